What follows belongs to an exercise in optimizing a design on an open flow for small area, a short achievable clock period and few clock cycles; a production flow would make more cautious choices.
RTL that was checked went through simulation tests only; none was proved equivalent to the original.
Runs are listed by start time; runs that overlapped did not see each other's results, and the first one shown may already differ from the original design.
Not every run is shown, and edits may drop behaviour that the tests do not exercise.
Function not checked in runs 5, 6, 13, 15, 26, 27, 32, 38 and 40 to 42: the RTL went through the layout flow alone.

===== design/flow/constraint.sdc =====
create_clock -name core_clock -period 8.0 [get_ports {Clk}]
set_input_delay 1.6000 -clock core_clock [delete_from_list [all_inputs] [get_ports {Clk}]]
set_output_delay 1.6000 -clock core_clock [all_outputs]
set_load 0.01 [all_outputs]

===== design/flow/config.mk =====
export PLATFORM = sky130hd
export DESIGN_NAME = EC_2
export DESIGN_NICKNAME = EC_2
export VERILOG_FILES = /design/flow/design.v
export SDC_FILE = /design/flow/constraint.sdc
export NUM_CORES = 4
export LEC_CHECK = 0
export CAP_MARGIN = 20
export CORE_MARGIN = 2
export CORE_UTILIZATION = 40
export SLEW_MARGIN = 20

===== design/flow/design.v =====
module Flip_Flop(
    input logic        clk,
    input logic        clear,
    input logic        D,
    output logic       Q,
    output logic       Q_bar
    );
    always_ff @(posedge clk or posedge clear) begin 
        if(clear) 
            Q <= 1'b0;
        else 
            Q <= D;
    end
    assign Q_bar = ~Q;
endmodule
module CU(
    input logic        Enter,
    input logic        Clk,
    input logic        Reset,
    input logic        Aeq0,
    input logic        Apos,
    input logic [2:0]  IR,
    output logic       IRload,
    output logic       JMPmux,
    output logic       PCload,
    output logic       Meminst,
    output logic       MemWr,
    output logic [1:0] Asel,
    output logic       Aload,
    output logic       Sub,
    output logic       Halt
    );
    logic [3:0] Q;
    logic [3:0] Q_bar;
    wire [4:0] and_gate_g;
    wire [3:0] or_gate_ff;
    wire [2:0] and_gate_ff;
    wire [1:0] and_gate_jmp_pc;
    wire [1:0] and_gate_pc;
    wire and_gate_Meminst;
    wire [1:0] and_gate_Aload;
    Flip_Flop U0 (
        .clk(Clk),
        .clear(Reset),
        .D(or_gate_ff[0]),
        .Q(Q[0]),
        .Q_bar(Q_bar[0])
    );
    Flip_Flop U1 (
        .clk(Clk),
        .clear(Reset),
        .D(or_gate_ff[1]),
        .Q(Q[1]),
        .Q_bar(Q_bar[1])
    );
    Flip_Flop U2 (
        .clk(Clk),
        .clear(Reset),
        .D(or_gate_ff[2]),
        .Q(Q[2]),
        .Q_bar(Q_bar[2])
    );
    Flip_Flop U3 (
        .clk(Clk),
        .clear(Reset),
        .D(or_gate_ff[3]),
        .Q(Q[3]),
        .Q_bar(Q_bar[3])
    );
    assign or_gate_ff[3] = and_gate_g[4] | and_gate_g[3] | and_gate_g[2];
    assign or_gate_ff[2] = and_gate_g[2] | and_gate_ff[2] | and_gate_g[4];
    assign or_gate_ff[1] = and_gate_g[1] | and_gate_ff[1] | and_gate_g[4];
    assign or_gate_ff[0] = and_gate_g[0] | and_gate_ff[0] | and_gate_g[4];
    assign and_gate_ff[2] = and_gate_g[3] & IR[2];
    assign and_gate_ff[1] = and_gate_g[3] & IR[1];
    assign and_gate_ff[0] = and_gate_g[3] & IR[0];
    assign and_gate_g[4] = Q[0] & Q[1] & Q[2] & Q[3];
    assign and_gate_g[3] = Q_bar[0] & Q[1] & Q_bar[2] & Q_bar[3];
    assign and_gate_g[2] = Q_bar[0] & Q_bar[1] & Q[2] & Q[3] & ~Enter;
    assign and_gate_g[1] = Q[0] & Q_bar[1] & Q_bar[2] & Q_bar[3];
    assign and_gate_g[0] = Q_bar[0] & Q_bar[1] & Q_bar[2] & Q_bar[3];
    assign IRload = Q_bar[3] & Q_bar[2] & Q_bar[1] & Q[0];
    assign and_gate_jmp_pc[1] = Q[3] & Q[2] & Q_bar[1] & Q[0];
    assign and_gate_jmp_pc[0] = Q[3] & Q[2] & Q[1] & Q_bar[0];
    assign JMPmux = and_gate_jmp_pc[1] | and_gate_jmp_pc[0];
    assign and_gate_pc[1] = and_gate_jmp_pc[1] & Aeq0;
    assign and_gate_pc[0] = and_gate_jmp_pc[0] & Apos;
    assign PCload = IRload | and_gate_pc[1] | and_gate_pc[0];
    assign and_gate_Meminst = Q_bar[3] & Q_bar[2] & Q[1] & Q_bar[0];
    assign MemWr = Q[3] & Q_bar[2] & Q_bar[1] & Q[0];
    assign Meminst = and_gate_Meminst | MemWr;
    assign Asel[1] = Q[3] & Q_bar[2] & Q_bar[1] & Q_bar[0];
    assign Asel[0] = Q[3] & Q[2] & Q_bar[1] & Q_bar[0];
    assign and_gate_Aload[1] = Q[3] & Q_bar[1] & Q_bar[0];
    assign and_gate_Aload[0] = Q[3] & Q_bar[2] & Q[1];
    assign Aload = and_gate_Aload[1] | and_gate_Aload[0];
    assign Sub = Q[3] & Q_bar[2] & Q[1] & Q[0];
    assign Halt = Q[3] & Q[2] & Q[1] & Q[0];
endmodule
module Mux4to1(
    input logic [1:0] sel,
    input logic [7:0] A,
    input logic [7:0] B,
    input logic [7:0] C,
    input logic [7:0] D,
    output logic [7:0] E
);
    always_comb begin 
        case(sel) 
            2'd0: E = A;
            2'd1: E = B; 
            2'd2: E = C;
            2'd3: E = D;
            default: E = 8'h00;
        endcase
    end
endmodule
module Mux2to1(
    input logic        sel,
    input logic [4:0]  A,
    input logic [4:0]  B,
    output logic [4:0] C
);
    always_comb begin 
        C = sel? B : A;
    end
endmodule
module Register8bit(
    input logic  clk, 
    input logic  clear, 
    input logic  load,
    input logic  [7:0] D,
    output logic [7:0] Q
    );
    always_ff @(posedge clk or posedge clear) begin
        if(clear)
            Q <= '0;
        else if(load)
            Q <= D;
    end
endmodule
module Register5bit(
    input logic  clk, 
    input logic  clear, 
    input logic  load,
    input logic  [4:0] D,
    output logic [4:0] Q
    );
    always_ff @(posedge clk or posedge clear) begin
        if(clear)
            Q <= '0;
        else if(load)
            Q <= D;
    end
endmodule
module Incr5bit(
    input logic  [4:0] D,
    output logic [4:0] Q
);
    always_comb begin
        Q = D + 1;
    end
endmodule 
module Adder8bit(
    input logic        sub,
    input logic [7:0]  A,
    input logic [7:0]  B,
    output logic [7:0] C
);
    always_comb begin 
        C = A + (sub ? -B : B);
    end 
endmodule 
module RAM32LocX8bit(
    input logic        clk,
    input logic        WE,
    input logic [4:0]  addr,
    input logic [7:0]  D,
    input logic        Load_en,
    input logic [4:0]  Load_addr,
    input logic [7:0]  Load_data,
    output logic [7:0] Q
);
    logic [7:0] mem [0:31];
    always_ff @(posedge clk) begin 
        if(Load_en)
            mem[Load_addr] <= Load_data;
        else if(WE) 
            mem[addr] <= D;
        Q <= mem[addr];
    end
endmodule
module DP(
    input logic        Clk,
    input logic        IRload,
    input logic        JMPmux,
    input logic        PCload,
    input logic        Meminst,
    input logic        MemWr,
    input logic        Aload,
    input logic        Reset,
    input logic        Sub,
    input logic [1:0]  Asel,
    input logic [7:0]  Data_input,
    input logic        Load_en,
    input logic [4:0]  Load_addr,
    input logic [7:0]  Load_data,
    output logic       Aeq0,
    output logic       Apos,
    output logic [2:0] IR,
    output logic [7:0] Data_output
    );
    logic [7:0] Mux4to1_out;
    logic [7:0] Adder8bit_out;
    logic [7:0] RAM_out;
    logic [4:0] Mux2to1_addr_out;
    logic [4:0] Mux2to1_jmp_out;
    logic [4:0] Register5bit_out;
    logic [4:0] Incr5bit_out;
    logic [7:0] Register8bit_out;
    logic [4:0] IR_intern;
    Mux4to1 U1 (
        .sel(Asel),
        .A(Adder8bit_out),
        .B(Data_input),
        .C(RAM_out),
        .D(8'h00),
        .E(Mux4to1_out)
    );
    Register8bit U2 (
        .clk(Clk),
        .clear(Reset),
        .load(Aload),
        .D(Mux4to1_out),
        .Q(Data_output)
    );
    Adder8bit U3 (
        .sub(Sub),
        .A(Data_output),
        .B(RAM_out),
        .C(Adder8bit_out)
    ); 
    RAM32LocX8bit U4 (
        .clk(Clk),
        .WE(MemWr),
        .addr(Mux2to1_addr_out),
        .D(Data_output),
        .Load_en(Load_en),
        .Load_addr(Load_addr),
        .Load_data(Load_data),
        .Q(RAM_out)
    );
    Mux2to1 U5 (
        .sel(Meminst),
        .A(Register5bit_out),
        .B(IR_intern),
        .C(Mux2to1_addr_out)
    );
    Register5bit U6 (
        .clk(Clk),
        .clear(Reset),
        .load(PCload),
        .D(Mux2to1_jmp_out),
        .Q(Register5bit_out)
    );
    Mux2to1 U7 (
        .sel(JMPmux),
        .A(Incr5bit_out),
        .B(IR_intern),
        .C(Mux2to1_jmp_out)
    );
    Incr5bit U8 (
        .D(Register5bit_out),
        .Q(Incr5bit_out)
    );
    Register8bit U9 (
        .clk(Clk),
        .clear(Reset),
        .load(IRload),
        .D(RAM_out),
        .Q(Register8bit_out)
    );
    assign IR = Register8bit_out[7:5];
    assign IR_intern = Register8bit_out[4:0];
    assign Aeq0 = ~|Data_output;
    assign Apos = ~Data_output[7];
endmodule
module EC_2(
    input logic        Enter,
    input logic        Clk,
    input logic        Reset, 
    input logic [7:0]  Data_input,
    input logic        Load_en,
    input logic [4:0]  Load_addr,
    input logic [7:0]  Load_data,
    output logic       Halt,
    output logic       In_wait,
    output logic [7:0] Data_output
    );
    logic       Aeq0;
    logic       Apos;
    logic [2:0] IR;
    logic       IRload;
    logic       JMPmux;
    logic       PCload;
    logic       Meminst;
    logic       MemWr;
    logic [1:0] Asel;
    logic       Aload;
    logic       Sub;
    CU U1 (
        .Enter(Enter),
        .Clk(Clk),
        .Reset(Reset),
        .Aeq0(Aeq0),
        .Apos(Apos),
        .IR(IR),
        .IRload(IRload),
        .JMPmux(JMPmux),
        .PCload(PCload),
        .Meminst(Meminst),
        .MemWr(MemWr),
        .Asel(Asel),
        .Aload(Aload),
        .Sub(Sub),
        .Halt(Halt)  
    );
    DP U2 (
        .Clk(Clk),
        .IRload(IRload),
        .JMPmux(JMPmux),
        .PCload(PCload),
        .Meminst(Meminst),
        .MemWr(MemWr),
        .Aload(Aload),
        .Reset(Reset),
        .Sub(Sub),
        .Asel(Asel),
        .Data_input(Data_input),
        .Load_en(Load_en),
        .Load_addr(Load_addr),
        .Load_data(Load_data),
        .Aeq0(Aeq0),
        .Apos(Apos),
        .IR(IR),
        .Data_output(Data_output)
    );
    assign In_wait = Asel[0];
endmodule

===== design/flow/run.sh =====
#!/bin/bash
# synth_recipe.tcl (not shown) runs the flow's synth.tcl, then flattens the netlist and writes it again
# the make line also repeats each setting of config.mk as NAME=value (left out here)
make -C /OpenROAD-flow-scripts/flow DESIGN_CONFIG=/design/flow/config.mk WORK_HOME=/design/flow/orfs CLKGATE_MAP_FILE= SYNTH_SCRIPT=/design/flow/synth_recipe.tcl finish

==> flow_metrics.env, run 1 <==
export IMPL_grt_pass1_vias=7294
export IMPL_synth_warnings=8
export IMPL_ys_ff_latch=289
export IMPL_cpMaxStageDelayCell="a2111oi_0"
export IMPL_num_io_pins=35
export IMPL_numCtsBuffers=29
export IMPL_first_pass_iters=5
export IMPL_drv_slew=0
export IMPL_whs_endpoint="U1.U2.Q$_DFF_PP0_"
export IMPL_drv_cap=0
export IMPL_routed_wl_microns=30000
export IMPL_start_util_pct=40.6
export IMPL_seq_area_frac_synth_pct=68.2
export IMPL_remaining_drc_errors=0
export IMPL_synthCells=868
export IMPL_io_buffers=34
export IMPL_gp_congestion=0.815
export IMPL_grtUsageMet1_pct=26.4
export IMPL_die_h_microns=180
export IMPL_relSlewSlack_pct=23.8
export IMPL_num_nets_final=938
export IMPL_drt_iter0_drc=839
export IMPL_layout_commonest_cell="edfxtp_1"
export IMPL_via_count=7515
export IMPL_layout_min_cycle_time_ps=4540
export IMPL_avgViaCountPerCell=5.70
export IMPL_r2r_setup_slack_ps=3460
export IMPL_setup_viol=0
export IMPL_worst_clock_skew_ps=6.72
export IMPL_rsz0062_at_grt="false"
export IMPL_cts_hold_buf=0
export IMPL_cts_tree="yes"
export IMPL_ant_nets=0
export IMPL_drive_gt1_share_pct=9.00
export IMPL_tightest_slew_ps=1110
export IMPL_grt_max_degree=57
export IMPL_area_growth_syn_to_layout_pct=13.2
export IMPL_path_class="flip-flop to flip-flop"
export IMPL_min_delay_path_depth=1
export IMPL_seq_area_sq_um=8470
export IMPL_fin_setup_tns_ps=0
export IMPL_synth_cell_types=59
export IMPL_grt_usage_pct=18.2
export IMPL_post_route_period_util_pct=56.8
export IMPL_grt_overflow=0
export IMPL_crit_required_ps=8410
export IMPL_cts_sinks=289
export IMPL_hold_viol_final=0
export IMPL_cp_depth=8
export IMPL_die_x_microns=180
export IMPL_crit_path_start_kind="flip-flop"
export IMPL_antenna_found_initial=1
export IMPL_globalRouteMet2Util_pct=28.9
export IMPL_clock_fmax_mhz=220
export IMPL_cts_resized=0
export IMPL_core_sq_um=30600
export IMPL_async_flop_share_pct=8.65
export IMPL_use_met3_pct=2.99
export IMPL_cts_root_buf="clkbuf_16"
export IMPL_busiest_layer="met2"
export IMPL_r2r_start="U1.U3.Q$_DFF_PP0_"
export IMPL_crit_fanout=50
export IMPL_clockBufferDepth=3
export IMPL_end_kind="flip-flop"
export IMPL_synth_fp_nets=905
export IMPL_layout_common_cells="edfxtp_1, mux2i_1, nand2_1"
export IMPL_r2r_end="U2.U4.Q[1]$_DFF_P_"
export IMPL_path_clk_slew_ps=60
export IMPL_hp_start="U2.U9.Q[7]$_DFFE_PP0P_"
export IMPL_fillers=2727
export IMPL_h_tree_depth=1
export IMPL_n_antenna_cell=0
export IMPL_num_rows=64
export IMPL_grt_pass1_wl_microns=45100
export IMPL_clkLatencyLatePin_ps=540
export IMPL_ys_flop_type="edfxtp_1"
export IMPL_syn_mean_instance_area_sq_um=14.3
export IMPL_crit_arrival_ps=4950
export IMPL_cpLargestDelayFamily="compound AO/OA/AOI/OAI gates"
export IMPL_rr_worst_depth=8
export IMPL_outcome="no timing/DRC/antenna violations"
export IMPL_cp_num_buf_inv=1
export IMPL_die_area_sq_um=32500
export IMPL_multi_input_area_sq_um=3710
export IMPL_critPathMaxStageDelay_ps=990
export IMPL_cts_setup_buffers=0
export IMPL_hpwlAfterDp_microns=19100
export IMPL_syn_cell_area_sq_um=12400
export IMPL_wl_per_cell_microns=22.8
export IMPL_critical_path_cell_chain="nand4bb_1 -> a21oi_4 -> nor2_4 -> buf_4 -> mux2_2 -> a2111oi_0 -> nand4_1 -> o41a_1"
export IMPL_hold_class="flip-flop to flip-flop"
export IMPL_synth_edff_count=256
==> worst register-to-register path, cell delays in order, from the launching register on <==
cell and delay, ps:
dfrtp_1 760, nand4bb_1 580, a21oi_4 740, nor2_4 30, buf_4 380, mux2_2 420, a2111oi_0 990, nand4_1 290
o41a_1 220
==> cells in the mapped netlist, types with 2 or more instances <==
cell | count | share of area [%]
nand2_1 | 56 | 1.7
ha_1 | 11 | 1.1
or2_2 | 3 | 0.15
a21o_1 | 8 | 0.48
nand4_1 | 12 | 0.60
nor3_1 | 8 | 0.32
o221ai_1 | 8 | 0.56
or3_1 | 3 | 0.15
nand2b_1 | 5 | 0.25
clkbuf_1 | 23 | 0.69
dfxtp_1 | 8 | 1.3
o22a_1 | 25 | 1.8
nand3_1 | 38 | 1.5
xnor2_1 | 8 | 0.56
xor2_1 | 4 | 0.28
buf_6 | 2 | 0.18
a21oi_1 | 20 | 0.81
mux2_1 | 4 | 0.36
a211oi_1 | 16 | 0.97
inv_1 | 15 | 0.45
o41a_1 | 8 | 0.72
a31oi_1 | 10 | 0.50
a2111oi_0 | 8 | 0.56
dfrtp_1 | 25 | 5.0
o211ai_1 | 3 | 0.18
nor2b_1 | 3 | 0.15
edfxtp_1 | 256 | 62
a21boi_0 | 9 | 0.54
a32o_1 | 2 | 0.16
buf_2 | 19 | 0.76
o21ai_0 | 35 | 1.4
mux2i_1 | 103 | 8.3
mux2_2 | 14 | 1.3
o22ai_1 | 19 | 0.96
nor2_1 | 52 | 1.6
o31ai_1 | 2 | 0.12
==> kinds of logic after synthesis <==
group / Yosys count / share of synthesized area [%]
mux: 121 / 9.92
xor+xnor: 12 / 0.845
flops: 289 / 68.2
fa+ha+maj: 12 / 1.27
compound gates: 183 / 10.5
simple gates: 190 / 7.18
buf+inv: 61 / 2.16
==> through the flow <==
| stage | util, % | std cells | hold WS, ps | setup slack (ps) | instance area, sq um |
|---|---|---|---|---|---|
| after floorplan | - | 868 | 463 | 4650 | 12400 |
| after detailed placement | 43.0 | 1265 | 500 | 3300 | 13200 |
| after CTS | 46.0 | 1317 | 515 | 3450 | 14100 |
| after global placement | 43.0 | 1265 | 488 | 3410 | 13200 |
| final | 46.0 | 1318 | 505 | 3460 | 14100 |
| after global routing | 46.0 | 1318 | 523 | 3170 | 14100 |
==> worst max path at each step <==
stage	start	end	slack, ps
after global placement	Load_en	U2.U4.mem[6][3]$_DFFE_PP_	3410
after detailed placement	Load_en	U2.U4.mem[6][3]$_DFFE_PP_	3300
after global routing	U1.U2.Q$_DFF_PP0_	U2.U4.Q[5]$_DFF_P_	3170
after floorplan	Load_en	U2.U4.mem[20][0]$_DFFE_PP_	4650
after CTS	U1.U2.Q$_DFF_PP0_	U2.U4.Q[5]$_DFF_P_	3450
final	U1.U3.Q$_DFF_PP0_	U2.U4.Q[1]$_DFF_P_	3460
==> area by class of cell <==
class                      count  area share, %
sequential                   289           60.2
multi-input combinational    518           26.3
clock buffer                  38           5.83
tap                          396           3.52
timing repair buffer          48           3.16
clock inverter                14          0.560
inverter                      15          0.400
==> layer usage <==
metal	routed length (microns)	vias up
met5	13	-
met4	594	2
met2	13900	263
li1	-	3453
met3	1840	41
met1	13700	3756
==> registers in the layout, summed over array words and instances, names as in the netlist, 5 cells and up <==
signal,flops
U2.U2.Q,8
U2.U4.Q,8
U2.U4.mem,256
U2.U6.Q,5
U2.U9.Q,8
Testbench counts, summed over its fixed seeds: cycles 174,096.
Power of run 1 is not shown: the default activity estimate is doubtful for this run.
==> run 2, diff against run 1 <==
==> design/flow/design.v (replaced) <==
module EC_2(
    input  logic       Enter,
    input  logic       Clk,
    input  logic       Reset,
    input  logic [7:0] Data_input,
    input  logic       Load_en,
    input  logic [4:0] Load_addr,
    input  logic [7:0] Load_data,
    output logic       Halt,
    output logic       In_wait,
    output logic [7:0] Data_output
    );
    localparam logic [2:0] OP_LOAD  = 3'd0;
    localparam logic [2:0] OP_STORE = 3'd1;
    localparam logic [2:0] OP_ADD   = 3'd2;
    localparam logic [2:0] OP_SUB   = 3'd3;
    localparam logic [2:0] OP_IN    = 3'd4;
    localparam logic [2:0] OP_JZ    = 3'd5;
    localparam logic [2:0] OP_JPOS  = 3'd6;
    localparam logic [2:0] OP_HALT  = 3'd7;
    logic [7:0] mem [0:31];
    logic [4:0] pc;       
    logic [7:0] ir_d;     
    logic       vd;       
    logic [7:0] ir_e;     
    logic       ve;       
    logic [7:0] opnd;     
    logic       tk;       
    logic [7:0] a;
    logic       halt_r;
    logic       inw;
    wire stall = halt_r | (inw & ~Enter);
    wire       squash   = ve & tk;
    wire [7:0] nx_word  = squash ? opnd : ir_d;
    wire       nx_valid = squash | vd;
    wire [2:0] nx_op    = nx_word[7:5];
    wire [4:0] ra       = nx_word[4:0];
    wire e_store = ve & (ir_e[7:5] == OP_STORE);
    logic [7:0] a_nx;
    always_comb begin
        a_nx = a;
        if (ve) begin
            case (ir_e[7:5])
                OP_LOAD: a_nx = opnd;
                OP_ADD:  a_nx = a + opnd;
                OP_SUB:  a_nx = a - opnd;
                OP_IN:   a_nx = Data_input;
                default: a_nx = a;
            endcase
        end
    end
    wire [7:0] rd_op = mem[ra];
    wire [7:0] rd_f  = mem[pc];
    wire [7:0] op_nx = (e_store && ir_e[4:0] == ra) ? a : rd_op;
    wire       nx_store = nx_valid & (nx_op == OP_STORE);
    wire [7:0] f_nx = (nx_store && ra == pc)              ? a_nx :
                      (e_store && ir_e[4:0] == pc)        ? a    : rd_f;
    wire tk_nx = nx_valid & (((nx_op == OP_JZ) & (a_nx == 8'd0)) |
                             ((nx_op == OP_JPOS) & ~a_nx[7]));
    wire [4:0] pc_nx = tk_nx ? ra + 5'd1 : pc + 5'd1;
    always_ff @(posedge Clk or posedge Reset) begin
        if (Reset) begin
            pc     <= 5'd0;
            vd     <= 1'b0;
            ve     <= 1'b0;
            a      <= 8'd0;
            halt_r <= 1'b0;
            inw    <= 1'b0;
        end else if (!stall) begin
            pc     <= pc_nx;
            vd     <= 1'b1;
            ve     <= nx_valid;
            a      <= a_nx;
            halt_r <= nx_valid & (nx_op == OP_HALT);
            inw    <= nx_valid & (nx_op == OP_IN);
        end
    end
    always_ff @(posedge Clk) begin
        if (!stall) begin
            ir_d <= f_nx;
            ir_e <= nx_word;
            opnd <= op_nx;
            tk   <= tk_nx;
        end
    end
    always_ff @(posedge Clk) begin
        if (Load_en)
            mem[Load_addr] <= Load_data;
        else if (e_store)
            mem[ir_e[4:0]] <= a;
    end
    assign Halt        = halt_r;
    assign In_wait     = inw;
    assign Data_output = a;
endmodule
==> run 2 against run 1 <==
Critical path depth up 7. Clock skew up 9.0 ps. Hold slack better by 2.2 ps. Synthesized cell count up 43%. Highest routed layer is now met4. Still clean on timing, DRC and antenna. Register-to-register slack worse by 150 ps. Critical path type unchanged. Clock-buffer cell count up 5. Global-route usage up 4.1 points. Core utilization down 0.52 points.
==> flow_metrics.env, run 2 <==
export IMPL_outcome="no timing/DRC/antenna violations"
export IMPL_grt_max_degree=76
export IMPL_clock_fmax_mhz=213
export IMPL_path_clk_slew_ps=60
export IMPL_syn_cell_area_sq_um=15400
export IMPL_gp_congestion=0.926
export IMPL_io_buffers=34
export IMPL_crit_path_start_kind="flip-flop"
export IMPL_critPathMaxStageDelay_ps=630
export IMPL_layout_common_cells="edfxtp_1, nand2_1, mux4_2"
export IMPL_h_tree_depth=2
export IMPL_ant_nets=0
export IMPL_grt_pass1_vias=10200
export IMPL_crit_arrival_ps=5140
export IMPL_clkLatencyLatePin_ps=520
export IMPL_cts_sinks=298
export IMPL_avgViaCountPerCell=6.09
export IMPL_core_sq_um=37800
export IMPL_die_h_microns=200
export IMPL_synth_warnings=1
export IMPL_n_antenna_cell=0
export IMPL_start_util_pct=40.8
export IMPL_fin_setup_tns_ps=0
export IMPL_cts_root_buf="clkbuf_16"
export IMPL_synth_area_leaders="edfxtp_1, mux4_2, nand2_1"
export IMPL_critical_path_cell_chain="and3b_1 -> a31oi_1 -> xnor2_1 -> ha_1 -> nand3b_1 -> a211oi_1 -> a311oi_1 -> o221a_2 -> o2111a_1 -> o21ai_1 -> o21ai_0 -> ha_1 -> or3_1 -> a21oi_1 -> a211o_1"
export IMPL_largest_register_ffs=256
export IMPL_synth_edff_count=281
export IMPL_tightest_slew_ps=1060
export IMPL_first_pass_iters=5
export IMPL_grt_overflow=0
export IMPL_cpMaxStageDelayCell="o21ai_1"
export IMPL_cts_tree="yes"
export IMPL_drt_iter0_drc=1299
export IMPL_synth_cell_types=58
export IMPL_die_area_sq_um=40200
export IMPL_hold_viol_final=0
export IMPL_numCtsBuffers=34
export IMPL_top_register="mem"
export IMPL_drv_cap=0
export IMPL_rr_worst_depth=15
export IMPL_routed_wl_microns=45100
export IMPL_post_place_ws_ps=3330
export IMPL_final_core_util_pct=45.5
export IMPL_via_count=10700
export IMPL_syn_mean_instance_area_sq_um=12.4
export IMPL_yosys_area_top_type="edfxtp_1"
export IMPL_yosys_area_top_type_share_pct=54.7
export IMPL_timing_hold_ws_ps=507
export IMPL_synth_fp_nets=1275
export IMPL_rsz0062_at_grt="false"
export IMPL_ys_flop_type="edfxtp_1"
export IMPL_hold_class="flip-flop to flip-flop"
export IMPL_num_nets_final=1269
export IMPL_clockBufferDepth=3
export IMPL_layout_min_cycle_time_ps=4700
export IMPL_cts_resized=0
export IMPL_crit_top_cell="ha_1"
export IMPL_remaining_drc_errors=0
export IMPL_num_io_pins=35
export IMPL_crit_fanout=16
export IMPL_post_route_period_util_pct=58.7
export IMPL_yosysMostFrequentCell="edfxtp_1"
export IMPL_layout_commonest_cell="edfxtp_1"
export IMPL_setup_slack_ps=3300
export IMPL_wl_per_cell_microns=25.6
export IMPL_synthCells=1240
export IMPL_drive_gt1_share_pct=13.7
export IMPL_die_x_microns=200
export IMPL_seq_area_frac_synth_pct=57.4
export IMPL_grt_usage_pct=22.3
export IMPL_area_growth_syn_to_layout_pct=11.6
export IMPL_cts_setup_buffers=0
export IMPL_drv_slew=0
export IMPL_end_kind="flip-flop"
export IMPL_relSlewSlack_pct=27.1
export IMPL_crit_required_ps=8450
export IMPL_setup_viol=0
export IMPL_synth_common_cells="edfxtp_1, nand2_1, mux4_2"
export IMPL_ys_ff_latch=298
export IMPL_grt_pass1_wl_microns=68000
export IMPL_worst_clock_skew_ps=15.7
export IMPL_min_delay_path_depth=1
export IMPL_path_class="flip-flop to flip-flop"
export IMPL_antenna_found_initial=0
export IMPL_cts_hold_buf=0
export IMPL_num_rows=71
export IMPL_async_flop_share_pct=5.70
export IMPL_hpwlAfterDp_microns=29100
==> run 2: changes by cell type in the layout (fill, tap and decap cells not counted), sizes merged, moves of 35 or more <==
cell    delta
a311oi    +49
nand3     +35
nand2    +223
mux2i     -77
mux4      +80
and3      +36
==> run 2: through the flow <==
stage                     instance area (sq um)  instances
after detailed placement                  16200       1709
after global routing                      17200       1766
final                                     17200       1766
after floorplan                           15400       1240
after global placement                    16200       1709
after CTS                                 17200       1766
==> run 2: path summary, 6_finish.rpt <==
path,endpoint,slack (ps),from
min in group asynchronous,a[0]$_DFFE_PP0N_,1510,Reset
max reg2reg,pc[2]$_DFFE_PP0N_,3300,ir_e[7]$_DFFE_PN_
max,pc[2]$_DFFE_PP0N_,3300,ir_e[7]$_DFFE_PN_
min reg2reg,vd$_DFFE_PP0N_,510,vd$_DFFE_PP0N_
min,vd$_DFFE_PP0N_,510,vd$_DFFE_PP0N_
max in group asynchronous,pc[0]$_DFFE_PP0N_,5980,Reset
==> run 2: layer usage <==
| layer | part of all wire [%] | up-vias | GRT usage (%) |
|---|---|---|---|
| li1 | - | 4731 | - |
| met1 | 42 | 5389 | 31.8 |
| met3 | 8.5 | 79 | 3.97 |
| met4 | 3.0 | 0 | 7.22 |
| met5 | 0 | - | 0 |
| met2 | 46 | 549 | 34.9 |
==> run 2: cell families (layout without fill, tap and decap cells) <==
kind of cell,Yosys count,after routing,share of synthesized area (%)
XOR/XNOR,28,28,1.59
multiplexers,114,114,14.1
adder cells (fa/ha/maj),10,10,0.860
AND/OR/NAND/NOR,499,499,14.4
flip-flops,298,298,57.4
buffers and inverters,112,127,3.12
AO/OA/AOI/OAI,179,179,8.51
==> run 2: worst max-delay path, delay by kind of cell (launching register included) <==
family                     cells  cell delay, ps
AOI/OAI and AO/OA              9            2080
xor gates and xnor gates       1             140
adders and majority gates      2             700
DFF                            1             620
and+or+nand+nor                3            1060
==> run 2: area by class of cell <==
| class | instances | area, sq um |
|---|---|---|
| Timing Repair Buffer | 51 | 468 |
| Clock buffer | 43 | 936 |
| Inverter | 19 | 73.8 |
| Clock inverter | 14 | 113 |
| Multi-Input combinational cell | 830 | 6120 |
| Fill cell | 3361 | 20600 |
| Sequential cell | 298 | 8870 |
| Tap cell | 511 | 639 |
Testbench counts for the RTL of run 2, summed over its fixed seeds: cycles 43,844.
Power of run 2 is not shown: the default activity estimate is doubtful for this run.
==> run 3, diff against run 2 <==
--- a/design/flow/config.mk
+++ b/design/flow/config.mk
@@ -8,4 +8,5 @@
 export CAP_MARGIN = 20
 export CORE_MARGIN = 2
 export CORE_UTILIZATION = 40
+export SETUP_SLACK_MARGIN = 5
 export SLEW_MARGIN = 20
==> run 3 against run 2 <==
Still clean on timing, DRC and antenna. Via count is 6.8% higher. Hold slack worse by 16 ps. Register-to-register slack better by 1000 ps. Setup slack better by 1000 ps. Design area increased by 12%. Critical path type unchanged. Critical endpoint unchanged. Highest routed layer unchanged.
==> flow_metrics.env, run 3 <==
export IMPL_wl_per_cell_microns=26.9
export IMPL_drive_gt1_share_pct=28.1
export IMPL_cts_root_buf="clkbuf_16"
export IMPL_drv_slew=0
export IMPL_grt_usage_pct=24.1
export IMPL_yosys_area_share_simple_pct=14.4
export IMPL_crit_arrival_ps=4160
export IMPL_clockBufferDepth=3
export IMPL_r2r_start="opnd[1]$_DFFE_PN_"
export IMPL_synth_area_leaders="edfxtp_1, mux4_2, nand2_1"
export IMPL_layout_commonest_cell="edfxtp_1"
export IMPL_syn_cell_area_sq_um=15400
export IMPL_cts_tree="yes"
export IMPL_start_util_pct=40.8
export IMPL_hold_viol_final=0
export IMPL_grt_overflow=0
export IMPL_core_sq_um=37800
export IMPL_synth_top_family_by_area="simple AND/OR/NAND/NOR gates"
export IMPL_yosys_area_top_type_share_pct=54.7
export IMPL_layout_min_cycle_time_ps=3700
export IMPL_numCtsBuffers=34
export IMPL_grt_pass1_vias=11000
export IMPL_synth_common_cells="edfxtp_1, nand2_1, mux4_2"
export IMPL_top_register="mem"
export IMPL_final_core_util_pct=50.8
export IMPL_n_antenna_cell=0
export IMPL_routed_wl_microns=50200
export IMPL_gp_congestion=0.856
export IMPL_area_growth_syn_to_layout_pct=24.7
export IMPL_die_h_microns=200
export IMPL_crit_fanout=7
export IMPL_async_flop_share_pct=5.70
export IMPL_synth_fa_ha_area_share_pct=0.860
export IMPL_die_area_sq_um=40200
export IMPL_outcome="no timing/DRC/antenna violations"
export IMPL_cts_hold_buf=0
export IMPL_seq_area_frac_synth_pct=57.4
export IMPL_hpwlAfterDp_microns=28400
export IMPL_syn_mean_instance_area_sq_um=12.4
export IMPL_avgViaCountPerCell=6.15
export IMPL_crit_required_ps=8460
export IMPL_ys_ff_latch=298
export IMPL_setup_viol=0
export IMPL_yosys_area_share_xor_xnor_pct=1.59
export IMPL_path_clk_slew_ps=60
export IMPL_yosysMostFrequentCell="edfxtp_1"
export IMPL_hp_start="inw$_DFFE_PP0N_"
export IMPL_yosys_area_top_type="edfxtp_1"
export IMPL_relSlewSlack_pct=35.8
export IMPL_final_area_sq_um=19200
export IMPL_antenna_found_initial=1
export IMPL_synthCells=1240
export IMPL_clock_fmax_mhz=270
export IMPL_largest_register_ffs=256
export IMPL_place_area_sq_um=16300
export IMPL_num_io_pins=35
export IMPL_cts_sinks=298
export IMPL_layout_common_cells="edfxtp_1, nand2_1, mux4_2"
export IMPL_rsz0062_at_grt="true"
export IMPL_worstSetupStartpoint="opnd[1]$_DFFE_PN_"
export IMPL_drv_cap=0
export IMPL_remaining_drc_errors=0
export IMPL_crit_path_start_kind="flip-flop"
export IMPL_ant_nets=0
export IMPL_end_kind="flip-flop"
export IMPL_synth_warnings=1
export IMPL_synth_mux_area_share_pct=14.1
export IMPL_first_pass_iters=6
export IMPL_num_rows=71
export IMPL_path_class="flip-flop to flip-flop"
export IMPL_grt_pass1_wl_microns=72600
export IMPL_post_place_ws_ps=3270
export IMPL_drt_iter0_drc=1434
export IMPL_tightest_slew_ps=945
export IMPL_fin_setup_tns_ps=0
export IMPL_hold_class="flip-flop to flip-flop"
export IMPL_io_buffers=34
export IMPL_grt_max_degree=73
export IMPL_setup_slack_ps=4300
export IMPL_h_tree_depth=2
export IMPL_post_route_period_util_pct=46.2
export IMPL_num_nets_final=1366
export IMPL_ys_flop_type="edfxtp_1"
export IMPL_clkLatencyLatePin_ps=540
export IMPL_worst_clock_skew_ps=32.7
export IMPL_via_count=11500
export IMPL_synth_fp_nets=1275
export IMPL_synth_cell_types=58
export IMPL_synth_compound_area_share_pct=8.51
export IMPL_die_x_microns=200
export IMPL_synth_edff_count=281
## run 3: cell families (layout without fill, tap and decap cells)
group / count (synthesis) / count (layout)
adders and majority gates: 10 / 10
buffers and inverters: 112 / 226
DFF: 298 / 298
xor gates and xnor gates: 28 / 28
AOI/OAI and AO/OA: 179 / 179
and+or+nand+nor: 499 / 500
muxes: 114 / 115
## run 3: worst max-delay path, cell delays in order (launching register included)
cell and delay, ps:
edfxtp_1 540, inv_2 100, ha_4 280, mux2i_2 80
fa_2 390, and3_4 170, or3_1 310, a21o_1 190
a211oi_2 220, o2111a_2 260, o21ai_4 90, nand2_1 80
o21ai_1 80, ha_2 240, or3_1 360, a21oi_2 120
a211o_1 100
## run 3: path summary, 6_finish.rpt
| kind | to | slack (ps) | cells past startpoint |
|---|---|---|---|
| setup / recovery | pc[2]$_DFFE_PP0N_ | 4300 | 16 |
| hold / removal | inw$_DFFE_PP0N_ | 490 | 2 |
| setup reg to reg | pc[2]$_DFFE_PP0N_ | 4300 | 16 |
| hold reg to reg | inw$_DFFE_PP0N_ | 490 | 2 |
| max in group asynchronous | pc[1]$_DFFE_PP0N_ | 5940 | 2 |
| min in group asynchronous | pc[4]$_DFFE_PP0N_ | 1520 | 2 |
## run 3: layout make-up
cell class                      count  area, sq um
Fill cell                        3197        18600
Timing Repair inverter              1         8.76
Timing Repair Buffer              145         1670
Tap cell                          511          639
Clock buffer                       42          881
Clock inverter                     19          231
Sequential cell                   298         8880
Multi-Input combinational cell    832         6830
Inverter                           19         97.6
## run 3: per-layer routing
| layer | vias up | track usage, % | share of wire, % |
|---|---|---|---|
| met5 | - | 0 | 0 |
| met4 | 0 | 8.78 | 3.7 |
| met3 | 101 | 4.91 | 9.6 |
| met2 | 706 | 37.5 | 46 |
| met1 | 5728 | 33.7 | 41 |
| li1 | 4948 | - | - |
## run 3: through the flow
stage | hold WS (ps) | instances
6_report | 491 | 1867
5_1_grt | 528 | 1867
4_1_cts | 497 | 1841
3_5_place_dp | 490 | 1707
3_3_place_gp | 500 | 1707
2_1_floorplan | 458 | 1240
## run 3: what timing repair did
action | in CTS | in global routing
resized for setup | 120 | 54
endpoints found under the setup margin | 573 | 503
gates cloned | 7 | 2
setup buffers | 66 | 24
pin swaps | 28 | 26
Power of run 3 is not shown: the default activity estimate is doubtful for this run.
==> run 4, diff against run 3 <==
--- a/design/flow/config.mk
+++ b/design/flow/config.mk
@@ -8,5 +8,5 @@
 export CAP_MARGIN = 20
 export CORE_MARGIN = 2
 export CORE_UTILIZATION = 40
-export SETUP_SLACK_MARGIN = 5
+export SETUP_SLACK_MARGIN = 3
 export SLEW_MARGIN = 20
==> run 4 against run 3 <==
Maximum frequency decreased by 20%. Sequential share of layout area increased by 5.3 points. Synthesized cell count unchanged. Non-clock buffer count decreased by 94. Cell count decreased by 5.4%. First-iteration DRC count decreased by 10%. Synthesized area unchanged. Highest routed layer unchanged.
==> flow_metrics.env, run 4 <==
export IMPL_outcome="no timing/DRC/antenna violations"
export IMPL_critical_path_cell_chain="nand2_1 -> a21oi_4 -> inv_4 -> buf_4 -> nand2_1 -> and3_1 -> a311oi_1 -> a311oi_1 -> a2111oi_0 -> a211o_1"
export IMPL_layout_min_cycle_time_ps=4610
export IMPL_synth_edff_count=281
export IMPL_cpMaxStageDelayCell="a2111oi_0"
export IMPL_cts_sinks=298
export IMPL_critPathMaxStageDelay_ps=720
export IMPL_hold_viol_final=0
export IMPL_yosys_area_top_type="edfxtp_1"
export IMPL_synth_common_cells="edfxtp_1, nand2_1, mux4_2"
export IMPL_crit_path_start_kind="flip-flop"
export IMPL_place_area_sq_um=16200
export IMPL_ys_flop_type="edfxtp_1"
export IMPL_clockBufferDepth=3
export IMPL_grt_max_degree=76
export IMPL_yosys_area_top_type_share_pct=54.7
export IMPL_avgViaCountPerCell=6.13
export IMPL_cp_num_buf_inv=2
export IMPL_path_clk_slew_ps=60
export IMPL_drv_slew=0
export IMPL_layout_common_cells="edfxtp_1, nand2_1, mux4_2"
export IMPL_grt_overflow=0
export IMPL_seq_area_frac_synth_pct=57.4
export IMPL_top_register="mem"
export IMPL_grt_usage_pct=22.3
export IMPL_hpwlAfterDp_microns=29100
export IMPL_synth_fp_nets=1275
export IMPL_gp_congestion=0.926
export IMPL_synth_warnings=1
export IMPL_cts_hold_buf=0
export IMPL_num_rows=71
export IMPL_crit_arrival_ps=5000
export IMPL_worst_clock_skew_ps=16.5
export IMPL_r2r_start="ve$_DFFE_PP0N_"
export IMPL_end_kind="flip-flop"
export IMPL_die_area_sq_um=40200
export IMPL_hp_start="vd$_DFFE_PP0N_"
export IMPL_cts_root_buf="clkbuf_16"
export IMPL_drt_iter0_drc=1285
export IMPL_cts_setup_buffers=0
export IMPL_h_tree_depth=2
export IMPL_grt_pass1_vias=10200
export IMPL_start_util_pct=40.8
export IMPL_via_count=10800
export IMPL_io_buffers=34
export IMPL_numCtsBuffers=34
export IMPL_grt_pass1_wl_microns=68000
export IMPL_final_area_sq_um=17200
export IMPL_crit_required_ps=8380
export IMPL_drive_gt1_share_pct=13.8
export IMPL_first_pass_iters=5
export IMPL_ant_nets=0
export IMPL_final_core_util_pct=45.5
export IMPL_cpLargestDelayFamily="compound AO/OA/AOI/OAI gates"
export IMPL_ys_ff_latch=298
export IMPL_fin_setup_tns_ps=0
export IMPL_wl_per_cell_microns=25.6
export IMPL_n_antenna_cell=0
export IMPL_largest_register_ffs=256
export IMPL_synth_cell_types=58
export IMPL_antenna_found_initial=0
export IMPL_die_x_microns=200
export IMPL_drv_cap=0
export IMPL_synth_area_leaders="edfxtp_1, mux4_2, nand2_1"
export IMPL_cts_tree="yes"
export IMPL_path_class="flip-flop to flip-flop"
export IMPL_remaining_drc_errors=0
export IMPL_yosysMostFrequentCell="edfxtp_1"
export IMPL_num_nets_final=1269
export IMPL_clkLatencyLatePin_ps=520
export IMPL_syn_mean_instance_area_sq_um=12.4
export IMPL_routed_wl_microns=45100
export IMPL_tightest_slew_ps=1100
export IMPL_crit_fanout=68
export IMPL_async_flop_share_pct=5.70
export IMPL_num_io_pins=35
export IMPL_synthCells=1240
export IMPL_die_h_microns=200
export IMPL_fillers=3361
export IMPL_hold_class="flip-flop to flip-flop"
export IMPL_rsz0062_at_grt="false"
export IMPL_layout_commonest_cell="edfxtp_1"
export IMPL_relSlewSlack_pct=24.3
export IMPL_clock_fmax_mhz=217
export IMPL_area_growth_syn_to_layout_pct=11.6
export IMPL_worstSetupStartpoint="ve$_DFFE_PP0N_"
export IMPL_post_route_period_util_pct=57.7
export IMPL_core_sq_um=37800
export IMPL_syn_cell_area_sq_um=15400
export IMPL_setup_viol=0
run 4: repair_timing:
action / CTS / global route
endpoints found under the setup margin: 0 / 1
resized for setup: 0 / 1
endpoints found under the hold margin: 0 / 0
run 4: worst paths after layout:
path	to	cells after the start	slack [ps]
max	opnd[6]$_DFFE_PN_	10	3390
min	vd$_DFFE_PP0N_	1	510
max reg2reg	opnd[6]$_DFFE_PN_	10	3390
min reg2reg	vd$_DFFE_PP0N_	1	510
max in group asynchronous	pc[0]$_DFFE_PP0N_	2	5980
min in group asynchronous	a[2]$_DFFE_PP0N_	2	1510
run 4: cells by family after synthesis:
| family | synth area share (%) |
|---|---|
| AOI/OAI and AO/OA | 8.51 |
| xor gates and xnor gates | 1.59 |
| adders and majority gates | 0.860 |
| buffers and inverters | 3.12 |
| DFF | 57.4 |
| muxes | 14.1 |
| and+or+nand+nor | 14.4 |
run 4: stage by stage:
step,hold slack [ps],instances,setup slack (ps)
2_1_floorplan,458,1240,4150
3_3_place_gp,491,1709,3340
3_5_place_dp,495,1709,3330
4_1_cts,509,1766,3300
5_1_grt,542,1766,3030
6_report,507,1766,3390
run 4: final cells by class:
cell class	instances	area, sq um	area share [%]
sequential	298	8870	51.5
multi-input combinational	830	6130	35.6
clock buffer	43	936	5.43
tap	511	639	3.71
timing repair buffer	51	468	2.72
clock inverter	14	113	0.654
inverter	19	73.8	0.429
run 4: routing by layer:
metal | wire length [microns] | part of all wire (%) | track usage, %
met5 | 0 | 0 | 0
met4 | 1340 | 3.0 | 7.22
met3 | 3650 | 8.1 | 3.97
met2 | 21000 | 46 | 34.9
met1 | 19200 | 42 | 31.8
run 4: worst register-to-register path, delay by kind of cell, from the launching register on:
kind,cells,cell delay [ps]
compound gates,5,1640
buf+inv,2,1300
simple gates,3,1000
flops,1,550
Power of run 4 is not shown: the default activity estimate is doubtful for this run.
==> run 5, diff against run 4 <==
==> design/flow/design.v (replaced) <==
module EC_2(
    input  logic       Enter,
    input  logic       Clk,
    input  logic       Reset,
    input  logic [7:0] Data_input,
    input  logic       Load_en,
    input  logic [4:0] Load_addr,
    input  logic [7:0] Load_data,
    output logic       Halt,
    output logic       In_wait,
    output logic [7:0] Data_output
    );
    localparam logic [2:0] OP_LOAD  = 3'd0;
    localparam logic [2:0] OP_STORE = 3'd1;
    localparam logic [2:0] OP_ADD   = 3'd2;
    localparam logic [2:0] OP_SUB   = 3'd3;
    localparam logic [2:0] OP_IN    = 3'd4;
    localparam logic [2:0] OP_JZ    = 3'd5;
    localparam logic [2:0] OP_JPOS  = 3'd6;
    localparam logic [2:0] OP_HALT  = 3'd7;
    logic [7:0] mem [0:31];
    logic [4:0] pc;       
    logic [7:0] ir_d;     
    logic       vd;       
    logic [4:0] ir_e;     
    logic       e_ld, e_st, e_add, e_sub;
    logic [7:0] opnd;     
    logic       tk;       
    logic [7:0] a;
    logic       halt_r;   
    logic       inw;      
    wire stall = halt_r | (inw & ~Enter);
    wire       nx_valid = tk | vd;
    wire [7:0] nx_word  = tk ? opnd : ir_d;
    wire [2:0] nx_op    = nx_word[7:5];
    wire [4:0] ra       = nx_word[4:0];
    wire [7:0] bx    = opnd ^ {8{e_sub}};
    wire [7:0] g0    = a & bx;
    wire [7:0] p0    = a ^ bx;
    wire [7:0] gk = {g0[7:1], g0[0] | (p0[0] & e_sub)};
    wire [7:0] pk = {p0[7:1], 1'b0};
    wire [7:0] g1 = gk | (pk & {gk[6:0], 1'b0});
    wire [7:0] p1 = pk & {pk[6:0], 1'b0};
    wire [7:0] g2 = g1 | (p1 & {g1[5:0], 2'b0});
    wire [7:0] p2 = p1 & {p1[5:0], 2'b0};
    wire [7:0] g3 = g2 | (p2 & {g2[3:0], 4'b0});
    wire [7:0] carry = {g3[6:0], e_sub};
    wire [7:0] sum   = p0 ^ carry;
    wire [7:0] ab_x     = a ^ opnd;
    wire       add_zero = (ab_x == {a[6:0] | opnd[6:0], 1'b0});
    wire       sub_zero = (ab_x == 8'd0);
    wire e_keep = ~(e_ld | e_add | e_sub | inw);
    wire [7:0] a_nx = ({8{e_ld}}          & opnd) |
                      ({8{e_add | e_sub}} & sum) |
                      ({8{inw}}           & Data_input) |
                      ({8{e_keep}}        & a);
    wire z_nx = (e_ld  & (opnd == 8'd0)) |
                (e_add & add_zero) |
                (e_sub & sub_zero) |
                (inw   & (Data_input == 8'd0)) |
                (e_keep & (a == 8'd0));
    logic [7:0] rd_op, rd_f;
    always_comb begin
        rd_op = 8'd0;
        rd_f  = 8'd0;
        for (int i = 0; i < 32; i++) begin
            rd_op = rd_op | (mem[i] & {8{ra == 5'(i)}});
            rd_f  = rd_f  | (mem[i] & {8{pc == 5'(i)}});
        end
    end
    wire [7:0] op_nx = (e_st && ir_e == ra) ? a : rd_op;
    wire       nx_store = nx_valid & (nx_op == OP_STORE);
    wire [7:0] f_nx = (nx_store && ra == pc)              ? a_nx :
                      (e_st && ir_e == pc)                ? a    : rd_f;
    wire tk_nx = nx_valid & (((nx_op == OP_JZ) & z_nx) |
                             ((nx_op == OP_JPOS) & ~a_nx[7]));
    wire [4:0] ra_p1 = {ra[4] ^ (&ra[3:0]), ra[3] ^ (&ra[2:0]), ra[2] ^ (&ra[1:0]), ra[1] ^ ra[0], ~ra[0]};
    wire [4:0] pc_p1 = {pc[4] ^ (&pc[3:0]), pc[3] ^ (&pc[2:0]), pc[2] ^ (&pc[1:0]), pc[1] ^ pc[0], ~pc[0]};
    wire [4:0] pc_nx = tk_nx ? ra_p1 : pc_p1;
    always_ff @(posedge Clk or posedge Reset) begin
        if (Reset) begin
            pc     <= 5'd0;
            vd     <= 1'b0;
            a      <= 8'd0;
            e_ld   <= 1'b0;
            e_st   <= 1'b0;
            e_add  <= 1'b0;
            e_sub  <= 1'b0;
            tk     <= 1'b0;
            halt_r <= 1'b0;
            inw    <= 1'b0;
        end else if (!stall) begin
            pc     <= pc_nx;
            vd     <= 1'b1;
            a      <= a_nx;
            e_ld   <= nx_valid & (nx_op == OP_LOAD);
            e_st   <= nx_store;
            e_add  <= nx_valid & (nx_op == OP_ADD);
            e_sub  <= nx_valid & (nx_op == OP_SUB);
            tk     <= tk_nx;
            halt_r <= nx_valid & (nx_op == OP_HALT);
            inw    <= nx_valid & (nx_op == OP_IN);
        end
    end
    always_ff @(posedge Clk) begin
        if (!stall) begin
            ir_d <= f_nx;
            ir_e <= ra;
            opnd <= op_nx;
        end
    end
    always_ff @(posedge Clk) begin
        if (Load_en)
            mem[Load_addr] <= Load_data;
        else if (e_st)
            mem[ir_e] <= a;
    end
    assign Halt        = halt_r;
    assign In_wait     = inw;
    assign Data_output = a;
endmodule
--- a/design/flow/config.mk
+++ b/design/flow/config.mk
@@ -8,5 +8,4 @@
 export CAP_MARGIN = 20
 export CORE_MARGIN = 2
 export CORE_UTILIZATION = 40
-export SETUP_SLACK_MARGIN = 3
 export SLEW_MARGIN = 20
==> run 5 against run 4 <==
Wire length grew 74%. Clock skew grew 7.1 ps. Die area down 7.4%. Flip-flop and latch count unchanged. Setup slack improved by 390 ps. Design area fell by 3.2%. Critical endpoint is now mem[3][6]$_DFFE_PP_. Core utilization rose by 1.7 points.
==> flow_metrics.env, run 5 <==
export IMPL_die_x_microns=193
export IMPL_rr_worst_depth=10
export IMPL_cts_resized=0
export IMPL_seq_area_frac_synth_pct=62.0
export IMPL_synth_edff_count=277
export IMPL_synth_common_cells="edfxtp_1, a22oi_1, nor2_1"
export IMPL_crit_arrival_ps=4430
export IMPL_cts_sinks=298
export IMPL_placed_cells=1637
export IMPL_yosys_area_top_type_share_pct=58.3
export IMPL_h_tree_depth=1
export IMPL_via_count=12300
export IMPL_timing_hold_ws_ps=474
export IMPL_path_class="primary input to flip-flop"
export IMPL_antenna_found_initial=7
export IMPL_gp_congestion=1.10
export IMPL_grt_pass1_vias=11500
export IMPL_ys_flop_type="edfxtp_1"
export IMPL_yosysMostFrequentCell="edfxtp_1"
export IMPL_area_growth_syn_to_layout_pct=16.9
export IMPL_numCtsBuffers=31
export IMPL_grt_usage_pct=42.6
export IMPL_io_buffers=34
export IMPL_fillers=3209
export IMPL_top_register="mem"
export IMPL_place_area_sq_um=15600
export IMPL_syn_cell_area_sq_um=14300
export IMPL_num_rows=69
export IMPL_clkLatencyLatePin_ps=590
export IMPL_layout_commonest_cell="edfxtp_1"
export IMPL_tightest_slew_ps=1290
export IMPL_start_util_pct=40.4
export IMPL_r2r_start="tk$_DFFE_PP0N_"
export IMPL_relSlewSlack_pct=14.0
export IMPL_avgViaCountPerCell=7.21
export IMPL_setup_viol=0
export IMPL_grt_overflow=0
export IMPL_drv_cap=0
export IMPL_largest_register_ffs=256
export IMPL_layout_min_cycle_time_ps=4220
export IMPL_layout_cells_non_filler=1699
export IMPL_core_sq_um=35300
export IMPL_num_io_pins=35
export IMPL_die_area_sq_um=37200
export IMPL_num_nets_final=1266
export IMPL_fin_setup_tns_ps=0
export IMPL_synth_fp_nets=1164
export IMPL_ant_nets=0
export IMPL_yosys_area_top_type="edfxtp_1"
export IMPL_drt_iter0_drc=2591
export IMPL_clock_fmax_mhz=237
export IMPL_cts_hold_buf=0
export IMPL_hold_viol_final=0
export IMPL_multi_input_area_sq_um=5240
export IMPL_r2r_setup_slack_ps=3790
export IMPL_clockBufferDepth=3
export IMPL_path_clk_slew_ps=60
export IMPL_worst_clock_skew_ps=23.5
export IMPL_drive_gt1_share_pct=12.7
export IMPL_post_route_period_util_pct=52.8
export IMPL_first_pass_iters=13
export IMPL_hpwlAfterDp_microns=59300
export IMPL_syn_mean_instance_area_sq_um=12.8
export IMPL_grt_pass1_wl_microns=103000
export IMPL_async_flop_share_pct=7.05
export IMPL_crit_required_ps=8210
export IMPL_routed_wl_microns=78600
export IMPL_endpoint="mem[3][6]$_DFFE_PP_"
export IMPL_rsz0062_at_grt="false"
export IMPL_crit_fanout=25
export IMPL_crit_path_start_kind="primary input"
export IMPL_r2r_end="opnd[4]$_DFFE_PN_"
export IMPL_remaining_drc_errors=0
export IMPL_grt_max_degree=33
export IMPL_synth_area_leaders="edfxtp_1, a22oi_1, dfrtp_1"
export IMPL_cts_setup_buffers=0
export IMPL_ys_ff_latch=298
export IMPL_wl_per_cell_microns=46.3
export IMPL_synthCells=1111
export IMPL_synth_warnings=1
export IMPL_final_area_sq_um=16700
export IMPL_end_kind="flip-flop"
export IMPL_outcome="no timing/DRC/antenna violations"
export IMPL_synth_cell_types=69
export IMPL_worstSetupStartpoint="Load_en"
export IMPL_seq_area_sq_um=8840
export IMPL_hold_class="flip-flop to flip-flop"
export IMPL_die_h_microns=193
export IMPL_cts_tree="yes"
export IMPL_cts_root_buf="clkbuf_16"
export IMPL_layout_common_cells="edfxtp_1, a22oi_1, nor2_1"
export IMPL_drv_slew=0
-- run 5: how the worst min path moves through the flow --
| stage | depth (start not counted) | end | slack [ps] | from |
|---|---|---|---|---|
| 3_3_place_gp | 1 | vd$_DFFE_PP0N_ | 450 | vd$_DFFE_PP0N_ |
| 5_1_grt | 1 | vd$_DFFE_PP0N_ | 490 | vd$_DFFE_PP0N_ |
| 6_report | 1 | vd$_DFFE_PP0N_ | 470 | vd$_DFFE_PP0N_ |
| 2_1_floorplan | 1 | vd$_DFFE_PP0N_ | 430 | vd$_DFFE_PP0N_ |
| 3_5_place_dp | 1 | vd$_DFFE_PP0N_ | 450 | vd$_DFFE_PP0N_ |
| 4_1_cts | 1 | vd$_DFFE_PP0N_ | 470 | vd$_DFFE_PP0N_ |
-- run 5: worst max-delay path, cell delays in order --
cell and delay (ps):
clkdlybuf4s50_1 670, nand2b_1 170, buf_4 360, mux2i_1 370, nand2_1 530, nor2_1 700
-- run 5: cell families (layout without fill, tap and decap cells) --
kind of cell               count (synthesis)  count (layout)  synth area share [%]
buffers and inverters                     66             192                  1.93
other                                      0               1                     0
DFF                                      298             298                  62.0
adders and majority gates                 28              28                  2.51
AOI/OAI and AO/OA                        333             333                  18.2
and+or+nand+nor                          328             328                  11.4
muxes                                     23              23                  1.76
xor gates and xnor gates                  35              35                  2.20
-- run 5: final cells by class --
| cell class | count | area share (%) |
|---|---|---|
| sequential | 298 | 53.1 |
| multi-input combinational | 747 | 31.4 |
| timing repair buffer | 99 | 4.94 |
| clock buffer | 32 | 4.68 |
| tap | 461 | 3.46 |
| clock inverter | 25 | 1.61 |
| inverter | 36 | 0.811 |
| antenna | 1 | 0.0150 |
-- run 5: per-stage QoR --
stage | util [%] | worst slack (ps)
after floorplan | - | 3960
after global placement | 44.2 | 3490
after detailed placement | 44.2 | 3400
after CTS | 47.1 | 3960
after global routing | 47.2 | 3640
final | 47.2 | 3780
-- run 5: per-layer routing --
layer	up-vias	track usage, %	routed length, microns
met4	10	28.6	7100
met1	6051	52.5	27800
met2	1101	63.6	33500
met3	332	14.1	10100
li1	4758	-	-
met5	-	0	71
Power of run 5 is not shown: the default activity estimate is doubtful for this run.
==> run 6, diff against run 5 <==
--- a/design/flow/config.mk
+++ b/design/flow/config.mk
@@ -8,4 +8,6 @@
 export CAP_MARGIN = 20
 export CORE_MARGIN = 2
 export CORE_UTILIZATION = 40
+export SETUP_SLACK_MARGIN = 5
 export SLEW_MARGIN = 20
+export TNS_END_PERCENT = 5
==> run 6 against run 5 <==
Synthesized area is the same. Critical path depth is 2 higher. Sequential share of layout area down 4.5 points. Global-route usage increased by 2.3 points. Setup slack improved by 840 ps. Cell count grew 4.2%. Critical endpoint is now ir_d[4]$_DFFE_PN_. Largest cell class unchanged.
==> flow_metrics.env, run 6 <==
export IMPL_outcome="no timing/DRC/antenna violations"
export IMPL_ys_ff_latch=298
export IMPL_drive_gt1_share_pct=28.1
export IMPL_first_pass_iters=9
export IMPL_io_buffers=34
export IMPL_gp_congestion=1.13
export IMPL_routed_wl_microns=83300
export IMPL_num_nets_final=1336
export IMPL_cpLargestDelayFamily="simple AND/OR/NAND/NOR gates"
export IMPL_top_register="mem"
export IMPL_yosysMostFrequentCell="edfxtp_1"
export IMPL_ys_flop_type="edfxtp_1"
export IMPL_die_x_microns=193
export IMPL_fillers=3013
export IMPL_syn_mean_instance_area_sq_um=12.8
export IMPL_cts_tree="yes"
export IMPL_clkLatencyLatePin_ps=560
export IMPL_path_class="flip-flop to flip-flop"
export IMPL_hold_class="flip-flop to flip-flop"
export IMPL_crit_required_ps=8270
export IMPL_cts_root_buf="clkbuf_16"
export IMPL_cts_hold_buf=0
export IMPL_largest_register_ffs=256
export IMPL_synthCells=1111
export IMPL_setup_viol=0
export IMPL_yosys_area_top_type="edfxtp_1"
export IMPL_grt_overflow=0
export IMPL_cts_sinks=298
export IMPL_wl_per_cell_microns=47.1
export IMPL_h_tree_depth=2
export IMPL_synth_area_leaders="edfxtp_1, a22oi_1, dfrtp_1"
export IMPL_synth_fp_nets=1164
export IMPL_via_count=12900
export IMPL_path_clk_slew_ps=60
export IMPL_end_kind="flip-flop"
export IMPL_drv_cap=0
export IMPL_cpMaxStageDelayCell="a222oi_1"
export IMPL_fin_setup_tns_ps=0
export IMPL_tightest_slew_ps=1150
export IMPL_layout_commonest_cell="edfxtp_1"
export IMPL_relSlewSlack_pct=23.1
export IMPL_synth_warnings=1
export IMPL_synth_common_cells="edfxtp_1, a22oi_1, nor2_1"
export IMPL_critical_path_cell_chain="ha_4 -> and3_4 -> ha_4 -> a222oi_1 -> nand4_1 -> nor3_2 -> mux2_4 -> mux2i_1"
export IMPL_crit_fanout=5
export IMPL_remaining_drc_errors=0
export IMPL_final_area_sq_um=18300
export IMPL_crit_arrival_ps=3650
export IMPL_grt_usage_pct=45.0
export IMPL_avgViaCountPerCell=7.30
export IMPL_die_h_microns=193
export IMPL_syn_cell_area_sq_um=14300
export IMPL_core_sq_um=35300
export IMPL_area_growth_syn_to_layout_pct=28.0
export IMPL_rsz0062_at_grt="true"
export IMPL_die_area_sq_um=37200
export IMPL_synth_cell_types=69
export IMPL_synth_edff_count=277
export IMPL_grt_pass1_vias=12200
export IMPL_yosys_area_top_type_share_pct=58.3
export IMPL_clockBufferDepth=3
export IMPL_worst_clock_skew_ps=20.5
export IMPL_hold_viol_final=0
export IMPL_critPathMaxStageDelay_ps=980
export IMPL_start_util_pct=40.4
export IMPL_num_rows=69
export IMPL_place_area_sq_um=15900
export IMPL_hpwlAfterDp_microns=60200
export IMPL_grt_max_degree=33
export IMPL_seq_area_frac_synth_pct=62.0
export IMPL_numCtsBuffers=34
export IMPL_drt_iter0_drc=2126
export IMPL_num_io_pins=35
export IMPL_ant_nets=0
export IMPL_crit_top_cell="ha_4"
export IMPL_drv_slew=0
export IMPL_cp_num_buf_inv=0
export IMPL_post_route_period_util_pct=42.2
export IMPL_async_flop_share_pct=7.05
export IMPL_clock_fmax_mhz=296
export IMPL_antenna_found_initial=5
export IMPL_layout_common_cells="edfxtp_1, a22oi_1, buf_4"
export IMPL_grt_pass1_wl_microns=109000
export IMPL_crit_path_start_kind="flip-flop"
export IMPL_layout_min_cycle_time_ps=3380
run 6: logic make-up after synthesis:
| kind of cell | Yosys count | synth area share, % |
|---|---|---|
| AOI/OAI and AO/OA | 333 | 18.2 |
| and+or+nand+nor | 328 | 11.4 |
| DFF | 298 | 62.0 |
| buffers and inverters | 66 | 1.93 |
| xor gates and xnor gates | 35 | 2.20 |
| adders and majority gates | 28 | 2.51 |
| muxes | 23 | 1.76 |
run 6: final cells by class:
cell class | instances | area (sq um) | area share (%)
Multi-Input combinational cell | 748 | 6130 | 33.6
Clock inverter | 20 | 220 | 1.21
Clock buffer | 40 | 895 | 4.90
Antenna cell | 2 | 5.00 | 0.0274
Timing Repair Buffer | 165 | 1420 | 7.78
Inverter | 36 | 138 | 0.754
Sequential cell | 298 | 8870 | 48.6
Tap cell | 461 | 577 | 3.16
run 6: worst paths after layout:
path / startpoint / endpoint / cells after the start / slack, ps
worst max register to register: pc[0]$_DFFE_PP0N_ / ir_d[4]$_DFFE_PN_ / 8 / 4620
worst max-delay path: pc[0]$_DFFE_PP0N_ / ir_d[4]$_DFFE_PN_ / 8 / 4620
max in group asynchronous: Reset / pc[3]$_DFFE_PP0N_ / 2 / 5710
worst min register to register: vd$_DFFE_PP0N_ / vd$_DFFE_PP0N_ / 1 / 510
min in group asynchronous: Reset / tk$_DFFE_PP0N_ / 2 / 1580
worst min-delay path: vd$_DFFE_PP0N_ / vd$_DFFE_PP0N_ / 1 / 510
run 6: worst register-to-register path, cell delays in order (launching register included):
cell and delay [ps]:
dfrtp_2 460, ha_4 190, and3_4 180, ha_4 190, a222oi_1 990, nand4_1 510
nor3_2 340, mux2_4 190, mux2i_1 50
run 6: layer usage:
layer,up-vias,track usage [%],share of wire (%)
li1,4910,-,-
met4,4,35.2,11
met2,1250,66.8,42
met3,408,17.4,14
met1,6356,51.9,34
met5,-,0,0.032
run 6: stage by stage:
stage          setup WS (ps)  instances  hold slack [ps]  utilization [%]
2_1_floorplan           4840       1111              426                -
3_3_place_gp            3500       1628              491             44.9
3_5_place_dp            3560       1630              496             45.0
4_1_cts                 4810       1727              515             49.8
5_1_grt                 4710       1769              537             51.7
6_report                4620       1770              505             51.7
run 6: repair_timing:
item | CTS | global route
setup endpoints to repair | 544 | 313
setup buffers | 36 | 38
pin swaps | 23 | 43
resized for setup | 90 | 68
gates cloned | 1 | 1
Power of run 6 is not shown: the default activity estimate is doubtful for this run.
==> run 7, diff against run 6 <==
--- a/design/flow/design.v
+++ b/design/flow/design.v
@@ -70,13 +70,13 @@
     end
     wire [7:0] op_nx = (e_st && ir_e == ra) ? a : rd_op;
     wire       nx_store = nx_valid & (nx_op == OP_STORE);
-    wire [7:0] f_nx = (nx_store && ra == pc)              ? a_nx :
-                      (e_st && ir_e == pc)                ? a    : rd_f;
+    wire       refetch  = nx_store & (ra == pc);
+    wire [7:0] f_nx = (e_st && ir_e == pc) ? a : rd_f;
     wire tk_nx = nx_valid & (((nx_op == OP_JZ) & z_nx) |
                              ((nx_op == OP_JPOS) & ~a_nx[7]));
     wire [4:0] ra_p1 = {ra[4] ^ (&ra[3:0]), ra[3] ^ (&ra[2:0]), ra[2] ^ (&ra[1:0]), ra[1] ^ ra[0], ~ra[0]};
     wire [4:0] pc_p1 = {pc[4] ^ (&pc[3:0]), pc[3] ^ (&pc[2:0]), pc[2] ^ (&pc[1:0]), pc[1] ^ pc[0], ~pc[0]};
-    wire [4:0] pc_nx = tk_nx ? ra_p1 : pc_p1;
+    wire [4:0] pc_nx = tk_nx ? ra_p1 : refetch ? pc : pc_p1;
     always_ff @(posedge Clk or posedge Reset) begin
         if (Reset) begin
             pc     <= 5'd0;
@@ -91,7 +91,7 @@
             inw    <= 1'b0;
         end else if (!stall) begin
             pc     <= pc_nx;
-            vd     <= 1'b1;
+            vd     <= ~refetch;
             a      <= a_nx;
             e_ld   <= nx_valid & (nx_op == OP_LOAD);
             e_st   <= nx_store;
--- a/design/flow/config.mk
+++ b/design/flow/config.mk
@@ -7,7 +7,7 @@
 export LEC_CHECK = 0
 export CAP_MARGIN = 20
 export CORE_MARGIN = 2
-export CORE_UTILIZATION = 40
+export CORE_UTILIZATION = 50
 export SETUP_SLACK_MARGIN = 5
 export SLEW_MARGIN = 20
 export TNS_END_PERCENT = 5
==> run 7 against run 6 <==
Still clean on timing, DRC and antenna. Flip-flop and latch count is the same. Hold slack improved by 15 ps. Die area down 20%.
==> flow_metrics.env, run 7 <==
export IMPL_crit_required_ps=8340
export IMPL_cts_root_buf="clkbuf_16"
export IMPL_core_sq_um=27900
export IMPL_clkLatencyLatePin_ps=610
export IMPL_seq_area_frac_synth_pct=62.4
export IMPL_ant_nets=0
export IMPL_hold_viol_final=0
export IMPL_synth_edff_count=277
export IMPL_grt_usage_pct=48.5
export IMPL_top_register="mem"
export IMPL_yosysMostFrequentCell="edfxtp_1"
export IMPL_path_clk_slew_ps=70
export IMPL_ys_flop_type="edfxtp_1"
export IMPL_placed_cells=1498
export IMPL_drive_gt1_share_pct=23.1
export IMPL_syn_mean_instance_area_sq_um=13.1
export IMPL_r2r_end="ir_d[2]$_DFFE_PP_"
export IMPL_synth_cell_types=63
export IMPL_die_area_sq_um=29700
export IMPL_synth_fp_nets=1133
export IMPL_numCtsBuffers=31
export IMPL_first_pass_iters=10
export IMPL_grt_overflow=0
export IMPL_layout_common_cells="edfxtp_1, a22oi_1, buf_4"
export IMPL_endpoint="ir_d[2]$_DFFE_PP_"
export IMPL_layout_cells_non_filler=1592
export IMPL_r2r_start="pc[3]$_DFFE_PP0P_"
export IMPL_io_buffers=34
export IMPL_wl_per_cell_microns=45.0
export IMPL_grt_pass1_vias=11300
export IMPL_fin_setup_tns_ps=0
export IMPL_h_tree_depth=1
export IMPL_num_nets_final=1240
export IMPL_gp_congestion=1.20
export IMPL_clockBufferDepth=3
export IMPL_final_core_util_pct=62.6
export IMPL_drv_slew=0
export IMPL_cts_sinks=298
export IMPL_synth_warnings=1
export IMPL_yosys_area_top_type="edfxtp_1"
export IMPL_outcome="no timing/DRC/antenna violations"
export IMPL_grt_max_degree=33
export IMPL_path_class="flip-flop to flip-flop"
export IMPL_tightest_slew_ps=1290
export IMPL_die_h_microns=172
export IMPL_start_util_pct=50.8
export IMPL_num_io_pins=35
export IMPL_die_x_microns=172
export IMPL_crit_path_start_kind="flip-flop"
export IMPL_seq_area_sq_um=8870
export IMPL_ys_ff_latch=298
export IMPL_num_rows=61
export IMPL_avgViaCountPerCell=7.99
export IMPL_synthCells=1080
export IMPL_worstSetupStartpoint="pc[3]$_DFFE_PP0P_"
export IMPL_crit_fanout=19
export IMPL_multi_input_area_sq_um=5990
export IMPL_routed_wl_microns=71700
export IMPL_async_flop_share_pct=7.05
export IMPL_drt_iter0_drc=2969
export IMPL_layout_min_cycle_time_ps=3460
export IMPL_fillers=2109
export IMPL_post_route_period_util_pct=43.3
export IMPL_antenna_found_initial=6
export IMPL_rr_worst_depth=6
export IMPL_setup_viol=0
export IMPL_drv_cap=0
export IMPL_relSlewSlack_pct=13.4
export IMPL_end_kind="flip-flop"
export IMPL_crit_arrival_ps=3800
export IMPL_cts_hold_buf=0
export IMPL_grt_pass1_wl_microns=95400
export IMPL_hpwlAfterDp_microns=51200
export IMPL_hold_class="flip-flop to flip-flop"
export IMPL_rsz0062_at_grt="true"
export IMPL_synth_common_cells="edfxtp_1, a22oi_1, nor2_1"
export IMPL_syn_cell_area_sq_um=14200
export IMPL_yosys_area_top_type_share_pct=58.7
export IMPL_largest_register_ffs=256
export IMPL_synth_area_leaders="edfxtp_1, a22oi_1, dfrtp_1"
export IMPL_via_count=12700
export IMPL_worst_clock_skew_ps=34.5
export IMPL_remaining_drc_errors=0
export IMPL_timing_hold_ws_ps=520
export IMPL_cts_tree="yes"
export IMPL_r2r_setup_slack_ps=4540
export IMPL_clock_fmax_mhz=289
export IMPL_layout_commonest_cell="edfxtp_1"
export IMPL_area_growth_syn_to_layout_pct=23.1
==> run 7: cell count changes in the layout (fill, tap and decap cells not counted), moves of 10 or more <==
cell / before / now
nand2_1: 57 / 45
a21oi_1: 10 / 20
buf_6: 11 / 1
nor2_1: 61 / 40
a22o_1: 24 / 34
buf_4: 117 / 65
==> run 7: what timing repair did <==
item,4_1_cts,5_1_grt
setup endpoints to repair,545,235
pin swaps,9,31
endpoints found under the hold margin,0,0
buffers inserted,11,22
cloned,1,0
resized for setup,48,73
==> run 7: area by class of cell <==
cell class / count / area share, %
clock buffers: 34 / 4.52
clock inverters: 22 / 1.73
well taps: 378 / 2.71
inverters: 33 / 0.754
flip-flops and latches: 298 / 50.9
diodes: 4 / 0.0574
repair buffers: 102 / 4.99
multi-input cells: 721 / 34.4
==> run 7: stage by stage <==
step	setup WS, ps	instance area (sq um)
finish	4540	17400
CTS	4760	16900
detailed placement	3770	15500
global placement	3830	15500
global route	4780	17400
floorplan	4840	14600
==> run 7: how the worst min path moves through the flow <==
| stage | start | to | slack (ps) | cells after the start |
|---|---|---|---|---|
| CTS | halt_r$_DFFE_PP0P_ | halt_r$_DFFE_PP0P_ | 510 | 1 |
| global route | halt_r$_DFFE_PP0P_ | halt_r$_DFFE_PP0P_ | 540 | 1 |
| global placement | halt_r$_DFFE_PP0P_ | halt_r$_DFFE_PP0P_ | 490 | 1 |
| detailed placement | halt_r$_DFFE_PP0P_ | halt_r$_DFFE_PP0P_ | 490 | 1 |
| finish | halt_r$_DFFE_PP0P_ | halt_r$_DFFE_PP0P_ | 520 | 1 |
| floorplan | vd$_DFFE_PP0P_ | vd$_DFFE_PP0P_ | 460 | 2 |
==> run 7: cell families (layout without fill, tap and decap cells) <==
logic type	after synthesis	in the layout	synth area share [%]
compound gates	346	346	18.9
xor+xnor	36	36	2.23
fa+ha+maj	28	28	2.53
buf+inv	62	191	1.99
flops	298	298	62.4
mux	22	22	1.63
other cells	0	4	0
simple gates	288	289	10.2
==> run 7: routing by layer <==
layer  track usage [%]  vias to the layer above  routed length [microns]  part of all wire (%)
li1                  -                     4717                        -                     -
met1              59.0                     6142                    24200                    34
met2              69.2                     1414                    28900                    40
met3              20.9                      444                    11100                    16
met4              34.4                        6                     7390                    10
met5                 0                        -                       40                 0.056
==> run 7: critical path: stages, from the launching register on <==
cell and delay, ps:
dfrtp_2 660, nand2b_1 270, nor2_2 200, a222oi_1 1100, nand4_1 480, nor3_4 360, mux2i_1 110
Testbench counts for the RTL of run 7, summed over its fixed seeds: cycles 43,846.
Power of run 7 is not shown: the default activity estimate is doubtful for this run.
==> run 8, diff against run 7 <==
--- a/design/flow/config.mk
+++ b/design/flow/config.mk
@@ -7,7 +7,8 @@
 export LEC_CHECK = 0
 export CAP_MARGIN = 20
 export CORE_MARGIN = 2
-export CORE_UTILIZATION = 50
+export CORE_UTILIZATION = 40
+export CTS_BUF_LIST = sky130_fd_sc_hd__clkbuf_4 sky130_fd_sc_hd__clkbuf_8
 export SETUP_SLACK_MARGIN = 5
 export SLEW_MARGIN = 20
 export TNS_END_PERCENT = 5
==> run 8 against run 7 <==
Wire length rose by 9.1%. Setup slack gained 150 ps. Clock skew fell by 7.3 ps. Maximum frequency up 4.6%. Critical path depth is 1 higher. Register-to-register slack better by 150 ps. Still clean. Global-route usage fell by 5.9 points. Cell count is 9.9% higher. Synthesized cell count unchanged. Die area increased by 24%. Largest cell class unchanged.
==> flow_metrics.env, run 8 <==
export IMPL_outcome="no timing/DRC/antenna violations"
export IMPL_layout_common_cells="edfxtp_1, a22oi_1, buf_4"
export IMPL_synth_edff_count=277
export IMPL_grt_overflow=0
export IMPL_fillers=3016
export IMPL_hold_class="flip-flop to flip-flop"
export IMPL_area_growth_syn_to_layout_pct=26.3
export IMPL_relSlewSlack_pct=19.7
export IMPL_synth_area_leaders="edfxtp_1, a22oi_1, dfrtp_1"
export IMPL_fin_setup_tns_ps=0
export IMPL_yosys_area_top_type_share_pct=58.7
export IMPL_grt_pass1_vias=12000
export IMPL_crit_arrival_ps=3710
export IMPL_ys_ff_latch=298
export IMPL_gp_congestion=1.15
export IMPL_grt_max_degree=33
export IMPL_post_route_period_util_pct=41.4
export IMPL_crit_fanout=8
export IMPL_io_buffers=34
export IMPL_remaining_drc_errors=0
export IMPL_layout_commonest_cell="edfxtp_1"
export IMPL_syn_cell_area_sq_um=14200
export IMPL_clockBufferDepth=3
export IMPL_synth_cell_types=63
export IMPL_worst_clock_skew_ps=27.2
export IMPL_cp_num_buf_inv=0
export IMPL_first_pass_iters=13
export IMPL_die_area_sq_um=36900
export IMPL_ant_nets=0
export IMPL_crit_path_start_kind="flip-flop"
export IMPL_drv_slew=0
export IMPL_synth_fp_nets=1133
export IMPL_cp_depth=7
export IMPL_min_delay_path_depth=1
export IMPL_path_class="flip-flop to flip-flop"
export IMPL_num_io_pins=35
export IMPL_start_util_pct=40.8
export IMPL_synthCells=1080
export IMPL_hold_viol_final=0
export IMPL_core_sq_um=34700
export IMPL_tightest_slew_ps=1200
export IMPL_cts_hold_buf=0
export IMPL_cts_tree="yes"
export IMPL_crit_required_ps=8400
export IMPL_grt_pass1_wl_microns=103000
export IMPL_drv_cap=0
export IMPL_yosysMostFrequentCell="edfxtp_1"
export IMPL_die_x_microns=192
export IMPL_cpMaxStageDelayCell="a222oi_1"
export IMPL_top_register="mem"
export IMPL_clock_fmax_mhz=302
export IMPL_die_h_microns=192
export IMPL_clkLatencyLatePin_ps=660
export IMPL_drt_iter0_drc=2098
export IMPL_critPathMaxStageDelay_ps=700
export IMPL_syn_mean_instance_area_sq_um=13.1
export IMPL_antenna_found_initial=3
export IMPL_grt_usage_pct=42.6
export IMPL_yosys_area_top_type="edfxtp_1"
export IMPL_synth_common_cells="edfxtp_1, a22oi_1, nor2_1"
export IMPL_cpLargestDelayFamily="simple AND/OR/NAND/NOR gates"
export IMPL_setup_viol=0
export IMPL_routed_wl_microns=78200
export IMPL_critical_path_cell_chain="ha_4 -> and3_1 -> ha_1 -> a222oi_1 -> nand4_1 -> or3_1 -> mux2_2"
export IMPL_cts_root_buf="clkbuf_8"
export IMPL_h_tree_depth=2
export IMPL_cts_sinks=298
export IMPL_via_count=12600
export IMPL_synth_warnings=1
export IMPL_wl_per_cell_microns=44.7
export IMPL_rsz0062_at_grt="true"
export IMPL_layout_min_cycle_time_ps=3310
export IMPL_num_nets_final=1307
export IMPL_drive_gt1_share_pct=28.3
export IMPL_rr_worst_depth=7
export IMPL_numCtsBuffers=51
export IMPL_num_rows=68
export IMPL_avgViaCountPerCell=7.19
export IMPL_end_kind="flip-flop"
export IMPL_largest_register_ffs=256
export IMPL_seq_area_frac_synth_pct=62.4
export IMPL_async_flop_share_pct=7.05
export IMPL_path_clk_slew_ps=60
export IMPL_ys_flop_type="edfxtp_1"
export IMPL_hpwlAfterDp_microns=55900
-- run 8: worst paths after layout --
| kind | start | to | slack (ps) |
|---|---|---|---|
| max in group asynchronous | Reset | e_sub$_DFFE_PP0P_ | 5920 |
| worst min register to register | halt_r$_DFFE_PP0P_ | halt_r$_DFFE_PP0P_ | 510 |
| worst min-delay path | halt_r$_DFFE_PP0P_ | halt_r$_DFFE_PP0P_ | 510 |
| min in group asynchronous | Reset | vd$_DFFE_PP0P_ | 1430 |
| worst max-delay path | pc[1]$_DFFE_PP0P_ | ir_d[7]$_DFFE_PP_ | 4690 |
| worst max register to register | pc[1]$_DFFE_PP0P_ | ir_d[7]$_DFFE_PP_ | 4690 |
-- run 8: cell families (layout without fill, tap and decap cells) --
logic type / Yosys count / after routing / synth area share (%)
AO/OA/AOI/OAI: 346 / 346 / 18.9
flip-flops: 298 / 298 / 62.4
AND/OR/NAND/NOR: 288 / 289 / 10.2
buffers and inverters: 62 / 273 / 1.99
XOR/XNOR: 36 / 36 / 2.23
adder cells (fa/ha/maj): 28 / 28 / 2.53
multiplexers: 22 / 22 / 1.63
other: 0 / 3 / 0
-- run 8: metrics by stage --
stage	area, sq um	hold WS [ps]	utilization, %	setup slack [ps]	std cells
final	17900	506	51.5	4690	1750
after global routing	17900	541	51.5	4640	1747
after CTS	17200	508	49.5	4620	1690
after detailed placement	15800	495	45.4	3700	1586
after global placement	15700	485	45.4	3750	1586
after floorplan	14600	463	-	4840	1080
-- run 8: layout make-up --
class | count | area (sq um) | area share [%]
clock buffer | 63 | 798 | 4.46
timing repair buffer | 149 | 1270 | 7.12
inverter | 33 | 130 | 0.728
sequential | 298 | 8870 | 49.6
clock inverter | 28 | 273 | 1.53
tap | 455 | 569 | 3.18
antenna | 3 | 7.51 | 0.0420
multi-input combinational | 721 | 5970 | 33.4
-- run 8: layer usage --
metal	GRT usage, %	routed length [microns]	vias to the layer above
li1	-	-	4863
met1	50.9	28100	6254
met2	63.8	33200	1099
met3	15.6	9720	365
met4	29.1	7080	4
met5	1.37	45	-
-- run 8: repair_timing --
| item | in CTS | in global routing |
|---|---|---|
| gates cloned | 1 | 0 |
| resized for setup | 56 | 60 |
| setup buffers | 12 | 56 |
| pin swaps | 12 | 23 |
| endpoints found under the setup margin | 566 | 182 |
Power of run 8 is not shown: the default activity estimate is doubtful for this run.
==> run 9, diff against run 8 <==
--- a/design/flow/config.mk
+++ b/design/flow/config.mk
@@ -5,6 +5,7 @@
 export SDC_FILE = /design/flow/constraint.sdc
 export NUM_CORES = 4
 export LEC_CHECK = 0
+export ABC_AREA = 1
 export CAP_MARGIN = 20
 export CORE_MARGIN = 2
 export CORE_UTILIZATION = 40
==> run 9 against run 8 <==
Still clean. Flip-flop and latch count stayed put. Design area is 2.4% higher. Synthesized area is 9.7% higher. Hold slack worse by 21 ps. Synthesized cell count is 62% higher. Die area is 9.5% higher. Highest routed layer is now met4.
==> flow_metrics.env, run 9 <==
export IMPL_outcome="no timing/DRC/antenna violations"
export IMPL_clkLatencyLatePin_ps=630
export IMPL_cp_num_buf_inv=1
export IMPL_routed_wl_microns=70200
export IMPL_seq_area_frac_synth_pct=56.9
export IMPL_layout_commonest_cell="nand2_1"
export IMPL_synth_cell_types=52
export IMPL_crit_fanout=3
export IMPL_post_route_period_util_pct=39.7
export IMPL_critPathMaxStageDelay_ps=570
export IMPL_yosysMostFrequentCell="nand2_1"
export IMPL_synth_fp_nets=1802
export IMPL_path_clk_slew_ps=60
export IMPL_wl_per_cell_microns=29.2
export IMPL_num_nets_final=1911
export IMPL_hold_class="flip-flop to flip-flop"
export IMPL_die_area_sq_um=40400
export IMPL_async_flop_share_pct=7.05
export IMPL_relSlewSlack_pct=40.5
export IMPL_first_pass_iters=7
export IMPL_layout_min_cycle_time_ps=3180
export IMPL_worst_clock_skew_ps=32.4
export IMPL_top_register="mem"
export IMPL_io_buffers=34
export IMPL_synth_area_leaders="edfxtp_1, nand2_1, nor2_1"
export IMPL_via_count=13700
export IMPL_antenna_found_initial=1
export IMPL_rr_worst_depth=10
export IMPL_cpMaxStageDelayCell="clkdlybuf4s50_1"
export IMPL_drt_iter0_drc=1856
export IMPL_ys_ff_latch=298
export IMPL_synthCells=1749
export IMPL_tightest_slew_ps=891
export IMPL_synth_warnings=1
export IMPL_largest_register_ffs=256
export IMPL_cts_hold_buf=0
export IMPL_clock_fmax_mhz=315
export IMPL_clockBufferDepth=3
export IMPL_final_core_util_pct=47.6
export IMPL_ant_nets=0
export IMPL_num_rows=72
export IMPL_cts_root_buf="clkbuf_8"
export IMPL_die_h_microns=201
export IMPL_critical_path_cell_chain="clkdlybuf4s50_1"
export IMPL_setup_viol=0
export IMPL_h_tree_depth=2
export IMPL_drv_slew=0
export IMPL_yosys_area_top_type_share_pct=53.6
export IMPL_grt_max_degree=38
export IMPL_cts_sinks=298
export IMPL_drive_gt1_share_pct=14.3
export IMPL_crit_required_ps=6400
export IMPL_gp_congestion=1.11
export IMPL_grt_pass1_wl_microns=97600
export IMPL_cpLargestDelayFamily="buffers and inverters"
export IMPL_grt_overflow=0
export IMPL_rsz0062_at_grt="true"
export IMPL_hold_viol_final=0
export IMPL_hpwlAfterDp_microns=53600
export IMPL_crit_arrival_ps=1580
export IMPL_drv_cap=0
export IMPL_die_x_microns=201
export IMPL_synth_edff_count=277
export IMPL_remaining_drc_errors=0
export IMPL_layout_common_cells="nand2_1, edfxtp_1, inv_1"
export IMPL_grt_pass1_vias=13100
export IMPL_avgViaCountPerCell=5.71
export IMPL_area_growth_syn_to_layout_pct=17.9
export IMPL_path_class="flip-flop to output pin"
export IMPL_min_delay_path_depth=2
export IMPL_timing_hold_ws_ps=485
export IMPL_yosys_area_top_type="edfxtp_1"
export IMPL_numCtsBuffers=50
export IMPL_crit_path_start_kind="flip-flop"
export IMPL_cts_tree="yes"
export IMPL_fin_setup_tns_ps=0
export IMPL_ys_flop_type="edfxtp_1"
export IMPL_start_util_pct=40.4
export IMPL_synth_common_cells="nand2_1, edfxtp_1, nor2_1"
export IMPL_end_kind="output pin"
export IMPL_cp_depth=1
export IMPL_syn_mean_instance_area_sq_um=8.88
export IMPL_syn_cell_area_sq_um=15500
export IMPL_core_sq_um=38500
export IMPL_grt_usage_pct=34.8
export IMPL_num_io_pins=35
==> run 9: changes by cell type in the layout (fill, tap and decap cells not counted), moves of 19 or more <==
| cell | change |
|---|---|
| inv_1 | +134 |
| nor2_1 | +89 |
| nand3_1 | +54 |
| a22o_1 | -23 |
| a221oi_1 | -19 |
| a222oi_1 | -31 |
| buf_4 | -72 |
| a22oi_1 | -149 |
| nor2_4 | +20 |
| nand2_1 | +682 |
| nor2_2 | +22 |
==> run 9: per-stage QoR <==
stage	worst slack (ps)	std cells	instance area [sq um]
floorplan	4940	1749	15900
global placement	3780	2301	16900
detailed placement	3770	2301	16900
CTS	4780	2400	18100
global route	4810	2407	18300
finish	4820	2408	18300
==> run 9: worst paths after layout <==
path,start,slack (ps),end
min,vd$_DFFE_PP0P_,490,vd$_DFFE_PP0P_
max,a[1]$_DFFE_PP0P_,4820,Data_output[1]
max reg2reg,pc[4]$_DFFE_PP0P_,4890,ir_d[2]$_DFFE_PP_
min reg2reg,vd$_DFFE_PP0P_,490,vd$_DFFE_PP0P_
min in group asynchronous,Reset,1460,e_st$_DFFE_PP0P_
max in group asynchronous,Reset,5870,tk$_DFFE_PP0P_
==> run 9: logic make-up after synthesis <==
group / after synthesis / share of synthesized area (%)
AND/OR/NAND/NOR: 1099 / 29.5
buffers and inverters: 188 / 5.08
AO/OA/AOI/OAI: 124 / 5.45
XOR/XNOR: 12 / 0.677
flip-flops: 298 / 56.9
adder cells (fa/ha/maj): 28 / 2.30
==> run 9: final cells by class <==
class,count,area [sq um]
Sequential cell,298,8850
Tap cell,518,648
Inverter,171,658
Antenna cell,1,2.50
Multi-Input combinational cell,1265,6450
Timing Repair Buffer,72,667
Fill cell,3745,20200
Clock buffer,67,822
Clock inverter,16,203
==> run 9: what timing repair did <==
item / 4_1_cts / 5_1_grt
setup endpoints to repair: 282 / 94
pin swaps: 8 / 3
buffers inserted: 14 / 7
resized for setup: 19 / 33
gates cloned: 2 / 0
==> run 9: metal layers <==
| layer | share of wire (%) | global-route usage, % |
|---|---|---|
| met1 | 40 | 46.7 |
| met2 | 42 | 50.9 |
| met3 | 10 | 7.71 |
| met5 | 0 | 0 |
| met4 | 7.2 | 22.6 |
Power of run 9 is not shown: the default activity estimate is doubtful for this run.
==> run 10, diff against run 9 <==
--- a/design/flow/design.v
+++ b/design/flow/design.v
@@ -103,15 +103,24 @@
         end
     end
     always_ff @(posedge Clk) begin
-        if (!stall) begin
+        if (!stall)
             ir_d <= f_nx;
-            ir_e <= ra;
-            opnd <= op_nx;
-        end
     end
     always_ff @(posedge Clk) begin
-        if (Load_en)
-            mem[Load_addr] <= Load_data;
+        ir_e <= ra;
+        opnd <= op_nx;
+    end
+    logic       ld_en;
+    logic [4:0] ld_addr;
+    logic [7:0] ld_data;
+    always_ff @(posedge Clk) begin
+        ld_en   <= Load_en;
+        ld_addr <= Load_addr;
+        ld_data <= Load_data;
+    end
+    always_ff @(posedge Clk) begin
+        if (ld_en)
+            mem[ld_addr] <= ld_data;
         else if (e_st)
             mem[ir_e] <= a;
     end
==> design/flow/flow/run.sh (new file) <==
#!/bin/bash
# Own layout flow: the standard flow (standard.sh) with two changes.
#  - sky130_fd_sc_hd__a222oi_1 is added to the platform's don't-use cells.
#    It has no stronger size, and as the last gate of a memory read it drives
#    a long wire slowly, which the resizer cannot fix.
#  - Ports are buffered with buf_4 rather than the default choice (a slow
#    clkdlybuf4s50_1 on the outputs).
# Everything else, including the synthesis script, is the standard flow.
# Each ORFS step logs to orfs/logs/...; make's own output goes to
# flow_make.log here.
set -euo pipefail
PLATFORM_DONT_USE="sky130_fd_sc_hd__probe_p_8 sky130_fd_sc_hd__probec_p_8 sky130_fd_sc_hd__lpflow_bleeder_1 sky130_fd_sc_hd__lpflow_clkbufkapwr_1 sky130_fd_sc_hd__lpflow_clkbufkapwr_16 sky130_fd_sc_hd__lpflow_clkbufkapwr_2 sky130_fd_sc_hd__lpflow_clkbufkapwr_4 sky130_fd_sc_hd__lpflow_clkbufkapwr_8 sky130_fd_sc_hd__lpflow_clkinvkapwr_1 sky130_fd_sc_hd__lpflow_clkinvkapwr_16 sky130_fd_sc_hd__lpflow_clkinvkapwr_2 sky130_fd_sc_hd__lpflow_clkinvkapwr_4 sky130_fd_sc_hd__lpflow_clkinvkapwr_8 sky130_fd_sc_hd__lpflow_decapkapwr_12 sky130_fd_sc_hd__lpflow_decapkapwr_3 sky130_fd_sc_hd__lpflow_decapkapwr_4 sky130_fd_sc_hd__lpflow_decapkapwr_6 sky130_fd_sc_hd__lpflow_decapkapwr_8 sky130_fd_sc_hd__lpflow_inputiso0n_1 sky130_fd_sc_hd__lpflow_inputiso0p_1 sky130_fd_sc_hd__lpflow_inputiso1n_1 sky130_fd_sc_hd__lpflow_inputiso1p_1 sky130_fd_sc_hd__lpflow_inputisolatch_1 sky130_fd_sc_hd__lpflow_isobufsrc_1 sky130_fd_sc_hd__lpflow_isobufsrc_16 sky130_fd_sc_hd__lpflow_isobufsrc_2 sky130_fd_sc_hd__lpflow_isobufsrc_4 sky130_fd_sc_hd__lpflow_isobufsrc_8 sky130_fd_sc_hd__lpflow_isobufsrckapwr_16 sky130_fd_sc_hd__lpflow_lsbuf_lh_hl_isowell_tap_1 sky130_fd_sc_hd__lpflow_lsbuf_lh_hl_isowell_tap_2 sky130_fd_sc_hd__lpflow_lsbuf_lh_hl_isowell_tap_4 sky130_fd_sc_hd__lpflow_lsbuf_lh_isowell_4 sky130_fd_sc_hd__lpflow_lsbuf_lh_isowell_tap_1 sky130_fd_sc_hd__lpflow_lsbuf_lh_isowell_tap_2 sky130_fd_sc_hd__lpflow_lsbuf_lh_isowell_tap_4 "
bash standard.sh finish \
  DONT_USE_CELLS="$PLATFORM_DONT_USE sky130_fd_sc_hd__a222oi_1" \
  BUFFER_PORTS_ARGS="-buffer_cell sky130_fd_sc_hd__buf_4" \
  > flow_make.log 2>&1
==> design/flow/standard.sh (new file) <==
#!/bin/bash
# synth_recipe.tcl (not shown) runs the flow's synth.tcl, then flattens the netlist and writes it again
# the make line also repeats each setting of config.mk as NAME=value (left out here)
make -C /OpenROAD-flow-scripts/flow DESIGN_CONFIG=/design/flow/config.mk WORK_HOME=/design/flow/orfs CLKGATE_MAP_FILE= SYNTH_SCRIPT=/design/flow/synth_recipe.tcl "${@:-finish}"
removed: design/flow/run.sh
==> run 10 against run 9 <==
Setup slack got worse by 190 ps. Global-route usage rose by 3.9 points. Clock-buffer cell count grew 14. Still clean on timing, DRC and antenna. Critical endpoint is now ir_d[4]$_DFFE_PP_. Via count grew 2.5%. Cell count grew 1.1%. Critical path type is now flip-flop to flip-flop. Largest cell class unchanged. First-iteration DRC count is 3.1% higher. Synthesized area increased by 1.5%. Wire length up 13%.
==> flow_metrics.env, run 10 <==
export IMPL_largest_register_ffs=256
export IMPL_synth_warnings=1
export IMPL_cts_tree="yes"
export IMPL_area_growth_syn_to_layout_pct=14.9
export IMPL_first_pass_iters=5
export IMPL_async_flop_share_pct=6.73
export IMPL_ys_flop_type="edfxtp_1"
export IMPL_grt_max_degree=33
export IMPL_rsz0062_at_grt="true"
export IMPL_cts_sinks=312
export IMPL_path_class="flip-flop to flip-flop"
export IMPL_final_area_sq_um=18100
export IMPL_outcome="no timing/DRC/antenna violations"
export IMPL_post_route_period_util_pct=42.1
export IMPL_top_register="mem"
export IMPL_synthCells=1761
export IMPL_clkLatencyLatePin_ps=720
export IMPL_yosys_area_top_type="edfxtp_1"
export IMPL_grt_pass1_vias=13400
export IMPL_path_clk_slew_ps=60
export IMPL_post_place_ws_ps=4340
export IMPL_core_sq_um=38800
export IMPL_gp_congestion=1.04
export IMPL_yosysMostFrequentCell="nand2_1"
export IMPL_layout_min_cycle_time_ps=3370
export IMPL_grt_pass1_wl_microns=108000
export IMPL_drive_gt1_share_pct=13.7
export IMPL_via_count=14100
export IMPL_crit_required_ps=8530
export IMPL_routed_wl_microns=79300
export IMPL_num_nets_final=1923
export IMPL_num_rows=72
export IMPL_grt_overflow=0
export IMPL_setup_slack_ps=4630
export IMPL_ant_nets=0
export IMPL_cts_root_buf="clkbuf_8"
export IMPL_relSlewSlack_pct=27.2
export IMPL_fin_setup_tns_ps=0
export IMPL_setup_viol=0
export IMPL_num_io_pins=35
export IMPL_syn_cell_area_sq_um=15800
export IMPL_h_tree_depth=2
export IMPL_multi_input_area_sq_um=6070
export IMPL_start_util_pct=40.6
export IMPL_hold_class="flip-flop to flip-flop"
export IMPL_die_h_microns=203
export IMPL_drt_iter0_drc=1913
export IMPL_io_buffers=34
export IMPL_tightest_slew_ps=1090
export IMPL_cts_hold_buf=0
export IMPL_syn_mean_instance_area_sq_um=8.96
export IMPL_die_x_microns=203
export IMPL_layout_common_cells="nand2_1, edfxtp_1, inv_1"
export IMPL_grt_usage_pct=38.7
export IMPL_remaining_drc_errors=0
export IMPL_drv_cap=0
export IMPL_clock_fmax_mhz=297
export IMPL_antenna_found_initial=1
export IMPL_numCtsBuffers=57
export IMPL_fillers=3870
export IMPL_seq_area_frac_synth_pct=57.0
export IMPL_die_area_sq_um=41000
export IMPL_hpwlAfterDp_microns=57900
export IMPL_ys_ff_latch=312
export IMPL_hold_viol_final=0
export IMPL_end_kind="flip-flop"
export IMPL_synth_cell_types=49
export IMPL_synth_common_cells="nand2_1, edfxtp_1, inv_1"
export IMPL_crit_fanout=9
export IMPL_synth_fp_nets=1814
export IMPL_synth_area_leaders="edfxtp_1, nand2_1, inv_1"
export IMPL_avgViaCountPerCell=5.79
export IMPL_wl_per_cell_microns=32.6
export IMPL_yosys_area_top_type_share_pct=50.3
export IMPL_clockBufferDepth=3
export IMPL_synth_edff_count=264
export IMPL_drv_slew=0
export IMPL_crit_path_start_kind="flip-flop"
export IMPL_worst_clock_skew_ps=60.2
export IMPL_crit_arrival_ps=3900
export IMPL_layout_commonest_cell="nand2_1"
export IMPL_seq_area_sq_um=8990
export IMPL_place_area_sq_um=16800
run 10: cell count changes in the layout (fill, tap and decap cells not counted), sizes merged, moves of 7 or more:
cell	change
buf	+34
nand2	-34
clkdlybuf4s50	-31
dfxtp	+27
inv	+18
clkbuf	+13
edfxtp	-13
o2111ai	+10
o21ai	+9
a21oi	-7
clkinv	+7
run 10: cell type report:
class | instances | area share [%]
clock buffers | 81 | 5.43
repair buffers | 71 | 2.96
clock inverters | 23 | 1.00
diodes | 1 | 0.0138
flip-flops and latches | 312 | 49.6
multi-input cells | 1243 | 33.5
inverters | 185 | 3.90
well taps | 518 | 3.58
run 10: repair_timing:
item | in CTS | in global routing
gates resized for setup | 14 | 20
buffers inserted | 0 | 5
gates cloned | 1 | 0
pin swaps | 1 | 1
setup endpoints to repair | 145 | 196
endpoints found under the hold margin | 0 | 0
run 10: path summary, 6_finish.rpt:
| check | start | end | slack (ps) | cells past startpoint |
|---|---|---|---|---|
| setup / recovery | pc[0]$_DFFE_PP0P_ | ir_d[4]$_DFFE_PP_ | 4630 | 12 |
| hold / removal | halt_r$_DFFE_PP0P_ | halt_r$_DFFE_PP0P_ | 490 | 2 |
| setup reg to reg | pc[0]$_DFFE_PP0P_ | ir_d[4]$_DFFE_PP_ | 4630 | 12 |
| hold reg to reg | halt_r$_DFFE_PP0P_ | halt_r$_DFFE_PP0P_ | 490 | 2 |
| max in group asynchronous | Reset | tk$_DFFE_PP0P_ | 6270 | 2 |
| min in group asynchronous | Reset | pc[4]$_DFFE_PP0P_ | 1130 | 2 |
run 10: cells by family (layout without fill, tap and decap cells):
kind of cell             Yosys count  in the layout  synth area share (%)
other                              0              1                     0
XOR/XNOR                          15             15                 0.833
buffers and inverters            207            360                  5.36
adder cells (fa/ha/maj)           28             28                  2.27
flip-flops                       312            312                  57.0
AO/OA/AOI/OAI                    138            139                  5.91
AND/OR/NAND/NOR                 1061           1061                  28.6
run 10: metrics by stage:
stage          std cells  hold WS [ps]  util (%)
6_report            2434           485      46.7
4_1_cts             2428           490      46.4
3_5_place_dp        2323           476      43.3
3_3_place_gp        2323           472      43.3
5_1_grt             2433           504      46.7
2_1_floorplan       1761           451         -
run 10: worst max-delay path, stage by stage, from the launching register on:
cell and delay [ps]:
dfrtp_1 470, inv_1 190, ha_2 440, inv_1 80, nor2_1 330, nand2_1 300
inv_1 450, nand2_1 280, o2111ai_1 170, nor3_1 100, nand3_1 240, nand2_1 80
inv_1 90
run 10: layer usage:
| metal | track usage (%) | part of all wire [%] |
|---|---|---|
| met1 | 49.8 | 38 |
| met4 | 28.5 | 8.9 |
| met2 | 57.1 | 42 |
| met5 | 0 | 0 |
| met3 | 9.10 | 11 |
Testbench counts for the RTL of run 10, summed over its fixed seeds: cycles 43,846.
Power of run 10 is not shown: the default activity estimate is doubtful for this run.
==> run 11, diff against run 10 <==
--- a/design/flow/config.mk
+++ b/design/flow/config.mk
@@ -6,10 +6,10 @@
 export NUM_CORES = 4
 export LEC_CHECK = 0
 export ABC_AREA = 1
-export CAP_MARGIN = 20
+export CAP_MARGIN = 50
 export CORE_MARGIN = 2
 export CORE_UTILIZATION = 40
 export CTS_BUF_LIST = sky130_fd_sc_hd__clkbuf_4 sky130_fd_sc_hd__clkbuf_8
 export SETUP_SLACK_MARGIN = 5
-export SLEW_MARGIN = 20
+export SLEW_MARGIN = 60
 export TNS_END_PERCENT = 5
==> run 11 against run 10 <==
Critical path depth rose by 1. Clock-buffer cell count fell by 1. Synthesized area did not move. Design area rose by 1.0%. Clock skew fell by 18 ps. First-iteration DRC count rose by 3.0%. Setup slack improved by 210 ps. Hold slack improved by 13 ps. Register-to-register slack improved by 210 ps. Die area did not move. Critical endpoint is now ir_d[0]$_DFFE_PP_. Largest cell class unchanged. Highest routed layer is now met5.
==> flow_metrics.env, run 11 <==
export IMPL_grt_overflow=0
export IMPL_timing_hold_ws_ps=499
export IMPL_crit_required_ps=8530
export IMPL_drt_iter0_drc=1971
export IMPL_num_rows=72
export IMPL_grt_usage_pct=38.6
export IMPL_antenna_found_initial=2
export IMPL_cts_tree="yes"
export IMPL_area_growth_syn_to_layout_pct=16.1
export IMPL_via_count=14100
export IMPL_hold_class="flip-flop to flip-flop"
export IMPL_grt_pass1_wl_microns=107000
export IMPL_die_h_microns=203
export IMPL_r2r_setup_slack_ps=4850
export IMPL_yosys_area_top_type_share_pct=50.3
export IMPL_synth_area_leaders="edfxtp_1, nand2_1, inv_1"
export IMPL_wl_met2_microns=33600
export IMPL_numCtsBuffers=56
export IMPL_start_util_pct=40.6
export IMPL_core_sq_um=38800
export IMPL_crit_path_start_kind="flip-flop"
export IMPL_routed_wl_microns=79100
export IMPL_ant_nets=0
export IMPL_end_kind="flip-flop"
export IMPL_layout_min_cycle_time_ps=3150
export IMPL_yosys_area_top_type="edfxtp_1"
export IMPL_layout_commonest_cell="nand2_1"
export IMPL_rsz0062_at_grt="true"
export IMPL_dr_max_layer_used="met5"
export IMPL_clock_fmax_mhz=317
export IMPL_io_buffers=34
export IMPL_crit_arrival_ps=3680
export IMPL_largest_register_ffs=256
export IMPL_num_nets_final=1929
export IMPL_synth_common_cells="nand2_1, edfxtp_1, inv_1"
export IMPL_hold_viol_final=0
export IMPL_grt_pass1_vias=13500
export IMPL_crit_top_cell="inv_1"
export IMPL_outcome="no timing/DRC/antenna violations"
export IMPL_clockBufferDepth=3
export IMPL_cpMaxStageDelayCell="dfrtp_2"
export IMPL_setup_viol=0
export IMPL_drv_cap=0
export IMPL_final_core_util_pct=47.2
export IMPL_critPathMaxStageDelay_ps=460
export IMPL_h_tree_depth=2
export IMPL_remaining_drc_errors=0
export IMPL_worst_clock_skew_ps=42.7
export IMPL_clkLatencyLatePin_ps=690
export IMPL_gp_congestion=1.04
export IMPL_setup_slack_ps=4850
export IMPL_synth_cell_types=49
export IMPL_die_x_microns=203
export IMPL_wl_met1_microns=30000
export IMPL_crit_fanout=9
export IMPL_cts_hold_buf=0
export IMPL_tightest_slew_ps=639
export IMPL_post_route_period_util_pct=39.4
export IMPL_synth_fp_nets=1814
export IMPL_drv_slew=0
export IMPL_synth_warnings=1
export IMPL_grt_max_degree=33
export IMPL_syn_mean_instance_area_sq_um=8.96
export IMPL_num_io_pins=35
export IMPL_fillers=3868
export IMPL_wl_met3_microns=8780
export IMPL_cts_sinks=312
export IMPL_top_register="mem"
export IMPL_first_pass_iters=8
export IMPL_seq_area_frac_synth_pct=57.0
export IMPL_yosysMostFrequentCell="nand2_1"
export IMPL_post_place_ws_ps=4770
export IMPL_avgViaCountPerCell=5.78
export IMPL_path_clk_slew_ps=60
export IMPL_path_class="flip-flop to flip-flop"
export IMPL_relSlewSlack_pct=57.3
export IMPL_layout_common_cells="nand2_1, edfxtp_1, inv_1"
export IMPL_n_antenna_cell=0
export IMPL_wl_per_cell_microns=32.4
export IMPL_drive_gt1_share_pct=15.1
export IMPL_async_flop_share_pct=6.73
export IMPL_die_area_sq_um=41000
export IMPL_critical_path_cell_chain="inv_1 -> ha_2 -> inv_1 -> nor2_1 -> nand2_1 -> clkinvlp_4 -> buf_4 -> a22o_1 -> nor2_1 -> and2_0 -> nand4_1 -> nand2_1 -> inv_1"
export IMPL_synthCells=1761
export IMPL_hpwlAfterDp_microns=58000
export IMPL_syn_cell_area_sq_um=15800
export IMPL_ys_ff_latch=312
export IMPL_cts_root_buf="clkbuf_8"
export IMPL_fin_setup_tns_ps=0
export IMPL_ys_flop_type="edfxtp_1"
export IMPL_synth_edff_count=264
run 11: through the flow:
step                      area, sq um  cells
final                           18300   2438
after global routing            18300   2438
after CTS                       18200   2435
after detailed placement        17000   2327
after global placement          16800   2323
after floorplan                 15800   1761
run 11: repair_timing:
item                                    in CTS  in global routing
hold endpoints to repair                     0                  0
setup buffers                                6                  2
resized for setup                            9                  3
pin swaps                                    0                  1
endpoints found under the setup margin      15                 15
run 11: path summary, 6_finish.rpt:
path,endpoint,cells past startpoint,from
max,ir_d[0]$_DFFE_PP_,13,pc[0]$_DFFE_PP0P_
min,halt_r$_DFFE_PP0P_,2,halt_r$_DFFE_PP0P_
max reg2reg,ir_d[0]$_DFFE_PP_,13,pc[0]$_DFFE_PP0P_
min reg2reg,halt_r$_DFFE_PP0P_,2,halt_r$_DFFE_PP0P_
max in group asynchronous,tk$_DFFE_PP0P_,2,Reset
min in group asynchronous,inw$_DFFE_PP0P_,2,Reset
run 11: final cells by class:
| type | instances | area, sq um | area share (%) |
|---|---|---|---|
| flip-flops and latches | 312 | 9000 | 49.1 |
| clock buffers | 80 | 970 | 5.30 |
| well taps | 518 | 648 | 3.54 |
| clock inverters | 22 | 135 | 0.738 |
| repair buffers | 79 | 638 | 3.48 |
| multi-input cells | 1242 | 6210 | 33.9 |
| inverters | 185 | 712 | 3.89 |
run 11: logic make-up (layout without fill, tap and decap cells):
| kind of cell | Yosys count | in the layout | share of synthesized area, % |
|---|---|---|---|
| AO/OA/AOI/OAI | 138 | 138 | 5.91 |
| XOR/XNOR | 15 | 15 | 0.833 |
| adder cells (fa/ha/maj) | 28 | 28 | 2.27 |
| buffers and inverters | 207 | 366 | 5.36 |
| flip-flops | 312 | 312 | 57.0 |
| AND/OR/NAND/NOR | 1061 | 1061 | 28.6 |
run 11: metal layers:
metal  track usage, %  vias up
met5                0        -
met4             27.5        4
met3             8.52      259
met2             57.9     1019
met1             49.5     6730
li1                 -     6077
run 11: critical path: cells and delay by family (launching register included):
| kind | cells | cell delay (ps) |
|---|---|---|
| and+or+nand+nor | 6 | 1230 |
| buffers and inverters | 5 | 630 |
| DFF | 1 | 460 |
| AOI/OAI and AO/OA | 1 | 270 |
| adders and majority gates | 1 | 440 |
Power of run 11 is not shown: the default activity estimate is doubtful for this run.
==> run 12, diff against run 11 <==
==> design/flow/config.mk (replaced) <==
export PLATFORM = sky130hd
export DESIGN_NAME = EC_2
export DESIGN_NICKNAME = EC_2
export VERILOG_FILES = /design/flow/design.v
export SDC_FILE = /design/flow/constraint.sdc
export NUM_CORES = 4
export LEC_CHECK = 0
export CAP_MARGIN = 20
export CORE_MARGIN = 2
export CORE_UTILIZATION = 40
export CTS_BUF_LIST = sky130_fd_sc_hd__clkbuf_4 sky130_fd_sc_hd__clkbuf_8
export SETUP_SLACK_MARGIN = 5
export SLEW_MARGIN = 20
export TNS_END_PERCENT = 5
==> run 12 against run 11 <==
Global-route usage is 2.7 points higher. Register-to-register slack worse by 20 ps. Non-clock buffer count is 39 higher. Critical path depth is 2 lower. Design area is 5.2% lower. Flip-flop and latch count stayed put. Synthesized area is 7.2% lower. Via count is 9.9% lower. Cell count is 25% lower.
==> flow_metrics.env, run 12 <==
export IMPL_outcome="no timing/DRC/antenna violations"
export IMPL_hold_viol_final=0
export IMPL_core_sq_um=36300
export IMPL_drt_iter0_drc=2109
export IMPL_cts_tree="yes"
export IMPL_num_rows=70
export IMPL_ys_flop_type="edfxtp_1"
export IMPL_antenna_found_initial=1
export IMPL_yosysMostFrequentCell="edfxtp_1"
export IMPL_grt_pass1_wl_microns=106000
export IMPL_cts_root_buf="clkbuf_8"
export IMPL_h_tree_depth=2
export IMPL_fillers=3339
export IMPL_synth_edff_count=264
export IMPL_synth_area_leaders="edfxtp_1, a22oi_1, dfxtp_1"
export IMPL_die_h_microns=195
export IMPL_n_antenna_cell=0
export IMPL_r2r_end="ir_d[3]$_DFFE_PP_"
export IMPL_ys_ff_latch=312
export IMPL_ant_nets=0
export IMPL_grt_overflow=0
export IMPL_synth_compound_area_share_pct=17.9
export IMPL_routed_wl_microns=78300
export IMPL_synth_fp_nets=1245
export IMPL_start_util_pct=40.3
export IMPL_crit_required_ps=8390
export IMPL_layout_min_cycle_time_ps=3180
export IMPL_num_nets_final=1378
export IMPL_drv_slew=0
export IMPL_path_class="flip-flop to flip-flop"
export IMPL_yosys_area_top_type="edfxtp_1"
export IMPL_synth_cell_types=70
export IMPL_yosys_area_share_xor_xnor_pct=2.03
export IMPL_hpwlAfterDp_microns=58100
export IMPL_whs_endpoint="vd$_DFFE_PP0P_"
export IMPL_r2r_setup_slack_ps=4820
export IMPL_clock_fmax_mhz=315
export IMPL_post_route_period_util_pct=39.7
export IMPL_hold_class="flip-flop to flip-flop"
export IMPL_layout_common_cells="edfxtp_1, buf_4, nand2_1"
export IMPL_async_flop_share_pct=6.73
export IMPL_yosys_area_top_type_share_pct=54.2
export IMPL_synth_warnings=1
export IMPL_largest_register_ffs=256
export IMPL_numCtsBuffers=52
export IMPL_rr_worst_depth=11
export IMPL_remaining_drc_errors=0
export IMPL_crit_arrival_ps=3560
export IMPL_area_growth_syn_to_layout_pct=18.7
export IMPL_synthCells=1192
export IMPL_drv_cap=0
export IMPL_first_pass_iters=8
export IMPL_yosys_area_share_simple_pct=12.0
export IMPL_seq_area_frac_synth_pct=61.5
export IMPL_syn_cell_area_sq_um=14600
export IMPL_tightest_slew_ps=1160
export IMPL_cts_hold_buf=0
export IMPL_synth_common_cells="edfxtp_1, nor2_1, nand2_1"
export IMPL_layout_commonest_cell="edfxtp_1"
export IMPL_die_x_microns=195
export IMPL_syn_mean_instance_area_sq_um=12.3
export IMPL_worst_clock_skew_ps=31.7
export IMPL_setup_viol=0
export IMPL_min_delay_path_depth=1
export IMPL_crit_path_start_kind="flip-flop"
export IMPL_synth_mux_area_share_pct=2.20
export IMPL_crit_fanout=27
export IMPL_gp_congestion=1.15
export IMPL_clkLatencyLatePin_ps=670
export IMPL_cts_sinks=312
export IMPL_rsz0062_at_grt="true"
export IMPL_grt_max_degree=33
export IMPL_die_area_sq_um=38100
export IMPL_num_io_pins=35
export IMPL_r2r_start="pc[4]$_DFFE_PP0P_"
export IMPL_fin_setup_tns_ps=0
export IMPL_end_kind="flip-flop"
export IMPL_grt_usage_pct=41.3
export IMPL_path_clk_slew_ps=60
export IMPL_avgViaCountPerCell=6.93
export IMPL_synth_top_family_by_area="compound AO/OA/AOI/OAI gates"
export IMPL_clockBufferDepth=3
export IMPL_relSlewSlack_pct=22.7
export IMPL_wl_per_cell_microns=42.7
export IMPL_grt_pass1_vias=12100
export IMPL_io_buffers=34
export IMPL_synth_fa_ha_area_share_pct=2.45
export IMPL_drive_gt1_share_pct=21.3
export IMPL_top_register="mem"
export IMPL_hp_start="vd$_DFFE_PP0P_"
export IMPL_via_count=12700
==> run 12: cell types whose count changed after synthesis, sizes merged, moves of 14 or more <==
| cell | before | now |
|---|---|---|
| nor2 | 210 | 129 |
| inv | 185 | 31 |
| nor4 | 2 | 25 |
| nand2 | 710 | 118 |
| a21oi | 13 | 34 |
| a22oi | 7 | 114 |
| o2111ai | 26 | 4 |
| nand3 | 82 | 23 |
| a22o | 7 | 59 |
| a221o | 0 | 19 |
| clkbuf | 11 | 25 |
| o22ai | 20 | 3 |
| mux2i | 0 | 17 |
| a221oi | 3 | 28 |
==> run 12: cell families after synthesis <==
logic type,Yosys count
AND/OR/NAND/NOR,381
AO/OA/AOI/OAI,340
flip-flops,312
buffers and inverters,70
XOR/XNOR,33
multiplexers,28
adder cells (fa/ha/maj),28
==> run 12: timing repair <==
action                     CTS  global route
setup endpoints to repair  111            32
gates resized for setup     57            10
cloned                       0             0
buffers inserted            14             3
pin swaps                    4             7
==> run 12: area by class of cell <==
type	count	area [sq um]	area share (%)
inverters	31	123	0.706
clock buffers	63	798	4.60
well taps	468	586	3.37
repair buffers	118	906	5.22
flip-flops and latches	312	9000	51.9
multi-input cells	810	5700	32.8
clock inverters	29	253	1.46
==> run 12: stage by stage <==
step,util (%),setup WS [ps],cell area (sq um),cells,hold WS (ps)
4_1_cts,47.5,4860,17300,1828,502
5_1_grt,47.8,4850,17400,1831,514
3_5_place_dp,43.6,3910,15900,1722,488
6_report,47.8,4820,17400,1831,511
3_3_place_gp,43.6,3890,15800,1722,480
2_1_floorplan,-,5060,14600,1192,442
==> run 12: worst max path at each step <==
stage                            from  slack [ps]             endpoint
finish              pc[4]$_DFFE_PP0P_        4820    ir_d[3]$_DFFE_PP_
detailed placement     tk$_DFFE_PP0P_        3910      opnd[4]$_DFF_P_
global route        pc[4]$_DFFE_PP0P_        4850    ir_d[4]$_DFFE_PP_
floorplan              tk$_DFFE_PP0P_        5060      opnd[1]$_DFF_P_
CTS                  e_st$_DFFE_PP0P_        4860  mem[6][3]$_DFFE_PP_
global placement       tk$_DFFE_PP0P_        3890      opnd[4]$_DFF_P_
==> run 12: critical path: stages (launching register included) <==
cell        delay [ps]
dfrtp_1            350
buf_8              270
clkinvlp_4         260
buf_12             190
nand2_4            130
nor2_1              70
buf_4              220
a22o_1             220
a221oi_1           260
nand4_1            430
nor3_2             400
a21oi_1            110
==> run 12: metal layers <==
layer / global-route usage (%) / vias to the layer above / wire [microns]
li1: - / 4994 / -
met1: 53.8 / 6334 / 30200
met3: 12.1 / 275 / 8870
met2: 60.9 / 1083 / 33200
met5: 0 / - / 9
met4: 24.9 / 2 / 5970
Power of run 12 is not shown: the default activity estimate is doubtful for this run.
==> run 13, diff against run 12 <==
--- a/design/flow/design.v
+++ b/design/flow/design.v
@@ -124,7 +124,20 @@
         else if (e_st)
             mem[ir_e] <= a;
     end
-    assign Halt        = halt_r;
-    assign In_wait     = inw;
-    assign Data_output = a;
+    logic [7:0] a_on;
+    logic       halt_on, inw_on;
+    always_ff @(posedge Clk or posedge Reset) begin
+        if (Reset) begin
+            a_on    <= 8'hff;
+            halt_on <= 1'b1;
+            inw_on  <= 1'b1;
+        end else if (!stall) begin
+            a_on    <= ~a_nx;
+            halt_on <= ~(nx_valid & (nx_op == OP_HALT));
+            inw_on  <= ~(nx_valid & (nx_op == OP_IN));
+        end
+    end
+    assign Halt        = ~halt_on;
+    assign In_wait     = ~inw_on;
+    assign Data_output = ~a_on;
 endmodule
==> run 13 against run 12 <==
Still clean on timing, DRC and antenna. Maximum frequency fell by 6.1%. Flip-flop and latch count grew 10. Synthesized area rose by 8.1%. Design area rose by 6.3%. Die area is 7.9% higher. Via count rose by 9.3%. Clock skew increased by 13 ps. Global-route usage decreased by 0.45 points. Register-to-register slack got worse by 210 ps. Clock-buffer cell count up 11. Critical path depth decreased by 2. Synthesized cell count up 15%. Critical path type unchanged. Critical endpoint is now ir_d[5]$_DFFE_PP_. Largest cell class unchanged.
==> flow_metrics.env, run 13 <==
export IMPL_first_pass_iters=5
export IMPL_synth_mux_area_share_pct=2.73
export IMPL_drive_gt1_share_pct=21.0
export IMPL_post_route_period_util_pct=42.3
export IMPL_wl_per_cell_microns=41.9
export IMPL_start_util_pct=40.7
export IMPL_yosysMostFrequentCell="edfxtp_1"
export IMPL_cts_tree="yes"
export IMPL_yosys_area_share_xor_xnor_pct=1.88
export IMPL_grt_usage_pct=40.8
export IMPL_yosys_area_share_simple_pct=12.0
export IMPL_synth_common_cells="edfxtp_1, nand2_1, nor2_1"
export IMPL_via_count=13900
export IMPL_numCtsBuffers=56
export IMPL_cp_num_buf_inv=2
export IMPL_path_class="flip-flop to flip-flop"
export IMPL_clockBufferDepth=3
export IMPL_outcome="no timing/DRC/antenna violations"
export IMPL_synth_cell_types=83
export IMPL_synth_area_leaders="edfxtp_1, a22oi_1, dfxtp_1"
export IMPL_syn_cell_area_sq_um=15800
export IMPL_critPathMaxStageDelay_ps=640
export IMPL_yosys_area_top_type_share_pct=50.1
export IMPL_crit_fanout=17
export IMPL_place_area_sq_um=17000
export IMPL_yosys_area_top_type="edfxtp_1"
export IMPL_ant_nets=0
export IMPL_cts_sinks=322
export IMPL_critical_path_cell_chain="inv_1 -> ha_1 -> buf_4 -> nand2b_1 -> nor3_2 -> a32oi_1 -> o2111ai_1 -> a211oi_1 -> a31oi_1"
export IMPL_drv_cap=0
export IMPL_h_tree_depth=2
export IMPL_grt_pass1_vias=13100
export IMPL_grt_overflow=0
export IMPL_cpLargestDelayFamily="compound AO/OA/AOI/OAI gates"
export IMPL_final_area_sq_um=18500
export IMPL_core_sq_um=38800
export IMPL_cts_root_buf="clkbuf_8"
export IMPL_cpMaxStageDelayCell="nor3_2"
export IMPL_synth_warnings=1
export IMPL_layout_commonest_cell="edfxtp_1"
export IMPL_layout_min_cycle_time_ps=3380
export IMPL_crit_arrival_ps=3820
export IMPL_setup_slack_ps=4620
export IMPL_clock_fmax_mhz=296
export IMPL_hold_viol_final=0
export IMPL_synth_fp_nets=1423
export IMPL_crit_required_ps=8430
export IMPL_crit_path_start_kind="flip-flop"
export IMPL_remaining_drc_errors=0
export IMPL_routed_wl_microns=84300
export IMPL_io_buffers=34
export IMPL_die_x_microns=203
export IMPL_grt_pass1_wl_microns=113000
export IMPL_tightest_slew_ps=1230
export IMPL_num_nets_final=1505
export IMPL_drv_slew=0
export IMPL_drt_iter0_drc=2213
export IMPL_hpwlAfterDp_microns=57900
export IMPL_synth_compound_area_share_pct=19.1
export IMPL_synth_top_family_by_area="compound AO/OA/AOI/OAI gates"
export IMPL_ys_flop_type="edfxtp_1"
export IMPL_hold_class="flip-flop to flip-flop"
export IMPL_fin_setup_tns_ps=0
export IMPL_synthCells=1370
export IMPL_num_io_pins=35
export IMPL_relSlewSlack_pct=17.7
export IMPL_antenna_found_initial=5
export IMPL_post_place_ws_ps=3990
export IMPL_clkLatencyLatePin_ps=710
export IMPL_die_area_sq_um=41100
export IMPL_setup_viol=0
export IMPL_avgViaCountPerCell=6.89
export IMPL_synth_edff_count=264
export IMPL_die_h_microns=203
export IMPL_seq_area_frac_synth_pct=58.5
export IMPL_synth_fa_ha_area_share_pct=2.26
export IMPL_num_rows=72
export IMPL_largest_register_ffs=256
export IMPL_fillers=3564
export IMPL_ys_ff_latch=322
export IMPL_layout_common_cells="edfxtp_1, nand2_1, buf_4"
export IMPL_worst_clock_skew_ps=44.3
export IMPL_syn_mean_instance_area_sq_um=11.5
export IMPL_top_register="mem"
export IMPL_grt_max_degree=47
export IMPL_path_clk_slew_ps=60
export IMPL_area_growth_syn_to_layout_pct=16.7
export IMPL_async_flop_share_pct=9.63
export IMPL_gp_congestion=1.04
export IMPL_end_kind="flip-flop"
export IMPL_rsz0062_at_grt="true"
==> run 13: cells by family (layout without fill, tap and decap cells) <==
family          after synthesis  after routing
flops                       322            322
mux                          40             40
compound gates              408            408
buf+inv                     139            263
xor+xnor                     33             33
other cells                   0              2
fa+ha+maj                    28             28
simple gates                400            400
==> run 13: final timing paths <==
kind                                    startpoint                 end  slack [ps]  cells after the start
min in group asynchronous                    Reset    a[5]$_DFFE_PP0P_        1030                      3
max in group asynchronous                    Reset      tk$_DFFE_PP0P_        6620                      3
worst max-delay path             pc[1]$_DFFE_PP0P_   ir_d[5]$_DFFE_PP_        4620                      9
worst min-delay path            halt_r$_DFFE_PP0P_  halt_r$_DFFE_PP0P_         480                      1
worst min register to register  halt_r$_DFFE_PP0P_  halt_r$_DFFE_PP0P_         480                      1
worst max register to register   pc[1]$_DFFE_PP0P_   ir_d[5]$_DFFE_PP_        4620                      9
==> run 13: metal layers <==
metal	up-vias	track usage [%]	wire length, microns
li1	5525	-	-
met1	6954	51.6	31300
met2	1109	61.3	36700
met3	278	9.95	9210
met4	2	29.6	7140
met5	-	0	13
==> run 13: layout make-up <==
class	instances	area, sq um	share of cell area (%)
tap	518	648	3.51
inverter	45	178	0.962
multi-input combinational	909	6310	34.2
timing repair buffer	117	931	5.04
timing repair inverter	1	7.51	0.0407
clock buffer	74	912	4.94
clock inverter	26	200	1.08
antenna	2	5.00	0.0271
sequential	322	9270	50.2
==> run 13: stage by stage <==
| step | hold WS (ps) | std cells | utilization, % |
|---|---|---|---|
| after floorplan | 437 | 1370 | - |
| final | 479 | 2014 | 47.5 |
| after detailed placement | 473 | 1894 | 43.8 |
| after CTS | 490 | 1999 | 47.1 |
| after global placement | 470 | 1892 | 43.7 |
| after global routing | 516 | 2012 | 47.5 |
==> run 13: what timing repair did <==
| item | CTS | global route |
|---|---|---|
| gates cloned | 0 | 1 |
| buffers inserted | 5 | 12 |
| setup endpoints to repair | 114 | 186 |
| pin swaps | 1 | 9 |
| endpoints found under the hold margin | 0 | 0 |
| hold buffers | 0 | 0 |
| gates resized for setup | 42 | 19 |
Power of run 13 is not shown: the default activity estimate is doubtful for this run.
==> run 14, diff against run 13 <==
--- a/design/flow/design.v
+++ b/design/flow/design.v
@@ -103,41 +103,19 @@
         end
     end
     always_ff @(posedge Clk) begin
-        if (!stall)
+        if (!stall) begin
             ir_d <= f_nx;
+            ir_e <= ra;
+            opnd <= op_nx;
+        end
     end
     always_ff @(posedge Clk) begin
-        ir_e <= ra;
-        opnd <= op_nx;
-    end
-    logic       ld_en;
-    logic [4:0] ld_addr;
-    logic [7:0] ld_data;
-    always_ff @(posedge Clk) begin
-        ld_en   <= Load_en;
-        ld_addr <= Load_addr;
-        ld_data <= Load_data;
-    end
-    always_ff @(posedge Clk) begin
-        if (ld_en)
-            mem[ld_addr] <= ld_data;
+        if (Load_en)
+            mem[Load_addr] <= Load_data;
         else if (e_st)
             mem[ir_e] <= a;
     end
-    logic [7:0] a_on;
-    logic       halt_on, inw_on;
-    always_ff @(posedge Clk or posedge Reset) begin
-        if (Reset) begin
-            a_on    <= 8'hff;
-            halt_on <= 1'b1;
-            inw_on  <= 1'b1;
-        end else if (!stall) begin
-            a_on    <= ~a_nx;
-            halt_on <= ~(nx_valid & (nx_op == OP_HALT));
-            inw_on  <= ~(nx_valid & (nx_op == OP_IN));
-        end
-    end
-    assign Halt        = ~halt_on;
-    assign In_wait     = ~inw_on;
-    assign Data_output = ~a_on;
+    assign Halt        = halt_r;
+    assign In_wait     = inw;
+    assign Data_output = a;
 endmodule
==> run 14 against run 13 <==
Critical endpoint is now ir_d[3]$_DFFE_PP_. Largest cell class unchanged. Register-to-register slack improved by 120 ps. Non-clock buffer count decreased by 3. Synthesized cell count decreased by 18%. Design area decreased by 5.7%. Maximum frequency increased by 3.8%. Critical path depth unchanged.
==> flow_metrics.env, run 14 <==
export IMPL_wl_per_cell_microns=41.6
export IMPL_first_pass_iters=6
export IMPL_path_clk_slew_ps=60
export IMPL_crit_path_start_kind="flip-flop"
export IMPL_grt_overflow=0
export IMPL_grt_usage_pct=38.6
export IMPL_hold_viol_final=0
export IMPL_yosys_area_share_xor_xnor_pct=2.14
export IMPL_synth_cell_types=69
export IMPL_min_delay_path_depth=1
export IMPL_routed_wl_microns=73300
export IMPL_synthCells=1126
export IMPL_syn_mean_instance_area_sq_um=12.7
export IMPL_yosys_area_top_type_share_pct=58.0
export IMPL_synth_fp_nets=1179
export IMPL_hold_class="flip-flop to flip-flop"
export IMPL_crit_arrival_ps=3640
export IMPL_synth_area_leaders="edfxtp_1, a22oi_1, dfrtp_1"
export IMPL_layout_commonest_cell="edfxtp_1"
export IMPL_clkLatencyLatePin_ps=660
export IMPL_drv_cap=0
export IMPL_seq_area_frac_synth_pct=61.7
export IMPL_setup_slack_ps=4740
export IMPL_num_io_pins=35
export IMPL_layout_min_cycle_time_ps=3260
export IMPL_multi_input_area_sq_um=5870
export IMPL_fillers=3157
export IMPL_clockBufferDepth=3
export IMPL_post_place_ws_ps=4030
export IMPL_gp_congestion=1.04
export IMPL_synth_edff_count=277
export IMPL_die_x_microns=193
export IMPL_cts_hold_buf=0
export IMPL_setup_viol=0
export IMPL_rsz0062_at_grt="true"
export IMPL_ant_nets=0
export IMPL_synth_fa_ha_area_share_pct=2.49
export IMPL_relSlewSlack_pct=19.1
export IMPL_syn_cell_area_sq_um=14300
export IMPL_rr_worst_depth=9
export IMPL_die_area_sq_um=37400
export IMPL_tightest_slew_ps=1210
export IMPL_cts_root_buf="clkbuf_8"
export IMPL_drv_slew=0
export IMPL_seq_area_sq_um=8850
export IMPL_cts_sinks=298
export IMPL_grt_pass1_vias=12100
export IMPL_antenna_found_initial=1
export IMPL_fin_setup_tns_ps=0
export IMPL_yosys_area_share_simple_pct=11.0
export IMPL_async_flop_share_pct=7.05
export IMPL_synth_warnings=1
export IMPL_top_register="mem"
export IMPL_end_kind="flip-flop"
export IMPL_via_count=12400
export IMPL_worst_clock_skew_ps=32.6
export IMPL_outcome="no timing/DRC/antenna violations"
export IMPL_grt_pass1_wl_microns=99100
export IMPL_yosys_area_top_type="edfxtp_1"
export IMPL_core_sq_um=35500
export IMPL_synth_top_family_by_area="compound AO/OA/AOI/OAI gates"
export IMPL_remaining_drc_errors=0
export IMPL_drt_iter0_drc=1666
export IMPL_grt_max_degree=33
export IMPL_synth_common_cells="edfxtp_1, a22oi_1, nor2_1"
export IMPL_avgViaCountPerCell=7.01
export IMPL_die_h_microns=193
export IMPL_layout_cells_non_filler=1764
export IMPL_synth_compound_area_share_pct=19.3
export IMPL_placed_cells=1643
export IMPL_area_growth_syn_to_layout_pct=21.3
export IMPL_h_tree_depth=2
export IMPL_cts_tree="yes"
export IMPL_layout_common_cells="edfxtp_1, a22oi_1, buf_4"
export IMPL_hpwlAfterDp_microns=50400
export IMPL_ys_ff_latch=298
export IMPL_drive_gt1_share_pct=25.0
export IMPL_num_nets_final=1317
export IMPL_start_util_pct=40.4
export IMPL_clock_fmax_mhz=307
export IMPL_crit_fanout=8
export IMPL_yosysMostFrequentCell="edfxtp_1"
export IMPL_ys_flop_type="edfxtp_1"
export IMPL_synth_mux_area_share_pct=1.43
export IMPL_io_buffers=34
export IMPL_crit_required_ps=8380
export IMPL_num_rows=69
export IMPL_numCtsBuffers=52
export IMPL_post_route_period_util_pct=40.8
export IMPL_path_class="flip-flop to flip-flop"
export IMPL_largest_register_ffs=256
==> run 14: changes by cell type after synthesis, sizes merged, moves of 13 or more <==
cell	delta
a21oi	-15
a221oi	-24
a22o	+14
a22oi	+75
clkbuf	-52
dfxtp	-27
edfxtp	+13
nand2	-44
nand3	-55
nand4	+29
o21ai	-26
==> run 14: layout make-up <==
type | instances | share of cell area (%)
diodes | 1 | 0.0144
clock buffers | 66 | 4.72
clock inverters | 26 | 1.34
inverters | 36 | 0.812
multi-input cells | 762 | 33.7
flip-flops and latches | 298 | 50.9
well taps | 461 | 3.31
repair buffers | 114 | 5.21
==> run 14: critical path, stage by stage, from the launching register on <==
cell      delay [ps]
dfrtp_1          470
inv_1            150
ha_1             250
nand2b_1         240
nor2_1            90
buf_4            230
a22oi_1          580
nand4_1          400
nor4_4           430
mux2i_1          120
==> run 14: repair_timing <==
action / in CTS / in global routing
resized for setup: 23 / 29
setup buffers: 12 / 16
setup endpoints to repair: 96 / 226
pin swaps: 1 / 10
==> run 14: through the flow <==
stage	hold slack, ps	instance area [sq um]	utilization [%]
2_1_floorplan	462	14700	-
4_1_cts	532	17100	48.1
5_1_grt	545	17400	49.0
6_report	533	17400	49.0
3_5_place_dp	520	15800	44.6
3_3_place_gp	508	15800	44.5
==> run 14: path summary, 6_finish.rpt <==
| check | from | to | slack (ps) |
|---|---|---|---|
| min in group asynchronous | Reset | pc[2]$_DFFE_PP0P_ | 1120 |
| setup / recovery | pc[0]$_DFFE_PP0P_ | ir_d[3]$_DFFE_PP_ | 4740 |
| hold / removal | halt_r$_DFFE_PP0P_ | halt_r$_DFFE_PP0P_ | 530 |
| hold reg to reg | halt_r$_DFFE_PP0P_ | halt_r$_DFFE_PP0P_ | 530 |
| max in group asynchronous | Reset | tk$_DFFE_PP0P_ | 6250 |
| setup reg to reg | pc[0]$_DFFE_PP0P_ | ir_d[3]$_DFFE_PP_ | 4740 |
==> run 14: cells by family (layout without fill, tap and decap cells) <==
kind of cell    Yosys count  count (layout)
fa+ha+maj                28              28
flops                   298             298
compound gates          361             361
xor+xnor                 35              35
other cells               0               1
buf+inv                  66             242
mux                      18              18
simple gates            320             320
==> run 14: metal layers <==
metal	track usage, %	vias to the layer above	wire (microns)
met5	0	-	111
met4	26.4	4	6160
met3	11.6	326	8610
met2	57.9	980	32000
met1	48.0	6194	26500
li1	-	4868	-
Testbench counts for the RTL of run 14, summed over its fixed seeds: cycles 43,846.
Power of run 14 is not shown: the default activity estimate is doubtful for this run.
==> run 15, diff against run 14 <==
--- a/design/flow/design.v
+++ b/design/flow/design.v
@@ -20,6 +20,7 @@
     localparam logic [2:0] OP_HALT  = 3'd7;
     logic [7:0] mem [0:31];
     logic [4:0] pc;       
+    logic [4:0] pcn;      
     logic [7:0] ir_d;     
     logic       vd;       
     logic [4:0] ir_e;     
@@ -74,12 +75,20 @@
     wire [7:0] f_nx = (e_st && ir_e == pc) ? a : rd_f;
     wire tk_nx = nx_valid & (((nx_op == OP_JZ) & z_nx) |
                              ((nx_op == OP_JPOS) & ~a_nx[7]));
-    wire [4:0] ra_p1 = {ra[4] ^ (&ra[3:0]), ra[3] ^ (&ra[2:0]), ra[2] ^ (&ra[1:0]), ra[1] ^ ra[0], ~ra[0]};
-    wire [4:0] pc_p1 = {pc[4] ^ (&pc[3:0]), pc[3] ^ (&pc[2:0]), pc[2] ^ (&pc[1:0]), pc[1] ^ pc[0], ~pc[0]};
-    wire [4:0] pc_nx = tk_nx ? ra_p1 : refetch ? pc : pc_p1;
+    function automatic logic [4:0] inc5(input logic [4:0] x);
+        inc5 = {x[4] ^ (&x[3:0]), x[3] ^ (&x[2:0]), x[2] ^ (&x[1:0]), x[1] ^ x[0], ~x[0]};
+    endfunction
+    wire [4:0] ird_p1 = inc5(ir_d[4:0]);
+    wire [4:0] opn_p1 = inc5(opnd[4:0]);
+    wire [4:0] ra_p1  = tk ? opn_p1 : ird_p1;
+    wire [4:0] ra_p2  = inc5(ra_p1);
+    wire [4:0] pcn_p1 = inc5(pcn);
+    wire [4:0] pc_nx  = tk_nx ? ra_p1 : refetch ? pc  : pcn;
+    wire [4:0] pcn_nx = tk_nx ? ra_p2 : refetch ? pcn : pcn_p1;
     always_ff @(posedge Clk or posedge Reset) begin
         if (Reset) begin
             pc     <= 5'd0;
+            pcn    <= 5'd1;
             vd     <= 1'b0;
             a      <= 8'd0;
             e_ld   <= 1'b0;
@@ -91,6 +100,7 @@
             inw    <= 1'b0;
         end else if (!stall) begin
             pc     <= pc_nx;
+            pcn    <= pcn_nx;
             vd     <= ~refetch;
             a      <= a_nx;
             e_ld   <= nx_valid & (nx_op == OP_LOAD);
@@ -103,15 +113,24 @@
         end
     end
     always_ff @(posedge Clk) begin
-        if (!stall) begin
+        if (!stall)
             ir_d <= f_nx;
-            ir_e <= ra;
-            opnd <= op_nx;
-        end
     end
     always_ff @(posedge Clk) begin
-        if (Load_en)
-            mem[Load_addr] <= Load_data;
+        ir_e <= ra;
+        opnd <= op_nx;
+    end
+    logic       ld_en;
+    logic [4:0] ld_addr;
+    logic [7:0] ld_data;
+    always_ff @(posedge Clk) begin
+        ld_en   <= Load_en;
+        ld_addr <= Load_addr;
+        ld_data <= Load_data;
+    end
+    always_ff @(posedge Clk) begin
+        if (ld_en)
+            mem[ld_addr] <= ld_data;
         else if (e_st)
             mem[ir_e] <= a;
     end
==> run 15 against run 14 <==
Setup slack better by 92 ps. Synthesized cell count up 7.6%. Highest routed layer unchanged. Global-route usage decreased by 0.50 points. Hold slack worse by 33 ps. Critical path type unchanged.
==> flow_metrics.env, run 15 <==
export IMPL_outcome="no timing/DRC/antenna violations"
export IMPL_synthCells=1212
export IMPL_synth_common_cells="edfxtp_1, a22oi_1, nor2_1"
export IMPL_layout_min_cycle_time_ps=3170
export IMPL_end_kind="flip-flop"
export IMPL_whs_endpoint="pcn[0]$_DFFE_PP1P_"
export IMPL_critPathMaxStageDelay_ps=570
export IMPL_synth_edff_count=264
export IMPL_crit_fanout=9
export IMPL_cts_hold_buf=0
export IMPL_yosysMostFrequentCell="edfxtp_1"
export IMPL_cts_root_buf="clkbuf_8"
export IMPL_antenna_found_initial=1
export IMPL_post_route_period_util_pct=39.6
export IMPL_layout_common_cells="edfxtp_1, a22oi_1, buf_4"
export IMPL_gp_congestion=1.12
export IMPL_timing_hold_ws_ps=500
export IMPL_drv_slew=0
export IMPL_worst_clock_skew_ps=21.4
export IMPL_tightest_slew_ps=1270
export IMPL_ys_flop_type="edfxtp_1"
export IMPL_async_flop_share_pct=8.20
export IMPL_synth_fp_nets=1260
export IMPL_hold_viol_final=0
export IMPL_cpMaxStageDelayCell="nand3b_1"
export IMPL_num_rows=71
export IMPL_syn_cell_area_sq_um=15200
export IMPL_clock_fmax_mhz=316
export IMPL_critical_path_cell_chain="nand3b_1 -> a221oi_2 -> buf_4 -> a22oi_1 -> nand3_1 -> or4_1 -> mux2_2"
export IMPL_drt_iter0_drc=1544
export IMPL_fillers=3438
export IMPL_grt_pass1_wl_microns=101000
export IMPL_ys_ff_latch=317
export IMPL_via_count=12800
export IMPL_wl_per_cell_microns=39.4
export IMPL_r2r_end="opnd[5]$_DFF_P_"
export IMPL_drive_gt1_share_pct=21.5
export IMPL_worstSetupStartpoint="opnd[1]$_DFF_P_"
export IMPL_grt_pass1_vias=12700
export IMPL_core_sq_um=37500
export IMPL_hpwlAfterDp_microns=52300
export IMPL_min_delay_path_depth=2
export IMPL_relSlewSlack_pct=15.4
export IMPL_die_x_microns=199
export IMPL_r2r_start="opnd[1]$_DFF_P_"
export IMPL_synth_cell_types=75
export IMPL_grt_overflow=0
export IMPL_fin_setup_tns_ps=0
export IMPL_first_pass_iters=14
export IMPL_start_util_pct=40.4
export IMPL_synth_area_leaders="edfxtp_1, a22oi_1, dfrtp_1"
export IMPL_syn_mean_instance_area_sq_um=12.5
export IMPL_cts_sinks=317
export IMPL_avgViaCountPerCell=6.81
export IMPL_path_clk_slew_ps=70
export IMPL_remaining_drc_errors=0
export IMPL_r2r_setup_slack_ps=4830
export IMPL_numCtsBuffers=55
export IMPL_layout_commonest_cell="edfxtp_1"
export IMPL_seq_area_frac_synth_pct=60.2
export IMPL_yosys_area_top_type="edfxtp_1"
export IMPL_io_buffers=34
export IMPL_largest_register_ffs=256
export IMPL_cts_tree="yes"
export IMPL_die_h_microns=199
export IMPL_rr_worst_depth=7
export IMPL_routed_wl_microns=74200
export IMPL_rsz0062_at_grt="true"
export IMPL_setup_viol=0
export IMPL_post_place_ws_ps=3830
export IMPL_yosys_area_top_type_share_pct=52.3
export IMPL_setup_slack_ps=4830
export IMPL_h_tree_depth=2
export IMPL_final_core_util_pct=47.5
export IMPL_path_class="flip-flop to flip-flop"
export IMPL_top_register="mem"
export IMPL_grt_max_degree=49
export IMPL_clkLatencyLatePin_ps=700
export IMPL_crit_arrival_ps=3750
export IMPL_grt_usage_pct=38.1
export IMPL_drv_cap=0
export IMPL_hold_class="flip-flop to flip-flop"
export IMPL_die_area_sq_um=39500
export IMPL_hp_start="pcn[0]$_DFFE_PP1P_"
export IMPL_num_io_pins=35
export IMPL_clockBufferDepth=3
export IMPL_crit_path_start_kind="flip-flop"
export IMPL_ant_nets=0
export IMPL_num_nets_final=1373
export IMPL_synth_warnings=1
export IMPL_crit_required_ps=8580
export IMPL_area_growth_syn_to_layout_pct=17.6
==> run 15: changes by cell type in the layout (fill, tap and decap cells not counted), moves of 12 or more <==
cell	previous run	this run
a22o_1	52	17
nand3_1	19	41
nor3_2	15	0
mux2_2	1	14
a32o_1	0	12
a22oi_1	157	175
nor2_1	46	85
edfxtp_1	277	264
a32oi_1	0	34
nand2_1	75	90
a221oi_2	0	17
a221o_1	13	0
nor2_4	30	1
dfxtp_1	0	22
==> run 15: worst max path at each step <==
stage,slack (ps),cells past startpoint,to
after detailed placement,3830,8,opnd[1]$_DFF_P_
after CTS,4880,1,Data_output[3]
final,4830,7,opnd[5]$_DFF_P_
after global placement,3850,8,opnd[1]$_DFF_P_
after floorplan,5030,8,pc[0]$_DFFE_PP0P_
after global routing,4770,4,mem[11][5]$_DFFE_PP_
==> run 15: worst max-delay path, delay by kind of cell (launching register included) <==
kind	cells	cell delay (ps)
AO/OA/AOI/OAI	2	710
buffers and inverters	1	270
flip-flops	1	560
multiplexers	1	280
AND/OR/NAND/NOR	3	1230
==> run 15: kinds of logic (layout without fill, tap and decap cells) <==
group | after synthesis | count (layout) | synth area share [%]
buf+inv | 81 | 238 | 2.47
xor+xnor | 39 | 39 | 2.25
mux | 23 | 24 | 1.74
compound gates | 376 | 376 | 19.9
simple gates | 353 | 353 | 11.5
fa+ha+maj | 23 | 23 | 1.95
flops | 317 | 317 | 60.2
other cells | 0 | 1 | 0
==> run 15: cell type report <==
| type | instances | area [sq um] | area share (%) |
|---|---|---|---|
| Sequential cell | 317 | 9130 | 51.2 |
| Multi-Input combinational cell | 815 | 5920 | 33.2 |
| Clock buffer | 69 | 887 | 4.98 |
| Timing Repair Buffer | 106 | 832 | 4.67 |
| Tap cell | 511 | 639 | 3.59 |
| Clock inverter | 33 | 288 | 1.61 |
| Inverter | 30 | 125 | 0.702 |
| Antenna cell | 1 | 2.50 | 0.0140 |
==> run 15: stage by stage <==
stage	cells	instance area [sq um]
finish	1882	17800
CTS	1880	17800
floorplan	1212	15200
global route	1881	17800
detailed placement	1773	16400
global placement	1771	16400
==> run 15: per-layer routing <==
| metal | vias up | part of all wire (%) | wire (microns) | track usage, % |
|---|---|---|---|---|
| li1 | 5157 | - | - | - |
| met1 | 6409 | 35 | 26100 | 43.7 |
| met2 | 934 | 46 | 34000 | 60.7 |
| met3 | 320 | 10 | 7460 | 9.97 |
| met4 | 2 | 8.9 | 6630 | 29.7 |
| met5 | - | 0.019 | 14 | 0 |
==> run 15: timing repair <==
action / CTS / global route
setup buffers: 4 / 0
pin swaps: 1 / 0
setup endpoints to repair: 165 / 146
resized for setup: 41 / 2
gates cloned: 1 / 0
Power of run 15 is not shown: the default activity estimate is doubtful for this run.
==> run 16, diff against run 15 <==
--- a/design/flow/design.v
+++ b/design/flow/design.v
@@ -20,7 +20,6 @@
     localparam logic [2:0] OP_HALT  = 3'd7;
     logic [7:0] mem [0:31];
     logic [4:0] pc;       
-    logic [4:0] pcn;      
     logic [7:0] ir_d;     
     logic       vd;       
     logic [4:0] ir_e;     
@@ -75,20 +74,12 @@
     wire [7:0] f_nx = (e_st && ir_e == pc) ? a : rd_f;
     wire tk_nx = nx_valid & (((nx_op == OP_JZ) & z_nx) |
                              ((nx_op == OP_JPOS) & ~a_nx[7]));
-    function automatic logic [4:0] inc5(input logic [4:0] x);
-        inc5 = {x[4] ^ (&x[3:0]), x[3] ^ (&x[2:0]), x[2] ^ (&x[1:0]), x[1] ^ x[0], ~x[0]};
-    endfunction
-    wire [4:0] ird_p1 = inc5(ir_d[4:0]);
-    wire [4:0] opn_p1 = inc5(opnd[4:0]);
-    wire [4:0] ra_p1  = tk ? opn_p1 : ird_p1;
-    wire [4:0] ra_p2  = inc5(ra_p1);
-    wire [4:0] pcn_p1 = inc5(pcn);
-    wire [4:0] pc_nx  = tk_nx ? ra_p1 : refetch ? pc  : pcn;
-    wire [4:0] pcn_nx = tk_nx ? ra_p2 : refetch ? pcn : pcn_p1;
+    wire [4:0] ra_p1 = {ra[4] ^ (&ra[3:0]), ra[3] ^ (&ra[2:0]), ra[2] ^ (&ra[1:0]), ra[1] ^ ra[0], ~ra[0]};
+    wire [4:0] pc_p1 = {pc[4] ^ (&pc[3:0]), pc[3] ^ (&pc[2:0]), pc[2] ^ (&pc[1:0]), pc[1] ^ pc[0], ~pc[0]};
+    wire [4:0] pc_nx = tk_nx ? ra_p1 : refetch ? pc : pc_p1;
     always_ff @(posedge Clk or posedge Reset) begin
         if (Reset) begin
             pc     <= 5'd0;
-            pcn    <= 5'd1;
             vd     <= 1'b0;
             a      <= 8'd0;
             e_ld   <= 1'b0;
@@ -100,7 +91,6 @@
             inw    <= 1'b0;
         end else if (!stall) begin
             pc     <= pc_nx;
-            pcn    <= pcn_nx;
             vd     <= ~refetch;
             a      <= a_nx;
             e_ld   <= nx_valid & (nx_op == OP_LOAD);
--- a/design/flow/config.mk
+++ b/design/flow/config.mk
@@ -8,7 +8,8 @@
 export CAP_MARGIN = 20
 export CORE_MARGIN = 2
 export CORE_UTILIZATION = 40
-export CTS_BUF_LIST = sky130_fd_sc_hd__clkbuf_4 sky130_fd_sc_hd__clkbuf_8
+export CTS_CLUSTER_DIAMETER = 80
+export CTS_CLUSTER_SIZE = 24
 export SETUP_SLACK_MARGIN = 5
 export SLEW_MARGIN = 20
 export TNS_END_PERCENT = 5
==> run 16 against run 15 <==
Cell count down 4.8%. Still clean. Die area down 3.4%. Clock-buffer cell count down 43. Clock skew up 31 ps. Synthesized area down 3.5%. Synthesized cell count down 1.7%.
==> flow_metrics.env, run 16 <==
export IMPL_layout_cells_non_filler=1792
export IMPL_path_class="flip-flop to flip-flop"
export IMPL_layout_common_cells="edfxtp_1, buf_4, nand2_1"
export IMPL_critical_path_cell_chain="buf_4 -> nand2b_1 -> nor2_1 -> a221oi_1 -> nand4_1 -> nor3_2 -> a21oi_1"
export IMPL_first_pass_iters=6
export IMPL_syn_cell_area_sq_um=14600
export IMPL_cts_tree="yes"
export IMPL_timing_hold_ws_ps=514
export IMPL_cts_root_buf="clkbuf_16"
export IMPL_routed_wl_microns=78100
export IMPL_cp_depth=7
export IMPL_crit_required_ps=8340
export IMPL_end_kind="flip-flop"
export IMPL_rr_worst_depth=7
export IMPL_clock_fmax_mhz=312
export IMPL_seq_area_frac_synth_pct=61.5
export IMPL_synthCells=1192
export IMPL_synth_cell_types=70
export IMPL_synth_warnings=1
export IMPL_num_io_pins=35
export IMPL_die_area_sq_um=38100
export IMPL_drv_cap=0
export IMPL_cpMaxStageDelayCell="nand4_1"
export IMPL_die_x_microns=195
export IMPL_fin_setup_tns_ps=0
export IMPL_top_register="mem"
export IMPL_num_rows=70
export IMPL_hpwlAfterDp_microns=58100
export IMPL_via_count=12700
export IMPL_hold_class="flip-flop to flip-flop"
export IMPL_critPathMaxStageDelay_ps=470
export IMPL_async_flop_share_pct=6.73
export IMPL_core_sq_um=36300
export IMPL_outcome="no timing/DRC/antenna violations"
export IMPL_ys_ff_latch=312
export IMPL_layout_min_cycle_time_ps=3210
export IMPL_cts_hold_buf=0
export IMPL_placed_cells=1722
export IMPL_clockBufferDepth=3
export IMPL_antenna_found_initial=1
export IMPL_crit_arrival_ps=3550
export IMPL_avgViaCountPerCell=7.09
export IMPL_hold_viol_final=0
export IMPL_cts_sinks=312
export IMPL_drive_gt1_share_pct=19.5
export IMPL_ant_nets=0
export IMPL_yosysMostFrequentCell="edfxtp_1"
export IMPL_relSlewSlack_pct=24.4
export IMPL_endpoint="ir_d[3]$_DFFE_PP_"
export IMPL_yosys_area_top_type_share_pct=54.2
export IMPL_num_nets_final=1361
export IMPL_die_h_microns=195
export IMPL_crit_path_start_kind="flip-flop"
export IMPL_synth_edff_count=264
export IMPL_worst_clock_skew_ps=52.7
export IMPL_remaining_drc_errors=0
export IMPL_drv_slew=0
export IMPL_post_route_period_util_pct=40.1
export IMPL_ys_flop_type="edfxtp_1"
export IMPL_path_clk_slew_ps=100
export IMPL_yosys_area_top_type="edfxtp_1"
export IMPL_r2r_end="ir_d[3]$_DFFE_PP_"
export IMPL_cp_num_buf_inv=1
export IMPL_worstSetupStartpoint="pc[3]$_DFFE_PP0P_"
export IMPL_syn_mean_instance_area_sq_um=12.3
export IMPL_start_util_pct=40.3
export IMPL_cpLargestDelayFamily="simple AND/OR/NAND/NOR gates"
export IMPL_h_tree_depth=1
export IMPL_largest_register_ffs=256
export IMPL_numCtsBuffers=21
export IMPL_synth_common_cells="edfxtp_1, nor2_1, nand2_1"
export IMPL_tightest_slew_ps=1130
export IMPL_setup_viol=0
export IMPL_layout_commonest_cell="edfxtp_1"
export IMPL_grt_pass1_wl_microns=105000
export IMPL_io_buffers=34
export IMPL_clkLatencyLatePin_ps=590
export IMPL_area_growth_syn_to_layout_pct=17.2
export IMPL_drt_iter0_drc=2167
export IMPL_wl_per_cell_microns=43.6
export IMPL_grt_usage_pct=40.7
export IMPL_grt_overflow=0
export IMPL_r2r_start="pc[3]$_DFFE_PP0P_"
export IMPL_r2r_setup_slack_ps=4790
export IMPL_rsz0062_at_grt="true"
export IMPL_grt_max_degree=33
export IMPL_synth_fp_nets=1245
export IMPL_gp_congestion=1.15
export IMPL_synth_area_leaders="edfxtp_1, a22oi_1, dfxtp_1"
export IMPL_grt_pass1_vias=11900
export IMPL_crit_fanout=26
[run 16: cell types whose count changed after synthesis, sizes merged, moves of 8 or more]
| cell | delta |
|---|---|
| a22o | +42 |
| nor2 | +34 |
| mux2i | +8 |
| nor4 | +13 |
| nand3 | -20 |
| a221oi | -16 |
| buf | -12 |
| a32o | -10 |
| a21oi | +12 |
| nand4 | -9 |
| a221o | +19 |
| a22oi | -61 |
| a32oi | -26 |
| nand2 | +27 |
[run 16: cells by family (layout without fill, tap and decap cells)]
kind of cell             Yosys count  after routing  synth area share, %
AO/OA/AOI/OAI                    340            340                 17.9
XOR/XNOR                          33             33                 2.03
adder cells (fa/ha/maj)           28             28                 2.45
buffers and inverters             70            201                 1.99
flip-flops                       312            312                 61.5
multiplexers                      28             28                 2.20
other                              0              1                    0
AND/OR/NAND/NOR                  381            381                 12.0
[run 16: per-stage QoR]
step | utilization, % | area, sq um | worst slack [ps]
3_3_place_gp | 43.6 | 15800 | 3890
6_report | 47.2 | 17100 | 4790
4_1_cts | 46.5 | 16900 | 4820
3_5_place_dp | 43.6 | 15900 | 3910
5_1_grt | 47.2 | 17100 | 4870
2_1_floorplan | - | 14600 | 5060
[run 16: worst min path at each step]
stage / from / cells past startpoint / to / slack (ps)
floorplan: vd$_DFFE_PP0P_ / 1 / vd$_DFFE_PP0P_ / 440
global placement: vd$_DFFE_PP0P_ / 1 / vd$_DFFE_PP0P_ / 480
detailed placement: vd$_DFFE_PP0P_ / 1 / vd$_DFFE_PP0P_ / 490
CTS: vd$_DFFE_PP0P_ / 1 / vd$_DFFE_PP0P_ / 510
global route: vd$_DFFE_PP0P_ / 1 / vd$_DFFE_PP0P_ / 520
finish: vd$_DFFE_PP0P_ / 1 / vd$_DFFE_PP0P_ / 510
[run 16: cell type report]
type                    instances  area (sq um)
inverters                      31           123
fillers                      3317         19200
repair buffers                132          1020
diodes                          1          2.50
multi-input cells             810          5710
flip-flops and latches        312          9010
well taps                     468           586
clock buffers                  26           544
clock inverters                12           151
[run 16: layer usage]
| metal | track usage (%) | up-vias | wire length, microns |
|---|---|---|---|
| met4 | 23.1 | 2 | 5790 |
| met3 | 8.67 | 275 | 8460 |
| met5 | 1.53 | - | 81 |
| met2 | 61.4 | 1092 | 33600 |
| met1 | 54.5 | 6374 | 30200 |
| li1 | - | 4957 | - |
[run 16: what timing repair did]
item,CTS,global route
setup buffers,15,15
cloned,0,1
gates resized for setup,57,17
pin swaps,5,8
endpoints found under the setup margin,109,41
Testbench counts for the RTL of run 16, summed over its fixed seeds: cycles 43,846.
Power of run 16 is not shown: the default activity estimate is doubtful for this run.
==> run 17, diff against run 16 <==
--- a/design/flow/config.mk
+++ b/design/flow/config.mk
@@ -8,8 +8,6 @@
 export CAP_MARGIN = 20
 export CORE_MARGIN = 2
 export CORE_UTILIZATION = 40
-export CTS_CLUSTER_DIAMETER = 80
-export CTS_CLUSTER_SIZE = 24
 export SETUP_SLACK_MARGIN = 5
 export SLEW_MARGIN = 20
 export TNS_END_PERCENT = 5
==> run 17 against run 16 <==
Still clean. Global-route usage increased by 0.54 points. Die area unchanged. Register-to-register slack worse by 130 ps. Synthesized area is the same. Setup slack got worse by 130 ps. Maximum frequency down 3.8%. Synthesized cell count unchanged. Wire length is 0.28% higher. Critical path depth unchanged. Non-clock buffer count fell by 15. Clock-buffer cell count grew 16. Highest routed layer unchanged.
==> flow_metrics.env, run 17 <==
export IMPL_r2r_start="pc[4]$_DFFE_PP0P_"
export IMPL_drv_slew=0
export IMPL_crit_path_start_kind="flip-flop"
export IMPL_synthCells=1192
export IMPL_ys_flop_type="edfxtp_1"
export IMPL_yosys_area_top_type="edfxtp_1"
export IMPL_synth_common_cells="edfxtp_1, nor2_1, nand2_1"
export IMPL_drt_iter0_drc=2166
export IMPL_synth_area_leaders="edfxtp_1, a22oi_1, dfxtp_1"
export IMPL_first_pass_iters=6
export IMPL_num_io_pins=35
export IMPL_antenna_found_initial=5
export IMPL_r2r_setup_slack_ps=4670
export IMPL_whs_endpoint="vd$_DFFE_PP0P_"
export IMPL_wl_met3_microns=9110
export IMPL_post_route_period_util_pct=41.7
export IMPL_cpLargestDelayFamily="compound AO/OA/AOI/OAI gates"
export IMPL_fin_setup_tns_ps=0
export IMPL_grt_max_degree=33
export IMPL_layout_commonest_cell="edfxtp_1"
export IMPL_start_util_pct=40.3
export IMPL_wl_met2_microns=33500
export IMPL_hp_start="vd$_DFFE_PP0P_"
export IMPL_path_class="flip-flop to flip-flop"
export IMPL_clkLatencyLatePin_ps=580
export IMPL_area_growth_syn_to_layout_pct=18.7
export IMPL_grt_overflow=0
export IMPL_rr_worst_depth=7
export IMPL_die_x_microns=195
export IMPL_r2r_end="ir_d[7]$_DFFE_PP_"
export IMPL_synth_edff_count=264
export IMPL_core_sq_um=36300
export IMPL_grt_usage_pct=41.2
export IMPL_path_clk_slew_ps=60
export IMPL_clock_fmax_mhz=300
export IMPL_crit_required_ps=8290
export IMPL_grt_pass1_vias=12000
export IMPL_yosysMostFrequentCell="edfxtp_1"
export IMPL_crit_fanout=27
export IMPL_numCtsBuffers=35
export IMPL_hpwlAfterDp_microns=58100
export IMPL_top_register="mem"
export IMPL_tightest_slew_ps=1100
export IMPL_cp_num_buf_inv=2
export IMPL_wl_met1_microns=29800
export IMPL_ant_nets=0
export IMPL_dr_max_layer_used="met5"
export IMPL_seq_area_frac_synth_pct=61.5
export IMPL_die_area_sq_um=38100
export IMPL_cts_sinks=312
export IMPL_h_tree_depth=2
export IMPL_layout_min_cycle_time_ps=3330
export IMPL_cts_root_buf="clkbuf_16"
export IMPL_end_kind="flip-flop"
export IMPL_min_delay_path_depth=1
export IMPL_num_rows=70
export IMPL_ys_ff_latch=312
export IMPL_largest_register_ffs=256
export IMPL_yosys_area_top_type_share_pct=54.2
export IMPL_grt_pass1_wl_microns=105000
export IMPL_cpMaxStageDelayCell="a22oi_1"
export IMPL_crit_arrival_ps=3620
export IMPL_worst_clock_skew_ps=21.1
export IMPL_clockBufferDepth=3
export IMPL_outcome="no timing/DRC/antenna violations"
export IMPL_drive_gt1_share_pct=19.1
export IMPL_rsz0062_at_grt="true"
export IMPL_cts_tree="yes"
export IMPL_async_flop_share_pct=6.73
export IMPL_setup_viol=0
export IMPL_hold_class="flip-flop to flip-flop"
export IMPL_hold_viol_final=0
export IMPL_die_h_microns=195
export IMPL_critical_path_cell_chain="buf_12 -> clkinvlp_4 -> ha_2 -> a22oi_1 -> nand4_1 -> nor4_2 -> a21oi_1"
export IMPL_drv_cap=0
export IMPL_syn_cell_area_sq_um=14600
export IMPL_remaining_drc_errors=0
export IMPL_routed_wl_microns=78300
export IMPL_layout_common_cells="edfxtp_1, nand2_1, buf_4"
export IMPL_gp_congestion=1.15
export IMPL_wl_per_cell_microns=43.5
export IMPL_relSlewSlack_pct=26.1
export IMPL_synth_cell_types=70
export IMPL_synth_fp_nets=1245
export IMPL_synth_warnings=1
export IMPL_critPathMaxStageDelay_ps=790
export IMPL_via_count=12700
export IMPL_cts_hold_buf=0
export IMPL_avgViaCountPerCell=7.05
export IMPL_io_buffers=34
export IMPL_syn_mean_instance_area_sq_um=12.3
export IMPL_num_nets_final=1360
==> run 17: cell counts after synthesis <==
Identical to the previous run, type by type.
==> run 17: worst max path at each step <==
stage	from	cells after the start	to
finish	pc[4]$_DFFE_PP0P_	7	ir_d[7]$_DFFE_PP_
global route	pc[4]$_DFFE_PP0P_	10	ir_d[1]$_DFFE_PP_
CTS	e_st$_DFFE_PP0P_	5	mem[7][5]$_DFFE_PP_
detailed placement	tk$_DFFE_PP0P_	11	opnd[4]$_DFF_P_
global placement	tk$_DFFE_PP0P_	11	opnd[4]$_DFF_P_
floorplan	tk$_DFFE_PP0P_	13	opnd[1]$_DFF_P_
==> run 17: cell type report <==
type / instances / area (sq um)
Clock inverter: 19 / 191
Tap cell: 468 / 586
Sequential cell: 312 / 9000
Antenna cell: 2 / 5.00
Fill cell: 3315 / 19000
Inverter: 31 / 123
Timing Repair Buffer: 117 / 895
Multi-Input combinational cell: 810 / 5660
Clock buffer: 42 / 912
==> run 17: through the flow <==
| stage | instances | setup WS, ps | util (%) | hold WS (ps) | area, sq um |
|---|---|---|---|---|---|
| final | 1801 | 4670 | 47.8 | 511 | 17400 |
| after global routing | 1800 | 4790 | 47.8 | 513 | 17400 |
| after CTS | 1797 | 4880 | 47.6 | 503 | 17300 |
| after detailed placement | 1722 | 3910 | 43.6 | 488 | 15900 |
| after global placement | 1722 | 3890 | 43.6 | 480 | 15800 |
| after floorplan | 1192 | 5060 | - | 442 | 14600 |
==> run 17: repair_timing <==
| item | CTS | global route |
|---|---|---|
| buffers inserted | 14 | 2 |
| setup endpoints to repair | 107 | 24 |
| gates cloned | 0 | 0 |
| pin swaps | 5 | 0 |
| gates resized for setup | 54 | 7 |
==> run 17: per-layer routing <==
metal | GRT usage (%) | vias to the layer above
met1 | 53.8 | 6370
met5 | 1.15 | -
met2 | 61.5 | 1080
met4 | 24.3 | 4
li1 | - | 4959
met3 | 11.4 | 291
==> run 17: kinds of logic after synthesis <==
group | share of synthesized area [%]
compound gates | 17.9
buf+inv | 1.99
simple gates | 12.0
flops | 61.5
xor+xnor | 2.03
mux | 2.20
fa+ha+maj | 2.45
Power of run 17 is not shown: the default activity estimate is doubtful for this run.
==> run 18, diff against run 17 <==
--- a/design/flow/config.mk
+++ b/design/flow/config.mk
@@ -8,6 +8,7 @@
 export CAP_MARGIN = 20
 export CORE_MARGIN = 2
 export CORE_UTILIZATION = 40
+export CTS_BUF_LIST = sky130_fd_sc_hd__clkbuf_4 sky130_fd_sc_hd__clkbuf_8
 export SETUP_SLACK_MARGIN = 5
 export SLEW_MARGIN = 20
-export TNS_END_PERCENT = 5
+export TNS_END_PERCENT = 100
==> run 18 against run 17 <==
Non-clock buffer count up 13. Synthesized cell count unchanged. Sequential share of layout area down 0.49 points. Register-to-register slack better by 270 ps. Maximum frequency up 8.7%. Highest routed layer unchanged.
==> flow_metrics.env, run 18 <==
export IMPL_outcome="no timing/DRC/antenna violations"
export IMPL_busiest_layer="met2"
export IMPL_core_sq_um=36300
export IMPL_setup_viol=0
export IMPL_antenna_found_initial=3
export IMPL_yosys_area_top_type_share_pct=54.2
export IMPL_die_h_microns=195
export IMPL_layout_min_cycle_time_ps=3060
export IMPL_cts_root_buf="clkbuf_8"
export IMPL_crit_arrival_ps=3450
export IMPL_yosysMostFrequentCell="edfxtp_1"
export IMPL_n_antenna_cell=0
export IMPL_avgViaCountPerCell=6.96
export IMPL_cp_num_buf_inv=4
export IMPL_num_rows=70
export IMPL_cts_hold_buf=0
export IMPL_top_register="mem"
export IMPL_post_route_period_util_pct=38.3
export IMPL_largest_register_ffs=256
export IMPL_tightest_slew_ps=1060
export IMPL_syn_mean_instance_area_sq_um=12.3
export IMPL_grt_max_degree=33
export IMPL_grtUsageMet1_pct=53.1
export IMPL_ys_flop_type="edfxtp_1"
export IMPL_drive_gt1_share_pct=23.6
export IMPL_grt_overflow=0
export IMPL_seq_area_frac_synth_pct=61.5
export IMPL_hpwlAfterDp_microns=58100
export IMPL_cts_sinks=312
export IMPL_async_flop_share_pct=6.73
export IMPL_crit_top_cell="buf_4"
export IMPL_drv_cap=0
export IMPL_gp_congestion=1.15
export IMPL_synth_edff_count=264
export IMPL_grt_pass1_wl_microns=106000
export IMPL_remaining_drc_errors=0
export IMPL_fin_setup_tns_ps=0
export IMPL_relSlewSlack_pct=29.4
export IMPL_clkLatencyLatePin_ps=670
export IMPL_area_growth_syn_to_layout_pct=20.0
export IMPL_synth_area_leaders="edfxtp_1, a22oi_1, dfxtp_1"
export IMPL_crit_fanout=27
export IMPL_grt_pass1_vias=12200
export IMPL_clock_fmax_mhz=326
export IMPL_cts_tree="yes"
export IMPL_ant_nets=0
export IMPL_numCtsBuffers=52
export IMPL_rsz0062_at_grt="true"
export IMPL_routed_wl_microns=78700
export IMPL_synth_fp_nets=1245
export IMPL_die_area_sq_um=38100
export IMPL_layout_common_cells="edfxtp_1, buf_4, nand2_1"
export IMPL_synth_cell_types=70
export IMPL_critPathMaxStageDelay_ps=400
export IMPL_yosys_area_top_type="edfxtp_1"
export IMPL_critical_path_cell_chain="buf_12 -> clkinvlp_4 -> buf_4 -> nand2_4 -> nor2_1 -> buf_4 -> a2111oi_4 -> nand4_1 -> nor4_4 -> a21oi_1"
export IMPL_synth_warnings=1
export IMPL_path_clk_slew_ps=60
export IMPL_use_met3_pct=13.1
export IMPL_cpMaxStageDelayCell="a2111oi_4"
export IMPL_grt_usage_pct=41.3
export IMPL_hold_viol_final=0
export IMPL_crit_required_ps=8390
export IMPL_hold_class="flip-flop to flip-flop"
export IMPL_h_tree_depth=2
export IMPL_wl_per_cell_microns=42.7
export IMPL_drv_slew=0
export IMPL_num_io_pins=35
export IMPL_globalRouteMet2Util_pct=60.8
export IMPL_synth_common_cells="edfxtp_1, nor2_1, nand2_1"
export IMPL_die_x_microns=195
export IMPL_syn_cell_area_sq_um=14600
export IMPL_path_class="flip-flop to flip-flop"
export IMPL_first_pass_iters=8
export IMPL_crit_path_start_kind="flip-flop"
export IMPL_cpLargestDelayFamily="simple AND/OR/NAND/NOR gates"
export IMPL_end_kind="flip-flop"
export IMPL_ys_ff_latch=312
export IMPL_num_nets_final=1390
export IMPL_drt_iter0_drc=2123
export IMPL_start_util_pct=40.3
export IMPL_clockBufferDepth=3
export IMPL_io_buffers=34
export IMPL_via_count=12800
export IMPL_layout_commonest_cell="edfxtp_1"
export IMPL_worst_clock_skew_ps=33.0
export IMPL_synthCells=1192
[run 18: cell counts after synthesis]
Identical to the previous run, type by type.
[run 18: metrics by stage]
stage | hold WS, ps | worst slack (ps) | cell area (sq um) | std cells | utilization (%)
floorplan | 442 | 5060 | 14600 | 1192 | -
global placement | 480 | 3890 | 15800 | 1722 | 43.6
detailed placement | 488 | 3910 | 15900 | 1722 | 43.6
CTS | 502 | 4870 | 17300 | 1831 | 47.6
global route | 514 | 4880 | 17600 | 1843 | 48.3
finish | 508 | 4940 | 17600 | 1843 | 48.3
[run 18: final timing paths]
check	startpoint	cells past startpoint	slack [ps]	end
worst max-delay path	pc[4]$_DFFE_PP0P_	10	4940	ir_d[6]$_DFFE_PP_
worst min-delay path	vd$_DFFE_PP0P_	1	510	vd$_DFFE_PP0P_
worst max register to register	pc[4]$_DFFE_PP0P_	10	4940	ir_d[6]$_DFFE_PP_
worst min register to register	vd$_DFFE_PP0P_	1	510	vd$_DFFE_PP0P_
max in group asynchronous	Reset	2	6120	tk$_DFFE_PP0P_
min in group asynchronous	Reset	2	1180	e_ld$_DFFE_PP0P_
[run 18: cell families after synthesis]
logic type	after synthesis	synth area share, %
xor gates and xnor gates	33	2.03
DFF	312	61.5
AOI/OAI and AO/OA	340	17.9
adders and majority gates	28	2.45
muxes	28	2.20
buffers and inverters	70	1.99
and+or+nand+nor	381	12.0
[run 18: final cells by class]
type / count / area [sq um]
clock buffer: 63 / 798
tap: 468 / 586
timing repair buffer: 130 / 996
fill: 3321 / 18800
multi-input combinational: 810 / 5790
clock inverter: 29 / 253
sequential: 312 / 9010
inverter: 31 / 123
[run 18: timing repair]
| item | CTS | global route |
|---|---|---|
| cloned | 0 | 0 |
| resized for setup | 66 | 34 |
| endpoints found under the hold margin | 0 | 0 |
| pin swaps | 8 | 11 |
| endpoints found under the setup margin | 111 | 35 |
| setup buffers | 17 | 12 |
[run 18: metal layers]
layer  vias to the layer above  wire [microns]
li1                       5024               -
met1                      6410           29700
met2                      1087           33200
met3                       296            9600
met4                         4            6190
met5                         -              22
Power of run 18 is not shown: the default activity estimate is doubtful for this run.
==> run 19, diff against run 18 <==
--- a/design/flow/flow/run.sh
+++ b/design/flow/flow/run.sh
@@ -1,10 +1,12 @@
 #!/bin/bash
-# Own layout flow: the standard flow (standard.sh) with two changes.
+# Own layout flow: the standard flow (standard.sh) with three changes.
 #  - sky130_fd_sc_hd__a222oi_1 is added to the platform's don't-use cells.
 #    It has no stronger size, and as the last gate of a memory read it drives
 #    a long wire slowly, which the resizer cannot fix.
 #  - Ports are buffered with buf_4 rather than the default choice (a slow
 #    clkdlybuf4s50_1 on the outputs).
+#  - Clock tree synthesis runs with the usual arguments plus
+#    -dont_use_dummy_load, so it adds no dummy load cells to the clock tree.
 # Everything else, including the synthesis script, is the standard flow.
 # Each ORFS step logs to orfs/logs/...; make's own output goes to
 # flow_make.log here.
@@ -13,4 +15,5 @@
 bash standard.sh finish \
   DONT_USE_CELLS="$PLATFORM_DONT_USE sky130_fd_sc_hd__a222oi_1" \
   BUFFER_PORTS_ARGS="-buffer_cell sky130_fd_sc_hd__buf_4" \
+  CTS_ARGS="-sink_clustering_enable -repair_clock_nets -dont_use_dummy_load -buf_list {sky130_fd_sc_hd__clkbuf_4 sky130_fd_sc_hd__clkbuf_8}" \
   > flow_make.log 2>&1
--- a/design/flow/config.mk
+++ b/design/flow/config.mk
@@ -11,4 +11,4 @@
 export CTS_BUF_LIST = sky130_fd_sc_hd__clkbuf_4 sky130_fd_sc_hd__clkbuf_8
 export SETUP_SLACK_MARGIN = 5
 export SLEW_MARGIN = 20
-export TNS_END_PERCENT = 100
+export TNS_END_PERCENT = 5
==> run 19 against run 18 <==
Critical path depth fell by 3. Register-to-register slack got worse by 120 ps. Synthesized area did not move. Clock-buffer cell count shrank 11. Maximum frequency fell by 3.7%. Clock skew up 40 ps. Still clean on timing, DRC and antenna. Flip-flop and latch count stayed put. Synthesized cell count did not move.
==> flow_metrics.env, run 19 <==
export IMPL_n_antenna_cell=0
export IMPL_r2r_setup_slack_ps=4820
export IMPL_setup_slack_ps=4820
export IMPL_ys_flop_type="edfxtp_1"
export IMPL_worst_clock_skew_ps=72.5
export IMPL_path_class="flip-flop to flip-flop"
export IMPL_post_route_period_util_pct=39.8
export IMPL_num_rows=70
export IMPL_rsz0062_at_grt="true"
export IMPL_rr_worst_depth=7
export IMPL_clkLatencyLatePin_ps=670
export IMPL_async_flop_share_pct=6.73
export IMPL_drv_slew=0
export IMPL_io_buffers=34
export IMPL_synth_edff_count=264
export IMPL_grt_pass1_vias=12100
export IMPL_hold_class="flip-flop to flip-flop"
export IMPL_cts_root_buf="clkbuf_8"
export IMPL_largest_register_ffs=256
export IMPL_grt_overflow=0
export IMPL_layout_common_cells="edfxtp_1, nand2_1, buf_4"
export IMPL_synthCells=1192
export IMPL_hold_viol_final=0
export IMPL_yosys_area_top_type_share_pct=54.2
export IMPL_drv_cap=0
export IMPL_ys_ff_latch=312
export IMPL_synth_fp_nets=1245
export IMPL_avgViaCountPerCell=7.06
export IMPL_drt_iter0_drc=2077
export IMPL_post_place_ws_ps=3910
export IMPL_numCtsBuffers=52
export IMPL_syn_mean_instance_area_sq_um=12.3
export IMPL_core_sq_um=36300
export IMPL_wl_per_cell_microns=43.6
export IMPL_cts_tree="yes"
export IMPL_seq_area_frac_synth_pct=61.5
export IMPL_crit_path_start_kind="flip-flop"
export IMPL_area_growth_syn_to_layout_pct=16.1
export IMPL_remaining_drc_errors=0
export IMPL_ant_nets=0
export IMPL_synth_common_cells="edfxtp_1, nor2_1, nand2_1"
export IMPL_num_nets_final=1376
export IMPL_clockBufferDepth=3
export IMPL_via_count=12600
export IMPL_hpwlAfterDp_microns=58100
export IMPL_setup_viol=0
export IMPL_synth_cell_types=70
export IMPL_synth_warnings=1
export IMPL_place_area_sq_um=15900
export IMPL_synth_area_leaders="edfxtp_1, a22oi_1, dfxtp_1"
export IMPL_relSlewSlack_pct=22.1
export IMPL_routed_wl_microns=77900
export IMPL_r2r_start="pc[2]$_DFFE_PP0P_"
export IMPL_hp_start="vd$_DFFE_PP0P_"
export IMPL_antenna_found_initial=2
export IMPL_tightest_slew_ps=1160
export IMPL_path_clk_slew_ps=60
export IMPL_crit_fanout=19
export IMPL_fin_setup_tns_ps=0
export IMPL_num_io_pins=35
export IMPL_cts_sinks=312
export IMPL_first_pass_iters=6
export IMPL_grt_pass1_wl_microns=105000
export IMPL_end_kind="flip-flop"
export IMPL_layout_min_cycle_time_ps=3180
export IMPL_h_tree_depth=2
export IMPL_yosys_area_top_type="edfxtp_1"
export IMPL_outcome="no timing/DRC/antenna violations"
export IMPL_grt_max_degree=33
export IMPL_crit_arrival_ps=3510
export IMPL_start_util_pct=40.3
export IMPL_grt_usage_pct=41.1
export IMPL_syn_cell_area_sq_um=14600
export IMPL_die_h_microns=195
export IMPL_yosysMostFrequentCell="edfxtp_1"
export IMPL_layout_commonest_cell="edfxtp_1"
export IMPL_gp_congestion=1.15
export IMPL_die_area_sq_um=38100
export IMPL_drive_gt1_share_pct=19.3
export IMPL_min_delay_path_depth=1
export IMPL_r2r_end="ir_d[7]$_DFFE_PP_"
export IMPL_crit_required_ps=8330
export IMPL_whs_endpoint="vd$_DFFE_PP0P_"
export IMPL_die_x_microns=195
export IMPL_clock_fmax_mhz=314
export IMPL_top_register="mem"
export IMPL_final_area_sq_um=17000
-- run 19: per-stage QoR --
stage | std cells | hold slack, ps | utilization, %
after CTS | 1789 | 501 | 46.5
after floorplan | 1192 | 442 | -
after global routing | 1789 | 513 | 46.7
final | 1789 | 501 | 46.7
after global placement | 1722 | 480 | 43.6
after detailed placement | 1722 | 488 | 43.6
-- run 19: cell type report --
class	instances	area, sq um
clock buffers	52	716
fillers	3348	19400
inverters	31	123
multi-input cells	810	5680
flip-flops and latches	312	9000
well taps	468	586
repair buffers	116	878
-- run 19: how the worst max path moves through the flow --
stage / from / end / slack, ps / cells after the start
after detailed placement: tk$_DFFE_PP0P_ / opnd[4]$_DFF_P_ / 3910 / 11
after floorplan: tk$_DFFE_PP0P_ / opnd[1]$_DFF_P_ / 5060 / 13
after CTS: inw$_DFFE_PP0P_ / In_wait / 4850 / 1
final: pc[2]$_DFFE_PP0P_ / ir_d[7]$_DFFE_PP_ / 4820 / 7
after global routing: e_sub$_DFFE_PP0P_ / pc[4]$_DFFE_PP0P_ / 4840 / 10
after global placement: tk$_DFFE_PP0P_ / opnd[4]$_DFF_P_ / 3890 / 11
-- run 19: what timing repair did --
| action | in CTS | in global routing |
|---|---|---|
| pin swaps | 4 | 6 |
| gates resized for setup | 51 | 12 |
| buffers inserted | 15 | 0 |
| endpoints found under the setup margin | 108 | 30 |
| hold buffers | 0 | 0 |
-- run 19: routing by layer --
metal	up-vias	global-route usage, %	share of wire, %
met5	-	0	0.022
met4	2	24.7	8.1
met3	314	12.0	12
met2	1138	61.4	42
met1	6221	53.1	37
li1	4956	-	-
-- run 19: cell families (layout without fill, tap and decap cells) --
logic type | count (synthesis) | in the layout | share of synthesized area (%)
muxes | 28 | 28 | 2.20
DFF | 312 | 312 | 61.5
AOI/OAI and AO/OA | 340 | 340 | 17.9
buffers and inverters | 70 | 199 | 1.99
xor gates and xnor gates | 33 | 33 | 2.03
and+or+nand+nor | 381 | 381 | 12.0
adders and majority gates | 28 | 28 | 2.45
-- run 19: worst max-delay path: stages (launching register included) --
cell,delay [ps]
dfrtp_2,490
buf_4,270
and3_1,240
ha_2,240
a22oi_1,610
nand4_1,190
nor4_2,690
a21oi_1,140
Power of run 19 is not shown: the default activity estimate is doubtful for this run.
==> run 20, diff against run 19 <==
--- a/design/flow/config.mk
+++ b/design/flow/config.mk
@@ -11,4 +11,4 @@
 export CTS_BUF_LIST = sky130_fd_sc_hd__clkbuf_4 sky130_fd_sc_hd__clkbuf_8
 export SETUP_SLACK_MARGIN = 5
 export SLEW_MARGIN = 20
-export TNS_END_PERCENT = 5
+export TNS_END_PERCENT = 100
==> run 20 against run 19 <==
Still clean on timing, DRC and antenna. Global-route usage about the same. Clock skew up 1.9 ps. Clock-buffer cell count unchanged. Design area up 1.5%. Critical path depth up 4. Highest routed layer is now met4.
==> flow_metrics.env, run 20 <==
export IMPL_yosys_area_top_type_share_pct=54.2
export IMPL_antenna_found_initial=3
export IMPL_core_sq_um=36300
export IMPL_worst_clock_skew_ps=74.4
export IMPL_cts_tree="yes"
export IMPL_synth_common_cells="edfxtp_1, nor2_1, nand2_1"
export IMPL_post_route_period_util_pct=38.5
export IMPL_ys_flop_type="edfxtp_1"
export IMPL_rr_worst_depth=11
export IMPL_syn_cell_area_sq_um=14600
export IMPL_clock_fmax_mhz=325
export IMPL_crit_path_start_kind="flip-flop"
export IMPL_synth_edff_count=264
export IMPL_synth_cell_types=70
export IMPL_outcome="no timing/DRC/antenna violations"
export IMPL_cp_num_buf_inv=4
export IMPL_crit_required_ps=8350
export IMPL_async_flop_share_pct=6.73
export IMPL_tightest_slew_ps=1050
export IMPL_cpLargestDelayFamily="simple AND/OR/NAND/NOR gates"
export IMPL_num_rows=70
export IMPL_seq_area_frac_synth_pct=61.5
export IMPL_ys_ff_latch=312
export IMPL_avgViaCountPerCell=7.09
export IMPL_cp_depth=11
export IMPL_critPathMaxStageDelay_ps=450
export IMPL_drv_slew=0
export IMPL_wl_per_cell_microns=43.4
export IMPL_relSlewSlack_pct=29.7
export IMPL_cpMaxStageDelayCell="nand4_1"
export IMPL_grt_overflow=0
export IMPL_multi_input_area_sq_um=5760
export IMPL_layout_commonest_cell="edfxtp_1"
export IMPL_gp_congestion=1.15
export IMPL_hold_class="flip-flop to flip-flop"
export IMPL_clkLatencyLatePin_ps=660
export IMPL_grt_max_degree=33
export IMPL_io_buffers=34
export IMPL_synth_fp_nets=1245
export IMPL_synthCells=1192
export IMPL_grt_usage_pct=41.1
export IMPL_crit_arrival_ps=3430
export IMPL_die_area_sq_um=38100
export IMPL_hpwlAfterDp_microns=58100
export IMPL_end_kind="flip-flop"
export IMPL_area_growth_syn_to_layout_pct=17.9
export IMPL_grt_pass1_wl_microns=105000
export IMPL_path_class="flip-flop to flip-flop"
export IMPL_routed_wl_microns=78600
export IMPL_cts_sinks=312
export IMPL_h_tree_depth=2
export IMPL_hold_viol_final=0
export IMPL_yosysMostFrequentCell="edfxtp_1"
export IMPL_min_delay_path_depth=1
export IMPL_largest_register_ffs=256
export IMPL_layout_min_cycle_time_ps=3080
export IMPL_cts_root_buf="clkbuf_8"
export IMPL_synth_area_leaders="edfxtp_1, a22oi_1, dfxtp_1"
export IMPL_remaining_drc_errors=0
export IMPL_num_nets_final=1394
export IMPL_numCtsBuffers=52
export IMPL_critical_path_cell_chain="buf_12 -> clkinvlp_4 -> buf_4 -> nand2_4 -> nor2_1 -> buf_4 -> a22o_1 -> a221oi_1 -> nand4_1 -> nor3_2 -> a21oi_1"
export IMPL_via_count=12800
export IMPL_die_h_microns=195
export IMPL_fillers=3331
export IMPL_top_register="mem"
export IMPL_rsz0062_at_grt="true"
export IMPL_clockBufferDepth=3
export IMPL_drt_iter0_drc=2089
export IMPL_start_util_pct=40.3
export IMPL_grt_pass1_vias=12000
export IMPL_ant_nets=0
export IMPL_placed_cells=1722
export IMPL_first_pass_iters=7
export IMPL_yosys_area_top_type="edfxtp_1"
export IMPL_setup_viol=0
export IMPL_syn_mean_instance_area_sq_um=12.3
export IMPL_drive_gt1_share_pct=21.9
export IMPL_path_clk_slew_ps=60
export IMPL_crit_top_cell="buf_4"
export IMPL_synth_warnings=1
export IMPL_crit_fanout=14
export IMPL_seq_area_sq_um=9010
export IMPL_layout_common_cells="edfxtp_1, buf_4, nand2_1"
export IMPL_layout_cells_non_filler=1809
export IMPL_drv_cap=0
export IMPL_die_x_microns=195
export IMPL_num_io_pins=35
export IMPL_fin_setup_tns_ps=0
run 20: cell counts after synthesis:
No cell type changed its count.
run 20: final cells by class:
type,instances,share of cell area (%)
diodes,2,0.0290
multi-input cells,810,33.4
inverters,31,0.711
clock buffers,52,4.15
flip-flops and latches,312,52.3
well taps,468,3.39
repair buffers,134,6.10
run 20: path summary, 6_finish.rpt:
check                             startpoint           endpoint  slack, ps
setup / recovery           pc[4]$_DFFE_PP0P_  ir_d[3]$_DFFE_PP_       4920
hold / removal                vd$_DFFE_PP0P_     vd$_DFFE_PP0P_        500
setup reg to reg           pc[4]$_DFFE_PP0P_  ir_d[3]$_DFFE_PP_       4920
hold reg to reg               vd$_DFFE_PP0P_     vd$_DFFE_PP0P_        500
max in group asynchronous              Reset     tk$_DFFE_PP0P_       6100
min in group asynchronous              Reset   a[1]$_DFFE_PP0P_       1210
run 20: timing repair:
item | CTS | global route
hold buffers | 0 | 0
setup endpoints to repair | 108 | 22
pin swaps | 7 | 14
gates resized for setup | 59 | 30
buffers inserted | 15 | 17
gates cloned | 0 | 1
run 20: cell families (layout without fill, tap and decap cells):
logic type,after synthesis,in the layout,share of synthesized area (%)
fa+ha+maj,28,28,2.45
compound gates,340,340,17.9
buf+inv,70,217,1.99
mux,28,28,2.20
simple gates,381,381,12.0
flops,312,312,61.5
other cells,0,2,0
xor+xnor,33,33,2.03
run 20: through the flow:
step	hold slack [ps]	cell area (sq um)	worst slack [ps]	util, %
after floorplan	442	14600	5060	-
after global placement	480	15800	3890	43.6
after CTS	501	16900	4870	46.6
after global routing	513	17200	4920	47.4
after detailed placement	488	15900	3910	43.6
final	501	17300	4920	47.5
run 20: metal layers:
layer	GRT usage, %	vias to the layer above	part of all wire [%]
met5	0	-	0
met4	24.3	0	8.1
met3	11.8	298	12
met2	61.4	1112	42
met1	53.4	6421	38
li1	-	4995	-
Power of run 20 is not shown: the default activity estimate is doubtful for this run.
==> run 21, diff against run 20 <==
--- a/design/flow/flow/run.sh
+++ b/design/flow/flow/run.sh
@@ -6,7 +6,8 @@
 #  - Ports are buffered with buf_4 rather than the default choice (a slow
 #    clkdlybuf4s50_1 on the outputs).
 #  - Clock tree synthesis runs with the usual arguments plus
-#    -dont_use_dummy_load, so it adds no dummy load cells to the clock tree.
+#    -dont_use_dummy_load, so it adds no dummy load cells to the clock tree,
+#    and with larger sink clusters (24 sinks, 80 um) on the default buffers.
 # Everything else, including the synthesis script, is the standard flow.
 # Each ORFS step logs to orfs/logs/...; make's own output goes to
 # flow_make.log here.
@@ -15,5 +16,5 @@
 bash standard.sh finish \
   DONT_USE_CELLS="$PLATFORM_DONT_USE sky130_fd_sc_hd__a222oi_1" \
   BUFFER_PORTS_ARGS="-buffer_cell sky130_fd_sc_hd__buf_4" \
-  CTS_ARGS="-sink_clustering_enable -repair_clock_nets -dont_use_dummy_load -buf_list {sky130_fd_sc_hd__clkbuf_4 sky130_fd_sc_hd__clkbuf_8}" \
+  CTS_ARGS="-sink_clustering_enable -repair_clock_nets -dont_use_dummy_load -sink_clustering_size 24 -sink_clustering_max_diameter 80" \
   > flow_make.log 2>&1
--- a/design/flow/config.mk
+++ b/design/flow/config.mk
@@ -8,7 +8,6 @@
 export CAP_MARGIN = 20
 export CORE_MARGIN = 2
 export CORE_UTILIZATION = 40
-export CTS_BUF_LIST = sky130_fd_sc_hd__clkbuf_4 sky130_fd_sc_hd__clkbuf_8
 export SETUP_SLACK_MARGIN = 5
 export SLEW_MARGIN = 20
 export TNS_END_PERCENT = 100
==> run 21 against run 20 <==
Still clean. Core utilization is 0.63 points lower. Sequential share of layout area is 0.68 points higher. Clock skew is 13 ps higher. Design area is 1.3% lower. Flip-flop and latch count stayed put. Wire length is 0.67% lower. Critical path type unchanged. Critical endpoint is now ir_d[6]$_DFFE_PP_.
==> flow_metrics.env, run 21 <==
export IMPL_ant_nets=0
export IMPL_die_x_microns=195
export IMPL_outcome="no timing/DRC/antenna violations"
export IMPL_yosys_area_top_type_share_pct=54.2
export IMPL_whs_endpoint="vd$_DFFE_PP0P_"
export IMPL_crit_path_start_kind="flip-flop"
export IMPL_seq_area_frac_synth_pct=61.5
export IMPL_r2r_setup_slack_ps=4900
export IMPL_h_tree_depth=1
export IMPL_final_area_sq_um=17000
export IMPL_layout_common_cells="edfxtp_1, buf_4, nand2_1"
export IMPL_avgViaCountPerCell=7.13
export IMPL_area_growth_syn_to_layout_pct=16.3
export IMPL_cts_root_buf="clkbuf_16"
export IMPL_gp_congestion=1.15
export IMPL_hpwlAfterDp_microns=58100
export IMPL_path_clk_slew_ps=100
export IMPL_drt_iter0_drc=2141
export IMPL_crit_fanout=19
export IMPL_remaining_drc_errors=0
export IMPL_synth_area_leaders="edfxtp_1, a22oi_1, dfxtp_1"
export IMPL_path_class="flip-flop to flip-flop"
export IMPL_numCtsBuffers=21
export IMPL_fin_setup_tns_ps=0
export IMPL_num_rows=70
export IMPL_grt_pass1_vias=11800
export IMPL_tightest_slew_ps=1070
export IMPL_routed_wl_microns=78000
export IMPL_first_pass_iters=6
export IMPL_worst_clock_skew_ps=87.8
export IMPL_cts_sinks=312
export IMPL_ys_flop_type="edfxtp_1"
export IMPL_hp_start="vd$_DFFE_PP0P_"
export IMPL_setup_viol=0
export IMPL_placed_cells=1722
export IMPL_top_register="mem"
export IMPL_start_util_pct=40.3
export IMPL_wl_per_cell_microns=44.1
export IMPL_synth_cell_types=70
export IMPL_io_buffers=34
export IMPL_grt_overflow=0
export IMPL_via_count=12600
export IMPL_num_nets_final=1355
export IMPL_syn_mean_instance_area_sq_um=12.3
export IMPL_drive_gt1_share_pct=19.7
export IMPL_die_h_microns=195
export IMPL_synth_common_cells="edfxtp_1, nor2_1, nand2_1"
export IMPL_relSlewSlack_pct=28.8
export IMPL_critPathMaxStageDelay_ps=510
export IMPL_hold_class="flip-flop to flip-flop"
export IMPL_place_area_sq_um=15900
export IMPL_async_flop_share_pct=6.73
export IMPL_cts_tree="yes"
export IMPL_crit_required_ps=8290
export IMPL_yosysMostFrequentCell="edfxtp_1"
export IMPL_post_route_period_util_pct=38.7
export IMPL_clock_fmax_mhz=323
export IMPL_drv_slew=0
export IMPL_ys_ff_latch=312
export IMPL_n_antenna_cell=0
export IMPL_synthCells=1192
export IMPL_cts_hold_buf=0
export IMPL_synth_fp_nets=1245
export IMPL_r2r_end="ir_d[6]$_DFFE_PP_"
export IMPL_min_delay_path_depth=1
export IMPL_hold_viol_final=0
export IMPL_cpMaxStageDelayCell="dfrtp_2"
export IMPL_layout_cells_non_filler=1768
export IMPL_r2r_start="pc[2]$_DFFE_PP0P_"
export IMPL_core_sq_um=36300
export IMPL_grt_max_degree=33
export IMPL_rr_worst_depth=8
export IMPL_end_kind="flip-flop"
export IMPL_layout_min_cycle_time_ps=3100
export IMPL_syn_cell_area_sq_um=14600
export IMPL_grt_usage_pct=40.8
export IMPL_clkLatencyLatePin_ps=580
export IMPL_clockBufferDepth=3
export IMPL_largest_register_ffs=256
export IMPL_rsz0062_at_grt="true"
export IMPL_synth_warnings=1
export IMPL_layout_commonest_cell="edfxtp_1"
export IMPL_timing_hold_ws_ps=504
export IMPL_antenna_found_initial=3
export IMPL_critical_path_cell_chain="buf_6 -> nand2_1 -> nor2_2 -> a32o_1 -> a221oi_1 -> nand4_1 -> nor4_4 -> a21oi_1"
export IMPL_drv_cap=0
export IMPL_grt_pass1_wl_microns=105000
export IMPL_die_area_sq_um=38100
export IMPL_yosys_area_top_type="edfxtp_1"
export IMPL_num_io_pins=35
export IMPL_synth_edff_count=264
export IMPL_crit_arrival_ps=3390
## run 21: cell counts after synthesis
Identical to the previous run, type by type.
## run 21: metrics by stage
| step | utilization (%) | setup slack [ps] |
|---|---|---|
| finish | 46.8 | 4900 |
| global route | 46.8 | 4950 |
| CTS | 46.1 | 4830 |
| global placement | 43.6 | 3890 |
| detailed placement | 43.6 | 3910 |
| floorplan | - | 5060 |
## run 21: final cells by class
type	instances	area, sq um
Sequential cell	312	9010
Tap cell	468	586
Timing Repair Buffer	126	980
Multi-Input combinational cell	810	5800
Clock buffer	21	526
Fill cell	3319	19300
Inverter	31	123
## run 21: what timing repair did
item | CTS | global route
gates resized for setup | 62 | 34
pin swaps | 6 | 11
endpoints found under the setup margin | 111 | 37
buffers inserted | 15 | 9
gates cloned | 0 | 1
## run 21: worst max path at each step
stage	start	to	slack (ps)	depth (start not counted)
after floorplan	tk$_DFFE_PP0P_	opnd[1]$_DFF_P_	5060	13
after global placement	tk$_DFFE_PP0P_	opnd[4]$_DFF_P_	3890	11
after detailed placement	tk$_DFFE_PP0P_	opnd[4]$_DFF_P_	3910	11
after CTS	pc[2]$_DFFE_PP0P_	ir_d[6]$_DFFE_PP_	4830	8
after global routing	ld_en$_DFF_P_	mem[10][0]$_DFFE_PP_	4950	4
final	pc[2]$_DFFE_PP0P_	ir_d[6]$_DFFE_PP_	4900	8
## run 21: worst max-delay path: cells and delay by family, from the launching register on
kind	cells	cell delay (ps)
flops	1	510
compound gates	3	620
simple gates	4	1440
buf+inv	1	230
## run 21: routing by layer
layer | up-vias | global-route usage [%] | part of all wire [%]
met5 | - | 0 | 0.033
met3 | 287 | 9.62 | 11
met1 | 6333 | 54.6 | 39
li1 | 4916 | - | -
met2 | 1065 | 62.0 | 43
met4 | 4 | 21.5 | 7.4
## run 21: logic make-up after synthesis
family	synth area share, %
xor gates and xnor gates	2.03
buffers and inverters	1.99
muxes	2.20
DFF	61.5
adders and majority gates	2.45
AOI/OAI and AO/OA	17.9
and+or+nand+nor	12.0
Power of run 21 is not shown: the default activity estimate is doubtful for this run.
==> run 22, diff against run 21 <==
--- a/design/flow/config.mk
+++ b/design/flow/config.mk
@@ -7,7 +7,8 @@
 export LEC_CHECK = 0
 export CAP_MARGIN = 20
 export CORE_MARGIN = 2
-export CORE_UTILIZATION = 40
+export CORE_UTILIZATION = 45
+export PLACE_DENSITY = 0.65
 export SETUP_SLACK_MARGIN = 5
 export SLEW_MARGIN = 20
 export TNS_END_PERCENT = 100
==> run 22 against run 21 <==
Clock skew fell by 39 ps. Critical path depth up 2. Sequential share of layout area is 0.20 points higher. Flip-flop and latch count is the same. Core utilization is 5.7 points higher. Largest cell class unchanged. Register-to-register slack lost 20 ps. Critical endpoint is now opnd[1]$_DFF_P_. Synthesized cell count unchanged. Die area is 11% lower. Clock-buffer cell count shrank 1. Via count grew 0.97%.
==> flow_metrics.env, run 22 <==
export IMPL_outcome="no timing/DRC/antenna violations"
export IMPL_fin_setup_tns_ps=0
export IMPL_r2r_start="tk$_DFFE_PP0P_"
export IMPL_cts_sinks=312
export IMPL_wl_per_cell_microns=43.9
export IMPL_crit_fanout=10
export IMPL_tightest_slew_ps=1180
export IMPL_synth_cell_types=70
export IMPL_crit_required_ps=8400
export IMPL_path_class="flip-flop to flip-flop"
export IMPL_yosys_area_top_type_share_pct=54.2
export IMPL_endpoint="opnd[1]$_DFF_P_"
export IMPL_crit_path_start_kind="flip-flop"
export IMPL_crit_arrival_ps=3520
export IMPL_drv_slew=0
export IMPL_end_kind="flip-flop"
export IMPL_yosys_area_share_simple_pct=12.0
export IMPL_yosysMostFrequentCell="edfxtp_1"
export IMPL_timing_hold_ws_ps=480
export IMPL_drv_cap=0
export IMPL_via_count=12700
export IMPL_drive_gt1_share_pct=20.3
export IMPL_antenna_found_initial=2
export IMPL_start_util_pct=45.3
export IMPL_cts_tree="yes"
export IMPL_io_buffers=34
export IMPL_clockBufferDepth=3
export IMPL_die_area_sq_um=34000
export IMPL_r2r_end="opnd[1]$_DFF_P_"
export IMPL_setup_slack_ps=4880
export IMPL_final_core_util_pct=52.5
export IMPL_ys_flop_type="edfxtp_1"
export IMPL_yosys_area_top_type="edfxtp_1"
export IMPL_synth_area_leaders="edfxtp_1, a22oi_1, dfxtp_1"
export IMPL_ys_ff_latch=312
export IMPL_worstSetupStartpoint="tk$_DFFE_PP0P_"
export IMPL_hold_class="flip-flop to flip-flop"
export IMPL_die_h_microns=184
export IMPL_first_pass_iters=6
export IMPL_area_growth_syn_to_layout_pct=15.8
export IMPL_rr_worst_depth=10
export IMPL_grt_overflow=0
export IMPL_syn_cell_area_sq_um=14600
export IMPL_grt_pass1_vias=11800
export IMPL_path_clk_slew_ps=90
export IMPL_largest_register_ffs=256
export IMPL_num_nets_final=1347
export IMPL_num_io_pins=35
export IMPL_synth_common_cells="edfxtp_1, nor2_1, nand2_1"
export IMPL_synth_top_family_by_area="compound AO/OA/AOI/OAI gates"
export IMPL_setup_viol=0
export IMPL_top_register="mem"
export IMPL_clkLatencyLatePin_ps=550
export IMPL_relSlewSlack_pct=21.4
export IMPL_synth_fa_ha_area_share_pct=2.45
export IMPL_remaining_drc_errors=0
export IMPL_async_flop_share_pct=6.73
export IMPL_synth_mux_area_share_pct=2.20
export IMPL_synthCells=1192
export IMPL_synth_compound_area_share_pct=17.9
export IMPL_routed_wl_microns=76200
export IMPL_clock_fmax_mhz=321
export IMPL_num_rows=66
export IMPL_grt_max_degree=33
export IMPL_hpwlAfterDp_microns=56100
export IMPL_post_route_period_util_pct=39.0
export IMPL_cts_hold_buf=0
export IMPL_syn_mean_instance_area_sq_um=12.3
export IMPL_seq_area_frac_synth_pct=61.5
export IMPL_ant_nets=0
export IMPL_layout_common_cells="edfxtp_1, buf_4, nand2_1"
export IMPL_core_sq_um=32300
export IMPL_numCtsBuffers=20
export IMPL_cts_root_buf="clkbuf_16"
export IMPL_hold_viol_final=0
export IMPL_post_place_ws_ps=3890
export IMPL_synth_fp_nets=1245
export IMPL_layout_min_cycle_time_ps=3120
export IMPL_layout_commonest_cell="edfxtp_1"
export IMPL_rsz0062_at_grt="true"
export IMPL_gp_congestion=1.07
export IMPL_grt_pass1_wl_microns=102000
export IMPL_synth_warnings=1
export IMPL_drt_iter0_drc=2237
export IMPL_r2r_setup_slack_ps=4880
export IMPL_die_x_microns=184
export IMPL_worst_clock_skew_ps=49.0
export IMPL_grt_usage_pct=44.9
export IMPL_h_tree_depth=1
export IMPL_yosys_area_share_xor_xnor_pct=2.03
export IMPL_synth_edff_count=264
export IMPL_avgViaCountPerCell=7.34
==> run 22: cell counts after synthesis <==
No cell type changed its count.
==> run 22: worst min path at each step <==
stage,from,end,cells past startpoint
3_3_place_gp,vd$_DFFE_PP0P_,vd$_DFFE_PP0P_,1
2_1_floorplan,vd$_DFFE_PP0P_,vd$_DFFE_PP0P_,1
5_1_grt,vd$_DFFE_PP0P_,vd$_DFFE_PP0P_,1
4_1_cts,vd$_DFFE_PP0P_,vd$_DFFE_PP0P_,1
3_5_place_dp,vd$_DFFE_PP0P_,vd$_DFFE_PP0P_,1
6_report,vd$_DFFE_PP0P_,vd$_DFFE_PP0P_,1
==> run 22: area by class of cell <==
cell class | count | area, sq um
antenna | 1 | 2.50
clock buffer | 20 | 500
fill | 2808 | 15300
inverter | 31 | 123
multi-input combinational | 810 | 5860
sequential | 312 | 9010
tap | 442 | 553
timing repair buffer | 119 | 911
==> run 22: kinds of logic after synthesis <==
kind of cell,after synthesis
buffers and inverters,70
muxes,28
xor gates and xnor gates,33
DFF,312
adders and majority gates,28
and+or+nand+nor,381
AOI/OAI and AO/OA,340
==> run 22: worst max-delay path, stage by stage (launching register included) <==
cell and delay, ps:
dfrtp_4 550, buf_4 160, buf_4 190, a32oi_4 400, nor2_2 70, buf_4 210, a22o_1 270, a221o_1 300
nor4_4 400, nand3_1 140, mux2_2 290
==> run 22: timing repair <==
item                       4_1_cts  5_1_grt
setup endpoints to repair      116       28
cloned                           0        0
resized for setup               53       45
buffers inserted                 6       17
pin swaps                        5       15
==> run 22: stage by stage <==
step                std cells  cell area, sq um
finish                   1735             17000
global route             1734             17000
floorplan                1192             14600
global placement         1690             15800
CTS                      1716             16600
detailed placement       1690             15800
==> run 22: metal layers <==
| layer | GRT usage, % | part of all wire [%] |
|---|---|---|
| met1 | 58.3 | 36 |
| met2 | 64.2 | 41 |
| met3 | 15.6 | 14 |
| met4 | 28.2 | 8.4 |
| met5 | 0 | 0.012 |
Power of run 22 is not shown: the default activity estimate is doubtful for this run.
==> run 23, diff against run 22 <==
--- a/design/flow/config.mk
+++ b/design/flow/config.mk
@@ -7,8 +7,8 @@
 export LEC_CHECK = 0
 export CAP_MARGIN = 20
 export CORE_MARGIN = 2
-export CORE_UTILIZATION = 45
-export PLACE_DENSITY = 0.65
+export CORE_UTILIZATION = 40
+export PLACE_DENSITY = 0.72
 export SETUP_SLACK_MARGIN = 5
 export SLEW_MARGIN = 20
 export TNS_END_PERCENT = 100
==> run 23 against run 22 <==
Setup slack improved by 31 ps. Cell count rose by 2.0%. Critical path depth fell by 2. Die area rose by 12%. Hold slack improved by 3.8 ps. Core utilization fell by 5.4 points. Synthesized area did not move. Clock skew fell by 11 ps. Maximum frequency rose by 1.0%. Wire length rose by 3.2%. Flip-flop and latch count did not move. First-iteration DRC count fell by 10%. Highest routed layer unchanged.
==> flow_metrics.env, run 23 <==
export IMPL_die_h_microns=195
export IMPL_syn_mean_instance_area_sq_um=12.3
export IMPL_io_buffers=34
export IMPL_yosys_area_share_simple_pct=12.0
export IMPL_drt_iter0_drc=2003
export IMPL_synth_mux_area_share_pct=2.20
export IMPL_core_sq_um=36300
export IMPL_async_flop_share_pct=6.73
export IMPL_hold_class="flip-flop to flip-flop"
export IMPL_hpwlAfterDp_microns=57500
export IMPL_remaining_drc_errors=0
export IMPL_grt_max_degree=33
export IMPL_r2r_setup_slack_ps=4910
export IMPL_wl_per_cell_microns=44.4
export IMPL_grt_pass1_vias=11700
export IMPL_synth_common_cells="edfxtp_1, nor2_1, nand2_1"
export IMPL_via_count=12500
export IMPL_r2r_start="pc[4]$_DFFE_PP0P_"
export IMPL_crit_required_ps=8420
export IMPL_num_rows=70
export IMPL_worst_clock_skew_ps=38.3
export IMPL_top_register="mem"
export IMPL_synth_cell_types=70
export IMPL_num_nets_final=1357
export IMPL_hold_viol_final=0
export IMPL_ant_nets=0
export IMPL_h_tree_depth=1
export IMPL_grt_pass1_wl_microns=104000
export IMPL_seq_area_sq_um=9020
export IMPL_clkLatencyLatePin_ps=560
export IMPL_crit_path_start_kind="flip-flop"
export IMPL_r2r_end="ir_d[5]$_DFFE_PP_"
export IMPL_ys_flop_type="edfxtp_1"
export IMPL_layout_commonest_cell="edfxtp_1"
export IMPL_synth_area_leaders="edfxtp_1, a22oi_1, dfxtp_1"
export IMPL_clock_fmax_mhz=324
export IMPL_start_util_pct=40.3
export IMPL_cts_tree="yes"
export IMPL_rr_worst_depth=8
export IMPL_synth_fa_ha_area_share_pct=2.45
export IMPL_layout_cells_non_filler=1770
export IMPL_avgViaCountPerCell=7.04
export IMPL_crit_arrival_ps=3510
export IMPL_seq_area_frac_synth_pct=61.5
export IMPL_antenna_found_initial=2
export IMPL_yosysMostFrequentCell="edfxtp_1"
export IMPL_yosys_area_share_xor_xnor_pct=2.03
export IMPL_n_antenna_cell=0
export IMPL_whs_endpoint="vd$_DFFE_PP0P_"
export IMPL_num_io_pins=35
export IMPL_yosys_area_top_type="edfxtp_1"
export IMPL_fillers=3256
export IMPL_multi_input_area_sq_um=5820
export IMPL_synth_warnings=1
export IMPL_die_x_microns=195
export IMPL_synth_top_family_by_area="compound AO/OA/AOI/OAI gates"
export IMPL_drv_slew=0
export IMPL_outcome="no timing/DRC/antenna violations"
export IMPL_cts_root_buf="clkbuf_16"
export IMPL_numCtsBuffers=22
export IMPL_rsz0062_at_grt="true"
export IMPL_post_route_period_util_pct=38.6
export IMPL_clockBufferDepth=3
export IMPL_die_area_sq_um=38100
export IMPL_path_clk_slew_ps=80
export IMPL_synth_edff_count=264
export IMPL_setup_viol=0
export IMPL_syn_cell_area_sq_um=14600
export IMPL_gp_congestion=1.08
export IMPL_largest_register_ffs=256
export IMPL_routed_wl_microns=78700
export IMPL_path_class="flip-flop to flip-flop"
export IMPL_layout_common_cells="edfxtp_1, buf_4, a22oi_1"
export IMPL_synth_fp_nets=1245
export IMPL_yosys_area_top_type_share_pct=54.2
export IMPL_fin_setup_tns_ps=0
export IMPL_end_kind="flip-flop"
export IMPL_grt_overflow=0
export IMPL_crit_fanout=14
export IMPL_synth_compound_area_share_pct=17.9
export IMPL_hp_start="vd$_DFFE_PP0P_"
export IMPL_first_pass_iters=6
export IMPL_area_growth_syn_to_layout_pct=16.9
export IMPL_placed_cells=1727
export IMPL_cts_sinks=312
export IMPL_min_delay_path_depth=1
export IMPL_layout_min_cycle_time_ps=3090
export IMPL_tightest_slew_ps=1240
export IMPL_drive_gt1_share_pct=20.4
export IMPL_grt_usage_pct=40.8
export IMPL_drv_cap=0
export IMPL_relSlewSlack_pct=16.8
export IMPL_ys_ff_latch=312
export IMPL_synthCells=1192
[run 23: layer usage]
metal,track usage [%],vias up,wire length (microns)
met5,0,-,11
met4,23.6,2,6060
met3,7.24,233,8470
met1,54.8,6288,30000
li1,-,4931,-
met2,62.3,1004,34100
[run 23: worst max-delay path by stage]
| stage | from | endpoint | slack [ps] | cells after the start |
|---|---|---|---|---|
| floorplan | tk$_DFFE_PP0P_ | opnd[1]$_DFF_P_ | 5060 | 13 |
| global placement | tk$_DFFE_PP0P_ | opnd[1]$_DFF_P_ | 3900 | 10 |
| detailed placement | tk$_DFFE_PP0P_ | opnd[1]$_DFF_P_ | 3890 | 10 |
| CTS | tk$_DFFE_PP0P_ | opnd[1]$_DFF_P_ | 4940 | 9 |
| global route | ld_en$_DFF_P_ | mem[9][4]$_DFFE_PP_ | 4940 | 4 |
| finish | pc[4]$_DFFE_PP0P_ | ir_d[5]$_DFFE_PP_ | 4910 | 8 |
[run 23: kinds of logic after synthesis]
family,after synthesis
mux,28
simple gates,381
buf+inv,70
fa+ha+maj,28
xor+xnor,33
compound gates,340
flops,312
[run 23: cell type report]
type,count,share of cell area [%]
Clock buffer,22,3.22
Sequential cell,312,52.7
Multi-Input combinational cell,810,34.0
Inverter,31,0.717
Timing Repair Buffer,127,5.95
Tap cell,468,3.42
[run 23: per-stage QoR]
step,setup WS [ps],area [sq um],hold WS [ps],util [%]
floorplan,5060,14600,442,-
global placement,3900,15900,457,43.8
detailed placement,3890,15900,462,43.8
CTS,4940,16800,480,46.1
global route,4940,17100,512,47.1
finish,4910,17100,484,47.1
[run 23: repair_timing]
action | in CTS | in global routing
hold buffers | 0 | 0
gates resized for setup | 49 | 48
gates cloned | 0 | 1
endpoints found under the hold margin | 0 | 0
setup buffers | 9 | 10
setup endpoints to repair | 134 | 42
pin swaps | 2 | 9
[run 23: critical path, cell delays in order, from the launching register on]
cell     delay (ps)
dfrtp_2         420
buf_12          170
inv_1           160
nand2_1         270
nor2_1          940
a22oi_1         340
nand4_1         320
nor3_1          170
a21oi_1         160
Power of run 23 is not shown: the default activity estimate is doubtful for this run.
==> run 24, diff against run 23 <==
--- a/design/flow/config.mk
+++ b/design/flow/config.mk
@@ -7,8 +7,7 @@
 export LEC_CHECK = 0
 export CAP_MARGIN = 20
 export CORE_MARGIN = 2
-export CORE_UTILIZATION = 40
-export PLACE_DENSITY = 0.72
+export CORE_UTILIZATION = 45
 export SETUP_SLACK_MARGIN = 5
 export SLEW_MARGIN = 20
 export TNS_END_PERCENT = 100
==> run 24 against run 23 <==
Synthesized cell count unchanged. First-iteration DRC count grew 6.6%. Hold slack improved by 4.5 ps. Global-route usage increased by 0.53 points. Maximum frequency is 0.40% lower. Via count grew 0.31%. Clock skew is essentially flat. Flip-flop and latch count unchanged. Clock-buffer cell count is 2 lower.
==> flow_metrics.env, run 24 <==
export IMPL_outcome="no timing/DRC/antenna violations"
export IMPL_remaining_drc_errors=0
export IMPL_grt_usage_pct=41.3
export IMPL_worst_clock_skew_ps=38.7
export IMPL_io_buffers=34
export IMPL_crit_arrival_ps=3350
export IMPL_cts_hold_buf=0
export IMPL_h_tree_depth=1
export IMPL_yosysMostFrequentCell="edfxtp_1"
export IMPL_end_kind="flip-flop"
export IMPL_relSlewSlack_pct=20.7
export IMPL_antenna_found_initial=2
export IMPL_start_util_pct=45.3
export IMPL_hold_viol_final=0
export IMPL_synth_edff_count=264
export IMPL_fin_setup_tns_ps=0
export IMPL_seq_area_frac_synth_pct=61.5
export IMPL_layout_min_cycle_time_ps=3100
export IMPL_path_clk_slew_ps=80
export IMPL_timing_hold_ws_ps=488
export IMPL_synth_cell_types=70
export IMPL_cts_sinks=312
export IMPL_via_count=12500
export IMPL_drv_slew=0
export IMPL_die_h_microns=184
export IMPL_clkLatencyLatePin_ps=550
export IMPL_syn_mean_instance_area_sq_um=12.3
export IMPL_num_nets_final=1329
export IMPL_path_class="flip-flop to flip-flop"
export IMPL_synth_common_cells="edfxtp_1, nor2_1, nand2_1"
export IMPL_tightest_slew_ps=1190
export IMPL_grtUsageMet1_pct=56.3
export IMPL_grt_overflow=0
export IMPL_synth_warnings=1
export IMPL_core_sq_um=32300
export IMPL_drt_iter0_drc=2135
export IMPL_num_io_pins=35
export IMPL_hold_class="flip-flop to flip-flop"
export IMPL_r2r_setup_slack_ps=4900
export IMPL_area_growth_syn_to_layout_pct=14.3
export IMPL_crit_path_start_kind="flip-flop"
export IMPL_fillers=2814
export IMPL_crit_required_ps=8250
export IMPL_cts_root_buf="clkbuf_16"
export IMPL_grt_max_degree=33
export IMPL_wl_per_cell_microns=40.7
export IMPL_crit_fanout=26
export IMPL_yosys_area_top_type_share_pct=54.2
export IMPL_ant_nets=0
export IMPL_r2r_end="ir_d[7]$_DFFE_PP_"
export IMPL_final_area_sq_um=16700
export IMPL_gp_congestion=1.09
export IMPL_die_area_sq_um=34000
export IMPL_rr_worst_depth=8
export IMPL_top_register="mem"
export IMPL_hp_start="vd$_DFFE_PP0P_"
export IMPL_whs_endpoint="vd$_DFFE_PP0P_"
export IMPL_clockBufferDepth=3
export IMPL_clock_fmax_mhz=323
export IMPL_min_delay_path_depth=1
export IMPL_avgViaCountPerCell=7.28
export IMPL_first_pass_iters=9
export IMPL_largest_register_ffs=256
export IMPL_setup_slack_ps=4900
export IMPL_post_route_period_util_pct=38.7
export IMPL_rsz0062_at_grt="true"
export IMPL_grt_pass1_wl_microns=94300
export IMPL_busiest_layer="met2"
export IMPL_hpwlAfterDp_microns=51300
export IMPL_cts_tree="yes"
export IMPL_yosys_area_top_type="edfxtp_1"
export IMPL_die_x_microns=184
export IMPL_use_met3_pct=14.0
export IMPL_num_rows=66
export IMPL_synthCells=1192
export IMPL_ys_flop_type="edfxtp_1"
export IMPL_ys_ff_latch=312
export IMPL_globalRouteMet2Util_pct=57.6
export IMPL_setup_viol=0
export IMPL_drive_gt1_share_pct=18.4
export IMPL_grt_pass1_vias=11300
export IMPL_async_flop_share_pct=6.73
export IMPL_layout_common_cells="edfxtp_1, nand2_1, a22oi_1"
export IMPL_numCtsBuffers=20
export IMPL_place_area_sq_um=15700
export IMPL_layout_commonest_cell="edfxtp_1"
export IMPL_syn_cell_area_sq_um=14600
export IMPL_drv_cap=0
export IMPL_post_place_ws_ps=4220
export IMPL_r2r_start="pc[3]$_DFFE_PP0P_"
export IMPL_synth_fp_nets=1245
export IMPL_routed_wl_microns=69900
export IMPL_synth_area_leaders="edfxtp_1, a22oi_1, dfxtp_1"
[run 24: cell counts after synthesis]
Identical to the previous run, type by type.
[run 24: final cells by class]
cell class	count	area, sq um	area share, %
Antenna cell	1	2.50	0.0150
Clock buffer	20	500	2.99
Inverter	31	126	0.756
Multi-Input combinational cell	810	5740	34.3
Sequential cell	312	9010	53.9
Tap cell	442	553	3.31
Timing Repair Buffer	101	791	4.73
[run 24: kinds of logic after synthesis]
group	after synthesis	share of synthesized area, %
buffers and inverters	70	1.99
AND/OR/NAND/NOR	381	12.0
XOR/XNOR	33	2.03
multiplexers	28	2.20
flip-flops	312	61.5
AO/OA/AOI/OAI	340	17.9
adder cells (fa/ha/maj)	28	2.45
[run 24: worst max-delay path by stage]
stage / start / to / cells past startpoint
global route: pc[3]$_DFFE_PP0P_ / ir_d[7]$_DFFE_PP_ / 8
floorplan: tk$_DFFE_PP0P_ / opnd[1]$_DFF_P_ / 13
global placement: tk$_DFFE_PP0P_ / opnd[5]$_DFF_P_ / 10
detailed placement: tk$_DFFE_PP0P_ / opnd[4]$_DFF_P_ / 11
CTS: tk$_DFFE_PP0P_ / opnd[5]$_DFF_P_ / 10
finish: pc[3]$_DFFE_PP0P_ / ir_d[7]$_DFFE_PP_ / 8
[run 24: what timing repair did]
action / CTS / global route
endpoints found under the setup margin: 189 / 73
setup buffers: 5 / 11
endpoints found under the hold margin: 0 / 0
pin swaps: 3 / 7
gates resized for setup: 42 / 48
[run 24: worst max-delay path: stages, from the launching register on]
cell and delay, ps:
dfrtp_1 330, buf_4 410, or2_2 450, nor2_1 70, buf_4 200, a22oi_1 310
nand4_1 260, nor4_4 550, a21oi_1 160
[run 24: per-stage QoR]
step	cells	utilization (%)
floorplan	1192	-
global route	1716	51.8
global placement	1678	48.6
detailed placement	1680	48.6
CTS	1705	50.8
finish	1717	51.8
[run 24: routing by layer]
layer	part of all wire [%]	routed length, microns	vias up
met3	14	9840	273
met5	0.011	8	-
met4	7.2	5060	2
li1	-	-	4872
met2	40	28100	1187
met1	39	26900	6162
Power of run 24 is not shown: the default activity estimate is doubtful for this run.
==> run 25, diff against run 24 <==
--- a/design/flow/config.mk
+++ b/design/flow/config.mk
@@ -7,7 +7,8 @@
 export LEC_CHECK = 0
 export CAP_MARGIN = 20
 export CORE_MARGIN = 2
-export CORE_UTILIZATION = 45
+export CORE_UTILIZATION = 50
+export PLACE_DENSITY = 0.7
 export SETUP_SLACK_MARGIN = 5
 export SLEW_MARGIN = 20
 export TNS_END_PERCENT = 100
==> run 25 against run 24 <==
Cell count is 3.0% lower. Setup slack worse by 13 ps. Die area is 9.8% lower. Maximum frequency is 0.43% lower. Clock-buffer cell count is 2 lower. Largest cell class unchanged.
==> flow_metrics.env, run 25 <==
export IMPL_syn_cell_area_sq_um=14600
export IMPL_clockBufferDepth=3
export IMPL_core_sq_um=28800
export IMPL_seq_area_frac_synth_pct=61.5
export IMPL_first_pass_iters=6
export IMPL_die_x_microns=175
export IMPL_tightest_slew_ps=1220
export IMPL_cts_root_buf="clkbuf_16"
export IMPL_grt_pass1_wl_microns=97600
export IMPL_crit_required_ps=8320
export IMPL_num_rows=62
export IMPL_clkLatencyLatePin_ps=530
export IMPL_r2r_setup_slack_ps=4890
export IMPL_drv_cap=0
export IMPL_cts_hold_buf=0
export IMPL_yosys_area_top_type="edfxtp_1"
export IMPL_relSlewSlack_pct=18.2
export IMPL_synth_edff_count=264
export IMPL_layout_cells_non_filler=1665
export IMPL_cts_sinks=312
export IMPL_drt_iter0_drc=2303
export IMPL_hold_class="flip-flop to flip-flop"
export IMPL_async_flop_share_pct=6.73
export IMPL_layout_min_cycle_time_ps=3110
export IMPL_clock_fmax_mhz=321
export IMPL_avgViaCountPerCell=7.68
export IMPL_largest_register_ffs=256
export IMPL_critPathMaxStageDelay_ps=460
export IMPL_yosysMostFrequentCell="edfxtp_1"
export IMPL_drv_slew=0
export IMPL_cpMaxStageDelayCell="dfrtp_2"
export IMPL_crit_path_start_kind="flip-flop"
export IMPL_grt_usage_pct=46.8
export IMPL_rsz0062_at_grt="true"
export IMPL_numCtsBuffers=18
export IMPL_crit_arrival_ps=3440
export IMPL_synth_fp_nets=1245
export IMPL_critical_path_cell_chain="inv_1 -> ha_2 -> nand2_1 -> nor2_2 -> buf_4 -> nand2_1 -> nand3_1 -> a221oi_1 -> o2111ai_1 -> nor2_1 -> a21oi_1"
export IMPL_h_tree_depth=1
export IMPL_rr_worst_depth=11
export IMPL_setup_viol=0
export IMPL_remaining_drc_errors=0
export IMPL_layout_common_cells="edfxtp_1, nand2_1, a22oi_1"
export IMPL_crit_top_cell="nand2_1"
export IMPL_min_delay_path_depth=1
export IMPL_top_register="mem"
export IMPL_start_util_pct=50.9
export IMPL_synth_cell_types=70
export IMPL_routed_wl_microns=72300
export IMPL_crit_fanout=11
export IMPL_end_kind="flip-flop"
export IMPL_grt_pass1_vias=12000
export IMPL_fin_setup_tns_ps=0
export IMPL_ant_nets=0
export IMPL_yosys_area_top_type_share_pct=54.2
export IMPL_num_io_pins=35
export IMPL_fillers=2354
export IMPL_ys_flop_type="edfxtp_1"
export IMPL_cts_tree="yes"
export IMPL_die_area_sq_um=30700
export IMPL_wl_per_cell_microns=43.5
export IMPL_r2r_end="ir_d[0]$_DFFE_PP_"
export IMPL_synth_area_leaders="edfxtp_1, a22oi_1, dfxtp_1"
export IMPL_path_clk_slew_ps=100
export IMPL_layout_commonest_cell="edfxtp_1"
export IMPL_path_class="flip-flop to flip-flop"
export IMPL_antenna_found_initial=6
export IMPL_io_buffers=34
export IMPL_timing_hold_ws_ps=491
export IMPL_placed_cells=1618
export IMPL_outcome="no timing/DRC/antenna violations"
export IMPL_endpoint="ir_d[0]$_DFFE_PP_"
export IMPL_gp_congestion=1.20
export IMPL_synth_warnings=1
export IMPL_drive_gt1_share_pct=18.8
export IMPL_setup_slack_ps=4890
export IMPL_grt_overflow=0
export IMPL_synth_common_cells="edfxtp_1, nor2_1, nand2_1"
export IMPL_die_h_microns=175
export IMPL_post_place_ws_ps=4180
export IMPL_r2r_start="pc[0]$_DFFE_PP0P_"
export IMPL_worst_clock_skew_ps=39.4
export IMPL_hpwlAfterDp_microns=52600
export IMPL_synthCells=1192
export IMPL_post_route_period_util_pct=38.9
export IMPL_ys_ff_latch=312
export IMPL_worstSetupStartpoint="pc[0]$_DFFE_PP0P_"
export IMPL_syn_mean_instance_area_sq_um=12.3
export IMPL_area_growth_syn_to_layout_pct=14.4
export IMPL_via_count=12800
export IMPL_grt_max_degree=33
export IMPL_num_nets_final=1335
export IMPL_hold_viol_final=0
==> run 25: critical path, delay by kind of cell (launching register included) <==
kind / cells / cell delay [ps]
AOI/OAI and AO/OA: 3 / 510
and+or+nand+nor: 5 / 1070
DFF: 1 / 460
buffers and inverters: 2 / 400
adders and majority gates: 1 / 460
==> run 25: layout make-up <==
| class | count | area [sq um] | area share (%) |
|---|---|---|---|
| Antenna cell | 1 | 2.50 | 0.0149 |
| Clock buffer | 18 | 450 | 2.69 |
| Inverter | 31 | 119 | 0.710 |
| Multi-Input combinational cell | 810 | 5850 | 34.9 |
| Sequential cell | 312 | 9010 | 53.8 |
| Tap cell | 384 | 480 | 2.87 |
| Timing Repair Buffer | 109 | 842 | 5.03 |
==> run 25: logic make-up after synthesis <==
group	count (synthesis)	synth area share [%]
AND/OR/NAND/NOR	381	12.0
AO/OA/AOI/OAI	340	17.9
flip-flops	312	61.5
buffers and inverters	70	1.99
XOR/XNOR	33	2.03
multiplexers	28	2.20
adder cells (fa/ha/maj)	28	2.45
==> run 25: stage by stage <==
stage | util, % | cell area (sq um)
5_1_grt | 58.2 | 16700
4_1_cts | 57.0 | 16400
3_5_place_dp | 54.2 | 15600
2_1_floorplan | - | 14600
6_report | 58.2 | 16700
3_3_place_gp | 54.2 | 15600
==> run 25: layer usage <==
layer	GRT usage [%]	vias up	part of all wire [%]
met2	67.8	1262	41
met1	60.0	6284	35
met4	30.2	8	9.4
li1	-	4876	-
met5	0	-	0.079
met3	16.3	350	14
==> run 25: worst min path at each step <==
stage | start | end | slack [ps]
3_5_place_dp | vd$_DFFE_PP0P_ | vd$_DFFE_PP0P_ | 470
6_report | vd$_DFFE_PP0P_ | vd$_DFFE_PP0P_ | 490
2_1_floorplan | vd$_DFFE_PP0P_ | vd$_DFFE_PP0P_ | 440
4_1_cts | vd$_DFFE_PP0P_ | vd$_DFFE_PP0P_ | 490
5_1_grt | vd$_DFFE_PP0P_ | vd$_DFFE_PP0P_ | 510
3_3_place_gp | vd$_DFFE_PP0P_ | vd$_DFFE_PP0P_ | 470
==> run 25: what timing repair did <==
action                     CTS  global route
setup buffers                9            19
setup endpoints to repair  182            78
gates resized for setup     59            41
pin swaps                    7             9
Power of run 25 is not shown: the default activity estimate is doubtful for this run.
==> run 26, diff against run 25 <==
--- a/design/flow/design.v
+++ b/design/flow/design.v
@@ -20,6 +20,7 @@
     localparam logic [2:0] OP_HALT  = 3'd7;
     logic [7:0] mem [0:31];
     logic [4:0] pc;       
+    logic [4:0] pcn;      
     logic [7:0] ir_d;     
     logic       vd;       
     logic [4:0] ir_e;     
@@ -74,12 +75,20 @@
     wire [7:0] f_nx = (e_st && ir_e == pc) ? a : rd_f;
     wire tk_nx = nx_valid & (((nx_op == OP_JZ) & z_nx) |
                              ((nx_op == OP_JPOS) & ~a_nx[7]));
-    wire [4:0] ra_p1 = {ra[4] ^ (&ra[3:0]), ra[3] ^ (&ra[2:0]), ra[2] ^ (&ra[1:0]), ra[1] ^ ra[0], ~ra[0]};
-    wire [4:0] pc_p1 = {pc[4] ^ (&pc[3:0]), pc[3] ^ (&pc[2:0]), pc[2] ^ (&pc[1:0]), pc[1] ^ pc[0], ~pc[0]};
-    wire [4:0] pc_nx = tk_nx ? ra_p1 : refetch ? pc : pc_p1;
+    function automatic logic [4:0] inc5(input logic [4:0] x);
+        inc5 = {x[4] ^ (&x[3:0]), x[3] ^ (&x[2:0]), x[2] ^ (&x[1:0]), x[1] ^ x[0], ~x[0]};
+    endfunction
+    wire [4:0] ird_p1 = inc5(ir_d[4:0]);
+    wire [4:0] opn_p1 = inc5(opnd[4:0]);
+    wire [4:0] ra_p1  = tk ? opn_p1 : ird_p1;
+    wire [4:0] ra_p2  = inc5(ra_p1);
+    wire [4:0] pcn_p1 = inc5(pcn);
+    wire [4:0] pc_nx  = tk_nx ? ra_p1 : refetch ? pc  : pcn;
+    wire [4:0] pcn_nx = tk_nx ? ra_p2 : refetch ? pcn : pcn_p1;
     always_ff @(posedge Clk or posedge Reset) begin
         if (Reset) begin
             pc     <= 5'd0;
+            pcn    <= 5'd1;
             vd     <= 1'b0;
             a      <= 8'd0;
             e_ld   <= 1'b0;
@@ -91,6 +100,7 @@
             inw    <= 1'b0;
         end else if (!stall) begin
             pc     <= pc_nx;
+            pcn    <= pcn_nx;
             vd     <= ~refetch;
             a      <= a_nx;
             e_ld   <= nx_valid & (nx_op == OP_LOAD);
--- a/design/flow/config.mk
+++ b/design/flow/config.mk
@@ -7,8 +7,7 @@
 export LEC_CHECK = 0
 export CAP_MARGIN = 20
 export CORE_MARGIN = 2
-export CORE_UTILIZATION = 50
-export PLACE_DENSITY = 0.7
+export CORE_UTILIZATION = 45
 export SETUP_SLACK_MARGIN = 5
 export SLEW_MARGIN = 20
 export TNS_END_PERCENT = 100
==> run 26 against run 25 <==
Flip-flop and latch count up 5. Design area grew 3.9%. Setup slack improved by 3.6 ps. Non-clock buffer count up 14. Synthesized area increased by 3.6%. Synthesized cell count grew 1.7%. Hold slack improved by 2.2 ps. Largest cell class unchanged. Clock skew is 8.3 ps higher.
==> flow_metrics.env, run 26 <==
export IMPL_end_kind="flip-flop"
export IMPL_grt_pass1_vias=12600
export IMPL_via_count=13100
export IMPL_synth_area_leaders="edfxtp_1, a22oi_1, dfrtp_1"
export IMPL_drt_iter0_drc=1841
export IMPL_synth_warnings=1
export IMPL_clkLatencyLatePin_ps=560
export IMPL_clockBufferDepth=3
export IMPL_path_clk_slew_ps=100
export IMPL_tightest_slew_ps=1390
export IMPL_drive_gt1_share_pct=20.9
export IMPL_layout_common_cells="edfxtp_1, a22oi_1, buf_4"
export IMPL_yosysMostFrequentCell="edfxtp_1"
export IMPL_drv_cap=0
export IMPL_crit_fanout=19
export IMPL_fin_setup_tns_ps=0
export IMPL_ys_flop_type="edfxtp_1"
export IMPL_path_class="flip-flop to flip-flop"
export IMPL_start_util_pct=45.4
export IMPL_yosys_area_top_type_share_pct=52.3
export IMPL_syn_mean_instance_area_sq_um=12.5
export IMPL_synth_cell_types=75
export IMPL_setup_viol=0
export IMPL_remaining_drc_errors=0
export IMPL_hold_viol_final=0
export IMPL_gp_congestion=1.13
export IMPL_synth_common_cells="edfxtp_1, a22oi_1, nor2_1"
export IMPL_cts_tree="yes"
export IMPL_post_route_period_util_pct=38.9
export IMPL_drv_slew=0
export IMPL_grt_pass1_wl_microns=102000
export IMPL_io_buffers=34
export IMPL_wl_per_cell_microns=42.9
export IMPL_rr_worst_depth=6
export IMPL_num_io_pins=35
export IMPL_syn_cell_area_sq_um=15200
export IMPL_ant_nets=0
export IMPL_r2r_setup_slack_ps=4890
export IMPL_cts_root_buf="clkbuf_16"
export IMPL_die_area_sq_um=35200
export IMPL_first_pass_iters=6
export IMPL_yosys_area_top_type="edfxtp_1"
export IMPL_core_sq_um=33400
export IMPL_r2r_start="ld_en$_DFF_P_"
export IMPL_relSlewSlack_pct=7.42
export IMPL_avgViaCountPerCell=7.43
export IMPL_async_flop_share_pct=8.20
export IMPL_hpwlAfterDp_microns=53000
export IMPL_die_x_microns=188
export IMPL_worst_clock_skew_ps=47.7
export IMPL_cts_hold_buf=0
export IMPL_min_delay_path_depth=2
export IMPL_area_growth_syn_to_layout_pct=14.8
export IMPL_synth_fp_nets=1260
export IMPL_outcome="no timing/DRC/antenna violations"
export IMPL_worstSetupStartpoint="ld_en$_DFF_P_"
export IMPL_die_h_microns=188
export IMPL_crit_path_start_kind="flip-flop"
export IMPL_hold_class="flip-flop to flip-flop"
export IMPL_seq_area_frac_synth_pct=60.2
export IMPL_crit_required_ps=8160
export IMPL_num_rows=67
export IMPL_synth_edff_count=264
export IMPL_antenna_found_initial=3
export IMPL_largest_register_ffs=256
export IMPL_numCtsBuffers=21
export IMPL_synthCells=1212
export IMPL_hp_start="pcn[0]$_DFFE_PP1P_"
export IMPL_layout_commonest_cell="edfxtp_1"
export IMPL_r2r_end="mem[5][7]$_DFFE_PP_"
export IMPL_grt_overflow=0
export IMPL_rsz0062_at_grt="true"
export IMPL_top_register="mem"
export IMPL_crit_arrival_ps=3270
export IMPL_fillers=2918
export IMPL_grt_usage_pct=42.3
export IMPL_endpoint="mem[5][7]$_DFFE_PP_"
export IMPL_routed_wl_microns=75500
export IMPL_cts_sinks=317
export IMPL_clock_fmax_mhz=322
export IMPL_h_tree_depth=1
export IMPL_grt_max_degree=49
export IMPL_ys_ff_latch=317
export IMPL_layout_min_cycle_time_ps=3110
export IMPL_num_nets_final=1357
[run 26: changes by cell type in the layout (fill, tap and decap cells not counted), moves of 10 or more]
cell	previous run	this run
a221oi_2	5	18
nand2_1	113	90
a22oi_1	109	175
nor2_1	100	75
a21oi_1	34	19
a32o_1	2	12
a22o_1	58	17
nor2_2	26	11
a221o_1	19	0
a32oi_1	5	34
buf_4	106	117
nand3_1	21	40
[run 26: cell families after synthesis]
kind of cell | share of synthesized area (%)
AO/OA/AOI/OAI | 19.9
AND/OR/NAND/NOR | 11.5
flip-flops | 60.2
buffers and inverters | 2.47
XOR/XNOR | 2.25
multiplexers | 1.74
adder cells (fa/ha/maj) | 1.95
[run 26: layout make-up]
type | count | area (sq um) | area share, %
Multi-Input combinational cell | 815 | 6070 | 34.9
Tap cell | 448 | 561 | 3.22
Timing Repair Buffer | 123 | 966 | 5.55
Inverter | 30 | 125 | 0.719
Clock buffer | 21 | 526 | 3.02
Sequential cell | 317 | 9140 | 52.5
Antenna cell | 3 | 7.51 | 0.0431
Timing Repair inverter | 1 | 8.76 | 0.0503
[run 26: worst min-delay path by stage]
stage,to,slack (ps)
after floorplan,pcn[0]$_DFFE_PP1P_,460
after global placement,pcn[0]$_DFFE_PP1P_,480
after detailed placement,halt_r$_DFFE_PP0P_,480
after CTS,pcn[0]$_DFFE_PP1P_,490
after global routing,pcn[0]$_DFFE_PP1P_,510
final,pcn[0]$_DFFE_PP1P_,490
[run 26: per-layer routing]
metal / vias to the layer above / global-route usage [%] / wire (microns)
met5: - / 0 / 13
met4: 2 / 32.8 / 7380
met3: 376 / 11.0 / 8360
met2: 1078 / 64.1 / 32900
met1: 6502 / 51.7 / 26900
li1: 5100 / - / -
[run 26: worst max-delay path, stage by stage, from the launching register on]
cell and delay [ps]:
dfxtp_1 490, nand2b_1 150, buf_4 310, mux2i_1 440
nor2b_1 250, nand2_1 200, nor2_2 870
[run 26: stage by stage]
stage / worst slack (ps) / cell area, sq um / instances / util [%] / hold slack [ps]
floorplan: 5030 / 15200 / 1212 / - / 460
global placement: 4020 / 16400 / 1714 / 49.0 / 477
detailed placement: 3890 / 16400 / 1718 / 49.2 / 480
CTS: 4940 / 17100 / 1748 / 51.4 / 488
global route: 4780 / 17400 / 1756 / 52.1 / 509
finish: 4890 / 17400 / 1758 / 52.2 / 493
[run 26: repair_timing]
action,4_1_cts,5_1_grt
cloned,1,2
buffers inserted,8,4
setup endpoints to repair,25,135
resized for setup,35,41
pin swaps,1,7
Power of run 26 is not shown: the default activity estimate is doubtful for this run.
==> run 27, diff against run 26 <==
--- a/design/flow/design.v
+++ b/design/flow/design.v
@@ -128,11 +128,12 @@
         ld_addr <= Load_addr;
         ld_data <= Load_data;
     end
+    wire       wen   = ld_en | e_st;
+    wire [4:0] waddr = ld_en ? ld_addr : ir_e;
+    wire [7:0] wdata = ld_en ? ld_data : a;
     always_ff @(posedge Clk) begin
-        if (ld_en)
-            mem[ld_addr] <= ld_data;
-        else if (e_st)
-            mem[ir_e] <= a;
+        if (wen)
+            mem[waddr] <= wdata;
     end
     assign Halt        = halt_r;
     assign In_wait     = inw;
==> run 27 against run 26 <==
Still clean on timing, DRC and antenna. Core utilization is 0.35 points lower. Design area decreased by 0.93%. Flip-flop and latch count is the same. Maximum frequency up 0.80%. Via count fell by 1.0%. Die area shrank 0.31%. Hold slack worse by 23 ps. Clock-buffer cell count unchanged. Setup slack better by 25 ps. Cell count shrank 0.57%. Sequential share of layout area up 0.49 points. Critical path type unchanged.
==> flow_metrics.env, run 27 <==
export IMPL_layout_common_cells="edfxtp_1, a22oi_1, buf_4"
export IMPL_critical_path_cell_chain="buf_12 -> mux2i_4 -> clkinv_2 -> a221oi_2 -> a22o_1 -> a221oi_1 -> nand4_1 -> nor4_2 -> a21oi_1"
export IMPL_hold_viol_final=0
export IMPL_min_delay_path_depth=2
export IMPL_num_nets_final=1350
export IMPL_synth_fp_nets=1259
export IMPL_io_buffers=34
export IMPL_cpLargestDelayFamily="compound AO/OA/AOI/OAI gates"
export IMPL_rsz0062_at_grt="true"
export IMPL_crit_required_ps=8490
export IMPL_placed_cells=1700
export IMPL_tightest_slew_ps=1300
export IMPL_layout_min_cycle_time_ps=3080
export IMPL_hp_start="pcn[0]$_DFFE_PP1P_"
export IMPL_grt_pass1_wl_microns=102000
export IMPL_cp_num_buf_inv=2
export IMPL_ys_ff_latch=317
export IMPL_grt_overflow=0
export IMPL_layout_commonest_cell="edfxtp_1"
export IMPL_hpwlAfterDp_microns=53800
export IMPL_yosysMostFrequentCell="edfxtp_1"
export IMPL_gp_congestion=1.12
export IMPL_synthCells=1211
export IMPL_grt_usage_pct=42.8
export IMPL_drv_slew=0
export IMPL_r2r_end="opnd[3]$_DFF_P_"
export IMPL_fillers=2909
export IMPL_cts_root_buf="clkbuf_16"
export IMPL_ys_flop_type="edfxtp_1"
export IMPL_core_sq_um=33300
export IMPL_async_flop_share_pct=8.20
export IMPL_crit_path_start_kind="flip-flop"
export IMPL_cts_tree="yes"
export IMPL_seq_area_frac_synth_pct=60.3
export IMPL_r2r_start="tk$_DFFE_PP0P_"
export IMPL_h_tree_depth=1
export IMPL_outcome="no timing/DRC/antenna violations"
export IMPL_setup_viol=0
export IMPL_routed_wl_microns=76200
export IMPL_avgViaCountPerCell=7.39
export IMPL_layout_cells_non_filler=1748
export IMPL_end_kind="flip-flop"
export IMPL_whs_endpoint="pcn[0]$_DFFE_PP1P_"
export IMPL_synth_warnings=1
export IMPL_multi_input_area_sq_um=5890
export IMPL_worst_clock_skew_ps=46.7
export IMPL_wl_per_cell_microns=43.6
export IMPL_clkLatencyLatePin_ps=560
export IMPL_clock_fmax_mhz=324
export IMPL_drive_gt1_share_pct=20.5
export IMPL_remaining_drc_errors=0
export IMPL_die_area_sq_um=35100
export IMPL_synth_cell_types=68
export IMPL_via_count=12900
export IMPL_first_pass_iters=7
export IMPL_path_class="flip-flop to flip-flop"
export IMPL_crit_arrival_ps=3570
export IMPL_largest_register_ffs=256
export IMPL_grt_pass1_vias=12200
export IMPL_drv_cap=0
export IMPL_fin_setup_tns_ps=0
export IMPL_hold_class="flip-flop to flip-flop"
export IMPL_numCtsBuffers=21
export IMPL_drt_iter0_drc=2239
export IMPL_seq_area_sq_um=9140
export IMPL_grt_max_degree=40
export IMPL_num_rows=67
export IMPL_syn_mean_instance_area_sq_um=12.5
export IMPL_synth_edff_count=264
export IMPL_area_growth_syn_to_layout_pct=14.1
export IMPL_yosys_area_top_type="edfxtp_1"
export IMPL_crit_fanout=9
export IMPL_critPathMaxStageDelay_ps=990
export IMPL_clockBufferDepth=3
export IMPL_cts_sinks=317
export IMPL_r2r_setup_slack_ps=4920
export IMPL_synth_area_leaders="edfxtp_1, a22oi_1, dfrtp_1"
export IMPL_antenna_found_initial=0
export IMPL_synth_common_cells="edfxtp_1, a22oi_1, nor2_1"
export IMPL_syn_cell_area_sq_um=15100
export IMPL_n_antenna_cell=0
export IMPL_cpMaxStageDelayCell="a221oi_2"
export IMPL_yosys_area_top_type_share_pct=52.5
export IMPL_relSlewSlack_pct=13.1
export IMPL_post_route_period_util_pct=38.6
export IMPL_ant_nets=0
export IMPL_num_io_pins=35
export IMPL_top_register="mem"
export IMPL_path_clk_slew_ps=90
export IMPL_die_h_microns=187
export IMPL_worstSetupStartpoint="tk$_DFFE_PP0P_"
export IMPL_cts_hold_buf=0
export IMPL_rr_worst_depth=9
export IMPL_die_x_microns=187
export IMPL_start_util_pct=45.4
==> run 27: logic make-up (layout without fill, tap and decap cells) <==
| group | after synthesis | count (layout) | synth area share, % |
|---|---|---|---|
| mux | 28 | 29 | 2.15 |
| compound gates | 358 | 358 | 18.5 |
| buf+inv | 87 | 175 | 2.71 |
| simple gates | 359 | 359 | 12.0 |
| flops | 317 | 317 | 60.3 |
| xor+xnor | 39 | 39 | 2.36 |
| fa+ha+maj | 23 | 23 | 1.95 |
==> run 27: repair_timing <==
item                       in CTS  in global routing
cloned                          1                  4
pin swaps                       2                 10
resized for setup              23                 40
setup endpoints to repair      24                 23
setup buffers                   5                 15
==> run 27: tightest hold or removal path: cells and delay by family, from the launching register on <==
family	cells	cell delay (ps)
flip-flops	1	380
AND/OR/NAND/NOR	2	90
==> run 27: final cells by class <==
type                       instances  share of cell area [%]
sequential                       317                    53.0
multi-input combinational        808                    34.2
timing repair buffer             122                    5.81
tap                              448                    3.25
clock buffer                      21                    3.05
inverter                          30                   0.689
timing repair inverter             2                  0.0653
==> run 27: worst max path at each step <==
stage                               to  depth (start not counted)  slack [ps]
floorplan           pcn[3]$_DFFE_PP0P_                          7        5010
global placement     pc[0]$_DFFE_PP0P_                          8        4110
detailed placement   pc[0]$_DFFE_PP0P_                          8        4090
CTS                    opnd[2]$_DFF_P_                          9        4930
global route        pcn[4]$_DFFE_PP0P_                         10        4900
finish                 opnd[3]$_DFF_P_                          9        4920
==> run 27: stage by stage <==
| stage | util [%] | hold slack (ps) | worst slack [ps] | area, sq um |
|---|---|---|---|---|
| 3_3_place_gp | 48.6 | 469 | 4110 | 16200 |
| 6_report | 51.8 | 470 | 4920 | 17200 |
| 3_5_place_dp | 48.7 | 470 | 4090 | 16200 |
| 2_1_floorplan | - | 439 | 5010 | 15100 |
| 4_1_cts | 50.7 | 478 | 4930 | 16900 |
| 5_1_grt | 51.8 | 506 | 4900 | 17200 |
==> run 27: per-layer routing <==
metal	vias up	part of all wire, %	global-route usage (%)
met3	385	13	14.6
met2	1154	42	63.1
met4	2	9.0	29.8
met1	6336	35	53.0
li1	5045	-	-
met5	-	0.060	0.962
Power of run 27 is not shown: the default activity estimate is doubtful for this run.
==> run 28, diff against run 27 <==
--- a/design/flow/design.v
+++ b/design/flow/design.v
@@ -20,7 +20,6 @@
     localparam logic [2:0] OP_HALT  = 3'd7;
     logic [7:0] mem [0:31];
     logic [4:0] pc;       
-    logic [4:0] pcn;      
     logic [7:0] ir_d;     
     logic       vd;       
     logic [4:0] ir_e;     
@@ -75,20 +74,12 @@
     wire [7:0] f_nx = (e_st && ir_e == pc) ? a : rd_f;
     wire tk_nx = nx_valid & (((nx_op == OP_JZ) & z_nx) |
                              ((nx_op == OP_JPOS) & ~a_nx[7]));
-    function automatic logic [4:0] inc5(input logic [4:0] x);
-        inc5 = {x[4] ^ (&x[3:0]), x[3] ^ (&x[2:0]), x[2] ^ (&x[1:0]), x[1] ^ x[0], ~x[0]};
-    endfunction
-    wire [4:0] ird_p1 = inc5(ir_d[4:0]);
-    wire [4:0] opn_p1 = inc5(opnd[4:0]);
-    wire [4:0] ra_p1  = tk ? opn_p1 : ird_p1;
-    wire [4:0] ra_p2  = inc5(ra_p1);
-    wire [4:0] pcn_p1 = inc5(pcn);
-    wire [4:0] pc_nx  = tk_nx ? ra_p1 : refetch ? pc  : pcn;
-    wire [4:0] pcn_nx = tk_nx ? ra_p2 : refetch ? pcn : pcn_p1;
+    wire [4:0] ra_p1 = {ra[4] ^ (&ra[3:0]), ra[3] ^ (&ra[2:0]), ra[2] ^ (&ra[1:0]), ra[1] ^ ra[0], ~ra[0]};
+    wire [4:0] pc_p1 = {pc[4] ^ (&pc[3:0]), pc[3] ^ (&pc[2:0]), pc[2] ^ (&pc[1:0]), pc[1] ^ pc[0], ~pc[0]};
+    wire [4:0] pc_nx = tk_nx ? ra_p1 : refetch ? pc : pc_p1;
     always_ff @(posedge Clk or posedge Reset) begin
         if (Reset) begin
             pc     <= 5'd0;
-            pcn    <= 5'd1;
             vd     <= 1'b0;
             a      <= 8'd0;
             e_ld   <= 1'b0;
@@ -100,7 +91,6 @@
             inw    <= 1'b0;
         end else if (!stall) begin
             pc     <= pc_nx;
-            pcn    <= pcn_nx;
             vd     <= ~refetch;
             a      <= a_nx;
             e_ld   <= nx_valid & (nx_op == OP_LOAD);
@@ -128,12 +118,11 @@
         ld_addr <= Load_addr;
         ld_data <= Load_data;
     end
-    wire       wen   = ld_en | e_st;
-    wire [4:0] waddr = ld_en ? ld_addr : ir_e;
-    wire [7:0] wdata = ld_en ? ld_data : a;
     always_ff @(posedge Clk) begin
-        if (wen)
-            mem[waddr] <= wdata;
+        if (ld_en)
+            mem[ld_addr] <= ld_data;
+        else if (e_st)
+            mem[ir_e] <= a;
     end
     assign Halt        = halt_r;
     assign In_wait     = inw;
--- a/design/flow/flow/run.sh
+++ b/design/flow/flow/run.sh
@@ -7,7 +7,7 @@
 #    clkdlybuf4s50_1 on the outputs).
 #  - Clock tree synthesis runs with the usual arguments plus
 #    -dont_use_dummy_load, so it adds no dummy load cells to the clock tree,
-#    and with larger sink clusters (24 sinks, 80 um) on the default buffers.
+#    and with larger sink clusters (30 sinks, 80 um) on the default buffers.
 # Everything else, including the synthesis script, is the standard flow.
 # Each ORFS step logs to orfs/logs/...; make's own output goes to
 # flow_make.log here.
@@ -16,5 +16,5 @@
 bash standard.sh finish \
   DONT_USE_CELLS="$PLATFORM_DONT_USE sky130_fd_sc_hd__a222oi_1" \
   BUFFER_PORTS_ARGS="-buffer_cell sky130_fd_sc_hd__buf_4" \
-  CTS_ARGS="-sink_clustering_enable -repair_clock_nets -dont_use_dummy_load -sink_clustering_size 24 -sink_clustering_max_diameter 80" \
+  CTS_ARGS="-sink_clustering_enable -repair_clock_nets -dont_use_dummy_load -sink_clustering_size 30 -sink_clustering_max_diameter 80" \
   > flow_make.log 2>&1
==> run 28 against run 27 <==
Flip-flop and latch count down 5. Maximum frequency grew 1.8%. Wire length is 8.4% lower. Still clean. Clock skew is 7.1 ps higher. Sequential share of layout area increased by 1.1 points. Critical endpoint is now ir_d[6]$_DFFE_PP_. Critical path type unchanged. Register-to-register slack improved by 60 ps. Core utilization shrank 0.19 points. Hold slack improved by 20 ps. Synthesized area shrank 3.2%. Cell count down 1.8%. Design area down 3.3%.
==> flow_metrics.env, run 28 <==
export IMPL_layout_commonest_cell="edfxtp_1"
export IMPL_synthCells=1192
export IMPL_seq_area_sq_um=9010
export IMPL_fin_setup_tns_ps=0
export IMPL_layout_min_cycle_time_ps=3030
export IMPL_num_nets_final=1329
export IMPL_cts_root_buf="clkbuf_16"
export IMPL_remaining_drc_errors=0
export IMPL_grt_usage_pct=41.3
export IMPL_drt_iter0_drc=2312
export IMPL_syn_cell_area_sq_um=14600
export IMPL_synth_warnings=1
export IMPL_final_core_util_pct=51.6
export IMPL_outcome="no timing/DRC/antenna violations"
export IMPL_drv_slew=0
export IMPL_largest_register_ffs=256
export IMPL_synth_common_cells="edfxtp_1, nor2_1, nand2_1"
export IMPL_end_kind="flip-flop"
export IMPL_yosys_area_top_type="edfxtp_1"
export IMPL_via_count=12300
export IMPL_hold_viol_final=0
export IMPL_avgViaCountPerCell=7.17
export IMPL_cts_tree="yes"
export IMPL_grt_max_degree=33
export IMPL_ant_nets=0
export IMPL_n_antenna_cell=0
export IMPL_wl_per_cell_microns=40.6
export IMPL_rsz0062_at_grt="true"
export IMPL_async_flop_share_pct=6.73
export IMPL_post_route_period_util_pct=37.9
export IMPL_synth_area_leaders="edfxtp_1, a22oi_1, dfxtp_1"
export IMPL_core_sq_um=32300
export IMPL_gp_congestion=1.09
export IMPL_seq_area_frac_synth_pct=61.5
export IMPL_cpMaxStageDelayCell="dfrtp_1"
export IMPL_layout_cells_non_filler=1716
export IMPL_path_clk_slew_ps=80
export IMPL_setup_viol=0
export IMPL_synth_edff_count=264
export IMPL_crit_required_ps=8260
export IMPL_crit_path_start_kind="flip-flop"
export IMPL_numCtsBuffers=19
export IMPL_worst_clock_skew_ps=53.8
export IMPL_critical_path_cell_chain="ha_2 -> and3_1 -> ha_1 -> a22o_1 -> a2111oi_2 -> nand4_1 -> nor4_2 -> a21oi_1"
export IMPL_clock_fmax_mhz=330
export IMPL_syn_mean_instance_area_sq_um=12.3
export IMPL_timing_hold_ws_ps=490
export IMPL_die_h_microns=184
export IMPL_hpwlAfterDp_microns=51300
export IMPL_die_x_microns=184
export IMPL_num_rows=66
export IMPL_multi_input_area_sq_um=5710
export IMPL_start_util_pct=45.3
export IMPL_crit_fanout=8
export IMPL_path_class="flip-flop to flip-flop"
export IMPL_synth_fp_nets=1245
export IMPL_first_pass_iters=7
export IMPL_area_growth_syn_to_layout_pct=13.9
export IMPL_fillers=2829
export IMPL_routed_wl_microns=69800
export IMPL_top_register="mem"
export IMPL_hold_class="flip-flop to flip-flop"
export IMPL_cts_sinks=312
export IMPL_clockBufferDepth=3
export IMPL_crit_arrival_ps=3290
export IMPL_grt_pass1_vias=11300
export IMPL_layout_common_cells="edfxtp_1, nand2_1, a22oi_1"
export IMPL_num_io_pins=35
export IMPL_critPathMaxStageDelay_ps=460
export IMPL_cts_hold_buf=0
export IMPL_io_buffers=34
export IMPL_yosys_area_top_type_share_pct=54.2
export IMPL_drv_cap=0
export IMPL_ys_ff_latch=312
export IMPL_ys_flop_type="edfxtp_1"
export IMPL_synth_cell_types=70
export IMPL_grt_pass1_wl_microns=94200
export IMPL_clkLatencyLatePin_ps=560
export IMPL_tightest_slew_ps=1120
export IMPL_die_area_sq_um=34000
export IMPL_relSlewSlack_pct=25.3
export IMPL_antenna_found_initial=0
export IMPL_h_tree_depth=1
export IMPL_placed_cells=1680
export IMPL_drive_gt1_share_pct=18.1
export IMPL_grt_overflow=0
export IMPL_yosysMostFrequentCell="edfxtp_1"
==> run 28: metrics by stage <==
stage,setup slack [ps],area [sq um]
floorplan,5060,14600
global placement,4290,15700
detailed placement,4220,15700
CTS,5010,16400
global route,4940,16700
finish,4970,16700
==> run 28: path summary, 6_finish.rpt <==
kind	start	to	slack, ps	depth (start not counted)
worst min-delay path	vd$_DFFE_PP0P_	vd$_DFFE_PP0P_	490	1
worst min register to register	vd$_DFFE_PP0P_	vd$_DFFE_PP0P_	490	1
min in group asynchronous	Reset	e_ld$_DFFE_PP0P_	1270	2
worst max register to register	pc[1]$_DFFE_PP0P_	ir_d[6]$_DFFE_PP_	4970	8
worst max-delay path	pc[1]$_DFFE_PP0P_	ir_d[6]$_DFFE_PP_	4970	8
max in group asynchronous	Reset	tk$_DFFE_PP0P_	6080	2
==> run 28: cell families (layout without fill, tap and decap cells) <==
logic type	after synthesis	after routing	synth area share (%)
mux	28	28	2.20
xor+xnor	33	33	2.03
simple gates	381	381	12.0
buf+inv	70	152	1.99
fa+ha+maj	28	28	2.45
flops	312	312	61.5
compound gates	340	340	17.9
==> run 28: layer usage <==
layer | global-route usage, % | wire (microns) | vias to the layer above
met4 | 20.0 | 4460 | 0
met1 | 56.9 | 27000 | 6083
met3 | 13.3 | 9790 | 232
met5 | 0 | 0 | -
met2 | 58.6 | 28500 | 1127
li1 | - | - | 4863
==> run 28: worst max-delay path, delay by kind of cell, from the launching register on <==
kind            cells  cell delay, ps
compound gates      3             870
simple gates        3             810
fa+ha+maj           2             610
flops               1             460
==> run 28: what timing repair did <==
item / 4_1_cts / 5_1_grt
pin swaps: 3 / 6
setup buffers: 5 / 12
gates cloned: 0 / 0
setup endpoints to repair: 182 / 64
resized for setup: 42 / 43
==> run 28: final cells by class <==
class | instances | area share, %
inverter | 31 | 0.758
multi-input combinational | 810 | 34.3
tap | 442 | 3.32
sequential | 312 | 54.0
timing repair buffer | 102 | 4.76
clock buffer | 19 | 2.85
Testbench counts for the RTL of run 28, summed over its fixed seeds: cycles 43,846.
Power of run 28 is not shown: the default activity estimate is doubtful for this run.
==> run 29, diff against run 28 <==
--- a/design/flow/config.mk
+++ b/design/flow/config.mk
@@ -8,6 +8,7 @@
 export CAP_MARGIN = 20
 export CORE_MARGIN = 2
 export CORE_UTILIZATION = 45
+export PLACE_DENSITY = 0.65
 export SETUP_SLACK_MARGIN = 5
 export SLEW_MARGIN = 20
 export TNS_END_PERCENT = 100
==> run 29 against run 28 <==
Still clean. Critical path depth increased by 2. Synthesized cell count unchanged. Non-clock buffer count increased by 15. Global-route usage increased by 3.8 points. Clock skew decreased by 15 ps. Sequential share of layout area decreased by 0.83 points. Design area increased by 1.5%. Clock-buffer cell count unchanged. Flip-flop and latch count unchanged. Hold slack got worse by 12 ps. Wire length increased by 9.5%. Synthesized area unchanged. Highest routed layer is now met5.
==> flow_metrics.env, run 29 <==
export IMPL_clkLatencyLatePin_ps=540
export IMPL_yosysMostFrequentCell="edfxtp_1"
export IMPL_busiest_layer="met2"
export IMPL_wl_per_cell_microns=44.1
export IMPL_ant_nets=0
export IMPL_cts_root_buf="clkbuf_16"
export IMPL_timing_hold_ws_ps=478
export IMPL_grt_usage_pct=45.1
export IMPL_first_pass_iters=8
export IMPL_grt_pass1_wl_microns=102000
export IMPL_antenna_found_initial=1
export IMPL_crit_arrival_ps=3530
export IMPL_die_x_microns=184
export IMPL_hold_viol_final=0
export IMPL_path_class="flip-flop to flip-flop"
export IMPL_routed_wl_microns=76400
export IMPL_h_tree_depth=1
export IMPL_outcome="no timing/DRC/antenna violations"
export IMPL_crit_fanout=5
export IMPL_synth_area_leaders="edfxtp_1, a22oi_1, dfxtp_1"
export IMPL_syn_mean_instance_area_sq_um=12.3
export IMPL_remaining_drc_errors=0
export IMPL_avgViaCountPerCell=7.39
export IMPL_relSlewSlack_pct=22.4
export IMPL_globalRouteMet2Util_pct=65.1
export IMPL_grtUsageMet1_pct=59.3
export IMPL_synth_common_cells="edfxtp_1, nor2_1, nand2_1"
export IMPL_hold_class="flip-flop to flip-flop"
export IMPL_num_io_pins=35
export IMPL_die_h_microns=184
export IMPL_ys_flop_type="edfxtp_1"
export IMPL_synth_cell_types=70
export IMPL_drv_slew=0
export IMPL_cts_sinks=312
export IMPL_tightest_slew_ps=1160
export IMPL_syn_cell_area_sq_um=14600
export IMPL_drive_gt1_share_pct=19.9
export IMPL_synth_fp_nets=1245
export IMPL_numCtsBuffers=19
export IMPL_drt_iter0_drc=2568
export IMPL_path_clk_slew_ps=100
export IMPL_num_nets_final=1344
export IMPL_layout_min_cycle_time_ps=3110
export IMPL_final_core_util_pct=52.4
export IMPL_die_area_sq_um=34000
export IMPL_synth_edff_count=264
export IMPL_use_met3_pct=14.6
export IMPL_top_register="mem"
export IMPL_area_growth_syn_to_layout_pct=15.7
export IMPL_largest_register_ffs=256
export IMPL_fin_setup_tns_ps=0
export IMPL_synth_warnings=1
export IMPL_grt_pass1_vias=11800
export IMPL_io_buffers=34
export IMPL_yosys_area_top_type="edfxtp_1"
export IMPL_grt_overflow=0
export IMPL_ys_ff_latch=312
export IMPL_drv_cap=0
export IMPL_grt_max_degree=33
export IMPL_seq_area_frac_synth_pct=61.5
export IMPL_core_sq_um=32300
export IMPL_gp_congestion=1.07
export IMPL_num_rows=66
export IMPL_rsz0062_at_grt="true"
export IMPL_end_kind="flip-flop"
export IMPL_hpwlAfterDp_microns=56100
export IMPL_crit_required_ps=8410
export IMPL_cts_hold_buf=0
export IMPL_yosys_area_top_type_share_pct=54.2
export IMPL_layout_commonest_cell="edfxtp_1"
export IMPL_async_flop_share_pct=6.73
export IMPL_start_util_pct=45.3
export IMPL_clock_fmax_mhz=321
export IMPL_synthCells=1192
export IMPL_via_count=12800
export IMPL_clockBufferDepth=3
export IMPL_setup_viol=0
export IMPL_post_route_period_util_pct=38.9
export IMPL_worst_clock_skew_ps=38.6
export IMPL_crit_path_start_kind="flip-flop"
export IMPL_cts_tree="yes"
export IMPL_layout_common_cells="edfxtp_1, nand2_1, buf_4"
[run 29: cell types whose count changed in the layout (fill, tap and decap cells not counted), moves of 4 or more]
cell and change:
nor4_2 -4, a22oi_1 -4, a22oi_2 +4, buf_4 +12, nor2_1 +4, nor2_2 -5, nor4_4 +5
[run 29: cell type report]
type / count / area [sq um]
diodes: 1 / 2.50
fillers: 2797 / 15400
clock buffers: 19 / 475
inverters: 31 / 119
repair buffers: 117 / 912
multi-input cells: 810 / 5860
well taps: 442 / 553
flip-flops and latches: 312 / 9010
[run 29: kinds of logic after synthesis]
family,count (synthesis),synth area share (%)
simple gates,381,12.0
fa+ha+maj,28,2.45
compound gates,340,17.9
xor+xnor,33,2.03
buf+inv,70,1.99
flops,312,61.5
mux,28,2.20
[run 29: path summary, 6_finish.rpt]
kind,startpoint,endpoint,slack [ps],depth (start not counted)
setup / recovery,tk$_DFFE_PP0P_,opnd[3]$_DFF_P_,4890,10
hold / removal,vd$_DFFE_PP0P_,vd$_DFFE_PP0P_,480,1
setup reg to reg,tk$_DFFE_PP0P_,opnd[3]$_DFF_P_,4890,10
hold reg to reg,vd$_DFFE_PP0P_,vd$_DFFE_PP0P_,480,1
max in group asynchronous,Reset,pc[1]$_DFFE_PP0P_,6150,2
min in group asynchronous,Reset,a[7]$_DFFE_PP0P_,1230,2
[run 29: repair_timing]
item | CTS | global route
resized for setup | 59 | 39
buffers inserted | 8 | 14
pin swaps | 7 | 11
endpoints found under the setup margin | 125 | 30
[run 29: layer usage]
| metal | share of wire, % | wire length, microns | vias to the layer above |
|---|---|---|---|
| met5 | 0.12 | 91 | - |
| met4 | 8.0 | 6140 | 4 |
| met3 | 13 | 10200 | 317 |
| met2 | 41 | 31600 | 1155 |
| met1 | 37 | 28400 | 6421 |
| li1 | - | - | 4902 |
[run 29: metrics by stage]
stage | instances | setup WS [ps] | instance area [sq um]
finish | 1732 | 4890 | 16900
global route | 1731 | 4890 | 16900
CTS | 1717 | 4790 | 16600
detailed placement | 1690 | 3890 | 15800
global placement | 1690 | 3850 | 15800
floorplan | 1192 | 5060 | 14600
[run 29: critical path, cell delays in order (launching register included)]
cell	delay (ps)
dfrtp_4	500
mux2i_4	270
buf_4	170
ha_1	210
nand2_1	140
nor2_1	780
buf_4	320
a22oi_1	80
nand2_1	160
nor4_1	80
a31oi_1	260
Power of run 29 is not shown: the default activity estimate is doubtful for this run.
==> run 30, diff against run 29 <==
--- a/design/flow/config.mk
+++ b/design/flow/config.mk
@@ -7,8 +7,7 @@
 export LEC_CHECK = 0
 export CAP_MARGIN = 20
 export CORE_MARGIN = 2
-export CORE_UTILIZATION = 45
-export PLACE_DENSITY = 0.65
+export CORE_UTILIZATION = 50
 export SETUP_SLACK_MARGIN = 5
 export SLEW_MARGIN = 20
 export TNS_END_PERCENT = 100
==> run 30 against run 29 <==
Still clean on timing, DRC and antenna. First-iteration DRC count down 5.1%. Global-route usage up 2.1 points. Critical path depth down 2. Clock skew up 4.0 ps. Via count down 0.25%. Sequential share of layout area up 0.96 points. Synthesized area unchanged. Wire length down 4.3%. Core utilization up 5.3 points. Flip-flop and latch count unchanged. Design area down 1.8%.
==> flow_metrics.env, run 30 <==
export IMPL_h_tree_depth=1
export IMPL_synthCells=1192
export IMPL_end_kind="flip-flop"
export IMPL_grt_pass1_wl_microns=97500
export IMPL_setup_viol=0
export IMPL_synth_common_cells="edfxtp_1, nor2_1, nand2_1"
export IMPL_remaining_drc_errors=0
export IMPL_layout_min_cycle_time_ps=3220
export IMPL_synth_area_leaders="edfxtp_1, a22oi_1, dfxtp_1"
export IMPL_routed_wl_microns=73100
export IMPL_die_area_sq_um=30700
export IMPL_die_x_microns=175
export IMPL_syn_mean_instance_area_sq_um=12.3
export IMPL_io_buffers=34
export IMPL_clockBufferDepth=3
export IMPL_cts_tree="yes"
export IMPL_ys_ff_latch=312
export IMPL_crit_fanout=26
export IMPL_ys_flop_type="edfxtp_1"
export IMPL_seq_area_frac_synth_pct=61.5
export IMPL_hold_class="flip-flop to flip-flop"
export IMPL_num_nets_final=1327
export IMPL_wl_met1_microns=25400
export IMPL_gp_congestion=1.19
export IMPL_path_clk_slew_ps=80
export IMPL_synth_edff_count=264
export IMPL_post_route_period_util_pct=40.2
export IMPL_async_flop_share_pct=6.73
export IMPL_wl_met3_microns=10600
export IMPL_wl_met2_microns=29700
export IMPL_cts_sinks=312
export IMPL_worst_clock_skew_ps=42.5
export IMPL_synth_cell_types=70
export IMPL_start_util_pct=50.9
export IMPL_relSlewSlack_pct=22.9
export IMPL_hold_viol_final=0
export IMPL_numCtsBuffers=17
export IMPL_drive_gt1_share_pct=19.1
export IMPL_outcome="no timing/DRC/antenna violations"
export IMPL_cts_hold_buf=0
export IMPL_ant_nets=0
export IMPL_synth_fp_nets=1245
export IMPL_top_register="mem"
export IMPL_grt_pass1_vias=11900
export IMPL_layout_commonest_cell="edfxtp_1"
export IMPL_cts_root_buf="clkbuf_16"
export IMPL_dr_max_layer_used="met5"
export IMPL_die_h_microns=175
export IMPL_first_pass_iters=8
export IMPL_largest_register_ffs=256
export IMPL_tightest_slew_ps=1160
export IMPL_fin_setup_tns_ps=0
export IMPL_via_count=12800
export IMPL_yosys_area_top_type_share_pct=54.2
export IMPL_crit_path_start_kind="flip-flop"
export IMPL_clock_fmax_mhz=311
export IMPL_drv_cap=0
export IMPL_wl_per_cell_microns=44.0
export IMPL_path_class="flip-flop to flip-flop"
export IMPL_hpwlAfterDp_microns=53300
export IMPL_grt_max_degree=33
export IMPL_num_io_pins=35
export IMPL_antenna_found_initial=6
export IMPL_clkLatencyLatePin_ps=530
export IMPL_fillers=2357
export IMPL_drt_iter0_drc=2436
export IMPL_avgViaCountPerCell=7.70
export IMPL_yosys_area_top_type="edfxtp_1"
export IMPL_syn_cell_area_sq_um=14600
export IMPL_crit_required_ps=8240
export IMPL_drv_slew=0
export IMPL_layout_common_cells="edfxtp_1, nand2_1, a22oi_1"
export IMPL_yosysMostFrequentCell="edfxtp_1"
export IMPL_rsz0062_at_grt="true"
export IMPL_crit_arrival_ps=3460
export IMPL_num_rows=62
export IMPL_core_sq_um=28800
export IMPL_grt_usage_pct=47.2
export IMPL_grt_overflow=0
export IMPL_area_growth_syn_to_layout_pct=13.6
export IMPL_synth_warnings=1
-- run 30: cells by family (layout without fill, tap and decap cells) --
group	after synthesis	count (layout)	synth area share [%]
adder cells (fa/ha/maj)	28	28	2.45
AND/OR/NAND/NOR	381	381	12.0
buffers and inverters	70	150	1.99
flip-flops	312	312	61.5
XOR/XNOR	33	33	2.03
multiplexers	28	28	2.20
other	0	3	0
AO/OA/AOI/OAI	340	340	17.9
-- run 30: stage by stage --
step                      setup slack [ps]  util (%)  std cells  cell area [sq um]  hold WS [ps]
after floorplan                       5060         -       1192              14600           442
after global placement                4020      54.2       1618              15600           463
after detailed placement              4060      54.2       1618              15600           462
after CTS                             4900      56.4       1638              16200           480
after global routing                  4860      57.7       1656              16600           508
final                                 4780      57.8       1659              16600           481
-- run 30: worst paths after layout --
| path | from | to | slack [ps] | cells past startpoint |
|---|---|---|---|---|
| max | pc[3]$_DFFE_PP0P_ | ir_d[1]$_DFFE_PP_ | 4780 | 8 |
| min | vd$_DFFE_PP0P_ | vd$_DFFE_PP0P_ | 480 | 1 |
| max reg2reg | pc[3]$_DFFE_PP0P_ | ir_d[1]$_DFFE_PP_ | 4780 | 8 |
| min reg2reg | vd$_DFFE_PP0P_ | vd$_DFFE_PP0P_ | 480 | 1 |
| max in group asynchronous | Reset | tk$_DFFE_PP0P_ | 6100 | 2 |
| min in group asynchronous | Reset | a[2]$_DFFE_PP0P_ | 1250 | 2 |
-- run 30: critical path: stages, from the launching register on --
cell	delay, ps
dfrtp_1	340
buf_4	400
nand2b_2	420
nor2_1	90
buf_4	210
a22oi_2	550
nand4_1	370
nor4_2	420
a21oi_1	140
-- run 30: area by class of cell --
class | count | area, sq um | area share [%]
antenna | 3 | 7.51 | 0.0452
timing repair buffer | 102 | 769 | 4.63
inverter | 31 | 119 | 0.715
clock buffer | 17 | 425 | 2.56
tap | 384 | 480 | 2.89
sequential | 312 | 9010 | 54.2
multi-input combinational | 810 | 5820 | 35.0
-- run 30: routing by layer --
layer / vias to the layer above / GRT usage, %
li1: 4860 / -
met2: 1310 / 67.3
met5: - / 0.321
met1: 6200 / 58.5
met4: 8 / 34.1
met3: 389 / 18.5
-- run 30: repair_timing --
action,in CTS,in global routing
endpoints found under the setup margin,162,91
buffers inserted,3,18
gates resized for setup,41,57
pin swaps,2,10
Power of run 30 is not shown: the default activity estimate is doubtful for this run.
==> run 31, diff against run 30 <==
--- a/design/flow/flow/run.sh
+++ b/design/flow/flow/run.sh
@@ -1,8 +1,12 @@
 #!/bin/bash
-# Own layout flow: the standard flow (standard.sh) with three changes.
+# Own layout flow: the standard flow (standard.sh) with four changes.
 #  - sky130_fd_sc_hd__a222oi_1 is added to the platform's don't-use cells.
 #    It has no stronger size, and as the last gate of a memory read it drives
 #    a long wire slowly, which the resizer cannot fix.
+#  - The half- and full-adder cells are added to the don't-use cells too, so
+#    synthesis leaves adders to abc as plain gates. Otherwise the adder step
+#    turns the address incrementers into half adders whose slow carry
+#    outputs then also drive the memory's address decoders.
 #  - Ports are buffered with buf_4 rather than the default choice (a slow
 #    clkdlybuf4s50_1 on the outputs).
 #  - Clock tree synthesis runs with the usual arguments plus
@@ -13,8 +17,9 @@
 # flow_make.log here.
 set -euo pipefail
 PLATFORM_DONT_USE="sky130_fd_sc_hd__probe_p_8 sky130_fd_sc_hd__probec_p_8 sky130_fd_sc_hd__lpflow_bleeder_1 sky130_fd_sc_hd__lpflow_clkbufkapwr_1 sky130_fd_sc_hd__lpflow_clkbufkapwr_16 sky130_fd_sc_hd__lpflow_clkbufkapwr_2 sky130_fd_sc_hd__lpflow_clkbufkapwr_4 sky130_fd_sc_hd__lpflow_clkbufkapwr_8 sky130_fd_sc_hd__lpflow_clkinvkapwr_1 sky130_fd_sc_hd__lpflow_clkinvkapwr_16 sky130_fd_sc_hd__lpflow_clkinvkapwr_2 sky130_fd_sc_hd__lpflow_clkinvkapwr_4 sky130_fd_sc_hd__lpflow_clkinvkapwr_8 sky130_fd_sc_hd__lpflow_decapkapwr_12 sky130_fd_sc_hd__lpflow_decapkapwr_3 sky130_fd_sc_hd__lpflow_decapkapwr_4 sky130_fd_sc_hd__lpflow_decapkapwr_6 sky130_fd_sc_hd__lpflow_decapkapwr_8 sky130_fd_sc_hd__lpflow_inputiso0n_1 sky130_fd_sc_hd__lpflow_inputiso0p_1 sky130_fd_sc_hd__lpflow_inputiso1n_1 sky130_fd_sc_hd__lpflow_inputiso1p_1 sky130_fd_sc_hd__lpflow_inputisolatch_1 sky130_fd_sc_hd__lpflow_isobufsrc_1 sky130_fd_sc_hd__lpflow_isobufsrc_16 sky130_fd_sc_hd__lpflow_isobufsrc_2 sky130_fd_sc_hd__lpflow_isobufsrc_4 sky130_fd_sc_hd__lpflow_isobufsrc_8 sky130_fd_sc_hd__lpflow_isobufsrckapwr_16 sky130_fd_sc_hd__lpflow_lsbuf_lh_hl_isowell_tap_1 sky130_fd_sc_hd__lpflow_lsbuf_lh_hl_isowell_tap_2 sky130_fd_sc_hd__lpflow_lsbuf_lh_hl_isowell_tap_4 sky130_fd_sc_hd__lpflow_lsbuf_lh_isowell_4 sky130_fd_sc_hd__lpflow_lsbuf_lh_isowell_tap_1 sky130_fd_sc_hd__lpflow_lsbuf_lh_isowell_tap_2 sky130_fd_sc_hd__lpflow_lsbuf_lh_isowell_tap_4 "
+ADDER_CELLS="sky130_fd_sc_hd__ha_1 sky130_fd_sc_hd__ha_2 sky130_fd_sc_hd__ha_4 sky130_fd_sc_hd__fa_1 sky130_fd_sc_hd__fa_2 sky130_fd_sc_hd__fa_4 sky130_fd_sc_hd__fah_1 sky130_fd_sc_hd__fahcin_1 sky130_fd_sc_hd__fahcon_1"
 bash standard.sh finish \
-  DONT_USE_CELLS="$PLATFORM_DONT_USE sky130_fd_sc_hd__a222oi_1" \
+  DONT_USE_CELLS="$PLATFORM_DONT_USE sky130_fd_sc_hd__a222oi_1 $ADDER_CELLS" \
   BUFFER_PORTS_ARGS="-buffer_cell sky130_fd_sc_hd__buf_4" \
   CTS_ARGS="-sink_clustering_enable -repair_clock_nets -dont_use_dummy_load -sink_clustering_size 30 -sink_clustering_max_diameter 80" \
   > flow_make.log 2>&1
--- a/design/flow/config.mk
+++ b/design/flow/config.mk
@@ -7,7 +7,7 @@
 export LEC_CHECK = 0
 export CAP_MARGIN = 20
 export CORE_MARGIN = 2
-export CORE_UTILIZATION = 50
+export CORE_UTILIZATION = 45
 export SETUP_SLACK_MARGIN = 5
 export SLEW_MARGIN = 20
 export TNS_END_PERCENT = 100
==> run 31 against run 30 <==
Clock skew up 51 ps. Hold slack better by 21 ps. Design area up 3.4%. Via count up 2.1%. Core utilization down 4.5 points. Critical path type unchanged. Register-to-register slack better by 130 ps. Largest cell class unchanged. Still clean.
==> flow_metrics.env, run 31 <==
export IMPL_hpwlAfterDp_microns=52000
export IMPL_worstSetupStartpoint="opnd[0]$_DFF_P_"
export IMPL_min_delay_path_depth=2
export IMPL_grt_usage_pct=44.5
export IMPL_hold_class="flip-flop to flip-flop"
export IMPL_avgViaCountPerCell=7.36
export IMPL_num_rows=66
export IMPL_die_x_microns=184
export IMPL_synth_edff_count=264
export IMPL_num_nets_final=1355
export IMPL_post_route_period_util_pct=38.5
export IMPL_numCtsBuffers=19
export IMPL_crit_required_ps=8430
export IMPL_multi_input_area_sq_um=5870
export IMPL_path_clk_slew_ps=70
export IMPL_seq_area_sq_um=9040
export IMPL_yosysMostFrequentCell="edfxtp_1"
export IMPL_r2r_end="pc[0]$_DFFE_PP0P_"
export IMPL_final_area_sq_um=17200
export IMPL_num_io_pins=35
export IMPL_setup_viol=0
export IMPL_drive_gt1_share_pct=21.4
export IMPL_core_sq_um=32300
export IMPL_syn_cell_area_sq_um=14600
export IMPL_grt_pass1_vias=12300
export IMPL_synthCells=1215
export IMPL_syn_mean_instance_area_sq_um=12.0
export IMPL_ys_flop_type="edfxtp_1"
export IMPL_r2r_setup_slack_ps=4920
export IMPL_ys_ff_latch=312
export IMPL_drt_iter0_drc=2058
export IMPL_grt_max_degree=40
export IMPL_yosys_area_top_type="edfxtp_1"
export IMPL_synth_cell_types=75
export IMPL_largest_register_ffs=256
export IMPL_fin_setup_tns_ps=0
export IMPL_clkLatencyLatePin_ps=590
export IMPL_grt_overflow=0
export IMPL_final_core_util_pct=53.3
export IMPL_rr_worst_depth=12
export IMPL_synth_fp_nets=1240
export IMPL_synth_warnings=1
export IMPL_place_area_sq_um=15900
export IMPL_grt_pass1_wl_microns=101000
export IMPL_layout_min_cycle_time_ps=3080
export IMPL_die_area_sq_um=34000
export IMPL_yosys_area_top_type_share_pct=54.2
export IMPL_top_register="mem"
export IMPL_area_growth_syn_to_layout_pct=17.6
export IMPL_antenna_found_initial=3
export IMPL_synth_common_cells="edfxtp_1, a22oi_1, nor2_1"
export IMPL_async_flop_share_pct=6.73
export IMPL_hp_start="halt_r$_DFFE_PP0P_"
export IMPL_seq_area_frac_synth_pct=61.5
export IMPL_rsz0062_at_grt="true"
export IMPL_remaining_drc_errors=0
export IMPL_layout_commonest_cell="edfxtp_1"
export IMPL_hold_viol_final=0
export IMPL_clockBufferDepth=3
export IMPL_routed_wl_microns=75400
export IMPL_h_tree_depth=1
export IMPL_crit_fanout=20
export IMPL_end_kind="flip-flop"
export IMPL_crit_path_start_kind="flip-flop"
export IMPL_r2r_start="opnd[0]$_DFF_P_"
export IMPL_gp_congestion=1.13
export IMPL_drv_slew=0
export IMPL_via_count=13000
export IMPL_die_h_microns=184
export IMPL_drv_cap=0
export IMPL_relSlewSlack_pct=20.1
export IMPL_tightest_slew_ps=1190
export IMPL_io_buffers=34
export IMPL_layout_common_cells="edfxtp_1, buf_4, a22oi_1"
export IMPL_first_pass_iters=8
export IMPL_timing_hold_ws_ps=502
export IMPL_ant_nets=0
export IMPL_cts_tree="yes"
export IMPL_wl_per_cell_microns=42.6
export IMPL_crit_arrival_ps=3520
export IMPL_worst_clock_skew_ps=93.8
export IMPL_fillers=2748
export IMPL_path_class="flip-flop to flip-flop"
export IMPL_cts_sinks=312
export IMPL_whs_endpoint="halt_r$_DFFE_PP0P_"
export IMPL_clock_fmax_mhz=324
export IMPL_outcome="no timing/DRC/antenna violations"
export IMPL_synth_area_leaders="edfxtp_1, a22oi_1, dfxtp_1"
export IMPL_cts_root_buf="clkbuf_16"
export IMPL_start_util_pct=45.3
run 31: worst max-delay path by stage:
stage,to,depth (start not counted)
after floorplan,pc[2]$_DFFE_PP0P_,9
after global placement,opnd[0]$_DFF_P_,10
after detailed placement,pc[3]$_DFFE_PP0P_,8
after CTS,pc[2]$_DFFE_PP0P_,12
after global routing,pc[2]$_DFFE_PP0P_,12
final,pc[0]$_DFFE_PP0P_,12
run 31: final cells by class:
cell class              instances  area share, %
flip-flops and latches        312           52.5
clock buffers                  19           2.76
diodes                          1         0.0146
multi-input cells             827           34.1
inverters                      24          0.524
well taps                     442           3.22
repair buffers                146           6.82
run 31: metal layers:
layer | routed length (microns) | share of wire, % | global-route usage (%)
met5 | 27 | 0.036 | 0
met4 | 7110 | 9.4 | 32.3
met3 | 9250 | 12 | 13.3
met2 | 33000 | 44 | 68.6
met1 | 26100 | 35 | 53.0
run 31: worst max-delay path, stage by stage, from the launching register on:
cell and delay (ps):
dfxtp_4 530, nand2b_1 120, a21oi_2 280, nor3_4 90
a221o_1 360, o41ai_4 350, buf_4 170, and4_4 270
o32ai_4 140, buf_6 190, buf_4 130, a211o_1 250
o21ai_1 70
run 31: timing repair:
action,4_1_cts,5_1_grt
resized for setup,68,28
hold buffers,0,0
gates cloned,2,0
buffers inserted,34,6
pin swaps,14,7
endpoints found under the setup margin,95,32
run 31: cell families (layout without fill, tap and decap cells):
group / count (synthesis) / count (layout) / synth area share, %
other: 0 / 1 / 0
and+or+nand+nor: 385 / 385 / 12.7
adders and majority gates: 2 / 2 / 0.145
buffers and inverters: 77 / 189 / 2.16
AOI/OAI and AO/OA: 371 / 372 / 19.0
xor gates and xnor gates: 36 / 36 / 2.16
DFF: 312 / 312 / 61.5
muxes: 32 / 32 / 2.29
run 31: metrics by stage:
step	worst slack [ps]	cells
global route	4850	1770
CTS	4930	1764
finish	4920	1771
floorplan	5010	1215
global placement	4010	1708
detailed placement	4270	1709
Power of run 31 is not shown: the default activity estimate is doubtful for this run.
==> run 32, diff against run 31 <==
--- a/design/flow/design.v
+++ b/design/flow/design.v
@@ -110,17 +110,9 @@
         ir_e <= ra;
         opnd <= op_nx;
     end
-    logic       ld_en;
-    logic [4:0] ld_addr;
-    logic [7:0] ld_data;
     always_ff @(posedge Clk) begin
-        ld_en   <= Load_en;
-        ld_addr <= Load_addr;
-        ld_data <= Load_data;
-    end
-    always_ff @(posedge Clk) begin
-        if (ld_en)
-            mem[ld_addr] <= ld_data;
+        if (Load_en)
+            mem[Load_addr] <= Load_data;
         else if (e_st)
             mem[ir_e] <= a;
     end
==> design/flow/flow/run.sh: back to that of run 28 <==
==> run 32 against run 31 <==
Die area shrank 2.3%. Wire length shrank 5.7%. Global-route usage shrank 2.0 points. Still clean on timing, DRC and antenna. Cell count shrank 6.9%. Setup slack lost 50 ps. First-iteration DRC count grew 20%. Critical path depth shrank 2. Hold slack lost 6.6 ps. Clock-buffer cell count shrank 2. Core utilization is essentially flat.
==> flow_metrics.env, run 32 <==
export IMPL_outcome="no timing/DRC/antenna violations"
export IMPL_ant_nets=0
export IMPL_hpwlAfterDp_microns=51700
export IMPL_crit_path_start_kind="flip-flop"
export IMPL_crit_fanout=9
export IMPL_die_x_microns=182
export IMPL_synthCells=1159
export IMPL_drive_gt1_share_pct=21.0
export IMPL_tightest_slew_ps=1200
export IMPL_placed_cells=1597
export IMPL_synth_area_leaders="edfxtp_1, a22oi_1, a22o_1"
export IMPL_synth_fp_nets=1212
export IMPL_top_register="mem"
export IMPL_crit_required_ps=8410
export IMPL_routed_wl_microns=71100
export IMPL_crit_arrival_ps=3550
export IMPL_post_route_period_util_pct=39.2
export IMPL_ys_ff_latch=298
export IMPL_clkLatencyLatePin_ps=540
export IMPL_post_place_ws_ps=4210
export IMPL_ys_flop_type="edfxtp_1"
export IMPL_setup_slack_ps=4870
export IMPL_num_nets_final=1301
export IMPL_antenna_found_initial=1
export IMPL_syn_mean_instance_area_sq_um=12.3
export IMPL_yosys_area_top_type_share_pct=55.5
export IMPL_clockBufferDepth=3
export IMPL_grtUsageMet1_pct=54.0
export IMPL_synth_cell_types=72
export IMPL_wl_per_cell_microns=43.1
export IMPL_largest_register_ffs=256
export IMPL_layout_min_cycle_time_ps=3130
export IMPL_io_buffers=34
export IMPL_seq_area_frac_synth_pct=61.0
export IMPL_avgViaCountPerCell=7.45
export IMPL_area_growth_syn_to_layout_pct=17.1
export IMPL_grt_usage_pct=42.4
export IMPL_rsz0062_at_grt="true"
export IMPL_cts_root_buf="clkbuf_16"
export IMPL_grt_overflow=0
export IMPL_gp_congestion=1.16
export IMPL_yosysMostFrequentCell="edfxtp_1"
export IMPL_hold_viol_final=0
export IMPL_synth_warnings=1
export IMPL_grt_max_degree=33
export IMPL_use_met3_pct=14.6
export IMPL_layout_common_cells="edfxtp_1, a22oi_1, nand2_1"
export IMPL_busiest_layer="met2"
export IMPL_drt_iter0_drc=2465
export IMPL_via_count=12300
export IMPL_die_h_microns=182
export IMPL_first_pass_iters=7
export IMPL_globalRouteMet2Util_pct=61.7
export IMPL_async_flop_share_pct=7.05
export IMPL_grt_pass1_vias=11700
export IMPL_cts_tree="yes"
export IMPL_h_tree_depth=1
export IMPL_num_rows=65
export IMPL_drv_slew=0
export IMPL_die_area_sq_um=33200
export IMPL_layout_commonest_cell="edfxtp_1"
export IMPL_remaining_drc_errors=0
export IMPL_path_class="flip-flop to flip-flop"
export IMPL_layout_cells_non_filler=1649
export IMPL_grt_pass1_wl_microns=95200
export IMPL_path_clk_slew_ps=90
export IMPL_cts_sinks=298
export IMPL_fin_setup_tns_ps=0
export IMPL_numCtsBuffers=17
export IMPL_end_kind="flip-flop"
export IMPL_setup_viol=0
export IMPL_num_io_pins=35
export IMPL_synth_edff_count=264
export IMPL_clock_fmax_mhz=319
export IMPL_core_sq_um=31400
export IMPL_start_util_pct=45.5
export IMPL_synth_common_cells="edfxtp_1, nor2_1, a22oi_1"
export IMPL_drv_cap=0
export IMPL_worst_clock_skew_ps=44.4
export IMPL_relSlewSlack_pct=19.5
export IMPL_yosys_area_top_type="edfxtp_1"
export IMPL_hold_class="flip-flop to flip-flop"
export IMPL_syn_cell_area_sq_um=14300
[run 32: changes by cell type after synthesis, moves of 17 or more]
cell and delta:
a221oi_1 -30, nor3_1 -29, a22o_1 +27, ha_1 +27, nor2_1 +27, a21oi_1 -25, a221o_1 +22, clkbuf_1 -17
[run 32: cell type report]
class                           instances  area [sq um]
Inverter                               33           124
Sequential cell                       298          8730
Multi-Input combinational cell        795          6010
Tap cell                              402           503
Fill cell                            2663         14700
Clock buffer                           17           425
Timing Repair Buffer                  103           938
Antenna cell                            1          2.50
[run 32: final timing paths]
path	start	to	slack, ps	cells after the start
max in group asynchronous	Reset	e_sub$_DFFE_PP0P_	6120	2
min in group asynchronous	Reset	a[6]$_DFFE_PP0P_	1240	2
worst min register to register	vd$_DFFE_PP0P_	vd$_DFFE_PP0P_	500	1
worst min-delay path	vd$_DFFE_PP0P_	vd$_DFFE_PP0P_	500	1
worst max-delay path	tk$_DFFE_PP0P_	opnd[4]$_DFF_P_	4870	10
worst max register to register	tk$_DFFE_PP0P_	opnd[4]$_DFF_P_	4870	10
[run 32: cell families (layout without fill, tap and decap cells)]
group / count (synthesis) / count (layout) / synth area share (%)
XOR/XNOR: 35 / 35 / 2.20
flip-flops: 298 / 298 / 61.0
adder cells (fa/ha/maj): 28 / 28 / 2.51
AND/OR/NAND/NOR: 370 / 371 / 12.0
AO/OA/AOI/OAI: 341 / 341 / 18.8
multiplexers: 20 / 20 / 1.61
other: 0 / 1 / 0
buffers and inverters: 67 / 153 / 1.88
[run 32: critical path, stage by stage (launching register included)]
cell and delay, ps:
dfrtp_4 510, buf_12 160, nor2b_1 110, a32oi_2 510, nor2b_1 150, ha_1 330
a22oi_1 270, nand3_1 210, nor4_1 350, and3_1 300, a21oi_1 100
[run 32: routing by layer]
metal,routed length (microns),up-vias
li1,-,4773
met2,29200,1157
met3,9800,333
met1,25700,6013
met4,6330,4
met5,84,-
[run 32: stage by stage]
step	utilization, %	hold slack (ps)	instance area, sq um
global route	53.3	530	16700
floorplan	-	442	14700
detailed placement	49.7	468	15600
global placement	49.5	472	15500
finish	53.3	496	16700
CTS	52.3	490	16400
[run 32: what timing repair did]
item | in CTS | in global routing
pin swaps | 15 | 5
hold buffers | 0 | 0
cloned | 0 | 1
gates resized for setup | 32 | 47
endpoints found under the setup margin | 136 | 152
hold endpoints to repair | 0 | 0
buffers inserted | 20 | 13
Power of run 32 is not shown: the default activity estimate is doubtful for this run.
==> run 33, diff against run 32 <==
--- a/design/flow/design.v
+++ b/design/flow/design.v
@@ -110,9 +110,17 @@
         ir_e <= ra;
         opnd <= op_nx;
     end
+    logic       ld_en;
+    logic [4:0] ld_addr;
+    logic [7:0] ld_data;
     always_ff @(posedge Clk) begin
-        if (Load_en)
-            mem[Load_addr] <= Load_data;
+        ld_en   <= Load_en;
+        ld_addr <= Load_addr;
+        ld_data <= Load_data;
+    end
+    always_ff @(posedge Clk) begin
+        if (ld_en)
+            mem[ld_addr] <= ld_data;
         else if (e_st)
             mem[ir_e] <= a;
     end
--- a/design/flow/config.mk
+++ b/design/flow/config.mk
@@ -8,6 +8,6 @@
 export CAP_MARGIN = 20
 export CORE_MARGIN = 2
 export CORE_UTILIZATION = 45
-export SETUP_SLACK_MARGIN = 5
+export SETUP_SLACK_MARGIN = 4.5
 export SLEW_MARGIN = 20
 export TNS_END_PERCENT = 100
==> run 33 against run 32 <==
Design area is 3.0% lower. Clock skew up 25 ps. Highest routed layer unchanged. Cell count increased by 3.0%. Core utilization fell by 3.0 points. Wire length is 2.6% higher. Register-to-register slack worse by 490 ps. Hold slack worse by 10 ps. Global-route usage up 0.87 points. Non-clock buffer count down 16. Synthesized cell count increased by 2.8%. Largest cell class unchanged. Sequential share of layout area up 3.3 points. Maximum frequency shrank 14%.
==> flow_metrics.env, run 33 <==
export IMPL_remaining_drc_errors=0
export IMPL_outcome="no timing/DRC/antenna violations"
export IMPL_synth_mux_area_share_pct=2.20
export IMPL_crit_arrival_ps=3960
export IMPL_via_count=12400
export IMPL_drv_slew=0
export IMPL_seq_area_frac_synth_pct=61.5
export IMPL_ys_ff_latch=312
export IMPL_drive_gt1_share_pct=12.6
export IMPL_synth_fa_ha_area_share_pct=2.45
export IMPL_clock_fmax_mhz=276
export IMPL_layout_commonest_cell="edfxtp_1"
export IMPL_fin_setup_tns_ps=0
export IMPL_die_area_sq_um=34000
export IMPL_numCtsBuffers=17
export IMPL_synth_cell_types=70
export IMPL_synth_top_family_by_area="compound AO/OA/AOI/OAI gates"
export IMPL_async_flop_share_pct=6.73
export IMPL_die_h_microns=184
export IMPL_critical_path_cell_chain="inv_1 -> ha_1 -> buf_4 -> nand2_1 -> nor2_1 -> a221oi_1 -> o2111ai_1 -> nor2_1 -> a21oi_1"
export IMPL_end_kind="flip-flop"
export IMPL_drt_iter0_drc=2353
export IMPL_synthCells=1192
export IMPL_fillers=2843
export IMPL_synth_warnings=1
export IMPL_grt_pass1_wl_microns=97700
export IMPL_grt_usage_pct=43.3
export IMPL_avgViaCountPerCell=7.28
export IMPL_layout_common_cells="edfxtp_1, nand2_1, nor2_1"
export IMPL_wl_per_cell_microns=42.9
export IMPL_n_antenna_cell=0
export IMPL_grt_max_degree=33
export IMPL_grt_pass1_vias=11500
export IMPL_core_sq_um=32300
export IMPL_area_growth_syn_to_layout_pct=10.9
export IMPL_yosys_area_share_xor_xnor_pct=2.03
export IMPL_drv_cap=0
export IMPL_synth_fp_nets=1245
export IMPL_cpMaxStageDelayCell="nor2_1"
export IMPL_path_class="flip-flop to flip-flop"
export IMPL_layout_min_cycle_time_ps=3630
export IMPL_crit_required_ps=8330
export IMPL_path_clk_slew_ps=100
export IMPL_h_tree_depth=1
export IMPL_synth_edff_count=264
export IMPL_synth_area_leaders="edfxtp_1, a22oi_1, dfxtp_1"
export IMPL_syn_mean_instance_area_sq_um=12.3
export IMPL_top_register="mem"
export IMPL_cts_tree="yes"
export IMPL_num_rows=66
export IMPL_yosysMostFrequentCell="edfxtp_1"
export IMPL_cts_hold_buf=0
export IMPL_num_nets_final=1312
export IMPL_hpwlAfterDp_microns=54300
export IMPL_setup_viol=0
export IMPL_largest_register_ffs=256
export IMPL_cts_root_buf="clkbuf_16"
export IMPL_ant_nets=0
export IMPL_tightest_slew_ps=1320
export IMPL_cpLargestDelayFamily="simple AND/OR/NAND/NOR gates"
export IMPL_seq_area_sq_um=9000
export IMPL_gp_congestion=1.17
export IMPL_first_pass_iters=6
export IMPL_relSlewSlack_pct=11.7
export IMPL_hold_class="flip-flop to flip-flop"
export IMPL_synth_compound_area_share_pct=17.9
export IMPL_num_io_pins=35
export IMPL_crit_top_cell="nor2_1"
export IMPL_cp_num_buf_inv=2
export IMPL_cts_sinks=312
export IMPL_crit_fanout=18
export IMPL_crit_path_start_kind="flip-flop"
export IMPL_hold_viol_final=0
export IMPL_antenna_found_initial=3
export IMPL_yosys_area_share_simple_pct=12.0
export IMPL_syn_cell_area_sq_um=14600
export IMPL_worst_clock_skew_ps=69.1
export IMPL_routed_wl_microns=73000
export IMPL_timing_hold_ws_ps=485
export IMPL_yosys_area_top_type="edfxtp_1"
export IMPL_clkLatencyLatePin_ps=550
export IMPL_ys_flop_type="edfxtp_1"
export IMPL_multi_input_area_sq_um=5480
export IMPL_post_route_period_util_pct=45.3
export IMPL_start_util_pct=45.3
export IMPL_yosys_area_top_type_share_pct=54.2
export IMPL_critPathMaxStageDelay_ps=1090
export IMPL_grt_overflow=0
export IMPL_io_buffers=34
export IMPL_die_x_microns=184
export IMPL_synth_common_cells="edfxtp_1, nor2_1, nand2_1"
export IMPL_rsz0062_at_grt="false"
export IMPL_clockBufferDepth=3
==> run 33: changes by cell type after synthesis, moves of 7 or more <==
| cell | before | now |
|---|---|---|
| nand2_1 | 98 | 118 |
| a22o_1 | 73 | 59 |
| dfxtp_1 | 13 | 27 |
| a21oi_1 | 25 | 34 |
| nand3_1 | 32 | 23 |
| a22oi_1 | 106 | 114 |
| nand2b_1 | 15 | 8 |
| xnor2_1 | 20 | 13 |
==> run 33: cell type report <==
cell class / count / share of cell area, %
Inverter: 31 / 0.732
Multi-Input combinational cell: 810 / 33.8
Sequential cell: 312 / 55.4
Timing Repair Buffer: 87 / 4.05
Clock buffer: 17 / 2.62
Tap cell: 442 / 3.41
==> run 33: what timing repair did <==
action / 4_1_cts / 5_1_grt
buffers inserted: 0 / 1
pin swaps: 0 / 0
gates resized for setup: 9 / 7
setup endpoints to repair: 10 / 8
==> run 33: final timing paths <==
path                              startpoint  cells after the start  slack, ps           endpoint
setup / recovery           pc[1]$_DFFE_PP0P_                      9       4370  ir_d[0]$_DFFE_PP_
hold / removal                vd$_DFFE_PP0P_                      1        490     vd$_DFFE_PP0P_
setup reg to reg           pc[1]$_DFFE_PP0P_                      9       4370  ir_d[0]$_DFFE_PP_
hold reg to reg               vd$_DFFE_PP0P_                      1        490     vd$_DFFE_PP0P_
max in group asynchronous              Reset                      2       6090     tk$_DFFE_PP0P_
min in group asynchronous              Reset                      2       1270   a[0]$_DFFE_PP0P_
==> run 33: per-stage QoR <==
stage,area (sq um),utilization (%),std cells,setup slack [ps]
after floorplan,14600,-,1192,4970
after global placement,15700,48.6,1680,3930
after detailed placement,15700,48.6,1681,3860
after CTS,16200,50.1,1698,4530
after global routing,16200,50.3,1699,4510
final,16200,50.3,1699,4370
==> run 33: cell families (layout without fill, tap and decap cells) <==
| logic type | Yosys count | count (layout) |
|---|---|---|
| flops | 312 | 312 |
| fa+ha+maj | 28 | 28 |
| buf+inv | 70 | 135 |
| mux | 28 | 28 |
| compound gates | 340 | 340 |
| simple gates | 381 | 381 |
| xor+xnor | 33 | 33 |
==> run 33: metal layers <==
layer / global-route usage, % / wire (microns) / share of wire, % / vias to the layer above
li1: - / - / - / 4835
met1: 56.0 / 26900 / 37 / 6127
met2: 63.7 / 30500 / 42 / 1115
met3: 13.5 / 9580 / 13 / 282
met4: 26.3 / 5920 / 8.1 / 4
met5: 0 / 24 / 0.033 / -
Testbench counts for the RTL of run 33, summed over its fixed seeds: cycles 43,846.
Power of run 33 is not shown: the default activity estimate is doubtful for this run.
==> run 34, diff against run 33 <==
==> design/flow/flow/run.sh (replaced) <==
#!/bin/bash
set -euo pipefail
PLATFORM_DONT_USE="sky130_fd_sc_hd__probe_p_8 sky130_fd_sc_hd__probec_p_8 sky130_fd_sc_hd__lpflow_bleeder_1 sky130_fd_sc_hd__lpflow_clkbufkapwr_1 sky130_fd_sc_hd__lpflow_clkbufkapwr_16 sky130_fd_sc_hd__lpflow_clkbufkapwr_2 sky130_fd_sc_hd__lpflow_clkbufkapwr_4 sky130_fd_sc_hd__lpflow_clkbufkapwr_8 sky130_fd_sc_hd__lpflow_clkinvkapwr_1 sky130_fd_sc_hd__lpflow_clkinvkapwr_16 sky130_fd_sc_hd__lpflow_clkinvkapwr_2 sky130_fd_sc_hd__lpflow_clkinvkapwr_4 sky130_fd_sc_hd__lpflow_clkinvkapwr_8 sky130_fd_sc_hd__lpflow_decapkapwr_12 sky130_fd_sc_hd__lpflow_decapkapwr_3 sky130_fd_sc_hd__lpflow_decapkapwr_4 sky130_fd_sc_hd__lpflow_decapkapwr_6 sky130_fd_sc_hd__lpflow_decapkapwr_8 sky130_fd_sc_hd__lpflow_inputiso0n_1 sky130_fd_sc_hd__lpflow_inputiso0p_1 sky130_fd_sc_hd__lpflow_inputiso1n_1 sky130_fd_sc_hd__lpflow_inputiso1p_1 sky130_fd_sc_hd__lpflow_inputisolatch_1 sky130_fd_sc_hd__lpflow_isobufsrc_1 sky130_fd_sc_hd__lpflow_isobufsrc_16 sky130_fd_sc_hd__lpflow_isobufsrc_2 sky130_fd_sc_hd__lpflow_isobufsrc_4 sky130_fd_sc_hd__lpflow_isobufsrc_8 sky130_fd_sc_hd__lpflow_isobufsrckapwr_16 sky130_fd_sc_hd__lpflow_lsbuf_lh_hl_isowell_tap_1 sky130_fd_sc_hd__lpflow_lsbuf_lh_hl_isowell_tap_2 sky130_fd_sc_hd__lpflow_lsbuf_lh_hl_isowell_tap_4 sky130_fd_sc_hd__lpflow_lsbuf_lh_isowell_4 sky130_fd_sc_hd__lpflow_lsbuf_lh_isowell_tap_1 sky130_fd_sc_hd__lpflow_lsbuf_lh_isowell_tap_2 sky130_fd_sc_hd__lpflow_lsbuf_lh_isowell_tap_4 "
bash standard.sh finish \
  DONT_USE_CELLS="$PLATFORM_DONT_USE sky130_fd_sc_hd__a222oi_1" \
  BUFFER_PORTS_ARGS="-buffer_cell sky130_fd_sc_hd__buf_4" \
  CTS_ARGS="-sink_clustering_enable -repair_clock_nets -dont_use_dummy_load -sink_clustering_size 30 -sink_clustering_max_diameter 80" \
  SETUP_SLACK_MARGIN=5.5 \
  > flow_make.log 2>&1
--- a/design/flow/config.mk
+++ b/design/flow/config.mk
@@ -8,6 +8,5 @@
 export CAP_MARGIN = 20
 export CORE_MARGIN = 2
 export CORE_UTILIZATION = 45
-export SETUP_SLACK_MARGIN = 4.5
 export SLEW_MARGIN = 20
 export TNS_END_PERCENT = 100
==> run 34 against run 33 <==
Critical path type unchanged. Design area rose by 18%. Maximum frequency grew 23%. Via count grew 7.6%. Flip-flop and latch count is the same. Core utilization grew 8.9 points. Cell count is 7.9% higher. Synthesized cell count is the same. First-iteration DRC count grew 3.0%. Hold slack better by 18 ps. Global-route usage rose by 2.9 points. Still clean on timing, DRC and antenna. Non-clock buffer count grew 131.
==> flow_metrics.env, run 34 <==
export IMPL_outcome="no timing/DRC/antenna violations"
export IMPL_largest_register_ffs=256
export IMPL_num_nets_final=1445
export IMPL_critPathMaxStageDelay_ps=460
export IMPL_yosysMostFrequentCell="edfxtp_1"
export IMPL_numCtsBuffers=18
export IMPL_antenna_found_initial=5
export IMPL_synth_area_leaders="edfxtp_1, a22oi_1, dfxtp_1"
export IMPL_layout_min_cycle_time_ps=2940
export IMPL_r2r_end="ir_d[2]$_DFFE_PP_"
export IMPL_crit_arrival_ps=3200
export IMPL_ys_ff_latch=312
export IMPL_fillers=2514
export IMPL_endpoint="ir_d[2]$_DFFE_PP_"
export IMPL_die_x_microns=184
export IMPL_seq_area_sq_um=9020
export IMPL_clock_fmax_mhz=340
export IMPL_rr_worst_depth=12
export IMPL_grt_max_degree=33
export IMPL_async_flop_share_pct=6.73
export IMPL_routed_wl_microns=78700
export IMPL_hold_class="flip-flop to flip-flop"
export IMPL_path_clk_slew_ps=110
export IMPL_setup_viol=0
export IMPL_first_pass_iters=7
export IMPL_crit_path_start_kind="flip-flop"
export IMPL_tightest_slew_ps=892
export IMPL_start_util_pct=45.3
export IMPL_relSlewSlack_pct=40.5
export IMPL_avgViaCountPerCell=7.26
export IMPL_core_sq_um=32300
export IMPL_path_class="flip-flop to flip-flop"
export IMPL_clockBufferDepth=3
export IMPL_grt_pass1_wl_microns=105000
export IMPL_die_area_sq_um=34000
export IMPL_yosys_area_top_type_share_pct=54.2
export IMPL_cts_hold_buf=0
export IMPL_grt_usage_pct=46.2
export IMPL_r2r_setup_slack_ps=5060
export IMPL_drv_slew=0
export IMPL_drt_iter0_drc=2424
export IMPL_clkLatencyLatePin_ps=570
export IMPL_rsz0062_at_grt="true"
export IMPL_seq_area_frac_synth_pct=61.5
export IMPL_multi_input_area_sq_um=6950
export IMPL_yosys_area_top_type="edfxtp_1"
export IMPL_die_h_microns=184
export IMPL_cts_sinks=312
export IMPL_synth_common_cells="edfxtp_1, nor2_1, nand2_1"
export IMPL_ys_flop_type="edfxtp_1"
export IMPL_synth_cell_types=70
export IMPL_wl_per_cell_microns=42.9
export IMPL_drv_cap=0
export IMPL_num_io_pins=35
export IMPL_syn_mean_instance_area_sq_um=12.3
export IMPL_synthCells=1192
export IMPL_synth_warnings=1
export IMPL_cpMaxStageDelayCell="dfrtp_2"
export IMPL_top_register="mem"
export IMPL_drive_gt1_share_pct=36.8
export IMPL_post_route_period_util_pct=36.8
export IMPL_layout_commonest_cell="edfxtp_1"
export IMPL_grt_pass1_vias=12500
export IMPL_cts_root_buf="clkbuf_16"
export IMPL_num_rows=66
export IMPL_hpwlAfterDp_microns=54900
export IMPL_end_kind="flip-flop"
export IMPL_io_buffers=34
export IMPL_synth_edff_count=264
export IMPL_syn_cell_area_sq_um=14600
export IMPL_crit_required_ps=8250
export IMPL_cts_tree="yes"
export IMPL_area_growth_syn_to_layout_pct=30.5
export IMPL_fin_setup_tns_ps=0
export IMPL_layout_common_cells="edfxtp_1, buf_4, nand2_1"
export IMPL_worstSetupStartpoint="pc[1]$_DFFE_PP0P_"
export IMPL_worst_clock_skew_ps=72.6
export IMPL_grt_overflow=0
export IMPL_crit_fanout=8
export IMPL_via_count=13300
export IMPL_remaining_drc_errors=0
export IMPL_r2r_start="pc[1]$_DFFE_PP0P_"
export IMPL_ant_nets=0
export IMPL_critical_path_cell_chain="buf_12 -> inv_4 -> ha_4 -> nand2_2 -> nor2_1 -> buf_4 -> nand2_2 -> nand2_1 -> a221oi_2 -> nand4_1 -> nor3_2 -> nor2_1"
export IMPL_synth_fp_nets=1245
export IMPL_hold_viol_final=0
export IMPL_h_tree_depth=1
export IMPL_gp_congestion=1.14
-- run 34: cell count changes in the layout (fill, tap and decap cells not counted), sizes merged --
| cell | before | now |
|---|---|---|
| bufbuf | 0 | 2 |
| nand2b | 8 | 9 |
| clkbuf | 17 | 18 |
| clkinv | 0 | 1 |
| buf | 87 | 216 |
| diode | 0 | 1 |
| inv | 31 | 29 |
| clkinvlp | 0 | 1 |
-- run 34: area by class of cell --
cell class                 instances  area share [%]
clock buffer                      18            2.36
antenna                            1          0.0131
tap                              442            2.90
inverter                          31           0.681
sequential                       312            47.2
multi-input combinational        811            36.4
timing repair buffer             218            10.4
-- run 34: per-layer routing --
| layer | up-vias | part of all wire [%] | global-route usage (%) |
|---|---|---|---|
| li1 | 5111 | - | - |
| met1 | 6562 | 36 | 58.8 |
| met2 | 1261 | 40 | 66.0 |
| met3 | 368 | 14 | 15.8 |
| met4 | 6 | 9.8 | 32.5 |
| met5 | - | 0.046 | 0 |
-- run 34: worst max-delay path: cells and delay by family (launching register included) --
| kind | cells | cell delay, ps |
|---|---|---|
| compound gates | 1 | 280 |
| flops | 1 | 460 |
| simple gates | 7 | 1300 |
| buf+inv | 3 | 370 |
| fa+ha+maj | 1 | 210 |
-- run 34: kinds of logic after synthesis --
logic type / synth area share (%)
fa+ha+maj: 2.45
mux: 2.20
buf+inv: 1.99
xor+xnor: 2.03
compound gates: 17.9
flops: 61.5
simple gates: 12.0
-- run 34: worst min-delay path by stage --
stage,end,from,depth (start not counted),slack [ps]
2_1_floorplan,vd$_DFFE_PP0P_,vd$_DFFE_PP0P_,1,440
3_3_place_gp,vd$_DFFE_PP0P_,vd$_DFFE_PP0P_,1,470
3_5_place_dp,vd$_DFFE_PP0P_,vd$_DFFE_PP0P_,1,470
4_1_cts,vd$_DFFE_PP0P_,vd$_DFFE_PP0P_,1,490
5_1_grt,vd$_DFFE_PP0P_,vd$_DFFE_PP0P_,1,510
6_report,vd$_DFFE_PP0P_,vd$_DFFE_PP0P_,1,500
-- run 34: timing repair --
item,CTS,global route
hold endpoints to repair,0,0
resized for setup,279,107
pin swaps,78,81
setup endpoints to repair,297,202
buffers inserted,84,45
cloned,2,1
-- run 34: metrics by stage --
step	instance area (sq um)	cells	hold WS, ps	setup slack [ps]	utilization (%)
finish	19100	1833	503	5060	59.1
floorplan	14800	1192	442	5200	-
global placement	15800	1682	465	4150	49.0
global route	19100	1832	510	5100	59.1
CTS	18200	1786	492	5220	56.4
detailed placement	15800	1682	472	4160	49.0
Power of run 34 is not shown: the default activity estimate is doubtful for this run.
==> run 35, diff against run 34 <==
--- a/design/flow/flow/run.sh
+++ b/design/flow/flow/run.sh
@@ -5,5 +5,5 @@
   DONT_USE_CELLS="$PLATFORM_DONT_USE sky130_fd_sc_hd__a222oi_1" \
   BUFFER_PORTS_ARGS="-buffer_cell sky130_fd_sc_hd__buf_4" \
   CTS_ARGS="-sink_clustering_enable -repair_clock_nets -dont_use_dummy_load -sink_clustering_size 30 -sink_clustering_max_diameter 80" \
-  SETUP_SLACK_MARGIN=5.5 \
+  SETUP_SLACK_MARGIN=6 \
   > flow_make.log 2>&1
==> run 35 against run 34 <==
Still clean. Flip-flop and latch count stayed put. Critical endpoint is now ir_d[6]$_DFFE_PP_. Highest routed layer unchanged. Register-to-register slack about the same. Clock-buffer cell count grew 1.
==> flow_metrics.env, run 35 <==
export IMPL_yosys_area_top_type_share_pct=54.2
export IMPL_layout_commonest_cell="edfxtp_1"
export IMPL_rsz0062_at_grt="true"
export IMPL_gp_congestion=1.09
export IMPL_r2r_setup_slack_ps=5060
export IMPL_hold_viol_final=0
export IMPL_synth_common_cells="edfxtp_1, nor2_1, nand2_1"
export IMPL_end_kind="flip-flop"
export IMPL_cts_tree="yes"
export IMPL_area_growth_syn_to_layout_pct=41.5
export IMPL_core_sq_um=32300
export IMPL_critPathMaxStageDelay_ps=510
export IMPL_critical_path_cell_chain="inv_2 -> ha_4 -> nand2_4 -> nor2_2 -> a2111oi_4 -> nand4_1 -> nor4_2 -> a21oi_1"
export IMPL_post_route_period_util_pct=36.7
export IMPL_path_clk_slew_ps=90
export IMPL_antenna_found_initial=3
export IMPL_crit_arrival_ps=3190
export IMPL_io_buffers=34
export IMPL_relSlewSlack_pct=47.3
export IMPL_start_util_pct=45.3
export IMPL_timing_hold_ws_ps=504
export IMPL_clkLatencyLatePin_ps=550
export IMPL_first_pass_iters=7
export IMPL_die_x_microns=184
export IMPL_num_nets_final=1530
export IMPL_yosys_area_top_type="edfxtp_1"
export IMPL_cts_hold_buf=0
export IMPL_tightest_slew_ps=787
export IMPL_synth_fp_nets=1245
export IMPL_path_class="flip-flop to flip-flop"
export IMPL_synth_warnings=1
export IMPL_h_tree_depth=1
export IMPL_drt_iter0_drc=2445
export IMPL_grt_usage_pct=47.6
export IMPL_remaining_drc_errors=0
export IMPL_seq_area_frac_synth_pct=61.5
export IMPL_wl_per_cell_microns=43.6
export IMPL_drv_slew=0
export IMPL_fin_setup_tns_ps=0
export IMPL_drive_gt1_share_pct=44.0
export IMPL_synth_area_leaders="edfxtp_1, a22oi_1, dfxtp_1"
export IMPL_cts_sinks=312
export IMPL_synthCells=1192
export IMPL_die_h_microns=184
export IMPL_num_io_pins=35
export IMPL_num_rows=66
export IMPL_outcome="no timing/DRC/antenna violations"
export IMPL_syn_mean_instance_area_sq_um=12.3
export IMPL_top_register="mem"
export IMPL_clockBufferDepth=3
export IMPL_die_area_sq_um=34000
export IMPL_grt_overflow=0
export IMPL_crit_required_ps=8250
export IMPL_hold_class="flip-flop to flip-flop"
export IMPL_final_core_util_pct=64.2
export IMPL_ys_flop_type="edfxtp_1"
export IMPL_yosysMostFrequentCell="edfxtp_1"
export IMPL_crit_fanout=11
export IMPL_largest_register_ffs=256
export IMPL_synth_edff_count=264
export IMPL_crit_path_start_kind="flip-flop"
export IMPL_ys_ff_latch=312
export IMPL_synth_cell_types=70
export IMPL_syn_cell_area_sq_um=14600
export IMPL_avgViaCountPerCell=7.38
export IMPL_layout_common_cells="edfxtp_1, buf_4, nand2_1"
export IMPL_clock_fmax_mhz=340
export IMPL_setup_viol=0
export IMPL_async_flop_share_pct=6.73
export IMPL_grt_pass1_wl_microns=108000
export IMPL_grt_pass1_vias=13200
export IMPL_routed_wl_microns=83700
export IMPL_cts_root_buf="clkbuf_16"
export IMPL_numCtsBuffers=19
export IMPL_layout_min_cycle_time_ps=2940
export IMPL_worst_clock_skew_ps=38.7
export IMPL_drv_cap=0
export IMPL_cpMaxStageDelayCell="nand4_1"
export IMPL_grt_max_degree=33
export IMPL_hpwlAfterDp_microns=52900
export IMPL_via_count=14200
export IMPL_ant_nets=0
[run 35: per-stage QoR]
stage | cell area (sq um) | instances | setup slack (ps)
floorplan | 15200 | 1192 | 5200
global placement | 16100 | 1685 | 4270
detailed placement | 16200 | 1687 | 4250
CTS | 19500 | 1846 | 5220
global route | 20700 | 1917 | 5090
finish | 20700 | 1920 | 5060
[run 35: cells by family after synthesis]
kind of cell / after synthesis / synth area share (%)
AO/OA/AOI/OAI: 340 / 17.9
multiplexers: 28 / 2.20
XOR/XNOR: 33 / 2.03
flip-flops: 312 / 61.5
AND/OR/NAND/NOR: 381 / 12.0
buffers and inverters: 70 / 1.99
adder cells (fa/ha/maj): 28 / 2.45
[run 35: timing repair]
item | CTS | global route
pin swaps | 122 | 106
setup endpoints to repair | 567 | 297
gates resized for setup | 310 | 127
cloned | 5 | 1
setup buffers | 135 | 70
hold endpoints to repair | 0 | 0
[run 35: cell type report]
class | count | area (sq um)
fillers | 2256 | 11600
flip-flops and latches | 312 | 9040
multi-input cells | 812 | 7360
repair buffers | 301 | 3120
well taps | 442 | 553
clock buffers | 19 | 475
inverters | 31 | 153
diodes | 3 | 7.51
[run 35: worst max-delay path, delay by kind of cell (launching register included)]
| kind | cells | cell delay, ps |
|---|---|---|
| adders and majority gates | 1 | 300 |
| buffers and inverters | 1 | 140 |
| and+or+nand+nor | 4 | 1190 |
| AOI/OAI and AO/OA | 2 | 530 |
| DFF | 1 | 480 |
[run 35: worst paths after layout]
path / from / to / cells after the start
max: pc[0]$_DFFE_PP0P_ / ir_d[6]$_DFFE_PP_ / 8
min: vd$_DFFE_PP0P_ / vd$_DFFE_PP0P_ / 1
max reg2reg: pc[0]$_DFFE_PP0P_ / ir_d[6]$_DFFE_PP_ / 8
min reg2reg: vd$_DFFE_PP0P_ / vd$_DFFE_PP0P_ / 1
max in group asynchronous: Reset / a[5]$_DFFE_PP0P_ / 2
min in group asynchronous: Reset / a[0]$_DFFE_PP0P_ / 2
[run 35: routing by layer]
layer | track usage, % | share of wire (%) | vias up
met4 | 34.1 | 10 | 4
met1 | 56.3 | 33 | 6945
met2 | 72.1 | 42 | 1434
met5 | 0 | 0.090 | -
met3 | 16.8 | 14 | 495
li1 | - | - | 5291
Power of run 35 is not shown: the default activity estimate is doubtful for this run.
==> run 36, diff against run 35 <==
==> design/flow/flow/run.sh (replaced) <==
#!/bin/bash
# Own layout flow: the standard flow (standard.sh) with three changes.
#  - sky130_fd_sc_hd__a222oi_1 is added to the platform's don't-use cells.
#    It has no stronger size, and as the last gate of a memory read it drives
#    a long wire slowly, which the resizer cannot fix.
#  - Ports are buffered with buf_4 rather than the default choice (a slow
#    clkdlybuf4s50_1 on the outputs).
#  - Clock tree synthesis runs with the usual arguments plus
#    -dont_use_dummy_load, so it adds no dummy load cells to the clock tree,
#    and with larger sink clusters (30 sinks, 60 um) on the default buffers.
# Everything else, including the synthesis script, is the standard flow.
# Each ORFS step logs to orfs/logs/...; make's own output goes to
# flow_make.log here.
set -euo pipefail
PLATFORM_DONT_USE="sky130_fd_sc_hd__probe_p_8 sky130_fd_sc_hd__probec_p_8 sky130_fd_sc_hd__lpflow_bleeder_1 sky130_fd_sc_hd__lpflow_clkbufkapwr_1 sky130_fd_sc_hd__lpflow_clkbufkapwr_16 sky130_fd_sc_hd__lpflow_clkbufkapwr_2 sky130_fd_sc_hd__lpflow_clkbufkapwr_4 sky130_fd_sc_hd__lpflow_clkbufkapwr_8 sky130_fd_sc_hd__lpflow_clkinvkapwr_1 sky130_fd_sc_hd__lpflow_clkinvkapwr_16 sky130_fd_sc_hd__lpflow_clkinvkapwr_2 sky130_fd_sc_hd__lpflow_clkinvkapwr_4 sky130_fd_sc_hd__lpflow_clkinvkapwr_8 sky130_fd_sc_hd__lpflow_decapkapwr_12 sky130_fd_sc_hd__lpflow_decapkapwr_3 sky130_fd_sc_hd__lpflow_decapkapwr_4 sky130_fd_sc_hd__lpflow_decapkapwr_6 sky130_fd_sc_hd__lpflow_decapkapwr_8 sky130_fd_sc_hd__lpflow_inputiso0n_1 sky130_fd_sc_hd__lpflow_inputiso0p_1 sky130_fd_sc_hd__lpflow_inputiso1n_1 sky130_fd_sc_hd__lpflow_inputiso1p_1 sky130_fd_sc_hd__lpflow_inputisolatch_1 sky130_fd_sc_hd__lpflow_isobufsrc_1 sky130_fd_sc_hd__lpflow_isobufsrc_16 sky130_fd_sc_hd__lpflow_isobufsrc_2 sky130_fd_sc_hd__lpflow_isobufsrc_4 sky130_fd_sc_hd__lpflow_isobufsrc_8 sky130_fd_sc_hd__lpflow_isobufsrckapwr_16 sky130_fd_sc_hd__lpflow_lsbuf_lh_hl_isowell_tap_1 sky130_fd_sc_hd__lpflow_lsbuf_lh_hl_isowell_tap_2 sky130_fd_sc_hd__lpflow_lsbuf_lh_hl_isowell_tap_4 sky130_fd_sc_hd__lpflow_lsbuf_lh_isowell_4 sky130_fd_sc_hd__lpflow_lsbuf_lh_isowell_tap_1 sky130_fd_sc_hd__lpflow_lsbuf_lh_isowell_tap_2 sky130_fd_sc_hd__lpflow_lsbuf_lh_isowell_tap_4 "
bash standard.sh finish \
  DONT_USE_CELLS="$PLATFORM_DONT_USE sky130_fd_sc_hd__a222oi_1" \
  BUFFER_PORTS_ARGS="-buffer_cell sky130_fd_sc_hd__buf_4" \
  CTS_ARGS="-sink_clustering_enable -repair_clock_nets -dont_use_dummy_load -sink_clustering_size 30 -sink_clustering_max_diameter 60" \
  > flow_make.log 2>&1
--- a/design/flow/config.mk
+++ b/design/flow/config.mk
@@ -8,5 +8,6 @@
 export CAP_MARGIN = 20
 export CORE_MARGIN = 2
 export CORE_UTILIZATION = 45
+export SETUP_SLACK_MARGIN = 5
 export SLEW_MARGIN = 20
 export TNS_END_PERCENT = 100
==> run 36 against run 35 <==
Synthesized cell count unchanged. Die area unchanged. Hold slack worse by 20 ps. Design area shrank 18%. Flip-flop and latch count is the same. Register-to-register slack got worse by 90 ps. Critical path type unchanged. Core utilization down 12 points. Non-clock buffer count shrank 199. Critical path depth grew 2. Clock skew up 31 ps. Highest routed layer is now met4. Cell count decreased by 10%. Setup slack worse by 86 ps.
==> flow_metrics.env, run 36 <==
export IMPL_syn_mean_instance_area_sq_um=12.3
export IMPL_outcome="no timing/DRC/antenna violations"
export IMPL_hpwlAfterDp_microns=51300
export IMPL_top_register="mem"
export IMPL_hold_class="flip-flop to flip-flop"
export IMPL_rsz0062_at_grt="true"
export IMPL_cts_hold_buf=0
export IMPL_end_kind="flip-flop"
export IMPL_wl_per_cell_microns=40.6
export IMPL_grt_pass1_vias=11400
export IMPL_synth_fp_nets=1245
export IMPL_placed_cells=1680
export IMPL_fin_setup_tns_ps=0
export IMPL_path_class="flip-flop to flip-flop"
export IMPL_async_flop_share_pct=6.73
export IMPL_grt_pass1_wl_microns=94500
export IMPL_synth_warnings=1
export IMPL_h_tree_depth=1
export IMPL_ys_flop_type="edfxtp_1"
export IMPL_setup_slack_ps=4980
export IMPL_layout_cells_non_filler=1727
export IMPL_cts_root_buf="clkbuf_16"
export IMPL_routed_wl_microns=70100
export IMPL_path_clk_slew_ps=50
export IMPL_drt_iter0_drc=2183
export IMPL_crit_path_start_kind="flip-flop"
export IMPL_seq_area_frac_synth_pct=61.5
export IMPL_avgViaCountPerCell=7.25
export IMPL_grt_usage_pct=41.4
export IMPL_multi_input_area_sq_um=5740
export IMPL_synth_cell_types=70
export IMPL_num_io_pins=35
export IMPL_layout_min_cycle_time_ps=3020
export IMPL_largest_register_ffs=256
export IMPL_remaining_drc_errors=0
export IMPL_yosys_area_top_type="edfxtp_1"
export IMPL_numCtsBuffers=29
export IMPL_crit_arrival_ps=3320
export IMPL_die_h_microns=184
export IMPL_ant_nets=0
export IMPL_io_buffers=34
export IMPL_start_util_pct=45.3
export IMPL_synth_area_leaders="edfxtp_1, a22oi_1, dfxtp_1"
export IMPL_num_nets_final=1339
export IMPL_synth_common_cells="edfxtp_1, nor2_1, nand2_1"
export IMPL_syn_cell_area_sq_um=14600
export IMPL_clkLatencyLatePin_ps=600
export IMPL_relSlewSlack_pct=20.3
export IMPL_hold_viol_final=0
export IMPL_via_count=12500
export IMPL_yosysMostFrequentCell="edfxtp_1"
export IMPL_worst_clock_skew_ps=69.9
export IMPL_crit_required_ps=8300
export IMPL_layout_commonest_cell="edfxtp_1"
export IMPL_setup_viol=0
export IMPL_grt_max_degree=33
export IMPL_cts_tree="yes"
export IMPL_clockBufferDepth=3
export IMPL_antenna_found_initial=1
export IMPL_clock_fmax_mhz=331
export IMPL_drv_slew=0
export IMPL_post_place_ws_ps=4220
export IMPL_synthCells=1192
export IMPL_cts_sinks=312
export IMPL_drv_cap=0
export IMPL_die_x_microns=184
export IMPL_yosys_area_top_type_share_pct=54.2
export IMPL_gp_congestion=1.09
export IMPL_tightest_slew_ps=1200
export IMPL_layout_common_cells="edfxtp_1, a22oi_1, nand2_1"
export IMPL_fillers=2802
export IMPL_drive_gt1_share_pct=19.1
export IMPL_die_area_sq_um=34000
export IMPL_crit_fanout=28
export IMPL_timing_hold_ws_ps=485
export IMPL_ys_ff_latch=312
export IMPL_grt_overflow=0
export IMPL_area_growth_syn_to_layout_pct=15.9
export IMPL_num_rows=66
export IMPL_post_route_period_util_pct=37.8
export IMPL_first_pass_iters=6
export IMPL_seq_area_sq_um=9010
export IMPL_synth_edff_count=264
export IMPL_core_sq_um=32300
run 36: changes by cell type in the layout (fill, tap and decap cells not counted), moves of 34 or more:
| cell | change |
|---|---|
| buf_4 | -84 |
| buf_6 | -69 |
| nor2_4 | -50 |
| buf_12 | -38 |
| a22oi_1 | +34 |
| a22oi_2 | -34 |
run 36: cell families after synthesis:
logic type	Yosys count	synth area share [%]
and+or+nand+nor	381	12.0
buffers and inverters	70	1.99
AOI/OAI and AO/OA	340	17.9
adders and majority gates	28	2.45
xor gates and xnor gates	33	2.03
DFF	312	61.5
muxes	28	2.20
run 36: path summary, 6_finish.rpt:
kind / from / endpoint / slack, ps / depth (start not counted)
worst max-delay path: pc[2]$_DFFE_PP0P_ / ir_d[0]$_DFFE_PP_ / 4980 / 10
worst min register to register: vd$_DFFE_PP0P_ / vd$_DFFE_PP0P_ / 480 / 1
max in group asynchronous: Reset / tk$_DFFE_PP0P_ / 6100 / 2
min in group asynchronous: Reset / e_add$_DFFE_PP0P_ / 1240 / 2
worst max register to register: pc[2]$_DFFE_PP0P_ / ir_d[0]$_DFFE_PP_ / 4980 / 10
worst min-delay path: vd$_DFFE_PP0P_ / vd$_DFFE_PP0P_ / 480 / 1
run 36: layout make-up:
type,instances,area share [%]
sequential,312,53.1
multi-input combinational,810,33.9
timing repair buffer,102,4.71
clock buffer,29,4.28
tap,442,3.26
inverter,31,0.745
antenna,1,0.0148
run 36: repair_timing:
| item | 4_1_cts | 5_1_grt |
|---|---|---|
| pin swaps | 3 | 6 |
| setup buffers | 5 | 12 |
| setup endpoints to repair | 191 | 77 |
| gates resized for setup | 43 | 49 |
run 36: critical path, cell delays in order (launching register included):
cell and delay, ps:
dfrtp_1 350, buf_8 270, nand2b_4 300, nor2_1 200, buf_4 240, a22oi_1 300, nand3_1 170, a221oi_2 230
o2111ai_2 290, nor2_4 260, a21oi_1 110
run 36: per-layer routing:
metal	GRT usage, %	up-vias	wire (microns)
met5	0	-	0
met4	22.2	0	4760
met2	58.4	1119	28500
met1	56.2	6254	27400
met3	13.9	246	9470
li1	-	4894	-
run 36: per-stage QoR:
| step | cell area, sq um | util, % |
|---|---|---|
| after floorplan | 14600 | - |
| after global placement | 15700 | 48.6 |
| after detailed placement | 15700 | 48.6 |
| after CTS | 16600 | 51.5 |
| after global routing | 17000 | 52.5 |
| final | 17000 | 52.5 |
Power of run 36 is not shown: the default activity estimate is doubtful for this run.
==> run 37, diff against run 36 <==
--- a/design/flow/flow/run.sh
+++ b/design/flow/flow/run.sh
@@ -7,7 +7,7 @@
 #    clkdlybuf4s50_1 on the outputs).
 #  - Clock tree synthesis runs with the usual arguments plus
 #    -dont_use_dummy_load, so it adds no dummy load cells to the clock tree,
-#    and with larger sink clusters (30 sinks, 60 um) on the default buffers.
+#    and with larger sink clusters (30 sinks, 80 um) on the default buffers.
 # Everything else, including the synthesis script, is the standard flow.
 # Each ORFS step logs to orfs/logs/...; make's own output goes to
 # flow_make.log here.
@@ -16,5 +16,5 @@
 bash standard.sh finish \
   DONT_USE_CELLS="$PLATFORM_DONT_USE sky130_fd_sc_hd__a222oi_1" \
   BUFFER_PORTS_ARGS="-buffer_cell sky130_fd_sc_hd__buf_4" \
-  CTS_ARGS="-sink_clustering_enable -repair_clock_nets -dont_use_dummy_load -sink_clustering_size 30 -sink_clustering_max_diameter 60" \
+  CTS_ARGS="-sink_clustering_enable -repair_clock_nets -dont_use_dummy_load -sink_clustering_size 30 -sink_clustering_max_diameter 80" \
   > flow_make.log 2>&1
--- a/design/flow/config.mk
+++ b/design/flow/config.mk
@@ -10,4 +10,4 @@
 export CORE_UTILIZATION = 45
 export SETUP_SLACK_MARGIN = 5
 export SLEW_MARGIN = 20
-export TNS_END_PERCENT = 100
+export TNS_END_PERCENT = 50
==> run 37 against run 36 <==
Largest cell class unchanged. First-iteration DRC count rose by 1.1%. Critical endpoint is now ir_d[5]$_DFFE_PP_. Global-route usage fell by 0.11 points. Still clean on timing, DRC and antenna. Core utilization fell by 0.96 points.
==> flow_metrics.env, run 37 <==
export IMPL_outcome="no timing/DRC/antenna violations"
export IMPL_yosysMostFrequentCell="edfxtp_1"
export IMPL_hold_viol_final=0
export IMPL_synth_cell_types=70
export IMPL_largest_register_ffs=256
export IMPL_layout_min_cycle_time_ps=3100
export IMPL_crit_arrival_ps=3370
export IMPL_drt_iter0_drc=2208
export IMPL_routed_wl_microns=69800
export IMPL_grt_overflow=0
export IMPL_num_io_pins=35
export IMPL_drive_gt1_share_pct=17.8
export IMPL_synth_common_cells="edfxtp_1, nor2_1, nand2_1"
export IMPL_syn_mean_instance_area_sq_um=12.3
export IMPL_grt_max_degree=33
export IMPL_h_tree_depth=1
export IMPL_num_rows=66
export IMPL_placed_cells=1680
export IMPL_path_class="flip-flop to flip-flop"
export IMPL_timing_hold_ws_ps=486
export IMPL_grt_pass1_wl_microns=94200
export IMPL_crit_path_start_kind="flip-flop"
export IMPL_rsz0062_at_grt="true"
export IMPL_syn_cell_area_sq_um=14600
export IMPL_first_pass_iters=8
export IMPL_fin_setup_tns_ps=0
export IMPL_end_kind="flip-flop"
export IMPL_gp_congestion=1.09
export IMPL_place_area_sq_um=15700
export IMPL_layout_cells_non_filler=1716
export IMPL_die_area_sq_um=34000
export IMPL_ys_ff_latch=312
export IMPL_setup_viol=0
export IMPL_layout_common_cells="edfxtp_1, nand2_1, a22oi_1"
export IMPL_numCtsBuffers=19
export IMPL_worst_clock_skew_ps=58.1
export IMPL_hpwlAfterDp_microns=51300
export IMPL_clockBufferDepth=3
export IMPL_crit_required_ps=8270
export IMPL_synth_area_leaders="edfxtp_1, a22oi_1, dfxtp_1"
export IMPL_tightest_slew_ps=1170
export IMPL_cts_hold_buf=0
export IMPL_yosys_area_top_type="edfxtp_1"
export IMPL_remaining_drc_errors=0
export IMPL_path_clk_slew_ps=80
export IMPL_synth_fp_nets=1245
export IMPL_hold_class="flip-flop to flip-flop"
export IMPL_seq_area_frac_synth_pct=61.5
export IMPL_cts_tree="yes"
export IMPL_drv_slew=0
export IMPL_cts_root_buf="clkbuf_16"
export IMPL_yosys_area_top_type_share_pct=54.2
export IMPL_crit_fanout=27
export IMPL_synth_warnings=1
export IMPL_die_x_microns=184
export IMPL_grt_usage_pct=41.3
export IMPL_relSlewSlack_pct=21.7
export IMPL_antenna_found_initial=0
export IMPL_wl_per_cell_microns=40.7
export IMPL_layout_commonest_cell="edfxtp_1"
export IMPL_num_nets_final=1329
export IMPL_core_sq_um=32300
export IMPL_n_antenna_cell=0
export IMPL_ys_flop_type="edfxtp_1"
export IMPL_avgViaCountPerCell=7.19
export IMPL_final_area_sq_um=16600
export IMPL_via_count=12300
export IMPL_synth_edff_count=264
export IMPL_grt_pass1_vias=11300
export IMPL_async_flop_share_pct=6.73
export IMPL_area_growth_syn_to_layout_pct=13.7
export IMPL_die_h_microns=184
export IMPL_post_route_period_util_pct=38.8
export IMPL_ant_nets=0
export IMPL_clock_fmax_mhz=322
export IMPL_cts_sinks=312
export IMPL_top_register="mem"
export IMPL_synthCells=1192
export IMPL_io_buffers=34
export IMPL_drv_cap=0
export IMPL_start_util_pct=45.3
export IMPL_clkLatencyLatePin_ps=560
-- run 37: cell type report --
cell class | count | area [sq um]
fill | 2830 | 15600
sequential | 312 | 9010
multi-input combinational | 810 | 5690
timing repair buffer | 102 | 793
tap | 442 | 553
clock buffer | 19 | 475
inverter | 31 | 126
-- run 37: worst max-delay path, cell delays in order, from the launching register on --
cell,delay [ps]
dfrtp_1,360
buf_8,260
clkinvlp_4,240
buf_12,180
nand2_1,160
nor2_1,210
a221oi_2,650
nand4_1,190
nor3_2,420
a21oi_1,120
-- run 37: metrics by stage --
| step | setup slack [ps] | utilization, % |
|---|---|---|
| after floorplan | 5060 | - |
| after global placement | 4290 | 48.6 |
| after detailed placement | 4220 | 48.6 |
| after CTS | 4990 | 50.7 |
| after global routing | 4930 | 51.6 |
| final | 4900 | 51.6 |
-- run 37: routing by layer --
metal	track usage [%]	wire length (microns)	vias up
met5	0	0	-
met3	13.3	10000	245
li1	-	-	4869
met2	58.6	28400	1136
met4	20.0	4580	0
met1	56.9	26800	6080
-- run 37: repair_timing --
| action | in CTS | in global routing |
|---|---|---|
| gates resized for setup | 41 | 38 |
| pin swaps | 3 | 6 |
| buffers inserted | 5 | 12 |
| endpoints found under the setup margin | 182 | 65 |
-- run 37: worst paths after layout --
check / from / to / slack (ps) / cells after the start
min reg2reg: vd$_DFFE_PP0P_ / vd$_DFFE_PP0P_ / 490 / 1
max in group asynchronous: Reset / tk$_DFFE_PP0P_ / 6080 / 2
max reg2reg: pc[4]$_DFFE_PP0P_ / ir_d[5]$_DFFE_PP_ / 4900 / 9
min in group asynchronous: Reset / a[7]$_DFFE_PP0P_ / 1260 / 2
max: pc[4]$_DFFE_PP0P_ / ir_d[5]$_DFFE_PP_ / 4900 / 9
min: vd$_DFFE_PP0P_ / vd$_DFFE_PP0P_ / 490 / 1
-- run 37: cells by family (layout without fill, tap and decap cells) --
family | after synthesis | count (layout) | synth area share, %
AOI/OAI and AO/OA | 340 | 340 | 17.9
xor gates and xnor gates | 33 | 33 | 2.03
adders and majority gates | 28 | 28 | 2.45
buffers and inverters | 70 | 152 | 1.99
DFF | 312 | 312 | 61.5
muxes | 28 | 28 | 2.20
and+or+nand+nor | 381 | 381 | 12.0
Power of run 37 is not shown: the default activity estimate is doubtful for this run.
==> run 38, diff against run 37 <==
--- a/design/flow/design.v
+++ b/design/flow/design.v
@@ -124,7 +124,14 @@
         else if (e_st)
             mem[ir_e] <= a;
     end
+    logic [7:0] a_out;
+    always_ff @(posedge Clk or posedge Reset) begin
+        if (Reset)
+            a_out <= 8'd0;
+        else if (!stall && !e_keep)
+            a_out <= a_nx;
+    end
     assign Halt        = halt_r;
     assign In_wait     = inw;
-    assign Data_output = a;
+    assign Data_output = a_out;
 endmodule
--- a/design/flow/config.mk
+++ b/design/flow/config.mk
@@ -10,4 +10,4 @@
 export CORE_UTILIZATION = 45
 export SETUP_SLACK_MARGIN = 5
 export SLEW_MARGIN = 20
-export TNS_END_PERCENT = 50
+export TNS_END_PERCENT = 100
==> run 38 against run 37 <==
Highest routed layer unchanged. Sequential share of layout area is 0.65 points higher. Synthesized cell count fell by 0.92%. Critical path depth rose by 1. Register-to-register slack about the same. Core utilization increased by 0.43 points. Still clean.
==> flow_metrics.env, run 38 <==
export IMPL_synthCells=1181
export IMPL_synth_edff_count=264
export IMPL_min_delay_path_depth=2
export IMPL_syn_cell_area_sq_um=14700
export IMPL_whs_endpoint="a_out[5]$_DFFE_PP0P_"
export IMPL_outcome="no timing/DRC/antenna violations"
export IMPL_tightest_slew_ps=1190
export IMPL_layout_commonest_cell="edfxtp_1"
export IMPL_h_tree_depth=1
export IMPL_first_pass_iters=9
export IMPL_layout_min_cycle_time_ps=3100
export IMPL_synth_compound_area_share_pct=18.2
export IMPL_clkLatencyLatePin_ps=540
export IMPL_cts_sinks=320
export IMPL_end_kind="flip-flop"
export IMPL_area_growth_syn_to_layout_pct=14.2
export IMPL_num_nets_final=1335
export IMPL_post_route_period_util_pct=38.8
export IMPL_hp_start="a_out[5]$_DFFE_PP0P_"
export IMPL_setup_viol=0
export IMPL_layout_common_cells="edfxtp_1, nand2_1, buf_4"
export IMPL_cpLargestDelayFamily="simple AND/OR/NAND/NOR gates"
export IMPL_fin_setup_tns_ps=0
export IMPL_synth_area_leaders="edfxtp_1, a22oi_1, dfrtp_1"
export IMPL_yosysMostFrequentCell="edfxtp_1"
export IMPL_r2r_end="opnd[7]$_DFF_P_"
export IMPL_fillers=2841
export IMPL_syn_mean_instance_area_sq_um=12.5
export IMPL_seq_area_sq_um=9220
export IMPL_relSlewSlack_pct=20.1
export IMPL_cts_tree="yes"
export IMPL_synth_warnings=1
export IMPL_via_count=12300
export IMPL_grt_max_degree=33
export IMPL_path_class="flip-flop to flip-flop"
export IMPL_synth_fa_ha_area_share_pct=2.43
export IMPL_clock_fmax_mhz=322
export IMPL_critPathMaxStageDelay_ps=690
export IMPL_r2r_setup_slack_ps=4900
export IMPL_crit_arrival_ps=3530
export IMPL_gp_congestion=1.11
export IMPL_hpwlAfterDp_microns=52100
export IMPL_final_core_util_pct=52.0
export IMPL_num_rows=66
export IMPL_drt_iter0_drc=2138
export IMPL_worst_clock_skew_ps=47.3
export IMPL_ys_flop_type="edfxtp_1"
export IMPL_ant_nets=0
export IMPL_die_x_microns=185
export IMPL_remaining_drc_errors=0
export IMPL_synth_top_family_by_area="compound AO/OA/AOI/OAI gates"
export IMPL_cp_num_buf_inv=1
export IMPL_largest_register_ffs=256
export IMPL_critical_path_cell_chain="mux2i_4 -> buf_4 -> ha_1 -> nand2_1 -> nor2_2 -> a22o_1 -> a221o_1 -> nor4_1 -> and4_1 -> a21oi_1"
export IMPL_numCtsBuffers=18
export IMPL_avgViaCountPerCell=7.12
export IMPL_drive_gt1_share_pct=18.4
export IMPL_grt_pass1_wl_microns=94900
export IMPL_grt_usage_pct=41.2
export IMPL_ys_ff_latch=320
export IMPL_yosys_area_top_type_share_pct=53.8
export IMPL_path_clk_slew_ps=100
export IMPL_cts_hold_buf=0
export IMPL_synth_fp_nets=1234
export IMPL_synth_common_cells="edfxtp_1, nor2_1, a22oi_1"
export IMPL_r2r_start="tk$_DFFE_PP0N_"
export IMPL_die_area_sq_um=34200
export IMPL_synth_cell_types=60
export IMPL_drv_cap=0
export IMPL_num_io_pins=35
export IMPL_clockBufferDepth=3
export IMPL_yosys_area_share_xor_xnor_pct=2.08
export IMPL_cts_root_buf="clkbuf_16"
export IMPL_hold_class="flip-flop to flip-flop"
export IMPL_crit_required_ps=8430
export IMPL_wl_per_cell_microns=40.9
export IMPL_multi_input_area_sq_um=5630
export IMPL_yosys_area_share_simple_pct=11.7
export IMPL_cpMaxStageDelayCell="nor2_2"
export IMPL_crit_path_start_kind="flip-flop"
export IMPL_drv_slew=0
export IMPL_top_register="mem"
export IMPL_routed_wl_microns=70600
export IMPL_core_sq_um=32400
export IMPL_crit_fanout=8
export IMPL_async_flop_share_pct=9.06
export IMPL_grt_overflow=0
export IMPL_start_util_pct=45.5
export IMPL_antenna_found_initial=1
export IMPL_yosys_area_top_type="edfxtp_1"
export IMPL_seq_area_frac_synth_pct=62.4
export IMPL_hold_viol_final=0
export IMPL_rr_worst_depth=10
export IMPL_grt_pass1_vias=11500
export IMPL_io_buffers=34
export IMPL_rsz0062_at_grt="true"
export IMPL_die_h_microns=185
export IMPL_synth_mux_area_share_pct=1.39
## run 38: metrics by stage
step	hold slack (ps)	setup slack, ps	cells	instance area, sq um
CTS	488	4920	1703	16500
global route	511	4930	1722	16800
global placement	461	3840	1678	15900
detailed placement	470	3840	1680	15900
finish	483	4900	1724	16800
floorplan	464	5020	1181	14700
## run 38: cell families (layout without fill, tap and decap cells)
group                      Yosys count  after routing
AOI/OAI and AO/OA                  349            349
adders and majority gates           28             28
other                                0              2
DFF                                320            320
muxes                               17             17
and+or+nand+nor                    367            367
buffers and inverters               65            164
xor gates and xnor gates            35             35
## run 38: layer usage
| metal | GRT usage, % | routed length, microns |
|---|---|---|
| met1 | 56.5 | 27600 |
| met5 | 0 | 0 |
| met3 | 11.7 | 8840 |
| met4 | 22.0 | 5110 |
| met2 | 59.3 | 29000 |
## run 38: layout make-up
cell class | instances | area share, %
Multi-Input combinational cell | 796 | 33.4
Sequential cell | 320 | 54.8
Tap cell | 442 | 3.29
Inverter | 36 | 0.825
Timing Repair Buffer | 110 | 4.97
Antenna cell | 2 | 0.0297
Clock buffer | 18 | 2.68
## run 38: worst reg2reg max path: stages (launching register included)
cell and delay [ps]:
dfrtp_4 500, mux2i_4 310, buf_4 160, ha_1 160, nand2_1 140, nor2_2 690
a22o_1 360, a221o_1 230, nor4_1 80, and4_1 210, a21oi_1 150
## run 38: timing repair
action,CTS,global route
buffers inserted,5,19
resized for setup,29,42
setup endpoints to repair,21,41
pin swaps,2,10
## run 38: worst max path at each step
stage,start,endpoint,cells past startpoint
6_report,tk$_DFFE_PP0N_,opnd[7]$_DFF_P_,10
5_1_grt,tk$_DFFE_PP0N_,opnd[7]$_DFF_P_,10
4_1_cts,tk$_DFFE_PP0N_,opnd[7]$_DFF_P_,9
3_5_place_dp,tk$_DFFE_PP0N_,opnd[7]$_DFF_P_,10
3_3_place_gp,tk$_DFFE_PP0N_,opnd[7]$_DFF_P_,10
2_1_floorplan,Data_input[3],pc[4]$_DFFE_PP0P_,7
Power of run 38 is not shown: the default activity estimate is doubtful for this run.
==> run 39, diff against run 38 <==
--- a/design/flow/design.v
+++ b/design/flow/design.v
@@ -124,14 +124,7 @@
         else if (e_st)
             mem[ir_e] <= a;
     end
-    logic [7:0] a_out;
-    always_ff @(posedge Clk or posedge Reset) begin
-        if (Reset)
-            a_out <= 8'd0;
-        else if (!stall && !e_keep)
-            a_out <= a_nx;
-    end
     assign Halt        = halt_r;
     assign In_wait     = inw;
-    assign Data_output = a_out;
+    assign Data_output = a;
 endmodule
--- a/design/flow/config.mk
+++ b/design/flow/config.mk
@@ -6,6 +6,8 @@
 export NUM_CORES = 4
 export LEC_CHECK = 0
 export CAP_MARGIN = 20
+export CELL_PAD_IN_SITES_DETAIL_PLACEMENT = 0
+export CELL_PAD_IN_SITES_GLOBAL_PLACEMENT = 0
 export CORE_MARGIN = 2
 export CORE_UTILIZATION = 45
 export SETUP_SLACK_MARGIN = 5
==> run 39 against run 38 <==
Clock-buffer cell count is 1 higher. Non-clock buffer count is 8 lower. Flip-flop and latch count is 8 lower. Maximum frequency is 2.5% higher. Design area is 0.94% lower. Synthesized area is 0.65% lower. First-iteration DRC count is 8.1% higher. Die area is 0.64% lower. Core utilization is 0.36 points lower. Critical path depth is 2 lower.
==> flow_metrics.env, run 39 <==
export IMPL_outcome="no timing/DRC/antenna violations"
export IMPL_crit_arrival_ps=3290
export IMPL_drv_cap=0
export IMPL_first_pass_iters=7
export IMPL_synth_warnings=1
export IMPL_clkLatencyLatePin_ps=560
export IMPL_numCtsBuffers=19
export IMPL_grt_pass1_wl_microns=94200
export IMPL_grt_usage_pct=41.3
export IMPL_layout_commonest_cell="edfxtp_1"
export IMPL_cts_tree="yes"
export IMPL_post_route_period_util_pct=37.9
export IMPL_grt_pass1_vias=11300
export IMPL_syn_mean_instance_area_sq_um=12.3
export IMPL_cts_root_buf="clkbuf_16"
export IMPL_post_place_ws_ps=4220
export IMPL_yosys_area_top_type_share_pct=54.2
export IMPL_async_flop_share_pct=6.73
export IMPL_start_util_pct=45.3
export IMPL_synth_compound_area_share_pct=17.9
export IMPL_layout_cells_non_filler=1716
export IMPL_largest_register_ffs=256
export IMPL_area_growth_syn_to_layout_pct=13.9
export IMPL_gp_congestion=1.09
export IMPL_clock_fmax_mhz=330
export IMPL_layout_common_cells="edfxtp_1, nand2_1, a22oi_1"
export IMPL_routed_wl_microns=69800
export IMPL_io_buffers=34
export IMPL_relSlewSlack_pct=25.3
export IMPL_yosysMostFrequentCell="edfxtp_1"
export IMPL_path_clk_slew_ps=80
export IMPL_crit_path_start_kind="flip-flop"
export IMPL_setup_viol=0
export IMPL_yosys_area_top_type="edfxtp_1"
export IMPL_hpwlAfterDp_microns=51300
export IMPL_yosys_area_share_simple_pct=12.0
export IMPL_ys_ff_latch=312
export IMPL_h_tree_depth=1
export IMPL_drv_slew=0
export IMPL_via_count=12300
export IMPL_num_nets_final=1329
export IMPL_setup_slack_ps=4970
export IMPL_fillers=2829
export IMPL_place_area_sq_um=15700
export IMPL_drt_iter0_drc=2312
export IMPL_die_x_microns=184
export IMPL_final_area_sq_um=16700
export IMPL_synth_top_family_by_area="compound AO/OA/AOI/OAI gates"
export IMPL_n_antenna_cell=0
export IMPL_cts_sinks=312
export IMPL_tightest_slew_ps=1120
export IMPL_core_sq_um=32300
export IMPL_synth_area_leaders="edfxtp_1, a22oi_1, dfxtp_1"
export IMPL_clockBufferDepth=3
export IMPL_num_io_pins=35
export IMPL_seq_area_frac_synth_pct=61.5
export IMPL_path_class="flip-flop to flip-flop"
export IMPL_cts_hold_buf=0
export IMPL_top_register="mem"
export IMPL_avgViaCountPerCell=7.17
export IMPL_num_rows=66
export IMPL_synth_common_cells="edfxtp_1, nor2_1, nand2_1"
export IMPL_drive_gt1_share_pct=18.1
export IMPL_synth_edff_count=264
export IMPL_crit_fanout=8
export IMPL_worst_clock_skew_ps=53.8
export IMPL_placed_cells=1680
export IMPL_grt_max_degree=33
export IMPL_synthCells=1192
export IMPL_rsz0062_at_grt="true"
export IMPL_hold_class="flip-flop to flip-flop"
export IMPL_ys_flop_type="edfxtp_1"
export IMPL_hold_viol_final=0
export IMPL_crit_required_ps=8260
export IMPL_syn_cell_area_sq_um=14600
export IMPL_die_h_microns=184
export IMPL_synth_fp_nets=1245
export IMPL_layout_min_cycle_time_ps=3030
export IMPL_synth_cell_types=70
export IMPL_remaining_drc_errors=0
export IMPL_antenna_found_initial=0
export IMPL_fin_setup_tns_ps=0
export IMPL_ant_nets=0
export IMPL_end_kind="flip-flop"
export IMPL_synth_mux_area_share_pct=2.20
export IMPL_yosys_area_share_xor_xnor_pct=2.03
export IMPL_synth_fa_ha_area_share_pct=2.45
export IMPL_die_area_sq_um=34000
export IMPL_grt_overflow=0
export IMPL_wl_per_cell_microns=40.6
run 39: cell families (layout without fill, tap and decap cells):
logic type	after synthesis	in the layout
XOR/XNOR	33	33
adder cells (fa/ha/maj)	28	28
buffers and inverters	70	152
flip-flops	312	312
multiplexers	28	28
AO/OA/AOI/OAI	340	340
AND/OR/NAND/NOR	381	381
run 39: repair_timing:
item	in CTS	in global routing
setup endpoints to repair	182	64
pin swaps	3	6
gates cloned	0	0
setup buffers	5	12
gates resized for setup	42	43
run 39: layout make-up:
cell class / count / area [sq um] / area share, %
inverters: 31 / 126 / 0.758
repair buffers: 102 / 793 / 4.76
flip-flops and latches: 312 / 9010 / 54.0
well taps: 442 / 553 / 3.32
clock buffers: 19 / 475 / 2.85
multi-input cells: 810 / 5710 / 34.3
run 39: per-stage QoR:
| step | hold WS, ps | util [%] |
|---|---|---|
| 2_1_floorplan | 442 | - |
| 3_3_place_gp | 462 | 48.6 |
| 3_5_place_dp | 466 | 48.6 |
| 4_1_cts | 485 | 50.8 |
| 5_1_grt | 515 | 51.6 |
| 6_report | 490 | 51.6 |
run 39: per-layer routing:
| layer | GRT usage [%] | vias to the layer above | part of all wire (%) |
|---|---|---|---|
| met2 | 58.6 | 1127 | 41 |
| li1 | - | 4863 | - |
| met5 | 0 | - | 0 |
| met3 | 13.3 | 232 | 14 |
| met1 | 56.9 | 6083 | 39 |
| met4 | 20.0 | 0 | 6.4 |
run 39: worst max-delay path: stages, from the launching register on:
cell and delay [ps]:
dfrtp_1 460, ha_2 300, and3_1 210, ha_1 310
a22o_1 310, a2111oi_2 430, nand4_1 350, nor4_2 250
a21oi_1 130
run 39: final timing paths:
check                                   from           endpoint  slack [ps]  cells after the start
setup / recovery           pc[1]$_DFFE_PP0P_  ir_d[6]$_DFFE_PP_        4970                      8
hold / removal                vd$_DFFE_PP0P_     vd$_DFFE_PP0P_         490                      1
setup reg to reg           pc[1]$_DFFE_PP0P_  ir_d[6]$_DFFE_PP_        4970                      8
hold reg to reg               vd$_DFFE_PP0P_     vd$_DFFE_PP0P_         490                      1
max in group asynchronous              Reset     tk$_DFFE_PP0P_        6080                      2
min in group asynchronous              Reset   e_ld$_DFFE_PP0P_        1270                      2
Testbench counts for the RTL of run 39, summed over its fixed seeds: cycles 43,846.
Power of run 39 is not shown: the default activity estimate is doubtful for this run.
==> run 40, diff against run 39 <==
--- a/design/flow/design.v
+++ b/design/flow/design.v
@@ -20,6 +20,8 @@
     localparam logic [2:0] OP_HALT  = 3'd7;
     logic [7:0] mem [0:31];
     logic [4:0] pc;       
+    logic [3:0] pc_lo;    
+    logic [7:0] pc_hi;    
     logic [7:0] ir_d;     
     logic       vd;       
     logic [4:0] ir_e;     
@@ -65,7 +67,7 @@
         rd_f  = 8'd0;
         for (int i = 0; i < 32; i++) begin
             rd_op = rd_op | (mem[i] & {8{ra == 5'(i)}});
-            rd_f  = rd_f  | (mem[i] & {8{pc == 5'(i)}});
+            rd_f  = rd_f  | (mem[i] & {8{pc_lo[i % 4] & pc_hi[i / 4]}});
         end
     end
     wire [7:0] op_nx = (e_st && ir_e == ra) ? a : rd_op;
@@ -77,9 +79,15 @@
     wire [4:0] ra_p1 = {ra[4] ^ (&ra[3:0]), ra[3] ^ (&ra[2:0]), ra[2] ^ (&ra[1:0]), ra[1] ^ ra[0], ~ra[0]};
     wire [4:0] pc_p1 = {pc[4] ^ (&pc[3:0]), pc[3] ^ (&pc[2:0]), pc[2] ^ (&pc[1:0]), pc[1] ^ pc[0], ~pc[0]};
     wire [4:0] pc_nx = tk_nx ? ra_p1 : refetch ? pc : pc_p1;
+    wire [3:0] pc_lo_nx = tk_nx   ? 4'(1) << ra_p1[1:0] :
+                          refetch ? pc_lo : {pc_lo[2:0], pc_lo[3]};
+    wire [7:0] pc_hi_nx = tk_nx   ? 8'(1) << ra_p1[4:2] :
+                          (refetch || !pc_lo[3]) ? pc_hi : {pc_hi[6:0], pc_hi[7]};
     always_ff @(posedge Clk or posedge Reset) begin
         if (Reset) begin
             pc     <= 5'd0;
+            pc_lo  <= 4'd1;
+            pc_hi  <= 8'd1;
             vd     <= 1'b0;
             a      <= 8'd0;
             e_ld   <= 1'b0;
@@ -91,6 +99,8 @@
             inw    <= 1'b0;
         end else if (!stall) begin
             pc     <= pc_nx;
+            pc_lo  <= pc_lo_nx;
+            pc_hi  <= pc_hi_nx;
             vd     <= ~refetch;
             a      <= a_nx;
             e_ld   <= nx_valid & (nx_op == OP_LOAD);
--- a/design/flow/config.mk
+++ b/design/flow/config.mk
@@ -6,8 +6,6 @@
 export NUM_CORES = 4
 export LEC_CHECK = 0
 export CAP_MARGIN = 20
-export CELL_PAD_IN_SITES_DETAIL_PLACEMENT = 0
-export CELL_PAD_IN_SITES_GLOBAL_PLACEMENT = 0
 export CORE_MARGIN = 2
 export CORE_UTILIZATION = 45
 export SETUP_SLACK_MARGIN = 5
==> run 40 against run 39 <==
Synthesized area is 4.1% higher. Still clean. First-iteration DRC count is 10% lower. Highest routed layer unchanged. Synthesized cell count is 4.3% higher. Critical path depth is 3 lower.
==> flow_metrics.env, run 40 <==
export IMPL_async_flop_share_pct=10.2
export IMPL_start_util_pct=45.5
export IMPL_crit_arrival_ps=3270
export IMPL_grt_usage_pct=33.9
export IMPL_top_register="mem"
export IMPL_via_count=12600
export IMPL_multi_input_area_sq_um=5860
export IMPL_h_tree_depth=1
export IMPL_cts_root_buf="clkbuf_16"
export IMPL_drv_cap=0
export IMPL_post_place_ws_ps=3920
export IMPL_outcome="no timing/DRC/antenna violations"
export IMPL_end_kind="flip-flop"
export IMPL_worstSetupStartpoint="pc_lo[1]$_DFFE_PP0P_"
export IMPL_ys_ff_latch=324
export IMPL_ys_flop_type="edfxtp_1"
export IMPL_fin_setup_tns_ps=0
export IMPL_die_h_microns=188
export IMPL_relSlewSlack_pct=27.6
export IMPL_synth_area_leaders="edfxtp_1, a22oi_1, dfrtp_1"
export IMPL_largest_register_ffs=256
export IMPL_clkLatencyLatePin_ps=560
export IMPL_path_class="flip-flop to flip-flop"
export IMPL_grt_pass1_vias=11900
export IMPL_seq_area_frac_synth_pct=61.0
export IMPL_syn_mean_instance_area_sq_um=12.3
export IMPL_grt_max_degree=35
export IMPL_clock_fmax_mhz=326
export IMPL_grt_pass1_wl_microns=86000
export IMPL_rsz0062_at_grt="true"
export IMPL_layout_commonest_cell="edfxtp_1"
export IMPL_yosys_area_top_type_share_pct=52.0
export IMPL_hpwlAfterDp_microns=39000
export IMPL_area_growth_syn_to_layout_pct=13.6
export IMPL_core_sq_um=33400
export IMPL_hold_viol_final=0
export IMPL_crit_required_ps=8200
export IMPL_num_nets_final=1369
export IMPL_num_rows=67
export IMPL_die_x_microns=188
export IMPL_layout_min_cycle_time_ps=3060
export IMPL_fillers=2862
export IMPL_num_io_pins=35
export IMPL_routed_wl_microns=60900
export IMPL_first_pass_iters=7
export IMPL_antenna_found_initial=0
export IMPL_clockBufferDepth=3
export IMPL_setup_slack_ps=4940
export IMPL_cts_tree="yes"
export IMPL_wl_per_cell_microns=34.5
export IMPL_r2r_start="pc_lo[1]$_DFFE_PP0P_"
export IMPL_r2r_setup_slack_ps=4940
export IMPL_remaining_drc_errors=0
export IMPL_synth_common_cells="edfxtp_1, a22oi_1, nand2_1"
export IMPL_drv_slew=0
export IMPL_synthCells=1243
export IMPL_hold_class="flip-flop to flip-flop"
export IMPL_die_area_sq_um=35300
export IMPL_grt_overflow=0
export IMPL_r2r_end="ir_d[6]$_DFFE_PP_"
export IMPL_worst_clock_skew_ps=68.0
export IMPL_synth_fp_nets=1295
export IMPL_crit_fanout=13
export IMPL_setup_viol=0
export IMPL_seq_area_sq_um=9310
export IMPL_drive_gt1_share_pct=17.3
export IMPL_rr_worst_depth=5
export IMPL_numCtsBuffers=19
export IMPL_endpoint="ir_d[6]$_DFFE_PP_"
export IMPL_synth_edff_count=264
export IMPL_cts_hold_buf=0
export IMPL_ant_nets=0
export IMPL_synth_cell_types=74
export IMPL_layout_common_cells="edfxtp_1, a22oi_1, buf_4"
export IMPL_yosysMostFrequentCell="edfxtp_1"
export IMPL_cts_sinks=324
export IMPL_tightest_slew_ps=1080
export IMPL_path_clk_slew_ps=60
export IMPL_synth_warnings=1
export IMPL_syn_cell_area_sq_um=15200
export IMPL_avgViaCountPerCell=7.15
export IMPL_post_route_period_util_pct=38.3
export IMPL_gp_congestion=0.997
export IMPL_drt_iter0_drc=2081
export IMPL_yosys_area_top_type="edfxtp_1"
export IMPL_crit_path_start_kind="flip-flop"
export IMPL_io_buffers=34
run 40: stage by stage:
stage	area (sq um)	instances	hold WS, ps	util [%]
global route	17300	1763	527	51.7
CTS	17100	1751	506	51.0
detailed placement	16400	1725	493	49.1
finish	17300	1764	498	51.7
floorplan	15300	1243	465	-
global placement	16400	1724	487	49.1
run 40: cells by family (layout without fill, tap and decap cells):
group | Yosys count | in the layout | share of synthesized area [%]
multiplexers | 15 | 15 | 1.09
XOR/XNOR | 35 | 35 | 2.06
AND/OR/NAND/NOR | 293 | 293 | 9.75
flip-flops | 324 | 324 | 61.0
other | 0 | 1 | 0
AO/OA/AOI/OAI | 435 | 437 | 20.8
buffers and inverters | 114 | 184 | 2.99
adder cells (fa/ha/maj) | 27 | 27 | 2.27
run 40: worst min path at each step:
stage                     slack, ps               start  cells past startpoint                  to
after floorplan                 470      vd$_DFFE_PP0P_                      1      vd$_DFFE_PP0P_
after global routing            530  halt_r$_DFFE_PP0P_                      1  halt_r$_DFFE_PP0P_
after detailed placement        490  halt_r$_DFFE_PP0P_                      1  halt_r$_DFFE_PP0P_
after CTS                       510  halt_r$_DFFE_PP0P_                      1  halt_r$_DFFE_PP0P_
after global placement          490  halt_r$_DFFE_PP0P_                      1  halt_r$_DFFE_PP0P_
final                           500  halt_r$_DFFE_PP0P_                      1  halt_r$_DFFE_PP0P_
run 40: critical path, cell delays in order, from the launching register on:
cell     delay, ps
dfrtp_1        750
inv_1          450
o22ai_1        140
or4_1          510
nor4_1         830
a21oi_1         80
run 40: metal layers:
metal	global-route usage (%)	share of wire [%]	wire [microns]
met5	0.275	0	0
met4	17.0	6.7	4060
met3	11.5	14	8530
met2	50.3	43	26000
met1	44.5	37	22300
run 40: final cells by class:
class / instances / area share [%]
Inverter: 44 / 0.955
Antenna cell: 1 / 0.0145
Clock buffer: 19 / 2.75
Timing Repair Buffer: 121 / 5.36
Multi-Input combinational cell: 807 / 33.9
Sequential cell: 324 / 53.8
Tap cell: 448 / 3.24
run 40: what timing repair did:
action / 4_1_cts / 5_1_grt
setup buffers: 6 / 11
cloned: 1 / 1
resized for setup: 21 / 24
pin swaps: 1 / 3
endpoints found under the setup margin: 26 / 27
Power of run 40 is not shown: the default activity estimate is doubtful for this run.
==> run 41, diff against run 40 <==
--- a/design/flow/design.v
+++ b/design/flow/design.v
@@ -76,12 +76,19 @@
     wire [7:0] f_nx = (e_st && ir_e == pc) ? a : rd_f;
     wire tk_nx = nx_valid & (((nx_op == OP_JZ) & z_nx) |
                              ((nx_op == OP_JPOS) & ~a_nx[7]));
-    wire [4:0] ra_p1 = {ra[4] ^ (&ra[3:0]), ra[3] ^ (&ra[2:0]), ra[2] ^ (&ra[1:0]), ra[1] ^ ra[0], ~ra[0]};
+    function automatic logic [4:0] inc5(input logic [4:0] x);
+        inc5 = {x[4] ^ (&x[3:0]), x[3] ^ (&x[2:0]), x[2] ^ (&x[1:0]), x[1] ^ x[0], ~x[0]};
+    endfunction
+    wire [4:0] ird_p1 = inc5(ir_d[4:0]);
+    wire [4:0] opn_p1 = inc5(opnd[4:0]);
+    wire [4:0] ra_p1  = tk ? opn_p1 : ird_p1;
+    wire [3:0] ra_p1_lo = tk ? 4'(1) << opn_p1[1:0] : 4'(1) << ird_p1[1:0];
+    wire [7:0] ra_p1_hi = tk ? 8'(1) << opn_p1[4:2] : 8'(1) << ird_p1[4:2];
     wire [4:0] pc_p1 = {pc[4] ^ (&pc[3:0]), pc[3] ^ (&pc[2:0]), pc[2] ^ (&pc[1:0]), pc[1] ^ pc[0], ~pc[0]};
     wire [4:0] pc_nx = tk_nx ? ra_p1 : refetch ? pc : pc_p1;
-    wire [3:0] pc_lo_nx = tk_nx   ? 4'(1) << ra_p1[1:0] :
+    wire [3:0] pc_lo_nx = tk_nx   ? ra_p1_lo :
                           refetch ? pc_lo : {pc_lo[2:0], pc_lo[3]};
-    wire [7:0] pc_hi_nx = tk_nx   ? 8'(1) << ra_p1[4:2] :
+    wire [7:0] pc_hi_nx = tk_nx   ? ra_p1_hi :
                           (refetch || !pc_lo[3]) ? pc_hi : {pc_hi[6:0], pc_hi[7]};
     always_ff @(posedge Clk or posedge Reset) begin
         if (Reset) begin
==> run 41 against run 40 <==
Still clean on timing, DRC and antenna. Sequential share of layout area fell by 1.0 points. Hold slack barely moved. Die area rose by 1.9%. Wire length rose by 2.9%. Synthesized cell count rose by 3.2%. Non-clock buffer count did not move. Critical endpoint is now opnd[0]$_DFF_P_. Largest cell class unchanged.
==> flow_metrics.env, run 41 <==
export IMPL_outcome="no timing/DRC/antenna violations"
export IMPL_die_h_microns=190
export IMPL_syn_cell_area_sq_um=15500
export IMPL_synth_fp_nets=1329
export IMPL_numCtsBuffers=18
export IMPL_yosys_area_top_type="edfxtp_1"
export IMPL_remaining_drc_errors=0
export IMPL_crit_fanout=11
export IMPL_via_count=13000
export IMPL_fin_setup_tns_ps=0
export IMPL_ant_nets=0
export IMPL_die_x_microns=190
export IMPL_cts_tree="yes"
export IMPL_syn_mean_instance_area_sq_um=12.1
export IMPL_path_class="flip-flop to flip-flop"
export IMPL_wl_per_cell_microns=34.9
export IMPL_crit_arrival_ps=3450
export IMPL_drt_iter0_drc=2052
export IMPL_synth_edff_count=264
export IMPL_start_util_pct=45.3
export IMPL_grt_overflow=0
export IMPL_antenna_found_initial=1
export IMPL_final_area_sq_um=17600
export IMPL_hold_viol_final=0
export IMPL_num_rows=68
export IMPL_post_route_period_util_pct=37.8
export IMPL_ys_ff_latch=324
export IMPL_grt_usage_pct=34.4
export IMPL_io_buffers=34
export IMPL_clkLatencyLatePin_ps=580
export IMPL_grt_max_degree=40
export IMPL_h_tree_depth=1
export IMPL_largest_register_ffs=256
export IMPL_crit_required_ps=8430
export IMPL_grt_pass1_vias=12200
export IMPL_routed_wl_microns=62700
export IMPL_drv_slew=0
export IMPL_seq_area_frac_synth_pct=59.9
export IMPL_ys_flop_type="edfxtp_1"
export IMPL_synth_warnings=1
export IMPL_worst_clock_skew_ps=111
export IMPL_yosysMostFrequentCell="edfxtp_1"
export IMPL_num_nets_final=1388
export IMPL_synth_area_leaders="edfxtp_1, a22oi_1, dfrtp_1"
export IMPL_avgViaCountPerCell=7.21
export IMPL_top_register="mem"
export IMPL_place_area_sq_um=16600
export IMPL_rsz0062_at_grt="true"
export IMPL_clockBufferDepth=3
export IMPL_layout_common_cells="edfxtp_1, a22oi_1, nand2_1"
export IMPL_synthCells=1283
export IMPL_die_area_sq_um=36000
export IMPL_drv_cap=0
export IMPL_async_flop_share_pct=10.2
export IMPL_cts_hold_buf=0
export IMPL_crit_path_start_kind="flip-flop"
export IMPL_synth_common_cells="edfxtp_1, a22oi_1, nand2_1"
export IMPL_synth_cell_types=72
export IMPL_first_pass_iters=8
export IMPL_relSlewSlack_pct=13.3
export IMPL_drive_gt1_share_pct=17.8
export IMPL_num_io_pins=35
export IMPL_hold_class="flip-flop to flip-flop"
export IMPL_end_kind="flip-flop"
export IMPL_path_clk_slew_ps=120
export IMPL_layout_min_cycle_time_ps=3020
export IMPL_gp_congestion=1.01
export IMPL_fillers=2903
export IMPL_yosys_area_top_type_share_pct=51.0
export IMPL_area_growth_syn_to_layout_pct=13.5
export IMPL_cts_sinks=324
export IMPL_clock_fmax_mhz=331
export IMPL_cts_root_buf="clkbuf_16"
export IMPL_grt_pass1_wl_microns=88100
export IMPL_hpwlAfterDp_microns=39900
export IMPL_setup_viol=0
export IMPL_layout_commonest_cell="edfxtp_1"
export IMPL_core_sq_um=34300
export IMPL_tightest_slew_ps=1290
run 41: metrics by stage:
stage	util (%)	cells	worst slack [ps]	hold WS, ps
after floorplan	-	1283	4890	439
after CTS	50.7	1788	4830	501
final	51.4	1797	4980	498
after global routing	51.4	1795	4910	541
after global placement	48.3	1744	4140	481
after detailed placement	48.5	1749	4030	479
run 41: layout make-up:
type / count / area, sq um / share of cell area, %
flip-flops and latches: 324 / 9310 / 52.8
multi-input cells: 845 / 6220 / 35.3
repair buffers: 121 / 951 / 5.39
well taps: 455 / 569 / 3.23
clock buffers: 18 / 450 / 2.55
inverters: 31 / 124 / 0.703
repair inverters: 1 / 5.00 / 0.0284
diodes: 2 / 5.00 / 0.0284
run 41: repair_timing:
item	4_1_cts	5_1_grt
gates resized for setup	36	29
pin swaps	6	5
endpoints found under the setup margin	113	105
setup buffers	18	7
cloned	3	0
run 41: kinds of logic after synthesis:
kind of cell / Yosys count / share of synthesized area, %
AOI/OAI and AO/OA: 401 / 20.1
and+or+nand+nor: 355 / 11.2
DFF: 324 / 59.9
buffers and inverters: 116 / 2.93
xor gates and xnor gates: 38 / 2.19
muxes: 28 / 1.90
adders and majority gates: 21 / 1.74
run 41: path summary, 6_finish.rpt:
kind | startpoint | to | slack, ps | cells past startpoint
worst min register to register | vd$_DFFE_PP0P_ | vd$_DFFE_PP0P_ | 500 | 2
worst max-delay path | opnd[2]$_DFF_P_ | opnd[0]$_DFF_P_ | 4980 | 7
max in group asynchronous | Reset | pc_lo[0]$_DFFE_PP1P_ | 6440 | 3
worst max register to register | opnd[2]$_DFF_P_ | opnd[0]$_DFF_P_ | 4980 | 7
worst min-delay path | vd$_DFFE_PP0P_ | vd$_DFFE_PP0P_ | 500 | 2
min in group asynchronous | Reset | a[2]$_DFFE_PP0P_ | 1180 | 3
run 41: per-layer routing:
metal	vias up	part of all wire, %	GRT usage [%]
li1	5243	-	-
met1	6323	37	45.0
met2	1124	43	51.5
met3	262	14	11.1
met4	0	6.4	17.1
met5	-	0	0
run 41: critical path, stage by stage (launching register included):
cell and delay (ps):
dfxtp_2 580, nand3b_1 480, a221oi_2 1190, a22o_1 290
a221oi_1 50, nand3_1 80, nor3_1 60, a21oi_1 130
Power of run 41 is not shown: the default activity estimate is doubtful for this run.
==> run 42, diff against run 41 <==
--- a/design/flow/design.v
+++ b/design/flow/design.v
@@ -19,9 +19,8 @@
     localparam logic [2:0] OP_JPOS  = 3'd6;
     localparam logic [2:0] OP_HALT  = 3'd7;
     logic [7:0] mem [0:31];
-    logic [4:0] pc;       
-    logic [3:0] pc_lo;    
-    logic [7:0] pc_hi;    
+    logic [3:0] pc_lo;
+    logic [7:0] pc_hi;
     logic [7:0] ir_d;     
     logic       vd;       
     logic [4:0] ir_e;     
@@ -72,8 +71,8 @@
     end
     wire [7:0] op_nx = (e_st && ir_e == ra) ? a : rd_op;
     wire       nx_store = nx_valid & (nx_op == OP_STORE);
-    wire       refetch  = nx_store & (ra == pc);
-    wire [7:0] f_nx = (e_st && ir_e == pc) ? a : rd_f;
+    wire       refetch  = nx_store & pc_lo[ra[1:0]] & pc_hi[ra[4:2]];
+    wire [7:0] f_nx = (e_st && pc_lo[ir_e[1:0]] && pc_hi[ir_e[4:2]]) ? a : rd_f;
     wire tk_nx = nx_valid & (((nx_op == OP_JZ) & z_nx) |
                              ((nx_op == OP_JPOS) & ~a_nx[7]));
     function automatic logic [4:0] inc5(input logic [4:0] x);
@@ -81,18 +80,14 @@
     endfunction
     wire [4:0] ird_p1 = inc5(ir_d[4:0]);
     wire [4:0] opn_p1 = inc5(opnd[4:0]);
-    wire [4:0] ra_p1  = tk ? opn_p1 : ird_p1;
     wire [3:0] ra_p1_lo = tk ? 4'(1) << opn_p1[1:0] : 4'(1) << ird_p1[1:0];
     wire [7:0] ra_p1_hi = tk ? 8'(1) << opn_p1[4:2] : 8'(1) << ird_p1[4:2];
-    wire [4:0] pc_p1 = {pc[4] ^ (&pc[3:0]), pc[3] ^ (&pc[2:0]), pc[2] ^ (&pc[1:0]), pc[1] ^ pc[0], ~pc[0]};
-    wire [4:0] pc_nx = tk_nx ? ra_p1 : refetch ? pc : pc_p1;
     wire [3:0] pc_lo_nx = tk_nx   ? ra_p1_lo :
                           refetch ? pc_lo : {pc_lo[2:0], pc_lo[3]};
     wire [7:0] pc_hi_nx = tk_nx   ? ra_p1_hi :
                           (refetch || !pc_lo[3]) ? pc_hi : {pc_hi[6:0], pc_hi[7]};
     always_ff @(posedge Clk or posedge Reset) begin
         if (Reset) begin
-            pc     <= 5'd0;
             pc_lo  <= 4'd1;
             pc_hi  <= 8'd1;
             vd     <= 1'b0;
@@ -105,7 +100,6 @@
             halt_r <= 1'b0;
             inw    <= 1'b0;
         end else if (!stall) begin
-            pc     <= pc_nx;
             pc_lo  <= pc_lo_nx;
             pc_hi  <= pc_hi_nx;
             vd     <= ~refetch;
==> run 42 against run 41 <==
Design area down 0.99%. Largest cell class unchanged. Synthesized area down 0.28%. Sequential share of layout area down 0.18 points. Setup slack worse by 54 ps. First-iteration DRC count up 11%. Highest routed layer is now met5. Cell count down 3.8%. Global-route usage down 1.3 points. Clock-buffer cell count unchanged. Wire length down 4.2%. Core utilization up 0.38 points. Clock skew down 62 ps.
==> flow_metrics.env, run 42 <==
export IMPL_outcome="no timing/DRC/antenna violations"
export IMPL_top_register="mem"
export IMPL_num_rows=67
export IMPL_num_nets_final=1325
export IMPL_yosys_area_top_type="edfxtp_1"
export IMPL_hold_class="flip-flop to flip-flop"
export IMPL_gp_congestion=0.954
export IMPL_post_route_period_util_pct=38.4
export IMPL_numCtsBuffers=18
export IMPL_yosys_area_top_type_share_pct=51.2
export IMPL_path_class="flip-flop to flip-flop"
export IMPL_first_pass_iters=6
export IMPL_busiest_layer="met2"
export IMPL_relSlewSlack_pct=23.4
export IMPL_tightest_slew_ps=1140
export IMPL_cts_hold_buf=0
export IMPL_synth_area_leaders="edfxtp_1, a22oi_1, dfrtp_1"
export IMPL_largest_register_ffs=256
export IMPL_layout_commonest_cell="edfxtp_1"
export IMPL_grt_overflow=0
export IMPL_critPathMaxStageDelay_ps=650
export IMPL_clockBufferDepth=3
export IMPL_hold_viol_final=0
export IMPL_r2r_end="opnd[2]$_DFF_P_"
export IMPL_grtUsageMet1_pct=43.0
export IMPL_die_h_microns=190
export IMPL_avgViaCountPerCell=7.24
export IMPL_hpwlAfterDp_microns=38500
export IMPL_ys_ff_latch=319
export IMPL_synth_edff_count=264
export IMPL_grt_pass1_vias=12100
export IMPL_synthCells=1232
export IMPL_synth_cell_types=77
export IMPL_fillers=2960
export IMPL_grt_max_degree=43
export IMPL_critical_path_cell_chain="buf_12 -> or3b_1 -> and2_1 -> a211oi_4 -> a22oi_1 -> nand3_1 -> nor4_4 -> a21oi_1"
export IMPL_core_sq_um=33700
export IMPL_crit_path_start_kind="flip-flop"
export IMPL_grt_pass1_wl_microns=85400
export IMPL_crit_required_ps=8430
export IMPL_use_met3_pct=8.04
export IMPL_worst_clock_skew_ps=48.3
export IMPL_cp_depth=8
export IMPL_crit_fanout=42
export IMPL_die_x_microns=190
export IMPL_clock_fmax_mhz=325
export IMPL_synth_common_cells="edfxtp_1, a22oi_1, nand2_1"
export IMPL_clkLatencyLatePin_ps=540
export IMPL_hp_start="vd$_DFFE_PP0P_"
export IMPL_io_buffers=34
export IMPL_antenna_found_initial=1
export IMPL_cpMaxStageDelayCell="a211oi_4"
export IMPL_num_io_pins=35
export IMPL_layout_common_cells="edfxtp_1, a22oi_1, buf_4"
export IMPL_via_count=12500
export IMPL_drv_cap=0
export IMPL_wl_per_cell_microns=34.8
export IMPL_placed_cells=1686
export IMPL_seq_area_frac_synth_pct=59.2
export IMPL_r2r_setup_slack_ps=4930
export IMPL_h_tree_depth=1
export IMPL_fin_setup_tns_ps=0
export IMPL_cts_tree="yes"
export IMPL_end_kind="flip-flop"
export IMPL_crit_arrival_ps=3510
export IMPL_drv_slew=0
export IMPL_ant_nets=0
export IMPL_whs_endpoint="vd$_DFFE_PP0P_"
export IMPL_routed_wl_microns=60100
export IMPL_drt_iter0_drc=2283
export IMPL_drive_gt1_share_pct=19.4
export IMPL_grt_usage_pct=33.1
export IMPL_syn_cell_area_sq_um=15500
export IMPL_min_delay_path_depth=1
export IMPL_remaining_drc_errors=0
export IMPL_synth_warnings=1
export IMPL_globalRouteMet2Util_pct=50.8
export IMPL_path_clk_slew_ps=80
export IMPL_rr_worst_depth=8
export IMPL_start_util_pct=46.0
export IMPL_synth_fp_nets=1276
export IMPL_cpLargestDelayFamily="simple AND/OR/NAND/NOR gates"
export IMPL_layout_cells_non_filler=1728
export IMPL_yosysMostFrequentCell="edfxtp_1"
export IMPL_die_area_sq_um=35900
export IMPL_r2r_start="tk$_DFFE_PP0P_"
export IMPL_async_flop_share_pct=8.78
export IMPL_area_growth_syn_to_layout_pct=12.7
export IMPL_cts_sinks=319
export IMPL_ys_flop_type="edfxtp_1"
export IMPL_cts_root_buf="clkbuf_16"
export IMPL_rsz0062_at_grt="true"
export IMPL_setup_viol=0
export IMPL_syn_mean_instance_area_sq_um=12.6
export IMPL_cp_num_buf_inv=1
export IMPL_layout_min_cycle_time_ps=3070
==> run 42: cells by family after synthesis <==
| logic type | count (synthesis) | synth area share (%) |
|---|---|---|
| XOR/XNOR | 30 | 1.79 |
| buffers and inverters | 108 | 2.87 |
| AND/OR/NAND/NOR | 307 | 9.68 |
| flip-flops | 319 | 59.2 |
| multiplexers | 47 | 3.98 |
| adder cells (fa/ha/maj) | 19 | 1.58 |
| AO/OA/AOI/OAI | 402 | 20.9 |
==> run 42: cell type report <==
class                   count  area [sq um]  share of cell area [%]
flip-flops and latches    319          9180                    52.6
multi-input cells         806          6270                    35.9
repair buffers            109           885                    5.07
well taps                 448           561                    3.21
clock buffers              18           450                    2.58
inverters                  27           108                   0.616
diodes                      1          2.50                  0.0143
==> run 42: how the worst max path moves through the flow <==
stage,start,end
after floorplan,Data_input[3],pc_hi[1]$_DFFE_PP0P_
after global placement,Enter,pc_hi[4]$_DFFE_PP0P_
after detailed placement,Enter,pc_hi[5]$_DFFE_PP0P_
after CTS,tk$_DFFE_PP0P_,opnd[3]$_DFF_P_
after global routing,e_sub$_DFFE_PP0P_,pc_hi[4]$_DFFE_PP0P_
final,tk$_DFFE_PP0P_,opnd[2]$_DFF_P_
==> run 42: per-stage QoR <==
step | hold slack, ps | area (sq um) | setup WS [ps] | util [%]
final | 509 | 17500 | 4930 | 51.8
after CTS | 510 | 17200 | 4940 | 51.0
after floorplan | 457 | 15500 | 4730 | -
after detailed placement | 494 | 16500 | 3880 | 48.9
after global placement | 476 | 16500 | 3970 | 48.8
after global routing | 550 | 17500 | 4900 | 51.8
==> run 42: metal layers <==
metal	up-vias	part of all wire, %
met3	257	13
met4	2	7.2
met1	6139	36
met2	1082	44
li1	5037	-
met5	-	0.083
==> run 42: timing repair <==
| item | CTS | global route |
|---|---|---|
| buffers inserted | 7 | 15 |
| pin swaps | 5 | 12 |
| gates resized for setup | 40 | 25 |
| gates cloned | 1 | 0 |
| endpoints found under the setup margin | 126 | 44 |
Power of run 42 is not shown: the default activity estimate is doubtful for this run.
==> run 43, diff against run 42 <==
==> design/flow/design.v: back to that of run 10 <==
--- a/design/flow/config.mk
+++ b/design/flow/config.mk
@@ -7,7 +7,7 @@
 export LEC_CHECK = 0
 export CAP_MARGIN = 20
 export CORE_MARGIN = 2
-export CORE_UTILIZATION = 45
+export CORE_UTILIZATION = 42
 export SETUP_SLACK_MARGIN = 5
 export SLEW_MARGIN = 20
 export TNS_END_PERCENT = 100
==> run 43 against run 42 <==
Clock skew decreased by 6.1 ps. Flip-flop and latch count shrank 7. Wire length increased by 23%. Design area fell by 2.4%. Setup slack better by 17 ps. Non-clock buffer count increased by 12. Clock-buffer cell count increased by 3.
==> flow_metrics.env, run 43 <==
export IMPL_crit_arrival_ps=3310
export IMPL_post_route_period_util_pct=38.2
export IMPL_grt_pass1_vias=11600
export IMPL_yosys_area_top_type="edfxtp_1"
export IMPL_yosysMostFrequentCell="edfxtp_1"
export IMPL_h_tree_depth=1
export IMPL_cpMaxStageDelayCell="dfrtp_2"
export IMPL_drive_gt1_share_pct=20.4
export IMPL_core_sq_um=34500
export IMPL_async_flop_share_pct=6.73
export IMPL_wl_met2_microns=30700
export IMPL_synth_area_leaders="edfxtp_1, a22oi_1, dfxtp_1"
export IMPL_cts_root_buf="clkbuf_16"
export IMPL_cts_sinks=312
export IMPL_critPathMaxStageDelay_ps=470
export IMPL_relSlewSlack_pct=23.0
export IMPL_avgViaCountPerCell=7.12
export IMPL_outcome="no timing/DRC/antenna violations"
export IMPL_fin_setup_tns_ps=0
export IMPL_syn_mean_instance_area_sq_um=12.3
export IMPL_hpwlAfterDp_microns=53900
export IMPL_gp_congestion=1.09
export IMPL_top_register="mem"
export IMPL_cts_tree="yes"
export IMPL_synth_cell_types=70
export IMPL_io_buffers=34
export IMPL_layout_commonest_cell="edfxtp_1"
export IMPL_setup_viol=0
export IMPL_clock_fmax_mhz=327
export IMPL_worst_clock_skew_ps=42.2
export IMPL_hold_class="flip-flop to flip-flop"
export IMPL_synth_fp_nets=1245
export IMPL_worstSetupStartpoint="pc[0]$_DFFE_PP0P_"
export IMPL_grt_pass1_wl_microns=99300
export IMPL_r2r_start="pc[0]$_DFFE_PP0P_"
export IMPL_tightest_slew_ps=1150
export IMPL_wl_per_cell_microns=42.3
export IMPL_via_count=12500
export IMPL_crit_path_start_kind="flip-flop"
export IMPL_seq_area_frac_synth_pct=61.5
export IMPL_antenna_found_initial=3
export IMPL_layout_min_cycle_time_ps=3060
export IMPL_cp_num_buf_inv=0
export IMPL_remaining_drc_errors=0
export IMPL_path_clk_slew_ps=90
export IMPL_synth_edff_count=264
export IMPL_drt_iter0_drc=1987
export IMPL_grt_max_degree=33
export IMPL_hp_start="vd$_DFFE_PP0P_"
export IMPL_area_growth_syn_to_layout_pct=16.5
export IMPL_drv_slew=0
export IMPL_ys_flop_type="edfxtp_1"
export IMPL_clockBufferDepth=3
export IMPL_crit_fanout=8
export IMPL_drv_cap=0
export IMPL_grt_usage_pct=40.8
export IMPL_num_rows=68
export IMPL_synth_warnings=1
export IMPL_clkLatencyLatePin_ps=560
export IMPL_routed_wl_microns=74000
export IMPL_wl_met3_microns=8890
export IMPL_dr_max_layer_used="met5"
export IMPL_die_h_microns=191
export IMPL_rsz0062_at_grt="true"
export IMPL_num_io_pins=35
export IMPL_wl_met1_microns=28400
export IMPL_die_area_sq_um=36400
export IMPL_die_x_microns=191
export IMPL_start_util_pct=42.5
export IMPL_largest_register_ffs=256
export IMPL_end_kind="flip-flop"
export IMPL_yosys_area_top_type_share_pct=54.2
export IMPL_numCtsBuffers=21
export IMPL_ys_ff_latch=312
export IMPL_ant_nets=0
export IMPL_first_pass_iters=6
export IMPL_syn_cell_area_sq_um=14600
export IMPL_synthCells=1192
export IMPL_critical_path_cell_chain="ha_4 -> and3_1 -> ha_1 -> a22o_4 -> a2111oi_4 -> nand4_1 -> nor4_4 -> a21oi_1"
export IMPL_num_nets_final=1350
export IMPL_synth_common_cells="edfxtp_1, nor2_1, nand2_1"
export IMPL_layout_common_cells="edfxtp_1, buf_4, nand2_1"
export IMPL_grt_overflow=0
export IMPL_hold_viol_final=0
export IMPL_min_delay_path_depth=1
export IMPL_cpLargestDelayFamily="simple AND/OR/NAND/NOR gates"
export IMPL_crit_required_ps=8250
export IMPL_cp_depth=8
export IMPL_rr_worst_depth=8
export IMPL_path_class="flip-flop to flip-flop"
run 43: changes by cell type after synthesis, sizes merged, moves of 16 or more:
cell and change:
nor4 +16, mux2 -16, a221oi -29, a22oi -43, buf -21, clkbuf -21, nor2 +55
run 43: metrics by stage:
step | utilization, % | area, sq um | setup WS [ps] | hold slack [ps] | instances
2_1_floorplan | - | 14600 | 5060 | 442 | 1192
4_1_cts | 48.4 | 16700 | 4930 | 488 | 1730
6_report | 49.5 | 17000 | 4940 | 488 | 1752
3_5_place_dp | 45.8 | 15800 | 3630 | 466 | 1701
5_1_grt | 49.5 | 17000 | 4960 | 500 | 1751
3_3_place_gp | 45.8 | 15800 | 3500 | 465 | 1700
run 43: metal layers:
| layer | track usage [%] | vias to the layer above |
|---|---|---|
| met1 | 54.6 | 6180 |
| li1 | - | 4919 |
| met5 | 0 | - |
| met3 | 11.8 | 283 |
| met4 | 25.1 | 4 |
| met2 | 58.3 | 1087 |
run 43: kinds of logic after synthesis:
kind of cell	count (synthesis)	share of synthesized area, %
flip-flops	312	61.5
multiplexers	28	2.20
XOR/XNOR	33	2.03
AO/OA/AOI/OAI	340	17.9
adder cells (fa/ha/maj)	28	2.45
buffers and inverters	70	1.99
AND/OR/NAND/NOR	381	12.0
run 43: path summary, 6_finish.rpt:
check | endpoint | slack, ps
max in group asynchronous | pc[1]$_DFFE_PP0P_ | 6120
min | vd$_DFFE_PP0P_ | 490
max reg2reg | ir_d[6]$_DFFE_PP_ | 4940
min reg2reg | vd$_DFFE_PP0P_ | 490
max | ir_d[6]$_DFFE_PP_ | 4940
min in group asynchronous | e_sub$_DFFE_PP0P_ | 1240
run 43: repair_timing:
action                                  in CTS  in global routing
pin swaps                                    6                 14
endpoints found under the hold margin        0                  0
hold buffers                                 0                  0
gates cloned                                 0                  0
setup buffers                                8                 20
endpoints found under the setup margin      23                 30
gates resized for setup                     62                 43
run 43: worst register-to-register path: cells and delay by family, from the launching register on:
kind / cells / cell delay, ps
compound gates: 3 / 880
fa+ha+maj: 2 / 540
flops: 1 / 470
simple gates: 3 / 870
run 43: layout make-up:
| class | count | area, sq um |
|---|---|---|
| antenna | 2 | 5.00 |
| fill | 3073 | 17400 |
| timing repair buffer | 121 | 933 |
| tap | 455 | 569 |
| clock buffer | 21 | 526 |
| inverter | 31 | 123 |
| sequential | 312 | 9010 |
| multi-input combinational | 810 | 5880 |
Testbench counts for the RTL of run 43, summed over its fixed seeds: cycles 43,846.
Power of run 43 is not shown: the default activity estimate is doubtful for this run.
==> run 44, diff against run 43 <==
--- a/design/flow/config.mk
+++ b/design/flow/config.mk
@@ -7,7 +7,7 @@
 export LEC_CHECK = 0
 export CAP_MARGIN = 20
 export CORE_MARGIN = 2
-export CORE_UTILIZATION = 42
+export CORE_UTILIZATION = 48
 export SETUP_SLACK_MARGIN = 5
 export SLEW_MARGIN = 20
 export TNS_END_PERCENT = 100
==> run 44 against run 43 <==
Wire length shrank 0.48%. Die area down 12%. Cell count decreased by 5.3%. Synthesized cell count did not move. Via count grew 2.5%. Design area shrank 2.7%. Clock-buffer cell count down 3. Still clean. Critical path depth is 1 higher. Highest routed layer unchanged. Setup slack worse by 27 ps. Sequential share of layout area up 1.5 points. Flip-flop and latch count stayed put.
==> flow_metrics.env, run 44 <==
export IMPL_synthCells=1192
export IMPL_ant_nets=0
export IMPL_fillers=2459
export IMPL_fin_setup_tns_ps=0
export IMPL_use_met3_pct=14.6
export IMPL_end_kind="flip-flop"
export IMPL_synth_cell_types=70
export IMPL_cts_hold_buf=0
export IMPL_wl_per_cell_microns=44.4
export IMPL_hold_class="flip-flop to flip-flop"
export IMPL_crit_fanout=10
export IMPL_grt_overflow=0
export IMPL_post_route_period_util_pct=38.6
export IMPL_cts_tree="yes"
export IMPL_layout_common_cells="edfxtp_1, nand2_1, a22oi_1"
export IMPL_synth_area_leaders="edfxtp_1, a22oi_1, dfxtp_1"
export IMPL_crit_path_start_kind="flip-flop"
export IMPL_seq_area_frac_synth_pct=61.5
export IMPL_gp_congestion=1.10
export IMPL_placed_cells=1632
export IMPL_path_clk_slew_ps=90
export IMPL_via_count=12800
export IMPL_synth_fp_nets=1245
export IMPL_grt_usage_pct=46.7
export IMPL_drv_slew=0
export IMPL_yosys_area_top_type_share_pct=54.2
export IMPL_clockBufferDepth=3
export IMPL_busiest_layer="met2"
export IMPL_layout_min_cycle_time_ps=3080
export IMPL_ys_flop_type="edfxtp_1"
export IMPL_hold_viol_final=0
export IMPL_clkLatencyLatePin_ps=550
export IMPL_crit_arrival_ps=3460
export IMPL_h_tree_depth=1
export IMPL_synth_edff_count=264
export IMPL_first_pass_iters=5
export IMPL_drv_cap=0
export IMPL_crit_required_ps=8380
export IMPL_rsz0062_at_grt="true"
export IMPL_die_area_sq_um=31900
export IMPL_timing_hold_ws_ps=509
export IMPL_num_io_pins=35
export IMPL_syn_mean_instance_area_sq_um=12.3
export IMPL_drive_gt1_share_pct=18.5
export IMPL_async_flop_share_pct=6.73
export IMPL_globalRouteMet2Util_pct=69.5
export IMPL_numCtsBuffers=18
export IMPL_top_register="mem"
export IMPL_worst_clock_skew_ps=59.9
export IMPL_num_rows=63
export IMPL_die_x_microns=179
export IMPL_die_h_microns=179
export IMPL_relSlewSlack_pct=24.6
export IMPL_largest_register_ffs=256
export IMPL_grt_max_degree=33
export IMPL_drt_iter0_drc=2264
export IMPL_clock_fmax_mhz=324
export IMPL_cts_sinks=312
export IMPL_tightest_slew_ps=1130
export IMPL_area_growth_syn_to_layout_pct=13.3
export IMPL_io_buffers=34
export IMPL_n_antenna_cell=0
export IMPL_avgViaCountPerCell=7.70
export IMPL_outcome="no timing/DRC/antenna violations"
export IMPL_setup_viol=0
export IMPL_grtUsageMet1_pct=55.8
export IMPL_synth_common_cells="edfxtp_1, nor2_1, nand2_1"
export IMPL_hpwlAfterDp_microns=53200
export IMPL_core_sq_um=29800
export IMPL_yosys_area_top_type="edfxtp_1"
export IMPL_remaining_drc_errors=0
export IMPL_layout_cells_non_filler=1660
export IMPL_routed_wl_microns=73700
export IMPL_synth_warnings=1
export IMPL_ys_ff_latch=312
export IMPL_antenna_found_initial=4
export IMPL_syn_cell_area_sq_um=14600
export IMPL_cts_root_buf="clkbuf_16"
export IMPL_num_nets_final=1325
export IMPL_start_util_pct=49.1
export IMPL_path_class="flip-flop to flip-flop"
export IMPL_yosysMostFrequentCell="edfxtp_1"
export IMPL_grt_pass1_wl_microns=98700
export IMPL_layout_commonest_cell="edfxtp_1"
export IMPL_grt_pass1_vias=12100
-- run 44: cell counts after synthesis --
No cell type changed its count.
-- run 44: layout make-up --
| cell class | instances | area, sq um | share of cell area, % |
|---|---|---|---|
| Clock buffer | 18 | 450 | 2.72 |
| Sequential cell | 312 | 9010 | 54.3 |
| Inverter | 31 | 123 | 0.740 |
| Multi-Input combinational cell | 810 | 5770 | 34.8 |
| Timing Repair Buffer | 99 | 743 | 4.48 |
| Tap cell | 390 | 488 | 2.94 |
-- run 44: final timing paths --
check / slack [ps] / start / depth (start not counted) / end
max: 4920 / tk$_DFFE_PP0P_ / 9 / opnd[7]$_DFF_P_
min: 510 / vd$_DFFE_PP0P_ / 1 / vd$_DFFE_PP0P_
max reg2reg: 4920 / tk$_DFFE_PP0P_ / 9 / opnd[7]$_DFF_P_
min reg2reg: 510 / vd$_DFFE_PP0P_ / 1 / vd$_DFFE_PP0P_
max in group asynchronous: 6050 / Reset / 2 / tk$_DFFE_PP0P_
min in group asynchronous: 1270 / Reset / 2 / pc[2]$_DFFE_PP0P_
-- run 44: kinds of logic (layout without fill, tap and decap cells) --
group | count (synthesis) | in the layout | share of synthesized area [%]
AOI/OAI and AO/OA | 340 | 340 | 17.9
xor gates and xnor gates | 33 | 33 | 2.03
adders and majority gates | 28 | 28 | 2.45
buffers and inverters | 70 | 148 | 1.99
DFF | 312 | 312 | 61.5
muxes | 28 | 28 | 2.20
and+or+nand+nor | 381 | 381 | 12.0
-- run 44: what timing repair did --
action                     4_1_cts  5_1_grt
pin swaps                        0        4
gates resized for setup         46       39
buffers inserted                 5        4
setup endpoints to repair      156       29
-- run 44: worst max-delay path: stages, from the launching register on --
cell and delay [ps]:
dfrtp_4 530, buf_4 220, nor3_1 450, nor2_2 180, nor2_1 600, buf_4 300, a22oi_1 100, nand4_1 130
nor3_1 60, a31oi_1 380
-- run 44: through the flow --
step / area [sq um] / worst slack (ps) / utilization, %
6_report: 16600 / 4920 / 55.6
5_1_grt: 16600 / 4970 / 55.6
4_1_cts: 16400 / 4910 / 54.9
3_5_place_dp: 15700 / 3870 / 52.6
3_3_place_gp: 15700 / 3950 / 52.6
2_1_floorplan: 14600 / 5060 / -
-- run 44: per-layer routing --
layer | share of wire, % | up-vias
met3 | 13 | 374
met1 | 34 | 6247
met2 | 43 | 1284
met4 | 10 | 6
met5 | 0.10 | -
li1 | - | 4871
Power of run 44 is not shown: the default activity estimate is doubtful for this run.

afterwards: timing with drivers on the ports:
Ports are ideal in the flow. The routed layouts listed here were re-timed in OpenROAD. Step 1, drivers: a clkbuf_16 drives Clk and a buf_2 each remaining input, both assumed. Step 2 times the ports against the registers' clock, not the clock port: input delays grow and output delays shrink by t, the midpoint of the rising clock arrivals with the driver on. Three values: no drivers, after step 1, after step 2; two values: the first two.
run | shift t [ns] | setup WS [ns] | worst register clock-pin slew, ns | worst slew at a driven data input, ns | cell pins on the clock port's net
run 1 | 0.582 | 3.459 / 3.459 / 3.185 | 0.07 / 0.07 | 0.05 | 1
run 2 | 0.568 | 3.305 / 3.305 / 3.285 | 0.06 / 0.06 | 0.09 | 1
run 3 | 0.578 | 4.300 / 4.300 / 3.813 | 0.06 / 0.06 | 0.04 | 1
run 4 | 0.568 | 3.387 / 3.387 / 3.387 | 0.06 / 0.06 | 0.08 | 1
run 5 | 0.632 | 3.778 / 3.792 / 3.173 | 0.07 / 0.07 | 0.04 | 1
run 6 | 0.599 | 4.622 / 4.622 / 4.283 | 0.07 / 0.07 | 0.06 | 1
run 7 | 0.643 | 4.538 / 4.538 / 4.272 | 0.08 / 0.08 | 0.04 | 1
run 8 | 0.697 | 4.689 / 4.689 / 4.226 | 0.07 / 0.07 | 0.04 | 1
run 9 | 0.671 | 4.822 / 4.768 / 4.355 | 0.07 / 0.07 | 0.04 | 1
run 10 | 0.738 | 4.631 / 4.631 / 4.253 | 0.07 / 0.07 | 0.04 | 1
run 11 | 0.718 | 4.846 / 4.846 / 4.846 | 0.07 / 0.07 | 0.04 | 1
run 12 | 0.706 | 4.823 / 4.823 / 4.497 | 0.08 / 0.08 | 0.04 | 1
run 13 | 0.746 | 4.616 / 4.616 / 4.470 | 0.07 / 0.07 | 0.05 | 1
run 14 | 0.693 | 4.739 / 4.739 / 4.231 | 0.07 / 0.07 | 0.04 | 1
run 15 | 0.735 | 4.831 / 4.816 / 4.442 | 0.07 / 0.07 | 0.05 | 1
run 16 | 0.615 | 4.794 / 4.794 / 4.499 | 0.10 / 0.10 | 0.04 | 1
run 17 | 0.623 | 4.668 / 4.668 / 4.482 | 0.07 / 0.07 | 0.04 | 1
run 18 | 0.706 | 4.935 / 4.935 / 4.601 | 0.08 / 0.08 | 0.04 | 1
run 19 | 0.682 | 4.817 / 4.800 / 4.489 | 0.07 / 0.07 | 0.04 | 1
run 20 | 0.679 | 4.920 / 4.920 / 4.620 | 0.07 / 0.07 | 0.04 | 1
run 21 | 0.595 | 4.901 / 4.901 / 4.648 | 0.10 / 0.10 | 0.04 | 1
run 22 | 0.578 | 4.881 / 4.881 / 4.575 | 0.10 / 0.10 | 0.04 | 1
run 23 | 0.599 | 4.913 / 4.913 / 4.707 | 0.10 / 0.10 | 0.05 | 1
run 24 | 0.583 | 4.900 / 4.900 / 4.673 | 0.09 / 0.09 | 0.05 | 1
run 25 | 0.565 | 4.887 / 4.887 / 4.649 | 0.10 / 0.10 | 0.04 | 1
run 26 | 0.593 | 4.890 / 4.890 / 4.593 | 0.10 / 0.10 | 0.05 | 1
run 27 | 0.595 | 4.915 / 4.915 / 4.542 | 0.09 / 0.09 | 0.07 | 1
run 28 | 0.583 | 4.970 / 4.970 / 4.663 | 0.11 / 0.11 | 0.05 | 1
run 29 | 0.579 | 4.885 / 4.885 / 4.530 | 0.11 / 0.11 | 0.04 | 1
run 30 | 0.568 | 4.782 / 4.782 / 4.547 | 0.11 / 0.11 | 0.05 | 1
run 31 | 0.598 | 4.916 / 4.916 / 4.486 | 0.12 / 0.12 | 0.05 | 1
run 32 | 0.584 | 4.866 / 4.866 / 4.499 | 0.11 / 0.11 | 0.05 | 1
run 33 | 0.567 | 4.372 / 4.372 / 4.372 | 0.11 / 0.11 | 0.04 | 1
run 34 | 0.593 | 5.055 / 5.055 / 4.740 | 0.12 / 0.12 | 0.04 | 1
run 35 | 0.589 | 5.063 / 5.063 / 4.722 | 0.11 / 0.11 | 0.04 | 1
run 36 | 0.620 | 4.977 / 4.968 / 4.677 | 0.10 / 0.10 | 0.05 | 1
run 37 | 0.584 | 4.898 / 4.898 / 4.684 | 0.11 / 0.11 | 0.05 | 1
run 38 | 0.574 | 4.895 / 4.895 / 4.776 | 0.11 / 0.11 | 0.06 | 1
run 39 | 0.583 | 4.970 / 4.970 / 4.663 | 0.11 / 0.11 | 0.05 | 1
run 40 | 0.576 | 4.935 / 4.935 / 4.538 | 0.12 / 0.12 | 0.04 | 1
run 41 | 0.579 | 4.979 / 4.979 / 4.450 | 0.12 / 0.12 | 0.05 | 1
run 42 | 0.563 | 4.926 / 4.926 / 4.513 | 0.12 / 0.12 | 0.05 | 1
run 43 | 0.587 | 4.943 / 4.943 / 4.733 | 0.11 / 0.11 | 0.04 | 1
run 44 | 0.569 | 4.916 / 4.886 / 4.613 | 0.11 / 0.11 | 0.04 | 1
After both steps every run listed still meets setup and hold. For run 5, which loses most, drivers alone change the setup slack by +0.014 ns; drivers and shift together by -0.605 ns.
